This design comes from an exercise in tuning for small area, a short achievable clock period and few clock cycles on the open sky130 flow, not from production work.
RTL that was checked went through simulation tests only; none was proved equivalent to the original.
The runs stand in the order in which they began. Some may have run side by side, so a run need not build on the results above it, and the first need not be the original design.
Some runs may be left out. An edit can pass the tests and still lose a function that they never use.
The RTL of runs 3 to 6, 9, 20 to 22 and 33 was laid out without a check of its function.

## flow/design.v

```verilog
module CONVEX(
input               CLK,
input               RST,
input       [4:0]   PT_XY,
output              READ_PT,
output reg  [9:0]   DROP_X,
output reg  [9:0]   DROP_Y,
output reg          DROP_V);
localparam IDLE     = 3'd0;
localparam INIT     = 3'd1;
localparam DELAY    = 3'd2;
localparam READ     = 3'd3;
localparam PROC     = 3'd4;
localparam WAIT     = 3'd5;
reg  [2:0]  state, state_w;
reg  [3:0]  cnt, cnt_w;
reg  [9:0]  PT_NEW_x, PT_NEW_y;
reg  [9:0]  PT_x [0:11], PT_x_w [0:11];
reg  [9:0]  PT_y [0:11], PT_y_w [0:11];
reg  [3:0]  PT_cnt;
reg  [9:0]  PT_IN_x, PT_IN_y, PT_LEFT_x, PT_LEFT_y, PT_RIGHT_x, PT_RIGHT_y;
wire [1:0]  PT_TYPE;
reg         CUT_TYPE_last;
reg  [3:0]  preserve_cnt, preserve_cnt_w;
wire [3:0]  preserve_cnt_add_one, preserve_cnt_minus_one;
reg         add_new, dropped, type_valid;
assign preserve_cnt_add_one = preserve_cnt + 1'b1;
assign preserve_cnt_minus_one = preserve_cnt - 1'b1;
assign READ_PT = (state_w == READ) || (state_w == INIT);
always @(*) begin
    state_w = state;
    case (state)
        IDLE:   state_w = INIT;
        INIT:   state_w = (cnt == 4'd11) ? DELAY : INIT;
        DELAY:  state_w = READ;
        READ:   state_w = (cnt[1:0] == 2'd3) ? PROC : READ;
        PROC:   state_w = (cnt == PT_cnt) ? WAIT : PROC;
        WAIT:   state_w = READ;
    endcase
end
always @(posedge CLK or posedge RST) begin
    if (RST)    state <= IDLE;
    else        state <= state_w;
end
always @(*) begin
    cnt_w = cnt;
    case (state)
        INIT:   cnt_w = (cnt == 4'd11) ? 4'd0 : cnt + 1'b1;
        READ:   cnt_w = (cnt[1:0] == 2'd3) ? 4'd0 : cnt + 1'b1;
        PROC:   cnt_w = cnt + 1'b1;
        WAIT:   cnt_w = 4'd0;
    endcase
end
always @(posedge CLK or posedge RST) begin
    if (RST)    cnt <= 4'd0;
    else        cnt <= cnt_w;
end
always @(posedge CLK) begin
    if (state == INIT || state == READ) begin
        PT_NEW_x <= cnt[1] ? PT_NEW_x : {PT_NEW_x[4:0], PT_XY};
        PT_NEW_y <= cnt[1] ? {PT_NEW_y[4:0], PT_XY} : PT_NEW_y;
    end
end
always @(posedge CLK) begin
    if (state == READ) PT_cnt <= preserve_cnt;
end
integer i;
always @(*) begin
    for (i = 0; i < 12; i = i + 1) begin
        PT_x_w[i] = PT_x[i];
        PT_y_w[i] = PT_y[i];
    end
    case (state)
        INIT, DELAY: begin
            for (i = 0; i < 12; i = i + 1) begin
                PT_x_w[preserve_cnt] = PT_NEW_x;
                PT_y_w[preserve_cnt] = PT_NEW_y;
            end
        end
        PROC, WAIT: begin
            for (i = 0; i < 11; i = i + 1) begin
                PT_x_w[i] = PT_x[i+1];
                PT_y_w[i] = PT_y[i+1];
            end
            if (!type_valid) begin
                PT_x_w[preserve_cnt] = PT_x[0];
                PT_y_w[preserve_cnt] = PT_y[0];
            end
            else if (PT_TYPE[1]) begin
                if (CUT_TYPE_last && !dropped) begin
                    PT_x_w[preserve_cnt] = PT_NEW_x;
                    PT_y_w[preserve_cnt] = PT_NEW_y;
                    PT_x_w[preserve_cnt_add_one] = PT_LEFT_x;
                    PT_y_w[preserve_cnt_add_one] = PT_LEFT_y;
                end
                else begin
                    PT_x_w[preserve_cnt] = PT_LEFT_x;
                    PT_y_w[preserve_cnt] = PT_LEFT_y;
                    if (!add_new && state[0]) begin
                        PT_x_w[preserve_cnt_add_one] = PT_NEW_x;
                        PT_y_w[preserve_cnt_add_one] = PT_NEW_y;
                    end
                end
            end
            else if (!PT_TYPE[0]) begin
                PT_x_w[preserve_cnt] = PT_LEFT_x;
                PT_y_w[preserve_cnt] = PT_LEFT_y;
            end
            else if (!add_new) begin
                PT_x_w[preserve_cnt] = PT_NEW_x;
                PT_y_w[preserve_cnt] = PT_NEW_y;
            end
        end
    endcase
end
always @(posedge CLK) begin
    for (i = 0; i < 12; i = i + 1) begin
        PT_x[i] <= PT_x_w[i];
        PT_y[i] <= PT_y_w[i];
    end
end
always @(posedge CLK) begin
    if (state == READ) begin
        PT_LEFT_x <= PT_x[preserve_cnt];
        PT_LEFT_y <= PT_y[preserve_cnt];
        PT_IN_x <= PT_x[0];
        PT_IN_y <= PT_y[0];
        PT_RIGHT_x <= PT_x[1];
        PT_RIGHT_y <= PT_y[1];
    end
    else begin
        PT_LEFT_x <= PT_IN_x;
        PT_LEFT_y <= PT_IN_y;
        PT_IN_x <= PT_RIGHT_x;
        PT_IN_y <= PT_RIGHT_y;
        PT_RIGHT_x <= PT_x[2];
        PT_RIGHT_y <= PT_y[2];
    end
end
TYPE t0(.clk(CLK), .IN_x(PT_IN_x), .IN_y(PT_IN_y), .LEFT_x(PT_LEFT_x), .LEFT_y(PT_LEFT_y), 
        .RIGHT_x(PT_RIGHT_x), .RIGHT_y(PT_RIGHT_y), .NEW_x(PT_NEW_x), .NEW_y(PT_NEW_y), .TYPE(PT_TYPE));
always @(posedge CLK or posedge RST) begin
    if (RST)                type_valid <= 1'b0;
    else if (state == PROC) type_valid <= 1'b1;
    else                    type_valid <= 1'b0;
end
always @(*) begin
    preserve_cnt_w = preserve_cnt;
    case(state)
        INIT: preserve_cnt_w = cnt[3:2];
        PROC, WAIT: begin
            case(PT_TYPE)
                2'd1:   preserve_cnt_w = add_new ? preserve_cnt_minus_one : preserve_cnt;
                2'd2:   preserve_cnt_w = ((CUT_TYPE_last && !dropped) || (!add_new && state[0])) ? preserve_cnt_add_one : preserve_cnt;
            endcase
        end
    endcase
end
always @(posedge CLK) begin
    if (RST)    preserve_cnt <= 3'd0;
    else        preserve_cnt <= preserve_cnt_w;
end
always @(posedge CLK or posedge RST) begin
    if (RST)                CUT_TYPE_last <= 1'b0;
    else if (type_valid)    CUT_TYPE_last <= PT_TYPE[1];
    else                    CUT_TYPE_last <= 1'b0;
end
always @(posedge CLK or posedge RST) begin
    if (RST)                add_new <= 1'b0;
    else if (type_valid)    add_new <= PT_TYPE[0] || (CUT_TYPE_last && PT_TYPE[1]) || add_new;
    else                    add_new <= 1'b0;
end
always @(posedge CLK or posedge RST) begin
    if (RST)                dropped <= 1'b0;
    else if (type_valid)    dropped <= PT_TYPE[0] || dropped;
    else                    dropped <= 1'b0;
end
always @(posedge CLK or posedge RST) begin
    if (RST) begin
        DROP_V <= 1'b0;
        DROP_X <= 10'd0;
        DROP_Y <= 10'd0;
    end
    else if (type_valid) begin
        if (PT_TYPE[0]) begin
            DROP_V <= 1'b1;
            DROP_X <= PT_LEFT_x;
            DROP_Y <= PT_LEFT_y;
        end
        else if (state[0] && !add_new && !PT_TYPE[1]) begin
            DROP_V <= 1'b1;
            DROP_X <= PT_NEW_x;
            DROP_Y <= PT_NEW_y;
        end
        else begin
            DROP_V <= 1'b0;
            DROP_X <= 10'd0;
            DROP_Y <= 10'd0;
        end
    end
    else begin
        DROP_V <= 1'b0;
        DROP_X <= 10'd0;
        DROP_Y <= 10'd0;
    end
end
endmodule
module TYPE(
    input               clk,
    input       [9:0]   IN_x,
    input       [9:0]   IN_y,
    input       [9:0]   LEFT_x,
    input       [9:0]   LEFT_y,
    input       [9:0]   RIGHT_x,
    input       [9:0]   RIGHT_y,
    input       [9:0]   NEW_x,
    input       [9:0]   NEW_y,
    output reg  [1:0]   TYPE
);
wire signed [10:0]  tmp1, tmp2, tmp3, tmp4, tmp5, tmp6;
reg  signed [20:0]  xl_yn_w, xl_yr_w, xn_yl_w, xn_yr_w, xr_yl_w, xr_yn_w;
reg  signed [20:0]  xl_yn, xl_yr, xn_yl, xn_yr, xr_yl, xr_yn;
wire                l_r;
wire        [1:0]   l_n, n_r;
assign tmp1 = (LEFT_x - IN_x);
assign tmp2 = (NEW_x - IN_x);
assign tmp3 = (RIGHT_x - IN_x);
assign tmp4 = (LEFT_y - IN_y);
assign tmp5 = (NEW_y - IN_y);
assign tmp6 = (RIGHT_y - IN_y);
always @(*) begin
    xl_yn_w = (tmp1 * tmp5);
    xl_yr_w = (tmp1 * tmp6);
    xn_yl_w = (tmp2 * tmp4);
    xn_yr_w = (tmp2 * tmp6);
    xr_yl_w = (tmp3 * tmp4);
    xr_yn_w = (tmp3 * tmp5);
end
always @(posedge clk) begin
    xl_yn <= xl_yn_w;
    xl_yr <= xl_yr_w;
    xn_yl <= xn_yl_w;
    xn_yr <= xn_yr_w;
    xr_yl <= xr_yl_w;
    xr_yn <= xr_yn_w;
end
assign l_r = (xl_yr < xr_yl) ? 1'b0 : 1'b1;
assign l_n = (xl_yn < xn_yl) ? 2'd0 : (xl_yn > xn_yl) ? 2'd1 : 2'd2;
assign n_r = (xn_yr < xr_yn) ? 2'd0 : (xn_yr > xr_yn) ? 2'd1 : 2'd2;
always @(*) begin
    TYPE = 2'd0;
    case({l_n[1], n_r[1]})
        2'b00: begin
            if (l_r == l_n[0] && l_r == n_r[0])         TYPE = 2'd0;  
            else if (l_r != l_n[0] && l_r != n_r[0])    TYPE = 2'd1;  
            else                                        TYPE = 2'd2;  
        end
        2'b01: begin
            if (l_r == l_n[0])  TYPE = 2'd0;
            else                TYPE = 2'd1;
        end
        2'b10: begin
            if (l_r == n_r[0])  TYPE = 2'd0;
            else                TYPE = 2'd1;
        end
    endcase
end
endmodule
```

## flow/run.sh

```bash
#!/bin/bash
# synth_recipe.tcl (not shown) runs the flow's synth.tcl, then flattens the netlist and writes it again
# the make line also repeats each setting of config.mk as NAME=value (left out here)
make -C /OpenROAD-flow-scripts/flow DESIGN_CONFIG=/design/flow/config.mk WORK_HOME=/design/flow/orfs CLKGATE_MAP_FILE= SYNTH_SCRIPT=/design/flow/synth_recipe.tcl finish
```

## flow/config.mk

```make
export PLATFORM = sky130hd
export DESIGN_NAME = CONVEX
export DESIGN_NICKNAME = CONVEX
export VERILOG_FILES = /design/flow/design.v
export SDC_FILE = /design/flow/constraint.sdc
export NUM_CORES = 4
export LEC_CHECK = 0
export CAP_MARGIN = 20
export CORE_MARGIN = 2
export CORE_UTILIZATION = 55
export SLEW_MARGIN = 20
```

## flow/constraint.sdc

```tcl
create_clock -name core_clock -period 8.5 [get_ports {CLK}]
set_input_delay 1.7000 -clock core_clock [delete_from_list [all_inputs] [get_ports {CLK}]]
set_output_delay 1.7000 -clock core_clock [all_outputs]
set_load 0.01 [all_outputs]
```

==> reports/qor.yml, run 1 <==
critical_path:
  crit_path_max_incr_delay_ns: 0.78
  timing_worst_setup_path_type: "flip-flop to flip-flop"
  end_kind: "flip-flop"
  crit_required_ns: 9.04
  startpoint_type: "flip-flop"
  arrival_ns: 8.51
  slowest_stage: "or4b_2"
  crit_path_frequent_cell: "fa_1"
  crit_fanout: 14
cells_and_area:
  fin_nets: 9151
  fillers: 11300
  final_layout_size_suffix_gt1_share_pct: 6.84
  syn_to_final_growth_pct: 6.50
  seqCellArea_um2: 12500
  multi_input_area_um2: 48600
drt:
  via_count: 66100
  ant_nets: 0
  drc: 0
  wl_mm: 282
  drt_iter0_drc: 10700
  viasPerCell: 6.79
  wl_per_cell_um: 29.0
  first_pass_iters: 10
die:
  die_w_um: 353
  start_util_pct: 55.2
  die_area_um2: 125000
  core_area_um2: 121000
  die_y_um: 353
  rows: 128
  io-pin-count: 29
timing:
  slew_violations: 0
  final.min_clock_period_ns: 7.96
  report.final.setup_viol: 0
  max_freq_ghz: 0.126
  fin_crit_sh_pct: 93.7
  hold_violations: 0
  rsz0062_at_grt: "false"
  relSlewSlack_pct: 19.7
  fin_setup_tns_ns: 0
  tightest_slew_ns: 1.20
  final.setup_skew_ns: 0.0656
yosys:
  ys.flop_type: "edfxtp_1"
  synth_edf_count: 264
  netlist_area_um2: 67000
  yosys_warnings: 6
  syn_nets: 9527
  synthMostInstantiatedCell: "a21oi_1"
  ys_seq_area_share_pct: 18.7
  ys_top_cells_by_area: "fa_1 (20%), edfxtp_1 (12%), a21oi_1 (8.6%), ha_1 (7.5%), dfxtp_1 (5.7%)"
  synth.distinct_cells: 78
  synth_seq_cells: 486
  synth_top_area_share_pct: 20.4
  synth_commonest_cells: "a21oi_1 (1147), inv_1 (948), nand2_1 (836), fa_1 (684), clkbuf_1 (668)"
  synth_cells: 8433
  async_reset_ff_share_pct: 6.58
  synth.avg_cell_area_um2: 7.95
  yosys.area.top_type: "fa_1"
global_route:
  antenna_found_initial: 16
  grt_pass1_vias: 63500
  grt_pass1_wl_mm: 417
  grt_start_max_net_pins: 203
  overflow: 0
  grt.total_usage_pct: 44.6
cts:
  cts_buffer_depth: 3
  cts_buffers: 68
  cts_root_buf: "clkbuf_16"
  cts_sinks: 486
  post_cts_buffers: 0
  cts_tree: "built"
  cts_max_level: 3
  clk_pin_slew_ns: 0.07
  clk_latency_ns: 0.71
worst_hold_path:
  hold_class: "flip-flop to flip-flop"
placed_design:
  port_buffers: 28
  hpwlAfterDp_mm: 188
  gp_congestion: 0.971
run:
  cap_viol_max_count: 0
status:
  status: "timing/DRC/antenna clean"
-- cell type report --
class                           count  area share [%]
Sequential cell                   486            17.6
Timing Repair Buffer              293            3.23
Tap cell                         1625            2.85
Clock buffer                       92            2.71
Antenna cell                        4          0.0140
Clock inverter                     31           0.536
Multi-Input combinational cell   6257            68.1
Inverter                          951            5.01
-- path summary, 6_finish.rpt --
path                                             from                   end  slack [ns]  cells after the start
worst max-delay path            PT_NEW_x[1]$_DFFE_PP_  t0.xn_yl[20]$_DFF_P_        0.54                     28
worst min register to register     PT_IN_y[1]$_DFF_P_  PT_LEFT_y[1]$_DFF_P_        0.42                      2
worst min-delay path               PT_IN_y[1]$_DFF_P_  PT_LEFT_y[1]$_DFF_P_        0.42                      2
max in group asynchronous                         RST   DROP_Y[7]$_DFF_PP0_        6.25                      2
min in group asynchronous                         RST   DROP_X[3]$_DFF_PP0_        1.65                      2
worst max register to register  PT_NEW_x[1]$_DFFE_PP_  t0.xn_yl[20]$_DFF_P_        0.54                     28
-- placed cells by master, fill, tap and decap left out, types with 42 or more instances in the layout --
master / netlist / layout
o211ai_1: 183 / 183
mux2_2: 43 / 43
a211oi_1: 172 / 170
fa_1: 684 / 684
nand3_1: 57 / 48
xor2_1: 52 / 50
a21oi_1: 1147 / 1138
a31oi_1: 55 / 53
nor3_1: 47 / 46
nor2b_1: 93 / 91
ha_1: 403 / 403
buf_4: 3 / 262
a221oi_1: 43 / 42
edfxtp_1: 264 / 264
dfxtp_1: 190 / 190
a21o_1: 195 / 195
and2_1: 301 / 288
nand2_1: 836 / 816
inv_1: 948 / 946
xnor2_1: 154 / 151
clkbuf_16: 0 / 70
o221ai_1: 170 / 170
nor2_1: 604 / 599
o21ai_0: 523 / 509
-- layer usage --
| metal | GRT usage (%) | routed length [um] |
|---|---|---|
| met1 | 61.8 | 108000 |
| met2 | 60.9 | 110000 |
| met3 | 15.8 | 46100 |
| met4 | 23.0 | 17500 |
| met5 | 0.302 | 103 |
-- sequential cells by signal, summed over array words and instances (netlist names), 21 cells and up --
| name | count |
|---|---|
| t0.xr_yl | 21 |
| t0.xl_yn | 21 |
| t0.xr_yn | 21 |
| t0.xl_yr | 21 |
| t0.xn_yl | 21 |
| PT_x | 120 |
| t0.xn_yr | 21 |
| PT_y | 120 |
-- worst max-delay path, delay by kind of cell (launching register included) --
kind | cells | cell delay [ns]
adders and majority gates | 7 | 3.15
AOI/OAI and AO/OA | 11 | 2.45
and+or+nand+nor | 5 | 1.35
buffers and inverters | 4 | 0.41
DFF | 1 | 0.39
xor gates and xnor gates | 1 | 0.09
-- what timing repair did --
| action | 4_1_cts | 5_1_grt |
|---|---|---|
| hold buffers | 0 | 0 |
| endpoints found under the setup margin | 0 | 3 |
| gates resized for setup | 0 | 3 |
-- per-stage QoR --
stage / setup WS (ns) / util, % / hold slack (ns) / cell area [um2] / std cells
after floorplan: 1.10 / - / 0.406 / 67000 / 8433
after global placement: 0.510 / 56.8 / 0.437 / 69000 / 9610
after detailed placement: 0.432 / 56.8 / 0.440 / 69000 / 9611
after CTS: 0.353 / 58.8 / 0.408 / 71300 / 9734
after global routing: 0.116 / 58.8 / 0.479 / 71400 / 9736
final: 0.538 / 58.8 / 0.419 / 71400 / 9739
-- kinds of logic after synthesis --
kind of cell	count (synthesis)	share of synthesized area, %
AO/OA/AOI/OAI	2799	25.9
XOR/XNOR	206	2.69
adder cells (fa/ha/maj)	1087	28.0
buffers and inverters	1690	9.56
flip-flops	486	18.7
multiplexers	76	1.22
AND/OR/NAND/NOR	2089	14.0
Testbench counts, summed over its fixed seeds: cycles 38,076.
Power of run 1 is not shown: default switching activity piles up to over one toggle a cycle in this logic, so the estimate is an artifact.
==> run 2, diff against run 1 <==
==> flow/design.v (replaced) <==
module CONVEX(
input               CLK,
input               RST,
input       [4:0]   PT_XY,
output reg          READ_PT,
output reg  [9:0]   DROP_X,
output reg  [9:0]   DROP_Y,
output reg          DROP_V);
reg  [2:0]  rx_cnt;
reg  [19:0] rx;
reg         rx_full;
reg  [19:0] pn;
reg         pn_v;
reg  [1:0]  npts;
wire        accept   = READ_PT && (rx_cnt == 3'd0 || rx_cnt == 3'd1);
wire [2:0]  rx_cnt_n = accept ? 3'd4 : (rx_cnt != 3'd0 ? rx_cnt - 3'd1 : 3'd0);
wire        rx_done  = (rx_cnt == 3'd1);
wire        pn_take;                        
wire        rx_move  = rx_full && (!pn_v || pn_take);
wire        rx_full_n = rx_done || (rx_full && !rx_move);
wire        pn_v_n    = rx_move || (pn_v && !pn_take);
always @(posedge CLK) begin
    if (rx_cnt != 3'd0) rx <= {rx[14:0], PT_XY};
    if (rx_move) pn <= rx;
end
always @(posedge CLK or posedge RST) begin
    if (RST) begin
        rx_cnt  <= 3'd0;
        rx_full <= 1'b0;
        pn_v    <= 1'b0;
        READ_PT <= 1'b0;
    end
    else begin
        rx_cnt  <= rx_cnt_n;
        rx_full <= rx_full_n;
        pn_v    <= pn_v_n;
        READ_PT <= !rx_full_n && (rx_cnt_n == 3'd0 || (rx_cnt_n == 3'd1 && !pn_v_n));
    end
end
reg  [19:0] Q [0:11];
reg  [3:0]  cnt;
wire        pop;
reg  [1:0]  npush;
reg  [19:0] D0, D1;
wire [3:0]  base = cnt - {3'd0, pop};
integer j;
always @(posedge CLK) begin
    for (j = 0; j < 12; j = j + 1) begin
        if (npush != 2'd0 && base == j)
            Q[j] <= D0;
        else if (npush == 2'd2 && base + 4'd1 == j)
            Q[j] <= D1;
        else if (pop && j < 11)
            Q[j] <= Q[(j < 11) ? j + 1 : 11];
    end
end
always @(posedge CLK or posedge RST) begin
    if (RST) cnt <= 4'd0;
    else     cnt <= base + {2'd0, npush};
end
reg         in_pass, need_last;
reg  [3:0]  popcnt;
reg  [19:0] FIRST, PREV, PT;
reg         fin;                            
reg  [3:0]  Hp;                             
wire        fin_set;
wire [3:0]  Hp_new;
wire        can_pop = (cnt >= 4'd2) || (cnt != 4'd0 && fin);
wire        last_is = in_pass && need_last;                 
wire        start   = (!in_pass || last_is) && pn_v && npts == 2'd2 && cnt != 4'd0;
wire        direct  = pn_v && npts != 2'd2;             
wire        mid_pop = in_pass && !need_last && can_pop;
assign      pop     = start || mid_pop;
assign      pn_take = start || direct;
wire        issue   = mid_pop || last_is;
wire [19:0] B       = need_last ? FIRST : Q[0];
always @(posedge CLK) begin
    if (start) begin
        FIRST <= Q[0];
        PT    <= pn;
    end
    if (pop) PREV <= Q[0];
end
always @(posedge CLK or posedge RST) begin
    if (RST) begin
        in_pass   <= 1'b0;
        need_last <= 1'b0;
        popcnt    <= 4'd0;
        npts      <= 2'd0;
        fin       <= 1'b0;
        Hp        <= 4'd0;
    end
    else begin
        if (direct) begin
            npts <= npts + 2'd1;
            if (npts == 2'd1) begin
                fin <= 1'b1;
                Hp  <= 4'd2;
            end
        end
        if (last_is) begin
            in_pass   <= 1'b0;
            need_last <= 1'b0;
            fin       <= 1'b0;
        end
        if (start) begin
            in_pass <= 1'b1;
            popcnt  <= 4'd1;
        end
        else if (mid_pop) begin
            popcnt <= popcnt + 4'd1;
            if (fin && popcnt + 4'd1 == Hp) need_last <= 1'b1;
        end
        if (fin_set) begin
            fin <= 1'b1;
            Hp  <= Hp_new;
        end
    end
end
reg         s1_v, s1_first, s1_last;
reg  [19:0] s1_A;
reg  [10:0] s1_aX, s1_nY, s1_bX, s1_bY;
reg         s2_v, s2_first, s2_last;
reg  [19:0] s2_A;
reg  [22:0] s2_s, s2_c;
reg         s3_v, s3_first, s3_last, s3_vis;
reg  [19:0] s3_A;
always @(posedge CLK) begin
    s1_A  <= PREV;
    s1_aX <= {1'b0, PREV[19:10]} - {1'b0, PT[19:10]};
    s1_nY <= {1'b0, PT[9:0]}     - {1'b0, PREV[9:0]};
    s1_bX <= {1'b0, B[19:10]}    - {1'b0, PT[19:10]};
    s1_bY <= {1'b0, B[9:0]}      - {1'b0, PT[9:0]};
    s1_first <= (popcnt == 4'd1);
    s1_last  <= need_last;
end
wire [22:0] cs_s, cs_c;
CXS cxs(.aX(s1_aX), .bY(s1_bY), .nY(s1_nY), .bX(s1_bX), .s(cs_s), .c(cs_c));
always @(posedge CLK) begin
    s2_A <= s1_A;
    s2_s <= cs_s;
    s2_c <= cs_c;
    s2_first <= s1_first;
    s2_last  <= s1_last;
end
wire [22:0] cs_t = s2_s + s2_c;
always @(posedge CLK) begin
    s3_A   <= s2_A;
    s3_vis <= cs_t[22];
    s3_first <= s2_first;
    s3_last  <= s2_last;
end
always @(posedge CLK or posedge RST) begin
    if (RST) begin
        s1_v <= 1'b0;
        s2_v <= 1'b0;
        s3_v <= 1'b0;
    end
    else begin
        s1_v <= issue;
        s2_v <= s1_v;
        s3_v <= s2_v;
    end
end
reg         prev_vis, vis0, anyvis;
reg  [19:0] R0, PD;
reg  [3:0]  Hrun;
reg         pend, pend_drop0, pend_ins0, pend_inside;
wire        vin   = prev_vis;
wire        vout  = s3_vis;
wire        dec   = s3_v && !s3_first;
wire        drop  = dec && vin && vout;
wire        ins   = dec && vout && !vin;
wire        drop0 = vout && vis0;
wire        ins0  = vis0 && !vout;
wire [3:0]  Hrun_n = Hrun - {3'd0, drop} + {3'd0, ins};
assign      fin_set = dec && s3_last;
assign      Hp_new  = Hrun_n - {3'd0, drop0} + {3'd0, ins0};
always @(*) begin
    npush = 2'd0;
    D0 = pn;
    D1 = PD;
    if (direct) begin
        npush = 2'd1;
    end
    else if (pend) begin
        D0 = R0;
        npush = pend_drop0 ? 2'd0 : pend_ins0 ? 2'd2 : 2'd1;
    end
    else if (dec) begin
        D0 = s3_A;
        npush = drop ? 2'd0 : ins ? 2'd2 : 2'd1;
    end
end
always @(posedge CLK) begin
    if (s3_v && s3_first) begin
        R0 <= s3_A;
        PD <= PT;
        vis0 <= s3_vis;
        prev_vis <= s3_vis;
        anyvis <= s3_vis;
        Hrun <= Hp;
    end
    else if (dec) begin
        prev_vis <= s3_vis;
        anyvis <= anyvis | s3_vis;
        Hrun <= Hrun_n;
    end
    if (fin_set) begin
        pend_drop0  <= drop0;
        pend_ins0   <= ins0;
        pend_inside <= !(anyvis || vout);
    end
end
always @(posedge CLK or posedge RST) begin
    if (RST) pend <= 1'b0;
    else     pend <= fin_set;
end
always @(posedge CLK) begin
    if (pend)
        {DROP_X, DROP_Y} <= pend_drop0 ? R0 : PD;
    else
        {DROP_X, DROP_Y} <= s3_A;
end
always @(posedge CLK or posedge RST) begin
    if (RST) DROP_V <= 1'b0;
    else     DROP_V <= pend ? (pend_drop0 || pend_inside) : drop;
end
endmodule
module CXS(input [10:0] aX, input [10:0] bY, input [10:0] nY, input [10:0] bX,
           output [22:0] s, output [22:0] c);
wire w1 = (aX[9] & bY[0]) ^ (aX[8] & bY[1]);
wire w2 = (aX[9] & bY[0]) & (aX[8] & bY[1]);
wire w3 = ~(aX[10] & bY[0]) ^ (aX[9] & bY[1]) ^ (aX[8] & bY[2]);
wire w4 = (~(aX[10] & bY[0]) & (aX[9] & bY[1])) | (~(aX[10] & bY[0]) & (aX[8] & bY[2])) | ((aX[9] & bY[1]) & (aX[8] & bY[2]));
wire w5 = (aX[7] & bY[3]) ^ (aX[6] & bY[4]) ^ (aX[5] & bY[5]);
wire w6 = ((aX[7] & bY[3]) & (aX[6] & bY[4])) | ((aX[7] & bY[3]) & (aX[5] & bY[5])) | ((aX[6] & bY[4]) & (aX[5] & bY[5]));
wire w7 = (aX[4] & bY[6]) ^ (aX[3] & bY[7]) ^ (aX[2] & bY[8]);
wire w8 = ((aX[4] & bY[6]) & (aX[3] & bY[7])) | ((aX[4] & bY[6]) & (aX[2] & bY[8])) | ((aX[3] & bY[7]) & (aX[2] & bY[8]));
wire w9 = ~(aX[10] & bY[1]) ^ (aX[9] & bY[2]) ^ (aX[8] & bY[3]);
wire w10 = (~(aX[10] & bY[1]) & (aX[9] & bY[2])) | (~(aX[10] & bY[1]) & (aX[8] & bY[3])) | ((aX[9] & bY[2]) & (aX[8] & bY[3]));
wire w11 = (aX[7] & bY[4]) ^ (aX[6] & bY[5]) ^ (aX[5] & bY[6]);
wire w12 = ((aX[7] & bY[4]) & (aX[6] & bY[5])) | ((aX[7] & bY[4]) & (aX[5] & bY[6])) | ((aX[6] & bY[5]) & (aX[5] & bY[6]));
wire w13 = (aX[4] & bY[7]) ^ (aX[3] & bY[8]);
wire w14 = (aX[4] & bY[7]) & (aX[3] & bY[8]);
wire w15 = ~(aX[10] & bY[2]) ^ (aX[9] & bY[3]) ^ (aX[8] & bY[4]);
wire w16 = (~(aX[10] & bY[2]) & (aX[9] & bY[3])) | (~(aX[10] & bY[2]) & (aX[8] & bY[4])) | ((aX[9] & bY[3]) & (aX[8] & bY[4]));
wire w17 = (aX[6] & bY[0]) ^ (aX[5] & bY[1]);
wire w18 = (aX[6] & bY[0]) & (aX[5] & bY[1]);
wire w19 = (aX[7] & bY[0]) ^ (aX[6] & bY[1]) ^ (aX[5] & bY[2]);
wire w20 = ((aX[7] & bY[0]) & (aX[6] & bY[1])) | ((aX[7] & bY[0]) & (aX[5] & bY[2])) | ((aX[6] & bY[1]) & (aX[5] & bY[2]));
wire w21 = (aX[4] & bY[3]) ^ (aX[3] & bY[4]) ^ (aX[2] & bY[5]);
wire w22 = ((aX[4] & bY[3]) & (aX[3] & bY[4])) | ((aX[4] & bY[3]) & (aX[2] & bY[5])) | ((aX[3] & bY[4]) & (aX[2] & bY[5]));
wire w23 = (aX[8] & bY[0]) ^ (aX[7] & bY[1]) ^ (aX[6] & bY[2]);
wire w24 = ((aX[8] & bY[0]) & (aX[7] & bY[1])) | ((aX[8] & bY[0]) & (aX[6] & bY[2])) | ((aX[7] & bY[1]) & (aX[6] & bY[2]));
wire w25 = (aX[5] & bY[3]) ^ (aX[4] & bY[4]) ^ (aX[3] & bY[5]);
wire w26 = ((aX[5] & bY[3]) & (aX[4] & bY[4])) | ((aX[5] & bY[3]) & (aX[3] & bY[5])) | ((aX[4] & bY[4]) & (aX[3] & bY[5]));
wire w27 = (aX[2] & bY[6]) ^ (aX[1] & bY[7]) ^ (aX[0] & bY[8]);
wire w28 = ((aX[2] & bY[6]) & (aX[1] & bY[7])) | ((aX[2] & bY[6]) & (aX[0] & bY[8])) | ((aX[1] & bY[7]) & (aX[0] & bY[8]));
wire w29 = (nY[8] & bX[0]) ^ (nY[7] & bX[1]);
wire w30 = (nY[8] & bX[0]) & (nY[7] & bX[1]);
wire w31 = w1 ^ (aX[7] & bY[2]) ^ (aX[6] & bY[3]);
wire w32 = (w1 & (aX[7] & bY[2])) | (w1 & (aX[6] & bY[3])) | ((aX[7] & bY[2]) & (aX[6] & bY[3]));
wire w33 = (aX[5] & bY[4]) ^ (aX[4] & bY[5]) ^ (aX[3] & bY[6]);
wire w34 = ((aX[5] & bY[4]) & (aX[4] & bY[5])) | ((aX[5] & bY[4]) & (aX[3] & bY[6])) | ((aX[4] & bY[5]) & (aX[3] & bY[6]));
wire w35 = (aX[2] & bY[7]) ^ (aX[1] & bY[8]) ^ (aX[0] & bY[9]);
wire w36 = ((aX[2] & bY[7]) & (aX[1] & bY[8])) | ((aX[2] & bY[7]) & (aX[0] & bY[9])) | ((aX[1] & bY[8]) & (aX[0] & bY[9]));
wire w37 = (nY[9] & bX[0]) ^ (nY[8] & bX[1]) ^ (nY[7] & bX[2]);
wire w38 = ((nY[9] & bX[0]) & (nY[8] & bX[1])) | ((nY[9] & bX[0]) & (nY[7] & bX[2])) | ((nY[8] & bX[1]) & (nY[7] & bX[2]));
wire w39 = (nY[6] & bX[3]) ^ (nY[5] & bX[4]) ^ (nY[4] & bX[5]);
wire w40 = ((nY[6] & bX[3]) & (nY[5] & bX[4])) | ((nY[6] & bX[3]) & (nY[4] & bX[5])) | ((nY[5] & bX[4]) & (nY[4] & bX[5]));
wire w41 = w3 ^ w5 ^ w7;
wire w42 = (w3 & w5) | (w3 & w7) | (w5 & w7);
wire w43 = (aX[1] & bY[9]) ^ (~aX[0] & bY[10]) ^ bY[10];
wire w44 = ((aX[1] & bY[9]) & (~aX[0] & bY[10])) | ((aX[1] & bY[9]) & bY[10]) | ((~aX[0] & bY[10]) & bY[10]);
wire w45 = ~(nY[10] & bX[0]) ^ (nY[9] & bX[1]) ^ (nY[8] & bX[2]);
wire w46 = (~(nY[10] & bX[0]) & (nY[9] & bX[1])) | (~(nY[10] & bX[0]) & (nY[8] & bX[2])) | ((nY[9] & bX[1]) & (nY[8] & bX[2]));
wire w47 = (nY[7] & bX[3]) ^ (nY[6] & bX[4]) ^ (nY[5] & bX[5]);
wire w48 = ((nY[7] & bX[3]) & (nY[6] & bX[4])) | ((nY[7] & bX[3]) & (nY[5] & bX[5])) | ((nY[6] & bX[4]) & (nY[5] & bX[5]));
wire w49 = (nY[4] & bX[6]) ^ (nY[3] & bX[7]) ^ (nY[2] & bX[8]);
wire w50 = ((nY[4] & bX[6]) & (nY[3] & bX[7])) | ((nY[4] & bX[6]) & (nY[2] & bX[8])) | ((nY[3] & bX[7]) & (nY[2] & bX[8]));
wire w51 = (nY[1] & bX[9]) ^ (~nY[0] & bX[10]);
wire w52 = (nY[1] & bX[9]) & (~nY[0] & bX[10]);
wire w53 = w9 ^ w11 ^ w13;
wire w54 = (w9 & w11) | (w9 & w13) | (w11 & w13);
wire w55 = (aX[2] & bY[9]) ^ (~aX[1] & bY[10]) ^ ~(nY[10] & bX[1]);
wire w56 = ((aX[2] & bY[9]) & (~aX[1] & bY[10])) | ((aX[2] & bY[9]) & ~(nY[10] & bX[1])) | ((~aX[1] & bY[10]) & ~(nY[10] & bX[1]));
wire w57 = (nY[9] & bX[2]) ^ (nY[8] & bX[3]) ^ (nY[7] & bX[4]);
wire w58 = ((nY[9] & bX[2]) & (nY[8] & bX[3])) | ((nY[9] & bX[2]) & (nY[7] & bX[4])) | ((nY[8] & bX[3]) & (nY[7] & bX[4]));
wire w59 = (nY[6] & bX[5]) ^ (nY[5] & bX[6]) ^ (nY[4] & bX[7]);
wire w60 = ((nY[6] & bX[5]) & (nY[5] & bX[6])) | ((nY[6] & bX[5]) & (nY[4] & bX[7])) | ((nY[5] & bX[6]) & (nY[4] & bX[7]));
wire w61 = (nY[3] & bX[8]) ^ (nY[2] & bX[9]) ^ (~nY[1] & bX[10]);
wire w62 = ((nY[3] & bX[8]) & (nY[2] & bX[9])) | ((nY[3] & bX[8]) & (~nY[1] & bX[10])) | ((nY[2] & bX[9]) & (~nY[1] & bX[10]));
wire w63 = 1'b1 ^ w4 ^ w6;
wire w64 = (1'b1 & w4) | (1'b1 & w6) | (w4 & w6);
wire w65 = w15 ^ (aX[7] & bY[5]) ^ (aX[6] & bY[6]);
wire w66 = (w15 & (aX[7] & bY[5])) | (w15 & (aX[6] & bY[6])) | ((aX[7] & bY[5]) & (aX[6] & bY[6]));
wire w67 = (aX[5] & bY[7]) ^ (aX[4] & bY[8]) ^ (aX[3] & bY[9]);
wire w68 = ((aX[5] & bY[7]) & (aX[4] & bY[8])) | ((aX[5] & bY[7]) & (aX[3] & bY[9])) | ((aX[4] & bY[8]) & (aX[3] & bY[9]));
wire w69 = (~aX[2] & bY[10]) ^ ~(nY[10] & bX[2]) ^ (nY[9] & bX[3]);
wire w70 = ((~aX[2] & bY[10]) & ~(nY[10] & bX[2])) | ((~aX[2] & bY[10]) & (nY[9] & bX[3])) | (~(nY[10] & bX[2]) & (nY[9] & bX[3]));
wire w71 = (nY[8] & bX[4]) ^ (nY[7] & bX[5]) ^ (nY[6] & bX[6]);
wire w72 = ((nY[8] & bX[4]) & (nY[7] & bX[5])) | ((nY[8] & bX[4]) & (nY[6] & bX[6])) | ((nY[7] & bX[5]) & (nY[6] & bX[6]));
wire w73 = (nY[5] & bX[7]) ^ (nY[4] & bX[8]) ^ (nY[3] & bX[9]);
wire w74 = ((nY[5] & bX[7]) & (nY[4] & bX[8])) | ((nY[5] & bX[7]) & (nY[3] & bX[9])) | ((nY[4] & bX[8]) & (nY[3] & bX[9]));
wire w75 = (~nY[2] & bX[10]) ^ w10 ^ w12;
wire w76 = ((~nY[2] & bX[10]) & w10) | ((~nY[2] & bX[10]) & w12) | (w10 & w12);
wire w77 = ~(aX[10] & bY[3]) ^ (aX[9] & bY[4]) ^ (aX[8] & bY[5]);
wire w78 = (~(aX[10] & bY[3]) & (aX[9] & bY[4])) | (~(aX[10] & bY[3]) & (aX[8] & bY[5])) | ((aX[9] & bY[4]) & (aX[8] & bY[5]));
wire w79 = (aX[7] & bY[6]) ^ (aX[6] & bY[7]) ^ (aX[5] & bY[8]);
wire w80 = ((aX[7] & bY[6]) & (aX[6] & bY[7])) | ((aX[7] & bY[6]) & (aX[5] & bY[8])) | ((aX[6] & bY[7]) & (aX[5] & bY[8]));
wire w81 = (aX[4] & bY[9]) ^ (~aX[3] & bY[10]) ^ ~(nY[10] & bX[3]);
wire w82 = ((aX[4] & bY[9]) & (~aX[3] & bY[10])) | ((aX[4] & bY[9]) & ~(nY[10] & bX[3])) | ((~aX[3] & bY[10]) & ~(nY[10] & bX[3]));
wire w83 = (nY[9] & bX[4]) ^ (nY[8] & bX[5]) ^ (nY[7] & bX[6]);
wire w84 = ((nY[9] & bX[4]) & (nY[8] & bX[5])) | ((nY[9] & bX[4]) & (nY[7] & bX[6])) | ((nY[8] & bX[5]) & (nY[7] & bX[6]));
wire w85 = (nY[6] & bX[7]) ^ (nY[5] & bX[8]) ^ (nY[4] & bX[9]);
wire w86 = ((nY[6] & bX[7]) & (nY[5] & bX[8])) | ((nY[6] & bX[7]) & (nY[4] & bX[9])) | ((nY[5] & bX[8]) & (nY[4] & bX[9]));
wire w87 = ~(aX[10] & bY[4]) ^ (aX[9] & bY[5]) ^ (aX[8] & bY[6]);
wire w88 = (~(aX[10] & bY[4]) & (aX[9] & bY[5])) | (~(aX[10] & bY[4]) & (aX[8] & bY[6])) | ((aX[9] & bY[5]) & (aX[8] & bY[6]));
wire w89 = (aX[7] & bY[7]) ^ (aX[6] & bY[8]) ^ (aX[5] & bY[9]);
wire w90 = ((aX[7] & bY[7]) & (aX[6] & bY[8])) | ((aX[7] & bY[7]) & (aX[5] & bY[9])) | ((aX[6] & bY[8]) & (aX[5] & bY[9]));
wire w91 = (~aX[4] & bY[10]) ^ ~(nY[10] & bX[4]) ^ (nY[9] & bX[5]);
wire w92 = ((~aX[4] & bY[10]) & ~(nY[10] & bX[4])) | ((~aX[4] & bY[10]) & (nY[9] & bX[5])) | (~(nY[10] & bX[4]) & (nY[9] & bX[5]));
wire w93 = ~(aX[10] & bY[5]) ^ (aX[9] & bY[6]) ^ (aX[8] & bY[7]);
wire w94 = (~(aX[10] & bY[5]) & (aX[9] & bY[6])) | (~(aX[10] & bY[5]) & (aX[8] & bY[7])) | ((aX[9] & bY[6]) & (aX[8] & bY[7]));
wire w95 = (aX[4] & bY[0]) ^ (aX[3] & bY[1]);
wire w96 = (aX[4] & bY[0]) & (aX[3] & bY[1]);
wire w97 = (aX[5] & bY[0]) ^ (aX[4] & bY[1]) ^ (aX[3] & bY[2]);
wire w98 = ((aX[5] & bY[0]) & (aX[4] & bY[1])) | ((aX[5] & bY[0]) & (aX[3] & bY[2])) | ((aX[4] & bY[1]) & (aX[3] & bY[2]));
wire w99 = (aX[2] & bY[3]) ^ (aX[1] & bY[4]) ^ (aX[0] & bY[5]);
wire w100 = ((aX[2] & bY[3]) & (aX[1] & bY[4])) | ((aX[2] & bY[3]) & (aX[0] & bY[5])) | ((aX[1] & bY[4]) & (aX[0] & bY[5]));
wire w101 = w17 ^ (aX[4] & bY[2]) ^ (aX[3] & bY[3]);
wire w102 = (w17 & (aX[4] & bY[2])) | (w17 & (aX[3] & bY[3])) | ((aX[4] & bY[2]) & (aX[3] & bY[3]));
wire w103 = (aX[2] & bY[4]) ^ (aX[1] & bY[5]) ^ (aX[0] & bY[6]);
wire w104 = ((aX[2] & bY[4]) & (aX[1] & bY[5])) | ((aX[2] & bY[4]) & (aX[0] & bY[6])) | ((aX[1] & bY[5]) & (aX[0] & bY[6]));
wire w105 = (nY[6] & bX[0]) ^ (nY[5] & bX[1]) ^ (nY[4] & bX[2]);
wire w106 = ((nY[6] & bX[0]) & (nY[5] & bX[1])) | ((nY[6] & bX[0]) & (nY[4] & bX[2])) | ((nY[5] & bX[1]) & (nY[4] & bX[2]));
wire w107 = w19 ^ w21 ^ (aX[1] & bY[6]);
wire w108 = (w19 & w21) | (w19 & (aX[1] & bY[6])) | (w21 & (aX[1] & bY[6]));
wire w109 = (aX[0] & bY[7]) ^ (nY[7] & bX[0]) ^ (nY[6] & bX[1]);
wire w110 = ((aX[0] & bY[7]) & (nY[7] & bX[0])) | ((aX[0] & bY[7]) & (nY[6] & bX[1])) | ((nY[7] & bX[0]) & (nY[6] & bX[1]));
wire w111 = (nY[5] & bX[2]) ^ (nY[4] & bX[3]) ^ (nY[3] & bX[4]);
wire w112 = ((nY[5] & bX[2]) & (nY[4] & bX[3])) | ((nY[5] & bX[2]) & (nY[3] & bX[4])) | ((nY[4] & bX[3]) & (nY[3] & bX[4]));
wire w113 = (nY[2] & bX[5]) ^ (nY[1] & bX[6]);
wire w114 = (nY[2] & bX[5]) & (nY[1] & bX[6]);
wire w115 = w23 ^ w25 ^ w27;
wire w116 = (w23 & w25) | (w23 & w27) | (w25 & w27);
wire w117 = w29 ^ (nY[6] & bX[2]) ^ (nY[5] & bX[3]);
wire w118 = (w29 & (nY[6] & bX[2])) | (w29 & (nY[5] & bX[3])) | ((nY[6] & bX[2]) & (nY[5] & bX[3]));
wire w119 = (nY[4] & bX[4]) ^ (nY[3] & bX[5]) ^ (nY[2] & bX[6]);
wire w120 = ((nY[4] & bX[4]) & (nY[3] & bX[5])) | ((nY[4] & bX[4]) & (nY[2] & bX[6])) | ((nY[3] & bX[5]) & (nY[2] & bX[6]));
wire w121 = (nY[1] & bX[7]) ^ (nY[0] & bX[8]) ^ w20;
wire w122 = ((nY[1] & bX[7]) & (nY[0] & bX[8])) | ((nY[1] & bX[7]) & w20) | ((nY[0] & bX[8]) & w20);
wire w123 = w31 ^ w33 ^ w35;
wire w124 = (w31 & w33) | (w31 & w35) | (w33 & w35);
wire w125 = w37 ^ w39 ^ (nY[3] & bX[6]);
wire w126 = (w37 & w39) | (w37 & (nY[3] & bX[6])) | (w39 & (nY[3] & bX[6]));
wire w127 = (nY[2] & bX[7]) ^ (nY[1] & bX[8]) ^ (nY[0] & bX[9]);
wire w128 = ((nY[2] & bX[7]) & (nY[1] & bX[8])) | ((nY[2] & bX[7]) & (nY[0] & bX[9])) | ((nY[1] & bX[8]) & (nY[0] & bX[9]));
wire w129 = w24 ^ w26 ^ w28;
wire w130 = (w24 & w26) | (w24 & w28) | (w26 & w28);
wire w131 = w41 ^ w43 ^ w45;
wire w132 = (w41 & w43) | (w41 & w45) | (w43 & w45);
wire w133 = w47 ^ w49 ^ w51;
wire w134 = (w47 & w49) | (w47 & w51) | (w49 & w51);
wire w135 = bX[10] ^ w2 ^ w32;
wire w136 = (bX[10] & w2) | (bX[10] & w32) | (w2 & w32);
wire w137 = w34 ^ w36 ^ w38;
wire w138 = (w34 & w36) | (w34 & w38) | (w36 & w38);
wire w139 = w53 ^ w55 ^ w57;
wire w140 = (w53 & w55) | (w53 & w57) | (w55 & w57);
wire w141 = w59 ^ w61 ^ w63;
wire w142 = (w59 & w61) | (w59 & w63) | (w61 & w63);
wire w143 = w8 ^ w42 ^ w44;
wire w144 = (w8 & w42) | (w8 & w44) | (w42 & w44);
wire w145 = w46 ^ w48 ^ w50;
wire w146 = (w46 & w48) | (w46 & w50) | (w48 & w50);
wire w147 = w65 ^ w67 ^ w69;
wire w148 = (w65 & w67) | (w65 & w69) | (w67 & w69);
wire w149 = w71 ^ w73 ^ w75;
wire w150 = (w71 & w73) | (w71 & w75) | (w73 & w75);
wire w151 = w14 ^ w54 ^ w56;
wire w152 = (w14 & w54) | (w14 & w56) | (w54 & w56);
wire w153 = w58 ^ w60 ^ w62;
wire w154 = (w58 & w60) | (w58 & w62) | (w60 & w62);
wire w155 = w77 ^ w79 ^ w81;
wire w156 = (w77 & w79) | (w77 & w81) | (w79 & w81);
wire w157 = w83 ^ w85 ^ (~nY[3] & bX[10]);
wire w158 = (w83 & w85) | (w83 & (~nY[3] & bX[10])) | (w85 & (~nY[3] & bX[10]));
wire w159 = w16 ^ w66 ^ w68;
wire w160 = (w16 & w66) | (w16 & w68) | (w66 & w68);
wire w161 = w70 ^ w72 ^ w74;
wire w162 = (w70 & w72) | (w70 & w74) | (w72 & w74);
wire w163 = w87 ^ w89 ^ w91;
wire w164 = (w87 & w89) | (w87 & w91) | (w89 & w91);
wire w165 = (nY[8] & bX[6]) ^ (nY[7] & bX[7]) ^ (nY[6] & bX[8]);
wire w166 = ((nY[8] & bX[6]) & (nY[7] & bX[7])) | ((nY[8] & bX[6]) & (nY[6] & bX[8])) | ((nY[7] & bX[7]) & (nY[6] & bX[8]));
wire w167 = (nY[5] & bX[9]) ^ (~nY[4] & bX[10]) ^ w78;
wire w168 = ((nY[5] & bX[9]) & (~nY[4] & bX[10])) | ((nY[5] & bX[9]) & w78) | ((~nY[4] & bX[10]) & w78);
wire w169 = w80 ^ w82 ^ w84;
wire w170 = (w80 & w82) | (w80 & w84) | (w82 & w84);
wire w171 = w93 ^ (aX[7] & bY[8]) ^ (aX[6] & bY[9]);
wire w172 = (w93 & (aX[7] & bY[8])) | (w93 & (aX[6] & bY[9])) | ((aX[7] & bY[8]) & (aX[6] & bY[9]));
wire w173 = (~aX[5] & bY[10]) ^ ~(nY[10] & bX[5]) ^ (nY[9] & bX[6]);
wire w174 = ((~aX[5] & bY[10]) & ~(nY[10] & bX[5])) | ((~aX[5] & bY[10]) & (nY[9] & bX[6])) | (~(nY[10] & bX[5]) & (nY[9] & bX[6]));
wire w175 = (nY[8] & bX[7]) ^ (nY[7] & bX[8]) ^ (nY[6] & bX[9]);
wire w176 = ((nY[8] & bX[7]) & (nY[7] & bX[8])) | ((nY[8] & bX[7]) & (nY[6] & bX[9])) | ((nY[7] & bX[8]) & (nY[6] & bX[9]));
wire w177 = (~nY[5] & bX[10]) ^ w88 ^ w90;
wire w178 = ((~nY[5] & bX[10]) & w88) | ((~nY[5] & bX[10]) & w90) | (w88 & w90);
wire w179 = ~(aX[10] & bY[6]) ^ (aX[9] & bY[7]) ^ (aX[8] & bY[8]);
wire w180 = (~(aX[10] & bY[6]) & (aX[9] & bY[7])) | (~(aX[10] & bY[6]) & (aX[8] & bY[8])) | ((aX[9] & bY[7]) & (aX[8] & bY[8]));
wire w181 = (aX[7] & bY[9]) ^ (~aX[6] & bY[10]) ^ ~(nY[10] & bX[6]);
wire w182 = ((aX[7] & bY[9]) & (~aX[6] & bY[10])) | ((aX[7] & bY[9]) & ~(nY[10] & bX[6])) | ((~aX[6] & bY[10]) & ~(nY[10] & bX[6]));
wire w183 = (nY[9] & bX[7]) ^ (nY[8] & bX[8]) ^ (nY[7] & bX[9]);
wire w184 = ((nY[9] & bX[7]) & (nY[8] & bX[8])) | ((nY[9] & bX[7]) & (nY[7] & bX[9])) | ((nY[8] & bX[8]) & (nY[7] & bX[9]));
wire w185 = ~(aX[10] & bY[7]) ^ (aX[9] & bY[8]) ^ (aX[8] & bY[9]);
wire w186 = (~(aX[10] & bY[7]) & (aX[9] & bY[8])) | (~(aX[10] & bY[7]) & (aX[8] & bY[9])) | ((aX[9] & bY[8]) & (aX[8] & bY[9]));
wire w187 = (aX[3] & bY[0]) ^ (aX[2] & bY[1]) ^ (aX[1] & bY[2]);
wire w188 = ((aX[3] & bY[0]) & (aX[2] & bY[1])) | ((aX[3] & bY[0]) & (aX[1] & bY[2])) | ((aX[2] & bY[1]) & (aX[1] & bY[2]));
wire w189 = w95 ^ (aX[2] & bY[2]) ^ (aX[1] & bY[3]);
wire w190 = (w95 & (aX[2] & bY[2])) | (w95 & (aX[1] & bY[3])) | ((aX[2] & bY[2]) & (aX[1] & bY[3]));
wire w191 = (aX[0] & bY[4]) ^ (nY[4] & bX[0]) ^ (nY[3] & bX[1]);
wire w192 = ((aX[0] & bY[4]) & (nY[4] & bX[0])) | ((aX[0] & bY[4]) & (nY[3] & bX[1])) | ((nY[4] & bX[0]) & (nY[3] & bX[1]));
wire w193 = w97 ^ w99 ^ (nY[5] & bX[0]);
wire w194 = (w97 & w99) | (w97 & (nY[5] & bX[0])) | (w99 & (nY[5] & bX[0]));
wire w195 = (nY[4] & bX[1]) ^ (nY[3] & bX[2]) ^ (nY[2] & bX[3]);
wire w196 = ((nY[4] & bX[1]) & (nY[3] & bX[2])) | ((nY[4] & bX[1]) & (nY[2] & bX[3])) | ((nY[3] & bX[2]) & (nY[2] & bX[3]));
wire w197 = (nY[1] & bX[4]) ^ (nY[0] & bX[5]);
wire w198 = (nY[1] & bX[4]) & (nY[0] & bX[5]);
wire w199 = w101 ^ w103 ^ w105;
wire w200 = (w101 & w103) | (w101 & w105) | (w103 & w105);
wire w201 = (nY[3] & bX[3]) ^ (nY[2] & bX[4]) ^ (nY[1] & bX[5]);
wire w202 = ((nY[3] & bX[3]) & (nY[2] & bX[4])) | ((nY[3] & bX[3]) & (nY[1] & bX[5])) | ((nY[2] & bX[4]) & (nY[1] & bX[5]));
wire w203 = (nY[0] & bX[6]) ^ w98 ^ w100;
wire w204 = ((nY[0] & bX[6]) & w98) | ((nY[0] & bX[6]) & w100) | (w98 & w100);
wire w205 = w107 ^ w109 ^ w111;
wire w206 = (w107 & w109) | (w107 & w111) | (w109 & w111);
wire w207 = w113 ^ (nY[0] & bX[7]) ^ w18;
wire w208 = (w113 & (nY[0] & bX[7])) | (w113 & w18) | ((nY[0] & bX[7]) & w18);
wire w209 = w102 ^ w104 ^ w106;
wire w210 = (w102 & w104) | (w102 & w106) | (w104 & w106);
wire w211 = w115 ^ w117 ^ w119;
wire w212 = (w115 & w117) | (w115 & w119) | (w117 & w119);
wire w213 = w121 ^ w22 ^ w108;
wire w214 = (w121 & w22) | (w121 & w108) | (w22 & w108);
wire w215 = w110 ^ w112 ^ w114;
wire w216 = (w110 & w112) | (w110 & w114) | (w112 & w114);
wire w217 = w123 ^ w125 ^ w127;
wire w218 = (w123 & w125) | (w123 & w127) | (w125 & w127);
wire w219 = w129 ^ w30 ^ w116;
wire w220 = (w129 & w30) | (w129 & w116) | (w30 & w116);
wire w221 = w118 ^ w120 ^ w122;
wire w222 = (w118 & w120) | (w118 & w122) | (w120 & w122);
wire w223 = w131 ^ w133 ^ w135;
wire w224 = (w131 & w133) | (w131 & w135) | (w133 & w135);
wire w225 = w137 ^ w40 ^ w124;
wire w226 = (w137 & w40) | (w137 & w124) | (w40 & w124);
wire w227 = w126 ^ w128 ^ w130;
wire w228 = (w126 & w128) | (w126 & w130) | (w128 & w130);
wire w229 = w139 ^ w141 ^ w143;
wire w230 = (w139 & w141) | (w139 & w143) | (w141 & w143);
wire w231 = w145 ^ w52 ^ w132;
wire w232 = (w145 & w52) | (w145 & w132) | (w52 & w132);
wire w233 = w134 ^ w136 ^ w138;
wire w234 = (w134 & w136) | (w134 & w138) | (w136 & w138);
wire w235 = w147 ^ w149 ^ w151;
wire w236 = (w147 & w149) | (w147 & w151) | (w149 & w151);
wire w237 = w153 ^ w64 ^ w140;
wire w238 = (w153 & w64) | (w153 & w140) | (w64 & w140);
wire w239 = w142 ^ w144 ^ w146;
wire w240 = (w142 & w144) | (w142 & w146) | (w144 & w146);
wire w241 = w155 ^ w157 ^ w159;
wire w242 = (w155 & w157) | (w155 & w159) | (w157 & w159);
wire w243 = w161 ^ w76 ^ w148;
wire w244 = (w161 & w76) | (w161 & w148) | (w76 & w148);
wire w245 = w150 ^ w152 ^ w154;
wire w246 = (w150 & w152) | (w150 & w154) | (w152 & w154);
wire w247 = w163 ^ w165 ^ w167;
wire w248 = (w163 & w165) | (w163 & w167) | (w165 & w167);
wire w249 = w169 ^ w86 ^ w156;
wire w250 = (w169 & w86) | (w169 & w156) | (w86 & w156);
wire w251 = w158 ^ w160 ^ w162;
wire w252 = (w158 & w160) | (w158 & w162) | (w160 & w162);
wire w253 = w171 ^ w173 ^ w175;
wire w254 = (w171 & w173) | (w171 & w175) | (w173 & w175);
wire w255 = w177 ^ w92 ^ w164;
wire w256 = (w177 & w92) | (w177 & w164) | (w92 & w164);
wire w257 = w166 ^ w168 ^ w170;
wire w258 = (w166 & w168) | (w166 & w170) | (w168 & w170);
wire w259 = w179 ^ w181 ^ w183;
wire w260 = (w179 & w181) | (w179 & w183) | (w181 & w183);
wire w261 = (~nY[6] & bX[10]) ^ w94 ^ w172;
wire w262 = ((~nY[6] & bX[10]) & w94) | ((~nY[6] & bX[10]) & w172) | (w94 & w172);
wire w263 = w174 ^ w176 ^ w178;
wire w264 = (w174 & w176) | (w174 & w178) | (w176 & w178);
wire w265 = w185 ^ (~aX[7] & bY[10]) ^ ~(nY[10] & bX[7]);
wire w266 = (w185 & (~aX[7] & bY[10])) | (w185 & ~(nY[10] & bX[7])) | ((~aX[7] & bY[10]) & ~(nY[10] & bX[7]));
wire w267 = (nY[9] & bX[8]) ^ (nY[8] & bX[9]) ^ (~nY[7] & bX[10]);
wire w268 = ((nY[9] & bX[8]) & (nY[8] & bX[9])) | ((nY[9] & bX[8]) & (~nY[7] & bX[10])) | ((nY[8] & bX[9]) & (~nY[7] & bX[10]));
wire w269 = w180 ^ w182 ^ w184;
wire w270 = (w180 & w182) | (w180 & w184) | (w182 & w184);
wire w271 = ~(aX[10] & bY[8]) ^ (aX[9] & bY[9]) ^ (~aX[8] & bY[10]);
wire w272 = (~(aX[10] & bY[8]) & (aX[9] & bY[9])) | (~(aX[10] & bY[8]) & (~aX[8] & bY[10])) | ((aX[9] & bY[9]) & (~aX[8] & bY[10]));
wire w273 = ~(nY[10] & bX[8]) ^ (nY[9] & bX[9]) ^ (~nY[8] & bX[10]);
wire w274 = (~(nY[10] & bX[8]) & (nY[9] & bX[9])) | (~(nY[10] & bX[8]) & (~nY[8] & bX[10])) | ((nY[9] & bX[9]) & (~nY[8] & bX[10]));
wire w275 = (aX[2] & bY[0]) ^ (aX[1] & bY[1]) ^ (aX[0] & bY[2]);
wire w276 = ((aX[2] & bY[0]) & (aX[1] & bY[1])) | ((aX[2] & bY[0]) & (aX[0] & bY[2])) | ((aX[1] & bY[1]) & (aX[0] & bY[2]));
wire w277 = w187 ^ (aX[0] & bY[3]) ^ (nY[3] & bX[0]);
wire w278 = (w187 & (aX[0] & bY[3])) | (w187 & (nY[3] & bX[0])) | ((aX[0] & bY[3]) & (nY[3] & bX[0]));
wire w279 = (nY[2] & bX[1]) ^ (nY[1] & bX[2]);
wire w280 = (nY[2] & bX[1]) & (nY[1] & bX[2]);
wire w281 = w189 ^ w191 ^ (nY[2] & bX[2]);
wire w282 = (w189 & w191) | (w189 & (nY[2] & bX[2])) | (w191 & (nY[2] & bX[2]));
wire w283 = (nY[1] & bX[3]) ^ (nY[0] & bX[4]) ^ w188;
wire w284 = ((nY[1] & bX[3]) & (nY[0] & bX[4])) | ((nY[1] & bX[3]) & w188) | ((nY[0] & bX[4]) & w188);
wire w285 = w193 ^ w195 ^ w197;
wire w286 = (w193 & w195) | (w193 & w197) | (w195 & w197);
wire w287 = w96 ^ w190 ^ w192;
wire w288 = (w96 & w190) | (w96 & w192) | (w190 & w192);
wire w289 = w199 ^ w201 ^ w203;
wire w290 = (w199 & w201) | (w199 & w203) | (w201 & w203);
wire w291 = w194 ^ w196 ^ w198;
wire w292 = (w194 & w196) | (w194 & w198) | (w196 & w198);
wire w293 = w205 ^ w207 ^ w209;
wire w294 = (w205 & w207) | (w205 & w209) | (w207 & w209);
wire w295 = w200 ^ w202 ^ w204;
wire w296 = (w200 & w202) | (w200 & w204) | (w202 & w204);
wire w297 = w211 ^ w213 ^ w215;
wire w298 = (w211 & w213) | (w211 & w215) | (w213 & w215);
wire w299 = w206 ^ w208 ^ w210;
wire w300 = (w206 & w208) | (w206 & w210) | (w208 & w210);
wire w301 = w217 ^ w219 ^ w221;
wire w302 = (w217 & w219) | (w217 & w221) | (w219 & w221);
wire w303 = w212 ^ w214 ^ w216;
wire w304 = (w212 & w214) | (w212 & w216) | (w214 & w216);
wire w305 = w223 ^ w225 ^ w227;
wire w306 = (w223 & w225) | (w223 & w227) | (w225 & w227);
wire w307 = w218 ^ w220 ^ w222;
wire w308 = (w218 & w220) | (w218 & w222) | (w220 & w222);
wire w309 = w229 ^ w231 ^ w233;
wire w310 = (w229 & w231) | (w229 & w233) | (w231 & w233);
wire w311 = w224 ^ w226 ^ w228;
wire w312 = (w224 & w226) | (w224 & w228) | (w226 & w228);
wire w313 = w235 ^ w237 ^ w239;
wire w314 = (w235 & w237) | (w235 & w239) | (w237 & w239);
wire w315 = w230 ^ w232 ^ w234;
wire w316 = (w230 & w232) | (w230 & w234) | (w232 & w234);
wire w317 = w241 ^ w243 ^ w245;
wire w318 = (w241 & w243) | (w241 & w245) | (w243 & w245);
wire w319 = w236 ^ w238 ^ w240;
wire w320 = (w236 & w238) | (w236 & w240) | (w238 & w240);
wire w321 = w247 ^ w249 ^ w251;
wire w322 = (w247 & w249) | (w247 & w251) | (w249 & w251);
wire w323 = w242 ^ w244 ^ w246;
wire w324 = (w242 & w244) | (w242 & w246) | (w244 & w246);
wire w325 = w253 ^ w255 ^ w257;
wire w326 = (w253 & w255) | (w253 & w257) | (w255 & w257);
wire w327 = w248 ^ w250 ^ w252;
wire w328 = (w248 & w250) | (w248 & w252) | (w250 & w252);
wire w329 = w259 ^ w261 ^ w263;
wire w330 = (w259 & w261) | (w259 & w263) | (w261 & w263);
wire w331 = w254 ^ w256 ^ w258;
wire w332 = (w254 & w256) | (w254 & w258) | (w256 & w258);
wire w333 = w265 ^ w267 ^ w269;
wire w334 = (w265 & w267) | (w265 & w269) | (w267 & w269);
wire w335 = w260 ^ w262 ^ w264;
wire w336 = (w260 & w262) | (w260 & w264) | (w262 & w264);
wire w337 = w271 ^ w273 ^ w186;
wire w338 = (w271 & w273) | (w271 & w186) | (w273 & w186);
wire w339 = w266 ^ w268 ^ w270;
wire w340 = (w266 & w268) | (w266 & w270) | (w268 & w270);
wire w341 = ~(aX[10] & bY[9]) ^ (~aX[9] & bY[10]) ^ ~(nY[10] & bX[9]);
wire w342 = (~(aX[10] & bY[9]) & (~aX[9] & bY[10])) | (~(aX[10] & bY[9]) & ~(nY[10] & bX[9])) | ((~aX[9] & bY[10]) & ~(nY[10] & bX[9]));
wire w343 = (~nY[9] & bX[10]) ^ w272 ^ w274;
wire w344 = ((~nY[9] & bX[10]) & w272) | ((~nY[9] & bX[10]) & w274) | (w272 & w274);
wire w345 = (aX[1] & bY[0]) ^ (aX[0] & bY[1]);
wire w346 = (aX[1] & bY[0]) & (aX[0] & bY[1]);
wire w347 = w275 ^ (nY[2] & bX[0]) ^ (nY[1] & bX[1]);
wire w348 = (w275 & (nY[2] & bX[0])) | (w275 & (nY[1] & bX[1])) | ((nY[2] & bX[0]) & (nY[1] & bX[1]));
wire w349 = w277 ^ w279 ^ (nY[0] & bX[3]);
wire w350 = (w277 & w279) | (w277 & (nY[0] & bX[3])) | (w279 & (nY[0] & bX[3]));
wire w351 = w281 ^ w283 ^ w278;
wire w352 = (w281 & w283) | (w281 & w278) | (w283 & w278);
wire w353 = w285 ^ w287 ^ w282;
wire w354 = (w285 & w287) | (w285 & w282) | (w287 & w282);
wire w355 = w289 ^ w291 ^ w286;
wire w356 = (w289 & w291) | (w289 & w286) | (w291 & w286);
wire w357 = w293 ^ w295 ^ w290;
wire w358 = (w293 & w295) | (w293 & w290) | (w295 & w290);
wire w359 = w297 ^ w299 ^ w294;
wire w360 = (w297 & w299) | (w297 & w294) | (w299 & w294);
wire w361 = w301 ^ w303 ^ w298;
wire w362 = (w301 & w303) | (w301 & w298) | (w303 & w298);
wire w363 = w305 ^ w307 ^ w302;
wire w364 = (w305 & w307) | (w305 & w302) | (w307 & w302);
wire w365 = w309 ^ w311 ^ w306;
wire w366 = (w309 & w311) | (w309 & w306) | (w311 & w306);
wire w367 = w313 ^ w315 ^ w310;
wire w368 = (w313 & w315) | (w313 & w310) | (w315 & w310);
wire w369 = w317 ^ w319 ^ w314;
wire w370 = (w317 & w319) | (w317 & w314) | (w319 & w314);
wire w371 = w321 ^ w323 ^ w318;
wire w372 = (w321 & w323) | (w321 & w318) | (w323 & w318);
wire w373 = w325 ^ w327 ^ w322;
wire w374 = (w325 & w327) | (w325 & w322) | (w327 & w322);
wire w375 = w329 ^ w331 ^ w326;
wire w376 = (w329 & w331) | (w329 & w326) | (w331 & w326);
wire w377 = w333 ^ w335 ^ w330;
wire w378 = (w333 & w335) | (w333 & w330) | (w335 & w330);
wire w379 = w337 ^ w339 ^ w334;
wire w380 = (w337 & w339) | (w337 & w334) | (w339 & w334);
wire w381 = w341 ^ w343 ^ w338;
wire w382 = (w341 & w343) | (w341 & w338) | (w343 & w338);
wire w383 = ~(~aX[10] & bY[10]) ^ ~(~nY[10] & bX[10]) ^ w342;
wire w384 = (~(~aX[10] & bY[10]) & ~(~nY[10] & bX[10])) | (~(~aX[10] & bY[10]) & w342) | (~(~nY[10] & bX[10]) & w342);
wire w385 = w345 ^ (nY[1] & bX[0]);
wire w386 = w345 & (nY[1] & bX[0]);
wire w387 = w347 ^ (nY[0] & bX[2]) ^ w346;
wire w388 = (w347 & (nY[0] & bX[2])) | (w347 & w346) | ((nY[0] & bX[2]) & w346);
wire w389 = w349 ^ w276 ^ w348;
wire w390 = (w349 & w276) | (w349 & w348) | (w276 & w348);
wire w391 = w351 ^ w280 ^ w350;
wire w392 = (w351 & w280) | (w351 & w350) | (w280 & w350);
wire w393 = w353 ^ w284 ^ w352;
wire w394 = (w353 & w284) | (w353 & w352) | (w284 & w352);
wire w395 = w355 ^ w288 ^ w354;
wire w396 = (w355 & w288) | (w355 & w354) | (w288 & w354);
wire w397 = w357 ^ w292 ^ w356;
wire w398 = (w357 & w292) | (w357 & w356) | (w292 & w356);
wire w399 = w359 ^ w296 ^ w358;
wire w400 = (w359 & w296) | (w359 & w358) | (w296 & w358);
wire w401 = w361 ^ w300 ^ w360;
wire w402 = (w361 & w300) | (w361 & w360) | (w300 & w360);
wire w403 = w363 ^ w304 ^ w362;
wire w404 = (w363 & w304) | (w363 & w362) | (w304 & w362);
wire w405 = w365 ^ w308 ^ w364;
wire w406 = (w365 & w308) | (w365 & w364) | (w308 & w364);
wire w407 = w367 ^ w312 ^ w366;
wire w408 = (w367 & w312) | (w367 & w366) | (w312 & w366);
wire w409 = w369 ^ w316 ^ w368;
wire w410 = (w369 & w316) | (w369 & w368) | (w316 & w368);
wire w411 = w371 ^ w320 ^ w370;
wire w412 = (w371 & w320) | (w371 & w370) | (w320 & w370);
wire w413 = w373 ^ w324 ^ w372;
wire w414 = (w373 & w324) | (w373 & w372) | (w324 & w372);
wire w415 = w375 ^ w328 ^ w374;
wire w416 = (w375 & w328) | (w375 & w374) | (w328 & w374);
wire w417 = w377 ^ w332 ^ w376;
wire w418 = (w377 & w332) | (w377 & w376) | (w332 & w376);
wire w419 = w379 ^ w336 ^ w378;
wire w420 = (w379 & w336) | (w379 & w378) | (w336 & w378);
wire w421 = w381 ^ w340 ^ w380;
wire w422 = (w381 & w340) | (w381 & w380) | (w340 & w380);
wire w423 = w383 ^ w344 ^ w382;
wire w424 = (w383 & w344) | (w383 & w382) | (w344 & w382);
assign s = {1'b1, w384, w423, w421, w419, w417, w415, w413, w411, w409, w407, w405, w403, w401, w399, w397, w395, w393, w391, w389, w387, w385, (aX[0] & bY[0])};
assign c = {1'b0, w424, w422, w420, w418, w416, w414, w412, w410, w408, w406, w404, w402, w400, w398, w396, w394, w392, w390, w388, w386, (nY[0] & bX[1]), (nY[0] & bX[0])};
endmodule
==> run 2 against run 1 <==
Critical path depth fell by 18; sequential share of layout area increased by 29 points; largest cell class is now registers; synthesized cell count shrank 68%.
==> reports/qor.yml, run 2 <==
status:
  status: "timing/DRC/antenna clean"
yosys:
  async_reset_ff_share_pct: 4.72  # -1.9 points
  ys.flop_type: "edfxtp_1"
  syn_nets: 3007  # -68%
  netlist_area_um2: 31600  # -53%
  synth_edf_count: 390  # +48%
  synthMostInstantiatedCell: "edfxtp_1"
  synth_seq_cells: 593  # +22%
  synth.distinct_cells: 61  # -22%
  synth.avg_cell_area_um2: 11.7  # +47%
  synth_commonest_cells: "edfxtp_1 (390), nand2_1 (285), inv_1 (272), mux2i_1 (249), fa_1 (206)"
  synth_top_area_share_pct: 37.1  # +17 points
  yosys.area.top_type: "edfxtp_1"
  synth_cells: 2700  # -68%
  ys_top_cells_by_area: "edfxtp_1 (37%), fa_1 (13%), dfxtp_1 (11%), mux2i_1 (7.9%), ha_1 (3.7%)"
  ys_seq_area_share_pct: 50.4  # +32 points
  yosys_warnings: 2  # -4
drt:
  m1WireLength_mm: 32.9  # -70%
  wl_per_cell_um: 21.2  # -27%
  ant_nets: 0  # unchanged
  viasPerCell: 5.42  # -20%
  wl_met3_mm: 2.80  # -94%
  wl_mm: 73.6  # -74%
  top_layer_used: "met4"
  first_pass_iters: 5  # -5
  wl_met2_mm: 36.4  # -67%
  drc: 0  # unchanged
  via_count: 18800  # -72%
  drt_iter0_drc: 1213  # -89%
global_route:
  grt_pass1_vias: 19700  # -69%
  grt.total_usage_pct: 25.5  # -19 points
  grt_start_max_net_pins: 62  # -69%
  overflow: 0  # unchanged
  grt_pass1_wl_mm: 116  # -72%
  antenna_found_initial: 1  # -15
timing:
  hold_violations: 0  # unchanged
  tightest_slew_ns: 1.09  # -0.108 ns
  report.final.setup_viol: 0  # unchanged
  relSlewSlack_pct: 26.5  # +6.8 points
  slew_violations: 0  # unchanged
  rsz0062_at_grt: "false"
  fin_crit_sh_pct: 59.9  # -34 points
  max_freq_ghz: 0.196  # +56%
  fin_setup_tns_ns: 0  # unchanged
  final.min_clock_period_ns: 5.09  # -2.87 ns
  final.setup_skew_ns: 0.0659  # +0.000305 ns
cts:
  clk_latency_ns: 0.64  # -0.07 ns
  clk_pin_slew_ns: 0.06  # about the same
  cts_max_level: 2  # -1
  cts_root_buf: "clkbuf_16"
  post_cts_buffers: 0  # unchanged
  cts_hold_buf: 0  # unchanged
  cts_sinks: 593  # +22%
  cts_resized: 0  # unchanged
  cts_buffer_depth: 3  # unchanged
  cts_tree: "built"
  cts_buffers: 61  # -10%
cells_and_area:
  final_layout_size_suffix_gt1_share_pct: 8.33  # +1.5 points
  largest-register: "Q"
  largest_reg_flops: 240
  fin_nets: 2975  # -67%
  diodes: 0  # -4
  syn_to_final_growth_pct: 9.18
  reg.largest.list: "Q: 240 flops, s2_c: 22 flops, s2_s: 22 flops"
  mostFrequentLayoutCell: "edfxtp_1"
  fillers: 4614  # -59%
  layout_common_cells: "edfxtp_1 (390), nand2_1 (285), inv_1 (271), mux2i_1 (249), fa_1 (206)"
die:
  rows: 87  # -32%
  die_area_um2: 59300  # -52%
  die_w_um: 244  # -31%
  io-pin-count: 29  # unchanged
  core_area_um2: 56600  # -53%
  die_y_um: 244  # -31%
  start_util_pct: 55.8  # +0.57 points
placed_design:
  hpwlAfterDp_mm: 53.1  # -72%
  gp_congestion: 0.858  # -12%
  port_buffers: 28  # unchanged
critical_path:
  crit_required_ns: 8.70  # -0.34 ns
  slowest_stage: "nand2_1"
  crit_path_max_incr_delay_ns: 1.01  # +0.23 ns
  end_kind: "flip-flop"
  arrival_ns: 5.29  # -3.22 ns
  crit_fanout: 21  # +7
  crit_chain: "nor3_1 > a22o_1 > inv_1 > ha_1 > ha_1 > or4b_1 > nand2_1 > o21a_1 > nand2_1 > nand2_1"
  crit_path_frequent_cell: "nand2_1"
  startpoint_type: "flip-flop"
  timing_worst_setup_path_type: "flip-flop to flip-flop"
worst_hold_path:
  hold_class: "flip-flop to flip-flop"
run:
  cap_viol_max_count: 0  # unchanged
## run 2: cell count changes after synthesis, moves of 172 or more
cell      previous run  this run
a21o_1             195        23
fa_1               684       206
nand2_1            836       285
ha_1               403        94
clkbuf_1           668       125
nor2_1             604       118
inv_1              948       272
mux2i_1             33       249
o211ai_1           183         2
a21oi_1           1147       108
o21ai_0            523       160
## run 2: final timing paths
path	from	end	slack (ns)	cells after the start
setup / recovery	cnt[3]$_DFF_PP0_	Q[0][1]$_DFFE_PP_	3.41	10
hold / removal	s1_A[12]$_DFF_P_	s2_A[12]$_DFF_P_	0.31	0
setup reg to reg	cnt[3]$_DFF_PP0_	Q[0][1]$_DFFE_PP_	3.41	10
hold reg to reg	s1_A[12]$_DFF_P_	s2_A[12]$_DFF_P_	0.31	0
max in group asynchronous	RST	pend$_DFF_PP0_	6.70	3
min in group asynchronous	RST	Hp[3]$_DFFE_PP0P_	1.49	3
## run 2: stage by stage
stage | hold WS (ns) | util [%] | instance area (um2) | cells | worst slack, ns
floorplan | 0.310 | - | 31600 | 2700 | 1.91
global placement | 0.310 | 57.5 | 32600 | 3361 | 3.64
detailed placement | 0.312 | 57.5 | 32600 | 3361 | 3.51
CTS | 0.316 | 60.9 | 34500 | 3469 | 3.43
global route | 0.316 | 60.9 | 34500 | 3469 | 3.04
finish | 0.310 | 60.9 | 34500 | 3469 | 3.41
## run 2: routing by layer
| layer | GRT usage (%) | vias to the layer above |
|---|---|---|
| met2 | 44.1 | 370 |
| met4 | 6.04 | 0 |
| met1 | 34.6 | 9382 |
| met5 | 0 | - |
| met3 | 3.04 | 94 |
| li1 | - | 8971 |
## run 2: cells by family after synthesis
logic type,Yosys count,share of synthesized area (%)
xor gates and xnor gates,41,1.14
adders and majority gates,300,16.8
and+or+nand+nor,652,9.91
DFF,593,50.4
AOI/OAI and AO/OA,363,6.31
buffers and inverters,444,5.50
muxes,307,9.96
## run 2: area by class of cell
type,instances,area (um2),area share (%)
clock inverter,33,288,0.835
tap,756,946,2.74
inverter,273,1020,2.97
sequential,593,15900,46.2
timing repair buffer,76,641,1.86
multi-input combinational,1663,14000,40.7
clock buffer,75,1620,4.70
## run 2: worst max-delay path, delay by kind of cell (launching register included)
kind	cells	cell delay (ns)
simple gates	5	2.84
buf+inv	1	0.11
compound gates	2	0.72
flops	1	0.48
fa+ha+maj	2	0.50
Testbench counts for the RTL of run 2, summed over its fixed seeds: cycles 26,407.
Power of run 2 is left out for the same reason.
==> run 3, diff against run 2 <==
--- a/flow/design.v
+++ b/flow/design.v
@@ -43,12 +43,16 @@
 reg  [1:0]  npush;
 reg  [19:0] D0, D1;
 wire [3:0]  base = cnt - {3'd0, pop};
+reg  [12:0] at;                             
 integer j;
+always @(*) begin
+    for (j = 0; j < 13; j = j + 1) at[j] = (cnt == j);
+end
 always @(posedge CLK) begin
     for (j = 0; j < 12; j = j + 1) begin
-        if (npush != 2'd0 && base == j)
+        if (pop ? at[j+1] : at[j])
             Q[j] <= D0;
-        else if (npush == 2'd2 && base + 4'd1 == j)
+        else if (j > 0 && (pop ? at[j] : at[(j > 0) ? j - 1 : 0]))
             Q[j] <= D1;
         else if (pop && j < 11)
             Q[j] <= Q[(j < 11) ? j + 1 : 11];
@@ -123,8 +127,6 @@
 reg         s2_v, s2_first, s2_last;
 reg  [19:0] s2_A;
 reg  [22:0] s2_s, s2_c;
-reg         s3_v, s3_first, s3_last, s3_vis;
-reg  [19:0] s3_A;
 always @(posedge CLK) begin
     s1_A  <= PREV;
     s1_aX <= {1'b0, PREV[19:10]} - {1'b0, PT[19:10]};
@@ -144,22 +146,19 @@
     s2_last  <= s1_last;
 end
 wire [22:0] cs_t = s2_s + s2_c;
-always @(posedge CLK) begin
-    s3_A   <= s2_A;
-    s3_vis <= cs_t[22];
-    s3_first <= s2_first;
-    s3_last  <= s2_last;
-end
+wire        s3_v     = s2_v;
+wire        s3_first = s2_first;
+wire        s3_last  = s2_last;
+wire        s3_vis   = cs_t[22];
+wire [19:0] s3_A     = s2_A;
 always @(posedge CLK or posedge RST) begin
     if (RST) begin
         s1_v <= 1'b0;
         s2_v <= 1'b0;
-        s3_v <= 1'b0;
     end
     else begin
         s1_v <= issue;
         s2_v <= s1_v;
-        s3_v <= s2_v;
     end
 end
 reg         prev_vis, vis0, anyvis;
--- a/flow/config.mk
+++ b/flow/config.mk
@@ -5,7 +5,9 @@
 export SDC_FILE = /design/flow/constraint.sdc
 export NUM_CORES = 4
 export LEC_CHECK = 0
+export ABC_CLOCK_PERIOD_IN_PS = 3500
 export CAP_MARGIN = 20
 export CORE_MARGIN = 2
 export CORE_UTILIZATION = 55
+export SETUP_SLACK_MARGIN = 4.5
 export SLEW_MARGIN = 20
==> run 3 against run 2 <==
Still clean on timing, DRC and antenna; worst setup slack gained 0.86 ns; first-iteration DRC count shrank 7.3%; final cell count grew 0.55%; maximum frequency grew 20%; critical path depth grew 1; sequential share of layout area shrank 1.7 points; die area shrank 1.1%; synthesized cell count shrank 0.67%; critical endpoint is now s2_s[10]$_DFF_P_; largest cell class unchanged.
==> reports/qor.yml, run 3 <==
cts:
  cts_tree: "built"
  clk_latency_ns: 0.64  # about the same
  cts_sinks: 569  # -4.0%
  cts_root_buf: "clkbuf_16"
  cts_buffer_depth: 3  # unchanged
  cts_buffers: 60  # -1.6%
  clk_pin_slew_ns: 0.06  # about the same
  cts_max_level: 2  # unchanged
critical_path:
  crit_fanout: 5  # -76%
  timing.rr.start: "s1_bY[3]$_DFF_P_"
  crit_required_ns: 9.00  # +0.30 ns
  ff2ff_setup_slack_ns: 4.27  # +0.86 ns
  timing_worst_setup_path_type: "flip-flop to flip-flop"
  r2r_end: "s2_s[10]$_DFF_P_"
  end_kind: "flip-flop"
  startpoint_type: "flip-flop"
  arrival_ns: 4.73  # -0.56 ns
  reg2reg_depth: 11  # +1
timing:
  relSlewSlack_pct: 25.6  # -0.89 points
  slew_violations: 0  # unchanged
  fin_setup_tns_ns: 0  # unchanged
  final.setup_skew_ns: 0.0221  # -0.0439 ns
  tightest_slew_ns: 1.12  # +0.0234 ns
  max_freq_ghz: 0.236  # +20%
  rsz0062_at_grt: "true"
  hold_violations: 0  # unchanged
  final.min_clock_period_ns: 4.23  # -0.860 ns
  report.final.setup_viol: 0  # unchanged
  fin_crit_sh_pct: 49.8  # -10 points
global_route:
  grt_pass1_wl_mm: 110  # -5.2%
  overflow: 0  # unchanged
  grt.total_usage_pct: 23.7  # -1.8 points
  antenna_found_initial: 1  # unchanged
  grt_start_max_net_pins: 66  # +6.5%
  grt_pass1_vias: 19600  # -0.45%
placed_design:
  port_buffers: 28  # unchanged
  hpwlAfterDp_mm: 46.8  # -12%
  gp_congestion: 0.896  # +4.5%
cells_and_area:
  fillers: 4511  # -2.2%
  fin_nets: 2996  # +0.71%
  final_layout_size_suffix_gt1_share_pct: 14.7  # +6.3 points
  diodes: 0  # unchanged
  largest-register: "Q"
  reg.largest.list: "Q: 240 flops, s2_c: 22 flops, s2_s: 22 flops"
  largest_reg_flops: 240  # unchanged
  final_core_util_pct: 62.1  # +1.2 points
  syn_to_final_growth_pct: 11.9
  mostFrequentLayoutCell: "edfxtp_1"
  layout_common_cells: "edfxtp_1 (390), nand2_1 (253), inv_1 (225), mux2i_1 (203), fa_1 (191)"
drt:
  wl_mm: 68.2  # -7.3%
  viasPerCell: 5.41  # -0.29%
  drc: 0  # unchanged
  ant_nets: 0  # unchanged
  wl_per_cell_um: 19.6  # -7.8%
  drt_iter0_drc: 1124  # -7.3%
  via_count: 18900  # +0.26%
  first_pass_iters: 7  # +2
yosys:
  yosys_warnings: 2  # unchanged
  netlist_area_um2: 31200  # -1.2%
  synthMostInstantiatedCell: "edfxtp_1"
  synth_top_area_share_pct: 37.5  # +0.43 points
  synth_commonest_cells: "edfxtp_1 (390), nand2_1 (261), inv_1 (252), fa_1 (206), mux2i_1 (203)"
  ys_top_cells_by_area: "edfxtp_1 (38%), fa_1 (13%), dfxtp_1 (9.7%), mux2i_1 (6.5%), ha_1 (4.0%)"
  synth_cells: 2682  # -0.67%
  synth.avg_cell_area_um2: 11.6  # -0.49%
  yosys.area.top_type: "edfxtp_1"
  synth_edf_count: 390  # unchanged
  ys.flop_type: "edfxtp_1"
  synth.distinct_cells: 66  # +8.2%
  syn_nets: 2995  # -0.40%
  async_reset_ff_share_pct: 4.75  # +0.023 points
  ys_seq_area_share_pct: 49.4  # -0.97 points
  synth_seq_cells: 569  # -4.0%
die:
  io-pin-count: 29  # unchanged
  die_w_um: 242  # -0.57%
  start_util_pct: 55.5  # -0.33 points
  die_y_um: 242  # -0.57%
  rows: 87  # unchanged
  die_area_um2: 58700  # -1.1%
  core_area_um2: 56300  # -0.58%
worst_hold_path:
  hp-start: "s1_last$_DFF_P_"
  hold_class: "flip-flop to flip-flop"
  holdPathStages: 0  # unchanged
  min_to: "s2_last$_DFF_P_"
status:
  status: "timing/DRC/antenna clean"
run:
  cap_viol_max_count: 0  # unchanged
==> run 3: cell types whose count changed after synthesis, sizes merged, moves of 18 or more <==
cell	before	now
a22o	3	21
and2	148	171
o21ai	192	161
dfxtp	175	152
inv	272	252
a31oi	5	26
nand2	285	261
mux2i	249	203
nor2	118	144
==> run 3: how the worst max path moves through the flow <==
stage	from	end	slack, ns	cells past startpoint
finish	s1_bY[3]$_DFF_P_	s2_s[10]$_DFF_P_	4.27	11
global route	s1_bY[3]$_DFF_P_	s2_s[10]$_DFF_P_	4.18	11
CTS	s1_bY[6]$_DFF_P_	s2_s[12]$_DFF_P_	4.27	12
detailed placement	s2_s[2]$_DFF_P_	Hp[3]$_DFFE_PP0P_	3.68	19
global placement	s2_s[2]$_DFF_P_	Hp[3]$_DFFE_PP0P_	3.78	19
floorplan	s1_bY[3]$_DFF_P_	s2_s[12]$_DFF_P_	4.39	13
==> run 3: cells by family after synthesis <==
family | share of synthesized area [%]
AOI/OAI and AO/OA | 7.69
buffers and inverters | 5.57
xor gates and xnor gates | 1.21
DFF | 49.4
muxes | 8.60
adders and majority gates | 17.2
and+or+nand+nor | 10.3
==> run 3: through the flow <==
step | area, um2 | worst slack, ns | hold WS [ns] | cells
global route | 34900 | 4.18 | 0.337 | 3488
global placement | 32100 | 3.78 | 0.311 | 3337
CTS | 34500 | 4.27 | 0.327 | 3472
detailed placement | 32100 | 3.68 | 0.312 | 3337
finish | 34900 | 4.27 | 0.329 | 3488
floorplan | 31400 | 4.39 | 0.310 | 2682
==> run 3: timing repair <==
| action | 4_1_cts | 5_1_grt |
|---|---|---|
| gates cloned | 1 | 0 |
| endpoints found under the setup margin | 49 | 43 |
| hold buffers | 0 | 0 |
| gates resized for setup | 74 | 88 |
| buffers inserted | 23 | 16 |
| pin swaps | 29 | 59 |
==> run 3: metal layers <==
metal | vias to the layer above | track usage, % | wire length, um
li1 | 9044 | - | -
met1 | 9342 | 32.5 | 31100
met2 | 372 | 39.8 | 33000
met3 | 108 | 3.68 | 2720
met4 | 0 | 6.08 | 1420
met5 | - | 0 | 0
==> run 3: cell type report <==
| cell class | count | area (um2) | share of cell area, % |
|---|---|---|---|
| clock buffer | 77 | 1620 | 4.63 |
| clock inverter | 34 | 477 | 1.36 |
| inverter | 254 | 957 | 2.74 |
| multi-input combinational | 1685 | 14500 | 41.4 |
| sequential | 569 | 15500 | 44.5 |
| tap | 756 | 946 | 2.71 |
| timing repair buffer | 112 | 943 | 2.70 |
| timing repair inverter | 1 | 5.00 | 0.0143 |
==> run 3: critical path, stage by stage, from the launching register on <==
cell,delay (ns)
dfxtp_4,0.40
nand2_2,0.07
fa_1,0.53
inv_1,0.06
fa_2,0.61
fa_2,0.44
fa_1,0.50
inv_2,0.04
fa_1,0.50
inv_1,0.05
fa_1,0.49
fa_1,0.41
Power of run 3 is left out for the same reason.
==> run 4, diff against run 3 <==
--- a/flow/config.mk
+++ b/flow/config.mk
@@ -5,7 +5,6 @@
 export SDC_FILE = /design/flow/constraint.sdc
 export NUM_CORES = 4
 export LEC_CHECK = 0
-export ABC_CLOCK_PERIOD_IN_PS = 3500
 export CAP_MARGIN = 20
 export CORE_MARGIN = 2
 export CORE_UTILIZATION = 55
==> run 4 against run 3 <==
Largest cell class unchanged; wire length stayed put; worst setup slack stayed put; critical path depth stayed put; via count stayed put.
==> reports/qor.yml, run 4 <==
status:
  status: "timing/DRC/antenna clean"
drt:
  viasPerCell: 5.41  # unchanged
  wl_per_cell_um: 19.6  # unchanged
  wl_mm: 68.2  # unchanged
  via_count: 18900  # unchanged
  drc: 0  # unchanged
  first_pass_iters: 7  # unchanged
  drt_iter0_drc: 1124  # unchanged
  ant_nets: 0  # unchanged
cts:
  cts_max_level: 2  # unchanged
  clk_latency_ns: 0.64  # about the same
  cts_root_buf: "clkbuf_16"
  cts_sinks: 569  # unchanged
  cts_buffer_depth: 3  # unchanged
  cts_buffers: 60  # unchanged
  clk_pin_slew_ns: 0.06  # about the same
  cts_tree: "built"
yosys:
  synth_seq_cells: 569  # unchanged
  syn_nets: 2995  # unchanged
  synth.distinct_cells: 66  # unchanged
  yosys_warnings: 2  # unchanged
  synth_top_area_share_pct: 37.5  # unchanged
  ys_seq_area_share_pct: 49.4  # unchanged
  ys_top_cells_by_area: "edfxtp_1 (38%), fa_1 (13%), dfxtp_1 (9.7%), mux2i_1 (6.5%), ha_1 (4.0%)"
  synth.avg_cell_area_um2: 11.6  # unchanged
  async_reset_ff_share_pct: 4.75  # unchanged
  synthMostInstantiatedCell: "edfxtp_1"
  synth_edf_count: 390  # unchanged
  synth_commonest_cells: "edfxtp_1 (390), nand2_1 (261), inv_1 (252), fa_1 (206), mux2i_1 (203)"
  netlist_area_um2: 31200  # unchanged
  ys.flop_type: "edfxtp_1"
  yosys.area.top_type: "edfxtp_1"
  synth_cells: 2682  # unchanged
placed_design:
  gp_congestion: 0.896  # unchanged
  hpwlAfterDp_mm: 46.8  # unchanged
  placed_area_um2: 32100  # unchanged
  port_buffers: 28  # unchanged
critical_path:
  reg2reg_depth: 11  # unchanged
  ff2ff_setup_slack_ns: 4.27  # about the same
  end_kind: "flip-flop"
  startpoint_type: "flip-flop"
  slowest_stage: "fa_2"
  crit_fanout: 5  # unchanged
  r2r_end: "s2_s[10]$_DFF_P_"
  crit_required_ns: 9.00  # about the same
  timing.rr.start: "s1_bY[3]$_DFF_P_"
  timing_worst_setup_path_type: "flip-flop to flip-flop"
  arrival_ns: 4.73  # about the same
  crit_path_max_incr_delay_ns: 0.61  # about the same
  crit_path_frequent_cell: "fa_1"
  crit_chain: "nand2_2 > fa_1 > inv_1 > fa_2 > fa_2 > fa_1 > inv_2 > fa_1 > inv_1 > fa_1 > fa_1"
timing:
  tightest_slew_ns: 1.12  # unchanged
  final.setup_skew_ns: 0.0221  # unchanged
  hold_violations: 0  # unchanged
  rsz0062_at_grt: "true"
  max_freq_ghz: 0.236  # unchanged
  fin_setup_tns_ns: 0  # unchanged
  slew_violations: 0  # unchanged
  relSlewSlack_pct: 25.6  # unchanged
  report.final.setup_viol: 0  # unchanged
  fin_crit_sh_pct: 49.8  # unchanged
  final.min_clock_period_ns: 4.23  # unchanged
die:
  start_util_pct: 55.5  # unchanged
  io-pin-count: 29  # unchanged
  die_w_um: 242  # unchanged
  rows: 87  # unchanged
  core_area_um2: 56300  # unchanged
  die_area_um2: 58700  # unchanged
  die_y_um: 242  # unchanged
cells_and_area:
  final_area_um2: 34900  # unchanged
  final_layout_size_suffix_gt1_share_pct: 14.7  # unchanged
  layout_common_cells: "edfxtp_1 (390), nand2_1 (253), inv_1 (225), mux2i_1 (203), fa_1 (191)"
  largest-register: "Q"
  reg.largest.list: "Q: 240 flops, s2_c: 22 flops, s2_s: 22 flops"
  syn_to_final_growth_pct: 11.9  # unchanged
  diodes: 0  # unchanged
  fin_nets: 2996  # unchanged
  mostFrequentLayoutCell: "edfxtp_1"
  largest_reg_flops: 240  # unchanged
global_route:
  overflow: 0  # unchanged
  grt_pass1_vias: 19600  # unchanged
  grtUsageMet1_pct: 32.5  # unchanged
  grt_pass1_wl_mm: 110  # unchanged
  grt.total_usage_pct: 23.7  # unchanged
  antenna_found_initial: 1  # unchanged
  grt_start_max_net_pins: 66  # unchanged
  busiest_layer: "met2"
  use_met2_pct: 39.8  # unchanged
  use_met3_pct: 3.68  # unchanged
worst_hold_path:
  hp-start: "s1_last$_DFF_P_"
  min_to: "s2_last$_DFF_P_"
  hold_class: "flip-flop to flip-flop"
  holdPathStages: 0  # unchanged
run:
  cap_viol_max_count: 0  # unchanged
[run 4: cell counts in the layout (fill, tap and decap cells not counted)]
No cell type changed its count.
[run 4: timing repair]
item,CTS,global route
pin swaps,29,59
setup buffers,23,16
cloned,1,0
hold buffers,0,0
resized for setup,74,88
endpoints found under the setup margin,49,43
[run 4: per-layer routing]
metal	up-vias	part of all wire (%)
met1	9342	46
met2	372	48
met4	0	2.1
met3	108	4.0
li1	9044	-
met5	-	0
[run 4: area by class of cell]
class                           instances  area, um2
Sequential cell                       569      15500
Inverter                              254        957
Clock buffer                           77       1620
Timing Repair Buffer                  112        943
Fill cell                            4511      21300
Timing Repair inverter                  1       5.00
Clock inverter                         34        477
Multi-Input combinational cell       1685      14500
Tap cell                              756        946
[run 4: how the worst max path moves through the flow]
stage,slack (ns),endpoint,cells past startpoint,startpoint
floorplan,4.39,s2_s[12]$_DFF_P_,13,s1_bY[3]$_DFF_P_
global placement,3.78,Hp[3]$_DFFE_PP0P_,19,s2_s[2]$_DFF_P_
detailed placement,3.68,Hp[3]$_DFFE_PP0P_,19,s2_s[2]$_DFF_P_
CTS,4.27,s2_s[12]$_DFF_P_,12,s1_bY[6]$_DFF_P_
global route,4.18,s2_s[10]$_DFF_P_,11,s1_bY[3]$_DFF_P_
finish,4.27,s2_s[10]$_DFF_P_,11,s1_bY[3]$_DFF_P_
[run 4: cell families after synthesis]
logic type,Yosys count,synth area share (%)
compound gates,398,7.69
xor+xnor,43,1.21
fa+ha+maj,306,17.2
buf+inv,428,5.57
flops,569,49.4
mux,261,8.60
simple gates,677,10.3
[run 4: worst max-delay path, delay by kind of cell (launching register included)]
family        cells  cell delay, ns
fa+ha+maj         7            3.48
buf+inv           3            0.15
flops             1            0.40
simple gates      1            0.07
[run 4: per-stage QoR]
step	setup slack [ns]	hold slack [ns]	utilization, %	cells
global route	4.18	0.337	62.1	3488
detailed placement	3.68	0.312	57.0	3337
floorplan	4.39	0.310	-	2682
finish	4.27	0.329	62.1	3488
CTS	4.27	0.327	61.4	3472
global placement	3.78	0.311	57.0	3337
Power of run 4 is left out for the same reason.
==> run 5, diff against run 4 <==
==> flow/design.v (replaced) <==
module CONVEX(
input               CLK,
input               RST,
input       [4:0]   PT_XY,
output reg          READ_PT,
output reg  [9:0]   DROP_X,
output reg  [9:0]   DROP_Y,
output reg          DROP_V);
reg  [2:0]  rx_cnt;
reg  [19:0] rx;
reg         rx_full;
reg  [19:0] pn;
reg         pn_v;
reg  [1:0]  npts;
wire        accept   = READ_PT && (rx_cnt == 3'd0 || rx_cnt == 3'd1);
wire [2:0]  rx_cnt_n = accept ? 3'd4 : (rx_cnt != 3'd0 ? rx_cnt - 3'd1 : 3'd0);
wire        rx_done  = (rx_cnt == 3'd1);
wire        pn_take;                        
wire        rx_move  = rx_full && (!pn_v || pn_take);
wire        rx_full_n = rx_done || (rx_full && !rx_move);
wire        pn_v_n    = rx_move || (pn_v && !pn_take);
always @(posedge CLK) begin
    if (rx_cnt != 3'd0) rx <= {rx[14:0], PT_XY};
    if (rx_move) pn <= rx;
end
always @(posedge CLK or posedge RST) begin
    if (RST) begin
        rx_cnt  <= 3'd0;
        rx_full <= 1'b0;
        pn_v    <= 1'b0;
        READ_PT <= 1'b1;
    end
    else begin
        rx_cnt  <= rx_cnt_n;
        rx_full <= rx_full_n;
        pn_v    <= pn_v_n;
        READ_PT <= !rx_full_n && (rx_cnt_n == 3'd0 || (rx_cnt_n == 3'd1 && !pn_v_n));
    end
end
reg  [19:0] Q [0:11];
reg  [3:0]  cnt;
wire        pop;
reg  [1:0]  npush;
reg  [19:0] D0, D1;
wire [3:0]  base = cnt - {3'd0, pop};
reg  [12:0] at;                             
integer j;
always @(*) begin
    for (j = 0; j < 13; j = j + 1) at[j] = (cnt == j);
end
always @(posedge CLK) begin
    for (j = 0; j < 12; j = j + 1) begin
        if (pop ? at[j+1] : at[j])
            Q[j] <= D0;
        else if (j > 0 && (pop ? at[j] : at[(j > 0) ? j - 1 : 0]))
            Q[j] <= D1;
        else if (pop && j < 11)
            Q[j] <= Q[(j < 11) ? j + 1 : 11];
    end
end
always @(posedge CLK or posedge RST) begin
    if (RST) cnt <= 4'd0;
    else     cnt <= base + {2'd0, npush};
end
reg         in_pass, need_last;
reg  [3:0]  popcnt;
reg  [19:0] FIRST, PREV, PT;
reg         fin;                            
reg  [3:0]  Hp;                             
wire        fin_set;
wire [3:0]  Hp_new;
wire        can_pop = (cnt >= 4'd2) || (cnt != 4'd0 && fin);
wire        last_is = in_pass && need_last;                 
wire        start   = (!in_pass || last_is) && pn_v && npts == 2'd2 && cnt != 4'd0;
wire        direct  = pn_v && npts != 2'd2;             
wire        mid_pop = in_pass && !need_last && can_pop;
assign      pop     = start || mid_pop;
assign      pn_take = start || direct;
wire        issue   = mid_pop || last_is;
wire [19:0] B       = need_last ? FIRST : Q[0];
always @(posedge CLK) begin
    if (start) begin
        FIRST <= Q[0];
        PT    <= pn;
    end
    if (pop) PREV <= Q[0];
end
always @(posedge CLK or posedge RST) begin
    if (RST) begin
        in_pass   <= 1'b0;
        need_last <= 1'b0;
        popcnt    <= 4'd0;
        npts      <= 2'd0;
        fin       <= 1'b0;
        Hp        <= 4'd0;
    end
    else begin
        if (direct) begin
            npts <= npts + 2'd1;
            if (npts == 2'd1) begin
                fin <= 1'b1;
                Hp  <= 4'd2;
            end
        end
        if (last_is) begin
            in_pass   <= 1'b0;
            need_last <= 1'b0;
            fin       <= 1'b0;
        end
        if (start) begin
            in_pass <= 1'b1;
            popcnt  <= 4'd1;
        end
        else if (mid_pop) begin
            popcnt <= popcnt + 4'd1;
            if (fin && popcnt + 4'd1 == Hp) need_last <= 1'b1;
        end
        if (fin_set) begin
            fin <= 1'b1;
            Hp  <= Hp_new;
        end
    end
end
reg         s1_v, s1_first, s1_last;
reg  [19:0] s1_A;
reg  [10:0] s1_aX, s1_nY;
reg  [5:0]  s1_oneY, s1_twoY, s1_negY, s1_oneX, s1_twoX, s1_negX;
reg         s2_v, s2_first, s2_last;
reg  [19:0] s2_A;
reg  [22:0] s2_r0, s2_r1, s2_r2;
function [17:0] booth;
    input [10:0] m;
    reg   [12:0] e;
    integer k;
    begin
        e = {m[10], m, 1'b0};
        for (k = 0; k < 6; k = k + 1) begin
            booth[k]      = e[2*k+1] ^ e[2*k];
            booth[6 + k]  = (e[2*k+2] & ~e[2*k+1] & ~e[2*k]) | (~e[2*k+2] & e[2*k+1] & e[2*k]);
            booth[12 + k] = e[2*k+2];
        end
    end
endfunction
wire [10:0] i_bX = {1'b0, B[19:10]} - {1'b0, PT[19:10]};
wire [10:0] i_bY = {1'b0, B[9:0]}   - {1'b0, PT[9:0]};
always @(posedge CLK) begin
    s1_A  <= PREV;
    s1_aX <= {1'b0, PREV[19:10]} - {1'b0, PT[19:10]};
    s1_nY <= {1'b0, PT[9:0]}     - {1'b0, PREV[9:0]};
    {s1_negY, s1_twoY, s1_oneY} <= booth(i_bY);
    {s1_negX, s1_twoX, s1_oneX} <= booth(i_bX);
    s1_first <= (popcnt == 4'd1);
    s1_last  <= need_last;
end
wire [22:0] cs_r0, cs_r1, cs_r2;
CXS cxs(.aX(s1_aX), .nY(s1_nY),
        .oneY(s1_oneY), .twoY(s1_twoY), .negY(s1_negY),
        .oneX(s1_oneX), .twoX(s1_twoX), .negX(s1_negX),
        .r0(cs_r0), .r1(cs_r1), .r2(cs_r2));
always @(posedge CLK) begin
    s2_A  <= s1_A;
    s2_r0 <= cs_r0;
    s2_r1 <= cs_r1;
    s2_r2 <= cs_r2;
    s2_first <= s1_first;
    s2_last  <= s1_last;
end
wire [22:0] cs_s = s2_r0 ^ s2_r1 ^ s2_r2;
wire [22:0] cs_c = {(s2_r0[21:0] & s2_r1[21:0]) | (s2_r0[21:0] & s2_r2[21:0]) | (s2_r1[21:0] & s2_r2[21:0]), 1'b0};
wire [22:0] cs_t = cs_s + cs_c;
wire        s3_v     = s2_v;
wire        s3_first = s2_first;
wire        s3_last  = s2_last;
wire        s3_vis   = cs_t[22];
wire [19:0] s3_A     = s2_A;
always @(posedge CLK or posedge RST) begin
    if (RST) begin
        s1_v <= 1'b0;
        s2_v <= 1'b0;
    end
    else begin
        s1_v <= issue;
        s2_v <= s1_v;
    end
end
reg         prev_vis, vis0, anyvis;
reg  [19:0] R0, PD;
reg  [3:0]  Hrun;
reg         pend, pend_drop0, pend_ins0, pend_inside;
wire        vin   = prev_vis;
wire        vout  = s3_vis;
wire        dec   = s3_v && !s3_first;
wire        drop  = dec && vin && vout;
wire        ins   = dec && vout && !vin;
wire        drop0 = vout && vis0;
wire        ins0  = vis0 && !vout;
wire [3:0]  Hrun_n = Hrun - {3'd0, drop} + {3'd0, ins};
assign      fin_set = dec && s3_last;
assign      Hp_new  = Hrun_n - {3'd0, drop0} + {3'd0, ins0};
always @(*) begin
    npush = 2'd0;
    D0 = pn;
    D1 = PD;
    if (direct) begin
        npush = 2'd1;
    end
    else if (pend) begin
        D0 = R0;
        npush = pend_drop0 ? 2'd0 : pend_ins0 ? 2'd2 : 2'd1;
    end
    else if (dec) begin
        D0 = s3_A;
        npush = drop ? 2'd0 : ins ? 2'd2 : 2'd1;
    end
end
always @(posedge CLK) begin
    if (s3_v && s3_first) begin
        R0 <= s3_A;
        PD <= PT;
        vis0 <= s3_vis;
        prev_vis <= s3_vis;
        anyvis <= s3_vis;
        Hrun <= Hp;
    end
    else if (dec) begin
        prev_vis <= s3_vis;
        anyvis <= anyvis | s3_vis;
        Hrun <= Hrun_n;
    end
    if (fin_set) begin
        pend_drop0  <= drop0;
        pend_ins0   <= ins0;
        pend_inside <= !(anyvis || vout);
    end
end
always @(posedge CLK or posedge RST) begin
    if (RST) pend <= 1'b0;
    else     pend <= fin_set;
end
always @(posedge CLK) begin
    if (pend)
        {DROP_X, DROP_Y} <= pend_drop0 ? R0 : PD;
    else
        {DROP_X, DROP_Y} <= s3_A;
end
always @(posedge CLK or posedge RST) begin
    if (RST) DROP_V <= 1'b0;
    else     DROP_V <= pend ? (pend_drop0 || pend_inside) : drop;
end
endmodule
module CXS(input [10:0] aX, input [10:0] nY,
           input [5:0] oneY, input [5:0] twoY, input [5:0] negY,
           input [5:0] oneX, input [5:0] twoX, input [5:0] negX,
           output [22:0] r0, output [22:0] r1, output [22:0] r2);
wire pY0_0 = ((oneY[0] & aX[0]) | (twoY[0] & 1'b0)) ^ negY[0];
wire pY0_1 = ((oneY[0] & aX[1]) | (twoY[0] & aX[0])) ^ negY[0];
wire pY0_2 = ((oneY[0] & aX[2]) | (twoY[0] & aX[1])) ^ negY[0];
wire pY0_3 = ((oneY[0] & aX[3]) | (twoY[0] & aX[2])) ^ negY[0];
wire pY0_4 = ((oneY[0] & aX[4]) | (twoY[0] & aX[3])) ^ negY[0];
wire pY0_5 = ((oneY[0] & aX[5]) | (twoY[0] & aX[4])) ^ negY[0];
wire pY0_6 = ((oneY[0] & aX[6]) | (twoY[0] & aX[5])) ^ negY[0];
wire pY0_7 = ((oneY[0] & aX[7]) | (twoY[0] & aX[6])) ^ negY[0];
wire pY0_8 = ((oneY[0] & aX[8]) | (twoY[0] & aX[7])) ^ negY[0];
wire pY0_9 = ((oneY[0] & aX[9]) | (twoY[0] & aX[8])) ^ negY[0];
wire pY0_10 = ((oneY[0] & aX[10]) | (twoY[0] & aX[9])) ^ negY[0];
wire pY0_11 = ((oneY[0] & aX[10]) | (twoY[0] & aX[10])) ^ negY[0];
wire pY1_0 = ((oneY[1] & aX[0]) | (twoY[1] & 1'b0)) ^ negY[1];
wire pY1_1 = ((oneY[1] & aX[1]) | (twoY[1] & aX[0])) ^ negY[1];
wire pY1_2 = ((oneY[1] & aX[2]) | (twoY[1] & aX[1])) ^ negY[1];
wire pY1_3 = ((oneY[1] & aX[3]) | (twoY[1] & aX[2])) ^ negY[1];
wire pY1_4 = ((oneY[1] & aX[4]) | (twoY[1] & aX[3])) ^ negY[1];
wire pY1_5 = ((oneY[1] & aX[5]) | (twoY[1] & aX[4])) ^ negY[1];
wire pY1_6 = ((oneY[1] & aX[6]) | (twoY[1] & aX[5])) ^ negY[1];
wire pY1_7 = ((oneY[1] & aX[7]) | (twoY[1] & aX[6])) ^ negY[1];
wire pY1_8 = ((oneY[1] & aX[8]) | (twoY[1] & aX[7])) ^ negY[1];
wire pY1_9 = ((oneY[1] & aX[9]) | (twoY[1] & aX[8])) ^ negY[1];
wire pY1_10 = ((oneY[1] & aX[10]) | (twoY[1] & aX[9])) ^ negY[1];
wire pY1_11 = ((oneY[1] & aX[10]) | (twoY[1] & aX[10])) ^ negY[1];
wire pY2_0 = ((oneY[2] & aX[0]) | (twoY[2] & 1'b0)) ^ negY[2];
wire pY2_1 = ((oneY[2] & aX[1]) | (twoY[2] & aX[0])) ^ negY[2];
wire pY2_2 = ((oneY[2] & aX[2]) | (twoY[2] & aX[1])) ^ negY[2];
wire pY2_3 = ((oneY[2] & aX[3]) | (twoY[2] & aX[2])) ^ negY[2];
wire pY2_4 = ((oneY[2] & aX[4]) | (twoY[2] & aX[3])) ^ negY[2];
wire pY2_5 = ((oneY[2] & aX[5]) | (twoY[2] & aX[4])) ^ negY[2];
wire pY2_6 = ((oneY[2] & aX[6]) | (twoY[2] & aX[5])) ^ negY[2];
wire pY2_7 = ((oneY[2] & aX[7]) | (twoY[2] & aX[6])) ^ negY[2];
wire pY2_8 = ((oneY[2] & aX[8]) | (twoY[2] & aX[7])) ^ negY[2];
wire pY2_9 = ((oneY[2] & aX[9]) | (twoY[2] & aX[8])) ^ negY[2];
wire pY2_10 = ((oneY[2] & aX[10]) | (twoY[2] & aX[9])) ^ negY[2];
wire pY2_11 = ((oneY[2] & aX[10]) | (twoY[2] & aX[10])) ^ negY[2];
wire pY3_0 = ((oneY[3] & aX[0]) | (twoY[3] & 1'b0)) ^ negY[3];
wire pY3_1 = ((oneY[3] & aX[1]) | (twoY[3] & aX[0])) ^ negY[3];
wire pY3_2 = ((oneY[3] & aX[2]) | (twoY[3] & aX[1])) ^ negY[3];
wire pY3_3 = ((oneY[3] & aX[3]) | (twoY[3] & aX[2])) ^ negY[3];
wire pY3_4 = ((oneY[3] & aX[4]) | (twoY[3] & aX[3])) ^ negY[3];
wire pY3_5 = ((oneY[3] & aX[5]) | (twoY[3] & aX[4])) ^ negY[3];
wire pY3_6 = ((oneY[3] & aX[6]) | (twoY[3] & aX[5])) ^ negY[3];
wire pY3_7 = ((oneY[3] & aX[7]) | (twoY[3] & aX[6])) ^ negY[3];
wire pY3_8 = ((oneY[3] & aX[8]) | (twoY[3] & aX[7])) ^ negY[3];
wire pY3_9 = ((oneY[3] & aX[9]) | (twoY[3] & aX[8])) ^ negY[3];
wire pY3_10 = ((oneY[3] & aX[10]) | (twoY[3] & aX[9])) ^ negY[3];
wire pY3_11 = ((oneY[3] & aX[10]) | (twoY[3] & aX[10])) ^ negY[3];
wire pY4_0 = ((oneY[4] & aX[0]) | (twoY[4] & 1'b0)) ^ negY[4];
wire pY4_1 = ((oneY[4] & aX[1]) | (twoY[4] & aX[0])) ^ negY[4];
wire pY4_2 = ((oneY[4] & aX[2]) | (twoY[4] & aX[1])) ^ negY[4];
wire pY4_3 = ((oneY[4] & aX[3]) | (twoY[4] & aX[2])) ^ negY[4];
wire pY4_4 = ((oneY[4] & aX[4]) | (twoY[4] & aX[3])) ^ negY[4];
wire pY4_5 = ((oneY[4] & aX[5]) | (twoY[4] & aX[4])) ^ negY[4];
wire pY4_6 = ((oneY[4] & aX[6]) | (twoY[4] & aX[5])) ^ negY[4];
wire pY4_7 = ((oneY[4] & aX[7]) | (twoY[4] & aX[6])) ^ negY[4];
wire pY4_8 = ((oneY[4] & aX[8]) | (twoY[4] & aX[7])) ^ negY[4];
wire pY4_9 = ((oneY[4] & aX[9]) | (twoY[4] & aX[8])) ^ negY[4];
wire pY4_10 = ((oneY[4] & aX[10]) | (twoY[4] & aX[9])) ^ negY[4];
wire pY4_11 = ((oneY[4] & aX[10]) | (twoY[4] & aX[10])) ^ negY[4];
wire pY5_0 = ((oneY[5] & aX[0]) | (twoY[5] & 1'b0)) ^ negY[5];
wire pY5_1 = ((oneY[5] & aX[1]) | (twoY[5] & aX[0])) ^ negY[5];
wire pY5_2 = ((oneY[5] & aX[2]) | (twoY[5] & aX[1])) ^ negY[5];
wire pY5_3 = ((oneY[5] & aX[3]) | (twoY[5] & aX[2])) ^ negY[5];
wire pY5_4 = ((oneY[5] & aX[4]) | (twoY[5] & aX[3])) ^ negY[5];
wire pY5_5 = ((oneY[5] & aX[5]) | (twoY[5] & aX[4])) ^ negY[5];
wire pY5_6 = ((oneY[5] & aX[6]) | (twoY[5] & aX[5])) ^ negY[5];
wire pY5_7 = ((oneY[5] & aX[7]) | (twoY[5] & aX[6])) ^ negY[5];
wire pY5_8 = ((oneY[5] & aX[8]) | (twoY[5] & aX[7])) ^ negY[5];
wire pY5_9 = ((oneY[5] & aX[9]) | (twoY[5] & aX[8])) ^ negY[5];
wire pY5_10 = ((oneY[5] & aX[10]) | (twoY[5] & aX[9])) ^ negY[5];
wire pY5_11 = ((oneY[5] & aX[10]) | (twoY[5] & aX[10])) ^ negY[5];
wire pX0_0 = ((oneX[0] & nY[0]) | (twoX[0] & 1'b0)) ^ negX[0];
wire pX0_1 = ((oneX[0] & nY[1]) | (twoX[0] & nY[0])) ^ negX[0];
wire pX0_2 = ((oneX[0] & nY[2]) | (twoX[0] & nY[1])) ^ negX[0];
wire pX0_3 = ((oneX[0] & nY[3]) | (twoX[0] & nY[2])) ^ negX[0];
wire pX0_4 = ((oneX[0] & nY[4]) | (twoX[0] & nY[3])) ^ negX[0];
wire pX0_5 = ((oneX[0] & nY[5]) | (twoX[0] & nY[4])) ^ negX[0];
wire pX0_6 = ((oneX[0] & nY[6]) | (twoX[0] & nY[5])) ^ negX[0];
wire pX0_7 = ((oneX[0] & nY[7]) | (twoX[0] & nY[6])) ^ negX[0];
wire pX0_8 = ((oneX[0] & nY[8]) | (twoX[0] & nY[7])) ^ negX[0];
wire pX0_9 = ((oneX[0] & nY[9]) | (twoX[0] & nY[8])) ^ negX[0];
wire pX0_10 = ((oneX[0] & nY[10]) | (twoX[0] & nY[9])) ^ negX[0];
wire pX0_11 = ((oneX[0] & nY[10]) | (twoX[0] & nY[10])) ^ negX[0];
wire pX1_0 = ((oneX[1] & nY[0]) | (twoX[1] & 1'b0)) ^ negX[1];
wire pX1_1 = ((oneX[1] & nY[1]) | (twoX[1] & nY[0])) ^ negX[1];
wire pX1_2 = ((oneX[1] & nY[2]) | (twoX[1] & nY[1])) ^ negX[1];
wire pX1_3 = ((oneX[1] & nY[3]) | (twoX[1] & nY[2])) ^ negX[1];
wire pX1_4 = ((oneX[1] & nY[4]) | (twoX[1] & nY[3])) ^ negX[1];
wire pX1_5 = ((oneX[1] & nY[5]) | (twoX[1] & nY[4])) ^ negX[1];
wire pX1_6 = ((oneX[1] & nY[6]) | (twoX[1] & nY[5])) ^ negX[1];
wire pX1_7 = ((oneX[1] & nY[7]) | (twoX[1] & nY[6])) ^ negX[1];
wire pX1_8 = ((oneX[1] & nY[8]) | (twoX[1] & nY[7])) ^ negX[1];
wire pX1_9 = ((oneX[1] & nY[9]) | (twoX[1] & nY[8])) ^ negX[1];
wire pX1_10 = ((oneX[1] & nY[10]) | (twoX[1] & nY[9])) ^ negX[1];
wire pX1_11 = ((oneX[1] & nY[10]) | (twoX[1] & nY[10])) ^ negX[1];
wire pX2_0 = ((oneX[2] & nY[0]) | (twoX[2] & 1'b0)) ^ negX[2];
wire pX2_1 = ((oneX[2] & nY[1]) | (twoX[2] & nY[0])) ^ negX[2];
wire pX2_2 = ((oneX[2] & nY[2]) | (twoX[2] & nY[1])) ^ negX[2];
wire pX2_3 = ((oneX[2] & nY[3]) | (twoX[2] & nY[2])) ^ negX[2];
wire pX2_4 = ((oneX[2] & nY[4]) | (twoX[2] & nY[3])) ^ negX[2];
wire pX2_5 = ((oneX[2] & nY[5]) | (twoX[2] & nY[4])) ^ negX[2];
wire pX2_6 = ((oneX[2] & nY[6]) | (twoX[2] & nY[5])) ^ negX[2];
wire pX2_7 = ((oneX[2] & nY[7]) | (twoX[2] & nY[6])) ^ negX[2];
wire pX2_8 = ((oneX[2] & nY[8]) | (twoX[2] & nY[7])) ^ negX[2];
wire pX2_9 = ((oneX[2] & nY[9]) | (twoX[2] & nY[8])) ^ negX[2];
wire pX2_10 = ((oneX[2] & nY[10]) | (twoX[2] & nY[9])) ^ negX[2];
wire pX2_11 = ((oneX[2] & nY[10]) | (twoX[2] & nY[10])) ^ negX[2];
wire pX3_0 = ((oneX[3] & nY[0]) | (twoX[3] & 1'b0)) ^ negX[3];
wire pX3_1 = ((oneX[3] & nY[1]) | (twoX[3] & nY[0])) ^ negX[3];
wire pX3_2 = ((oneX[3] & nY[2]) | (twoX[3] & nY[1])) ^ negX[3];
wire pX3_3 = ((oneX[3] & nY[3]) | (twoX[3] & nY[2])) ^ negX[3];
wire pX3_4 = ((oneX[3] & nY[4]) | (twoX[3] & nY[3])) ^ negX[3];
wire pX3_5 = ((oneX[3] & nY[5]) | (twoX[3] & nY[4])) ^ negX[3];
wire pX3_6 = ((oneX[3] & nY[6]) | (twoX[3] & nY[5])) ^ negX[3];
wire pX3_7 = ((oneX[3] & nY[7]) | (twoX[3] & nY[6])) ^ negX[3];
wire pX3_8 = ((oneX[3] & nY[8]) | (twoX[3] & nY[7])) ^ negX[3];
wire pX3_9 = ((oneX[3] & nY[9]) | (twoX[3] & nY[8])) ^ negX[3];
wire pX3_10 = ((oneX[3] & nY[10]) | (twoX[3] & nY[9])) ^ negX[3];
wire pX3_11 = ((oneX[3] & nY[10]) | (twoX[3] & nY[10])) ^ negX[3];
wire pX4_0 = ((oneX[4] & nY[0]) | (twoX[4] & 1'b0)) ^ negX[4];
wire pX4_1 = ((oneX[4] & nY[1]) | (twoX[4] & nY[0])) ^ negX[4];
wire pX4_2 = ((oneX[4] & nY[2]) | (twoX[4] & nY[1])) ^ negX[4];
wire pX4_3 = ((oneX[4] & nY[3]) | (twoX[4] & nY[2])) ^ negX[4];
wire pX4_4 = ((oneX[4] & nY[4]) | (twoX[4] & nY[3])) ^ negX[4];
wire pX4_5 = ((oneX[4] & nY[5]) | (twoX[4] & nY[4])) ^ negX[4];
wire pX4_6 = ((oneX[4] & nY[6]) | (twoX[4] & nY[5])) ^ negX[4];
wire pX4_7 = ((oneX[4] & nY[7]) | (twoX[4] & nY[6])) ^ negX[4];
wire pX4_8 = ((oneX[4] & nY[8]) | (twoX[4] & nY[7])) ^ negX[4];
wire pX4_9 = ((oneX[4] & nY[9]) | (twoX[4] & nY[8])) ^ negX[4];
wire pX4_10 = ((oneX[4] & nY[10]) | (twoX[4] & nY[9])) ^ negX[4];
wire pX4_11 = ((oneX[4] & nY[10]) | (twoX[4] & nY[10])) ^ negX[4];
wire pX5_0 = ((oneX[5] & nY[0]) | (twoX[5] & 1'b0)) ^ negX[5];
wire pX5_1 = ((oneX[5] & nY[1]) | (twoX[5] & nY[0])) ^ negX[5];
wire pX5_2 = ((oneX[5] & nY[2]) | (twoX[5] & nY[1])) ^ negX[5];
wire pX5_3 = ((oneX[5] & nY[3]) | (twoX[5] & nY[2])) ^ negX[5];
wire pX5_4 = ((oneX[5] & nY[4]) | (twoX[5] & nY[3])) ^ negX[5];
wire pX5_5 = ((oneX[5] & nY[5]) | (twoX[5] & nY[4])) ^ negX[5];
wire pX5_6 = ((oneX[5] & nY[6]) | (twoX[5] & nY[5])) ^ negX[5];
wire pX5_7 = ((oneX[5] & nY[7]) | (twoX[5] & nY[6])) ^ negX[5];
wire pX5_8 = ((oneX[5] & nY[8]) | (twoX[5] & nY[7])) ^ negX[5];
wire pX5_9 = ((oneX[5] & nY[9]) | (twoX[5] & nY[8])) ^ negX[5];
wire pX5_10 = ((oneX[5] & nY[10]) | (twoX[5] & nY[9])) ^ negX[5];
wire pX5_11 = ((oneX[5] & nY[10]) | (twoX[5] & nY[10])) ^ negX[5];
wire w1 = pY0_10 ^ pY1_8;
wire w2 = pY0_10 & pY1_8;
wire w3 = pY0_6 ^ pY1_4;
wire w4 = pY0_6 & pY1_4;
wire w5 = pY0_8 ^ pY1_6 ^ pY2_4;
wire w6 = (pY0_8 & pY1_6) | (pY0_8 & pY2_4) | (pY1_6 & pY2_4);
wire w7 = pY3_2 ^ pY4_0;
wire w8 = pY3_2 & pY4_0;
wire w9 = pY0_9 ^ pY1_7 ^ pY2_5;
wire w10 = (pY0_9 & pY1_7) | (pY0_9 & pY2_5) | (pY1_7 & pY2_5);
wire w11 = pY3_3 ^ pY4_1;
wire w12 = pY3_3 & pY4_1;
wire w13 = w1 ^ pY2_6 ^ pY3_4;
wire w14 = (w1 & pY2_6) | (w1 & pY3_4) | (pY2_6 & pY3_4);
wire w15 = pY4_2 ^ pY5_0 ^ negY[5];
wire w16 = (pY4_2 & pY5_0) | (pY4_2 & negY[5]) | (pY5_0 & negY[5]);
wire w17 = pX0_10 ^ pX1_8 ^ pX2_6;
wire w18 = (pX0_10 & pX1_8) | (pX0_10 & pX2_6) | (pX1_8 & pX2_6);
wire w19 = ~pY0_11 ^ pY1_9 ^ pY2_7;
wire w20 = (~pY0_11 & pY1_9) | (~pY0_11 & pY2_7) | (pY1_9 & pY2_7);
wire w21 = pY3_5 ^ pY4_3 ^ pY5_1;
wire w22 = (pY3_5 & pY4_3) | (pY3_5 & pY5_1) | (pY4_3 & pY5_1);
wire w23 = ~pX0_11 ^ pX1_9 ^ pX2_7;
wire w24 = (~pX0_11 & pX1_9) | (~pX0_11 & pX2_7) | (pX1_9 & pX2_7);
wire w25 = pX3_5 ^ pX4_3;
wire w26 = pX3_5 & pX4_3;
wire w27 = pY1_10 ^ pY2_8 ^ pY3_6;
wire w28 = (pY1_10 & pY2_8) | (pY1_10 & pY3_6) | (pY2_8 & pY3_6);
wire w29 = pY4_4 ^ pY5_2 ^ pX1_10;
wire w30 = (pY4_4 & pY5_2) | (pY4_4 & pX1_10) | (pY5_2 & pX1_10);
wire w31 = pX2_8 ^ pX3_6 ^ pX4_4;
wire w32 = (pX2_8 & pX3_6) | (pX2_8 & pX4_4) | (pX3_6 & pX4_4);
wire w33 = ~pY1_11 ^ pY2_9 ^ pY3_7;
wire w34 = (~pY1_11 & pY2_9) | (~pY1_11 & pY3_7) | (pY2_9 & pY3_7);
wire w35 = pY4_5 ^ pY5_3 ^ ~pX1_11;
wire w36 = (pY4_5 & pY5_3) | (pY4_5 & ~pX1_11) | (pY5_3 & ~pX1_11);
wire w37 = pX2_9 ^ pX3_7;
wire w38 = pX2_9 & pX3_7;
wire w39 = pY2_10 ^ pY3_8 ^ pY4_6;
wire w40 = (pY2_10 & pY3_8) | (pY2_10 & pY4_6) | (pY3_8 & pY4_6);
wire w41 = ~pY2_11 ^ pY3_9;
wire w42 = ~pY2_11 & pY3_9;
wire w43 = pY0_4 ^ pY1_2 ^ pY2_0;
wire w44 = (pY0_4 & pY1_2) | (pY0_4 & pY2_0) | (pY1_2 & pY2_0);
wire w45 = pY0_5 ^ pY1_3;
wire w46 = pY0_5 & pY1_3;
wire w47 = w3 ^ pY2_2 ^ pY3_0;
wire w48 = (w3 & pY2_2) | (w3 & pY3_0) | (pY2_2 & pY3_0);
wire w49 = negY[3] ^ pX0_6 ^ pX1_4;
wire w50 = (negY[3] & pX0_6) | (negY[3] & pX1_4) | (pX0_6 & pX1_4);
wire w51 = pY0_7 ^ pY1_5 ^ pY2_3;
wire w52 = (pY0_7 & pY1_5) | (pY0_7 & pY2_3) | (pY1_5 & pY2_3);
wire w53 = pY3_1 ^ pX0_7 ^ pX1_5;
wire w54 = (pY3_1 & pX0_7) | (pY3_1 & pX1_5) | (pX0_7 & pX1_5);
wire w55 = pX2_3 ^ pX3_1;
wire w56 = pX2_3 & pX3_1;
wire w57 = w5 ^ w7 ^ negY[4];
wire w58 = (w5 & w7) | (w5 & negY[4]) | (w7 & negY[4]);
wire w59 = pX0_8 ^ pX1_6 ^ pX2_4;
wire w60 = (pX0_8 & pX1_6) | (pX0_8 & pX2_4) | (pX1_6 & pX2_4);
wire w61 = pX3_2 ^ pX4_0 ^ negX[4];
wire w62 = (pX3_2 & pX4_0) | (pX3_2 & negX[4]) | (pX4_0 & negX[4]);
wire w63 = w9 ^ w11 ^ pX0_9;
wire w64 = (w9 & w11) | (w9 & pX0_9) | (w11 & pX0_9);
wire w65 = pX1_7 ^ pX2_5 ^ pX3_3;
wire w66 = (pX1_7 & pX2_5) | (pX1_7 & pX3_3) | (pX2_5 & pX3_3);
wire w67 = pX4_1 ^ w6 ^ w8;
wire w68 = (pX4_1 & w6) | (pX4_1 & w8) | (w6 & w8);
wire w69 = w13 ^ w15 ^ w17;
wire w70 = (w13 & w15) | (w13 & w17) | (w15 & w17);
wire w71 = pX3_4 ^ pX4_2 ^ pX5_0;
wire w72 = (pX3_4 & pX4_2) | (pX3_4 & pX5_0) | (pX4_2 & pX5_0);
wire w73 = negX[5] ^ w10 ^ w12;
wire w74 = (negX[5] & w10) | (negX[5] & w12) | (w10 & w12);
wire w75 = w19 ^ w21 ^ w23;
wire w76 = (w19 & w21) | (w19 & w23) | (w21 & w23);
wire w77 = w25 ^ pX5_1 ^ w2;
wire w78 = (w25 & pX5_1) | (w25 & w2) | (pX5_1 & w2);
wire w79 = w14 ^ w16 ^ w18;
wire w80 = (w14 & w16) | (w14 & w18) | (w16 & w18);
wire w81 = w27 ^ w29 ^ w31;
wire w82 = (w27 & w29) | (w27 & w31) | (w29 & w31);
wire w83 = pX5_2 ^ 1'b1 ^ w20;
wire w84 = (pX5_2 & 1'b1) | (pX5_2 & w20) | (1'b1 & w20);
wire w85 = w22 ^ w24 ^ w26;
wire w86 = (w22 & w24) | (w22 & w26) | (w24 & w26);
wire w87 = w33 ^ w35 ^ w37;
wire w88 = (w33 & w35) | (w33 & w37) | (w35 & w37);
wire w89 = pX4_5 ^ pX5_3 ^ 1'b1;
wire w90 = (pX4_5 & pX5_3) | (pX4_5 & 1'b1) | (pX5_3 & 1'b1);
wire w91 = w28 ^ w30 ^ w32;
wire w92 = (w28 & w30) | (w28 & w32) | (w30 & w32);
wire w93 = w39 ^ pY5_4 ^ pX2_10;
wire w94 = (w39 & pY5_4) | (w39 & pX2_10) | (pY5_4 & pX2_10);
wire w95 = pX3_8 ^ pX4_6 ^ pX5_4;
wire w96 = (pX3_8 & pX4_6) | (pX3_8 & pX5_4) | (pX4_6 & pX5_4);
wire w97 = w34 ^ w36 ^ w38;
wire w98 = (w34 & w36) | (w34 & w38) | (w36 & w38);
wire w99 = w41 ^ pY4_7 ^ pY5_5;
wire w100 = (w41 & pY4_7) | (w41 & pY5_5) | (pY4_7 & pY5_5);
wire w101 = ~pX2_11 ^ pX3_9 ^ pX4_7;
wire w102 = (~pX2_11 & pX3_9) | (~pX2_11 & pX4_7) | (pX3_9 & pX4_7);
wire w103 = pX5_5 ^ 1'b1 ^ w40;
wire w104 = (pX5_5 & 1'b1) | (pX5_5 & w40) | (1'b1 & w40);
wire w105 = pY3_10 ^ pY4_8 ^ pY5_6;
wire w106 = (pY3_10 & pY4_8) | (pY3_10 & pY5_6) | (pY4_8 & pY5_6);
wire w107 = pX3_10 ^ pX4_8 ^ pX5_6;
wire w108 = (pX3_10 & pX4_8) | (pX3_10 & pX5_6) | (pX4_8 & pX5_6);
wire w109 = ~pY3_11 ^ pY4_9 ^ pY5_7;
wire w110 = (~pY3_11 & pY4_9) | (~pY3_11 & pY5_7) | (pY4_9 & pY5_7);
wire w111 = ~pX3_11 ^ pX4_9;
wire w112 = ~pX3_11 & pX4_9;
wire w113 = pY0_2 ^ pY1_0 ^ negY[1];
wire w114 = (pY0_2 & pY1_0) | (pY0_2 & negY[1]) | (pY1_0 & negY[1]);
wire w115 = pY0_3 ^ pY1_1;
wire w116 = pY0_3 & pY1_1;
wire w117 = w43 ^ negY[2] ^ pX0_4;
wire w118 = (w43 & negY[2]) | (w43 & pX0_4) | (negY[2] & pX0_4);
wire w119 = pX1_2 ^ pX2_0;
wire w120 = pX1_2 & pX2_0;
wire w121 = w45 ^ pY2_1 ^ pX0_5;
wire w122 = (w45 & pY2_1) | (w45 & pX0_5) | (pY2_1 & pX0_5);
wire w123 = pX1_3 ^ pX2_1 ^ w44;
wire w124 = (pX1_3 & pX2_1) | (pX1_3 & w44) | (pX2_1 & w44);
wire w125 = w47 ^ w49 ^ pX2_2;
wire w126 = (w47 & w49) | (w47 & pX2_2) | (w49 & pX2_2);
wire w127 = pX3_0 ^ negX[3] ^ w46;
wire w128 = (pX3_0 & negX[3]) | (pX3_0 & w46) | (negX[3] & w46);
wire w129 = w51 ^ w53 ^ w55;
wire w130 = (w51 & w53) | (w51 & w55) | (w53 & w55);
wire w131 = w4 ^ w48 ^ w50;
wire w132 = (w4 & w48) | (w4 & w50) | (w48 & w50);
wire w133 = w57 ^ w59 ^ w61;
wire w134 = (w57 & w59) | (w57 & w61) | (w59 & w61);
wire w135 = w52 ^ w54 ^ w56;
wire w136 = (w52 & w54) | (w52 & w56) | (w54 & w56);
wire w137 = w63 ^ w65 ^ w67;
wire w138 = (w63 & w65) | (w63 & w67) | (w65 & w67);
wire w139 = w58 ^ w60 ^ w62;
wire w140 = (w58 & w60) | (w58 & w62) | (w60 & w62);
wire w141 = w69 ^ w71 ^ w73;
wire w142 = (w69 & w71) | (w69 & w73) | (w71 & w73);
wire w143 = w64 ^ w66 ^ w68;
wire w144 = (w64 & w66) | (w64 & w68) | (w66 & w68);
wire w145 = w75 ^ w77 ^ w79;
wire w146 = (w75 & w77) | (w75 & w79) | (w77 & w79);
wire w147 = w70 ^ w72 ^ w74;
wire w148 = (w70 & w72) | (w70 & w74) | (w72 & w74);
wire w149 = w81 ^ w83 ^ w85;
wire w150 = (w81 & w83) | (w81 & w85) | (w83 & w85);
wire w151 = w76 ^ w78 ^ w80;
wire w152 = (w76 & w78) | (w76 & w80) | (w78 & w80);
wire w153 = w87 ^ w89 ^ w91;
wire w154 = (w87 & w89) | (w87 & w91) | (w89 & w91);
wire w155 = w82 ^ w84 ^ w86;
wire w156 = (w82 & w84) | (w82 & w86) | (w84 & w86);
wire w157 = w93 ^ w95 ^ w97;
wire w158 = (w93 & w95) | (w93 & w97) | (w95 & w97);
wire w159 = w88 ^ w90 ^ w92;
wire w160 = (w88 & w90) | (w88 & w92) | (w90 & w92);
wire w161 = w99 ^ w101 ^ w103;
wire w162 = (w99 & w101) | (w99 & w103) | (w101 & w103);
wire w163 = w94 ^ w96 ^ w98;
wire w164 = (w94 & w96) | (w94 & w98) | (w96 & w98);
wire w165 = w105 ^ w107 ^ w42;
wire w166 = (w105 & w107) | (w105 & w42) | (w107 & w42);
wire w167 = w100 ^ w102 ^ w104;
wire w168 = (w100 & w102) | (w100 & w104) | (w102 & w104);
wire w169 = w109 ^ w111 ^ pX5_7;
wire w170 = (w109 & w111) | (w109 & pX5_7) | (w111 & pX5_7);
wire w171 = 1'b1 ^ w106 ^ w108;
wire w172 = (1'b1 & w106) | (1'b1 & w108) | (w106 & w108);
wire w173 = pY4_10 ^ pY5_8 ^ pX4_10;
wire w174 = (pY4_10 & pY5_8) | (pY4_10 & pX4_10) | (pY5_8 & pX4_10);
wire w175 = pX5_8 ^ w110 ^ w112;
wire w176 = (pX5_8 & w110) | (pX5_8 & w112) | (w110 & w112);
wire w177 = ~pY4_11 ^ pY5_9 ^ ~pX4_11;
wire w178 = (~pY4_11 & pY5_9) | (~pY4_11 & ~pX4_11) | (pY5_9 & ~pX4_11);
wire w179 = pX5_9 ^ 1'b1;
wire w180 = pX5_9 & 1'b1;
wire w181 = pY0_0 ^ negY[0];
wire w182 = pY0_0 & negY[0];
wire w183 = w113 ^ pX0_2;
wire w184 = w113 & pX0_2;
wire w185 = w115 ^ pX0_3 ^ pX1_1;
wire w186 = (w115 & pX0_3) | (w115 & pX1_1) | (pX0_3 & pX1_1);
wire w187 = w117 ^ w119 ^ negX[2];
wire w188 = (w117 & w119) | (w117 & negX[2]) | (w119 & negX[2]);
wire w189 = w121 ^ w123 ^ w118;
wire w190 = (w121 & w123) | (w121 & w118) | (w123 & w118);
wire w191 = w125 ^ w127 ^ w122;
wire w192 = (w125 & w127) | (w125 & w122) | (w127 & w122);
wire w193 = w129 ^ w131 ^ w126;
wire w194 = (w129 & w131) | (w129 & w126) | (w131 & w126);
wire w195 = w133 ^ w135 ^ w130;
wire w196 = (w133 & w135) | (w133 & w130) | (w135 & w130);
wire w197 = w137 ^ w139 ^ w134;
wire w198 = (w137 & w139) | (w137 & w134) | (w139 & w134);
wire w199 = w141 ^ w143 ^ w138;
wire w200 = (w141 & w143) | (w141 & w138) | (w143 & w138);
wire w201 = w145 ^ w147 ^ w142;
wire w202 = (w145 & w147) | (w145 & w142) | (w147 & w142);
wire w203 = w149 ^ w151 ^ w146;
wire w204 = (w149 & w151) | (w149 & w146) | (w151 & w146);
wire w205 = w153 ^ w155 ^ w150;
wire w206 = (w153 & w155) | (w153 & w150) | (w155 & w150);
wire w207 = w157 ^ w159 ^ w154;
wire w208 = (w157 & w159) | (w157 & w154) | (w159 & w154);
wire w209 = w161 ^ w163 ^ w158;
wire w210 = (w161 & w163) | (w161 & w158) | (w163 & w158);
wire w211 = w165 ^ w167 ^ w162;
wire w212 = (w165 & w167) | (w165 & w162) | (w167 & w162);
wire w213 = w169 ^ w171 ^ w166;
wire w214 = (w169 & w171) | (w169 & w166) | (w171 & w166);
wire w215 = w173 ^ w175 ^ w170;
wire w216 = (w173 & w175) | (w173 & w170) | (w175 & w170);
wire w217 = w177 ^ w179 ^ w174;
wire w218 = (w177 & w179) | (w177 & w174) | (w179 & w174);
wire w219 = pY5_10 ^ pX5_10 ^ w178;
wire w220 = (pY5_10 & pX5_10) | (pY5_10 & w178) | (pX5_10 & w178);
wire w221 = ~pY5_11 ^ ~pX5_11;
wire w222 = ~pY5_11 & ~pX5_11;
assign r0 = {w222, w221, w219, w217, w215, w213, w211, w209, w207, w205, w203, w201, w199, w197, w195, w193, w191, w189, w187, w185, w183, pY0_1, w181};
assign r1 = {1'b0, 1'b1, w180, w176, w172, w168, w164, w160, w156, w152, w148, w144, w140, w136, w132, w128, w124, w120, w116, w114, pX1_0, pX0_1, pX0_0};
assign r2 = {1'b0, w220, w218, w216, w214, w212, w210, w208, w206, w204, w202, w200, w198, w196, w194, w192, w190, w188, w186, w184, negX[1], w182, negX[0]};
endmodule
--- a/flow/config.mk
+++ b/flow/config.mk
@@ -8,5 +8,5 @@
 export CAP_MARGIN = 20
 export CORE_MARGIN = 2
 export CORE_UTILIZATION = 55
-export SETUP_SLACK_MARGIN = 4.5
+export SETUP_SLACK_MARGIN = 3.5
 export SLEW_MARGIN = 20
==> run 5 against run 4 <==
Still clean on timing, DRC and antenna; non-clock buffer count fell by 47; flip-flop and latch count rose by 34; final cell count fell by 5.6%; cell area barely moved; count of clock-buffer cells in the layout rose by 19; wire length rose by 0.26%; critical path type unchanged; critical endpoint is now Hp[3]$_DFFE_PP0P_.
==> reports/qor.yml, run 5 <==
status:
  status: "timing/DRC/antenna clean"
placed_design:
  port_buffers: 28  # unchanged
  gp_congestion: 0.897  # about the same
  hpwlAfterDp_mm: 48.1  # +2.9%
  placed_area_um2: 32300  # +0.80%
die:
  die_y_um: 243  # +0.52%
  rows: 87  # unchanged
  die_w_um: 243  # +0.52%
  core_area_um2: 56500  # +0.39%
  io-pin-count: 29  # unchanged
  die_area_um2: 59300  # +1.1%
  start_util_pct: 55.8  # +0.38 points
yosys:
  syn_nets: 2738  # -8.6%
  yosys.area.top_type: "edfxtp_1"
  synth_commonest_cells: "mux2i_1 (490), edfxtp_1 (390), inv_1 (263), dfxtp_1 (186), xnor2_1 (127)"
  netlist_area_um2: 31500  # +1.1%
  ys_seq_area_share_pct: 51.1  # +1.6 points
  synth_cells: 2511  # -6.4%
  async_reset_ff_share_pct: 4.48  # -0.27 points
  yosys_warnings: 2  # unchanged
  ys.flop_type: "edfxtp_1"
  synth_seq_cells: 603  # +6.0%
  ys_top_cells_by_area: "edfxtp_1 (37%), mux2i_1 (16%), dfxtp_1 (12%), fa_1 (7.2%), ha_1 (4.2%)"
  synth.avg_cell_area_um2: 12.6  # +7.9%
  synth_edf_count: 390  # unchanged
  synthMostInstantiatedCell: "mux2i_1"
  synth_top_area_share_pct: 37.1  # -0.40 points
  synth.distinct_cells: 67  # +1.5%
cts:
  clk_pin_slew_ns: 0.06  # about the same
  cts_hold_buf: 0  # unchanged
  cts_buffers: 69  # +15%
  cts_root_buf: "clkbuf_16"
  cts_sinks: 603  # +6.0%
  cts_buffer_depth: 3  # unchanged
  clk_latency_ns: 0.60  # -0.04 ns
  cts_tree: "built"
  cts_max_level: 3  # +1
cells_and_area:
  fillers: 4423  # -2.0%
  largest_reg_flops: 240  # unchanged
  multi_input_area_um2: 13900  # -3.5%
  fin_nets: 2709  # -9.6%
  mostFrequentLayoutCell: "mux2i_1"
  final_layout_size_suffix_gt1_share_pct: 8.51  # -6.2 points
  largest-register: "Q"
  syn_to_final_growth_pct: 10.7
  reg.largest.list: "Q: 240 flops, s2_r0: 23 flops, s2_r2: 22 flops"
  seqCellArea_um2: 16100  # +3.8%
  diodes: 0  # unchanged
  layout_common_cells: "mux2i_1 (484), edfxtp_1 (390), inv_1 (261), dfxtp_1 (186), xnor2_1 (126)"
  final_area_um2: 34900  # about the same
global_route:
  overflow: 0  # unchanged
  grt.total_usage_pct: 23.6  # -0.17 points
  grt_pass1_vias: 19100  # -2.5%
  antenna_found_initial: 0  # -1
  grt_start_max_net_pins: 65  # -1.5%
  grt_pass1_wl_mm: 110  # about the same
drt:
  viasPerCell: 5.59  # +3.3%
  first_pass_iters: 7  # unchanged
  via_count: 18400  # -2.4%
  wl_mm: 68.4  # +0.26%
  wl_per_cell_um: 20.8  # +6.2%
  ant_nets: 0  # unchanged
  drt_iter0_drc: 1194  # +6.2%
  drc: 0  # unchanged
timing:
  fin_setup_tns_ns: 0  # unchanged
  max_freq_ghz: 0.210  # -11%
  relSlewSlack_pct: 29.1  # +3.5 points
  final.setup_skew_ns: 0.0211  # -0.00100 ns
  report.final.setup_viol: 0  # unchanged
  tightest_slew_ns: 1.06  # -0.0522 ns
  slew_violations: 0  # unchanged
  rsz0062_at_grt: "false"
  fin_crit_sh_pct: 56.1  # +6.3 points
  hold_violations: 0  # unchanged
  final.min_clock_period_ns: 4.77  # +0.535 ns
critical_path:
  timing_worst_setup_path_type: "flip-flop to flip-flop"
  startpoint_type: "flip-flop"
  arrival_ns: 5.24  # +0.51 ns
  end_kind: "flip-flop"
  crit_fanout: 3  # -2
  crit_required_ns: 8.97  # -0.03 ns
run:
  cap_viol_max_count: 0  # unchanged
worst_hold_path:
  hold_class: "flip-flop to flip-flop"
run 5: stage by stage:
step           hold slack (ns)  util (%)  instances  setup WS, ns
2_1_floorplan            0.310         -       2511          3.79
3_3_place_gp             0.310      57.2       3156          2.93
3_5_place_dp             0.312      57.2       3157          2.67
4_1_cts                  0.325      61.6       3288          3.51
5_1_grt                  0.331      61.8       3294          3.48
6_report                 0.324      61.8       3294          3.73
run 5: final timing paths:
path,start,to,slack [ns],depth (start not counted)
max,s2_r0[19]$_DFF_P_,Hp[3]$_DFFE_PP0P_,3.73,21
min,s1_A[5]$_DFF_P_,s2_A[5]$_DFF_P_,0.32,0
max reg2reg,s2_r0[19]$_DFF_P_,Hp[3]$_DFFE_PP0P_,3.73,21
min reg2reg,s1_A[5]$_DFF_P_,s2_A[5]$_DFF_P_,0.32,0
max in group asynchronous,RST,pend$_DFF_PP0_,6.62,2
min in group asynchronous,RST,rx_cnt[0]$_DFF_PP0_,1.48,2
run 5: cell type report:
type	count	share of cell area, %
tap	756	2.71
clock inverter	31	0.982
timing repair buffer	65	1.60
multi-input combinational	1479	39.9
sequential	603	46.1
inverter	264	2.85
clock buffer	96	5.78
run 5: routing by layer:
layer,vias up,track usage [%],wire length (um)
li1,8729,-,-
met1,9199,32.0,31200
met2,370,39.5,33000
met3,113,3.28,2730
met4,0,6.98,1490
met5,-,0,0
run 5: cell families after synthesis:
kind of cell             Yosys count  share of synthesized area, %
flip-flops                       603                          51.1
buffers and inverters            429                          5.55
adder cells (fa/ha/maj)          220                          11.4
AO/OA/AOI/OAI                    291                          6.12
AND/OR/NAND/NOR                  259                          3.89
XOR/XNOR                         193                          5.36
multiplexers                     516                          16.6
run 5: critical path: stages (launching register included):
cell	delay [ns]
dfxtp_1	0.31
inv_1	0.05
fa_1	0.53
inv_1	0.05
ha_1	0.31
a21o_1	0.18
a21o_1	0.20
a221oi_4	0.34
nand3_4	0.20
xnor2_4	0.24
nand3_2	0.13
ha_4	0.33
inv_1	0.04
ha_2	0.18
fa_2	0.54
inv_1	0.06
ha_1	0.28
a21o_1	0.19
a21oi_2	0.14
xnor2_1	0.14
xnor2_1	0.13
o21ai_0	0.09
run 5: timing repair:
item	in CTS	in global routing
resized for setup	9	12
endpoints found under the hold margin	0	0
setup buffers	4	4
setup endpoints to repair	10	1
pin swaps	5	7
Power of run 5 is left out for the same reason.
==> run 6, diff against run 5 <==
--- a/flow/config.mk
+++ b/flow/config.mk
@@ -8,5 +8,5 @@
 export CAP_MARGIN = 20
 export CORE_MARGIN = 2
 export CORE_UTILIZATION = 55
-export SETUP_SLACK_MARGIN = 3.5
+export SETUP_SLACK_MARGIN = 5
 export SLEW_MARGIN = 20
==> run 6 against run 5 <==
Still clean; area after synthesis unchanged; cell area increased by 0.82%; register-to-register slack improved by 0.27 ns; sequential share of layout area decreased by 0.25 points.
==> reports/qor.yml, run 6 <==
status:
  status: "timing/DRC/antenna clean"
yosys:
  ys.flop_type: "edfxtp_1"
  ys_seq_area_share_pct: 51.1  # unchanged
  async_reset_ff_share_pct: 4.48  # unchanged
  netlist_area_um2: 31500  # unchanged
  synth.avg_cell_area_um2: 12.6  # unchanged
  synth_top_area_share_pct: 37.1  # unchanged
  synthMostInstantiatedCell: "mux2i_1"
  synth_edf_count: 390  # unchanged
  synth_commonest_cells: "mux2i_1 (490), edfxtp_1 (390), inv_1 (263), dfxtp_1 (186), xnor2_1 (127)"
  yosys.area.top_type: "edfxtp_1"
  syn_nets: 2738  # unchanged
  synth.distinct_cells: 67  # unchanged
  yosys_warnings: 2  # unchanged
  synth_seq_cells: 603  # unchanged
  synth_cells: 2511  # unchanged
  ys_top_cells_by_area: "edfxtp_1 (37%), mux2i_1 (16%), dfxtp_1 (12%), fa_1 (7.2%), ha_1 (4.2%)"
cells_and_area:
  fin_nets: 2711  # +0.074%
  mostFrequentLayoutCell: "mux2i_1"
  largest-register: "Q"
  fillers: 4408  # -0.34%
  final_core_util_pct: 62.3  # +0.50 points
  final_area_um2: 35200  # +0.82%
  multi_input_area_um2: 14200  # +2.1%
  reg.largest.list: "Q: 240 flops, s2_r0: 23 flops, s2_r2: 22 flops"
  largest_reg_flops: 240  # unchanged
  final_layout_size_suffix_gt1_share_pct: 10.5  # +2.0 points
  syn_to_final_growth_pct: 11.6
  layout.cells.non_filler: 3289  # -0.15%
  seqCellArea_um2: 16200  # +0.26%
  layout_common_cells: "mux2i_1 (484), edfxtp_1 (390), inv_1 (250), dfxtp_1 (168), xnor2_1 (125)"
  diodes: 0  # unchanged
cts:
  cts_sinks: 603  # unchanged
  cts_tree: "built"
  cts_buffers: 67  # -2.9%
  clk_pin_slew_ns: 0.06  # about the same
  clk_latency_ns: 0.61  # about the same
  cts_max_level: 3  # unchanged
  cts_root_buf: "clkbuf_16"
  cts_buffer_depth: 3  # unchanged
drt:
  wl_per_cell_um: 20.9  # +0.46%
  first_pass_iters: 6  # -1
  ant_nets: 0  # unchanged
  drc: 0  # unchanged
  wl_mm: 68.6  # +0.30%
  viasPerCell: 5.56  # -0.53%
  drt_iter0_drc: 905  # -24%
  via_count: 18300  # -0.68%
timing:
  relSlewSlack_pct: 27.8  # -1.3 points
  final.setup_skew_ns: 0.0191  # -0.00195 ns
  report.final.setup_viol: 0  # unchanged
  final.min_clock_period_ns: 4.50  # -0.269 ns
  fin_crit_sh_pct: 52.9  # -3.2 points
  rsz0062_at_grt: "true"
  slew_violations: 0  # unchanged
  hold_violations: 0  # unchanged
  fin_setup_tns_ns: 0  # unchanged
  tightest_slew_ns: 1.08  # +0.0196 ns
  max_freq_ghz: 0.222  # +6.0%
die:
  die_area_um2: 59300  # unchanged
  start_util_pct: 55.8  # unchanged
  rows: 87  # unchanged
  die_w_um: 243  # unchanged
  io-pin-count: 29  # unchanged
  die_y_um: 243  # unchanged
  core_area_um2: 56500  # unchanged
global_route:
  antenna_found_initial: 0  # unchanged
  grt_start_max_net_pins: 65  # unchanged
  grt.total_usage_pct: 23.5  # -0.056 points
  grt_pass1_vias: 18800  # -1.4%
  grt_pass1_wl_mm: 109  # -0.28%
  overflow: 0  # unchanged
placed_design:
  port_buffers: 28  # unchanged
  dp.cells: 3157  # unchanged
  hpwlAfterDp_mm: 47.5  # -1.2%
  gp_congestion: 0.938  # +4.6%
  placed_area_um2: 32400  # +0.23%
critical_path:
  arrival_ns: 4.98  # -0.26 ns
  crit_required_ns: 8.98  # about the same
  crit_fanout: 4  # +1
  ff2ff_setup_slack_ns: 4.00  # +0.27 ns
  end_kind: "flip-flop"
  startpoint_type: "flip-flop"
  timing_worst_setup_path_type: "flip-flop to flip-flop"
worst_hold_path:
  hold_class: "flip-flop to flip-flop"
run:
  cap_viol_max_count: 0  # unchanged
-- run 6: final timing paths --
kind,to,cells past startpoint,start
worst min-delay path,s2_A[11]$_DFF_P_,0,s1_A[11]$_DFF_P_
worst min register to register,s2_A[11]$_DFF_P_,0,s1_A[11]$_DFF_P_
min in group asynchronous,popcnt[1]$_DFFE_PP0N_,2,RST
max in group asynchronous,pend$_DFF_PP0_,2,RST
worst max-delay path,Hp[3]$_DFFE_PP0P_,22,s2_r2[19]$_DFF_P_
worst max register to register,Hp[3]$_DFFE_PP0P_,22,s2_r2[19]$_DFF_P_
-- run 6: final cells by class --
cell class                      count  area share [%]
Clock buffer                       86            5.29
Tap cell                          756            2.69
Clock inverter                     32           0.928
Multi-Input combinational cell   1482            40.4
Inverter                          264            2.86
Sequential cell                   603            45.9
Timing Repair Buffer               66            1.90
-- run 6: stage by stage --
step / hold WS, ns / setup slack, ns
finish: 0.318 / 4.00
global route: 0.320 / 3.76
CTS: 0.325 / 3.93
detailed placement: 0.314 / 3.36
global placement: 0.313 / 3.46
floorplan: 0.310 / 4.16
-- run 6: per-layer routing --
metal / up-vias / global-route usage (%) / part of all wire, %
met4: 0 / 6.86 / 2.5
li1: 8715 / - / -
met2: 315 / 39.0 / 49
met5: - / 0 / 0
met1: 9136 / 32.3 / 46
met3: 119 / 3.32 / 3.0
-- run 6: timing repair --
| action | 4_1_cts | 5_1_grt |
|---|---|---|
| hold buffers | 0 | 0 |
| endpoints found under the setup margin | 275 | 211 |
| gates cloned | 1 | 2 |
| resized for setup | 58 | 58 |
| buffers inserted | 6 | 5 |
| pin swaps | 26 | 17 |
-- run 6: worst max-delay path, stage by stage, from the launching register on --
cell and delay (ns):
dfxtp_2 0.32, inv_2 0.03, fa_1 0.54, inv_2 0.05, ha_4 0.25, nand4_1 0.15
buf_4 0.20, nor4_4 0.30, o311ai_2 0.19, nand3_4 0.13, xnor2_4 0.09, and3b_1 0.22
ha_4 0.26, inv_2 0.03, ha_4 0.15, fa_2 0.54, inv_2 0.06, ha_4 0.20
a21o_1 0.16, a21oi_2 0.13, xnor2_1 0.15, xnor2_1 0.14, o21ai_1 0.07
-- run 6: kinds of logic (layout without fill, tap and decap cells) --
logic type,Yosys count,after routing,share of synthesized area (%)
buf+inv,429,448,5.55
flops,603,603,51.1
simple gates,259,261,3.89
fa+ha+maj,220,220,11.4
xor+xnor,193,193,5.36
mux,516,517,16.6
compound gates,291,291,6.12
Power of run 6 is left out for the same reason.
==> run 7, diff against run 6 <==
--- a/flow/design.v
+++ b/flow/design.v
@@ -60,7 +60,7 @@
 end
 always @(posedge CLK or posedge RST) begin
     if (RST) cnt <= 4'd0;
-    else     cnt <= base + {2'd0, npush};
+    else     cnt <= (npush == 2'd0) ? base : (npush == 2'd1) ? base + 4'd1 : base + 4'd2;
 end
 reg         in_pass, need_last;
 reg  [3:0]  popcnt;
@@ -194,9 +194,14 @@
 wire        ins   = dec && vout && !vin;
 wire        drop0 = vout && vis0;
 wire        ins0  = vis0 && !vout;
-wire [3:0]  Hrun_n = Hrun - {3'd0, drop} + {3'd0, ins};
+wire [3:0]  Hrun_m2 = Hrun - 4'd2;
+wire [3:0]  Hrun_m1 = Hrun - 4'd1;
+wire [3:0]  Hrun_p1 = Hrun + 4'd1;
+wire [3:0]  Hrun_n = drop ? Hrun_m1 : ins ? Hrun_p1 : Hrun;
 assign      fin_set = dec && s3_last;
-assign      Hp_new  = Hrun_n - {3'd0, drop0} + {3'd0, ins0};
+assign      Hp_new  = (drop && drop0) ? Hrun_m2 :
+                      ((drop && !drop0) || (!ins && drop0)) ? Hrun_m1 :
+                      (!drop && !ins && ins0) || (ins && !drop0) ? Hrun_p1 : Hrun;
 always @(*) begin
     npush = 2'd0;
     D0 = pn;
==> run 7 against run 6 <==
Clock skew is 0.0032 ns lower; worst setup slack improved by 1.1 ns; flip-flop and latch count stayed put; final cell count grew 6.6%; first-iteration DRC count increased by 34%.
==> reports/qor.yml, run 7 <==
status:
  status: "timing/DRC/antenna clean"
cts:
  cts_sinks: 603  # unchanged
  cts_tree: "built"
  cts_buffer_depth: 3  # unchanged
  clk_pin_slew_ns: 0.05  # about the same
  cts_buffers: 68  # +1.5%
  clk_latency_ns: 0.59  # -0.02 ns
  cts_hold_buf: 0  # unchanged
  cts_root_buf: "clkbuf_16"
  cts_max_level: 3  # unchanged
cells_and_area:
  syn_to_final_growth_pct: 10.2
  reg.largest.list: "Q: 240 flops, s2_r0: 23 flops, s2_r2: 22 flops"
  largest-register: "Q"
  multi_input_area_um2: 13700  # -3.6%
  final_layout_size_suffix_gt1_share_pct: 9.67  # -0.87 points
  seqCellArea_um2: 16100  # about the same
  mostFrequentLayoutCell: "edfxtp_1"
  largest_reg_flops: 240  # unchanged
  diodes: 0  # unchanged
  fin_nets: 2913  # +7.5%
  layout_common_cells: "edfxtp_1 (390), mux2i_1 (248), inv_1 (224), nand2_1 (211), dfxtp_1 (173)"
  fillers: 4543  # +3.1%
yosys:
  synth_top_area_share_pct: 37.4  # +0.32 points
  netlist_area_um2: 31300  # -0.86%
  synth_seq_cells: 603  # unchanged
  synthMostInstantiatedCell: "edfxtp_1"
  synth_cells: 2751  # +9.6%
  ys_top_cells_by_area: "edfxtp_1 (37%), dfxtp_1 (12%), mux2i_1 (8.0%), fa_1 (7.1%), ha_1 (3.8%)"
  syn_nets: 2964  # +8.3%
  synth_edf_count: 390  # unchanged
  yosys.area.top_type: "edfxtp_1"
  ys_seq_area_share_pct: 51.5  # +0.44 points
  yosys_warnings: 2  # unchanged
  async_reset_ff_share_pct: 4.48  # unchanged
  synth_commonest_cells: "edfxtp_1 (390), mux2i_1 (249), inv_1 (227), nand2_1 (212), dfxtp_1 (186)"
  ys.flop_type: "edfxtp_1"
  synth.avg_cell_area_um2: 11.4  # -9.5%
  synth.distinct_cells: 63  # -6.0%
critical_path:
  r2r_end: "s2_r0[10]$_DFF_P_"
  end_kind: "flip-flop"
  ff2ff_setup_slack_ns: 5.12  # +1.12 ns
  crit_path_frequent_cell: "fa_1"
  timing_worst_setup_path_type: "flip-flop to flip-flop"
  crit_chain: "a22oi_1 > xnor2_1 > ha_1 > fa_1 > inv_1 > fa_1 > inv_1 > fa_1 > fa_1"
  timing.rr.start: "s1_twoY[1]$_DFF_P_"
  slowest_stage: "fa_1"
  crit_path_max_incr_delay_ns: 0.54  # about the same
  arrival_ns: 3.84  # -1.14 ns
  reg2reg_depth: 9  # -59%
  crit_family: "adder cells"
  crit_required_ns: 8.97  # about the same
  startpoint_type: "flip-flop"
  crit_fanout: 11  # +7
  critical_path_buf_inv_count: 2  # -3
placed_design:
  gp_congestion: 0.903  # -3.7%
  port_buffers: 28  # unchanged
  hpwlAfterDp_mm: 47.8  # +0.63%
timing:
  max_freq_ghz: 0.296  # +33%
  tightest_slew_ns: 1.15  # +0.0678 ns
  relSlewSlack_pct: 22.8  # -5.0 points
  report.final.setup_viol: 0  # unchanged
  slew_violations: 0  # unchanged
  final.setup_skew_ns: 0.0159  # -0.00318 ns
  fin_setup_tns_ns: 0  # unchanged
  final.min_clock_period_ns: 3.38  # -1.12 ns
  timing.hold.ws_ns: 0.326  # +0.00735 ns
  rsz0062_at_grt: "true"
  hold_violations: 0  # unchanged
  fin_crit_sh_pct: 39.7  # -13 points
die:
  die_area_um2: 58800  # -0.85%
  core_area_um2: 56300  # -0.39%
  rows: 87  # unchanged
  die_w_um: 242  # -0.43%
  die_y_um: 242  # -0.43%
  io-pin-count: 29  # unchanged
  start_util_pct: 55.6  # -0.27 points
global_route:
  overflow: 0  # unchanged
  antenna_found_initial: 0  # unchanged
  grt_pass1_wl_mm: 112  # +2.4%
  grt.total_usage_pct: 24.2  # +0.69 points
  grt_pass1_vias: 19600  # +4.1%
  grt_start_max_net_pins: 71  # +9.2%
drt:
  drc: 0  # unchanged
  wl_mm: 70.2  # +2.3%
  via_count: 19500  # +6.9%
  drt_iter0_drc: 1217  # +34%
  ant_nets: 0  # unchanged
  wl_per_cell_um: 20.0  # -4.0%
  viasPerCell: 5.58  # +0.29%
  first_pass_iters: 7  # +1
run:
  cap_viol_max_count: 0  # unchanged
worst_hold_path:
  min_to: "s2_last$_DFF_P_"
  hold_class: "flip-flop to flip-flop"
  holdPathStages: 0  # unchanged
  hp-start: "s1_last$_DFF_P_"
run 7: logic make-up after synthesis:
logic type	count (synthesis)	synth area share (%)
adders and majority gates	206	10.9
DFF	603	51.5
muxes	311	10.2
buffers and inverters	425	5.42
xor gates and xnor gates	188	5.27
and+or+nand+nor	504	6.92
AOI/OAI and AO/OA	514	9.77
run 7: per-layer routing:
metal	global-route usage (%)	routed length [um]	vias up
li1	-	-	9418
met1	32.7	31700	9553
met2	40.2	33600	451
met3	3.28	2910	125
met4	8.66	1970	0
met5	0	0	-
run 7: per-stage QoR:
| step | cells | worst slack, ns | instance area, um2 | util [%] |
|---|---|---|---|---|
| finish | 3506 | 5.12 | 34500 | 61.2 |
| CTS | 3501 | 4.98 | 34300 | 61.0 |
| floorplan | 2751 | 5.00 | 31300 | - |
| detailed placement | 3377 | 3.42 | 32100 | 57.0 |
| global route | 3506 | 4.95 | 34500 | 61.2 |
| global placement | 3376 | 3.54 | 32100 | 57.0 |
run 7: final cells by class:
| class | instances | share of cell area [%] |
|---|---|---|
| flip-flops and latches | 603 | 46.9 |
| multi-input cells | 1725 | 39.8 |
| clock buffers | 94 | 5.47 |
| well taps | 756 | 2.75 |
| inverters | 227 | 2.48 |
| repair buffers | 74 | 1.94 |
| clock inverters | 26 | 0.650 |
| repair inverters | 1 | 0.0145 |
run 7: worst max-delay path by stage:
stage                        endpoint  slack, ns  cells after the start               start
floorplan            cnt[3]$_DFF_PP0_       5.00                     15    cnt[1]$_DFF_PP0_
global route         cnt[3]$_DFF_PP0_       4.95                     12    cnt[0]$_DFF_PP0_
CTS                  cnt[1]$_DFF_PP0_       4.98                     12    s2_r0[7]$_DFF_P_
detailed placement   cnt[3]$_DFF_PP0_       3.42                     12    cnt[3]$_DFF_PP0_
global placement     cnt[3]$_DFF_PP0_       3.54                     12    cnt[3]$_DFF_PP0_
finish              s2_r0[10]$_DFF_P_       5.12                      9  s1_twoY[1]$_DFF_P_
run 7: repair_timing:
action | CTS | global route
endpoints found under the hold margin | 0 | 0
resized for setup | 29 | 23
buffers inserted | 1 | 4
pin swaps | 1 | 4
gates cloned | 3 | 0
setup endpoints to repair | 318 | 141
Testbench counts for the RTL of run 7, summed over its fixed seeds: cycles 24,484.
Power of run 7 is left out for the same reason.
==> run 8, diff against run 7 <==
==> flow/flow/run.sh (new file) <==
#!/bin/bash
set -euo pipefail
MARGIN=${MARGIN:-6}
sed -E "s/SETUP_SLACK_MARGIN=[0-9.]+/SETUP_SLACK_MARGIN=${MARGIN}/" standard.sh > standard_margin.sh
grep -q "SETUP_SLACK_MARGIN=${MARGIN}" standard_margin.sh
bash standard_margin.sh > flow.log 2>&1
==> flow/standard.sh (new file) <==
#!/bin/bash
# synth_recipe.tcl (not shown) runs the flow's synth.tcl, then flattens the netlist and writes it again
# the make line also repeats each setting of config.mk as NAME=value (left out here)
make -C /OpenROAD-flow-scripts/flow DESIGN_CONFIG=/design/flow/config.mk WORK_HOME=/design/flow/orfs CLKGATE_MAP_FILE= SYNTH_SCRIPT=/design/flow/synth_recipe.tcl "${@:-finish}"
removed: flow/run.sh
==> run 8 against run 7 <==
Still clean; cell area rose by 19%; area after synthesis did not move; worst setup slack improved by 0.16 ns; count of clock-buffer cells in the layout rose by 4; via count rose by 14%; first-iteration DRC count rose by 57%; die area did not move; flip-flop and latch count did not move; core utilization rose by 11 points.
==> reports/qor.yml, run 8 <==
timing:
  report.final.setup_viol: 0  # unchanged
  fin_crit_sh_pct: 37.8  # -1.9 points
  tightest_slew_ns: 1.00  # -0.150 ns
  final.min_clock_period_ns: 3.21  # -0.164 ns
  rsz0062_at_grt: "true"
  fin_setup_tns_ns: 0  # unchanged
  max_freq_ghz: 0.311  # +5.1%
  relSlewSlack_pct: 33.2  # +10 points
  hold_violations: 0  # unchanged
  slew_violations: 0  # unchanged
  final.setup_skew_ns: 0.0392  # +0.0233 ns
cts:
  cts_buffer_depth: 3  # unchanged
  cts_buffers: 66  # -2.9%
  cts_sinks: 603  # unchanged
  cts_hold_buf: 0  # unchanged
  clk_pin_slew_ns: 0.06  # about the same
  cts_max_level: 3  # unchanged
  cts_tree: "built"
  clk_latency_ns: 0.63  # +0.04 ns
  cts_root_buf: "clkbuf_16"
die:
  die_area_um2: 58800  # unchanged
  core_area_um2: 56300  # unchanged
  die_w_um: 242  # unchanged
  io-pin-count: 29  # unchanged
  rows: 87  # unchanged
  die_y_um: 242  # unchanged
  start_util_pct: 55.6  # unchanged
drt:
  wl_mm: 96.2  # +37%
  viasPerCell: 5.98  # +7.3%
  drc: 0  # unchanged
  via_count: 22400  # +14%
  drt_iter0_drc: 1910  # +57%
  wl_per_cell_um: 25.7  # +28%
  first_pass_iters: 7  # unchanged
  ant_nets: 0  # unchanged
cells_and_area:
  layout.cells.non_filler: 3742  # +6.7%
  layout_common_cells: "edfxtp_1 (390), mux2i_1 (202), inv_1 (197), nand2_1 (183), dfxtp_1 (122)"
  multi_input_area_um2: 16100  # +17%
  seqCellArea_um2: 16300  # +0.98%
  largest-register: "Q"
  syn_to_final_growth_pct: 30.6
  largest_reg_flops: 240  # unchanged
  fin_nets: 3147  # +8.0%
  mostFrequentLayoutCell: "edfxtp_1"
  diodes: 0  # unchanged
  reg.largest.list: "Q: 240 flops, s2_r0: 23 flops, s2_r2: 22 flops"
  fillers: 3761  # -17%
  final_layout_size_suffix_gt1_share_pct: 32.6  # +23 points
critical_path:
  slowest_stage: "fa_2"
  end_kind: "flip-flop"
  timing_worst_setup_path_type: "flip-flop to flip-flop"
  r2r_end: "s2_r0[10]$_DFF_P_"
  crit_path_max_incr_delay_ns: 0.54  # about the same
  crit_chain: "a22oi_2 > xnor2_1 > ha_1 > fa_2 > inv_2 > fa_2 > inv_2 > fa_2 > fa_2"
  arrival_ns: 3.67  # -0.17 ns
  crit_required_ns: 8.96  # about the same
  ff2ff_setup_slack_ns: 5.29  # +0.16 ns
  startpoint_type: "flip-flop"
  reg2reg_depth: 9  # unchanged
  timing.rr.start: "s1_oneY[0]$_DFF_P_"
  crit_path_frequent_cell: "fa_2"
  crit_fanout: 3  # -8
yosys:
  synth_commonest_cells: "edfxtp_1 (390), mux2i_1 (249), inv_1 (227), nand2_1 (212), dfxtp_1 (186)"
  ys_top_cells_by_area: "edfxtp_1 (37%), dfxtp_1 (12%), mux2i_1 (8.0%), fa_1 (7.1%), ha_1 (3.8%)"
  syn_nets: 2964  # unchanged
  ys_seq_area_share_pct: 51.5  # unchanged
  synth_edf_count: 390  # unchanged
  yosys.area.top_type: "edfxtp_1"
  synth.distinct_cells: 63  # unchanged
  ys.flop_type: "edfxtp_1"
  netlist_area_um2: 31300  # unchanged
  async_reset_ff_share_pct: 4.48  # unchanged
  yosys_warnings: 2  # unchanged
  synth_top_area_share_pct: 37.4  # unchanged
  synth.avg_cell_area_um2: 11.4  # unchanged
  synth_seq_cells: 603  # unchanged
  synthMostInstantiatedCell: "edfxtp_1"
  synth_cells: 2751  # unchanged
placed_design:
  gp_congestion: 0.916  # +1.4%
  port_buffers: 28  # unchanged
  dp.cells: 3376  # -0.030%
  hpwlAfterDp_mm: 48.6  # +1.5%
worst_hold_path:
  hold_class: "flip-flop to flip-flop"
  min_to: "s2_last$_DFF_P_"
  hp-start: "s1_last$_DFF_P_"
  holdPathStages: 0  # unchanged
run:
  cap_viol_max_count: 0  # unchanged
global_route:
  grt.total_usage_pct: 30.9  # +6.7 points
  grt_start_max_net_pins: 61  # -14%
  grt_pass1_vias: 22400  # +14%
  grt_pass1_wl_mm: 138  # +23%
  antenna_found_initial: 1  # +1
  overflow: 0  # unchanged
status:
  status: "timing/DRC/antenna clean"
## run 8: cell types whose count changed in the layout (fill, tap and decap cells not counted), sizes merged, moves of 3 or more
cell           delta
clkdlybuf4s50    -22
clkbuf           +12
clkinv            -9
buf             +243
inv               +3
bufinv            +3
## run 8: metrics by stage
| stage | instance area (um2) | worst slack, ns | hold slack [ns] | util (%) |
|---|---|---|---|---|
| detailed placement | 32500 | 4.39 | 0.312 | 57.7 |
| finish | 40900 | 5.29 | 0.326 | 72.6 |
| CTS | 38800 | 5.30 | 0.326 | 69.0 |
| global placement | 32400 | 4.48 | 0.310 | 57.7 |
| floorplan | 32000 | 5.11 | 0.310 | - |
| global route | 40900 | 5.21 | 0.327 | 72.6 |
## run 8: per-layer routing
layer  vias to the layer above  GRT usage (%)  wire length [um]
met4                         0           16.4              7380
li1                       9935              -                 -
met1                     11000           38.0             36400
met2                      1023           53.2             46700
met3                       397           4.22              5810
met5                         -              0                 0
## run 8: final cells by class
cell class | count | area share [%]
clock inverter | 22 | 0.750
timing repair buffer | 305 | 10.7
multi-input combinational | 1730 | 39.4
sequential | 603 | 39.9
tap | 756 | 2.32
timing repair inverter | 1 | 0.0184
inverter | 227 | 2.11
clock buffer | 98 | 4.82
## run 8: worst max-delay path: cells and delay by family, from the launching register on
kind / cells / cell delay, ns
AOI/OAI and AO/OA: 1 / 0.19
xor gates and xnor gates: 1 / 0.10
adders and majority gates: 5 / 2.35
buffers and inverters: 2 / 0.08
DFF: 1 / 0.37
## run 8: cell families (layout without fill, tap and decap cells)
| kind of cell | Yosys count | count (layout) | share of synthesized area [%] |
|---|---|---|---|
| buffers and inverters | 425 | 653 | 5.42 |
| multiplexers | 311 | 311 | 10.2 |
| AO/OA/AOI/OAI | 514 | 517 | 9.77 |
| XOR/XNOR | 188 | 188 | 5.27 |
| adder cells (fa/ha/maj) | 206 | 206 | 10.9 |
| flip-flops | 603 | 603 | 51.5 |
| AND/OR/NAND/NOR | 504 | 508 | 6.92 |
## run 8: worst max-delay path by stage
stage	startpoint	to	slack (ns)	depth (start not counted)
finish	s1_oneY[0]$_DFF_P_	s2_r0[10]$_DFF_P_	5.29	9
global route	s1_aX[7]$_DFF_P_	s2_r0[10]$_DFF_P_	5.21	9
CTS	s1_oneY[0]$_DFF_P_	s2_r0[10]$_DFF_P_	5.30	9
detailed placement	cnt[3]$_DFF_PP0_	cnt[3]$_DFF_PP0_	4.39	12
global placement	cnt[3]$_DFF_PP0_	cnt[3]$_DFF_PP0_	4.48	12
floorplan	cnt[1]$_DFF_PP0_	cnt[3]$_DFF_PP0_	5.11	15
## run 8: repair_timing
action / CTS / global route
gates cloned: 60 / 11
resized for setup: 649 / 324
setup buffers: 121 / 54
endpoints found under the setup margin: 511 / 423
pin swaps: 157 / 155
Power of run 8 is left out for the same reason.
==> run 9, diff against run 8 <==
--- a/flow/design.v
+++ b/flow/design.v
@@ -60,7 +60,7 @@
 end
 always @(posedge CLK or posedge RST) begin
     if (RST) cnt <= 4'd0;
-    else     cnt <= (npush == 2'd0) ? base : (npush == 2'd1) ? base + 4'd1 : base + 4'd2;
+    else     cnt <= vout ? cnt_n1 : cnt_n0;
 end
 reg         in_pass, need_last;
 reg  [3:0]  popcnt;
@@ -197,26 +197,20 @@
 wire [3:0]  Hrun_m2 = Hrun - 4'd2;
 wire [3:0]  Hrun_m1 = Hrun - 4'd1;
 wire [3:0]  Hrun_p1 = Hrun + 4'd1;
-wire [3:0]  Hrun_n = drop ? Hrun_m1 : ins ? Hrun_p1 : Hrun;
+wire [3:0]  Hrun_n  = !vout ? Hrun : vin ? Hrun_m1 : Hrun_p1;
 assign      fin_set = dec && s3_last;
-assign      Hp_new  = (drop && drop0) ? Hrun_m2 :
-                      ((drop && !drop0) || (!ins && drop0)) ? Hrun_m1 :
-                      (!drop && !ins && ins0) || (ins && !drop0) ? Hrun_p1 : Hrun;
+wire [3:0]  Hp_v0   = vis0 ? Hrun_p1 : Hrun;
+wire [3:0]  Hp_v1   = vin ? (vis0 ? Hrun_m2 : Hrun_m1) : (vis0 ? Hrun : Hrun_p1);
+assign      Hp_new  = vout ? Hp_v1 : Hp_v0;
+wire [1:0]  pend_n  = pend_drop0 ? 2'd0 : pend_ins0 ? 2'd2 : 2'd1;
+wire [1:0]  npush0  = direct ? 2'd1 : pend ? pend_n : dec ? 2'd1 : 2'd0;
+wire [1:0]  npush1  = direct ? 2'd1 : pend ? pend_n : dec ? (vin ? 2'd0 : 2'd2) : 2'd0;
+wire [3:0]  cnt_n0  = (npush0 == 2'd0) ? base : (npush0 == 2'd1) ? base + 4'd1 : base + 4'd2;
+wire [3:0]  cnt_n1  = (npush1 == 2'd0) ? base : (npush1 == 2'd1) ? base + 4'd1 : base + 4'd2;
 always @(*) begin
-    npush = 2'd0;
-    D0 = pn;
+    npush = vout ? npush1 : npush0;
+    D0 = direct ? pn : pend ? R0 : s3_A;
     D1 = PD;
-    if (direct) begin
-        npush = 2'd1;
-    end
-    else if (pend) begin
-        D0 = R0;
-        npush = pend_drop0 ? 2'd0 : pend_ins0 ? 2'd2 : 2'd1;
-    end
-    else if (dec) begin
-        D0 = s3_A;
-        npush = drop ? 2'd0 : ins ? 2'd2 : 2'd1;
-    end
 end
 always @(posedge CLK) begin
     if (s3_v && s3_first) begin
@@ -401,229 +395,229 @@
 wire pX5_9 = ((oneX[5] & nY[9]) | (twoX[5] & nY[8])) ^ negX[5];
 wire pX5_10 = ((oneX[5] & nY[10]) | (twoX[5] & nY[9])) ^ negX[5];
 wire pX5_11 = ((oneX[5] & nY[10]) | (twoX[5] & nY[10])) ^ negX[5];
-wire w1 = pY0_10 ^ pY1_8;
-wire w2 = pY0_10 & pY1_8;
-wire w3 = pY0_6 ^ pY1_4;
-wire w4 = pY0_6 & pY1_4;
-wire w5 = pY0_8 ^ pY1_6 ^ pY2_4;
-wire w6 = (pY0_8 & pY1_6) | (pY0_8 & pY2_4) | (pY1_6 & pY2_4);
-wire w7 = pY3_2 ^ pY4_0;
-wire w8 = pY3_2 & pY4_0;
-wire w9 = pY0_9 ^ pY1_7 ^ pY2_5;
-wire w10 = (pY0_9 & pY1_7) | (pY0_9 & pY2_5) | (pY1_7 & pY2_5);
-wire w11 = pY3_3 ^ pY4_1;
-wire w12 = pY3_3 & pY4_1;
-wire w13 = w1 ^ pY2_6 ^ pY3_4;
-wire w14 = (w1 & pY2_6) | (w1 & pY3_4) | (pY2_6 & pY3_4);
-wire w15 = pY4_2 ^ pY5_0 ^ negY[5];
-wire w16 = (pY4_2 & pY5_0) | (pY4_2 & negY[5]) | (pY5_0 & negY[5]);
-wire w17 = pX0_10 ^ pX1_8 ^ pX2_6;
-wire w18 = (pX0_10 & pX1_8) | (pX0_10 & pX2_6) | (pX1_8 & pX2_6);
-wire w19 = ~pY0_11 ^ pY1_9 ^ pY2_7;
-wire w20 = (~pY0_11 & pY1_9) | (~pY0_11 & pY2_7) | (pY1_9 & pY2_7);
-wire w21 = pY3_5 ^ pY4_3 ^ pY5_1;
-wire w22 = (pY3_5 & pY4_3) | (pY3_5 & pY5_1) | (pY4_3 & pY5_1);
-wire w23 = ~pX0_11 ^ pX1_9 ^ pX2_7;
-wire w24 = (~pX0_11 & pX1_9) | (~pX0_11 & pX2_7) | (pX1_9 & pX2_7);
-wire w25 = pX3_5 ^ pX4_3;
-wire w26 = pX3_5 & pX4_3;
-wire w27 = pY1_10 ^ pY2_8 ^ pY3_6;
-wire w28 = (pY1_10 & pY2_8) | (pY1_10 & pY3_6) | (pY2_8 & pY3_6);
-wire w29 = pY4_4 ^ pY5_2 ^ pX1_10;
-wire w30 = (pY4_4 & pY5_2) | (pY4_4 & pX1_10) | (pY5_2 & pX1_10);
-wire w31 = pX2_8 ^ pX3_6 ^ pX4_4;
-wire w32 = (pX2_8 & pX3_6) | (pX2_8 & pX4_4) | (pX3_6 & pX4_4);
-wire w33 = ~pY1_11 ^ pY2_9 ^ pY3_7;
-wire w34 = (~pY1_11 & pY2_9) | (~pY1_11 & pY3_7) | (pY2_9 & pY3_7);
-wire w35 = pY4_5 ^ pY5_3 ^ ~pX1_11;
-wire w36 = (pY4_5 & pY5_3) | (pY4_5 & ~pX1_11) | (pY5_3 & ~pX1_11);
-wire w37 = pX2_9 ^ pX3_7;
-wire w38 = pX2_9 & pX3_7;
-wire w39 = pY2_10 ^ pY3_8 ^ pY4_6;
-wire w40 = (pY2_10 & pY3_8) | (pY2_10 & pY4_6) | (pY3_8 & pY4_6);
-wire w41 = ~pY2_11 ^ pY3_9;
-wire w42 = ~pY2_11 & pY3_9;
-wire w43 = pY0_4 ^ pY1_2 ^ pY2_0;
-wire w44 = (pY0_4 & pY1_2) | (pY0_4 & pY2_0) | (pY1_2 & pY2_0);
-wire w45 = pY0_5 ^ pY1_3;
-wire w46 = pY0_5 & pY1_3;
-wire w47 = w3 ^ pY2_2 ^ pY3_0;
-wire w48 = (w3 & pY2_2) | (w3 & pY3_0) | (pY2_2 & pY3_0);
-wire w49 = negY[3] ^ pX0_6 ^ pX1_4;
-wire w50 = (negY[3] & pX0_6) | (negY[3] & pX1_4) | (pX0_6 & pX1_4);
-wire w51 = pY0_7 ^ pY1_5 ^ pY2_3;
-wire w52 = (pY0_7 & pY1_5) | (pY0_7 & pY2_3) | (pY1_5 & pY2_3);
-wire w53 = pY3_1 ^ pX0_7 ^ pX1_5;
-wire w54 = (pY3_1 & pX0_7) | (pY3_1 & pX1_5) | (pX0_7 & pX1_5);
-wire w55 = pX2_3 ^ pX3_1;
-wire w56 = pX2_3 & pX3_1;
-wire w57 = w5 ^ w7 ^ negY[4];
-wire w58 = (w5 & w7) | (w5 & negY[4]) | (w7 & negY[4]);
-wire w59 = pX0_8 ^ pX1_6 ^ pX2_4;
-wire w60 = (pX0_8 & pX1_6) | (pX0_8 & pX2_4) | (pX1_6 & pX2_4);
-wire w61 = pX3_2 ^ pX4_0 ^ negX[4];
-wire w62 = (pX3_2 & pX4_0) | (pX3_2 & negX[4]) | (pX4_0 & negX[4]);
-wire w63 = w9 ^ w11 ^ pX0_9;
-wire w64 = (w9 & w11) | (w9 & pX0_9) | (w11 & pX0_9);
-wire w65 = pX1_7 ^ pX2_5 ^ pX3_3;
-wire w66 = (pX1_7 & pX2_5) | (pX1_7 & pX3_3) | (pX2_5 & pX3_3);
-wire w67 = pX4_1 ^ w6 ^ w8;
-wire w68 = (pX4_1 & w6) | (pX4_1 & w8) | (w6 & w8);
-wire w69 = w13 ^ w15 ^ w17;
-wire w70 = (w13 & w15) | (w13 & w17) | (w15 & w17);
-wire w71 = pX3_4 ^ pX4_2 ^ pX5_0;
-wire w72 = (pX3_4 & pX4_2) | (pX3_4 & pX5_0) | (pX4_2 & pX5_0);
-wire w73 = negX[5] ^ w10 ^ w12;
-wire w74 = (negX[5] & w10) | (negX[5] & w12) | (w10 & w12);
-wire w75 = w19 ^ w21 ^ w23;
-wire w76 = (w19 & w21) | (w19 & w23) | (w21 & w23);
-wire w77 = w25 ^ pX5_1 ^ w2;
-wire w78 = (w25 & pX5_1) | (w25 & w2) | (pX5_1 & w2);
-wire w79 = w14 ^ w16 ^ w18;
-wire w80 = (w14 & w16) | (w14 & w18) | (w16 & w18);
-wire w81 = w27 ^ w29 ^ w31;
-wire w82 = (w27 & w29) | (w27 & w31) | (w29 & w31);
-wire w83 = pX5_2 ^ 1'b1 ^ w20;
-wire w84 = (pX5_2 & 1'b1) | (pX5_2 & w20) | (1'b1 & w20);
-wire w85 = w22 ^ w24 ^ w26;
-wire w86 = (w22 & w24) | (w22 & w26) | (w24 & w26);
-wire w87 = w33 ^ w35 ^ w37;
-wire w88 = (w33 & w35) | (w33 & w37) | (w35 & w37);
-wire w89 = pX4_5 ^ pX5_3 ^ 1'b1;
-wire w90 = (pX4_5 & pX5_3) | (pX4_5 & 1'b1) | (pX5_3 & 1'b1);
-wire w91 = w28 ^ w30 ^ w32;
-wire w92 = (w28 & w30) | (w28 & w32) | (w30 & w32);
-wire w93 = w39 ^ pY5_4 ^ pX2_10;
-wire w94 = (w39 & pY5_4) | (w39 & pX2_10) | (pY5_4 & pX2_10);
-wire w95 = pX3_8 ^ pX4_6 ^ pX5_4;
-wire w96 = (pX3_8 & pX4_6) | (pX3_8 & pX5_4) | (pX4_6 & pX5_4);
-wire w97 = w34 ^ w36 ^ w38;
-wire w98 = (w34 & w36) | (w34 & w38) | (w36 & w38);
-wire w99 = w41 ^ pY4_7 ^ pY5_5;
-wire w100 = (w41 & pY4_7) | (w41 & pY5_5) | (pY4_7 & pY5_5);
-wire w101 = ~pX2_11 ^ pX3_9 ^ pX4_7;
-wire w102 = (~pX2_11 & pX3_9) | (~pX2_11 & pX4_7) | (pX3_9 & pX4_7);
-wire w103 = pX5_5 ^ 1'b1 ^ w40;
-wire w104 = (pX5_5 & 1'b1) | (pX5_5 & w40) | (1'b1 & w40);
-wire w105 = pY3_10 ^ pY4_8 ^ pY5_6;
-wire w106 = (pY3_10 & pY4_8) | (pY3_10 & pY5_6) | (pY4_8 & pY5_6);
-wire w107 = pX3_10 ^ pX4_8 ^ pX5_6;
-wire w108 = (pX3_10 & pX4_8) | (pX3_10 & pX5_6) | (pX4_8 & pX5_6);
-wire w109 = ~pY3_11 ^ pY4_9 ^ pY5_7;
-wire w110 = (~pY3_11 & pY4_9) | (~pY3_11 & pY5_7) | (pY4_9 & pY5_7);
-wire w111 = ~pX3_11 ^ pX4_9;
-wire w112 = ~pX3_11 & pX4_9;
-wire w113 = pY0_2 ^ pY1_0 ^ negY[1];
-wire w114 = (pY0_2 & pY1_0) | (pY0_2 & negY[1]) | (pY1_0 & negY[1]);
-wire w115 = pY0_3 ^ pY1_1;
-wire w116 = pY0_3 & pY1_1;
-wire w117 = w43 ^ negY[2] ^ pX0_4;
-wire w118 = (w43 & negY[2]) | (w43 & pX0_4) | (negY[2] & pX0_4);
-wire w119 = pX1_2 ^ pX2_0;
-wire w120 = pX1_2 & pX2_0;
-wire w121 = w45 ^ pY2_1 ^ pX0_5;
-wire w122 = (w45 & pY2_1) | (w45 & pX0_5) | (pY2_1 & pX0_5);
-wire w123 = pX1_3 ^ pX2_1 ^ w44;
-wire w124 = (pX1_3 & pX2_1) | (pX1_3 & w44) | (pX2_1 & w44);
-wire w125 = w47 ^ w49 ^ pX2_2;
-wire w126 = (w47 & w49) | (w47 & pX2_2) | (w49 & pX2_2);
-wire w127 = pX3_0 ^ negX[3] ^ w46;
-wire w128 = (pX3_0 & negX[3]) | (pX3_0 & w46) | (negX[3] & w46);
-wire w129 = w51 ^ w53 ^ w55;
-wire w130 = (w51 & w53) | (w51 & w55) | (w53 & w55);
-wire w131 = w4 ^ w48 ^ w50;
-wire w132 = (w4 & w48) | (w4 & w50) | (w48 & w50);
-wire w133 = w57 ^ w59 ^ w61;
-wire w134 = (w57 & w59) | (w57 & w61) | (w59 & w61);
-wire w135 = w52 ^ w54 ^ w56;
-wire w136 = (w52 & w54) | (w52 & w56) | (w54 & w56);
-wire w137 = w63 ^ w65 ^ w67;
-wire w138 = (w63 & w65) | (w63 & w67) | (w65 & w67);
-wire w139 = w58 ^ w60 ^ w62;
-wire w140 = (w58 & w60) | (w58 & w62) | (w60 & w62);
-wire w141 = w69 ^ w71 ^ w73;
-wire w142 = (w69 & w71) | (w69 & w73) | (w71 & w73);
-wire w143 = w64 ^ w66 ^ w68;
-wire w144 = (w64 & w66) | (w64 & w68) | (w66 & w68);
-wire w145 = w75 ^ w77 ^ w79;
-wire w146 = (w75 & w77) | (w75 & w79) | (w77 & w79);
-wire w147 = w70 ^ w72 ^ w74;
-wire w148 = (w70 & w72) | (w70 & w74) | (w72 & w74);
-wire w149 = w81 ^ w83 ^ w85;
-wire w150 = (w81 & w83) | (w81 & w85) | (w83 & w85);
-wire w151 = w76 ^ w78 ^ w80;
-wire w152 = (w76 & w78) | (w76 & w80) | (w78 & w80);
-wire w153 = w87 ^ w89 ^ w91;
-wire w154 = (w87 & w89) | (w87 & w91) | (w89 & w91);
-wire w155 = w82 ^ w84 ^ w86;
-wire w156 = (w82 & w84) | (w82 & w86) | (w84 & w86);
-wire w157 = w93 ^ w95 ^ w97;
-wire w158 = (w93 & w95) | (w93 & w97) | (w95 & w97);
-wire w159 = w88 ^ w90 ^ w92;
-wire w160 = (w88 & w90) | (w88 & w92) | (w90 & w92);
-wire w161 = w99 ^ w101 ^ w103;
-wire w162 = (w99 & w101) | (w99 & w103) | (w101 & w103);
-wire w163 = w94 ^ w96 ^ w98;
-wire w164 = (w94 & w96) | (w94 & w98) | (w96 & w98);
-wire w165 = w105 ^ w107 ^ w42;
-wire w166 = (w105 & w107) | (w105 & w42) | (w107 & w42);
-wire w167 = w100 ^ w102 ^ w104;
-wire w168 = (w100 & w102) | (w100 & w104) | (w102 & w104);
-wire w169 = w109 ^ w111 ^ pX5_7;
-wire w170 = (w109 & w111) | (w109 & pX5_7) | (w111 & pX5_7);
-wire w171 = 1'b1 ^ w106 ^ w108;
-wire w172 = (1'b1 & w106) | (1'b1 & w108) | (w106 & w108);
-wire w173 = pY4_10 ^ pY5_8 ^ pX4_10;
-wire w174 = (pY4_10 & pY5_8) | (pY4_10 & pX4_10) | (pY5_8 & pX4_10);
-wire w175 = pX5_8 ^ w110 ^ w112;
-wire w176 = (pX5_8 & w110) | (pX5_8 & w112) | (w110 & w112);
-wire w177 = ~pY4_11 ^ pY5_9 ^ ~pX4_11;
-wire w178 = (~pY4_11 & pY5_9) | (~pY4_11 & ~pX4_11) | (pY5_9 & ~pX4_11);
-wire w179 = pX5_9 ^ 1'b1;
-wire w180 = pX5_9 & 1'b1;
-wire w181 = pY0_0 ^ negY[0];
-wire w182 = pY0_0 & negY[0];
-wire w183 = w113 ^ pX0_2;
-wire w184 = w113 & pX0_2;
-wire w185 = w115 ^ pX0_3 ^ pX1_1;
-wire w186 = (w115 & pX0_3) | (w115 & pX1_1) | (pX0_3 & pX1_1);
-wire w187 = w117 ^ w119 ^ negX[2];
-wire w188 = (w117 & w119) | (w117 & negX[2]) | (w119 & negX[2]);
-wire w189 = w121 ^ w123 ^ w118;
-wire w190 = (w121 & w123) | (w121 & w118) | (w123 & w118);
-wire w191 = w125 ^ w127 ^ w122;
-wire w192 = (w125 & w127) | (w125 & w122) | (w127 & w122);
-wire w193 = w129 ^ w131 ^ w126;
-wire w194 = (w129 & w131) | (w129 & w126) | (w131 & w126);
-wire w195 = w133 ^ w135 ^ w130;
-wire w196 = (w133 & w135) | (w133 & w130) | (w135 & w130);
-wire w197 = w137 ^ w139 ^ w134;
-wire w198 = (w137 & w139) | (w137 & w134) | (w139 & w134);
-wire w199 = w141 ^ w143 ^ w138;
-wire w200 = (w141 & w143) | (w141 & w138) | (w143 & w138);
-wire w201 = w145 ^ w147 ^ w142;
-wire w202 = (w145 & w147) | (w145 & w142) | (w147 & w142);
-wire w203 = w149 ^ w151 ^ w146;
-wire w204 = (w149 & w151) | (w149 & w146) | (w151 & w146);
-wire w205 = w153 ^ w155 ^ w150;
-wire w206 = (w153 & w155) | (w153 & w150) | (w155 & w150);
-wire w207 = w157 ^ w159 ^ w154;
-wire w208 = (w157 & w159) | (w157 & w154) | (w159 & w154);
-wire w209 = w161 ^ w163 ^ w158;
-wire w210 = (w161 & w163) | (w161 & w158) | (w163 & w158);
-wire w211 = w165 ^ w167 ^ w162;
-wire w212 = (w165 & w167) | (w165 & w162) | (w167 & w162);
-wire w213 = w169 ^ w171 ^ w166;
-wire w214 = (w169 & w171) | (w169 & w166) | (w171 & w166);
-wire w215 = w173 ^ w175 ^ w170;
-wire w216 = (w173 & w175) | (w173 & w170) | (w175 & w170);
-wire w217 = w177 ^ w179 ^ w174;
-wire w218 = (w177 & w179) | (w177 & w174) | (w179 & w174);
-wire w219 = pY5_10 ^ pX5_10 ^ w178;
-wire w220 = (pY5_10 & pX5_10) | (pY5_10 & w178) | (pX5_10 & w178);
-wire w221 = ~pY5_11 ^ ~pX5_11;
-wire w222 = ~pY5_11 & ~pX5_11;
-assign r0 = {w222, w221, w219, w217, w215, w213, w211, w209, w207, w205, w203, w201, w199, w197, w195, w193, w191, w189, w187, w185, w183, pY0_1, w181};
-assign r1 = {1'b0, 1'b1, w180, w176, w172, w168, w164, w160, w156, w152, w148, w144, w140, w136, w132, w128, w124, w120, w116, w114, pX1_0, pX0_1, pX0_0};
-assign r2 = {1'b0, w220, w218, w216, w214, w212, w210, w208, w206, w204, w202, w200, w198, w196, w194, w192, w190, w188, w186, w184, negX[1], w182, negX[0]};
+wire neg5s = negY[5] ^ negX[5];
+wire neg5c = negY[5] & negX[5];
+wire w1 = pY0_6 ^ pY1_4;
+wire w2 = pY0_6 & pY1_4;
+wire w3 = pY0_8 ^ pY1_6 ^ pY2_4;
+wire w4 = (pY0_8 & pY1_6) | (pY0_8 & pY2_4) | (pY1_6 & pY2_4);
+wire w5 = pY3_2 ^ pY4_0;
+wire w6 = pY3_2 & pY4_0;
+wire w7 = pY0_9 ^ pY1_7 ^ pY2_5;
+wire w8 = (pY0_9 & pY1_7) | (pY0_9 & pY2_5) | (pY1_7 & pY2_5);
+wire w9 = pY3_3 ^ pY4_1;
+wire w10 = pY3_3 & pY4_1;
+wire w11 = pY0_10 ^ pY1_8 ^ pY2_6;
+wire w12 = (pY0_10 & pY1_8) | (pY0_10 & pY2_6) | (pY1_8 & pY2_6);
+wire w13 = pY3_4 ^ pY4_2 ^ pY5_0;
+wire w14 = (pY3_4 & pY4_2) | (pY3_4 & pY5_0) | (pY4_2 & pY5_0);
+wire w15 = pX0_10 ^ pX1_8 ^ pX2_6;
+wire w16 = (pX0_10 & pX1_8) | (pX0_10 & pX2_6) | (pX1_8 & pX2_6);
+wire w17 = ~pY0_11 ^ pY1_9 ^ pY2_7;
+wire w18 = (~pY0_11 & pY1_9) | (~pY0_11 & pY2_7) | (pY1_9 & pY2_7);
+wire w19 = pY3_5 ^ pY4_3 ^ pY5_1;
+wire w20 = (pY3_5 & pY4_3) | (pY3_5 & pY5_1) | (pY4_3 & pY5_1);
+wire w21 = ~pX0_11 ^ pX1_9 ^ pX2_7;
+wire w22 = (~pX0_11 & pX1_9) | (~pX0_11 & pX2_7) | (pX1_9 & pX2_7);
+wire w23 = pX3_5 ^ pX4_3;
+wire w24 = pX3_5 & pX4_3;
+wire w25 = pY1_10 ^ pY2_8 ^ pY3_6;
+wire w26 = (pY1_10 & pY2_8) | (pY1_10 & pY3_6) | (pY2_8 & pY3_6);
+wire w27 = pY4_4 ^ pY5_2 ^ pX1_10;
+wire w28 = (pY4_4 & pY5_2) | (pY4_4 & pX1_10) | (pY5_2 & pX1_10);
+wire w29 = pX2_8 ^ pX3_6 ^ pX4_4;
+wire w30 = (pX2_8 & pX3_6) | (pX2_8 & pX4_4) | (pX3_6 & pX4_4);
+wire w31 = ~pY1_11 ^ pY2_9 ^ pY3_7;
+wire w32 = (~pY1_11 & pY2_9) | (~pY1_11 & pY3_7) | (pY2_9 & pY3_7);
+wire w33 = pY4_5 ^ pY5_3 ^ ~pX1_11;
+wire w34 = (pY4_5 & pY5_3) | (pY4_5 & ~pX1_11) | (pY5_3 & ~pX1_11);
+wire w35 = pX2_9 ^ pX3_7;
+wire w36 = pX2_9 & pX3_7;
+wire w37 = pY2_10 ^ pY3_8 ^ pY4_6;
+wire w38 = (pY2_10 & pY3_8) | (pY2_10 & pY4_6) | (pY3_8 & pY4_6);
+wire w39 = ~pY2_11 ^ pY3_9;
+wire w40 = ~pY2_11 & pY3_9;
+wire w41 = pY0_4 ^ pY1_2 ^ pY2_0;
+wire w42 = (pY0_4 & pY1_2) | (pY0_4 & pY2_0) | (pY1_2 & pY2_0);
+wire w43 = pY0_5 ^ pY1_3;
+wire w44 = pY0_5 & pY1_3;
+wire w45 = w1 ^ pY2_2 ^ pY3_0;
+wire w46 = (w1 & pY2_2) | (w1 & pY3_0) | (pY2_2 & pY3_0);
+wire w47 = negY[3] ^ pX0_6 ^ pX1_4;
+wire w48 = (negY[3] & pX0_6) | (negY[3] & pX1_4) | (pX0_6 & pX1_4);
+wire w49 = pY0_7 ^ pY1_5 ^ pY2_3;
+wire w50 = (pY0_7 & pY1_5) | (pY0_7 & pY2_3) | (pY1_5 & pY2_3);
+wire w51 = pY3_1 ^ pX0_7 ^ pX1_5;
+wire w52 = (pY3_1 & pX0_7) | (pY3_1 & pX1_5) | (pX0_7 & pX1_5);
+wire w53 = pX2_3 ^ pX3_1;
+wire w54 = pX2_3 & pX3_1;
+wire w55 = w3 ^ w5 ^ negY[4];
+wire w56 = (w3 & w5) | (w3 & negY[4]) | (w5 & negY[4]);
+wire w57 = pX0_8 ^ pX1_6 ^ pX2_4;
+wire w58 = (pX0_8 & pX1_6) | (pX0_8 & pX2_4) | (pX1_6 & pX2_4);
+wire w59 = pX3_2 ^ pX4_0 ^ negX[4];
+wire w60 = (pX3_2 & pX4_0) | (pX3_2 & negX[4]) | (pX4_0 & negX[4]);
+wire w61 = w7 ^ w9 ^ pX0_9;
+wire w62 = (w7 & w9) | (w7 & pX0_9) | (w9 & pX0_9);
+wire w63 = pX1_7 ^ pX2_5 ^ pX3_3;
+wire w64 = (pX1_7 & pX2_5) | (pX1_7 & pX3_3) | (pX2_5 & pX3_3);
+wire w65 = pX4_1 ^ w4 ^ w6;
+wire w66 = (pX4_1 & w4) | (pX4_1 & w6) | (w4 & w6);
+wire w67 = w11 ^ w13 ^ w15;
+wire w68 = (w11 & w13) | (w11 & w15) | (w13 & w15);
+wire w69 = pX3_4 ^ pX4_2 ^ pX5_0;
+wire w70 = (pX3_4 & pX4_2) | (pX3_4 & pX5_0) | (pX4_2 & pX5_0);
+wire w71 = neg5s ^ w8 ^ w10;
+wire w72 = (neg5s & w8) | (neg5s & w10) | (w8 & w10);
+wire w73 = w17 ^ w19 ^ w21;
+wire w74 = (w17 & w19) | (w17 & w21) | (w19 & w21);
+wire w75 = w23 ^ pX5_1 ^ neg5c;
+wire w76 = (w23 & pX5_1) | (w23 & neg5c) | (pX5_1 & neg5c);
+wire w77 = w12 ^ w14 ^ w16;
+wire w78 = (w12 & w14) | (w12 & w16) | (w14 & w16);
+wire w79 = w25 ^ w27 ^ w29;
+wire w80 = (w25 & w27) | (w25 & w29) | (w27 & w29);
+wire w81 = pX5_2 ^ 1'b1 ^ w18;
+wire w82 = (pX5_2 & 1'b1) | (pX5_2 & w18) | (1'b1 & w18);
+wire w83 = w20 ^ w22 ^ w24;
+wire w84 = (w20 & w22) | (w20 & w24) | (w22 & w24);
+wire w85 = w31 ^ w33 ^ w35;
+wire w86 = (w31 & w33) | (w31 & w35) | (w33 & w35);
+wire w87 = pX4_5 ^ pX5_3 ^ 1'b1;
+wire w88 = (pX4_5 & pX5_3) | (pX4_5 & 1'b1) | (pX5_3 & 1'b1);
+wire w89 = w26 ^ w28 ^ w30;
+wire w90 = (w26 & w28) | (w26 & w30) | (w28 & w30);
+wire w91 = w37 ^ pY5_4 ^ pX2_10;
+wire w92 = (w37 & pY5_4) | (w37 & pX2_10) | (pY5_4 & pX2_10);
+wire w93 = pX3_8 ^ pX4_6 ^ pX5_4;
+wire w94 = (pX3_8 & pX4_6) | (pX3_8 & pX5_4) | (pX4_6 & pX5_4);
+wire w95 = w32 ^ w34 ^ w36;
+wire w96 = (w32 & w34) | (w32 & w36) | (w34 & w36);
+wire w97 = w39 ^ pY4_7 ^ pY5_5;
+wire w98 = (w39 & pY4_7) | (w39 & pY5_5) | (pY4_7 & pY5_5);
+wire w99 = ~pX2_11 ^ pX3_9 ^ pX4_7;
+wire w100 = (~pX2_11 & pX3_9) | (~pX2_11 & pX4_7) | (pX3_9 & pX4_7);
+wire w101 = pX5_5 ^ 1'b1 ^ w38;
+wire w102 = (pX5_5 & 1'b1) | (pX5_5 & w38) | (1'b1 & w38);
+wire w103 = pY3_10 ^ pY4_8 ^ pY5_6;
+wire w104 = (pY3_10 & pY4_8) | (pY3_10 & pY5_6) | (pY4_8 & pY5_6);
+wire w105 = pX3_10 ^ pX4_8 ^ pX5_6;
+wire w106 = (pX3_10 & pX4_8) | (pX3_10 & pX5_6) | (pX4_8 & pX5_6);
+wire w107 = ~pY3_11 ^ pY4_9 ^ pY5_7;
+wire w108 = (~pY3_11 & pY4_9) | (~pY3_11 & pY5_7) | (pY4_9 & pY5_7);
+wire w109 = ~pX3_11 ^ pX4_9;
+wire w110 = ~pX3_11 & pX4_9;
+wire w111 = pY0_2 ^ pY1_0 ^ negY[1];
+wire w112 = (pY0_2 & pY1_0) | (pY0_2 & negY[1]) | (pY1_0 & negY[1]);
+wire w113 = pY0_3 ^ pY1_1;
+wire w114 = pY0_3 & pY1_1;
+wire w115 = w41 ^ negY[2] ^ pX0_4;
+wire w116 = (w41 & negY[2]) | (w41 & pX0_4) | (negY[2] & pX0_4);
+wire w117 = pX1_2 ^ pX2_0;
+wire w118 = pX1_2 & pX2_0;
+wire w119 = w43 ^ pY2_1 ^ pX0_5;
+wire w120 = (w43 & pY2_1) | (w43 & pX0_5) | (pY2_1 & pX0_5);
+wire w121 = pX1_3 ^ pX2_1 ^ w42;
+wire w122 = (pX1_3 & pX2_1) | (pX1_3 & w42) | (pX2_1 & w42);
+wire w123 = w45 ^ w47 ^ pX2_2;
+wire w124 = (w45 & w47) | (w45 & pX2_2) | (w47 & pX2_2);
+wire w125 = pX3_0 ^ negX[3] ^ w44;
+wire w126 = (pX3_0 & negX[3]) | (pX3_0 & w44) | (negX[3] & w44);
+wire w127 = w49 ^ w51 ^ w53;
+wire w128 = (w49 & w51) | (w49 & w53) | (w51 & w53);
+wire w129 = w2 ^ w46 ^ w48;
+wire w130 = (w2 & w46) | (w2 & w48) | (w46 & w48);
+wire w131 = w55 ^ w57 ^ w59;
+wire w132 = (w55 & w57) | (w55 & w59) | (w57 & w59);
+wire w133 = w50 ^ w52 ^ w54;
+wire w134 = (w50 & w52) | (w50 & w54) | (w52 & w54);
+wire w135 = w61 ^ w63 ^ w65;
+wire w136 = (w61 & w63) | (w61 & w65) | (w63 & w65);
+wire w137 = w56 ^ w58 ^ w60;
+wire w138 = (w56 & w58) | (w56 & w60) | (w58 & w60);
+wire w139 = w67 ^ w69 ^ w71;
+wire w140 = (w67 & w69) | (w67 & w71) | (w69 & w71);
+wire w141 = w62 ^ w64 ^ w66;
+wire w142 = (w62 & w64) | (w62 & w66) | (w64 & w66);
+wire w143 = w73 ^ w75 ^ w77;
+wire w144 = (w73 & w75) | (w73 & w77) | (w75 & w77);
+wire w145 = w68 ^ w70 ^ w72;
+wire w146 = (w68 & w70) | (w68 & w72) | (w70 & w72);
+wire w147 = w79 ^ w81 ^ w83;
+wire w148 = (w79 & w81) | (w79 & w83) | (w81 & w83);
+wire w149 = w74 ^ w76 ^ w78;
+wire w150 = (w74 & w76) | (w74 & w78) | (w76 & w78);
+wire w151 = w85 ^ w87 ^ w89;
+wire w152 = (w85 & w87) | (w85 & w89) | (w87 & w89);
+wire w153 = w80 ^ w82 ^ w84;
+wire w154 = (w80 & w82) | (w80 & w84) | (w82 & w84);
+wire w155 = w91 ^ w93 ^ w95;
+wire w156 = (w91 & w93) | (w91 & w95) | (w93 & w95);
+wire w157 = w86 ^ w88 ^ w90;
+wire w158 = (w86 & w88) | (w86 & w90) | (w88 & w90);
+wire w159 = w97 ^ w99 ^ w101;
+wire w160 = (w97 & w99) | (w97 & w101) | (w99 & w101);
+wire w161 = w92 ^ w94 ^ w96;
+wire w162 = (w92 & w94) | (w92 & w96) | (w94 & w96);
+wire w163 = w103 ^ w105 ^ w40;
+wire w164 = (w103 & w105) | (w103 & w40) | (w105 & w40);
+wire w165 = w98 ^ w100 ^ w102;
+wire w166 = (w98 & w100) | (w98 & w102) | (w100 & w102);
+wire w167 = w107 ^ w109 ^ pX5_7;
+wire w168 = (w107 & w109) | (w107 & pX5_7) | (w109 & pX5_7);
+wire w169 = 1'b1 ^ w104 ^ w106;
+wire w170 = (1'b1 & w104) | (1'b1 & w106) | (w104 & w106);
+wire w171 = pY4_10 ^ pY5_8 ^ pX4_10;
+wire w172 = (pY4_10 & pY5_8) | (pY4_10 & pX4_10) | (pY5_8 & pX4_10);
+wire w173 = pX5_8 ^ w108 ^ w110;
+wire w174 = (pX5_8 & w108) | (pX5_8 & w110) | (w108 & w110);
+wire w175 = ~pY4_11 ^ pY5_9 ^ ~pX4_11;
+wire w176 = (~pY4_11 & pY5_9) | (~pY4_11 & ~pX4_11) | (pY5_9 & ~pX4_11);
+wire w177 = pX5_9 ^ 1'b1;
+wire w178 = pX5_9 & 1'b1;
+wire w179 = pY0_0 ^ negY[0];
+wire w180 = pY0_0 & negY[0];
+wire w181 = w111 ^ pX0_2;
+wire w182 = w111 & pX0_2;
+wire w183 = w113 ^ pX0_3 ^ pX1_1;
+wire w184 = (w113 & pX0_3) | (w113 & pX1_1) | (pX0_3 & pX1_1);
+wire w185 = w115 ^ w117 ^ negX[2];
+wire w186 = (w115 & w117) | (w115 & negX[2]) | (w117 & negX[2]);
+wire w187 = w119 ^ w121 ^ w116;
+wire w188 = (w119 & w121) | (w119 & w116) | (w121 & w116);
+wire w189 = w123 ^ w125 ^ w120;
+wire w190 = (w123 & w125) | (w123 & w120) | (w125 & w120);
+wire w191 = w127 ^ w129 ^ w124;
+wire w192 = (w127 & w129) | (w127 & w124) | (w129 & w124);
+wire w193 = w131 ^ w133 ^ w128;
+wire w194 = (w131 & w133) | (w131 & w128) | (w133 & w128);
+wire w195 = w135 ^ w137 ^ w132;
+wire w196 = (w135 & w137) | (w135 & w132) | (w137 & w132);
+wire w197 = w139 ^ w141 ^ w136;
+wire w198 = (w139 & w141) | (w139 & w136) | (w141 & w136);
+wire w199 = w143 ^ w145 ^ w140;
+wire w200 = (w143 & w145) | (w143 & w140) | (w145 & w140);
+wire w201 = w147 ^ w149 ^ w144;
+wire w202 = (w147 & w149) | (w147 & w144) | (w149 & w144);
+wire w203 = w151 ^ w153 ^ w148;
+wire w204 = (w151 & w153) | (w151 & w148) | (w153 & w148);
+wire w205 = w155 ^ w157 ^ w152;
+wire w206 = (w155 & w157) | (w155 & w152) | (w157 & w152);
+wire w207 = w159 ^ w161 ^ w156;
+wire w208 = (w159 & w161) | (w159 & w156) | (w161 & w156);
+wire w209 = w163 ^ w165 ^ w160;
+wire w210 = (w163 & w165) | (w163 & w160) | (w165 & w160);
+wire w211 = w167 ^ w169 ^ w164;
+wire w212 = (w167 & w169) | (w167 & w164) | (w169 & w164);
+wire w213 = w171 ^ w173 ^ w168;
+wire w214 = (w171 & w173) | (w171 & w168) | (w173 & w168);
+wire w215 = w175 ^ w177 ^ w172;
+wire w216 = (w175 & w177) | (w175 & w172) | (w177 & w172);
+wire w217 = pY5_10 ^ pX5_10 ^ w176;
+wire w218 = (pY5_10 & pX5_10) | (pY5_10 & w176) | (pX5_10 & w176);
+wire w219 = ~pY5_11 ^ ~pX5_11;
+wire w220 = ~pY5_11 & ~pX5_11;
+assign r0 = {w220, w219, w217, w215, w213, w211, w209, w207, w205, w203, w201, w199, w197, w195, w193, w191, w189, w187, w185, w183, w181, pY0_1, w179};
+assign r1 = {1'b0, 1'b1, w178, w174, w170, w166, w162, w158, w154, w150, w146, w142, w138, w134, w130, w126, w122, w118, w114, w112, pX1_0, pX0_1, pX0_0};
+assign r2 = {1'b0, w218, w216, w214, w212, w210, w208, w206, w204, w202, w200, w198, w196, w194, w192, w190, w188, w186, w184, w182, negX[1], w180, negX[0]};
 endmodule
==> flow/run.sh (new file) <==
#!/bin/bash
# synth_recipe.tcl (not shown) runs the flow's synth.tcl, then flattens the netlist and writes it again
# the make line also repeats each setting of config.mk as NAME=value (left out here)
make -C /OpenROAD-flow-scripts/flow DESIGN_CONFIG=/design/flow/config.mk WORK_HOME=/design/flow/orfs CLKGATE_MAP_FILE= SYNTH_SCRIPT=/design/flow/synth_recipe.tcl finish
removed: flow/flow/run.sh
removed: flow/standard.sh
==> run 9 against run 8 <==
Worst setup slack worse by 0.23 ns; sequential share of layout area up 6.7 points; final cell count fell by 6.7%; global-route usage decreased by 7.1 points; clock skew decreased by 0.018 ns; hold slack lost 0.00084 ns; count of clock-buffer cells in the layout down 11; core utilization fell by 11 points; still clean; cell area down 15%; non-clock buffer count fell by 227; area after synthesis grew 0.18%; register-to-register slack got worse by 0.19 ns.
==> reports/qor.yml, run 9 <==
timing:
  relSlewSlack_pct: 25.8  # -7.4 points
  hold_violations: 0  # unchanged
  fin_setup_tns_ns: 0  # unchanged
  rsz0062_at_grt: "true"
  slew_violations: 0  # unchanged
  max_freq_ghz: 0.290  # -6.7%
  report.final.setup_viol: 0  # unchanged
  final.min_clock_period_ns: 3.44  # +0.231 ns
  fin_crit_sh_pct: 40.5  # +2.7 points
  tightest_slew_ns: 1.10  # +0.104 ns
  final.setup_skew_ns: 0.0216  # -0.0177 ns
global_route:
  grt_start_max_net_pins: 66  # +8.2%
  antenna_found_initial: 2  # +1
  grt_pass1_vias: 19600  # -12%
  grt_pass1_wl_mm: 111  # -20%
  overflow: 0  # unchanged
  grt.total_usage_pct: 23.8  # -7.1 points
cells_and_area:
  fin_nets: 2901  # -7.8%
  final_layout_size_suffix_gt1_share_pct: 10.3  # -22 points
  largest_reg_flops: 240  # unchanged
  fillers: 4590  # +22%
  syn_to_final_growth_pct: 10.5
  layout_common_cells: "edfxtp_1 (390), nand2_1 (284), mux2i_1 (248), inv_1 (227), o21ai_0 (174)"
  layout.cells.non_filler: 3491  # -6.7%
  seqCellArea_um2: 16100  # -1.0%
  reg.largest.list: "Q: 240 flops, s2_r0: 23 flops, s2_r2: 22 flops"
  multi_input_area_um2: 13700  # -15%
  largest-register: "Q"
  diodes: 0  # unchanged
  mostFrequentLayoutCell: "edfxtp_1"
yosys:
  netlist_area_um2: 31300  # +0.18%
  synth_commonest_cells: "edfxtp_1 (390), nand2_1 (285), mux2i_1 (250), inv_1 (229)"
  yosys_warnings: 2  # unchanged
  synth.avg_cell_area_um2: 11.5  # +0.95%
  syn_nets: 2944  # -0.67%
  synth.distinct_cells: 75  # +19%
  synth_edf_count: 390  # unchanged
  synth_top_area_share_pct: 37.4  # -0.069 points
  synthMostInstantiatedCell: "edfxtp_1"
  yosys.area.top_type: "edfxtp_1"
  ys_seq_area_share_pct: 51.4  # -0.095 points
  ys_top_cells_by_area: "edfxtp_1 (37%), dfxtp_1 (12%), mux2i_1 (8.0%), fa_1 (7.2%), ha_1 (3.8%)"
  synth_seq_cells: 603  # unchanged
  async_reset_ff_share_pct: 4.48  # unchanged
  ys.flop_type: "edfxtp_1"
  synth_cells: 2730  # -0.76%
cts:
  cts_buffer_depth: 3  # unchanged
  clk_latency_ns: 0.61  # -0.02 ns
  cts_buffers: 67  # +1.5%
  clk_pin_slew_ns: 0.06  # about the same
  cts_max_level: 3  # unchanged
  cts_tree: "built"
  cts_root_buf: "clkbuf_16"
  cts_sinks: 603  # unchanged
drt:
  drc: 0  # unchanged
  top_layer_used: "met4"
  first_pass_iters: 6  # -1
  ant_nets: 0  # unchanged
  wl_mm: 69.3  # -28%
  via_count: 19500  # -13%
  m1WireLength_mm: 31.4  # -14%
  wl_met2_mm: 33.2  # -29%
  viasPerCell: 5.58  # -6.8%
  wl_met3_mm: 2.63  # -55%
  wl_per_cell_um: 19.9  # -23%
  drt_iter0_drc: 1245  # -35%
critical_path:
  crit_fanout: 3  # unchanged
  slowest_stage: "dfstp_2"
  crit_chain: "clkdlybuf4s50_1"
  crit_path_max_incr_delay_ns: 0.59  # +0.05 ns
  end_kind: "primary output"
  crit_required_ns: 6.80  # -2.16 ns
  crit_family: "flip-flops"
  timing_worst_setup_path_type: "flip-flop to primary output"
  arrival_ns: 1.74  # -1.93 ns
  critical_path_buf_inv_count: 1  # -1
  startpoint_type: "flip-flop"
run:
  cap_viol_max_count: 0  # unchanged
placed_design:
  dp.cells: 3367  # -0.27%
  hpwlAfterDp_mm: 47.4  # -2.3%
  gp_congestion: 0.927  # +1.2%
  port_buffers: 28  # unchanged
die:
  die_w_um: 243  # about the same
  die_area_um2: 58900  # +0.18%
  start_util_pct: 55.6  # about the same
  die_y_um: 243  # about the same
  io-pin-count: 29  # unchanged
  rows: 87  # unchanged
  core_area_um2: 56400  # +0.19%
worst_hold_path:
  hold_class: "flip-flop to flip-flop"
status:
  status: "timing/DRC/antenna clean"
[run 9: changes by cell type after synthesis, sizes merged, moves of 14 or more]
cell / delta
o21ai: +94
a21oi: -89
nand3: -14
nor2: -84
nand2: +73
[run 9: kinds of logic after synthesis]
logic type / after synthesis / synth area share, %
buffers and inverters: 422 / 5.39
adders and majority gates: 208 / 11.0
AOI/OAI and AO/OA: 516 / 9.84
xor gates and xnor gates: 198 / 5.64
DFF: 603 / 51.4
and+or+nand+nor: 473 / 6.58
muxes: 310 / 10.1
[run 9: area by class of cell]
type / count / share of cell area (%)
Tap cell: 756 / 2.73
Multi-Input combinational cell: 1706 / 39.7
Inverter: 231 / 2.53
Timing Repair Buffer: 78 / 2.10
Sequential cell: 603 / 46.6
Clock inverter: 30 / 1.05
Clock buffer: 87 / 5.33
[run 9: final timing paths]
check                      slack [ns]  depth (start not counted)               start           endpoint
setup / recovery                 5.06                          1   READ_PT$_DFF_PP1_            READ_PT
hold / removal                   0.33                          0     s1_A[1]$_DFF_P_    s2_A[1]$_DFF_P_
setup reg to reg                 5.10                          8  s1_twoY[1]$_DFF_P_  s2_r0[10]$_DFF_P_
hold reg to reg                  0.33                          0     s1_A[1]$_DFF_P_    s2_A[1]$_DFF_P_
max in group asynchronous        6.53                          2                 RST   cnt[1]$_DFF_PP0_
min in group asynchronous        1.51                          2                 RST   DROP_V$_DFF_PP0_
[run 9: routing by layer]
layer / track usage [%] / up-vias
met2: 39.7 / 448
li1: - / 9327
met4: 8.17 / 0
met3: 3.64 / 145
met5: 0 / -
met1: 32.0 / 9547
[run 9: stage by stage]
| stage | hold slack (ns) | area, um2 | util (%) | setup WS, ns |
|---|---|---|---|---|
| floorplan | 0.310 | 31300 | - | 5.04 |
| global placement | 0.312 | 32200 | 57.1 | 4.65 |
| detailed placement | 0.312 | 32200 | 57.1 | 4.60 |
| CTS | 0.326 | 34500 | 61.2 | 4.96 |
| global route | 0.336 | 34600 | 61.4 | 4.96 |
| finish | 0.325 | 34600 | 61.4 | 5.06 |
[run 9: repair_timing]
item	CTS	global route
setup buffers	2	3
hold endpoints to repair	0	0
cloned	1	0
gates resized for setup	8	34
setup endpoints to repair	196	168
pin swaps	1	1
hold buffers	0	0
Power of run 9 is left out for the same reason.
==> run 10, diff against run 9 <==
--- a/flow/design.v
+++ b/flow/design.v
@@ -2,7 +2,7 @@
 input               CLK,
 input               RST,
 input       [4:0]   PT_XY,
-output reg          READ_PT,
+output              READ_PT,
 output reg  [9:0]   DROP_X,
 output reg  [9:0]   DROP_Y,
 output reg          DROP_V);
@@ -12,29 +12,34 @@
 reg  [19:0] pn;
 reg         pn_v;
 reg  [1:0]  npts;
+reg         rp_n;                           
+assign      READ_PT = !rp_n;
 wire        accept   = READ_PT && (rx_cnt == 3'd0 || rx_cnt == 3'd1);
 wire [2:0]  rx_cnt_n = accept ? 3'd4 : (rx_cnt != 3'd0 ? rx_cnt - 3'd1 : 3'd0);
 wire        rx_done  = (rx_cnt == 3'd1);
 wire        pn_take;                        
-wire        rx_move  = rx_full && (!pn_v || pn_take);
-wire        rx_full_n = rx_done || (rx_full && !rx_move);
-wire        pn_v_n    = rx_move || (pn_v && !pn_take);
+wire        pn_free  = !pn_v || pn_take;
+wire        rx_move  = rx_full && pn_free;
+wire        rx_byp   = rx_done && pn_free;
+wire        rx_full_n = (rx_done && !pn_free) || (rx_full && !rx_move);
+wire        pn_v_n    = rx_move || rx_byp || (pn_v && !pn_take);
 always @(posedge CLK) begin
     if (rx_cnt != 3'd0) rx <= {rx[14:0], PT_XY};
-    if (rx_move) pn <= rx;
+    if (rx_move)     pn <= rx;
+    else if (rx_byp) pn <= {rx[14:0], PT_XY};
 end
 always @(posedge CLK or posedge RST) begin
     if (RST) begin
         rx_cnt  <= 3'd0;
         rx_full <= 1'b0;
         pn_v    <= 1'b0;
-        READ_PT <= 1'b1;
+        rp_n    <= 1'b0;
     end
     else begin
         rx_cnt  <= rx_cnt_n;
         rx_full <= rx_full_n;
         pn_v    <= pn_v_n;
-        READ_PT <= !rx_full_n && (rx_cnt_n == 3'd0 || (rx_cnt_n == 3'd1 && !pn_v_n));
+        rp_n    <= !(!rx_full_n && (rx_cnt_n == 3'd0 || (rx_cnt_n == 3'd1 && !pn_v_n)));
     end
 end
 reg  [19:0] Q [0:11];
@@ -69,11 +74,11 @@
 reg  [3:0]  Hp;                             
 wire        fin_set;
 wire [3:0]  Hp_new;
-wire        can_pop = (cnt >= 4'd2) || (cnt != 4'd0 && fin);
+wire        all_popped = fin && (popcnt == Hp);
 wire        last_is = in_pass && need_last;                 
 wire        start   = (!in_pass || last_is) && pn_v && npts == 2'd2 && cnt != 4'd0;
 wire        direct  = pn_v && npts != 2'd2;             
-wire        mid_pop = in_pass && !need_last && can_pop;
+wire        mid_pop = in_pass && !need_last && !all_popped && cnt != 4'd0;
 assign      pop     = start || mid_pop;
 assign      pn_take = start || direct;
 wire        issue   = mid_pop || last_is;
@@ -115,6 +120,8 @@
             popcnt <= popcnt + 4'd1;
             if (fin && popcnt + 4'd1 == Hp) need_last <= 1'b1;
         end
+        else if (in_pass && !need_last && all_popped)
+            need_last <= 1'b1;
         if (fin_set) begin
             fin <= 1'b1;
             Hp  <= Hp_new;
==> run 10 against run 9 <==
Non-clock buffer count down 2; final cell count up 4.3%; cell area up 0.90%; critical path depth up 8; first-iteration DRC count up 24%; clock skew up 0.0052 ns; maximum frequency up 1.2%; hold slack about the same; global-route usage up 2.5 points; register-to-register slack about the same.
==> reports/qor.yml, run 10 <==
status:
  status: "timing/DRC/antenna clean"
yosys:
  synth_seq_cells: 603  # unchanged
  synth-xor-area-share_pct: 5.55  # -0.088 points
  netlist_area_um2: 31700  # +1.1%
  synth_cells: 2883  # +5.6%
  async_reset_ff_share_pct: 4.48  # unchanged
  synth_compound_area_share_pct: 13.1  # +3.2 points
  synthSimpleGateAreaFrac_pct: 7.42  # +0.85 points
  ys_seq_area_share_pct: 50.9  # -0.56 points
  synthMostInstantiatedCell: "edfxtp_1"
  synth_edf_count: 390  # unchanged
  ys_top_cells_by_area: "edfxtp_1 (37%), dfxtp_1 (12%), fa_1 (7.1%), mux2i_1 (5.3%), a21oi_1 (4.0%)"
  yosys_warnings: 2  # unchanged
  synth.avg_cell_area_um2: 11.0  # -4.3%
  yosys.area.top_type: "edfxtp_1"
  ys.flop_type: "edfxtp_1"
  synth_top_family_by_area: "compound AO/OA/AOI/OAI gates"
  syn_nets: 3097  # +5.2%
  synth_mux_area_share_pct: 6.76  # -3.4 points
  synth_fa_ha_area_share_pct: 10.8  # -0.15 points
  synth_top_area_share_pct: 37.0  # -0.40 points
  synth.distinct_cells: 77  # +2.7%
  synth_commonest_cells: "edfxtp_1 (390), a21oi_1 (254), inv_1 (231), nand2_1 (194), o21ai_0 (187)"
cts:
  cts_buffer_depth: 3  # unchanged
  cts_buffers: 67  # unchanged
  cts_sinks: 603  # unchanged
  cts_max_level: 3  # unchanged
  cts_tree: "built"
  cts_root_buf: "clkbuf_16"
  clk_latency_ns: 0.61  # about the same
  clk_pin_slew_ns: 0.06  # about the same
drt:
  via_count: 21100  # +8.2%
  first_pass_iters: 7  # +1
  ant_nets: 0  # unchanged
  wl_per_cell_um: 21.6  # +8.6%
  drc: 0  # unchanged
  viasPerCell: 5.79  # +3.8%
  drt_iter0_drc: 1538  # +24%
  wl_mm: 78.5  # +13%
cells_and_area:
  final_layout_size_suffix_gt1_share_pct: 9.37  # -0.95 points
  layout_common_cells: "edfxtp_1 (390), a21oi_1 (251), inv_1 (230), nand2_1 (192), o21ai_0 (185)"
  mostFrequentLayoutCell: "edfxtp_1"
  reg.largest.list: "Q: 240 flops, s2_r0: 23 flops, s2_r2: 22 flops"
  layout.cells.non_filler: 3640  # +4.3%
  fin_nets: 3044  # +4.9%
  largest_reg_flops: 240  # unchanged
  fillers: 4633  # +0.94%
  syn_to_final_growth_pct: 10.3
  largest-register: "Q"
critical_path:
  timing_worst_setup_path_type: "flip-flop to flip-flop"
  worstSetupStartpoint: "s1_aX[4]$_DFF_P_"
  slowest_stage: "dfxtp_1"
  end_kind: "flip-flop"
  crit_required_ns: 8.97  # +2.17 ns
  crit_path_max_incr_delay_ns: 0.66  # +0.07 ns
  startpoint_type: "flip-flop"
  crit_fanout: 11  # +8
  crit_path_frequent_cell: "fa_1"
  crit_chain: "a22oi_1 > xor2_1 > fa_1 > inv_1 > fa_1 > inv_1 > fa_1 > inv_1 > fa_1"
  arrival_ns: 3.87  # +2.13 ns
  reg2reg_depth: 9  # +1
  timing.rr.start: "s1_aX[4]$_DFF_P_"
timing:
  tightest_slew_ns: 1.17  # +0.0611 ns
  relSlewSlack_pct: 22.2  # -3.7 points
  fin_setup_tns_ns: 0  # unchanged
  timing.hold.ws_ns: 0.325  # -0.000115 ns
  final.min_clock_period_ns: 3.40  # -0.0405 ns
  report.final.setup_viol: 0  # unchanged
  final.setup_skew_ns: 0.0268  # +0.00522 ns
  fin_crit_sh_pct: 40.0  # -0.48 points
  slew_violations: 0  # unchanged
  max_freq_ghz: 0.294  # +1.2%
  hold_violations: 0  # unchanged
  rsz0062_at_grt: "true"
die:
  die_area_um2: 59500  # +1.1%
  die_y_um: 244  # +0.53%
  rows: 87  # unchanged
  die_w_um: 244  # +0.53%
  core_area_um2: 56700  # +0.58%
  io-pin-count: 29  # unchanged
  start_util_pct: 55.8  # +0.28 points
global_route:
  grt_pass1_wl_mm: 121  # +9.6%
  grt_start_max_net_pins: 61  # -7.6%
  grt.total_usage_pct: 26.3  # +2.5 points
  antenna_found_initial: 0  # -2
  grt_pass1_vias: 20700  # +5.7%
  overflow: 0  # unchanged
run:
  cap_viol_max_count: 0  # unchanged
placed_design:
  dp.cells: 3507  # +4.2%
  gp_congestion: 0.907  # -2.1%
  port_buffers: 28  # unchanged
  hpwlAfterDp_mm: 54.3  # +14%
worst_hold_path:
  hold_class: "flip-flop to flip-flop"
  holdPathStages: 0  # unchanged
  hp-start: "s1_A[17]$_DFF_P_"
run 10: critical path, delay by kind of cell, from the launching register on:
kind | cells | cell delay (ns)
fa+ha+maj | 4 | 2.04
flops | 1 | 0.66
xor+xnor | 1 | 0.20
compound gates | 1 | 0.19
buf+inv | 3 | 0.17
run 10: final cells by class:
class | count | area [um2] | share of cell area (%)
Timing Repair Buffer | 76 | 721 | 2.06
Multi-Input combinational cell | 1848 | 14100 | 40.3
Clock buffer | 97 | 1950 | 5.59
Clock inverter | 25 | 200 | 0.573
Sequential cell | 603 | 16100 | 46.2
Inverter | 234 | 895 | 2.56
Antenna cell | 1 | 2.50 | 0.00716
Tap cell | 756 | 946 | 2.71
run 10: worst paths after layout:
path,to,slack (ns)
worst min-delay path,s2_A[17]$_DFF_P_,0.33
max in group asynchronous,pend$_DFF_PP0_,6.65
min in group asynchronous,rx_cnt[2]$_DFF_PP0_,1.47
worst min register to register,s2_A[17]$_DFF_P_,0.33
worst max-delay path,s2_r0[10]$_DFF_P_,5.10
worst max register to register,s2_r0[10]$_DFF_P_,5.10
run 10: repair_timing:
action / 4_1_cts / 5_1_grt
setup buffers: 1 / 5
gates resized for setup: 17 / 39
setup endpoints to repair: 167 / 88
pin swaps: 2 / 4
cloned: 1 / 3
hold buffers: 0 / 0
run 10: logic make-up (layout without fill, tap and decap cells):
logic type | after synthesis | in the layout
buf+inv | 434 | 432
flops | 603 | 603
fa+ha+maj | 207 | 207
compound gates | 706 | 706
xor+xnor | 200 | 202
simple gates | 524 | 524
other cells | 0 | 1
mux | 209 | 209
run 10: per-stage QoR:
step	setup WS, ns	area [um2]	util [%]
after floorplan	5.04	31700	-
after global placement	4.10	32500	57.2
after detailed placement	3.96	32500	57.2
after CTS	5.00	34700	61.2
after global routing	4.98	34900	61.6
final	5.10	34900	61.6
run 10: metal layers:
metal / part of all wire (%) / GRT usage [%] / wire, um / vias up
li1: - / - / - / 9952
met1: 43 / 35.4 / 34100 / 10300
met2: 48 / 44.2 / 38000 / 638
met3: 5.4 / 3.91 / 4280 / 151
met4: 2.7 / 8.23 / 2110 / 0
met5: 0 / 0 / 0 / -
Testbench counts for the RTL of run 10, summed over its fixed seeds: cycles 23,697.
Power of run 10 is left out for the same reason.
==> run 11, diff against run 10 <==
==> flow/flow/run.sh (new file) <==
#!/bin/bash
set -euo pipefail
MARGIN=${MARGIN:-5.3}
sed -E "s/SETUP_SLACK_MARGIN=[0-9.]+/SETUP_SLACK_MARGIN=${MARGIN}/" standard.sh > standard_margin.sh
grep -q "SETUP_SLACK_MARGIN=${MARGIN}" standard_margin.sh
bash standard_margin.sh > flow.log 2>&1
==> flow/standard.sh (new file) <==
#!/bin/bash
# synth_recipe.tcl (not shown) runs the flow's synth.tcl, then flattens the netlist and writes it again
# the make line also repeats each setting of config.mk as NAME=value (left out here)
make -C /OpenROAD-flow-scripts/flow DESIGN_CONFIG=/design/flow/config.mk WORK_HOME=/design/flow/orfs CLKGATE_MAP_FILE= SYNTH_SCRIPT=/design/flow/synth_recipe.tcl "${@:-finish}"
removed: flow/run.sh
==> run 11 against run 10 <==
Still clean on timing, DRC and antenna; final cell count is 0.44% higher; sequential share of layout area shrank 0.24 points; wire length grew 1.4%; register-to-register slack better by 0.17 ns; worst setup slack better by 0.17 ns; clock skew fell by 0.0027 ns; hold slack worse by 0.00058 ns; first-iteration DRC count is 12% higher; area after synthesis stayed put; core utilization is 0.78 points higher; critical path depth up 5; maximum frequency rose by 5.3%.
==> reports/qor.yml, run 11 <==
status:
  status: "timing/DRC/antenna clean"
die:
  die_w_um: 244  # unchanged
  io-pin-count: 29  # unchanged
  die_area_um2: 59500  # unchanged
  start_util_pct: 55.8  # unchanged
  die_y_um: 244  # unchanged
  core_area_um2: 56700  # unchanged
  rows: 87  # unchanged
timing:
  hold_violations: 0  # unchanged
  tightest_slew_ns: 1.14  # -0.0240 ns
  final.setup_skew_ns: 0.0241  # -0.00272 ns
  final.min_clock_period_ns: 3.23  # -0.172 ns
  fin_crit_sh_pct: 38.0  # -2.0 points
  max_freq_ghz: 0.310  # +5.3%
  relSlewSlack_pct: 23.9  # +1.7 points
  rsz0062_at_grt: "true"
  fin_setup_tns_ns: 0  # unchanged
  timing.hold.ws_ns: 0.325  # -0.000576 ns
  report.final.setup_viol: 0  # unchanged
  slew_violations: 0  # unchanged
yosys:
  synthMostInstantiatedCell: "edfxtp_1"
  synth_top_area_share_pct: 37.0  # unchanged
  yosys_warnings: 2  # unchanged
  synth_cells: 2883  # unchanged
  async_reset_ff_share_pct: 4.48  # unchanged
  ys.flop_type: "edfxtp_1"
  synth.avg_cell_area_um2: 11.0  # unchanged
  synth_seq_cells: 603  # unchanged
  ys_top_cells_by_area: "edfxtp_1 (37%), dfxtp_1 (12%), fa_1 (7.1%), mux2i_1 (5.3%), a21oi_1 (4.0%)"
  netlist_area_um2: 31700  # unchanged
  synth.distinct_cells: 77  # unchanged
  synth_commonest_cells: "edfxtp_1 (390), a21oi_1 (254), inv_1 (231), nand2_1 (194), o21ai_0 (187)"
  synth_edf_count: 390  # unchanged
  ys_seq_area_share_pct: 50.9  # unchanged
  syn_nets: 3097  # unchanged
  yosys.area.top_type: "edfxtp_1"
cts:
  cts_buffer_depth: 3  # unchanged
  clk_latency_ns: 0.60  # about the same
  clk_pin_slew_ns: 0.06  # about the same
  cts_buffers: 67  # unchanged
  cts_root_buf: "clkbuf_16"
  cts_tree: "built"
  cts_max_level: 3  # unchanged
  cts_sinks: 603  # unchanged
drt:
  viasPerCell: 5.81  # +0.33%
  wl_mm: 79.6  # +1.4%
  via_count: 21200  # +0.77%
  first_pass_iters: 6  # -1
  drt_iter0_drc: 1726  # +12%
  ant_nets: 0  # unchanged
  drc: 0  # unchanged
  wl_per_cell_um: 21.8  # +1.0%
global_route:
  grt.total_usage_pct: 26.6  # +0.28 points
  overflow: 0  # unchanged
  grt_pass1_vias: 20900  # +0.72%
  grt_start_max_net_pins: 62  # +1.6%
  grt_pass1_wl_mm: 123  # +1.2%
  antenna_found_initial: 2  # +2
critical_path:
  crit_path_max_incr_delay_ns: 0.54  # -0.12 ns
  crit_chain: "inv_2 > fa_1 > inv_2 > ha_4 > a21o_1 > a211o_1 > o211ai_1 > nand3_2 > a31oi_4 > xnor2_2 > buf_6 > o21bai_2 > a211oi_2 > xnor2_1"
  reg2reg_depth: 14  # +5
  critical_path_depth: 14  # +5
  timing_worst_setup_path_type: "flip-flop to flip-flop"
  slowest_stage: "fa_1"
  end_kind: "flip-flop"
  startpoint_type: "flip-flop"
  crit_required_ns: 9.02  # +0.05 ns
  crit_fanout: 5  # -6
  crit_path_frequent_cell: "inv_2"
  arrival_ns: 3.75  # -0.12 ns
  critical_path_buf_inv_count: 3  # unchanged
  crit_family: "compound AO/OA/AOI/OAI gates"
cells_and_area:
  reg.largest.list: "Q: 240 flops, s2_r0: 23 flops, s2_r2: 22 flops"
  seqCellArea_um2: 16300  # +0.73%
  fillers: 4584  # -1.1%
  mostFrequentLayoutCell: "edfxtp_1"
  diodes: 0  # -1
  layout.cells.non_filler: 3656  # +0.44%
  syn_to_final_growth_pct: 11.7
  largest_reg_flops: 240  # unchanged
  multi_input_area_um2: 14200  # +1.1%
  largest-register: "Q"
  fin_nets: 3061  # +0.56%
  layout_common_cells: "edfxtp_1 (390), a21oi_1 (249), inv_1 (228), nand2_1 (191), o21ai_0 (179)"
  final_layout_size_suffix_gt1_share_pct: 11.8  # +2.5 points
placed_design:
  hpwlAfterDp_mm: 54.2  # -0.24%
  gp_congestion: 0.869  # -4.2%
  dp.cells: 3506  # -0.029%
  port_buffers: 28  # unchanged
run:
  cap_viol_max_count: 0  # unchanged
worst_hold_path:
  hold_class: "flip-flop to flip-flop"
  holdPathStages: 0  # unchanged
-- run 11: cell counts after synthesis --
No cell type changed its count.
-- run 11: through the flow --
| step | cell area [um2] | util (%) | setup slack, ns |
|---|---|---|---|
| after global routing | 35400 | 62.4 | 5.15 |
| after CTS | 35000 | 61.7 | 5.26 |
| after detailed placement | 32400 | 57.2 | 3.99 |
| after floorplan | 31700 | - | 5.30 |
| final | 35400 | 62.4 | 5.27 |
| after global placement | 32400 | 57.2 | 4.12 |
-- run 11: routing by layer --
metal | vias to the layer above | part of all wire, % | GRT usage (%)
met5 | - | 0 | 0
met4 | 0 | 2.6 | 8.00
met3 | 122 | 4.7 | 3.49
met2 | 610 | 49 | 44.6
met1 | 10500 | 44 | 36.3
li1 | 9977 | - | -
-- run 11: cell type report --
type | count | share of cell area (%)
multi-input combinational | 1848 | 40.2
clock buffer | 97 | 5.44
tap | 756 | 2.67
sequential | 603 | 46.0
inverter | 234 | 2.53
timing repair buffer | 92 | 2.55
clock inverter | 25 | 0.608
timing repair inverter | 1 | 0.0248
-- run 11: logic make-up (layout without fill, tap and decap cells) --
family,Yosys count,count (layout),synth area share (%)
AOI/OAI and AO/OA,706,706,13.1
xor gates and xnor gates,200,200,5.55
adders and majority gates,207,207,10.8
buffers and inverters,434,449,5.48
DFF,603,603,50.9
muxes,209,209,6.76
and+or+nand+nor,524,526,7.42
-- run 11: final timing paths --
| path | start | to | slack (ns) |
|---|---|---|---|
| worst min-delay path | s1_A[3]$_DFF_P_ | s2_A[3]$_DFF_P_ | 0.32 |
| min in group asynchronous | RST | rp_n$_DFF_PP0_ | 1.47 |
| max in group asynchronous | RST | pend$_DFF_PP0_ | 6.68 |
| worst max register to register | s2_r2[3]$_DFF_P_ | cnt[3]$_DFF_PP0_ | 5.27 |
| worst min register to register | s1_A[3]$_DFF_P_ | s2_A[3]$_DFF_P_ | 0.32 |
| worst max-delay path | s2_r2[3]$_DFF_P_ | cnt[3]$_DFF_PP0_ | 5.27 |
-- run 11: timing repair --
| action | 4_1_cts | 5_1_grt |
|---|---|---|
| cloned | 4 | 3 |
| pin swaps | 13 | 12 |
| hold buffers | 0 | 0 |
| setup buffers | 5 | 16 |
| gates resized for setup | 115 | 75 |
| endpoints found under the setup margin | 266 | 209 |
Power of run 11 is left out for the same reason.
==> run 12, diff against run 11 <==
--- a/flow/design.v
+++ b/flow/design.v
@@ -48,17 +48,20 @@
 reg  [1:0]  npush;
 reg  [19:0] D0, D1;
 wire [3:0]  base = cnt - {3'd0, pop};
+wire        s3_v, s3_first, s3_last, s3_vis;
+wire [19:0] s3_A;
 reg  [12:0] at;                             
-integer j;
+integer k, j;
 always @(*) begin
-    for (j = 0; j < 13; j = j + 1) at[j] = (cnt == j);
+    for (k = 0; k < 13; k = k + 1) at[k] = (cnt == k);
 end
+wire        base_odd = cnt[0] ^ pop;
+wire [19:0] DE = base_odd ? D1 : D0;        
+wire [19:0] DO = base_odd ? D0 : D1;        
 always @(posedge CLK) begin
     for (j = 0; j < 12; j = j + 1) begin
-        if (pop ? at[j+1] : at[j])
-            Q[j] <= D0;
-        else if (j > 0 && (pop ? at[j] : at[(j > 0) ? j - 1 : 0]))
-            Q[j] <= D1;
+        if (pop ? (at[j+1] || at[j]) : (at[j] || (j > 0 && at[(j > 0) ? j - 1 : 0])))
+            Q[j] <= (j % 2 == 0) ? DE : DO;
         else if (pop && j < 11)
             Q[j] <= Q[(j < 11) ? j + 1 : 11];
     end
@@ -69,25 +72,23 @@
 end
 reg         in_pass, need_last;
 reg  [3:0]  popcnt;
-reg  [19:0] FIRST, PREV, PT;
+reg  [19:0] PREV, PT, R0;
+reg         r0_ok;                          
 reg         fin;                            
 reg  [3:0]  Hp;                             
 wire        fin_set;
 wire [3:0]  Hp_new;
 wire        all_popped = fin && (popcnt == Hp);
-wire        last_is = in_pass && need_last;                 
+wire        last_is = in_pass && need_last && r0_ok;
 wire        start   = (!in_pass || last_is) && pn_v && npts == 2'd2 && cnt != 4'd0;
 wire        direct  = pn_v && npts != 2'd2;             
 wire        mid_pop = in_pass && !need_last && !all_popped && cnt != 4'd0;
 assign      pop     = start || mid_pop;
 assign      pn_take = start || direct;
 wire        issue   = mid_pop || last_is;
-wire [19:0] B       = need_last ? FIRST : Q[0];
+wire [19:0] B       = need_last ? R0 : Q[0];
 always @(posedge CLK) begin
-    if (start) begin
-        FIRST <= Q[0];
-        PT    <= pn;
-    end
+    if (start) PT <= pn;
     if (pop) PREV <= Q[0];
 end
 always @(posedge CLK or posedge RST) begin
@@ -175,11 +176,11 @@
 wire [22:0] cs_s = s2_r0 ^ s2_r1 ^ s2_r2;
 wire [22:0] cs_c = {(s2_r0[21:0] & s2_r1[21:0]) | (s2_r0[21:0] & s2_r2[21:0]) | (s2_r1[21:0] & s2_r2[21:0]), 1'b0};
 wire [22:0] cs_t = cs_s + cs_c;
-wire        s3_v     = s2_v;
-wire        s3_first = s2_first;
-wire        s3_last  = s2_last;
-wire        s3_vis   = cs_t[22];
-wire [19:0] s3_A     = s2_A;
+assign      s3_v     = s2_v;
+assign      s3_first = s2_first;
+assign      s3_last  = s2_last;
+assign      s3_vis   = cs_t[22];
+assign      s3_A     = s2_A;
 always @(posedge CLK or posedge RST) begin
     if (RST) begin
         s1_v <= 1'b0;
@@ -191,7 +192,7 @@
     end
 end
 reg         prev_vis, vis0, anyvis;
-reg  [19:0] R0, PD;
+reg  [19:0] PD;
 reg  [3:0]  Hrun;
 reg         pend, pend_drop0, pend_ins0, pend_inside;
 wire        vin   = prev_vis;
@@ -240,8 +241,14 @@
     end
 end
 always @(posedge CLK or posedge RST) begin
-    if (RST) pend <= 1'b0;
-    else     pend <= fin_set;
+    if (RST) begin
+        pend  <= 1'b0;
+        r0_ok <= 1'b0;
+    end
+    else begin
+        pend  <= fin_set;
+        r0_ok <= start ? 1'b0 : (s3_v && s3_first) ? 1'b1 : r0_ok;
+    end
 end
 always @(posedge CLK) begin
     if (pend)
==> run 12 against run 11 <==
Count of clock-buffer cells in the layout down 7; area after synthesis down 9.3%; sequential share of layout area grew 1.2 points; wire length decreased by 7.8%; hold slack improved by 0.0011 ns; flip-flop and latch count is 19 lower; synthesized cell count decreased by 11%; core utilization increased by 2.3 points; cell area is 5.9% lower; global-route usage increased by 0.16 points; register-to-register slack worse by 0.16 ns; critical path type unchanged; critical endpoint is now Hp[3]$_DFFE_PP0P_.
==> reports/qor.yml, run 12 <==
yosys:
  yosys.area.top_type: "edfxtp_1"
  ys.flop_type: "edfxtp_1"
  synth_top_area_share_pct: 38.7  # +1.7 points
  netlist_area_um2: 28700  # -9.3%
  synth_commonest_cells: "edfxtp_1 (370), inv_1 (249), nor2_1 (222), nand2_1 (212), a21oi_1 (199)"
  synth_seq_cells: 584  # -3.2%
  synth.avg_cell_area_um2: 11.3  # +2.5%
  yosys_warnings: 2  # unchanged
  ys_top_cells_by_area: "edfxtp_1 (39%), dfxtp_1 (13%), fa_1 (7.8%), ha_1 (4.1%), xnor2_1 (3.6%)"
  syn_nets: 2766  # -11%
  synth.distinct_cells: 65  # -16%
  ys_seq_area_share_pct: 54.1  # +3.2 points
  synth_edf_count: 370  # -5.1%
  synthMostInstantiatedCell: "edfxtp_1"
  synth_cells: 2552  # -11%
  async_reset_ff_share_pct: 4.79  # +0.32 points
cts:
  cts_buffer_depth: 3  # unchanged
  cts_buffers: 61  # -9.0%
  cts_root_buf: "clkbuf_16"
  clk_latency_ns: 0.65  # +0.05 ns
  cts_sinks: 584  # -3.2%
  clk_pin_slew_ns: 0.06  # about the same
  cts_hold_buf: 0  # unchanged
  cts_tree: "built"
  cts_max_level: 2  # -1
placed_design:
  gp_congestion: 0.953  # +9.6%
  place_ws_ns: 3.12  # -0.863 ns
  port_buffers: 28  # unchanged
  hpwlAfterDp_mm: 47.2  # -13%
timing:
  worst_slack_ns: 5.11  # -0.157 ns
  slew_violations: 0  # unchanged
  hold_violations: 0  # unchanged
  report.final.setup_viol: 0  # unchanged
  tightest_slew_ns: 1.11  # -0.0343 ns
  fin_setup_tns_ns: 0  # unchanged
  fin_crit_sh_pct: 39.8  # +1.8 points
  relSlewSlack_pct: 25.9  # +2.0 points
  final.min_clock_period_ns: 3.39  # +0.157 ns
  max_freq_ghz: 0.295  # -4.6%
  final.setup_skew_ns: 0.0334  # +0.00937 ns
  rsz0062_at_grt: "true"
cells_and_area:
  reg.largest.list: "Q: 240 flops, s2_r0: 23 flops, s2_r2: 22 flops"
  syn_to_final_growth_pct: 15.9
  largest_reg_flops: 240  # unchanged
  fillers: 4100  # -11%
  mostFrequentLayoutCell: "edfxtp_1"
  diodes: 0  # unchanged
  layout_common_cells: "edfxtp_1 (370), inv_1 (241), nor2_1 (208), nand2_1 (206), a21oi_1 (136)"
  fin_nets: 2811  # -8.2%
  final_layout_size_suffix_gt1_share_pct: 16.6  # +4.8 points
  largest-register: "Q"
critical_path:
  crit_path_frequent_cell: "inv_2"
  crit_path_max_incr_delay_ns: 0.55  # about the same
  crit_chain: "inv_2 > fa_1 > inv_2 > ha_4 > a21o_1 > a211o_1 > o211ai_1 > nand4_1 > a31oi_4 > xnor2_4 > buf_8 > mux2i_2 > xor2_1 > a22o_1"
  startpoint_type: "flip-flop"
  slowest_stage: "fa_1"
  r2r_end: "Hp[3]$_DFFE_PP0P_"
  crit_fanout: 6  # +1
  timing_worst_setup_path_type: "flip-flop to flip-flop"
  reg2reg_depth: 14  # unchanged
  ff2ff_setup_slack_ns: 5.11  # -0.16 ns
  end_kind: "flip-flop"
  crit_required_ns: 9.03  # about the same
  timing.rr.start: "s2_r2[3]$_DFF_P_"
  arrival_ns: 3.92  # +0.17 ns
global_route:
  grt_pass1_vias: 18600  # -11%
  grt_start_max_net_pins: 62  # unchanged
  grt.total_usage_pct: 26.8  # +0.16 points
  antenna_found_initial: 0  # -2
  grt_pass1_wl_mm: 109  # -11%
  overflow: 0  # unchanged
drt:
  first_pass_iters: 5  # -1
  drt_iter0_drc: 1571  # -9.0%
  via_count: 19000  # -10%
  viasPerCell: 5.72  # -1.5%
  wl_per_cell_um: 22.1  # +1.4%
  drc: 0  # unchanged
  ant_nets: 0  # unchanged
  wl_mm: 73.4  # -7.8%
die:
  rows: 83  # -4.6%
  start_util_pct: 55.8  # -0.069 points
  die_w_um: 233  # -4.7%
  die_area_um2: 54100  # -9.1%
  io-pin-count: 29  # unchanged
  die_y_um: 233  # -4.7%
  core_area_um2: 51500  # -9.2%
run:
  cap_viol_max_count: 0  # unchanged
worst_hold_path:
  min_to: "s2_A[4]$_DFF_P_"
  holdPathStages: 0  # unchanged
  hp-start: "s1_A[4]$_DFF_P_"
  hold_class: "flip-flop to flip-flop"
status:
  status: "timing/DRC/antenna clean"
-- run 12: layout make-up --
class                      count  area [um2]  share of cell area [%]
clock inverter                22         203                   0.609
clock buffer                  90        1720                    5.16
timing repair buffer         117        1180                    3.54
timing repair inverter         1        5.00                  0.0150
tap                          680         851                    2.56
sequential                   584       15700                    47.1
multi-input combinational   1581       12700                    38.1
inverter                     251         963                    2.89
-- run 12: layer usage --
metal / share of wire (%) / vias up / global-route usage [%]
li1: - / 8792 / -
met1: 40 / 9326 / 33.8
met2: 50 / 712 / 46.1
met3: 6.3 / 196 / 3.75
met4: 4.3 / 0 / 11.7
met5: 0 / - / 0
-- run 12: metrics by stage --
| step | hold slack [ns] | std cells | area [um2] | util (%) |
|---|---|---|---|---|
| after floorplan | 0.310 | 2552 | 29000 | - |
| after global placement | 0.311 | 3142 | 29800 | 57.9 |
| after detailed placement | 0.312 | 3142 | 29800 | 57.9 |
| after CTS | 0.326 | 3273 | 32100 | 62.3 |
| after global routing | 0.331 | 3326 | 33300 | 64.6 |
| final | 0.326 | 3326 | 33300 | 64.6 |
-- run 12: critical path: cells and delay by family (launching register included) --
kind	cells	cell delay, ns
AOI/OAI and AO/OA	5	1.12
xor gates and xnor gates	2	0.24
adders and majority gates	2	0.76
buffers and inverters	3	0.26
DFF	1	0.32
muxes	1	0.23
and+or+nand+nor	1	0.33
-- run 12: how the worst max path moves through the flow --
| stage | to | cells past startpoint | startpoint | slack (ns) |
|---|---|---|---|---|
| finish | Hp[3]$_DFFE_PP0P_ | 14 | s2_r2[3]$_DFF_P_ | 5.11 |
| global route | cnt[3]$_DFF_PP0_ | 14 | s2_r2[3]$_DFF_P_ | 4.92 |
| CTS | cnt[3]$_DFF_PP0_ | 14 | s2_r2[3]$_DFF_P_ | 4.95 |
| detailed placement | cnt[2]$_DFF_PP0_ | 14 | cnt[3]$_DFF_PP0_ | 3.12 |
| global placement | cnt[2]$_DFF_PP0_ | 14 | cnt[3]$_DFF_PP0_ | 3.23 |
| floorplan | cnt[2]$_DFF_PP0_ | 16 | cnt[1]$_DFF_PP0_ | 5.00 |
-- run 12: kinds of logic (layout without fill, tap and decap cells) --
family | count (synthesis) | count (layout) | synth area share (%)
muxes | 97 | 97 | 3.56
AOI/OAI and AO/OA | 550 | 550 | 11.3
xor gates and xnor gates | 202 | 202 | 6.24
adders and majority gates | 207 | 207 | 11.9
DFF | 584 | 584 | 54.1
buffers and inverters | 390 | 481 | 5.27
and+or+nand+nor | 522 | 525 | 7.65
-- run 12: repair_timing --
action | 4_1_cts | 5_1_grt
resized for setup | 112 | 203
buffers inserted | 15 | 49
pin swaps | 13 | 51
endpoints found under the setup margin | 322 | 272
gates cloned | 4 | 4
Testbench counts for the RTL of run 12, summed over its fixed seeds: cycles 24,019.
Power of run 12 is left out for the same reason.
==> run 13, diff against run 12 <==
==> flow/run.sh (new file) <==
#!/bin/bash
# synth_recipe.tcl (not shown) runs the flow's synth.tcl, then flattens the netlist and writes it again
# the make line also repeats each setting of config.mk as NAME=value (left out here)
make -C /OpenROAD-flow-scripts/flow DESIGN_CONFIG=/design/flow/config.mk WORK_HOME=/design/flow/orfs CLKGATE_MAP_FILE= SYNTH_SCRIPT=/design/flow/synth_recipe.tcl finish
removed: flow/flow/run.sh
removed: flow/standard.sh
==> run 13 against run 12 <==
Still clean on timing, DRC and antenna; hold slack lost 0.011 ns; flip-flop and latch count is the same; worst setup slack lost 0.035 ns; critical path depth is the same; maximum frequency shrank 1.0%; sequential share of layout area grew 1.7 points; non-clock buffer count shrank 54; global-route usage shrank 0.29 points; die area is the same; register-to-register slack lost 0.04 ns; synthesized cell count is the same; via count shrank 2.4%; largest cell class unchanged.
==> reports/qor.yml, run 13 <==
yosys:
  synth-xor-area-share_pct: 6.24  # unchanged
  synth_compound_area_share_pct: 11.3  # unchanged
  synth_fa_ha_area_share_pct: 11.9  # unchanged
  synth_cells: 2552  # unchanged
  synth_commonest_cells: "edfxtp_1 (370), inv_1 (249), nor2_1 (222), nand2_1 (212), a21oi_1 (199)"
  synth_top_family_by_area: "adder cells"
  synth.avg_cell_area_um2: 11.3  # unchanged
  synth_edf_count: 370  # unchanged
  ys_top_cells_by_area: "edfxtp_1 (39%), dfxtp_1 (13%), fa_1 (7.8%), ha_1 (4.1%), xnor2_1 (3.6%)"
  async_reset_ff_share_pct: 4.79  # unchanged
  ys.flop_type: "edfxtp_1"
  ys_seq_area_share_pct: 54.1  # unchanged
  synthSimpleGateAreaFrac_pct: 7.65  # unchanged
  syn_nets: 2766  # unchanged
  synth_top_area_share_pct: 38.7  # unchanged
  synth.distinct_cells: 65  # unchanged
  synth_seq_cells: 584  # unchanged
  synth_mux_area_share_pct: 3.56  # unchanged
  netlist_area_um2: 28700  # unchanged
  yosys.area.top_type: "edfxtp_1"
  yosys_warnings: 2  # unchanged
  synthMostInstantiatedCell: "edfxtp_1"
cts:
  clk_latency_ns: 0.63  # -0.02 ns
  cts_sinks: 584  # unchanged
  cts_buffers: 60  # -1.6%
  cts_root_buf: "clkbuf_16"
  cts_max_level: 2  # unchanged
  cts_buffer_depth: 3  # unchanged
  cts_tree: "built"
  clk_pin_slew_ns: 0.06  # about the same
timing:
  tightest_slew_ns: 1.07  # -0.0349 ns
  rsz0062_at_grt: "true"
  final.min_clock_period_ns: 3.42  # +0.0351 ns
  hold_violations: 0  # unchanged
  slew_violations: 0  # unchanged
  final.setup_skew_ns: 0.0278  # -0.00563 ns
  fin_setup_tns_ns: 0  # unchanged
  max_freq_ghz: 0.292  # -1.0%
  fin_crit_sh_pct: 40.3  # +0.41 points
  report.final.setup_viol: 0  # unchanged
  relSlewSlack_pct: 28.2  # +2.3 points
global_route:
  grt.total_usage_pct: 26.5  # -0.29 points
  antenna_found_initial: 1  # +1
  grt_start_max_net_pins: 65  # +4.8%
  overflow: 0  # unchanged
  grt_pass1_vias: 18600  # +0.36%
  grt_pass1_wl_mm: 108  # -0.67%
placed_design:
  gp_congestion: 0.992  # +4.1%
  port_buffers: 28  # unchanged
  hpwlAfterDp_mm: 47.0  # -0.41%
die:
  die_area_um2: 54100  # unchanged
  start_util_pct: 55.8  # unchanged
  die_w_um: 233  # unchanged
  die_y_um: 233  # unchanged
  rows: 83  # unchanged
  io-pin-count: 29  # unchanged
  core_area_um2: 51500  # unchanged
critical_path:
  timing.rr.start: "s2_r2[3]$_DFF_P_"
  ff2ff_setup_slack_ns: 5.08  # -0.04 ns
  crit_chain: "inv_2 > fa_1 > inv_2 > ha_4 > a21o_1 > a211o_1 > o211ai_1 > nand4_1 > a31oi_4 > xnor2_4 > buf_8 > mux2i_2 > xor2_1 > a22o_1"
  reg2reg_depth: 14  # unchanged
  crit_required_ns: 9.00  # -0.03 ns
  startpoint_type: "flip-flop"
  r2r_end: "Hp[3]$_DFFE_PP0P_"
  arrival_ns: 3.93  # about the same
  timing_worst_setup_path_type: "flip-flop to flip-flop"
  endpoint: "Hp[3]$_DFFE_PP0P_"
  worstSetupStartpoint: "s2_r2[3]$_DFF_P_"
  slowest_stage: "fa_1"
  end_kind: "flip-flop"
  crit_fanout: 5  # -1
  crit_path_frequent_cell: "inv_2"
  crit_path_max_incr_delay_ns: 0.54  # about the same
cells_and_area:
  fillers: 4244  # +3.5%
  mostFrequentLayoutCell: "edfxtp_1"
  largest_reg_flops: 240  # unchanged
  diodes: 0  # unchanged
  final_layout_size_suffix_gt1_share_pct: 9.27  # -7.4 points
  layout_common_cells: "edfxtp_1 (370), inv_1 (245), nor2_1 (221), nand2_1 (206), a21oi_1 (197)"
  multi_input_area_um2: 12000  # -5.7%
  fin_nets: 2754  # -2.0%
  seqCellArea_um2: 15600  # -0.91%
  syn_to_final_growth_pct: 10.8
  largest-register: "Q"
  reg.largest.list: "Q: 240 flops, s2_r0: 23 flops, s2_r2: 22 flops"
status:
  status: "timing/DRC/antenna clean"
drt:
  wl_mm: 69.8  # -5.0%
  drc: 0  # unchanged
  viasPerCell: 5.68  # -0.73%
  ant_nets: 0  # unchanged
  via_count: 18600  # -2.4%
  first_pass_iters: 5  # unchanged
  wl_per_cell_um: 21.3  # -3.3%
  drt_iter0_drc: 1510  # -3.9%
run:
  cap_viol_max_count: 0  # unchanged
worst_hold_path:
  hold_class: "flip-flop to flip-flop"
## run 13: logic make-up (layout without fill, tap and decap cells)
family / after synthesis / in the layout
fa+ha+maj: 207 / 207
simple gates: 522 / 523
buf+inv: 390 / 427
flops: 584 / 584
xor+xnor: 202 / 202
compound gates: 550 / 550
mux: 97 / 97
## run 13: what timing repair did
action	in CTS	in global routing
hold buffers	0	0
pin swaps	15	2
endpoints found under the setup margin	286	45
gates cloned	3	0
setup buffers	12	2
gates resized for setup	20	26
endpoints found under the hold margin	0	0
## run 13: how the worst min path moves through the flow
stage                                start               end  slack [ns]  cells after the start
final                      s1_A[8]$_DFF_P_   s2_A[8]$_DFF_P_        0.32                      0
after global routing       s1_A[7]$_DFF_P_   s2_A[7]$_DFF_P_        0.33                      0
after floorplan            s1_A[0]$_DFF_P_   s2_A[0]$_DFF_P_        0.31                      0
after detailed placement  s1_A[16]$_DFF_P_  s2_A[16]$_DFF_P_        0.31                      0
after global placement    s1_A[18]$_DFF_P_  s2_A[18]$_DFF_P_        0.31                      0
after CTS                  s1_A[9]$_DFF_P_   s2_A[9]$_DFF_P_        0.33                      0
## run 13: per-stage QoR
stage                     hold WS [ns]  cell area [um2]  std cells  util [%]  setup WS, ns
after global routing             0.333            31800       3270      61.8          4.90
after floorplan                  0.310            28800       2552         -          5.00
after detailed placement         0.312            29600       3141      57.5          3.37
final                            0.315            31800       3270      61.8          5.08
after global placement           0.310            29600       3141      57.5          3.45
after CTS                        0.327            31700       3268      61.6          4.91
## run 13: area by class of cell
class	instances	area share [%]
Clock buffer	80	5.05
Clock inverter	32	0.826
Inverter	251	2.99
Multi-Input combinational cell	1579	37.6
Sequential cell	584	48.9
Tap cell	680	2.67
Timing Repair Buffer	63	1.96
Timing Repair inverter	1	0.0157
## run 13: routing by layer
layer,vias to the layer above,part of all wire [%],GRT usage (%)
li1,8665,-,-
met1,9083,40,33.7
met2,663,50,46.0
met3,159,6.2,3.92
met4,0,3.4,9.49
met5,-,0,0
## run 13: worst max-delay path, delay by kind of cell, from the launching register on
family,cells,cell delay (ns)
AOI/OAI and AO/OA,5,1.13
adders and majority gates,2,0.75
DFF,1,0.32
and+or+nand+nor,1,0.32
buffers and inverters,3,0.27
xor gates and xnor gates,2,0.27
muxes,1,0.23
Power of run 13 is left out for the same reason.
==> run 14, diff against run 13 <==
--- a/flow/config.mk
+++ b/flow/config.mk
@@ -8,5 +8,6 @@
 export CAP_MARGIN = 20
 export CORE_MARGIN = 2
 export CORE_UTILIZATION = 55
+export CTS_BUF_LIST = sky130_fd_sc_hd__clkbuf_4
 export SETUP_SLACK_MARGIN = 5
 export SLEW_MARGIN = 20
==> run 14 against run 13 <==
Worst setup slack improved by 0.0079 ns; first-iteration DRC count fell by 4.5%; cell area rose by 0.39%; hold slack improved by 0.0038 ns; critical path depth fell by 5; final cell count rose by 5.3%; clock skew rose by 0.013 ns; register-to-register slack barely moved; still clean; die area did not move.
==> reports/qor.yml, run 14 <==
status:
  status: "timing/DRC/antenna clean"
critical_path:
  arrival_ns: 4.25  # +0.32 ns
  reg2reg_depth: 9  # -5
  end_kind: "flip-flop"
  crit_fanout: 11  # +6
  startpoint_type: "flip-flop"
  crit_required_ns: 9.33  # +0.33 ns
  r2r_end: "s2_r0[9]$_DFF_P_"
  timing.rr.start: "s1_twoY[1]$_DFF_P_"
  ff2ff_setup_slack_ns: 5.09  # about the same
  timing_worst_setup_path_type: "flip-flop to flip-flop"
worst_hold_path:
  hp-start: "s1_A[4]$_DFF_P_"
  min_to: "s2_A[4]$_DFF_P_"
  hold_class: "flip-flop to flip-flop"
  holdPathStages: 0  # unchanged
cts:
  cts_max_level: 4  # +2
  cts_sinks: 584  # unchanged
  cts_hold_buf: 0  # unchanged
  clk_latency_ns: 0.99  # +0.36 ns
  cts_buffer_depth: 3  # unchanged
  cts_buffers: 157  # +160%
  cts_tree: "built"
  clk_pin_slew_ns: 0.06  # about the same
  cts_root_buf: "clkbuf_4"
yosys:
  async_reset_ff_share_pct: 4.79  # unchanged
  netlist_area_um2: 28700  # unchanged
  synth.avg_cell_area_um2: 11.3  # unchanged
  ys_top_cells_by_area: "edfxtp_1 (39%), dfxtp_1 (13%), fa_1 (7.8%), ha_1 (4.1%), xnor2_1 (3.6%)"
  synth_cells: 2552  # unchanged
  yosys.area.top_type: "edfxtp_1"
  synth.distinct_cells: 65  # unchanged
  ys.flop_type: "edfxtp_1"
  synthMostInstantiatedCell: "edfxtp_1"
  synth_top_area_share_pct: 38.7  # unchanged
  synth_commonest_cells: "edfxtp_1 (370), inv_1 (249), nor2_1 (222), nand2_1 (212), a21oi_1 (199)"
  ys_seq_area_share_pct: 54.1  # unchanged
  synth_edf_count: 370  # unchanged
  syn_nets: 2766  # unchanged
  synth_seq_cells: 584  # unchanged
  yosys_warnings: 2  # unchanged
die:
  core_area_um2: 51500  # unchanged
  rows: 83  # unchanged
  die_y_um: 233  # unchanged
  start_util_pct: 55.8  # unchanged
  die_area_um2: 54100  # unchanged
  die_w_um: 233  # unchanged
  io-pin-count: 29  # unchanged
global_route:
  grt.total_usage_pct: 27.3  # +0.80 points
  antenna_found_initial: 3  # +2
  overflow: 0  # unchanged
  grt_pass1_wl_mm: 110  # +2.0%
  grt_start_max_net_pins: 65  # unchanged
  grt_pass1_vias: 19600  # +5.3%
cells_and_area:
  mostFrequentLayoutCell: "edfxtp_1"
  final_layout_size_suffix_gt1_share_pct: 14.9  # +5.6 points
  fin_nets: 2850  # +3.5%
  layout_common_cells: "edfxtp_1 (370), inv_1 (245), clkbuf_4 (229), nor2_1 (221), nand2_1 (206)"
  final_area_um2: 31900  # +0.39%
  largest-register: "Q"
  layout.cells.non_filler: 3443  # +5.3%
  largest_reg_flops: 240  # unchanged
  syn_to_final_growth_pct: 11.2
  reg.largest.list: "Q: 240 flops, s2_r0: 23 flops, s2_r2: 22 flops"
placed_design:
  placed_area_um2: 29600  # unchanged
  port_buffers: 28  # unchanged
  hpwlAfterDp_mm: 47.0  # unchanged
  dp.cells: 3141  # unchanged
  gp_congestion: 0.992  # unchanged
timing:
  report.final.setup_viol: 0  # unchanged
  rsz0062_at_grt: "true"
  relSlewSlack_pct: 27.9  # -0.26 points
  fin_crit_sh_pct: 40.2  # -0.093 points
  slew_violations: 0  # unchanged
  final.setup_skew_ns: 0.0409  # +0.0131 ns
  final.min_clock_period_ns: 3.41  # -0.00788 ns
  tightest_slew_ns: 1.08  # +0.00393 ns
  fin_setup_tns_ns: 0  # unchanged
  hold_violations: 0  # unchanged
  max_freq_ghz: 0.293  # +0.23%
drt:
  ant_nets: 0  # unchanged
  drc: 0  # unchanged
  viasPerCell: 5.57  # -1.9%
  via_count: 19200  # +3.3%
  first_pass_iters: 5  # unchanged
  wl_per_cell_um: 20.7  # -3.1%
  wl_mm: 71.2  # +2.0%
  drt_iter0_drc: 1442  # -4.5%
run:
  cap_viol_max_count: 0  # unchanged
run 14: cell types whose count changed in the layout (fill, tap and decap cells not counted), sizes merged, moves of 2 or more:
cell           before  now
bufinv              3    5
clkbuf             80  229
clkdlybuf4s50      28    6
clkinv             23   44
clkinvlp            7    5
diode               0    3
dlygate4sd2         0   21
run 14: critical path, stage by stage (launching register included):
cell,delay (ns)
dfxtp_1,0.66
a22oi_1,0.20
xor2_1,0.20
fa_1,0.52
inv_1,0.06
fa_1,0.54
inv_1,0.06
fa_1,0.54
inv_1,0.06
fa_1,0.46
run 14: worst max path at each step:
| stage | start | endpoint | slack [ns] | depth (start not counted) |
|---|---|---|---|---|
| after global routing | cnt[1]$_DFF_PP0_ | cnt[2]$_DFF_PP0_ | 4.92 | 15 |
| after floorplan | cnt[1]$_DFF_PP0_ | cnt[2]$_DFF_PP0_ | 5.00 | 16 |
| after global placement | cnt[3]$_DFF_PP0_ | cnt[2]$_DFF_PP0_ | 3.45 | 13 |
| final | s1_twoY[1]$_DFF_P_ | s2_r0[9]$_DFF_P_ | 5.09 | 9 |
| after detailed placement | cnt[3]$_DFF_PP0_ | cnt[2]$_DFF_PP0_ | 3.37 | 13 |
| after CTS | cnt[1]$_DFF_PP0_ | cnt[2]$_DFF_PP0_ | 4.88 | 15 |
run 14: area by class of cell:
| type | instances | area [um2] |
|---|---|---|
| Timing Repair inverter | 1 | 5.00 |
| Fill cell | 4329 | 19600 |
| Multi-Input combinational cell | 1579 | 11900 |
| Timing Repair Buffer | 62 | 549 |
| Tap cell | 680 | 851 |
| Clock inverter | 54 | 363 |
| Inverter | 251 | 952 |
| Antenna cell | 3 | 7.51 |
| Sequential cell | 584 | 15600 |
| Clock buffer | 229 | 1720 |
run 14: logic make-up (layout without fill, tap and decap cells):
logic type | after synthesis | after routing | synth area share [%]
DFF | 584 | 584 | 54.1
AOI/OAI and AO/OA | 550 | 550 | 11.3
and+or+nand+nor | 522 | 523 | 7.65
buffers and inverters | 390 | 597 | 5.27
adders and majority gates | 207 | 207 | 11.9
xor gates and xnor gates | 202 | 202 | 6.24
muxes | 97 | 97 | 3.56
other | 0 | 3 | 0
run 14: per-stage QoR:
stage | setup WS, ns | util, % | hold slack [ns]
after floorplan | 5.00 | - | 0.310
after global placement | 3.45 | 57.5 | 0.310
after detailed placement | 3.37 | 57.5 | 0.312
after CTS | 4.88 | 61.9 | 0.311
after global routing | 4.92 | 62.0 | 0.323
final | 5.09 | 62.0 | 0.319
run 14: what timing repair did:
action                                  4_1_cts  5_1_grt
pin swaps                                    14        2
resized for setup                            41       23
endpoints found under the setup margin      308      217
buffers inserted                             12        2
cloned                                        2        0
run 14: per-layer routing:
layer  wire length, um  global-route usage [%]  share of wire (%)  vias up
li1                  -                       -                  -     8958
met1             29000                    33.4                 41     9441
met2             36000                    46.7                 51      639
met3              4130                    5.93                5.8      140
met4              2060                    11.6                2.9        0
met5                 0                       0                  0        -
Power of run 14 is left out for the same reason.
==> run 15, diff against run 14 <==
--- a/flow/config.mk
+++ b/flow/config.mk
@@ -8,6 +8,7 @@
 export CAP_MARGIN = 20
 export CORE_MARGIN = 2
 export CORE_UTILIZATION = 55
-export CTS_BUF_LIST = sky130_fd_sc_hd__clkbuf_4
+export CTS_CLUSTER_DIAMETER = 150
+export CTS_CLUSTER_SIZE = 30
 export SETUP_SLACK_MARGIN = 5
 export SLEW_MARGIN = 20
==> run 15 against run 14 <==
Worst setup slack got worse by 0.037 ns; still clean on timing, DRC and antenna; count of clock-buffer cells in the layout fell by 190; critical path depth rose by 5; via count fell by 4.6%; clock skew fell by 0.0036 ns; maximum frequency fell by 1.1%; highest routed layer unchanged; die area did not move; critical path type unchanged.
==> reports/qor.yml, run 15 <==
placed_design:
  hpwlAfterDp_mm: 47.0  # unchanged
  port_buffers: 28  # unchanged
  placed_area_um2: 29600  # unchanged
  gp_congestion: 0.992  # unchanged
yosys:
  ys.flop_type: "edfxtp_1"
  synth.avg_cell_area_um2: 11.3  # unchanged
  synth_edf_count: 370  # unchanged
  ys_top_cells_by_area: "edfxtp_1 (39%), dfxtp_1 (13%), fa_1 (7.8%), ha_1 (4.1%), xnor2_1 (3.6%)"
  synth_top_area_share_pct: 38.7  # unchanged
  synth_cells: 2552  # unchanged
  netlist_area_um2: 28700  # unchanged
  synth_commonest_cells: "edfxtp_1 (370), inv_1 (249), nor2_1 (222), nand2_1 (212), a21oi_1 (199)"
  synth_seq_cells: 584  # unchanged
  synth.distinct_cells: 65  # unchanged
  synthMostInstantiatedCell: "edfxtp_1"
  syn_nets: 2766  # unchanged
  ys_seq_area_share_pct: 54.1  # unchanged
  async_reset_ff_share_pct: 4.79  # unchanged
  yosys.area.top_type: "edfxtp_1"
  yosys_warnings: 2  # unchanged
cells_and_area:
  syn_to_final_growth_pct: 6.72
  largest-register: "Q"
  layout_common_cells: "edfxtp_1 (370), inv_1 (245), nor2_1 (221), nand2_1 (206), a21oi_1 (193)"
  final_core_util_pct: 59.5  # -2.5 points
  reg.largest.list: "Q: 240 flops, s2_r0: 23 flops, s2_r2: 22 flops"
  final_layout_size_suffix_gt1_share_pct: 7.61  # -7.3 points
  final_area_um2: 30700  # -4.0%
  mostFrequentLayoutCell: "edfxtp_1"
  fin_nets: 2721  # -4.5%
  fillers: 4352  # +0.53%
  largest_reg_flops: 240  # unchanged
critical_path:
  arrival_ns: 3.93  # -0.32 ns
  timing_worst_setup_path_type: "flip-flop to flip-flop"
  crit_fanout: 5  # -6
  crit_path_frequent_cell: "inv_2"
  crit_family: "compound AO/OA/AOI/OAI gates"
  crit_path_max_incr_delay_ns: 0.54  # -0.12 ns
  end_kind: "flip-flop"
  startpoint_type: "flip-flop"
  slowest_stage: "fa_1"
  crit_chain: "inv_2 > fa_1 > inv_2 > ha_4 > a21o_1 > a211o_1 > o211ai_1 > nand4_1 > a31oi_4 > xnor2_4 > buf_8 > mux2i_2 > xor2_1 > a22o_1"
  crit_required_ns: 8.98  # -0.35 ns
  critical_path_buf_inv_count: 3  # unchanged
cts:
  cts_sinks: 584  # unchanged
  clk_pin_slew_ns: 0.12  # +0.06 ns
  cts_tree: "built"
  cts_max_level: 1  # -3
  clk_latency_ns: 0.59  # -0.40 ns
  cts_buffers: 23  # -85%
  cts_hold_buf: 0  # unchanged
  cts_root_buf: "clkbuf_16"
  cts_buffer_depth: 3  # unchanged
timing:
  fin_crit_sh_pct: 40.6  # +0.44 points
  final.setup_skew_ns: 0.0374  # -0.00355 ns
  rsz0062_at_grt: "true"
  relSlewSlack_pct: 25.4  # -2.5 points
  slew_violations: 0  # unchanged
  max_freq_ghz: 0.290  # -1.1%
  final.min_clock_period_ns: 3.45  # +0.0373 ns
  hold_violations: 0  # unchanged
  tightest_slew_ns: 1.11  # +0.0373 ns
  report.final.setup_viol: 0  # unchanged
  fin_setup_tns_ns: 0  # unchanged
global_route:
  grt.total_usage_pct: 26.0  # -1.3 points
  antenna_found_initial: 1  # -2
  grt_pass1_vias: 18200  # -7.3%
  grt_pass1_wl_mm: 107  # -3.2%
  grt_start_max_net_pins: 65  # unchanged
  overflow: 0  # unchanged
drt:
  drc: 0  # unchanged
  first_pass_iters: 5  # unchanged
  wl_per_cell_um: 21.6  # +4.4%
  viasPerCell: 5.71  # +2.5%
  drt_iter0_drc: 1477  # +2.4%
  ant_nets: 0  # unchanged
  wl_mm: 69.1  # -2.9%
  via_count: 18300  # -4.6%
die:
  io-pin-count: 29  # unchanged
  start_util_pct: 55.8  # unchanged
  die_w_um: 233  # unchanged
  die_area_um2: 54100  # unchanged
  core_area_um2: 51500  # unchanged
  rows: 83  # unchanged
  die_y_um: 233  # unchanged
worst_hold_path:
  hold_class: "flip-flop to flip-flop"
status:
  status: "timing/DRC/antenna clean"
run:
  cap_viol_max_count: 0  # unchanged
run 15: worst paths after layout:
| path | start | endpoint | slack [ns] | cells after the start |
|---|---|---|---|---|
| worst max-delay path | s2_r2[3]$_DFF_P_ | Hp[3]$_DFFE_PP0P_ | 5.05 | 14 |
| worst min-delay path | s1_A[17]$_DFF_P_ | s2_A[17]$_DFF_P_ | 0.33 | 0 |
| worst max register to register | s2_r2[3]$_DFF_P_ | Hp[3]$_DFFE_PP0P_ | 5.05 | 14 |
| worst min register to register | s1_A[17]$_DFF_P_ | s2_A[17]$_DFF_P_ | 0.33 | 0 |
| max in group asynchronous | RST | r0_ok$_DFFE_PP0P_ | 6.71 | 3 |
| min in group asynchronous | RST | DROP_V$_DFF_PP0_ | 1.48 | 3 |
run 15: area by class of cell:
type	count	area [um2]	share of cell area, %
Antenna cell	1	2.50	0.00816
Sequential cell	584	15600	50.8
Clock inverter	2	25.0	0.0816
Timing Repair Buffer	67	643	2.10
Tap cell	680	851	2.78
Multi-Input combinational cell	1579	12000	39.1
Inverter	251	952	3.11
Timing Repair inverter	1	5.00	0.0163
Clock buffer	39	636	2.07
run 15: metal layers:
metal	wire length [um]	global-route usage, %	share of wire (%)	vias up
met5	0	0	0	-
met4	1580	6.23	2.3	0
met3	3610	2.65	5.2	103
met2	35300	46.5	51	539
met1	28700	33.9	41	9098
li1	-	-	-	8550
run 15: logic make-up (layout without fill, tap and decap cells):
kind of cell	count (synthesis)	in the layout	share of synthesized area [%]
buffers and inverters	390	360	5.27
xor gates and xnor gates	202	202	6.24
adders and majority gates	207	207	11.9
other	0	1	0
AOI/OAI and AO/OA	550	550	11.3
DFF	584	584	54.1
and+or+nand+nor	522	523	7.65
muxes	97	97	3.56
run 15: worst reg2reg max path: stages, from the launching register on:
cell	delay [ns]
dfxtp_2	0.33
inv_2	0.03
fa_1	0.54
inv_2	0.05
ha_4	0.21
a21o_1	0.15
a211o_1	0.25
o211ai_1	0.24
nand4_1	0.32
a31oi_4	0.36
xnor2_4	0.16
buf_8	0.18
mux2i_2	0.24
xor2_1	0.09
a22o_1	0.18
run 15: what timing repair did:
action / CTS / global route
buffers inserted: 11 / 7
pin swaps: 16 / 5
setup endpoints to repair: 286 / 231
endpoints found under the hold margin: 0 / 0
cloned: 3 / 0
resized for setup: 24 / 30
run 15: stage by stage:
step | hold slack (ns) | setup WS [ns] | instances
2_1_floorplan | 0.310 | 5.00 | 2552
3_3_place_gp | 0.310 | 3.45 | 3141
3_5_place_dp | 0.312 | 3.37 | 3141
4_1_cts | 0.336 | 4.86 | 3196
5_1_grt | 0.341 | 4.83 | 3203
6_report | 0.333 | 5.05 | 3204
Power of run 15 is left out for the same reason.
==> run 16, diff against run 15 <==
--- a/flow/config.mk
+++ b/flow/config.mk
@@ -8,7 +8,7 @@
 export CAP_MARGIN = 20
 export CORE_MARGIN = 2
 export CORE_UTILIZATION = 55
-export CTS_CLUSTER_DIAMETER = 150
-export CTS_CLUSTER_SIZE = 30
+export CTS_CLUSTER_DIAMETER = 100
+export CTS_CLUSTER_SIZE = 25
 export SETUP_SLACK_MARGIN = 5
 export SLEW_MARGIN = 20
==> run 16 against run 15 <==
Critical path depth rose by 1; die area unchanged; core utilization rose by 0.44 points; register-to-register slack better by 0.03 ns; still clean on timing, DRC and antenna; non-clock buffer count rose by 1; clock skew down 0.013 ns; count of clock-buffer cells in the layout increased by 9; maximum frequency up 1.0%; hold slack about the same; worst setup slack better by 0.034 ns.
==> reports/qor.yml, run 16 <==
cells_and_area:
  reg.largest.list: "Q: 240 flops, s2_r0: 23 flops, s2_r2: 22 flops"
  syn_to_final_growth_pct: 7.51
  final_layout_size_suffix_gt1_share_pct: 8.17  # +0.56 points
  largest_reg_flops: 240  # unchanged
  largest-register: "Q"
  fillers: 4352  # unchanged
  mostFrequentLayoutCell: "edfxtp_1"
  multi_input_area_um2: 12000  # -0.11%
  fin_nets: 2727  # +0.22%
  diodes: 0  # -1
  seqCellArea_um2: 15600  # about the same
  layout_common_cells: "edfxtp_1 (370), inv_1 (245), nor2_1 (220), nand2_1 (206), a21oi_1 (192)"
die:
  start_util_pct: 55.8  # unchanged
  die_area_um2: 54100  # unchanged
  rows: 83  # unchanged
  die_w_um: 233  # unchanged
  core_area_um2: 51500  # unchanged
  die_y_um: 233  # unchanged
  io-pin-count: 29  # unchanged
timing:
  max_freq_ghz: 0.293  # +1.0%
  hold_violations: 0  # unchanged
  final.setup_skew_ns: 0.0247  # -0.0127 ns
  report.final.setup_viol: 0  # unchanged
  final.min_clock_period_ns: 3.42  # -0.0342 ns
  rsz0062_at_grt: "true"
  relSlewSlack_pct: 26.8  # +1.3 points
  fin_setup_tns_ns: 0  # unchanged
  slew_violations: 0  # unchanged
  tightest_slew_ns: 1.09  # -0.0197 ns
  fin_crit_sh_pct: 40.2  # -0.40 points
drt:
  first_pass_iters: 5  # unchanged
  viasPerCell: 5.70  # -0.18%
  drt_iter0_drc: 1409  # -4.6%
  wl_mm: 69.5  # +0.55%
  drc: 0  # unchanged
  ant_nets: 0  # unchanged
  via_count: 18300  # +0.16%
  wl_per_cell_um: 21.6  # +0.21%
yosys:
  netlist_area_um2: 28700  # unchanged
  yosys.area.top_type: "edfxtp_1"
  synth.avg_cell_area_um2: 11.3  # unchanged
  synth_edf_count: 370  # unchanged
  synth.distinct_cells: 65  # unchanged
  ys_seq_area_share_pct: 54.1  # unchanged
  synthMostInstantiatedCell: "edfxtp_1"
  ys.flop_type: "edfxtp_1"
  yosys_warnings: 2  # unchanged
  synth_seq_cells: 584  # unchanged
  syn_nets: 2766  # unchanged
  synth_top_area_share_pct: 38.7  # unchanged
  synth_commonest_cells: "edfxtp_1 (370), inv_1 (249), nor2_1 (222), nand2_1 (212), a21oi_1 (199)"
  ys_top_cells_by_area: "edfxtp_1 (39%), dfxtp_1 (13%), fa_1 (7.8%), ha_1 (4.1%), xnor2_1 (3.6%)"
  synth_cells: 2552  # unchanged
  async_reset_ff_share_pct: 4.79  # unchanged
cts:
  cts_max_level: 1  # unchanged
  cts_buffer_depth: 3  # unchanged
  cts_tree: "built"
  clk_pin_slew_ns: 0.11  # about the same
  cts_sinks: 584  # unchanged
  cts_buffers: 28  # +22%
  cts_root_buf: "clkbuf_16"
  clk_latency_ns: 0.62  # +0.03 ns
critical_path:
  critical_path_depth: 15  # +1
  reg2reg_depth: 15  # +1
  startpoint_type: "flip-flop"
  timing.rr.start: "cnt[1]$_DFF_PP0_"
  crit_fanout: 10  # +5
  timing_worst_setup_path_type: "flip-flop to flip-flop"
  crit_path_frequent_cell: "inv_1"
  r2r_end: "cnt[2]$_DFF_PP0_"
  end_kind: "flip-flop"
  crit_chain: "or4_4 > nand2_4 > nor2_4 > nor2_8 > clkinvlp_4 > buf_4 > ha_1 > xnor2_2 > inv_1 > ha_2 > inv_1 > nor2_1 > mux2_2 > a221oi_2 > a31oi_1"
  crit_required_ns: 9.00  # +0.02 ns
  arrival_ns: 3.92  # about the same
  crit_family: "simple AND/OR/NAND/NOR gates"
  endpoint: "cnt[2]$_DFF_PP0_"
  ff2ff_setup_slack_ns: 5.08  # +0.03 ns
  critical_path_buf_inv_count: 4  # +1
  crit_path_max_incr_delay_ns: 0.59  # +0.05 ns
  worstSetupStartpoint: "cnt[1]$_DFF_PP0_"
  slowest_stage: "or4_4"
worst_hold_path:
  hold_class: "flip-flop to flip-flop"
global_route:
  grt_start_max_net_pins: 65  # unchanged
  grt_pass1_vias: 18300  # +0.80%
  antenna_found_initial: 0  # -1
  overflow: 0  # unchanged
  grt.total_usage_pct: 26.2  # +0.20 points
  grt_pass1_wl_mm: 107  # +0.67%
run:
  cap_viol_max_count: 0  # unchanged
placed_design:
  hpwlAfterDp_mm: 47.0  # unchanged
  port_buffers: 28  # unchanged
  gp_congestion: 0.992  # unchanged
status:
  status: "timing/DRC/antenna clean"
## run 16: layout make-up
class	count	area share, %
Clock inverter	4	0.126
Tap cell	680	2.75
Multi-Input combinational cell	1579	38.8
Inverter	251	3.08
Clock buffer	48	2.72
Timing Repair inverter	1	0.0162
Sequential cell	584	50.4
Timing Repair Buffer	68	2.16
## run 16: cell families (layout without fill, tap and decap cells)
group / after synthesis / after routing / share of synthesized area, %
compound gates: 550 / 550 / 11.3
xor+xnor: 202 / 202 / 6.24
fa+ha+maj: 207 / 207 / 11.9
buf+inv: 390 / 372 / 5.27
flops: 584 / 584 / 54.1
mux: 97 / 97 / 3.56
simple gates: 522 / 523 / 7.65
## run 16: how the worst min path moves through the flow
stage | from | endpoint | depth (start not counted)
floorplan | s1_A[0]$_DFF_P_ | s2_A[0]$_DFF_P_ | 0
global placement | s1_A[18]$_DFF_P_ | s2_A[18]$_DFF_P_ | 0
detailed placement | s1_A[16]$_DFF_P_ | s2_A[16]$_DFF_P_ | 0
CTS | s1_A[9]$_DFF_P_ | s2_A[9]$_DFF_P_ | 0
global route | s1_A[7]$_DFF_P_ | s2_A[7]$_DFF_P_ | 0
finish | s1_A[0]$_DFF_P_ | s2_A[0]$_DFF_P_ | 0
## run 16: timing repair
item | 4_1_cts | 5_1_grt
hold buffers | 0 | 0
pin swaps | 16 | 2
resized for setup | 22 | 34
endpoints found under the setup margin | 286 | 76
gates cloned | 3 | 0
setup buffers | 13 | 6
## run 16: per-layer routing
layer / vias to the layer above / share of wire (%) / global-route usage [%]
met2: 516 / 51 / 46.3
met4: 0 / 2.6 / 7.17
met5: - / 0 / 0
li1: 8569 / - / -
met3: 115 / 5.1 / 3.06
met1: 9120 / 42 / 34.0
## run 16: metrics by stage
stage / hold slack, ns / std cells / util, % / worst slack, ns / cell area, um2
after CTS: 0.336 / 3209 / 59.7 / 4.87 / 30700
after global placement: 0.310 / 3141 / 57.5 / 3.45 / 29600
after detailed placement: 0.312 / 3141 / 57.5 / 3.37 / 29600
after floorplan: 0.310 / 2552 / - / 5.00 / 28800
final: 0.334 / 3215 / 60.0 / 5.08 / 30900
after global routing: 0.345 / 3215 / 60.0 / 4.89 / 30900
Power of run 16 is left out for the same reason.
==> run 17, diff against run 16 <==
--- a/flow/config.mk
+++ b/flow/config.mk
@@ -8,7 +8,7 @@
 export CAP_MARGIN = 20
 export CORE_MARGIN = 2
 export CORE_UTILIZATION = 55
-export CTS_CLUSTER_DIAMETER = 100
-export CTS_CLUSTER_SIZE = 25
+export CTS_CLUSTER_DIAMETER = 120
+export CTS_CLUSTER_SIZE = 20
 export SETUP_SLACK_MARGIN = 5
 export SLEW_MARGIN = 20
==> run 17 against run 16 <==
Maximum frequency grew 0.30%; area after synthesis stayed put; via count increased by 0.89%; clock skew rose by 0.014 ns; final cell count increased by 0.31%; worst setup slack better by 0.010 ns; count of clock-buffer cells in the layout increased by 12; register-to-register slack about the same; core utilization grew 0.22 points; wire length is 0.20% higher; critical endpoint is now Hp[3]$_DFFE_PP0P_; largest cell class unchanged; highest routed layer unchanged.
==> reports/qor.yml, run 17 <==
status:
  status: "timing/DRC/antenna clean"
cts:
  cts_max_level: 2  # +1
  cts_buffer_depth: 3  # unchanged
  cts_root_buf: "clkbuf_16"
  cts_tree: "built"
  clk_pin_slew_ns: 0.08  # -0.03 ns
  cts_sinks: 584  # unchanged
  cts_buffers: 35  # +25%
  clk_latency_ns: 0.60  # -0.02 ns
  cts_hold_buf: 0  # unchanged
critical_path:
  timing_worst_setup_path_type: "flip-flop to flip-flop"
  reg2reg_depth: 14  # -1
  arrival_ns: 3.89  # -0.03 ns
  end_kind: "flip-flop"
  crit_fanout: 5  # -5
  crit_required_ns: 8.98  # -0.02 ns
  startpoint_type: "flip-flop"
drt:
  first_pass_iters: 6  # +1
  via_count: 18500  # +0.89%
  viasPerCell: 5.73  # +0.58%
  drc: 0  # unchanged
  wl_per_cell_um: 21.6  # -0.11%
  wl_mm: 69.7  # +0.20%
  ant_nets: 0  # unchanged
  drt_iter0_drc: 1477  # +4.8%
cells_and_area:
  fillers: 4345  # -0.16%
  reg.largest.list: "Q: 240 flops, s2_r0: 23 flops, s2_r2: 22 flops"
  mostFrequentLayoutCell: "edfxtp_1"
  largest_reg_flops: 240  # unchanged
  syn_to_final_growth_pct: 7.90
  fin_nets: 2733  # +0.22%
  largest-register: "Q"
  diodes: 0  # unchanged
  layout_common_cells: "edfxtp_1 (370), inv_1 (245), nor2_1 (221), nand2_1 (206), a21oi_1 (195)"
  final_area_um2: 31000  # +0.36%
  final_layout_size_suffix_gt1_share_pct: 7.94  # -0.23 points
yosys:
  synth_top_area_share_pct: 38.7  # unchanged
  yosys.area.top_type: "edfxtp_1"
  synthMostInstantiatedCell: "edfxtp_1"
  synth_cells: 2552  # unchanged
  ys_seq_area_share_pct: 54.1  # unchanged
  synth_commonest_cells: "edfxtp_1 (370), inv_1 (249), nor2_1 (222), nand2_1 (212), a21oi_1 (199)"
  synth_edf_count: 370  # unchanged
  ys.flop_type: "edfxtp_1"
  syn_nets: 2766  # unchanged
  async_reset_ff_share_pct: 4.79  # unchanged
  yosys_warnings: 2  # unchanged
  netlist_area_um2: 28700  # unchanged
  ys_top_cells_by_area: "edfxtp_1 (39%), dfxtp_1 (13%), fa_1 (7.8%), ha_1 (4.1%), xnor2_1 (3.6%)"
  synth_seq_cells: 584  # unchanged
  synth.avg_cell_area_um2: 11.3  # unchanged
  synth.distinct_cells: 65  # unchanged
timing:
  relSlewSlack_pct: 27.6  # +0.88 points
  slew_violations: 0  # unchanged
  final.setup_skew_ns: 0.0388  # +0.0141 ns
  max_freq_ghz: 0.294  # +0.30%
  rsz0062_at_grt: "true"
  hold_violations: 0  # unchanged
  report.final.setup_viol: 0  # unchanged
  fin_setup_tns_ns: 0  # unchanged
  tightest_slew_ns: 1.08  # -0.0131 ns
  final.min_clock_period_ns: 3.41  # -0.0103 ns
  fin_crit_sh_pct: 40.1  # -0.12 points
die:
  die_w_um: 233  # unchanged
  die_area_um2: 54100  # unchanged
  start_util_pct: 55.8  # unchanged
  die_y_um: 233  # unchanged
  core_area_um2: 51500  # unchanged
  io-pin-count: 29  # unchanged
  rows: 83  # unchanged
placed_design:
  hpwlAfterDp_mm: 47.0  # unchanged
  gp_congestion: 0.992  # unchanged
  placed_area_um2: 29600  # unchanged
  port_buffers: 28  # unchanged
global_route:
  grt_start_max_net_pins: 65  # unchanged
  grt_pass1_wl_mm: 107  # about the same
  overflow: 0  # unchanged
  grt_pass1_vias: 18500  # +0.77%
  antenna_found_initial: 1  # +1
  grt.total_usage_pct: 26.3  # +0.18 points
worst_hold_path:
  holdPathStages: 0  # unchanged
  hold_class: "flip-flop to flip-flop"
run:
  cap_viol_max_count: 0  # unchanged
run 17: changes by cell type in the layout (fill, tap and decap cells not counted), sizes merged:
| cell | before | now |
|---|---|---|
| inv | 252 | 251 |
| buf | 40 | 38 |
| clkbuf | 48 | 60 |
| clkinv | 1 | 2 |
| clkinvlp | 3 | 2 |
| bufbuf | 0 | 1 |
run 17: what timing repair did:
item,CTS,global route
gates resized for setup,20,25
setup endpoints to repair,284,66
pin swaps,15,2
gates cloned,3,0
setup buffers,12,6
run 17: critical path, cell delays in order, from the launching register on:
cell and delay, ns:
dfxtp_2 0.33, inv_2 0.03, fa_1 0.54, inv_2 0.05
ha_4 0.21, a21o_1 0.15, a211o_1 0.25, o211ai_1 0.22
nand4_1 0.32, a31oi_4 0.32, xnor2_4 0.19, buf_8 0.20
mux2i_2 0.23, xor2_1 0.09, a22o_1 0.18
run 17: logic make-up (layout without fill, tap and decap cells):
logic type | Yosys count | count (layout) | share of synthesized area (%)
compound gates | 550 | 550 | 11.3
xor+xnor | 202 | 202 | 6.24
fa+ha+maj | 207 | 207 | 11.9
buf+inv | 390 | 382 | 5.27
flops | 584 | 584 | 54.1
mux | 97 | 97 | 3.56
simple gates | 522 | 523 | 7.65
run 17: cell type report:
type,instances,area [um2],share of cell area (%)
Inverter,251,952,3.07
Timing Repair Buffer,67,633,2.04
Clock buffer,60,991,3.20
Sequential cell,584,15600,50.2
Multi-Input combinational cell,1579,12000,38.6
Tap cell,680,851,2.74
Clock inverter,3,41.3,0.133
Timing Repair inverter,1,5.00,0.0161
run 17: through the flow:
stage                     hold slack [ns]  instances  util [%]  setup slack, ns
after floorplan                     0.310       2552         -             5.00
after global placement              0.310       3141      57.5             3.45
after detailed placement            0.312       3141      57.5             3.37
after CTS                           0.324       3219      60.0             4.93
after global routing                0.334       3225      60.2             4.90
final                               0.323       3225      60.2             5.09
run 17: path summary, 6_finish.rpt:
path / slack, ns / endpoint / from
worst max-delay path: 5.09 / Hp[3]$_DFFE_PP0P_ / s2_r2[3]$_DFF_P_
worst min-delay path: 0.32 / s2_A[8]$_DFF_P_ / s1_A[8]$_DFF_P_
worst max register to register: 5.09 / Hp[3]$_DFFE_PP0P_ / s2_r2[3]$_DFF_P_
worst min register to register: 0.32 / s2_A[8]$_DFF_P_ / s1_A[8]$_DFF_P_
max in group asynchronous: 6.71 / need_last$_DFF_PP0_ / RST
min in group asynchronous: 1.48 / cnt[1]$_DFF_PP0_ / RST
run 17: routing by layer:
layer	wire [um]	share of wire, %	vias up	track usage, %
li1	-	-	8594	-
met1	28600	41	9156	34.0
met2	34900	50	595	45.8
met3	3890	5.6	138	3.35
met4	2300	3.3	0	9.18
met5	0	0	-	0
Power of run 17 is left out for the same reason.
==> run 18, diff against run 17 <==
--- a/flow/design.v
+++ b/flow/design.v
@@ -71,31 +71,34 @@
     else     cnt <= vout ? cnt_n1 : cnt_n0;
 end
 reg         in_pass, need_last;
-reg  [3:0]  popcnt;
-reg  [19:0] PREV, PT, R0;
+reg  [3:0]  tc;                             
+reg  [19:0] PT, R0;
 reg         r0_ok;                          
 reg         fin;                            
 reg  [3:0]  Hp;                             
 wire        fin_set;
 wire [3:0]  Hp_new;
-wire        all_popped = fin && (popcnt == Hp);
+reg         s1_v, s2_v;
+wire [1:0]  ip      = {1'b0, s1_v} + {1'b0, s2_v};
+wire [19:0] A       = (ip == 2'd0) ? Q[0] : (ip == 2'd1) ? Q[1] : Q[2];
+wire [19:0] B       = need_last ? R0 : (ip == 2'd0) ? Q[1] : (ip == 2'd1) ? Q[2] : Q[3];
+wire        avail2  = (cnt >= {2'd0, ip} + 4'd2);
+wire        all_normal = fin && (tc + 4'd1 == Hp);
 wire        last_is = in_pass && need_last && r0_ok;
-wire        start   = (!in_pass || last_is) && pn_v && npts == 2'd2 && cnt != 4'd0;
+wire        start   = (!in_pass || last_is) && pn_v && npts == 2'd2;
 wire        direct  = pn_v && npts != 2'd2;             
-wire        mid_pop = in_pass && !need_last && !all_popped && cnt != 4'd0;
-assign      pop     = start || mid_pop;
+wire        normal  = in_pass && !need_last && !all_normal && avail2;
 assign      pn_take = start || direct;
-wire        issue   = mid_pop || last_is;
-wire [19:0] B       = need_last ? R0 : Q[0];
+wire        issue   = normal || last_is;
+assign      pop     = s2_v;                 
 always @(posedge CLK) begin
     if (start) PT <= pn;
-    if (pop) PREV <= Q[0];
 end
 always @(posedge CLK or posedge RST) begin
     if (RST) begin
         in_pass   <= 1'b0;
         need_last <= 1'b0;
-        popcnt    <= 4'd0;
+        tc        <= 4'd0;
         npts      <= 2'd0;
         fin       <= 1'b0;
         Hp        <= 4'd0;
@@ -115,13 +118,13 @@
         end
         if (start) begin
             in_pass <= 1'b1;
-            popcnt  <= 4'd1;
+            tc      <= 4'd0;
         end
-        else if (mid_pop) begin
-            popcnt <= popcnt + 4'd1;
-            if (fin && popcnt + 4'd1 == Hp) need_last <= 1'b1;
+        else if (normal) begin
+            tc <= tc + 4'd1;
+            if (fin && tc + 4'd2 == Hp) need_last <= 1'b1;
         end
-        else if (in_pass && !need_last && all_popped)
+        else if (in_pass && !need_last && all_normal)
             need_last <= 1'b1;
         if (fin_set) begin
             fin <= 1'b1;
@@ -129,12 +132,10 @@
         end
     end
 end
-reg         s1_v, s1_first, s1_last;
-reg  [19:0] s1_A;
+reg         s1_first, s1_last;
 reg  [10:0] s1_aX, s1_nY;
 reg  [5:0]  s1_oneY, s1_twoY, s1_negY, s1_oneX, s1_twoX, s1_negX;
-reg         s2_v, s2_first, s2_last;
-reg  [19:0] s2_A;
+reg         s2_first, s2_last;
 reg  [22:0] s2_r0, s2_r1, s2_r2;
 function [17:0] booth;
     input [10:0] m;
@@ -152,12 +153,11 @@
 wire [10:0] i_bX = {1'b0, B[19:10]} - {1'b0, PT[19:10]};
 wire [10:0] i_bY = {1'b0, B[9:0]}   - {1'b0, PT[9:0]};
 always @(posedge CLK) begin
-    s1_A  <= PREV;
-    s1_aX <= {1'b0, PREV[19:10]} - {1'b0, PT[19:10]};
-    s1_nY <= {1'b0, PT[9:0]}     - {1'b0, PREV[9:0]};
+    s1_aX <= {1'b0, A[19:10]} - {1'b0, PT[19:10]};
+    s1_nY <= {1'b0, PT[9:0]}     - {1'b0, A[9:0]};
     {s1_negY, s1_twoY, s1_oneY} <= booth(i_bY);
     {s1_negX, s1_twoX, s1_oneX} <= booth(i_bX);
-    s1_first <= (popcnt == 4'd1);
+    s1_first <= (tc == 4'd0) && !need_last;
     s1_last  <= need_last;
 end
 wire [22:0] cs_r0, cs_r1, cs_r2;
@@ -166,7 +166,6 @@
         .oneX(s1_oneX), .twoX(s1_twoX), .negX(s1_negX),
         .r0(cs_r0), .r1(cs_r1), .r2(cs_r2));
 always @(posedge CLK) begin
-    s2_A  <= s1_A;
     s2_r0 <= cs_r0;
     s2_r1 <= cs_r1;
     s2_r2 <= cs_r2;
@@ -180,7 +179,7 @@
 assign      s3_first = s2_first;
 assign      s3_last  = s2_last;
 assign      s3_vis   = cs_t[22];
-assign      s3_A     = s2_A;
+assign      s3_A     = Q[0];                  
 always @(posedge CLK or posedge RST) begin
     if (RST) begin
         s1_v <= 1'b0;
==> run 18 against run 17 <==
Register-to-register slack worse by 0.08 ns; count of clock-buffer cells in the layout decreased by 8; synthesized cell count grew 6.9%; critical endpoint is now s1_twoX[4]$_DFF_P_; largest cell class unchanged.
==> reports/qor.yml, run 18 <==
status:
  status: "timing/DRC/antenna clean"
yosys:
  synth.avg_cell_area_um2: 10.4  # -7.7%
  synth_edf_count: 350  # -5.4%
  synthMostInstantiatedCell: "edfxtp_1"
  synth.distinct_cells: 60  # -7.7%
  syn_nets: 2947  # +6.5%
  synth_cells: 2727  # +6.9%
  synth_seq_cells: 524  # -10%
  ys_seq_area_share_pct: 49.9  # -4.2 points
  synth_commonest_cells: "edfxtp_1 (350), nor2_1 (312), a21oi_1 (284), inv_1 (256), nand2_1 (214)"
  async_reset_ff_share_pct: 5.34  # +0.55 points
  yosys.area.top_type: "edfxtp_1"
  netlist_area_um2: 28300  # -1.3%
  yosys_warnings: 2  # unchanged
  ys.flop_type: "edfxtp_1"
  synth_top_area_share_pct: 37.1  # -1.6 points
  ys_top_cells_by_area: "edfxtp_1 (37%), dfxtp_1 (10%), fa_1 (7.9%), a21oi_1 (5.0%), ha_1 (4.5%)"
drt:
  wl_mm: 67.5  # -3.0%
  viasPerCell: 5.70  # -0.53%
  via_count: 19300  # +4.3%
  drt_iter0_drc: 1671  # +13%
  drc: 0  # unchanged
  ant_nets: 0  # unchanged
  wl_per_cell_um: 20.0  # -7.5%
  first_pass_iters: 5  # -1
global_route:
  grt_pass1_wl_mm: 107  # -0.43%
  grt_start_max_net_pins: 65  # unchanged
  grt_pass1_vias: 18800  # +1.7%
  antenna_found_initial: 0  # -1
  grt.total_usage_pct: 25.4  # -0.92 points
  overflow: 0  # unchanged
die:
  start_util_pct: 55.5  # -0.29 points
  io-pin-count: 29  # unchanged
  core_area_um2: 51100  # -0.81%
  die_y_um: 231  # -0.65%
  rows: 83  # unchanged
  die_area_um2: 53400  # -1.3%
  die_w_um: 231  # -0.65%
worst_hold_path:
  hold_class: "flip-flop to flip-flop"
  holdPathStages: 0  # unchanged
  hp-start: "s1_first$_DFF_P_"
  min_to: "s2_first$_DFF_P_"
timing:
  final.min_clock_period_ns: 3.48  # +0.0773 ns
  rsz0062_at_grt: "true"
  fin_setup_tns_ns: 0  # unchanged
  hold_violations: 0  # unchanged
  final.setup_skew_ns: 0.0482  # +0.00932 ns
  report.final.setup_viol: 0  # unchanged
  worst_slack_ns: 5.02  # -0.0773 ns
  slew_violations: 0  # unchanged
  max_freq_ghz: 0.287  # -2.2%
  fin_crit_sh_pct: 41.0  # +0.91 points
  tightest_slew_ns: 1.08  # -0.000383 ns
  relSlewSlack_pct: 27.8  # +0.12 points
critical_path:
  ff2ff_setup_slack_ns: 5.02  # -0.08 ns
  crit_path_max_incr_delay_ns: 0.70  # +0.16 ns
  timing_worst_setup_path_type: "flip-flop to flip-flop"
  crit_fanout: 11  # +6
  crit_family: "simple AND/OR/NAND/NOR gates"
  reg2reg_depth: 15  # +1
  timing.rr.start: "s1_v$_DFF_PP0_"
  startpoint_type: "flip-flop"
  end_kind: "flip-flop"
  r2r_end: "s1_twoX[4]$_DFF_P_"
  slowest_stage: "or4b_2"
  critical_path_buf_inv_count: 5  # +2
  crit_required_ns: 9.04  # +0.06 ns
  crit_chain: "inv_1 > ha_4 > buf_6 > buf_4 > buf_12 > mux2i_1 > nor2_1 > a21oi_1 > o21ai_0 > ha_1 > or4b_2 > o2111ai_1 > nor2_1 > inv_1 > mux2i_1"
  arrival_ns: 4.02  # +0.13 ns
cts:
  cts_max_level: 1  # -1
  cts_sinks: 524  # -10%
  clk_pin_slew_ns: 0.10  # +0.02 ns
  cts_buffer_depth: 3  # unchanged
  clk_latency_ns: 0.65  # +0.05 ns
  cts_tree: "built"
  cts_hold_buf: 0  # unchanged
  cts_root_buf: "clkbuf_16"
  cts_buffers: 30  # -14%
placed_design:
  gp_congestion: 0.941  # -5.2%
  place_ws_ns: 4.00  # +0.636 ns
  hpwlAfterDp_mm: 47.6  # +1.3%
  port_buffers: 28  # unchanged
cells_and_area:
  fillers: 4334  # -0.25%
  syn_to_final_growth_pct: 7.64
  multi_input_area_um2: 12900  # +7.5%
  reg.largest.list: "Q: 240 flops, s2_r0: 23 flops, s2_r2: 22 flops"
  largest-register: "Q"
  seqCellArea_um2: 14200  # -9.1%
  final_layout_size_suffix_gt1_share_pct: 6.63  # -1.3 points
  largest_reg_flops: 240  # unchanged
  diodes: 0  # unchanged
  mostFrequentLayoutCell: "edfxtp_1"
  fin_nets: 2899  # +6.1%
  layout_common_cells: "edfxtp_1 (350), nor2_1 (307), a21oi_1 (270), inv_1 (255), nand2_1 (213)"
run:
  cap_viol_max_count: 0  # unchanged
run 18: changes by cell type after synthesis, sizes merged, moves of 12 or more:
| cell | change |
|---|---|
| a21oi | +75 |
| buf | -38 |
| clkbuf | +59 |
| dfxtp | -40 |
| edfxtp | -20 |
| mux2 | -19 |
| mux2i | +34 |
| nor2 | +87 |
| xor2 | -12 |
run 18: worst max path at each step:
stage,startpoint,to,cells past startpoint
after floorplan,s2_v$_DFF_PP0_,s1_aX[9]$_DFF_P_,18
after global placement,s2_v$_DFF_PP0_,s1_twoX[4]$_DFF_P_,17
after detailed placement,s2_v$_DFF_PP0_,s1_twoX[4]$_DFF_P_,17
after CTS,s2_v$_DFF_PP0_,s1_twoX[4]$_DFF_P_,17
after global routing,s1_v$_DFF_PP0_,s1_aX[10]$_DFF_P_,18
final,s1_v$_DFF_PP0_,s1_twoX[4]$_DFF_P_,15
run 18: cell type report:
| type | instances | area share [%] |
|---|---|---|
| clock buffers | 52 | 2.73 |
| flip-flops and latches | 524 | 46.4 |
| repair buffers | 80 | 2.53 |
| clock inverters | 2 | 0.152 |
| multi-input cells | 1781 | 42.2 |
| inverters | 262 | 3.27 |
| well taps | 680 | 2.79 |
run 18: what timing repair did:
action                                 4_1_cts  5_1_grt
setup endpoints to repair                   73       46
gates cloned                                 0        1
gates resized for setup                     19       52
pin swaps                                    7       19
setup buffers                               12        9
endpoints found under the hold margin        0        0
run 18: per-layer routing:
metal / share of wire, % / vias up / track usage (%)
met5: 0 / - / 0
met4: 3.4 / 0 / 7.54
met3: 5.2 / 91 / 2.78
met2: 47 / 549 / 41.9
met1: 45 / 9473 / 35.7
li1: - / 9162 / -
run 18: kinds of logic (layout without fill, tap and decap cells):
kind of cell / after synthesis / count (layout) / synth area share (%)
adder cells (fa/ha/maj): 213 / 213 / 12.4
multiplexers: 112 / 112 / 4.06
buffers and inverters: 422 / 396 / 5.61
XOR/XNOR: 197 / 197 / 6.09
AO/OA/AOI/OAI: 626 / 626 / 12.7
AND/OR/NAND/NOR: 633 / 633 / 9.33
flip-flops: 524 / 524 / 49.9
run 18: stage by stage:
stage	instances	utilization (%)	hold WS [ns]	area, um2
floorplan	2727	-	0.310	28400
global placement	3305	57.1	0.313	29200
detailed placement	3305	57.1	0.323	29200
CTS	3371	59.2	0.350	30300
global route	3381	59.7	0.357	30500
finish	3381	59.7	0.351	30500
Testbench counts for the RTL of run 18, summed over its fixed seeds: cycles 23,933.
Power of run 18 is left out for the same reason.
==> run 19, diff against run 18 <==
--- a/flow/config.mk
+++ b/flow/config.mk
@@ -8,7 +8,7 @@
 export CAP_MARGIN = 20
 export CORE_MARGIN = 2
 export CORE_UTILIZATION = 55
-export CTS_CLUSTER_DIAMETER = 120
-export CTS_CLUSTER_SIZE = 20
+export CTS_CLUSTER_DIAMETER = 140
+export CTS_CLUSTER_SIZE = 24
 export SETUP_SLACK_MARGIN = 5
 export SLEW_MARGIN = 20
==> run 19 against run 18 <==
Critical path depth decreased by 6; sequential share of layout area rose by 0.33 points; count of clock-buffer cells in the layout fell by 8; hold slack gained 0.0018 ns; core utilization down 0.42 points; worst setup slack better by 0.090 ns; via count decreased by 0.75%; register-to-register slack improved by 0.09 ns; die area unchanged.
==> reports/qor.yml, run 19 <==
cells_and_area:
  final_layout_size_suffix_gt1_share_pct: 6.25  # -0.37 points
  largest-register: "Q"
  diodes: 0  # unchanged
  syn_to_final_growth_pct: 6.88
  largest_reg_flops: 240  # unchanged
  layout_common_cells: "edfxtp_1 (350), nor2_1 (307), a21oi_1 (269), inv_1 (255), nand2_1 (213)"
  mostFrequentLayoutCell: "edfxtp_1"
  fin_nets: 2888  # -0.38%
  reg.largest.list: "Q: 240 flops, s2_r0: 23 flops, s2_r2: 22 flops"
yosys:
  synth.distinct_cells: 60  # unchanged
  synth-xor-area-share_pct: 6.09  # unchanged
  synth_top_family_by_area: "compound AO/OA/AOI/OAI gates"
  synth_mux_area_share_pct: 4.06  # unchanged
  synth_compound_area_share_pct: 12.7  # unchanged
  async_reset_ff_share_pct: 5.34  # unchanged
  synth.avg_cell_area_um2: 10.4  # unchanged
  synth_edf_count: 350  # unchanged
  synth_seq_cells: 524  # unchanged
  synth_cells: 2727  # unchanged
  synth_fa_ha_area_share_pct: 12.4  # unchanged
  synth_commonest_cells: "edfxtp_1 (350), nor2_1 (312), a21oi_1 (284), inv_1 (256), nand2_1 (214)"
  ys.flop_type: "edfxtp_1"
  ys_seq_area_share_pct: 49.9  # unchanged
  ys_top_cells_by_area: "edfxtp_1 (37%), dfxtp_1 (10%), fa_1 (7.9%), a21oi_1 (5.0%), ha_1 (4.5%)"
  netlist_area_um2: 28300  # unchanged
  synth_top_area_share_pct: 37.1  # unchanged
  yosys.area.top_type: "edfxtp_1"
  synthMostInstantiatedCell: "edfxtp_1"
  yosys_warnings: 2  # unchanged
  syn_nets: 2947  # unchanged
  synthSimpleGateAreaFrac_pct: 9.33  # unchanged
drt:
  via_count: 19100  # -0.75%
  wl_per_cell_um: 19.8  # -0.65%
  ant_nets: 0  # unchanged
  first_pass_iters: 6  # +1
  drt_iter0_drc: 1564  # -6.4%
  drc: 0  # unchanged
  viasPerCell: 5.68  # -0.31%
  wl_mm: 66.8  # -1.1%
placed_design:
  port_buffers: 28  # unchanged
  gp_congestion: 0.941  # unchanged
  hpwlAfterDp_mm: 47.6  # unchanged
cts:
  cts_tree: "built"
  cts_buffer_depth: 3  # unchanged
  cts_sinks: 524  # unchanged
  cts_root_buf: "clkbuf_16"
  clk_pin_slew_ns: 0.10  # about the same
  clk_latency_ns: 0.61  # -0.04 ns
  cts_max_level: 1  # unchanged
  cts_buffers: 25  # -17%
run:
  cap_viol_max_count: 0  # unchanged
timing:
  tightest_slew_ns: 1.08  # +0.00211 ns
  rsz0062_at_grt: "true"
  report.final.setup_viol: 0  # unchanged
  slew_violations: 0  # unchanged
  fin_setup_tns_ns: 0  # unchanged
  hold_violations: 0  # unchanged
  max_freq_ghz: 0.295  # +2.6%
  final.setup_skew_ns: 0.0400  # -0.00812 ns
  relSlewSlack_pct: 27.6  # -0.14 points
  final.min_clock_period_ns: 3.39  # -0.0897 ns
  fin_crit_sh_pct: 39.9  # -1.1 points
global_route:
  overflow: 0  # unchanged
  grt.total_usage_pct: 25.4  # -0.055 points
  antenna_found_initial: 0  # unchanged
  grt_pass1_vias: 18700  # -0.31%
  grt_start_max_net_pins: 65  # unchanged
  grt_pass1_wl_mm: 107  # -0.25%
critical_path:
  end_kind: "flip-flop"
  crit_path_max_incr_delay_ns: 0.64  # -0.06 ns
  slowest_stage: "dfxtp_1"
  arrival_ns: 3.96  # -0.06 ns
  crit_required_ns: 9.06  # +0.02 ns
  startpoint_type: "flip-flop"
  timing_worst_setup_path_type: "flip-flop to flip-flop"
  crit_chain: "a22oi_1 > xor2_1 > fa_1 > inv_1 > fa_1 > inv_1 > fa_1 > inv_1 > fa_1"
  crit_fanout: 11  # unchanged
  crit_path_frequent_cell: "fa_1"
worst_hold_path:
  hold_class: "flip-flop to flip-flop"
die:
  die_w_um: 231  # unchanged
  start_util_pct: 55.5  # unchanged
  io-pin-count: 29  # unchanged
  die_y_um: 231  # unchanged
  core_area_um2: 51100  # unchanged
  rows: 83  # unchanged
  die_area_um2: 53400  # unchanged
status:
  status: "timing/DRC/antenna clean"
[run 19: cell types whose count changed in the layout (fill, tap and decap cells not counted), moves of 2 or more]
cell / delta
nor2b_1: +2
buf_6: -2
nor2b_2: -2
buf_4: -4
clkbuf_1: -4
clkbuf_16: -5
[run 19: kinds of logic after synthesis]
| logic type | Yosys count |
|---|---|
| xor+xnor | 197 |
| fa+ha+maj | 213 |
| mux | 112 |
| simple gates | 633 |
| buf+inv | 422 |
| compound gates | 626 |
| flops | 524 |
[run 19: path summary, 6_finish.rpt]
check	startpoint	end	slack [ns]	cells after the start
hold / removal	s1_first$_DFF_P_	s2_first$_DFF_P_	0.35	0
hold reg to reg	s1_first$_DFF_P_	s2_first$_DFF_P_	0.35	0
max in group asynchronous	RST	pend$_DFF_PP0_	6.67	3
min in group asynchronous	RST	rx_full$_DFF_PP0_	1.49	3
setup reg to reg	s1_aX[4]$_DFF_P_	s2_r0[10]$_DFF_P_	5.11	9
setup / recovery	s1_aX[4]$_DFF_P_	s2_r0[10]$_DFF_P_	5.11	9
[run 19: layout make-up]
cell class / count / area [um2]
Sequential cell: 524 / 14200
Tap cell: 680 / 851
Multi-Input combinational cell: 1781 / 12900
Timing Repair Buffer: 74 / 711
Clock buffer: 44 / 718
Inverter: 262 / 997
Fill cell: 4362 / 20800
Clock inverter: 1 / 8.76
[run 19: repair_timing]
action                     4_1_cts  5_1_grt
buffers inserted                11        5
setup endpoints to repair       73       56
gates resized for setup         16       50
pin swaps                        6       14
hold buffers                     0        0
[run 19: critical path: cells and delay by family, from the launching register on]
| family | cells | cell delay [ns] |
|---|---|---|
| adders and majority gates | 4 | 2.15 |
| xor gates and xnor gates | 1 | 0.19 |
| buffers and inverters | 3 | 0.18 |
| DFF | 1 | 0.64 |
| AOI/OAI and AO/OA | 1 | 0.19 |
[run 19: stage by stage]
stage,hold slack [ns],utilization (%),std cells,setup slack [ns],instance area (um2)
after floorplan,0.310,-,2727,5.01,28400
after global placement,0.313,57.1,3305,4.11,29200
after detailed placement,0.323,57.1,3305,4.00,29200
after CTS,0.352,58.9,3361,4.99,30100
after global routing,0.358,59.3,3366,4.91,30300
final,0.353,59.3,3366,5.11,30300
[run 19: per-layer routing]
metal  vias to the layer above  global-route usage (%)  share of wire (%)
met4                         0                    6.90                2.7
met1                      9393                    35.9                 45
li1                       9116                       -                  -
met2                       541                    41.9                 47
met3                        80                    2.61                5.4
met5                         -                       0                  0
Power of run 19 is left out for the same reason.
==> run 20, diff against run 19 <==
--- a/flow/design.v
+++ b/flow/design.v
@@ -78,13 +78,14 @@
 reg  [3:0]  Hp;                             
 wire        fin_set;
 wire [3:0]  Hp_new;
-reg         s1_v, s2_v;
+reg         s1_v, s2_v, s1_first, s1_last, s2_first, s2_last;
 wire [1:0]  ip      = {1'b0, s1_v} + {1'b0, s2_v};
 wire [19:0] A       = (ip == 2'd0) ? Q[0] : (ip == 2'd1) ? Q[1] : Q[2];
-wire [19:0] B       = need_last ? R0 : (ip == 2'd0) ? Q[1] : (ip == 2'd1) ? Q[2] : Q[3];
+wire        r0_now  = s2_v && s2_first;
+wire [19:0] B       = need_last ? (r0_ok ? R0 : Q[0]) : (ip == 2'd0) ? Q[1] : (ip == 2'd1) ? Q[2] : Q[3];
 wire        avail2  = (cnt >= {2'd0, ip} + 4'd2);
 wire        all_normal = fin && (tc + 4'd1 == Hp);
-wire        last_is = in_pass && need_last && r0_ok;
+wire        last_is = in_pass && need_last && (r0_ok || r0_now);
 wire        start   = (!in_pass || last_is) && pn_v && npts == 2'd2;
 wire        direct  = pn_v && npts != 2'd2;             
 wire        normal  = in_pass && !need_last && !all_normal && avail2;
@@ -132,10 +133,8 @@
         end
     end
 end
-reg         s1_first, s1_last;
 reg  [10:0] s1_aX, s1_nY;
 reg  [5:0]  s1_oneY, s1_twoY, s1_negY, s1_oneX, s1_twoX, s1_negX;
-reg         s2_first, s2_last;
 reg  [22:0] s2_r0, s2_r1, s2_r2;
 function [17:0] booth;
     input [10:0] m;
==> flow/config.mk (replaced) <==
export PLATFORM = sky130hd
export DESIGN_NAME = CONVEX
export DESIGN_NICKNAME = CONVEX
export VERILOG_FILES = /design/flow/design.v
export SDC_FILE = /design/flow/constraint.sdc
export NUM_CORES = 4
export LEC_CHECK = 0
export ABC_AREA = 1
export CAP_MARGIN = 20
export CORE_MARGIN = 2
export CORE_UTILIZATION = 55
export CTS_CLUSTER_DIAMETER = 120
export CTS_CLUSTER_SIZE = 20
export SETUP_SLACK_MARGIN = 5
export SLEW_MARGIN = 20
==> run 20 against run 19 <==
Register-to-register slack better by 0.02 ns; count of clock-buffer cells in the layout increased by 8; core utilization increased by 0.63 points; critical path depth unchanged.
==> reports/qor.yml, run 20 <==
yosys:
  synth_commonest_cells: "nand2_1 (655), inv_1 (371), edfxtp_1 (350), xor2_1 (178), o21ai_0 (172)"
  synth_edf_count: 350  # unchanged
  async_reset_ff_share_pct: 5.34  # unchanged
  synth_seq_cells: 524  # unchanged
  yosys_warnings: 2  # unchanged
  synth_top_area_share_pct: 35.9  # -1.2 points
  syn_nets: 3160  # +7.2%
  ys_top_cells_by_area: "edfxtp_1 (36%), dfxtp_1 (10%), nand2_1 (8.4%), fa_1 (7.7%), xor2_1 (5.3%)"
  synth.distinct_cells: 55  # -8.3%
  netlist_area_um2: 29300  # +3.3%
  yosys.area.top_type: "edfxtp_1"
  ys_seq_area_share_pct: 48.3  # -1.6 points
  synthMostInstantiatedCell: "nand2_1"
  ys.flop_type: "edfxtp_1"
  synth.avg_cell_area_um2: 9.96  # -4.2%
  synth_cells: 2940  # +7.8%
global_route:
  grt_pass1_vias: 20100  # +7.1%
  grt_start_max_net_pins: 57  # -12%
  antenna_found_initial: 0  # unchanged
  overflow: 0  # unchanged
  grt.total_usage_pct: 26.9  # +1.6 points
  grt_pass1_wl_mm: 117  # +9.2%
timing:
  hold_violations: 0  # unchanged
  tightest_slew_ns: 1.09  # +0.0104 ns
  final.setup_skew_ns: 0.0687  # +0.0287 ns
  fin_setup_tns_ns: 0  # unchanged
  final.min_clock_period_ns: 3.38  # -0.0153 ns
  report.final.setup_viol: 0  # unchanged
  max_freq_ghz: 0.296  # +0.45%
  fin_crit_sh_pct: 39.8  # -0.18 points
  relSlewSlack_pct: 27.1  # -0.52 points
  slew_violations: 0  # unchanged
  rsz0062_at_grt: "false"
die:
  rows: 84  # +1.2%
  die_y_um: 235  # +1.6%
  die_area_um2: 55100  # +3.3%
  die_w_um: 235  # +1.6%
  start_util_pct: 55.6  # +0.14 points
  core_area_um2: 52700  # +3.1%
  io-pin-count: 29  # unchanged
cells_and_area:
  reg.largest.list: "Q: 240 flops, s2_r0: 23 flops, s2_r2: 22 flops"
  syn_to_final_growth_pct: 7.75
  seqCellArea_um2: 14200  # about the same
  largest-register: "Q"
  fin_nets: 3170  # +9.8%
  largest_reg_flops: 240  # unchanged
  final_layout_size_suffix_gt1_share_pct: 12.2  # +6.0 points
  mostFrequentLayoutCell: "nand2_1"
  diodes: 0  # unchanged
  layout_common_cells: "nand2_1 (654), inv_1 (368), edfxtp_1 (350), xor2_1 (175), o21ai_0 (168)"
  fillers: 4572  # +4.8%
  multi_input_area_um2: 13100  # +2.2%
drt:
  drc: 0  # unchanged
  wl_mm: 75.7  # +13%
  viasPerCell: 5.59  # -1.7%
  drt_iter0_drc: 1913  # +22%
  via_count: 20500  # +6.9%
  ant_nets: 0  # unchanged
  first_pass_iters: 6  # unchanged
  wl_per_cell_um: 20.7  # +4.2%
cts:
  clk_latency_ns: 0.66  # +0.05 ns
  cts_tree: "built"
  clk_pin_slew_ns: 0.09  # about the same
  cts_max_level: 1  # unchanged
  cts_buffers: 30  # +20%
  cts_sinks: 524  # unchanged
  cts_buffer_depth: 3  # unchanged
  cts_root_buf: "clkbuf_16"
critical_path:
  ff2ff_setup_slack_ns: 5.12  # +0.02 ns
  crit_chain: "inv_2 > xor2_1 > fa_1 > inv_1 > fa_1 > inv_1 > fa_1 > inv_1 > fa_1"
  crit_required_ns: 9.05  # about the same
  slowest_stage: "dfxtp_1"
  crit_path_frequent_cell: "fa_1"
  arrival_ns: 3.92  # -0.04 ns
  end_kind: "flip-flop"
  crit_fanout: 8  # -3
  timing_worst_setup_path_type: "flip-flop to flip-flop"
  startpoint_type: "flip-flop"
  crit_path_max_incr_delay_ns: 0.63  # about the same
status:
  status: "timing/DRC/antenna clean"
placed_design:
  port_buffers: 28  # unchanged
  hpwlAfterDp_mm: 56.0  # +18%
  gp_congestion: 0.952  # +1.2%
run:
  cap_viol_max_count: 0  # unchanged
worst_hold_path:
  hold_class: "flip-flop to flip-flop"
## run 20: critical path: cells and delay by family, from the launching register on
family	cells	cell delay [ns]
adders and majority gates	4	2.09
DFF	1	0.63
buffers and inverters	4	0.37
xor gates and xnor gates	1	0.22
## run 20: area by class of cell
type	instances	area share (%)
multi-input cells	1888	41.7
repair buffers	83	2.45
inverters	421	5.39
clock inverters	3	0.242
flip-flops and latches	524	44.8
repair inverters	2	0.0396
well taps	688	2.73
clock buffers	52	2.64
## run 20: timing repair
action	in CTS	in global routing
pin swaps	0	1
setup buffers	1	24
endpoints found under the setup margin	65	36
cloned	1	3
resized for setup	21	55
hold buffers	0	0
## run 20: final timing paths
path,startpoint,endpoint,cells past startpoint
worst max-delay path,s1_negY[4]$_DFF_P_,s2_r0[12]$_DFF_P_,9
worst min-delay path,s1_last$_DFF_P_,s2_last$_DFF_P_,0
worst max register to register,s1_negY[4]$_DFF_P_,s2_r0[12]$_DFF_P_,9
worst min register to register,s1_last$_DFF_P_,s2_last$_DFF_P_,0
max in group asynchronous,RST,Hp[1]$_DFFE_PP0P_,3
min in group asynchronous,RST,cnt[0]$_DFF_PP0_,3
## run 20: layer usage
metal	track usage [%]	routed length [um]
met5	0	0
met3	2.61	3740
met1	37.4	33400
met4	8.13	2510
met2	45.0	36000
## run 20: cell families (layout without fill, tap and decap cells)
family	after synthesis	in the layout	share of synthesized area, %
and+or+nand+nor	860	860	11.7
muxes	113	113	4.37
xor gates and xnor gates	198	198	5.92
adders and majority gates	213	213	12.0
buffers and inverters	528	561	7.34
AOI/OAI and AO/OA	504	504	10.5
DFF	524	524	48.3
## run 20: through the flow
step                area, um2  cells  hold WS (ns)  setup slack (ns)  utilization (%)
global route            31600   3661         0.355              4.99             59.9
floorplan               29300   2940         0.310              5.06                -
CTS                     31100   3633         0.333              5.01             59.1
global placement        30100   3576         0.312              3.88             57.2
finish                  31600   3661         0.334              5.12             59.9
detailed placement      30100   3576         0.312              3.80             57.2
Power of run 20 is left out for the same reason.
==> run 21, diff against run 20 <==
--- a/flow/design.v
+++ b/flow/design.v
@@ -80,9 +80,10 @@
 wire [3:0]  Hp_new;
 reg         s1_v, s2_v, s1_first, s1_last, s2_first, s2_last;
 wire [1:0]  ip      = {1'b0, s1_v} + {1'b0, s2_v};
-wire [19:0] A       = (ip == 2'd0) ? Q[0] : (ip == 2'd1) ? Q[1] : Q[2];
+reg         ip_0, ip_1, ip_2;
+wire [19:0] A       = ip_0 ? Q[0] : ip_1 ? Q[1] : Q[2];
 wire        r0_now  = s2_v && s2_first;
-wire [19:0] B       = need_last ? (r0_ok ? R0 : Q[0]) : (ip == 2'd0) ? Q[1] : (ip == 2'd1) ? Q[2] : Q[3];
+wire [19:0] B       = need_last ? (r0_ok ? R0 : Q[0]) : ip_0 ? Q[1] : ip_1 ? Q[2] : Q[3];
 wire        avail2  = (cnt >= {2'd0, ip} + 4'd2);
 wire        all_normal = fin && (tc + 4'd1 == Hp);
 wire        last_is = in_pass && need_last && (r0_ok || r0_now);
@@ -183,10 +184,16 @@
     if (RST) begin
         s1_v <= 1'b0;
         s2_v <= 1'b0;
+        ip_0 <= 1'b1;
+        ip_1 <= 1'b0;
+        ip_2 <= 1'b0;
     end
     else begin
         s1_v <= issue;
         s2_v <= s1_v;
+        ip_0 <= !issue && !s1_v;
+        ip_1 <= issue ^ s1_v;
+        ip_2 <= issue && s1_v;
     end
 end
 reg         prev_vis, vis0, anyvis;
--- a/flow/config.mk
+++ b/flow/config.mk
@@ -5,7 +5,6 @@
 export SDC_FILE = /design/flow/constraint.sdc
 export NUM_CORES = 4
 export LEC_CHECK = 0
-export ABC_AREA = 1
 export CAP_MARGIN = 20
 export CORE_MARGIN = 2
 export CORE_UTILIZATION = 55
==> run 21 against run 20 <==
Count of clock-buffer cells in the layout is 3 higher; core utilization is 0.58 points lower; cell area is 3.5% lower; die area shrank 2.6%; critical path depth unchanged; clock skew down 0.045 ns; worst setup slack worse by 0.0090 ns; maximum frequency decreased by 0.26%; via count decreased by 7.3%; wire length is 12% lower; critical path type unchanged; highest routed layer unchanged.
==> reports/qor.yml, run 21 <==
yosys:
  yosys_warnings: 2  # unchanged
  synth_compound_area_share_pct: 12.5  # +2.0 points
  synth_edf_count: 350  # unchanged
  synth_mux_area_share_pct: 4.85  # +0.48 points
  synth.distinct_cells: 67  # +22%
  synth_cells: 2714  # -7.7%
  yosys.area.top_type: "edfxtp_1"
  synth_top_family_by_area: "compound AO/OA/AOI/OAI gates"
  synthMostInstantiatedCell: "edfxtp_1"
  synth_seq_cells: 526  # +0.38%
  synthSimpleGateAreaFrac_pct: 8.98  # -2.7 points
  netlist_area_um2: 28500  # -2.7%
  ys_seq_area_share_pct: 49.8  # +1.5 points
  synth_top_area_share_pct: 36.9  # +0.98 points
  ys_top_cells_by_area: "edfxtp_1 (37%), dfxtp_1 (10%), fa_1 (7.9%), a21oi_1 (4.8%), ha_1 (4.4%)"
  ys.flop_type: "edfxtp_1"
  synth.avg_cell_area_um2: 10.5  # +5.4%
  async_reset_ff_share_pct: 5.70  # +0.36 points
  synth-xor-area-share_pct: 6.05  # +0.13 points
  synth_commonest_cells: "edfxtp_1 (350), nor2_1 (317), a21oi_1 (276), inv_1 (253), nand2_1 (204)"
  syn_nets: 2934  # -7.2%
  synth_fa_ha_area_share_pct: 12.3  # +0.33 points
placed_design:
  gp_congestion: 0.887  # -6.8%
  port_buffers: 28  # unchanged
  hpwlAfterDp_mm: 48.8  # -13%
  dp.cells: 3294  # -7.9%
global_route:
  grt_start_max_net_pins: 81  # +42%
  grt_pass1_wl_mm: 106  # -9.3%
  grt_pass1_vias: 18800  # -6.3%
  antenna_found_initial: 0  # unchanged
  overflow: 0  # unchanged
  grt.total_usage_pct: 25.0  # -1.9 points
cells_and_area:
  largest_reg_flops: 240  # unchanged
  fin_nets: 2878  # -9.2%
  seqCellArea_um2: 14200  # +0.37%
  reg.largest.list: "Q: 240 flops, s2_r0: 23 flops, s2_r2: 22 flops"
  layout_common_cells: "edfxtp_1 (350), nor2_1 (312), a21oi_1 (273), inv_1 (252), nand2_1 (201)"
  multi_input_area_um2: 12800  # -2.4%
  mostFrequentLayoutCell: "edfxtp_1"
  final_layout_size_suffix_gt1_share_pct: 5.82  # -6.4 points
  fillers: 4354  # -4.8%
  syn_to_final_growth_pct: 6.82
  final_core_util_pct: 59.4  # -0.58 points
  layout.cells.non_filler: 3363  # -8.1%
  largest-register: "Q"
drt:
  ant_nets: 0  # unchanged
  drt_iter0_drc: 1419  # -26%
  viasPerCell: 5.64  # +0.93%
  wl_mm: 66.9  # -12%
  wl_per_cell_um: 19.9  # -3.8%
  first_pass_iters: 5  # -1
  drc: 0  # unchanged
  via_count: 19000  # -7.3%
die:
  die_area_um2: 53700  # -2.6%
  io-pin-count: 29  # unchanged
  start_util_pct: 55.6  # -0.057 points
  rows: 83  # -1.2%
  core_area_um2: 51300  # -2.6%
  die_w_um: 232  # -1.3%
  die_y_um: 232  # -1.3%
cts:
  cts_tree: "built"
  clk_pin_slew_ns: 0.09  # about the same
  cts_sinks: 526  # +0.38%
  cts_hold_buf: 0  # unchanged
  cts_buffer_depth: 3  # unchanged
  cts_root_buf: "clkbuf_16"
  cts_max_level: 1  # unchanged
  cts_buffers: 30  # unchanged
  clk_latency_ns: 0.63  # -0.03 ns
critical_path:
  crit_fanout: 12  # +4
  arrival_ns: 3.95  # +0.03 ns
  crit_required_ns: 9.06  # about the same
  startpoint_type: "flip-flop"
  crit_path_max_incr_delay_ns: 0.65  # +0.02 ns
  crit_path_frequent_cell: "fa_1"
  timing_worst_setup_path_type: "flip-flop to flip-flop"
  crit_chain: "a22oi_1 > xor2_1 > fa_1 > inv_1 > fa_1 > inv_1 > fa_1 > inv_1 > fa_1"
  slowest_stage: "dfxtp_1"
  end_kind: "flip-flop"
timing:
  fin_crit_sh_pct: 39.9  # +0.11 points
  tightest_slew_ns: 0.963  # -0.130 ns
  report.final.setup_viol: 0  # unchanged
  hold_violations: 0  # unchanged
  relSlewSlack_pct: 35.6  # +8.5 points
  fin_setup_tns_ns: 0  # unchanged
  timing.hold.ws_ns: 0.328  # -0.00537 ns
  slew_violations: 0  # unchanged
  rsz0062_at_grt: "true"
  max_freq_ghz: 0.295  # -0.26%
  final.min_clock_period_ns: 3.39  # +0.00897 ns
  final.setup_skew_ns: 0.0242  # -0.0445 ns
worst_hold_path:
  hold_class: "flip-flop to flip-flop"
status:
  status: "timing/DRC/antenna clean"
run:
  cap_viol_max_count: 0  # unchanged
==> run 21: cell types whose count changed after synthesis, sizes merged, moves of 88 or more <==
| cell | change |
|---|---|
| xor2 | -109 |
| inv | -127 |
| a22oi | +94 |
| nand2 | -453 |
| mux2 | -88 |
| xnor2 | +108 |
| o22ai | -104 |
| mux2i | +110 |
| a21oi | +176 |
| nor2 | +212 |
==> run 21: worst paths after layout <==
kind                                     from  cells past startpoint  slack [ns]                end
min                          s1_first$_DFF_P_                      0        0.33   s2_first$_DFF_P_
min in group asynchronous                 RST                      3        1.46   cnt[0]$_DFF_PP0_
max                        s1_oneY[2]$_DFF_P_                      9        5.11  s2_r0[14]$_DFF_P_
min reg2reg                  s1_first$_DFF_P_                      0        0.33   s2_first$_DFF_P_
max reg2reg                s1_oneY[2]$_DFF_P_                      9        5.11  s2_r0[14]$_DFF_P_
max in group asynchronous                 RST                      3        6.68     pend$_DFF_PP0_
==> run 21: repair_timing <==
item	4_1_cts	5_1_grt
gates cloned	0	4
endpoints found under the hold margin	0	0
pin swaps	1	3
buffers inserted	3	5
endpoints found under the setup margin	22	67
gates resized for setup	7	26
==> run 21: layer usage <==
metal  vias to the layer above  track usage [%]  part of all wire [%]
li1                       9129                -                     -
met1                      9315             34.8                    45
met2                       432             41.7                    48
met3                        91             3.38                   5.0
met4                         0             6.11                   2.2
met5                         -                0                     0
==> run 21: logic make-up (layout without fill, tap and decap cells) <==
family                     count (synthesis)  count (layout)
muxes                                    135             135
adders and majority gates                213             213
AOI/OAI and AO/OA                        612             612
and+or+nand+nor                          615             615
DFF                                      526             526
buffers and inverters                    416             384
xor gates and xnor gates                 197             197
other                                      0               1
==> run 21: through the flow <==
step	setup WS [ns]	area, um2
floorplan	5.04	28500
global placement	4.74	29300
detailed placement	4.71	29300
CTS	5.00	30200
global route	4.96	30400
finish	5.11	30400
==> run 21: cell type report <==
| cell class | instances | area share [%] |
|---|---|---|
| Inverter | 259 | 3.21 |
| Clock buffer | 55 | 2.84 |
| Sequential cell | 526 | 46.7 |
| Multi-Input combinational cell | 1772 | 42.1 |
| Tap cell | 680 | 2.79 |
| Timing Repair Buffer | 69 | 2.31 |
| Clock inverter | 1 | 0.0534 |
| Antenna cell | 1 | 0.00822 |
==> run 21: worst max-delay path: cells and delay by family (launching register included) <==
kind,cells,cell delay [ns]
AOI/OAI and AO/OA,1,0.20
xor gates and xnor gates,1,0.20
adders and majority gates,4,2.11
buffers and inverters,3,0.16
DFF,1,0.65
Power of run 21 is left out for the same reason.
==> run 22, diff against run 21 <==
--- a/flow/config.mk
+++ b/flow/config.mk
@@ -7,7 +7,7 @@
 export LEC_CHECK = 0
 export CAP_MARGIN = 20
 export CORE_MARGIN = 2
-export CORE_UTILIZATION = 55
+export CORE_UTILIZATION = 70
 export CTS_CLUSTER_DIAMETER = 120
 export CTS_CLUSTER_SIZE = 20
 export SETUP_SLACK_MARGIN = 5
==> run 22 against run 21 <==
Still clean; non-clock buffer count is 1 lower; synthesized cell count did not move; clock skew is 0.0027 ns higher; wire length fell by 0.48%; critical endpoint is now s2_r0[10]$_DFF_P_; highest routed layer unchanged.
==> reports/qor.yml, run 22 <==
cts:
  cts_buffers: 30  # unchanged
  cts_sinks: 526  # unchanged
  clk_latency_ns: 0.64  # about the same
  cts_tree: "built"
  clk_pin_slew_ns: 0.08  # about the same
  cts_max_level: 1  # unchanged
  cts_buffer_depth: 3  # unchanged
  cts_root_buf: "clkbuf_16"
cells_and_area:
  multi_input_area_um2: 12800  # +0.16%
  final_area_um2: 30300  # -0.48%
  fillers: 2778  # -36%
  layout.cells.non_filler: 3205  # -4.7%
  largest_reg_flops: 240  # unchanged
  syn_to_final_growth_pct: 6.30
  fin_nets: 2878  # unchanged
  final_layout_size_suffix_gt1_share_pct: 5.56  # -0.26 points
  reg.largest.list: "Q: 240 flops, s2_r0: 23 flops, s2_r2: 22 flops"
  diodes: 0  # -1
  largest-register: "Q"
  mostFrequentLayoutCell: "edfxtp_1"
  layout_common_cells: "edfxtp_1 (350), nor2_1 (314), a21oi_1 (273), inv_1 (252), nand2_1 (200)"
  seqCellArea_um2: 14200  # about the same
yosys:
  synth_commonest_cells: "edfxtp_1 (350), nor2_1 (317), a21oi_1 (276), inv_1 (253), nand2_1 (204)"
  synth_cells: 2714  # unchanged
  netlist_area_um2: 28500  # unchanged
  ys.flop_type: "edfxtp_1"
  synth_seq_cells: 526  # unchanged
  synth.distinct_cells: 67  # unchanged
  synth_edf_count: 350  # unchanged
  yosys_warnings: 2  # unchanged
  yosys.area.top_type: "edfxtp_1"
  syn_nets: 2934  # unchanged
  synthMostInstantiatedCell: "edfxtp_1"
  ys_seq_area_share_pct: 49.8  # unchanged
  ys_top_cells_by_area: "edfxtp_1 (37%), dfxtp_1 (10%), fa_1 (7.9%), a21oi_1 (4.8%), ha_1 (4.4%)"
  synth.avg_cell_area_um2: 10.5  # unchanged
  async_reset_ff_share_pct: 5.70  # unchanged
  synth_top_area_share_pct: 36.9  # unchanged
timing:
  slew_violations: 0  # unchanged
  timing.hold.ws_ns: 0.333  # +0.00469 ns
  relSlewSlack_pct: 33.5  # -2.1 points
  fin_setup_tns_ns: 0  # unchanged
  report.final.setup_viol: 0  # unchanged
  final.setup_skew_ns: 0.0269  # +0.00268 ns
  tightest_slew_ns: 0.994  # +0.0310 ns
  hold_violations: 0  # unchanged
  final.min_clock_period_ns: 3.39  # -0.00135 ns
  rsz0062_at_grt: "true"
  fin_crit_sh_pct: 39.8  # about the same
  max_freq_ghz: 0.295  # about the same
drt:
  wl_mm: 66.6  # -0.48%
  viasPerCell: 6.14  # +8.8%
  ant_nets: 0  # unchanged
  wl_per_cell_um: 20.8  # +4.4%
  via_count: 19700  # +3.7%
  drc: 0  # unchanged
  drt_iter0_drc: 1920  # +35%
  first_pass_iters: 7  # +2
global_route:
  overflow: 0  # unchanged
  antenna_found_initial: 0  # unchanged
  grt_pass1_vias: 19000  # +1.2%
  grt.total_usage_pct: 31.4  # +6.3 points
  grt_pass1_wl_mm: 103  # -2.4%
  grt_start_max_net_pins: 81  # unchanged
placed_design:
  port_buffers: 28  # unchanged
  dp.cells: 3134  # -4.9%
  gp_congestion: 0.943  # +6.4%
  hpwlAfterDp_mm: 47.6  # -2.4%
  placed_area_um2: 29100  # -0.76%
die:
  rows: 73  # -12%
  die_area_um2: 42400  # -21%
  io-pin-count: 29  # unchanged
  die_y_um: 206  # -11%
  die_w_um: 206  # -11%
  start_util_pct: 71.3  # +16 points
  core_area_um2: 40000  # -22%
critical_path:
  timing_worst_setup_path_type: "flip-flop to flip-flop"
  crit_fanout: 13  # +1
  arrival_ns: 3.88  # -0.07 ns
  crit_required_ns: 8.99  # -0.07 ns
  startpoint_type: "flip-flop"
  end_kind: "flip-flop"
run:
  cap_viol_max_count: 0  # unchanged
status:
  status: "timing/DRC/antenna clean"
worst_hold_path:
  hold_class: "flip-flop to flip-flop"
run 22: cell counts after synthesis:
Identical to the previous run, type by type.
run 22: cells by family after synthesis:
logic type | synth area share (%)
and+or+nand+nor | 8.98
AOI/OAI and AO/OA | 12.5
DFF | 49.8
buffers and inverters | 5.57
adders and majority gates | 12.3
xor gates and xnor gates | 6.05
muxes | 4.85
run 22: timing repair:
action | 4_1_cts | 5_1_grt
gates cloned | 0 | 6
buffers inserted | 4 | 5
pin swaps | 1 | 2
setup endpoints to repair | 25 | 37
resized for setup | 8 | 22
hold buffers | 0 | 0
run 22: critical path: stages (launching register included):
cell and delay, ns:
dfxtp_1 0.88, xor2_1 0.20, fa_1 0.54, inv_1 0.05
fa_1 0.47, inv_1 0.05, fa_1 0.54, inv_1 0.06
fa_1 0.46
run 22: final cells by class:
| class | instances | share of cell area [%] |
|---|---|---|
| Sequential cell | 526 | 46.9 |
| Multi-Input combinational cell | 1773 | 42.4 |
| Inverter | 259 | 3.23 |
| Clock buffer | 52 | 2.75 |
| Timing Repair Buffer | 68 | 2.44 |
| Tap cell | 525 | 2.17 |
| Clock inverter | 2 | 0.153 |
run 22: routing by layer:
layer / share of wire [%] / up-vias / routed length, um / global-route usage [%]
met4: 3.8 / 0 / 2520 / 10.7
met5: 0 / - / 0 / 0
met1: 41 / 9523 / 27200 / 43.6
li1: - / 9110 / - / -
met3: 7.9 / 140 / 5270 / 4.45
met2: 47 / 897 / 31600 / 51.2
run 22: through the flow:
stage	setup slack [ns]	util, %
CTS	5.01	75.0
global placement	4.75	72.6
global route	4.98	75.7
finish	5.11	75.7
detailed placement	4.72	72.7
floorplan	5.04	-
run 22: path summary, 6_finish.rpt:
path / depth (start not counted) / slack (ns) / end / startpoint
setup / recovery: 8 / 5.11 / s2_r0[10]$_DFF_P_ / s1_negX[1]$_DFF_P_
hold / removal: 0 / 0.33 / s2_first$_DFF_P_ / s1_first$_DFF_P_
setup reg to reg: 8 / 5.11 / s2_r0[10]$_DFF_P_ / s1_negX[1]$_DFF_P_
hold reg to reg: 0 / 0.33 / s2_first$_DFF_P_ / s1_first$_DFF_P_
max in group asynchronous: 3 / 6.69 / pend$_DFF_PP0_ / RST
min in group asynchronous: 3 / 1.45 / s1_v$_DFF_PP0_ / RST
Power of run 22 is left out for the same reason.
==> run 23, diff against run 22 <==
--- a/flow/design.v
+++ b/flow/design.v
@@ -55,7 +55,8 @@
 always @(*) begin
     for (k = 0; k < 13; k = k + 1) at[k] = (cnt == k);
 end
-wire        base_odd = cnt[0] ^ pop;
+reg         pend, pend_drop0, pend_ins0, pend_inside, pend_swap;
+wire        base_odd = cnt[0] ^ pop ^ (pend && pend_swap);
 wire [19:0] DE = base_odd ? D1 : D0;        
 wire [19:0] DO = base_odd ? D0 : D1;        
 always @(posedge CLK) begin
@@ -78,7 +79,9 @@
 reg  [3:0]  Hp;                             
 wire        fin_set;
 wire [3:0]  Hp_new;
-reg         s1_v, s2_v, s1_first, s1_last, s2_first, s2_last;
+reg         s1_v, s2_v, s1_first, s1_last, s2_first, s2_last, s1_tri, s2_tri;
+reg         tri_act;
+wire        tri_d;
 wire [1:0]  ip      = {1'b0, s1_v} + {1'b0, s2_v};
 reg         ip_0, ip_1, ip_2;
 wire [19:0] A       = ip_0 ? Q[0] : ip_1 ? Q[1] : Q[2];
@@ -86,7 +89,7 @@
 wire [19:0] B       = need_last ? (r0_ok ? R0 : Q[0]) : ip_0 ? Q[1] : ip_1 ? Q[2] : Q[3];
 wire        avail2  = (cnt >= {2'd0, ip} + 4'd2);
 wire        all_normal = fin && (tc + 4'd1 == Hp);
-wire        last_is = in_pass && need_last && (r0_ok || r0_now);
+wire        last_is = in_pass && need_last && (r0_ok || r0_now) && !tri_act;
 wire        start   = (!in_pass || last_is) && pn_v && npts == 2'd2;
 wire        direct  = pn_v && npts != 2'd2;             
 wire        normal  = in_pass && !need_last && !all_normal && avail2;
@@ -102,6 +105,7 @@
         need_last <= 1'b0;
         tc        <= 4'd0;
         npts      <= 2'd0;
+        tri_act   <= 1'b0;
         fin       <= 1'b0;
         Hp        <= 4'd0;
     end
@@ -109,8 +113,9 @@
         if (direct) begin
             npts <= npts + 2'd1;
             if (npts == 2'd1) begin
-                fin <= 1'b1;
-                Hp  <= 4'd2;
+                fin     <= 1'b1;
+                Hp      <= 4'd2;
+                tri_act <= 1'b1;
             end
         end
         if (last_is) begin
@@ -132,6 +137,11 @@
             fin <= 1'b1;
             Hp  <= Hp_new;
         end
+        if (tri_d) begin
+            in_pass   <= 1'b0;
+            need_last <= 1'b0;
+            tri_act   <= 1'b0;
+        end
     end
 end
 reg  [10:0] s1_aX, s1_nY;
@@ -159,6 +169,7 @@
     {s1_negX, s1_twoX, s1_oneX} <= booth(i_bX);
     s1_first <= (tc == 4'd0) && !need_last;
     s1_last  <= need_last;
+    s1_tri   <= tri_act;
 end
 wire [22:0] cs_r0, cs_r1, cs_r2;
 CXS cxs(.aX(s1_aX), .nY(s1_nY),
@@ -171,6 +182,7 @@
     s2_r2 <= cs_r2;
     s2_first <= s1_first;
     s2_last  <= s1_last;
+    s2_tri   <= s1_tri;
 end
 wire [22:0] cs_s = s2_r0 ^ s2_r1 ^ s2_r2;
 wire [22:0] cs_c = {(s2_r0[21:0] & s2_r1[21:0]) | (s2_r0[21:0] & s2_r2[21:0]) | (s2_r1[21:0] & s2_r2[21:0]), 1'b0};
@@ -199,7 +211,6 @@
 reg         prev_vis, vis0, anyvis;
 reg  [19:0] PD;
 reg  [3:0]  Hrun;
-reg         pend, pend_drop0, pend_ins0, pend_inside;
 wire        vin   = prev_vis;
 wire        vout  = s3_vis;
 wire        dec   = s3_v && !s3_first;
@@ -211,10 +222,11 @@
 wire [3:0]  Hrun_m1 = Hrun - 4'd1;
 wire [3:0]  Hrun_p1 = Hrun + 4'd1;
 wire [3:0]  Hrun_n  = !vout ? Hrun : vin ? Hrun_m1 : Hrun_p1;
-assign      fin_set = dec && s3_last;
+assign      tri_d   = s3_v && s2_tri;
+assign      fin_set = (dec && s3_last) || tri_d;
 wire [3:0]  Hp_v0   = vis0 ? Hrun_p1 : Hrun;
 wire [3:0]  Hp_v1   = vin ? (vis0 ? Hrun_m2 : Hrun_m1) : (vis0 ? Hrun : Hrun_p1);
-assign      Hp_new  = vout ? Hp_v1 : Hp_v0;
+assign      Hp_new  = tri_d ? 4'd3 : vout ? Hp_v1 : Hp_v0;
 wire [1:0]  pend_n  = pend_drop0 ? 2'd0 : pend_ins0 ? 2'd2 : 2'd1;
 wire [1:0]  npush0  = direct ? 2'd1 : pend ? pend_n : dec ? 2'd1 : 2'd0;
 wire [1:0]  npush1  = direct ? 2'd1 : pend ? pend_n : dec ? (vin ? 2'd0 : 2'd2) : 2'd0;
@@ -240,9 +252,10 @@
         Hrun <= Hrun_n;
     end
     if (fin_set) begin
-        pend_drop0  <= drop0;
-        pend_ins0   <= ins0;
-        pend_inside <= !(anyvis || vout);
+        pend_drop0  <= drop0 && !tri_d;
+        pend_ins0   <= ins0 || tri_d;
+        pend_inside <= !(anyvis || vout) && !tri_d;
+        pend_swap   <= tri_d && !vout;
     end
 end
 always @(posedge CLK or posedge RST) begin
--- a/flow/config.mk
+++ b/flow/config.mk
@@ -7,7 +7,7 @@
 export LEC_CHECK = 0
 export CAP_MARGIN = 20
 export CORE_MARGIN = 2
-export CORE_UTILIZATION = 70
+export CORE_UTILIZATION = 55
 export CTS_CLUSTER_DIAMETER = 120
 export CTS_CLUSTER_SIZE = 20
 export SETUP_SLACK_MARGIN = 5
==> run 23 against run 22 <==
Non-clock buffer count fell by 3; maximum frequency decreased by 1.4%; sequential share of layout area down 0.16 points; cell area rose by 1.1%; core utilization decreased by 16 points; first-iteration DRC count fell by 38%; largest cell class unchanged.
==> reports/qor.yml, run 23 <==
status:
  status: "timing/DRC/antenna clean"
timing:
  fin_crit_sh_pct: 40.4  # +0.57 points
  rsz0062_at_grt: "true"
  final.setup_skew_ns: 0.0611  # +0.0342 ns
  fin_setup_tns_ns: 0  # unchanged
  report.final.setup_viol: 0  # unchanged
  tightest_slew_ns: 1.02  # +0.0207 ns
  final.min_clock_period_ns: 3.43  # +0.0484 ns
  relSlewSlack_pct: 30.4  # -3.2 points
  max_freq_ghz: 0.291  # -1.4%
  slew_violations: 0  # unchanged
  hold_violations: 0  # unchanged
die:
  start_util_pct: 55.7  # -16 points
  die_y_um: 232  # +13%
  rows: 83  # +14%
  die_w_um: 232  # +13%
  io-pin-count: 29  # unchanged
  core_area_um2: 51300  # +28%
  die_area_um2: 53800  # +27%
cells_and_area:
  layout_common_cells: "edfxtp_1 (351), inv_1 (248), nor2_1 (246), a21oi_1 (227), nand2_1 (220)"
  diodes: 0  # unchanged
  reg.largest.list: "Q: 240 flops, s2_r0: 23 flops, s2_r2: 22 flops"
  fillers: 4297  # +55%
  largest_reg_flops: 240  # unchanged
  largest-register: "Q"
  fin_nets: 2833  # -1.6%
  mostFrequentLayoutCell: "edfxtp_1"
  final_layout_size_suffix_gt1_share_pct: 5.88  # +0.32 points
  syn_to_final_growth_pct: 7.27
critical_path:
  critical_path_buf_inv_count: 3  # unchanged
  crit_fanout: 40  # +27
  startpoint_type: "flip-flop"
  arrival_ns: 3.80  # -0.08 ns
  end_kind: "flip-flop"
  timing_worst_setup_path_type: "flip-flop to flip-flop"
  slowest_stage: "mux2i_1"
  crit_chain: "clkinv_1 > ha_1 > inv_1 > xnor2_2 > buf_4 > mux2i_1 > o21ai_0"
  ff2ff_setup_slack_ns: 5.07  # -0.05 ns
  crit_family: "buffers and inverters"
  critical_path_depth: 7  # -1
  crit_required_ns: 8.86  # -0.13 ns
  reg2reg_depth: 7  # -1
  crit_path_max_incr_delay_ns: 0.91  # +0.03 ns
yosys:
  synth.distinct_cells: 59  # -12%
  synthMostInstantiatedCell: "edfxtp_1"
  yosys_warnings: 2  # unchanged
  synth_seq_cells: 530  # +0.76%
  ys_top_cells_by_area: "edfxtp_1 (37%), dfxtp_1 (10%), fa_1 (7.9%), mux2i_1 (5.3%), ha_1 (4.4%)"
  synth_top_area_share_pct: 36.9  # +0.039 points
  synth_commonest_cells: "edfxtp_1 (351), nor2_1 (252), inv_1 (248), a21oi_1 (230), nand2_1 (222)"
  syn_nets: 2887  # -1.6%
  ys_seq_area_share_pct: 50.0  # +0.24 points
  synth.avg_cell_area_um2: 10.7  # +1.9%
  netlist_area_um2: 28600  # +0.18%
  yosys.area.top_type: "edfxtp_1"
  synth_cells: 2667  # -1.7%
  synth_edf_count: 351  # +0.29%
  async_reset_ff_share_pct: 5.85  # +0.15 points
  ys.flop_type: "edfxtp_1"
cts:
  cts_buffers: 30  # unchanged
  cts_tree: "built"
  cts_max_level: 1  # unchanged
  cts_buffer_depth: 3  # unchanged
  cts_sinks: 530  # +0.76%
  cts_root_buf: "clkbuf_16"
  clk_pin_slew_ns: 0.09  # about the same
  clk_latency_ns: 0.65  # about the same
global_route:
  grt_pass1_vias: 18800  # -1.1%
  antenna_found_initial: 0  # unchanged
  grt_start_max_net_pins: 64  # -21%
  grt_pass1_wl_mm: 107  # +4.1%
  overflow: 0  # unchanged
  grt.total_usage_pct: 25.8  # -5.5 points
placed_design:
  port_buffers: 28  # unchanged
  gp_congestion: 0.919  # -2.6%
  hpwlAfterDp_mm: 49.7  # +4.3%
drt:
  wl_per_cell_um: 20.7  # -0.23%
  viasPerCell: 5.65  # -7.9%
  first_pass_iters: 5  # -2
  drt_iter0_drc: 1199  # -38%
  drc: 0  # unchanged
  wl_mm: 68.7  # +3.2%
  via_count: 18700  # -4.7%
  ant_nets: 0  # unchanged
worst_hold_path:
  holdPathStages: 0  # unchanged
  hold_class: "flip-flop to flip-flop"
run:
  cap_viol_max_count: 0  # unchanged
[run 23: cell count changes after synthesis, sizes merged, moves of 6 or more]
cell    delta
nor2      -65
buf       -11
mux2i     +41
o21ai     +11
nand2     +18
a21o       +6
clkbuf     +6
and2       +6
a21oi     -47
[run 23: path summary, 6_finish.rpt]
check                                 start                 end
min                        s1_first$_DFF_P_    s2_first$_DFF_P_
min in group asynchronous               RST   Hp[1]$_DFFE_PP0P_
max in group asynchronous               RST      pend$_DFF_PP0_
min reg2reg                s1_first$_DFF_P_    s2_first$_DFF_P_
max reg2reg                cnt[0]$_DFF_PP0_  Q[9][16]$_DFFE_PP_
max                        cnt[0]$_DFF_PP0_  Q[9][16]$_DFFE_PP_
[run 23: metal layers]
layer | share of wire (%) | track usage [%] | vias up
li1 | - | - | 8988
met5 | 0 | 0 | -
met1 | 43 | 32.7 | 9255
met3 | 2.9 | 2.73 | 115
met4 | 3.7 | 8.59 | 0
met2 | 50 | 46.3 | 383
[run 23: logic make-up (layout without fill, tap and decap cells)]
group | after synthesis | count (layout) | synth area share [%]
DFF | 530 | 530 | 50.0
xor gates and xnor gates | 198 | 199 | 6.14
buffers and inverters | 404 | 371 | 5.32
AOI/OAI and AO/OA | 574 | 574 | 11.7
and+or+nand+nor | 572 | 572 | 8.31
adders and majority gates | 214 | 214 | 12.3
muxes | 175 | 175 | 6.24
[run 23: final cells by class]
class | instances | area (um2) | area share (%)
repair buffers | 65 | 714 | 2.33
clock inverters | 2 | 41.3 | 0.135
inverters | 252 | 946 | 3.09
multi-input cells | 1734 | 12900 | 42.3
clock buffers | 52 | 833 | 2.72
well taps | 680 | 851 | 2.78
flip-flops and latches | 530 | 14300 | 46.7
[run 23: what timing repair did]
| item | in CTS | in global routing |
|---|---|---|
| gates cloned | 4 | 1 |
| hold buffers | 0 | 0 |
| endpoints found under the setup margin | 36 | 49 |
| pin swaps | 2 | 3 |
| resized for setup | 11 | 35 |
| buffers inserted | 5 | 1 |
[run 23: worst reg2reg max path, delay by kind of cell (launching register included)]
family                   cells  cell delay, ns
adder cells (fa/ha/maj)      1            0.41
AO/OA/AOI/OAI                1            0.23
XOR/XNOR                     1            0.15
multiplexers                 1            0.93
flip-flops                   1            0.38
buffers and inverters        3            1.06
[run 23: stage by stage]
stage                     std cells  util [%]  hold WS (ns)  worst slack, ns  cell area [um2]
after floorplan                2667         -         0.310             5.03            28600
after CTS                      3310      59.3         0.336             4.97            30400
after detailed placement       3247      57.2         0.315             4.41            29400
after global placement         3247      57.2         0.314             4.49            29400
final                          3315      59.7         0.338             5.07            30600
after global routing           3315      59.7         0.343             4.87            30600
Testbench counts for the RTL of run 23, summed over its fixed seeds: cycles 23,534.
Power of run 23 is left out for the same reason.
==> run 24, diff against run 23 <==
==> flow/flow/run.sh (new file) <==
#!/bin/bash
set -euo pipefail
MARGIN=${MARGIN:-5.3}
sed -E "s/SETUP_SLACK_MARGIN=[0-9.]+/SETUP_SLACK_MARGIN=${MARGIN}/" standard.sh > standard_margin.sh
grep -q "SETUP_SLACK_MARGIN=${MARGIN}" standard_margin.sh
bash standard_margin.sh > flow.log 2>&1
==> flow/standard.sh (new file) <==
#!/bin/bash
# synth_recipe.tcl (not shown) runs the flow's synth.tcl, then flattens the netlist and writes it again
# the make line also repeats each setting of config.mk as NAME=value (left out here)
make -C /OpenROAD-flow-scripts/flow DESIGN_CONFIG=/design/flow/config.mk WORK_HOME=/design/flow/orfs CLKGATE_MAP_FILE= SYNTH_SCRIPT=/design/flow/synth_recipe.tcl "${@:-finish}"
removed: flow/run.sh
==> run 24 against run 23 <==
Maximum frequency grew 2.6%; global-route usage rose by 0.60 points; worst setup slack better by 0.087 ns; critical path depth is 3 higher; wire length up 2.7%; clock skew fell by 0.025 ns; sequential share of layout area decreased by 0.75 points; die area unchanged; final cell count rose by 0.72%; core utilization grew 1.5 points; critical endpoint is now Hp[3]$_DFFE_PP0P_.
==> reports/qor.yml, run 24 <==
critical_path:
  r2r_end: "Hp[3]$_DFFE_PP0P_"
  timing.rr.start: "s2_r0[20]$_DFF_P_"
  slowest_stage: "fa_1"
  worstSetupStartpoint: "s2_r0[20]$_DFF_P_"
  ff2ff_setup_slack_ns: 5.15  # +0.09 ns
  reg2reg_depth: 10  # +3
  crit_required_ns: 8.98  # +0.12 ns
  endpoint: "Hp[3]$_DFFE_PP0P_"
  crit_chain: "fa_1 > ha_1 > a21o_1 > a21o_1 > a221oi_4 > o211ai_4 > xnor2_4 > mux2i_1 > or3_1 > a32o_1"
  timing_worst_setup_path_type: "flip-flop to flip-flop"
  end_kind: "flip-flop"
  arrival_ns: 3.83  # +0.03 ns
  crit_path_frequent_cell: "a21o_1"
  critical_path_buf_inv_count: 0  # -3
  critical_path_depth: 10  # +3
  crit_path_max_incr_delay_ns: 0.48  # -0.43 ns
  crit_family: "compound AO/OA/AOI/OAI gates"
  crit_fanout: 5  # -88%
  startpoint_type: "flip-flop"
cts:
  cts_hold_buf: 0  # unchanged
  cts_tree: "built"
  cts_buffer_depth: 3  # unchanged
  clk_pin_slew_ns: 0.08  # about the same
  cts_buffers: 30  # unchanged
  cts_root_buf: "clkbuf_16"
  cts_sinks: 530  # unchanged
  cts_max_level: 1  # unchanged
  clk_latency_ns: 0.62  # -0.03 ns
timing:
  fin_setup_tns_ns: 0  # unchanged
  tightest_slew_ns: 1.09  # +0.0781 ns
  fin_crit_sh_pct: 39.4  # -1.0 points
  rsz0062_at_grt: "true"
  final.setup_skew_ns: 0.0362  # -0.0249 ns
  report.final.setup_viol: 0  # unchanged
  slew_violations: 0  # unchanged
  relSlewSlack_pct: 27.1  # -3.3 points
  final.min_clock_period_ns: 3.35  # -0.0865 ns
  hold_violations: 0  # unchanged
  max_freq_ghz: 0.299  # +2.6%
die:
  die_area_um2: 53800  # unchanged
  start_util_pct: 55.7  # unchanged
  rows: 83  # unchanged
  die_w_um: 232  # unchanged
  die_y_um: 232  # unchanged
  core_area_um2: 51300  # unchanged
  io-pin-count: 29  # unchanged
global_route:
  grt_pass1_wl_mm: 109  # +1.5%
  grt.total_usage_pct: 26.4  # +0.60 points
  overflow: 0  # unchanged
  grt_pass1_vias: 18800  # +0.10%
  grt_start_max_net_pins: 65  # +1.6%
  antenna_found_initial: 2  # +2
yosys:
  async_reset_ff_share_pct: 5.85  # unchanged
  synth_cells: 2667  # unchanged
  synth_edf_count: 351  # unchanged
  synthSimpleGateAreaFrac_pct: 8.31  # unchanged
  ys_top_cells_by_area: "edfxtp_1 (37%), dfxtp_1 (10%), fa_1 (7.9%), mux2i_1 (5.3%), ha_1 (4.4%)"
  ys_seq_area_share_pct: 50.0  # unchanged
  synthMostInstantiatedCell: "edfxtp_1"
  synth-xor-area-share_pct: 6.14  # unchanged
  syn_nets: 2887  # unchanged
  yosys.area.top_type: "edfxtp_1"
  yosys_warnings: 2  # unchanged
  synth.avg_cell_area_um2: 10.7  # unchanged
  synth_mux_area_share_pct: 6.24  # unchanged
  synth_compound_area_share_pct: 11.7  # unchanged
  ys.flop_type: "edfxtp_1"
  synth_fa_ha_area_share_pct: 12.3  # unchanged
  synth.distinct_cells: 59  # unchanged
  synth_commonest_cells: "edfxtp_1 (351), nor2_1 (252), inv_1 (248), a21oi_1 (230), nand2_1 (222)"
  synth_seq_cells: 530  # unchanged
  netlist_area_um2: 28600  # unchanged
  synth_top_family_by_area: "adder cells"
  synth_top_area_share_pct: 36.9  # unchanged
cells_and_area:
  syn_to_final_growth_pct: 9.90
  mostFrequentLayoutCell: "edfxtp_1"
  largest_reg_flops: 240  # unchanged
  fillers: 4266  # -0.72%
  final_area_um2: 31400  # +2.5%
  reg.largest.list: "Q: 240 flops, s2_r0: 23 flops, s2_r2: 22 flops"
  final_layout_size_suffix_gt1_share_pct: 11.2  # +5.3 points
  largest-register: "Q"
  fin_nets: 2857  # +0.85%
  diodes: 0  # unchanged
  layout_common_cells: "edfxtp_1 (351), nor2_1 (243), inv_1 (241), a21oi_1 (222), nand2_1 (217)"
drt:
  wl_mm: 70.5  # +2.7%
  drt_iter0_drc: 1502  # +25%
  via_count: 18800  # +0.54%
  first_pass_iters: 5  # unchanged
  drc: 0  # unchanged
  viasPerCell: 5.64  # -0.18%
  ant_nets: 0  # unchanged
  wl_per_cell_um: 21.1  # +1.9%
placed_design:
  gp_congestion: 0.891  # -3.1%
  port_buffers: 28  # unchanged
  hpwlAfterDp_mm: 49.5  # -0.31%
  placed_area_um2: 29400  # about the same
run:
  cap_viol_max_count: 0  # unchanged
worst_hold_path:
  hold_class: "flip-flop to flip-flop"
  holdPathStages: 0  # unchanged
  hp-start: "s1_last$_DFF_P_"
status:
  status: "timing/DRC/antenna clean"
-- run 24: changes by cell type in the layout (fill, tap and decap cells not counted), sizes merged --
cell | before | now
buf | 33 | 55
bufbuf | 3 | 5
clkdlybuf4s50 | 28 | 11
clkinv | 4 | 3
dlygate4sd2 | 0 | 17
nor2b | 23 | 24
-- run 24: metal layers --
metal  share of wire (%)  global-route usage (%)
met2                  48                    44.4
met5               0.030                       0
met1                  42                    34.2
met4                 5.4                    12.4
met3                 4.7                    3.29
-- run 24: worst min path at each step --
stage                             to  slack, ns
floorplan           s2_first$_DFF_P_       0.31
global placement      s2_tri$_DFF_P_       0.31
detailed placement    s2_tri$_DFF_P_       0.31
CTS                  s2_last$_DFF_P_       0.32
global route         s2_last$_DFF_P_       0.33
finish               s2_last$_DFF_P_       0.32
-- run 24: area by class of cell --
class / instances / area [um2] / area share, %
flip-flops and latches: 530 / 14400 / 45.9
multi-input cells: 1735 / 13400 / 42.6
inverters: 252 / 947 / 3.02
repair buffers: 88 / 941 / 3.00
clock buffers: 53 / 858 / 2.73
well taps: 680 / 851 / 2.71
clock inverters: 1 / 11.3 / 0.0359
-- run 24: cell families after synthesis --
group / count (synthesis)
mux: 175
buf+inv: 404
fa+ha+maj: 214
simple gates: 572
xor+xnor: 198
flops: 530
compound gates: 574
-- run 24: what timing repair did --
item / 4_1_cts / 5_1_grt
gates cloned: 7 / 1
pin swaps: 24 / 42
setup buffers: 12 / 14
resized for setup: 134 / 111
hold endpoints to repair: 0 / 0
endpoints found under the setup margin: 179 / 197
-- run 24: per-stage QoR --
step	instances	util [%]	setup WS [ns]	hold slack (ns)
final	3339	61.2	5.15	0.320
after global routing	3339	61.2	5.06	0.327
after CTS	3322	60.1	5.11	0.318
after detailed placement	3249	57.3	4.59	0.312
after global placement	3249	57.3	4.61	0.313
after floorplan	2667	-	5.30	0.310
Power of run 24 is left out for the same reason.
==> run 25, diff against run 24 <==
--- a/flow/design.v
+++ b/flow/design.v
@@ -56,7 +56,8 @@
     for (k = 0; k < 13; k = k + 1) at[k] = (cnt == k);
 end
 reg         pend, pend_drop0, pend_ins0, pend_inside, pend_swap;
-wire        base_odd = cnt[0] ^ pop ^ (pend && pend_swap);
+reg         bodd;
+wire        base_odd = bodd;
 wire [19:0] DE = base_odd ? D1 : D0;        
 wire [19:0] DO = base_odd ? D0 : D1;        
 always @(posedge CLK) begin
@@ -68,8 +69,14 @@
     end
 end
 always @(posedge CLK or posedge RST) begin
-    if (RST) cnt <= 4'd0;
-    else     cnt <= vout ? cnt_n1 : cnt_n0;
+    if (RST) begin
+        cnt  <= 4'd0;
+        bodd <= 1'b0;
+    end
+    else begin
+        cnt  <= vout ? cnt_n1 : cnt_n0;
+        bodd <= (vout ? cnt_n1[0] : cnt_n0[0]) ^ s1_v ^ (tri_d && !vout);
+    end
 end
 reg         in_pass, need_last;
 reg  [3:0]  tc;                             
==> flow/run.sh (new file) <==
#!/bin/bash
# synth_recipe.tcl (not shown) runs the flow's synth.tcl, then flattens the netlist and writes it again
# the make line also repeats each setting of config.mk as NAME=value (left out here)
make -C /OpenROAD-flow-scripts/flow DESIGN_CONFIG=/design/flow/config.mk WORK_HOME=/design/flow/orfs CLKGATE_MAP_FILE= SYNTH_SCRIPT=/design/flow/synth_recipe.tcl finish
removed: flow/flow/run.sh
removed: flow/standard.sh
==> run 25 against run 24 <==
Non-clock buffer count is 19 lower; area after synthesis is 0.15% higher; core utilization is 1.6 points lower; maximum frequency is 1.1% lower; count of clock-buffer cells in the layout stayed put; sequential share of layout area is 0.82 points higher; critical path type unchanged.
==> reports/qor.yml, run 25 <==
critical_path:
  critical_path_buf_inv_count: 3  # +3
  startpoint_type: "flip-flop"
  critical_path_depth: 9  # -1
  timing_worst_setup_path_type: "flip-flop to flip-flop"
  reg2reg_depth: 9  # -1
  crit_required_ns: 8.98  # about the same
  crit_path_frequent_cell: "fa_1"
  end_kind: "flip-flop"
  crit_family: "adder cells"
  crit_chain: "a22oi_1 > xor2_1 > fa_1 > inv_1 > fa_1 > inv_1 > fa_1 > inv_1 > fa_1"
  crit_path_max_incr_delay_ns: 0.72  # +0.24 ns
  arrival_ns: 3.87  # +0.04 ns
  slowest_stage: "dfxtp_1"
  crit_fanout: 12  # +7
cells_and_area:
  reg.largest.list: "Q: 240 flops, s2_r0: 23 flops, s2_r2: 22 flops"
  syn_to_final_growth_pct: 7.08
  fillers: 4337  # +1.7%
  layout_common_cells: "edfxtp_1 (350), nor2_1 (244), inv_1 (235), a21oi_1 (220), nand2_1 (204)"
  largest_reg_flops: 240  # unchanged
  largest-register: "Q"
  mostFrequentLayoutCell: "edfxtp_1"
  layout.cells.non_filler: 3302  # -1.1%
  fin_nets: 2820  # -1.3%
  final_layout_size_suffix_gt1_share_pct: 6.83  # -4.4 points
  diodes: 0  # unchanged
  final_area_um2: 30600  # -2.4%
die:
  start_util_pct: 55.6  # about the same
  rows: 83  # unchanged
  die_area_um2: 53800  # +0.15%
  die_y_um: 232  # about the same
  core_area_um2: 51400  # +0.20%
  io-pin-count: 29  # unchanged
  die_w_um: 232  # about the same
timing:
  final.min_clock_period_ns: 3.39  # +0.0387 ns
  worst_slack_ns: 5.11  # -0.0387 ns
  hold_violations: 0  # unchanged
  fin_crit_sh_pct: 39.8  # +0.46 points
  slew_violations: 0  # unchanged
  report.final.setup_viol: 0  # unchanged
  fin_setup_tns_ns: 0  # unchanged
  final.setup_skew_ns: 0.0264  # -0.00984 ns
  rsz0062_at_grt: "true"
  max_freq_ghz: 0.295  # -1.1%
  relSlewSlack_pct: 35.2  # +8.0 points
  tightest_slew_ns: 0.973  # -0.120 ns
yosys:
  synth_edf_count: 350  # -0.28%
  synth_cells: 2654  # -0.49%
  synth_top_area_share_pct: 36.7  # -0.16 points
  yosys_warnings: 2  # unchanged
  synth.distinct_cells: 62  # +5.1%
  async_reset_ff_share_pct: 6.04  # +0.19 points
  synth.avg_cell_area_um2: 10.8  # +0.64%
  ys_seq_area_share_pct: 49.9  # -0.092 points
  yosys.area.top_type: "edfxtp_1"
  ys_top_cells_by_area: "edfxtp_1 (37%), dfxtp_1 (10%), fa_1 (7.8%), mux2i_1 (5.2%), ha_1 (4.4%)"
  syn_nets: 2874  # -0.45%
  synthMostInstantiatedCell: "edfxtp_1"
  ys.flop_type: "edfxtp_1"
  synth_seq_cells: 530  # unchanged
  synth_commonest_cells: "edfxtp_1 (350), nor2_1 (247), inv_1 (235), a21oi_1 (221), nand2_1 (206)"
  netlist_area_um2: 28600  # +0.15%
drt:
  drt_iter0_drc: 1517  # +1.0%
  via_count: 18800  # -0.40%
  wl_per_cell_um: 21.0  # -0.40%
  first_pass_iters: 6  # +1
  ant_nets: 0  # unchanged
  viasPerCell: 5.68  # +0.71%
  drc: 0  # unchanged
  wl_mm: 69.5  # -1.5%
placed_design:
  place_ws_ns: 4.53  # -0.0578 ns
  dp.cells: 3238  # -0.34%
  port_buffers: 28  # unchanged
  hpwlAfterDp_mm: 49.6  # about the same
  placed_area_um2: 29400  # +0.15%
  gp_congestion: 0.963  # +8.1%
cts:
  cts_hold_buf: 0  # unchanged
  cts_root_buf: "clkbuf_16"
  cts_tree: "built"
  clk_latency_ns: 0.62  # about the same
  clk_pin_slew_ns: 0.09  # about the same
  cts_buffer_depth: 3  # unchanged
  cts_sinks: 530  # unchanged
  cts_buffers: 30  # unchanged
  cts_max_level: 1  # unchanged
worst_hold_path:
  holdPathStages: 0  # unchanged
  hold_class: "flip-flop to flip-flop"
global_route:
  grt.total_usage_pct: 26.0  # -0.39 points
  grt_start_max_net_pins: 65  # unchanged
  overflow: 0  # unchanged
  grt_pass1_wl_mm: 108  # -0.87%
  antenna_found_initial: 0  # -2
  grt_pass1_vias: 18700  # -0.95%
status:
  status: "timing/DRC/antenna clean"
run:
  cap_viol_max_count: 0  # unchanged
run 25: worst paths after layout:
kind                                          end          startpoint  slack, ns
worst max-delay path            s2_r0[12]$_DFF_P_  s1_oneX[4]$_DFF_P_       5.11
worst min-delay path             s2_first$_DFF_P_    s1_first$_DFF_P_       0.33
worst max register to register  s2_r0[12]$_DFF_P_  s1_oneX[4]$_DFF_P_       5.11
worst min register to register   s2_first$_DFF_P_    s1_first$_DFF_P_       0.33
max in group asynchronous          ip_0$_DFF_PP1_                 RST       6.64
min in group asynchronous        cnt[2]$_DFF_PP0_                 RST       1.49
run 25: logic make-up (layout without fill, tap and decap cells):
kind of cell               count (synthesis)  after routing  synth area share, %
adders and majority gates                213            213                 12.3
muxes                                    171            171                 6.09
AOI/OAI and AO/OA                        602            602                 12.4
xor gates and xnor gates                 197            197                 6.06
buffers and inverters                    393            361                 5.20
and+or+nand+nor                          548            548                 8.04
DFF                                      530            530                 49.9
run 25: worst reg2reg max path: stages (launching register included):
cell and delay [ns]:
dfxtp_1 0.72, a22oi_1 0.21, xor2_1 0.19, fa_1 0.52, inv_1 0.05, fa_1 0.48
inv_1 0.06, fa_1 0.53, inv_1 0.06, fa_1 0.46
run 25: area by class of cell:
type                            count  area (um2)  share of cell area [%]
Tap cell                          680         851                    2.78
Clock inverter                      1        11.3                  0.0368
Timing Repair Buffer               69         733                    2.39
Clock buffer                       53         858                    2.80
Inverter                          238         893                    2.92
Multi-Input combinational cell   1731       13000                    42.3
Sequential cell                   530       14300                    46.8
run 25: through the flow:
| step | hold WS (ns) | utilization [%] |
|---|---|---|
| 4_1_cts | 0.330 | 59.3 |
| 3_3_place_gp | 0.310 | 57.2 |
| 3_5_place_dp | 0.312 | 57.2 |
| 2_1_floorplan | 0.310 | - |
| 5_1_grt | 0.336 | 59.6 |
| 6_report | 0.331 | 59.6 |
run 25: routing by layer:
layer	GRT usage (%)	part of all wire, %
met2	44.3	48
met1	36.2	45
met5	0	0
met3	2.16	4.3
met4	6.63	2.2
run 25: timing repair:
action	in CTS	in global routing
resized for setup	19	41
pin swaps	3	1
hold endpoints to repair	0	0
cloned	4	1
setup buffers	1	4
setup endpoints to repair	71	50
Testbench counts for the RTL of run 25, summed over its fixed seeds: cycles 23,534.
Power of run 25 is left out for the same reason.
==> run 26, diff against run 25 <==
==> flow/flow/run.sh (new file) <==
#!/bin/bash
set -euo pipefail
MARGIN=${MARGIN:-5.3}
sed -E "s/SETUP_SLACK_MARGIN=[0-9.]+/SETUP_SLACK_MARGIN=${MARGIN}/" standard.sh > standard_margin.sh
grep -q "SETUP_SLACK_MARGIN=${MARGIN}" standard_margin.sh
bash standard_margin.sh > flow.log 2>&1
==> flow/standard.sh (new file) <==
#!/bin/bash
# synth_recipe.tcl (not shown) runs the flow's synth.tcl, then flattens the netlist and writes it again
# the make line also repeats each setting of config.mk as NAME=value (left out here)
make -C /OpenROAD-flow-scripts/flow DESIGN_CONFIG=/design/flow/config.mk WORK_HOME=/design/flow/orfs CLKGATE_MAP_FILE= SYNTH_SCRIPT=/design/flow/synth_recipe.tcl "${@:-finish}"
removed: flow/run.sh
==> run 26 against run 25 <==
Critical path depth grew 6; flip-flop and latch count is the same; first-iteration DRC count shrank 5.7%; count of clock-buffer cells in the layout shrank 2; die area is the same; clock skew grew 0.020 ns; global-route usage grew 0.49 points; cell area grew 3.5%; sequential share of layout area shrank 1.1 points; area after synthesis is the same; core utilization grew 2.1 points.
==> reports/qor.yml, run 26 <==
global_route:
  grt_pass1_vias: 19000  # +1.6%
  grt_start_max_net_pins: 65  # unchanged
  grt_pass1_wl_mm: 109  # +1.2%
  overflow: 0  # unchanged
  antenna_found_initial: 0  # unchanged
  grt.total_usage_pct: 26.5  # +0.49 points
die:
  die_area_um2: 53800  # unchanged
  rows: 83  # unchanged
  start_util_pct: 55.6  # unchanged
  die_w_um: 232  # unchanged
  core_area_um2: 51400  # unchanged
  die_y_um: 232  # unchanged
  io-pin-count: 29  # unchanged
timing:
  hold_violations: 0  # unchanged
  fin_setup_tns_ns: 0  # unchanged
  tightest_slew_ns: 1.05  # +0.0758 ns
  rsz0062_at_grt: "true"
  final.min_clock_period_ns: 3.35  # -0.0402 ns
  max_freq_ghz: 0.299  # +1.2%
  slew_violations: 0  # unchanged
  relSlewSlack_pct: 30.1  # -5.1 points
  fin_crit_sh_pct: 39.4  # -0.47 points
  final.setup_skew_ns: 0.0463  # +0.0199 ns
  report.final.setup_viol: 0  # unchanged
drt:
  viasPerCell: 5.72  # +0.61%
  via_count: 19100  # +1.9%
  wl_mm: 71.5  # +2.9%
  drt_iter0_drc: 1431  # -5.7%
  drc: 0  # unchanged
  wl_per_cell_um: 21.4  # +1.6%
  ant_nets: 0  # unchanged
  first_pass_iters: 5  # -1
critical_path:
  timing_worst_setup_path_type: "flip-flop to flip-flop"
  crit_required_ns: 9.07  # +0.09 ns
  r2r_end: "cnt[3]$_DFF_PP0_"
  crit_chain: "inv_2 > fa_1 > inv_1 > ha_1 > nand4_1 > nor3_4 > and3_4 > a221oi_4 > o211ai_4 > xnor2_4 > buf_12 > buf_16 > a21o_1 > a221oi_2 > xnor2_1"
  arrival_ns: 3.92  # +0.05 ns
  timing.rr.start: "s2_r0[15]$_DFF_P_"
  ff2ff_setup_slack_ns: 5.15  # +0.04 ns
  startpoint_type: "flip-flop"
  reg2reg_depth: 15  # +6
  worstSetupStartpoint: "s2_r0[15]$_DFF_P_"
  slowest_stage: "fa_1"
  endpoint: "cnt[3]$_DFF_PP0_"
  crit_path_max_incr_delay_ns: 0.52  # -0.20 ns
  end_kind: "flip-flop"
  crit_fanout: 5  # -7
cts:
  cts_max_level: 1  # unchanged
  clk_latency_ns: 0.64  # +0.02 ns
  cts_hold_buf: 0  # unchanged
  cts_tree: "built"
  cts_buffer_depth: 3  # unchanged
  cts_buffers: 30  # unchanged
  cts_sinks: 530  # unchanged
  cts_root_buf: "clkbuf_16"
  clk_pin_slew_ns: 0.09  # about the same
placed_design:
  gp_congestion: 0.989  # +2.8%
  port_buffers: 28  # unchanged
  hpwlAfterDp_mm: 49.2  # -0.75%
yosys:
  synth-xor-area-share_pct: 6.06  # unchanged
  synth_cells: 2654  # unchanged
  async_reset_ff_share_pct: 6.04  # unchanged
  synth_seq_cells: 530  # unchanged
  synth.avg_cell_area_um2: 10.8  # unchanged
  yosys_warnings: 2  # unchanged
  synth.distinct_cells: 62  # unchanged
  ys_seq_area_share_pct: 49.9  # unchanged
  synthSimpleGateAreaFrac_pct: 8.04  # unchanged
  ys.flop_type: "edfxtp_1"
  syn_nets: 2874  # unchanged
  synth_compound_area_share_pct: 12.4  # unchanged
  synth_fa_ha_area_share_pct: 12.3  # unchanged
  synth_top_area_share_pct: 36.7  # unchanged
  netlist_area_um2: 28600  # unchanged
  synth_mux_area_share_pct: 6.09  # unchanged
  synth_top_family_by_area: "compound AO/OA/AOI/OAI gates"
  yosys.area.top_type: "edfxtp_1"
  synth_edf_count: 350  # unchanged
  ys_top_cells_by_area: "edfxtp_1 (37%), dfxtp_1 (10%), fa_1 (7.8%), mux2i_1 (5.2%), ha_1 (4.4%)"
  synthMostInstantiatedCell: "edfxtp_1"
  synth_commonest_cells: "edfxtp_1 (350), nor2_1 (247), inv_1 (235), a21oi_1 (221), nand2_1 (206)"
cells_and_area:
  syn_to_final_growth_pct: 10.8
  fin_nets: 2863  # +1.5%
  reg.largest.list: "Q: 240 flops, s2_r0: 23 flops, s2_r2: 22 flops"
  final_layout_size_suffix_gt1_share_pct: 12.1  # +5.3 points
  diodes: 0  # unchanged
  largest-register: "Q"
  largest_reg_flops: 240  # unchanged
  layout_common_cells: "edfxtp_1 (350), nor2_1 (239), inv_1 (232), a21oi_1 (209), nand2_1 (201)"
  mostFrequentLayoutCell: "edfxtp_1"
  final_core_util_pct: 61.6  # +2.1 points
status:
  status: "timing/DRC/antenna clean"
run:
  cap_viol_max_count: 0  # unchanged
worst_hold_path:
  hold_class: "flip-flop to flip-flop"
-- run 26: worst min path at each step --
stage	endpoint	depth (start not counted)	from
floorplan	s2_first$_DFF_P_	0	s1_first$_DFF_P_
global placement	s2_tri$_DFF_P_	0	s1_tri$_DFF_P_
detailed placement	s2_last$_DFF_P_	0	s1_last$_DFF_P_
CTS	s2_last$_DFF_P_	0	s1_last$_DFF_P_
global route	s2_last$_DFF_P_	0	s1_last$_DFF_P_
finish	s2_last$_DFF_P_	0	s1_last$_DFF_P_
-- run 26: repair_timing --
action / 4_1_cts / 5_1_grt
endpoints found under the setup margin: 139 / 100
gates resized for setup: 137 / 131
cloned: 8 / 1
pin swaps: 37 / 54
buffers inserted: 28 / 18
-- run 26: logic make-up (layout without fill, tap and decap cells) --
family | Yosys count | count (layout)
AOI/OAI and AO/OA | 602 | 602
xor gates and xnor gates | 197 | 197
adders and majority gates | 213 | 213
buffers and inverters | 393 | 403
DFF | 530 | 530
muxes | 171 | 171
and+or+nand+nor | 548 | 548
-- run 26: layout make-up --
| cell class | count | area [um2] |
|---|---|---|
| Clock buffer | 51 | 830 |
| Clock inverter | 2 | 41.3 |
| Fill cell | 4226 | 19700 |
| Inverter | 238 | 893 |
| Multi-Input combinational cell | 1731 | 13400 |
| Sequential cell | 530 | 14500 |
| Tap cell | 680 | 851 |
| Timing Repair Buffer | 112 | 1230 |
-- run 26: worst max-delay path, delay by kind of cell, from the launching register on --
kind / cells / cell delay (ns)
xor gates and xnor gates: 2 / 0.35
adders and majority gates: 2 / 0.79
DFF: 1 / 0.33
AOI/OAI and AO/OA: 4 / 1.01
buffers and inverters: 4 / 0.37
and+or+nand+nor: 3 / 0.47
-- run 26: routing by layer --
metal | global-route usage [%] | vias to the layer above | share of wire [%]
met5 | 0 | - | 0
met4 | 8.27 | 0 | 3.3
met3 | 2.35 | 142 | 3.9
met2 | 45.8 | 505 | 49
met1 | 35.6 | 9424 | 44
li1 | - | 9050 | -
-- run 26: metrics by stage --
stage                     hold WS (ns)  instance area [um2]  instances  worst slack, ns
final                            0.333                31700       3344             5.15
after global routing             0.339                31700       3344             5.04
after CTS                        0.335                31100       3325             5.10
after detailed placement         0.316                29400       3236             4.49
after global placement           0.311                29400       3236             4.52
after floorplan                  0.310                28600       2654             5.30
Power of run 26 is left out for the same reason.
==> run 27, diff against run 26 <==
==> flow/flow/run.sh (replaced) <==
#!/bin/bash
set -euo pipefail
MARGIN=${MARGIN:-5.6}
sed -E "s/SETUP_SLACK_MARGIN=[0-9.]+/SETUP_SLACK_MARGIN=${MARGIN}/" standard.sh > standard_margin.sh
grep -q "SETUP_SLACK_MARGIN=${MARGIN}" standard_margin.sh
bash standard_margin.sh > flow.log 2>&1
==> run 27 against run 26 <==
Cell area grew 4.0%; final cell count grew 2.8%; core utilization up 2.5 points; worst setup slack better by 0.095 ns; count of clock-buffer cells in the layout increased by 3; maximum frequency up 2.9%; first-iteration DRC count shrank 3.3%; critical path depth down 1; area after synthesis is the same; via count up 3.8%.
==> reports/qor.yml, run 27 <==
yosys:
  synth_seq_cells: 530  # unchanged
  synth_top_area_share_pct: 36.7  # unchanged
  ys_seq_area_share_pct: 49.9  # unchanged
  synthMostInstantiatedCell: "edfxtp_1"
  synth_cells: 2654  # unchanged
  ys_top_cells_by_area: "edfxtp_1 (37%), dfxtp_1 (10%), fa_1 (7.8%), mux2i_1 (5.2%), ha_1 (4.4%)"
  synth_commonest_cells: "edfxtp_1 (350), nor2_1 (247), inv_1 (235), a21oi_1 (221), nand2_1 (206)"
  ys.flop_type: "edfxtp_1"
  yosys_warnings: 2  # unchanged
  netlist_area_um2: 28600  # unchanged
  syn_nets: 2874  # unchanged
  synth_edf_count: 350  # unchanged
  synth.avg_cell_area_um2: 10.8  # unchanged
  async_reset_ff_share_pct: 6.04  # unchanged
  yosys.area.top_type: "edfxtp_1"
  synth.distinct_cells: 62  # unchanged
cts:
  clk_pin_slew_ns: 0.09  # about the same
  cts_buffers: 30  # unchanged
  cts_buffer_depth: 3  # unchanged
  clk_latency_ns: 0.62  # -0.02 ns
  cts_sinks: 530  # unchanged
  cts_root_buf: "clkbuf_16"
  cts_tree: "built"
  cts_max_level: 1  # unchanged
worst_hold_path:
  hold_class: "flip-flop to flip-flop"
drt:
  drc: 0  # unchanged
  via_count: 19800  # +3.8%
  drt_iter0_drc: 1384  # -3.3%
  ant_nets: 0  # unchanged
  wl_mm: 75.1  # +5.1%
  wl_per_cell_um: 21.9  # +2.2%
  viasPerCell: 5.77  # +0.92%
  first_pass_iters: 5  # unchanged
cells_and_area:
  mostFrequentLayoutCell: "edfxtp_1"
  final_layout_size_suffix_gt1_share_pct: 19.3  # +7.2 points
  layout_common_cells: "edfxtp_1 (350), nor2_1 (235), inv_1 (215), a21oi_1 (210), nand2_1 (201)"
  largest_reg_flops: 240  # unchanged
  reg.largest.list: "Q: 240 flops, s2_r0: 23 flops, s2_r2: 22 flops"
  fillers: 4085  # -3.3%
  diodes: 0  # unchanged
  fin_nets: 2955  # +3.2%
  syn_to_final_growth_pct: 15.2
  largest-register: "Q"
placed_design:
  port_buffers: 28  # unchanged
  gp_congestion: 0.933  # -5.8%
  hpwlAfterDp_mm: 49.2  # about the same
die:
  io-pin-count: 29  # unchanged
  start_util_pct: 55.6  # unchanged
  rows: 83  # unchanged
  core_area_um2: 51400  # unchanged
  die_area_um2: 53800  # unchanged
  die_y_um: 232  # unchanged
  die_w_um: 232  # unchanged
global_route:
  grt.total_usage_pct: 27.6  # +1.1 points
  antenna_found_initial: 0  # unchanged
  grt_pass1_vias: 19400  # +2.2%
  grt_pass1_wl_mm: 114  # +4.0%
  grt_start_max_net_pins: 65  # unchanged
  overflow: 0  # unchanged
timing:
  fin_crit_sh_pct: 38.3  # -1.1 points
  fin_setup_tns_ns: 0  # unchanged
  report.final.setup_viol: 0  # unchanged
  hold_violations: 0  # unchanged
  tightest_slew_ns: 1.01  # -0.0369 ns
  slew_violations: 0  # unchanged
  final.setup_skew_ns: 0.0218  # -0.0245 ns
  rsz0062_at_grt: "true"
  final.min_clock_period_ns: 3.25  # -0.0952 ns
  max_freq_ghz: 0.308  # +2.9%
  relSlewSlack_pct: 32.6  # +2.5 points
critical_path:
  startpoint_type: "flip-flop"
  crit_fanout: 5  # unchanged
  timing_worst_setup_path_type: "flip-flop to flip-flop"
  crit_required_ns: 9.01  # -0.06 ns
  end_kind: "flip-flop"
  arrival_ns: 3.76  # -0.16 ns
status:
  status: "timing/DRC/antenna clean"
run:
  cap_viol_max_count: 0  # unchanged
## run 27: cell counts after synthesis
No cell type changed its count.
## run 27: final timing paths
path | endpoint | slack, ns | cells after the start | start
hold / removal | s2_tri$_DFF_P_ | 0.34 | 0 | s1_tri$_DFF_P_
max in group asynchronous | s2_v$_DFF_PP0_ | 6.65 | 3 | RST
setup / recovery | Hp[3]$_DFFE_PP0P_ | 5.25 | 14 | s2_r2[3]$_DFF_P_
min in group asynchronous | npts[0]$_DFFE_PP0P_ | 1.47 | 3 | RST
hold reg to reg | s2_tri$_DFF_P_ | 0.34 | 0 | s1_tri$_DFF_P_
setup reg to reg | Hp[3]$_DFFE_PP0P_ | 5.25 | 14 | s2_r2[3]$_DFF_P_
## run 27: metal layers
| metal | up-vias | GRT usage [%] | wire [um] |
|---|---|---|---|
| met4 | 0 | 7.85 | 2230 |
| li1 | 9239 | - | - |
| met5 | - | 0 | 0 |
| met2 | 590 | 48.0 | 37200 |
| met1 | 9869 | 36.8 | 32100 |
| met3 | 141 | 2.73 | 3690 |
## run 27: metrics by stage
stage / util (%) / hold slack [ns] / cells / area, um2 / setup WS [ns]
floorplan: - / 0.310 / 2654 / 29200 / 5.53
global placement: 57.6 / 0.313 / 3234 / 29600 / 4.55
detailed placement: 57.6 / 0.318 / 3234 / 29600 / 4.52
CTS: 62.4 / 0.339 / 3393 / 32100 / 5.23
global route: 64.1 / 0.346 / 3438 / 33000 / 5.10
finish: 64.1 / 0.338 / 3438 / 33000 / 5.25
## run 27: area by class of cell
cell class	instances	area, um2	area share, %
clock buffers	54	862	2.62
clock inverters	1	11.3	0.0342
inverters	238	893	2.71
multi-input cells	1732	13900	42.0
flip-flops and latches	530	14500	44.0
well taps	680	851	2.58
repair buffers	203	2000	6.07
## run 27: worst max-delay path, cell delays in order (launching register included)
cell and delay, ns:
dfxtp_2 0.33, inv_2 0.03, fa_1 0.54, inv_2 0.05
ha_4 0.20, a21o_1 0.18, a21oi_2 0.16, o21ai_4 0.10
a221oi_4 0.39, o211ai_4 0.17, xnor2_4 0.24, buf_8 0.19
mux2i_4 0.25, a221oi_1 0.10, nand3b_1 0.18
## run 27: cells by family after synthesis
logic type	Yosys count	synth area share (%)
compound gates	602	12.4
simple gates	548	8.04
flops	530	49.9
buf+inv	393	5.20
fa+ha+maj	213	12.3
xor+xnor	197	6.06
mux	171	6.09
## run 27: what timing repair did
item / 4_1_cts / 5_1_grt
resized for setup: 304 / 138
hold buffers: 0 / 0
cloned: 9 / 5
pin swaps: 95 / 86
setup endpoints to repair: 187 / 132
buffers inserted: 95 / 40
Power of run 27 is left out for the same reason.
==> run 28, diff against run 27 <==
==> flow/run.sh (new file) <==
#!/bin/bash
# synth_recipe.tcl (not shown) runs the flow's synth.tcl, then flattens the netlist and writes it again
# the make line also repeats each setting of config.mk as NAME=value (left out here)
make -C /OpenROAD-flow-scripts/flow DESIGN_CONFIG=/design/flow/config.mk WORK_HOME=/design/flow/orfs CLKGATE_MAP_FILE= SYNTH_SCRIPT=/design/flow/synth_recipe.tcl finish
--- a/flow/config.mk
+++ b/flow/config.mk
@@ -5,10 +5,10 @@
 export SDC_FILE = /design/flow/constraint.sdc
 export NUM_CORES = 4
 export LEC_CHECK = 0
-export CAP_MARGIN = 20
+export CAP_MARGIN = 0
 export CORE_MARGIN = 2
 export CORE_UTILIZATION = 55
 export CTS_CLUSTER_DIAMETER = 120
 export CTS_CLUSTER_SIZE = 20
 export SETUP_SLACK_MARGIN = 5
-export SLEW_MARGIN = 20
+export SLEW_MARGIN = 0
removed: flow/flow/run.sh
removed: flow/standard.sh
==> run 28 against run 27 <==
Final cell count fell by 3.9%; maximum frequency is 4.9% lower; sequential share of layout area up 2.8 points.
==> reports/qor.yml, run 28 <==
yosys:
  synthSimpleGateAreaFrac_pct: 8.04  # unchanged
  ys.flop_type: "edfxtp_1"
  yosys.area.top_type: "edfxtp_1"
  ys_seq_area_share_pct: 49.9  # unchanged
  synth-xor-area-share_pct: 6.06  # unchanged
  synth_commonest_cells: "edfxtp_1 (350), nor2_1 (247), inv_1 (235), a21oi_1 (221), nand2_1 (206)"
  synth_top_family_by_area: "compound AO/OA/AOI/OAI gates"
  synth_compound_area_share_pct: 12.4  # unchanged
  synth_mux_area_share_pct: 6.09  # unchanged
  synth.distinct_cells: 62  # unchanged
  synthMostInstantiatedCell: "edfxtp_1"
  synth_edf_count: 350  # unchanged
  syn_nets: 2874  # unchanged
  yosys_warnings: 2  # unchanged
  ys_top_cells_by_area: "edfxtp_1 (37%), dfxtp_1 (10%), fa_1 (7.8%), mux2i_1 (5.2%), ha_1 (4.4%)"
  async_reset_ff_share_pct: 6.04  # unchanged
  synth_seq_cells: 530  # unchanged
  synth_fa_ha_area_share_pct: 12.3  # unchanged
  synth.avg_cell_area_um2: 10.8  # unchanged
  synth_top_area_share_pct: 36.7  # unchanged
  netlist_area_um2: 28600  # unchanged
  synth_cells: 2654  # unchanged
drt:
  first_pass_iters: 5  # unchanged
  via_count: 18700  # -5.5%
  wl_mm: 69.7  # -7.2%
  wl_per_cell_um: 21.1  # -3.5%
  viasPerCell: 5.67  # -1.7%
  ant_nets: 0  # unchanged
  drt_iter0_drc: 1401  # +1.2%
  drc: 0  # unchanged
critical_path:
  critical_path_buf_inv_count: 3  # unchanged
  crit_fanout: 11  # +6
  end_kind: "flip-flop"
  ff2ff_setup_slack_ns: 5.08  # -0.17 ns
  crit_path_max_incr_delay_ns: 0.66  # +0.12 ns
  timing_worst_setup_path_type: "flip-flop to flip-flop"
  startpoint_type: "flip-flop"
  slowest_stage: "dfxtp_1"
  crit_path_frequent_cell: "fa_1"
  crit_chain: "a22oi_1 > xor2_1 > fa_1 > inv_1 > fa_1 > inv_1 > fa_1 > inv_1 > fa_1"
  crit_family: "adder cells"
  crit_required_ns: 9.01  # about the same
  arrival_ns: 3.93  # +0.17 ns
global_route:
  grt_pass1_vias: 18600  # -4.0%
  antenna_found_initial: 0  # unchanged
  grt_pass1_wl_mm: 108  # -5.2%
  grt_start_max_net_pins: 65  # unchanged
  overflow: 0  # unchanged
  grt.total_usage_pct: 26.0  # -1.6 points
cells_and_area:
  largest_reg_flops: 240  # unchanged
  fin_nets: 2822  # -4.5%
  layout_common_cells: "edfxtp_1 (350), nor2_1 (244), inv_1 (235), a21oi_1 (219), nand2_1 (205)"
  final_core_util_pct: 59.6  # -4.5 points
  largest-register: "Q"
  diodes: 0  # unchanged
  syn_to_final_growth_pct: 7.11
  final_layout_size_suffix_gt1_share_pct: 6.67  # -13 points
  mostFrequentLayoutCell: "edfxtp_1"
  reg.largest.list: "Q: 240 flops, s2_r0: 23 flops, s2_r2: 22 flops"
timing:
  relSlewSlack_pct: 22.0  # -11 points
  timing.hold.ws_ns: 0.333  # -0.00525 ns
  tightest_slew_ns: 1.17  # +0.155 ns
  rsz0062_at_grt: "true"
  worst_slack_ns: 5.08  # -0.169 ns
  max_freq_ghz: 0.292  # -4.9%
  report.final.setup_viol: 0  # unchanged
  final.min_clock_period_ns: 3.42  # +0.169 ns
  fin_crit_sh_pct: 40.2  # +2.0 points
  hold_violations: 0  # unchanged
  slew_violations: 0  # unchanged
  final.setup_skew_ns: 0.0246  # +0.00278 ns
  fin_setup_tns_ns: 0  # unchanged
placed_design:
  place_ws_ns: 4.48  # -0.0415 ns
  hpwlAfterDp_mm: 49.6  # +0.83%
  port_buffers: 28  # unchanged
  gp_congestion: 0.963  # +3.2%
die:
  io-pin-count: 29  # unchanged
  die_w_um: 232  # unchanged
  die_area_um2: 53800  # unchanged
  rows: 83  # unchanged
  core_area_um2: 51400  # unchanged
  die_y_um: 232  # unchanged
  start_util_pct: 55.6  # unchanged
status:
  status: "timing/DRC/antenna clean"
cts:
  cts_tree: "built"
  cts_buffer_depth: 3  # unchanged
  cts_max_level: 1  # unchanged
  cts_buffers: 30  # unchanged
  cts_hold_buf: 0  # unchanged
  clk_latency_ns: 0.63  # about the same
  cts_sinks: 530  # unchanged
  clk_pin_slew_ns: 0.09  # about the same
  cts_root_buf: "clkbuf_16"
worst_hold_path:
  hold_class: "flip-flop to flip-flop"
run:
  cap_viol_max_count: 0  # unchanged
## run 28: cell counts after synthesis
No cell type changed its count.
## run 28: cells by family after synthesis
group	after synthesis
AO/OA/AOI/OAI	602
AND/OR/NAND/NOR	548
flip-flops	530
buffers and inverters	393
adder cells (fa/ha/maj)	213
XOR/XNOR	197
multiplexers	171
## run 28: worst register-to-register path, cell delays in order, from the launching register on
cell and delay, ns:
dfxtp_1 0.66, a22oi_1 0.19, xor2_1 0.19, fa_1 0.55, inv_1 0.06, fa_1 0.54, inv_1 0.06, fa_1 0.53
inv_1 0.05, fa_1 0.47
## run 28: metrics by stage
| stage | cell area, um2 | instances |
|---|---|---|
| after floorplan | 28600 | 2654 |
| after global placement | 29400 | 3237 |
| after detailed placement | 29400 | 3237 |
| after CTS | 30500 | 3296 |
| after global routing | 30600 | 3304 |
| final | 30600 | 3304 |
## run 28: worst paths after layout
| kind | startpoint | endpoint | depth (start not counted) |
|---|---|---|---|
| hold reg to reg | s1_tri$_DFF_P_ | s2_tri$_DFF_P_ | 0 |
| min in group asynchronous | RST | cnt[3]$_DFF_PP0_ | 3 |
| max in group asynchronous | RST | r0_ok$_DFFE_PP0P_ | 3 |
| hold / removal | s1_tri$_DFF_P_ | s2_tri$_DFF_P_ | 0 |
| setup reg to reg | s1_aX[8]$_DFF_P_ | s2_r0[9]$_DFF_P_ | 9 |
| setup / recovery | s1_aX[8]$_DFF_P_ | s2_r0[9]$_DFF_P_ | 9 |
## run 28: final cells by class
type / count / area [um2]
Clock buffer: 52 / 833
Timing Repair Buffer: 71 / 733
Tap cell: 680 / 851
Fill cell: 4350 / 20800
Sequential cell: 530 / 14300
Clock inverter: 2 / 41.3
Inverter: 238 / 893
Multi-Input combinational cell: 1731 / 13000
## run 28: metal layers
layer / global-route usage [%] / routed length [um] / part of all wire [%] / up-vias
met2: 44.0 / 33400 / 48 / 530
met1: 36.1 / 31400 / 45 / 9128
met4: 6.81 / 1850 / 2.6 / 0
met5: 0 / 0 / 0 / -
li1: - / - / - / 8961
met3: 2.39 / 3060 / 4.4 / 121
## run 28: repair_timing
action                                  in CTS  in global routing
gates cloned                                 4                  2
gates resized for setup                     16                 40
buffers inserted                             1                  6
endpoints found under the setup margin      71                 47
pin swaps                                    2                  6
endpoints found under the hold margin        0                  0
Power of run 28 is left out for the same reason.
==> run 29, diff against run 28 <==
--- a/flow/design.v
+++ b/flow/design.v
@@ -18,11 +18,14 @@
 wire [2:0]  rx_cnt_n = accept ? 3'd4 : (rx_cnt != 3'd0 ? rx_cnt - 3'd1 : 3'd0);
 wire        rx_done  = (rx_cnt == 3'd1);
 wire        pn_take;                        
-wire        pn_free  = !pn_v || pn_take;
+reg         use_pn;
+wire        use_pn_n;
+wire        pn_free  = !(pn_v || use_pn) || pn_take;
 wire        rx_move  = rx_full && pn_free;
 wire        rx_byp   = rx_done && pn_free;
 wire        rx_full_n = (rx_done && !pn_free) || (rx_full && !rx_move);
-wire        pn_v_n    = rx_move || rx_byp || (pn_v && !pn_take);
+wire        pn_start;                       
+wire        pn_v_n    = rx_move || rx_byp || (pn_v && !pn_take && !pn_start);
 always @(posedge CLK) begin
     if (rx_cnt != 3'd0) rx <= {rx[14:0], PT_XY};
     if (rx_move)     pn <= rx;
@@ -33,13 +36,15 @@
         rx_cnt  <= 3'd0;
         rx_full <= 1'b0;
         pn_v    <= 1'b0;
+        use_pn  <= 1'b0;
         rp_n    <= 1'b0;
     end
     else begin
         rx_cnt  <= rx_cnt_n;
         rx_full <= rx_full_n;
         pn_v    <= pn_v_n;
-        rp_n    <= !(!rx_full_n && (rx_cnt_n == 3'd0 || (rx_cnt_n == 3'd1 && !pn_v_n)));
+        use_pn  <= use_pn_n;
+        rp_n    <= !(!rx_full_n && (rx_cnt_n == 3'd0 || (rx_cnt_n == 3'd1 && !pn_v_n && !use_pn_n)));
     end
 end
 reg  [19:0] Q [0:11];
@@ -100,11 +105,16 @@
 wire        start   = (!in_pass || last_is) && pn_v && npts == 2'd2;
 wire        direct  = pn_v && npts != 2'd2;             
 wire        normal  = in_pass && !need_last && !all_normal && avail2;
-assign      pn_take = start || direct;
+wire        keep_pn  = start && (s1_v || s2_v);
+wire        to_pt    = (start && !keep_pn) || (use_pn && pend);
+assign      use_pn_n = keep_pn || (use_pn && !pend);
+assign      pn_take  = direct || to_pt;
+assign      pn_start = start;
+wire [19:0] P        = use_pn ? pn : PT;    
 wire        issue   = normal || last_is;
 assign      pop     = s2_v;                 
 always @(posedge CLK) begin
-    if (start) PT <= pn;
+    if (to_pt) PT <= pn;
 end
 always @(posedge CLK or posedge RST) begin
     if (RST) begin
@@ -167,11 +177,11 @@
         end
     end
 endfunction
-wire [10:0] i_bX = {1'b0, B[19:10]} - {1'b0, PT[19:10]};
-wire [10:0] i_bY = {1'b0, B[9:0]}   - {1'b0, PT[9:0]};
+wire [10:0] i_bX = {1'b0, B[19:10]} - {1'b0, P[19:10]};
+wire [10:0] i_bY = {1'b0, B[9:0]}   - {1'b0, P[9:0]};
 always @(posedge CLK) begin
-    s1_aX <= {1'b0, A[19:10]} - {1'b0, PT[19:10]};
-    s1_nY <= {1'b0, PT[9:0]}     - {1'b0, A[9:0]};
+    s1_aX <= {1'b0, A[19:10]} - {1'b0, P[19:10]};
+    s1_nY <= {1'b0, P[9:0]}      - {1'b0, A[9:0]};
     {s1_negY, s1_twoY, s1_oneY} <= booth(i_bY);
     {s1_negX, s1_twoX, s1_oneX} <= booth(i_bX);
     s1_first <= (tc == 4'd0) && !need_last;
@@ -216,7 +226,6 @@
     end
 end
 reg         prev_vis, vis0, anyvis;
-reg  [19:0] PD;
 reg  [3:0]  Hrun;
 wire        vin   = prev_vis;
 wire        vout  = s3_vis;
@@ -242,12 +251,11 @@
 always @(*) begin
     npush = vout ? npush1 : npush0;
     D0 = direct ? pn : pend ? R0 : s3_A;
-    D1 = PD;
+    D1 = PT;
 end
 always @(posedge CLK) begin
     if (s3_v && s3_first) begin
         R0 <= s3_A;
-        PD <= PT;
         vis0 <= s3_vis;
         prev_vis <= s3_vis;
         anyvis <= s3_vis;
@@ -277,7 +285,7 @@
 end
 always @(posedge CLK) begin
     if (pend)
-        {DROP_X, DROP_Y} <= pend_drop0 ? R0 : PD;
+        {DROP_X, DROP_Y} <= pend_drop0 ? R0 : PT;
     else
         {DROP_X, DROP_Y} <= s3_A;
 end
--- a/flow/config.mk
+++ b/flow/config.mk
@@ -5,10 +5,10 @@
 export SDC_FILE = /design/flow/constraint.sdc
 export NUM_CORES = 4
 export LEC_CHECK = 0
-export CAP_MARGIN = 0
+export CAP_MARGIN = 20
 export CORE_MARGIN = 2
 export CORE_UTILIZATION = 55
 export CTS_CLUSTER_DIAMETER = 120
 export CTS_CLUSTER_SIZE = 20
 export SETUP_SLACK_MARGIN = 5
-export SLEW_MARGIN = 0
+export SLEW_MARGIN = 20
==> run 29 against run 28 <==
Global-route usage decreased by 0.26 points; flip-flop and latch count decreased by 19; count of clock-buffer cells in the layout decreased by 2; core utilization increased by 0.096 points; synthesized cell count increased by 0.94%; still clean on timing, DRC and antenna; sequential share of layout area decreased by 1.7 points; non-clock buffer count increased by 6; critical path depth increased by 3; area after synthesis decreased by 0.93%; hold slack got worse by 0.0064 ns; die area decreased by 0.92%.
==> reports/qor.yml, run 29 <==
yosys:
  synth_seq_cells: 511  # -3.6%
  synth_commonest_cells: "edfxtp_1 (330), nor2_1 (242), a21oi_1 (228), inv_1 (225), nand2_1 (219)"
  async_reset_ff_share_pct: 6.46  # +0.42 points
  synth_top_family_by_area: "compound AO/OA/AOI/OAI gates"
  synth-xor-area-share_pct: 6.09  # +0.026 points
  ys_seq_area_share_pct: 48.4  # -1.6 points
  ys_top_cells_by_area: "edfxtp_1 (35%), dfxtp_1 (10%), fa_1 (7.9%), mux2i_1 (5.9%), ha_1 (4.5%)"
  synth_compound_area_share_pct: 12.5  # +0.099 points
  synth_top_area_share_pct: 35.0  # -1.8 points
  syn_nets: 2900  # +0.90%
  synth_cells: 2679  # +0.94%
  synthSimpleGateAreaFrac_pct: 8.57  # +0.53 points
  synthMostInstantiatedCell: "edfxtp_1"
  synth.distinct_cells: 61  # -1.6%
  synth_fa_ha_area_share_pct: 12.5  # +0.20 points
  yosys_warnings: 2  # unchanged
  synth_edf_count: 330  # -5.7%
  ys.flop_type: "edfxtp_1"
  synth_mux_area_share_pct: 6.85  # +0.76 points
  netlist_area_um2: 28300  # -0.93%
  yosys.area.top_type: "edfxtp_1"
  synth.avg_cell_area_um2: 10.6  # -1.9%
cts:
  clk_pin_slew_ns: 0.10  # about the same
  clk_latency_ns: 0.60  # -0.03 ns
  cts_root_buf: "clkbuf_16"
  cts_tree: "built"
  cts_hold_buf: 0  # unchanged
  cts_sinks: 511  # -3.6%
  cts_buffers: 29  # -3.3%
  cts_buffer_depth: 3  # unchanged
  cts_max_level: 1  # unchanged
critical_path:
  arrival_ns: 4.01  # +0.08 ns
  reg2reg_depth: 12  # +3
  timing_worst_setup_path_type: "flip-flop to flip-flop"
  r2r_end: "Hp[3]$_DFFE_PP0P_"
  end_kind: "flip-flop"
  crit_fanout: 6  # -5
  worstSetupStartpoint: "s2_r0[3]$_DFF_P_"
  startpoint_type: "flip-flop"
  crit_required_ns: 9.00  # about the same
  timing.rr.start: "s2_r0[3]$_DFF_P_"
  endpoint: "Hp[3]$_DFFE_PP0P_"
  ff2ff_setup_slack_ns: 4.99  # -0.09 ns
status:
  status: "timing/DRC/antenna clean"
global_route:
  grt_pass1_wl_mm: 107  # -0.88%
  grt.total_usage_pct: 25.7  # -0.26 points
  antenna_found_initial: 1  # +1
  grt_start_max_net_pins: 67  # +3.1%
  grt_pass1_vias: 18600  # -0.19%
  overflow: 0  # unchanged
placed_design:
  gp_congestion: 0.912  # -5.3%
  port_buffers: 28  # unchanged
  place_ws_ns: 3.85  # -0.631 ns
  placed_area_um2: 29100  # -1.1%
  hpwlAfterDp_mm: 49.9  # +0.61%
cells_and_area:
  largest_reg_flops: 240  # unchanged
  reg.largest.list: "Q: 240 flops, s2_r0: 23 flops, s2_r2: 22 flops"
  largest-register: "Q"
  fin_nets: 2849  # +0.96%
  final_area_um2: 30500  # -0.45%
  syn_to_final_growth_pct: 7.64
  mostFrequentLayoutCell: "edfxtp_1"
  layout_common_cells: "edfxtp_1 (330), nor2_1 (238), a21oi_1 (223), inv_1 (220), nand2_1 (215)"
  final_layout_size_suffix_gt1_share_pct: 6.68  # +0.015 points
  seqCellArea_um2: 13700  # -4.1%
  diodes: 0  # unchanged
  multi_input_area_um2: 13400  # +3.5%
  fillers: 4363  # +0.30%
timing:
  report.final.setup_viol: 0  # unchanged
  slew_violations: 0  # unchanged
  fin_crit_sh_pct: 41.3  # +1.1 points
  final.setup_skew_ns: 0.0227  # -0.00184 ns
  worst_slack_ns: 4.99  # -0.0896 ns
  fin_setup_tns_ns: 0  # unchanged
  hold_violations: 0  # unchanged
  final.min_clock_period_ns: 3.51  # +0.0896 ns
  max_freq_ghz: 0.285  # -2.6%
  rsz0062_at_grt: "true"
  tightest_slew_ns: 1.05  # -0.113 ns
  relSlewSlack_pct: 29.8  # +7.7 points
worst_hold_path:
  holdPathStages: 0  # unchanged
  hold_class: "flip-flop to flip-flop"
die:
  core_area_um2: 51100  # -0.61%
  rows: 83  # unchanged
  die_w_um: 231  # -0.46%
  io-pin-count: 29  # unchanged
  die_y_um: 231  # -0.46%
  start_util_pct: 55.5  # -0.18 points
  die_area_um2: 53300  # -0.92%
drt:
  ant_nets: 0  # unchanged
  wl_mm: 67.9  # -2.6%
  drt_iter0_drc: 1285  # -8.3%
  via_count: 18800  # +0.25%
  drc: 0  # unchanged
  wl_per_cell_um: 20.4  # -3.3%
  viasPerCell: 5.65  # -0.47%
  first_pass_iters: 5  # unchanged
run:
  cap_viol_max_count: 0  # unchanged
run 29: cell types whose count changed after synthesis, moves of 6 or more:
cell      before  now
nor3b_1        2    8
xor2_1        75   67
nand2b_1      27   19
o21a_1        14    5
a21oi_1      221  228
inv_1        235  225
nand2_1      206  219
a21o_1        23   14
edfxtp_1     350  330
o21ai_0      172  179
mux2i_1      148  168
xnor2_1      121  128
run 29: worst max-delay path, stage by stage (launching register included):
cell	delay, ns
dfxtp_1	0.31
inv_1	0.05
fa_1	0.52
inv_1	0.06
ha_4	0.21
a2111o_1	0.36
o211ai_1	0.45
o211ai_1	0.30
xnor2_4	0.21
buf_12	0.17
and2_4	0.14
or3_4	0.37
a32o_1	0.26
run 29: what timing repair did:
action | CTS | global route
resized for setup | 29 | 40
setup endpoints to repair | 40 | 55
gates cloned | 5 | 0
buffers inserted | 11 | 8
pin swaps | 10 | 17
run 29: layout make-up:
| cell class | count | area share [%] |
|---|---|---|
| Clock buffer | 50 | 2.64 |
| Inverter | 227 | 2.79 |
| Multi-Input combinational cell | 1782 | 44.0 |
| Tap cell | 680 | 2.79 |
| Sequential cell | 511 | 45.0 |
| Timing Repair Buffer | 77 | 2.74 |
| Clock inverter | 1 | 0.0369 |
run 29: per-layer routing:
metal	wire length [um]	track usage, %	share of wire, %
met1	30300	34.8	45
met2	33200	44.3	49
met3	2360	2.11	3.5
met4	2000	7.64	2.9
met5	14	0	0.021
run 29: worst min-delay path by stage:
| stage | startpoint | endpoint |
|---|---|---|
| after floorplan | s1_first$_DFF_P_ | s2_first$_DFF_P_ |
| after global placement | s1_last$_DFF_P_ | s2_last$_DFF_P_ |
| after detailed placement | s1_last$_DFF_P_ | s2_last$_DFF_P_ |
| after CTS | s1_tri$_DFF_P_ | s2_tri$_DFF_P_ |
| after global routing | s1_last$_DFF_P_ | s2_last$_DFF_P_ |
| final | s1_tri$_DFF_P_ | s2_tri$_DFF_P_ |
run 29: logic make-up (layout without fill, tap and decap cells):
logic type,Yosys count,in the layout
AOI/OAI and AO/OA,607,607
and+or+nand+nor,573,573
DFF,511,511
buffers and inverters,386,355
adders and majority gates,215,215
xor gates and xnor gates,196,196
muxes,191,191
run 29: metrics by stage:
stage	hold slack [ns]	utilization, %	cells
after CTS	0.332	59.3	3319
final	0.326	59.7	3328
after floorplan	0.310	-	2679
after global routing	0.342	59.7	3328
after global placement	0.312	56.9	3252
after detailed placement	0.312	56.9	3252
Testbench counts for the RTL of run 29, summed over its fixed seeds: cycles 23,534.
Power of run 29 is left out for the same reason.
==> run 30, diff against run 29 <==
--- a/flow/design.v
+++ b/flow/design.v
@@ -50,7 +50,6 @@
 reg  [19:0] Q [0:11];
 reg  [3:0]  cnt;
 wire        pop;
-reg  [1:0]  npush;
 reg  [19:0] D0, D1;
 wire [3:0]  base = cnt - {3'd0, pop};
 wire        s3_v, s3_first, s3_last, s3_vis;
@@ -60,7 +59,7 @@
 always @(*) begin
     for (k = 0; k < 13; k = k + 1) at[k] = (cnt == k);
 end
-reg         pend, pend_drop0, pend_ins0, pend_inside, pend_swap;
+reg         pend, pend_drop0, pend_ins0, pend_inside;
 reg         bodd;
 wire        base_odd = bodd;
 wire [19:0] DE = base_odd ? D1 : D0;        
@@ -90,12 +89,11 @@
 reg         fin;                            
 reg  [3:0]  Hp;                             
 wire        fin_set;
-wire [3:0]  Hp_new;
 reg         s1_v, s2_v, s1_first, s1_last, s2_first, s2_last, s1_tri, s2_tri;
 reg         tri_act;
 wire        tri_d;
 wire [1:0]  ip      = {1'b0, s1_v} + {1'b0, s2_v};
-reg         ip_0, ip_1, ip_2;
+reg         ip_0, ip_1;
 wire [19:0] A       = ip_0 ? Q[0] : ip_1 ? Q[1] : Q[2];
 wire        r0_now  = s2_v && s2_first;
 wire [19:0] B       = need_last ? (r0_ok ? R0 : Q[0]) : ip_0 ? Q[1] : ip_1 ? Q[2] : Q[3];
@@ -124,14 +122,12 @@
         npts      <= 2'd0;
         tri_act   <= 1'b0;
         fin       <= 1'b0;
-        Hp        <= 4'd0;
     end
     else begin
         if (direct) begin
             npts <= npts + 2'd1;
             if (npts == 2'd1) begin
                 fin     <= 1'b1;
-                Hp      <= 4'd2;
                 tri_act <= 1'b1;
             end
         end
@@ -152,7 +148,6 @@
             need_last <= 1'b1;
         if (fin_set) begin
             fin <= 1'b1;
-            Hp  <= Hp_new;
         end
         if (tri_d) begin
             in_pass   <= 1'b0;
@@ -215,14 +210,12 @@
         s2_v <= 1'b0;
         ip_0 <= 1'b1;
         ip_1 <= 1'b0;
-        ip_2 <= 1'b0;
     end
     else begin
         s1_v <= issue;
         s2_v <= s1_v;
         ip_0 <= !issue && !s1_v;
         ip_1 <= issue ^ s1_v;
-        ip_2 <= issue && s1_v;
     end
 end
 reg         prev_vis, vis0, anyvis;
@@ -231,25 +224,33 @@
 wire        vout  = s3_vis;
 wire        dec   = s3_v && !s3_first;
 wire        drop  = dec && vin && vout;
-wire        ins   = dec && vout && !vin;
 wire        drop0 = vout && vis0;
 wire        ins0  = vis0 && !vout;
 wire [3:0]  Hrun_m2 = Hrun - 4'd2;
 wire [3:0]  Hrun_m1 = Hrun - 4'd1;
 wire [3:0]  Hrun_p1 = Hrun + 4'd1;
-wire [3:0]  Hrun_n  = !vout ? Hrun : vin ? Hrun_m1 : Hrun_p1;
 assign      tri_d   = s3_v && s2_tri;
 assign      fin_set = (dec && s3_last) || tri_d;
 wire [3:0]  Hp_v0   = vis0 ? Hrun_p1 : Hrun;
 wire [3:0]  Hp_v1   = vin ? (vis0 ? Hrun_m2 : Hrun_m1) : (vis0 ? Hrun : Hrun_p1);
-assign      Hp_new  = tri_d ? 4'd3 : vout ? Hp_v1 : Hp_v0;
+wire [3:0]  Hp_h    = (direct && npts == 2'd1) ? 4'd2 : Hp;
+wire [3:0]  Hp_c0   = fin_set ? (tri_d ? 4'd3 : Hp_v0) : Hp_h;
+wire [3:0]  Hp_c1   = fin_set ? (tri_d ? 4'd3 : Hp_v1) : Hp_h;
+wire [3:0]  Hrun_c0 = (s3_v && s3_first) ? Hp : Hrun;
+wire [3:0]  Hrun_c1 = (s3_v && s3_first) ? Hp : dec ? (vin ? Hrun_m1 : Hrun_p1) : Hrun;
+always @(posedge CLK or posedge RST) begin
+    if (RST) Hp <= 4'd0;
+    else     Hp <= vout ? Hp_c1 : Hp_c0;
+end
+always @(posedge CLK) begin
+    Hrun <= vout ? Hrun_c1 : Hrun_c0;
+end
 wire [1:0]  pend_n  = pend_drop0 ? 2'd0 : pend_ins0 ? 2'd2 : 2'd1;
 wire [1:0]  npush0  = direct ? 2'd1 : pend ? pend_n : dec ? 2'd1 : 2'd0;
 wire [1:0]  npush1  = direct ? 2'd1 : pend ? pend_n : dec ? (vin ? 2'd0 : 2'd2) : 2'd0;
 wire [3:0]  cnt_n0  = (npush0 == 2'd0) ? base : (npush0 == 2'd1) ? base + 4'd1 : base + 4'd2;
 wire [3:0]  cnt_n1  = (npush1 == 2'd0) ? base : (npush1 == 2'd1) ? base + 4'd1 : base + 4'd2;
 always @(*) begin
-    npush = vout ? npush1 : npush0;
     D0 = direct ? pn : pend ? R0 : s3_A;
     D1 = PT;
 end
@@ -259,18 +260,15 @@
         vis0 <= s3_vis;
         prev_vis <= s3_vis;
         anyvis <= s3_vis;
-        Hrun <= Hp;
     end
     else if (dec) begin
         prev_vis <= s3_vis;
         anyvis <= anyvis | s3_vis;
-        Hrun <= Hrun_n;
     end
     if (fin_set) begin
         pend_drop0  <= drop0 && !tri_d;
         pend_ins0   <= ins0 || tri_d;
         pend_inside <= !(anyvis || vout) && !tri_d;
-        pend_swap   <= tri_d && !vout;
     end
 end
 always @(posedge CLK or posedge RST) begin
==> run 30 against run 29 <==
Wire length down 0.18%; maximum frequency up 3.6%; via count down 0.16%; register-to-register slack better by 0.12 ns; clock skew up 0.011 ns; final cell count down 1.1%; area after synthesis down 0.45%; critical endpoint is now Hrun[2]$_DFFE_PP_.
==> reports/qor.yml, run 30 <==
yosys:
  yosys.area.top_type: "edfxtp_1"
  ys_seq_area_share_pct: 48.6  # +0.22 points
  synthMostInstantiatedCell: "edfxtp_1"
  synth.distinct_cells: 61  # unchanged
  synth.avg_cell_area_um2: 10.6  # +0.44%
  netlist_area_um2: 28200  # -0.45%
  synth_seq_cells: 511  # unchanged
  synth_top_area_share_pct: 35.1  # +0.16 points
  syn_nets: 2876  # -0.83%
  ys_top_cells_by_area: "edfxtp_1 (35%), dfxtp_1 (11%), fa_1 (7.9%), mux2i_1 (6.0%), ha_1 (4.5%)"
  synth_cells: 2655  # -0.90%
  async_reset_ff_share_pct: 6.46  # unchanged
  ys.flop_type: "edfxtp_1"
  yosys_warnings: 2  # unchanged
  synth_edf_count: 330  # unchanged
  synth_commonest_cells: "edfxtp_1 (330), nor2_1 (241), inv_1 (232), a21oi_1 (229), nand2_1 (217)"
critical_path:
  arrival_ns: 3.76  # -0.25 ns
  startpoint_type: "flip-flop"
  end_kind: "flip-flop"
  crit_path_max_incr_delay_ns: 0.53  # about the same
  crit_required_ns: 8.87  # -0.13 ns
  crit_family: "adder cells"
  crit_chain: "inv_1 > fa_1 > inv_1 > ha_1 > a2111o_1 > o211ai_1 > nand3_2 > xor2_4 > buf_6 > buf_4 > nor2_4 > mux2_4"
  slowest_stage: "fa_1"
  critical_path_buf_inv_count: 4  # +1
  crit_fanout: 5  # -1
  timing_worst_setup_path_type: "flip-flop to flip-flop"
  crit_path_frequent_cell: "inv_1"
cells_and_area:
  final_layout_size_suffix_gt1_share_pct: 5.73  # -0.96 points
  largest_reg_flops: 240  # unchanged
  largest-register: "Q"
  diodes: 0  # unchanged
  fin_nets: 2820  # -1.0%
  mostFrequentLayoutCell: "edfxtp_1"
  reg.largest.list: "Q: 240 flops, s2_r0: 23 flops, s2_r2: 22 flops"
  layout_common_cells: "edfxtp_1 (330), nor2_1 (237), inv_1 (232), a21oi_1 (226), nand2_1 (215)"
  syn_to_final_growth_pct: 7.08
placed_design:
  gp_congestion: 0.881  # -3.4%
  hpwlAfterDp_mm: 49.0  # -1.8%
  port_buffers: 28  # unchanged
cts:
  clk_pin_slew_ns: 0.09  # about the same
  cts_tree: "built"
  cts_root_buf: "clkbuf_16"
  cts_sinks: 511  # unchanged
  clk_latency_ns: 0.64  # +0.04 ns
  cts_buffers: 29  # unchanged
  cts_max_level: 1  # unchanged
  cts_hold_buf: 0  # unchanged
  cts_buffer_depth: 3  # unchanged
die:
  io-pin-count: 29  # unchanged
  die_w_um: 230  # -0.22%
  die_y_um: 230  # -0.22%
  rows: 82  # -1.2%
  core_area_um2: 50400  # -1.4%
  die_area_um2: 53100  # -0.45%
  start_util_pct: 56.0  # +0.53 points
timing:
  relSlewSlack_pct: 26.8  # -3.0 points
  slew_violations: 0  # unchanged
  fin_setup_tns_ns: 0  # unchanged
  max_freq_ghz: 0.295  # +3.6%
  fin_crit_sh_pct: 39.9  # -1.4 points
  final.setup_skew_ns: 0.0337  # +0.0110 ns
  report.final.setup_viol: 0  # unchanged
  rsz0062_at_grt: "false"
  final.min_clock_period_ns: 3.39  # -0.122 ns
  hold_violations: 0  # unchanged
  tightest_slew_ns: 1.10  # +0.0449 ns
worst_hold_path:
  hold_class: "flip-flop to flip-flop"
drt:
  first_pass_iters: 6  # +1
  via_count: 18800  # -0.16%
  drt_iter0_drc: 1640  # +28%
  drc: 0  # unchanged
  wl_per_cell_um: 20.6  # +0.94%
  wl_mm: 67.8  # -0.18%
  viasPerCell: 5.70  # +0.96%
  ant_nets: 0  # unchanged
global_route:
  grt.total_usage_pct: 25.7  # -0.066 points
  grt_start_max_net_pins: 60  # -10%
  grt_pass1_vias: 18400  # -0.98%
  antenna_found_initial: 0  # -1
  grt_pass1_wl_mm: 106  # -0.45%
  overflow: 0  # unchanged
status:
  status: "timing/DRC/antenna clean"
run:
  cap_viol_max_count: 0  # unchanged
run 30: cell count changes in the layout (fill, tap and decap cells not counted), sizes merged, moves of 3 or more:
cell    delta
a211oi     -3
buf        -8
inv        +9
mux2       +4
nand2b     -6
nand3      +3
nor3       +4
nor3b      -3
o21ai      -9
o21bai     -3
run 30: cells by family (layout without fill, tap and decap cells):
| group | after synthesis | count (layout) | share of synthesized area, % |
|---|---|---|---|
| buffers and inverters | 392 | 356 | 5.25 |
| XOR/XNOR | 199 | 199 | 6.25 |
| multiplexers | 196 | 196 | 7.08 |
| AND/OR/NAND/NOR | 559 | 559 | 8.32 |
| adder cells (fa/ha/maj) | 215 | 215 | 12.5 |
| AO/OA/AOI/OAI | 583 | 583 | 12.0 |
| flip-flops | 511 | 511 | 48.6 |
run 30: area by class of cell:
class | instances | area, um2
Multi-Input combinational cell | 1752 | 13200
Clock inverter | 2 | 31.3
Clock buffer | 49 | 801
Sequential cell | 511 | 13700
Timing Repair Buffer | 70 | 761
Inverter | 235 | 882
Fill cell | 4203 | 20200
Tap cell | 672 | 841
run 30: path summary, 6_finish.rpt:
kind / slack, ns / endpoint / from / cells after the start
max in group asynchronous: 6.61 / r0_ok$_DFFE_PP0P_ / RST / 3
worst min register to register: 0.33 / s2_last$_DFF_P_ / s1_last$_DFF_P_ / 0
min in group asynchronous: 1.48 / rx_cnt[2]$_DFF_PP0_ / RST / 3
worst max register to register: 5.11 / Hrun[2]$_DFFE_PP_ / s2_r0[3]$_DFF_P_ / 12
worst min-delay path: 0.33 / s2_last$_DFF_P_ / s1_last$_DFF_P_ / 0
worst max-delay path: 5.11 / Hrun[2]$_DFFE_PP_ / s2_r0[3]$_DFF_P_ / 12
run 30: stage by stage:
step	utilization (%)	worst slack (ns)	instance area (um2)	hold WS [ns]	instances
6_report	60.0	5.11	30200	0.330	3291
5_1_grt	60.0	5.00	30200	0.334	3291
4_1_cts	59.7	5.00	30100	0.329	3286
3_5_place_dp	57.5	4.63	29000	0.313	3223
3_3_place_gp	57.5	4.65	28900	0.313	3221
2_1_floorplan	-	5.10	28200	0.310	2655
run 30: worst register-to-register path, stage by stage (launching register included):
cell      delay (ns)
dfxtp_1         0.31
inv_1           0.05
fa_1            0.53
inv_1           0.04
ha_1            0.28
a2111o_1        0.37
o211ai_1        0.39
nand3_2         0.22
xor2_4          0.21
buf_6           0.14
buf_4           0.14
nor2_4          0.16
mux2_4          0.32
run 30: routing by layer:
metal | part of all wire [%] | track usage (%) | vias to the layer above
li1 | - | - | 8971
met1 | 46 | 36.6 | 9146
met2 | 45 | 41.2 | 547
met3 | 5.7 | 3.24 | 93
met4 | 3.2 | 7.72 | 0
met5 | 0 | 0 | -
run 30: repair_timing:
action / CTS / global route
pin swaps: 8 / 5
setup endpoints to repair: 48 / 53
gates cloned: 4 / 1
resized for setup: 15 / 23
setup buffers: 8 / 4
Testbench counts for the RTL of run 30, summed over its fixed seeds: cycles 23,534.
Power of run 30 is left out for the same reason.
==> run 31, diff against run 30 <==
--- a/flow/config.mk
+++ b/flow/config.mk
@@ -8,7 +8,7 @@
 export CAP_MARGIN = 20
 export CORE_MARGIN = 2
 export CORE_UTILIZATION = 55
-export CTS_CLUSTER_DIAMETER = 120
-export CTS_CLUSTER_SIZE = 20
+export CTS_CLUSTER_DIAMETER = 140
+export CTS_CLUSTER_SIZE = 24
 export SETUP_SLACK_MARGIN = 5
 export SLEW_MARGIN = 20
==> run 31 against run 30 <==
Critical path depth up 2; register-to-register slack is essentially flat; final cell count down 0.40%; die area unchanged; largest cell class unchanged; clock skew is 0.0070 ns lower; flip-flop and latch count stayed put; area after synthesis unchanged.
==> reports/qor.yml, run 31 <==
cells_and_area:
  reg.largest.list: "Q: 240 flops, s2_r0: 23 flops, s2_r2: 22 flops"
  largest-register: "Q"
  syn_to_final_growth_pct: 6.27
  fin_nets: 2809  # -0.39%
  mostFrequentLayoutCell: "edfxtp_1"
  layout_common_cells: "edfxtp_1 (330), nor2_1 (237), inv_1 (232), a21oi_1 (226), nand2_1 (214)"
  largest_reg_flops: 240  # unchanged
  diodes: 0  # unchanged
  final_layout_size_suffix_gt1_share_pct: 5.33  # -0.39 points
global_route:
  grt_start_max_net_pins: 60  # unchanged
  antenna_found_initial: 0  # unchanged
  overflow: 0  # unchanged
  grt.total_usage_pct: 25.4  # -0.30 points
  grt_pass1_vias: 18300  # -0.66%
  grt_pass1_wl_mm: 105  # -0.93%
critical_path:
  crit_path_max_incr_delay_ns: 0.46  # -0.07 ns
  crit_fanout: 23  # +18
  end_kind: "flip-flop"
  timing.rr.start: "use_pn$_DFF_PP0_"
  crit_required_ns: 9.01  # +0.14 ns
  timing_worst_setup_path_type: "flip-flop to flip-flop"
  crit_chain: "buf_4 > mux2i_1 > inv_1 > ha_1 > inv_1 > fa_1 > a21o_1 > a21oi_2 > o21bai_1 > a2111o_1 > nand2_1 > xnor2_1 > or2_2 > mux2i_1"
  worstSetupStartpoint: "use_pn$_DFF_PP0_"
  slowest_stage: "fa_1"
  critical_path_buf_inv_count: 3  # -1
  crit_family: "compound AO/OA/AOI/OAI gates"
  startpoint_type: "flip-flop"
  arrival_ns: 3.90  # +0.14 ns
worst_hold_path:
  hold_class: "flip-flop to flip-flop"
  hp-start: "s1_last$_DFF_P_"
yosys:
  synth.avg_cell_area_um2: 10.6  # unchanged
  ys_top_cells_by_area: "edfxtp_1 (35%), dfxtp_1 (11%), fa_1 (7.9%), mux2i_1 (6.0%), ha_1 (4.5%)"
  yosys.area.top_type: "edfxtp_1"
  syn_nets: 2876  # unchanged
  synth_commonest_cells: "edfxtp_1 (330), nor2_1 (241), inv_1 (232), a21oi_1 (229), nand2_1 (217)"
  synth.distinct_cells: 61  # unchanged
  synth_cells: 2655  # unchanged
  synth_edf_count: 330  # unchanged
  yosys_warnings: 2  # unchanged
  ys_seq_area_share_pct: 48.6  # unchanged
  synth_top_area_share_pct: 35.1  # unchanged
  ys.flop_type: "edfxtp_1"
  async_reset_ff_share_pct: 6.46  # unchanged
  synthMostInstantiatedCell: "edfxtp_1"
  synth_seq_cells: 511  # unchanged
  netlist_area_um2: 28200  # unchanged
status:
  status: "timing/DRC/antenna clean"
die:
  io-pin-count: 29  # unchanged
  die_area_um2: 53100  # unchanged
  die_w_um: 230  # unchanged
  rows: 82  # unchanged
  start_util_pct: 56.0  # unchanged
  core_area_um2: 50400  # unchanged
  die_y_um: 230  # unchanged
placed_design:
  port_buffers: 28  # unchanged
  hpwlAfterDp_mm: 49.0  # unchanged
  gp_congestion: 0.881  # unchanged
cts:
  cts_max_level: 1  # unchanged
  cts_sinks: 511  # unchanged
  cts_buffers: 25  # -14%
  cts_hold_buf: 0  # unchanged
  clk_latency_ns: 0.60  # -0.04 ns
  clk_pin_slew_ns: 0.10  # about the same
  cts_root_buf: "clkbuf_16"
  cts_tree: "built"
  cts_buffer_depth: 3  # unchanged
timing:
  max_freq_ghz: 0.295  # about the same
  relSlewSlack_pct: 25.6  # -1.2 points
  rsz0062_at_grt: "true"
  fin_setup_tns_ns: 0  # unchanged
  report.final.setup_viol: 0  # unchanged
  timing.hold.ws_ns: 0.338  # +0.00776 ns
  final.setup_skew_ns: 0.0268  # -0.00698 ns
  slew_violations: 0  # unchanged
  hold_violations: 0  # unchanged
  tightest_slew_ns: 1.12  # +0.0176 ns
  fin_crit_sh_pct: 39.9  # about the same
  final.min_clock_period_ns: 3.39  # +0.0000300 ns
drt:
  wl_per_cell_um: 20.5  # -0.39%
  drt_iter0_drc: 1649  # +0.55%
  wl_mm: 67.3  # -0.79%
  via_count: 18700  # -0.16%
  drc: 0  # unchanged
  viasPerCell: 5.71  # +0.24%
  ant_nets: 0  # unchanged
  first_pass_iters: 6  # unchanged
run:
  cap_viol_max_count: 0  # unchanged
## run 31: cell count changes in the layout (fill, tap and decap cells not counted), sizes merged
cell,before,now
buf,37,31
bufbuf,4,2
clkbuf,50,45
## run 31: final cells by class
type                       instances  area, um2
fill                            4228      20400
sequential                       511      13700
multi-input combinational       1752      13100
inverter                         235        882
tap                              672        841
clock buffer                      43        693
timing repair buffer              63        668
clock inverter                     2       28.8
## run 31: metal layers
layer	wire length (um)	vias to the layer above	share of wire, %	track usage [%]
li1	-	8949	-	-
met3	4090	78	6.1	3.13
met2	30600	553	46	40.6
met1	30700	9147	46	36.5
met5	0	-	0	0
met4	1860	0	2.8	7.18
## run 31: worst paths after layout
check,end,slack [ns],depth (start not counted)
worst min register to register,s2_last$_DFF_P_,0.34,0
worst max-delay path,s1_twoY[4]$_DFF_P_,5.11,14
worst max register to register,s1_twoY[4]$_DFF_P_,5.11,14
min in group asynchronous,rx_cnt[2]$_DFF_PP0_,1.52,3
worst min-delay path,s2_last$_DFF_P_,0.34,0
max in group asynchronous,pend$_DFF_PP0_,6.59,3
## run 31: timing repair
action	4_1_cts	5_1_grt
hold endpoints to repair	0	0
pin swaps	1	3
cloned	2	2
setup endpoints to repair	48	46
resized for setup	11	18
buffers inserted	4	2
## run 31: through the flow
step / util (%) / std cells / setup slack, ns / cell area, um2
floorplan: - / 2655 / 5.10 / 28200
global placement: 57.5 / 3221 / 4.65 / 28900
detailed placement: 57.5 / 3223 / 4.63 / 29000
CTS: 59.2 / 3274 / 4.96 / 29800
global route: 59.5 / 3278 / 4.90 / 30000
finish: 59.5 / 3278 / 5.11 / 30000
## run 31: kinds of logic (layout without fill, tap and decap cells)
logic type | after synthesis | in the layout | share of synthesized area [%]
AO/OA/AOI/OAI | 583 | 583 | 12.0
XOR/XNOR | 199 | 199 | 6.25
adder cells (fa/ha/maj) | 215 | 215 | 12.5
buffers and inverters | 392 | 343 | 5.25
flip-flops | 511 | 511 | 48.6
multiplexers | 196 | 196 | 7.08
AND/OR/NAND/NOR | 559 | 559 | 8.32
Power of run 31 is left out for the same reason.
==> run 32, diff against run 31 <==
--- a/flow/design.v
+++ b/flow/design.v
@@ -198,11 +198,25 @@
 end
 wire [22:0] cs_s = s2_r0 ^ s2_r1 ^ s2_r2;
 wire [22:0] cs_c = {(s2_r0[21:0] & s2_r1[21:0]) | (s2_r0[21:0] & s2_r2[21:0]) | (s2_r1[21:0] & s2_r2[21:0]), 1'b0};
-wire [22:0] cs_t = cs_s + cs_c;
+wire [21:0] cs_g = cs_s[21:0] & cs_c[21:0];
+wire [21:0] cs_p = cs_s[21:0] | cs_c[21:0];
+reg  [31:0] t_g, t_p;
+integer     lv, q;
+always @(*) begin
+    t_g = {10'd0, cs_g};
+    t_p = {{10{1'b1}}, cs_p};
+    for (lv = 1; lv < 32; lv = lv * 2)
+        for (q = 0; q < 32; q = q + 2 * lv) begin
+            t_g[q] = t_g[q + lv] | (t_p[q + lv] & t_g[q]);
+            t_p[q] = t_p[q + lv] & t_p[q];
+        end
+end
+wire [1:0]  cs_gp = {t_g[0], t_p[0]};
+wire        cs_sign = cs_s[22] ^ cs_c[22] ^ cs_gp[1];
 assign      s3_v     = s2_v;
 assign      s3_first = s2_first;
 assign      s3_last  = s2_last;
-assign      s3_vis   = cs_t[22];
+assign      s3_vis   = cs_sign;
 assign      s3_A     = Q[0];                  
 always @(posedge CLK or posedge RST) begin
     if (RST) begin
--- a/flow/config.mk
+++ b/flow/config.mk
@@ -8,7 +8,7 @@
 export CAP_MARGIN = 20
 export CORE_MARGIN = 2
 export CORE_UTILIZATION = 55
-export CTS_CLUSTER_DIAMETER = 140
-export CTS_CLUSTER_SIZE = 24
+export CTS_CLUSTER_DIAMETER = 120
+export CTS_CLUSTER_SIZE = 20
 export SETUP_SLACK_MARGIN = 5
 export SLEW_MARGIN = 20
==> run 32 against run 31 <==
Still clean; sequential share of layout area grew 0.087 points; first-iteration DRC count shrank 9.0%; cell area shrank 0.16%; synthesized cell count shrank 0.94%; final cell count shrank 0.61%; worst setup slack lost 0.040 ns; clock skew shrank 0.0050 ns; core utilization is essentially flat; flip-flop and latch count is the same; register-to-register slack lost 0.04 ns; die area shrank 0.49%.
==> reports/qor.yml, run 32 <==
status:
  status: "timing/DRC/antenna clean"
cts:
  cts_tree: "built"
  cts_sinks: 511  # unchanged
  clk_latency_ns: 0.62  # +0.02 ns
  clk_pin_slew_ns: 0.09  # about the same
  cts_buffer_depth: 3  # unchanged
  cts_root_buf: "clkbuf_16"
  cts_buffers: 29  # +16%
  cts_hold_buf: 0  # unchanged
  cts_max_level: 1  # unchanged
yosys:
  synth_commonest_cells: "edfxtp_1 (330), nor2_1 (241), inv_1 (227), a21oi_1 (224), nand2_1 (205)"
  yosys.area.top_type: "edfxtp_1"
  ys_seq_area_share_pct: 48.8  # +0.24 points
  synthMostInstantiatedCell: "edfxtp_1"
  ys_top_cells_by_area: "edfxtp_1 (35%), dfxtp_1 (11%), fa_1 (8.0%), mux2i_1 (6.0%), a21oi_1 (4.0%)"
  synth_cells: 2630  # -0.94%
  synth_seq_cells: 511  # unchanged
  ys.flop_type: "edfxtp_1"
  async_reset_ff_share_pct: 6.46  # unchanged
  yosys_warnings: 2  # unchanged
  synth_top_area_share_pct: 35.3  # +0.18 points
  netlist_area_um2: 28100  # -0.50%
  syn_nets: 2831  # -1.6%
  synth_edf_count: 330  # unchanged
  synth.distinct_cells: 74  # +21%
  synth.avg_cell_area_um2: 10.7  # +0.45%
die:
  die_w_um: 230  # -0.25%
  die_area_um2: 52800  # -0.49%
  start_util_pct: 55.8  # -0.16 points
  die_y_um: 230  # -0.25%
  rows: 82  # unchanged
  io-pin-count: 29  # unchanged
  core_area_um2: 50300  # -0.20%
drt:
  wl_mm: 66.8  # -0.75%
  viasPerCell: 5.67  # -0.72%
  first_pass_iters: 8  # +2
  drc: 0  # unchanged
  via_count: 18500  # -1.3%
  ant_nets: 0  # unchanged
  wl_per_cell_um: 20.5  # -0.14%
  drt_iter0_drc: 1500  # -9.0%
cells_and_area:
  fillers: 4247  # +0.45%
  layout_common_cells: "edfxtp_1 (330), nor2_1 (238), inv_1 (227), a21oi_1 (221), nand2_1 (202)"
  fin_nets: 2766  # -1.5%
  seqCellArea_um2: 13700  # about the same
  largest-register: "Q"
  diodes: 0  # unchanged
  largest_reg_flops: 240  # unchanged
  multi_input_area_um2: 13000  # -0.80%
  syn_to_final_growth_pct: 6.63
  final_layout_size_suffix_gt1_share_pct: 5.65  # +0.31 points
  mostFrequentLayoutCell: "edfxtp_1"
  reg.largest.list: "Q: 240 flops, s2_r0: 23 flops, s2_r2: 22 flops"
timing:
  tightest_slew_ns: 1.10  # -0.0134 ns
  max_freq_ghz: 0.292  # -1.2%
  fin_crit_sh_pct: 40.3  # +0.46 points
  hold_violations: 0  # unchanged
  rsz0062_at_grt: "true"
  relSlewSlack_pct: 26.5  # +0.89 points
  slew_violations: 0  # unchanged
  report.final.setup_viol: 0  # unchanged
  fin_setup_tns_ns: 0  # unchanged
  final.setup_skew_ns: 0.0217  # -0.00502 ns
  final.min_clock_period_ns: 3.43  # +0.0395 ns
  worst_slack_ns: 5.07  # -0.0395 ns
critical_path:
  r2r_end: "s2_r0[14]$_DFF_P_"
  worstSetupStartpoint: "s1_oneY[2]$_DFF_P_"
  end_kind: "flip-flop"
  ff2ff_setup_slack_ns: 5.07  # -0.04 ns
  crit_path_max_incr_delay_ns: 0.66  # +0.20 ns
  crit_required_ns: 8.98  # -0.03 ns
  arrival_ns: 3.90  # about the same
  startpoint_type: "flip-flop"
  crit_path_frequent_cell: "fa_1"
  crit_chain: "a22oi_1 > xnor2_1 > fa_1 > inv_1 > fa_1 > inv_1 > fa_1 > fa_1"
  timing_worst_setup_path_type: "flip-flop to flip-flop"
  crit_fanout: 12  # -48%
  timing.rr.start: "s1_oneY[2]$_DFF_P_"
  endpoint: "s2_r0[14]$_DFF_P_"
  reg2reg_depth: 8  # -6
  slowest_stage: "dfxtp_1"
global_route:
  overflow: 0  # unchanged
  grt.total_usage_pct: 25.4  # +0.040 points
  antenna_found_initial: 0  # unchanged
  grt_pass1_wl_mm: 106  # +0.33%
  grt_pass1_vias: 18500  # +1.6%
  grt_start_max_net_pins: 81  # +35%
placed_design:
  gp_congestion: 0.871  # -1.2%
  hpwlAfterDp_mm: 48.4  # -1.1%
  port_buffers: 28  # unchanged
  place_ws_ns: 4.62  # -0.0169 ns
worst_hold_path:
  hold_class: "flip-flop to flip-flop"
  holdPathStages: 0  # unchanged
run:
  cap_viol_max_count: 0  # unchanged
run 32: cell families (layout without fill, tap and decap cells):
| kind of cell | Yosys count | count (layout) | share of synthesized area [%] |
|---|---|---|---|
| buffers and inverters | 386 | 341 | 5.24 |
| adders and majority gates | 197 | 197 | 11.8 |
| DFF | 511 | 511 | 48.8 |
| AOI/OAI and AO/OA | 603 | 603 | 12.8 |
| and+or+nand+nor | 537 | 538 | 8.03 |
| xor gates and xnor gates | 202 | 202 | 6.33 |
| muxes | 194 | 194 | 7.06 |
run 32: layer usage:
metal	vias up	track usage, %	share of wire (%)	wire (um)
li1	8907	-	-	-
met1	9048	36.7	46	31000
met2	451	41.9	47	31300
met3	73	2.50	4.9	3240
met4	0	5.34	1.7	1170
met5	-	0	0	0
run 32: worst min path at each step:
| stage | from | end |
|---|---|---|
| CTS | s1_first$_DFF_P_ | s2_first$_DFF_P_ |
| floorplan | s1_first$_DFF_P_ | s2_first$_DFF_P_ |
| global route | s1_last$_DFF_P_ | s2_last$_DFF_P_ |
| finish | s1_last$_DFF_P_ | s2_last$_DFF_P_ |
| detailed placement | s1_last$_DFF_P_ | s2_last$_DFF_P_ |
| global placement | s1_last$_DFF_P_ | s2_last$_DFF_P_ |
run 32: timing repair:
action,CTS,global route
buffers inserted,2,3
gates cloned,1,3
endpoints found under the setup margin,34,38
gates resized for setup,7,20
pin swaps,1,3
run 32: critical path: cells and delay by family, from the launching register on:
kind	cells	cell delay [ns]
compound gates	1	0.19
xor+xnor	1	0.19
fa+ha+maj	4	2.13
buf+inv	2	0.12
flops	1	0.66
run 32: final cells by class:
cell class	instances	share of cell area, %
Clock buffer	50	2.69
Tap cell	672	2.81
Inverter	227	2.85
Clock inverter	2	0.0669
Sequential cell	511	45.8
Timing Repair Buffer	62	2.17
Multi-Input combinational cell	1734	43.6
run 32: stage by stage:
step,std cells,hold slack [ns],util (%),area (um2)
6_report,3258,0.335,59.5,29900
5_1_grt,3258,0.341,59.5,29900
4_1_cts,3251,0.339,59.2,29700
3_5_place_dp,3196,0.322,57.4,28900
3_3_place_gp,3195,0.313,57.4,28800
2_1_floorplan,2630,0.310,-,28100
Testbench counts for the RTL of run 32, summed over its fixed seeds: cycles 23,534.
Power of run 32 is left out for the same reason.
==> run 33, diff against run 32 <==
--- a/flow/design.v
+++ b/flow/design.v
@@ -158,6 +158,7 @@
 end
 reg  [10:0] s1_aX, s1_nY;
 reg  [5:0]  s1_oneY, s1_twoY, s1_negY, s1_oneX, s1_twoX, s1_negX;
+reg  [5:0]  s1_oneY_n, s1_twoY_n, s1_oneX_n, s1_twoX_n;    
 reg  [22:0] s2_r0, s2_r1, s2_r2;
 function [17:0] booth;
     input [10:0] m;
@@ -174,11 +175,15 @@
 endfunction
 wire [10:0] i_bX = {1'b0, B[19:10]} - {1'b0, P[19:10]};
 wire [10:0] i_bY = {1'b0, B[9:0]}   - {1'b0, P[9:0]};
+wire [17:0] i_encY = booth(i_bY);
+wire [17:0] i_encX = booth(i_bX);
 always @(posedge CLK) begin
     s1_aX <= {1'b0, A[19:10]} - {1'b0, P[19:10]};
     s1_nY <= {1'b0, P[9:0]}      - {1'b0, A[9:0]};
-    {s1_negY, s1_twoY, s1_oneY} <= booth(i_bY);
-    {s1_negX, s1_twoX, s1_oneX} <= booth(i_bX);
+    {s1_negY, s1_twoY, s1_oneY} <= i_encY;
+    {s1_negX, s1_twoX, s1_oneX} <= i_encX;
+    {s1_twoY_n, s1_oneY_n} <= ~i_encY[11:0];
+    {s1_twoX_n, s1_oneX_n} <= ~i_encX[11:0];
     s1_first <= (tc == 4'd0) && !need_last;
     s1_last  <= need_last;
     s1_tri   <= tri_act;
@@ -187,6 +192,7 @@
 CXS cxs(.aX(s1_aX), .nY(s1_nY),
         .oneY(s1_oneY), .twoY(s1_twoY), .negY(s1_negY),
         .oneX(s1_oneX), .twoX(s1_twoX), .negX(s1_negX),
+        .oneY_n(s1_oneY_n), .twoY_n(s1_twoY_n), .oneX_n(s1_oneX_n), .twoX_n(s1_twoX_n),
         .r0(cs_r0), .r1(cs_r1), .r2(cs_r2));
 always @(posedge CLK) begin
     s2_r0 <= cs_r0;
@@ -309,6 +315,7 @@
 module CXS(input [10:0] aX, input [10:0] nY,
            input [5:0] oneY, input [5:0] twoY, input [5:0] negY,
            input [5:0] oneX, input [5:0] twoX, input [5:0] negX,
+           input [5:0] oneY_n, input [5:0] twoY_n, input [5:0] oneX_n, input [5:0] twoX_n,
            output [22:0] r0, output [22:0] r1, output [22:0] r2);
 wire pY0_0 = ((oneY[0] & aX[0]) | (twoY[0] & 1'b0)) ^ negY[0];
 wire pY0_1 = ((oneY[0] & aX[1]) | (twoY[0] & aX[0])) ^ negY[0];
@@ -316,144 +323,144 @@
 wire pY0_3 = ((oneY[0] & aX[3]) | (twoY[0] & aX[2])) ^ negY[0];
 wire pY0_4 = ((oneY[0] & aX[4]) | (twoY[0] & aX[3])) ^ negY[0];
 wire pY0_5 = ((oneY[0] & aX[5]) | (twoY[0] & aX[4])) ^ negY[0];
-wire pY0_6 = ((oneY[0] & aX[6]) | (twoY[0] & aX[5])) ^ negY[0];
-wire pY0_7 = ((oneY[0] & aX[7]) | (twoY[0] & aX[6])) ^ negY[0];
-wire pY0_8 = ((oneY[0] & aX[8]) | (twoY[0] & aX[7])) ^ negY[0];
-wire pY0_9 = ((oneY[0] & aX[9]) | (twoY[0] & aX[8])) ^ negY[0];
-wire pY0_10 = ((oneY[0] & aX[10]) | (twoY[0] & aX[9])) ^ negY[0];
-wire pY0_11 = ((oneY[0] & aX[10]) | (twoY[0] & aX[10])) ^ negY[0];
+wire pY0_6 = ((~oneY_n[0] & aX[6]) | (~twoY_n[0] & aX[5])) ^ negY[0];
+wire pY0_7 = ((~oneY_n[0] & aX[7]) | (~twoY_n[0] & aX[6])) ^ negY[0];
+wire pY0_8 = ((~oneY_n[0] & aX[8]) | (~twoY_n[0] & aX[7])) ^ negY[0];
+wire pY0_9 = ((~oneY_n[0] & aX[9]) | (~twoY_n[0] & aX[8])) ^ negY[0];
+wire pY0_10 = ((~oneY_n[0] & aX[10]) | (~twoY_n[0] & aX[9])) ^ negY[0];
+wire pY0_11 = ((~oneY_n[0] & aX[10]) | (~twoY_n[0] & aX[10])) ^ negY[0];
 wire pY1_0 = ((oneY[1] & aX[0]) | (twoY[1] & 1'b0)) ^ negY[1];
 wire pY1_1 = ((oneY[1] & aX[1]) | (twoY[1] & aX[0])) ^ negY[1];
 wire pY1_2 = ((oneY[1] & aX[2]) | (twoY[1] & aX[1])) ^ negY[1];
 wire pY1_3 = ((oneY[1] & aX[3]) | (twoY[1] & aX[2])) ^ negY[1];
 wire pY1_4 = ((oneY[1] & aX[4]) | (twoY[1] & aX[3])) ^ negY[1];
 wire pY1_5 = ((oneY[1] & aX[5]) | (twoY[1] & aX[4])) ^ negY[1];
-wire pY1_6 = ((oneY[1] & aX[6]) | (twoY[1] & aX[5])) ^ negY[1];
-wire pY1_7 = ((oneY[1] & aX[7]) | (twoY[1] & aX[6])) ^ negY[1];
-wire pY1_8 = ((oneY[1] & aX[8]) | (twoY[1] & aX[7])) ^ negY[1];
-wire pY1_9 = ((oneY[1] & aX[9]) | (twoY[1] & aX[8])) ^ negY[1];
-wire pY1_10 = ((oneY[1] & aX[10]) | (twoY[1] & aX[9])) ^ negY[1];
-wire pY1_11 = ((oneY[1] & aX[10]) | (twoY[1] & aX[10])) ^ negY[1];
+wire pY1_6 = ((~oneY_n[1] & aX[6]) | (~twoY_n[1] & aX[5])) ^ negY[1];
+wire pY1_7 = ((~oneY_n[1] & aX[7]) | (~twoY_n[1] & aX[6])) ^ negY[1];
+wire pY1_8 = ((~oneY_n[1] & aX[8]) | (~twoY_n[1] & aX[7])) ^ negY[1];
+wire pY1_9 = ((~oneY_n[1] & aX[9]) | (~twoY_n[1] & aX[8])) ^ negY[1];
+wire pY1_10 = ((~oneY_n[1] & aX[10]) | (~twoY_n[1] & aX[9])) ^ negY[1];
+wire pY1_11 = ((~oneY_n[1] & aX[10]) | (~twoY_n[1] & aX[10])) ^ negY[1];
 wire pY2_0 = ((oneY[2] & aX[0]) | (twoY[2] & 1'b0)) ^ negY[2];
 wire pY2_1 = ((oneY[2] & aX[1]) | (twoY[2] & aX[0])) ^ negY[2];
 wire pY2_2 = ((oneY[2] & aX[2]) | (twoY[2] & aX[1])) ^ negY[2];
 wire pY2_3 = ((oneY[2] & aX[3]) | (twoY[2] & aX[2])) ^ negY[2];
 wire pY2_4 = ((oneY[2] & aX[4]) | (twoY[2] & aX[3])) ^ negY[2];
 wire pY2_5 = ((oneY[2] & aX[5]) | (twoY[2] & aX[4])) ^ negY[2];
-wire pY2_6 = ((oneY[2] & aX[6]) | (twoY[2] & aX[5])) ^ negY[2];
-wire pY2_7 = ((oneY[2] & aX[7]) | (twoY[2] & aX[6])) ^ negY[2];
-wire pY2_8 = ((oneY[2] & aX[8]) | (twoY[2] & aX[7])) ^ negY[2];
-wire pY2_9 = ((oneY[2] & aX[9]) | (twoY[2] & aX[8])) ^ negY[2];
-wire pY2_10 = ((oneY[2] & aX[10]) | (twoY[2] & aX[9])) ^ negY[2];
-wire pY2_11 = ((oneY[2] & aX[10]) | (twoY[2] & aX[10])) ^ negY[2];
+wire pY2_6 = ((~oneY_n[2] & aX[6]) | (~twoY_n[2] & aX[5])) ^ negY[2];
+wire pY2_7 = ((~oneY_n[2] & aX[7]) | (~twoY_n[2] & aX[6])) ^ negY[2];
+wire pY2_8 = ((~oneY_n[2] & aX[8]) | (~twoY_n[2] & aX[7])) ^ negY[2];
+wire pY2_9 = ((~oneY_n[2] & aX[9]) | (~twoY_n[2] & aX[8])) ^ negY[2];
+wire pY2_10 = ((~oneY_n[2] & aX[10]) | (~twoY_n[2] & aX[9])) ^ negY[2];
+wire pY2_11 = ((~oneY_n[2] & aX[10]) | (~twoY_n[2] & aX[10])) ^ negY[2];
 wire pY3_0 = ((oneY[3] & aX[0]) | (twoY[3] & 1'b0)) ^ negY[3];
 wire pY3_1 = ((oneY[3] & aX[1]) | (twoY[3] & aX[0])) ^ negY[3];
 wire pY3_2 = ((oneY[3] & aX[2]) | (twoY[3] & aX[1])) ^ negY[3];
 wire pY3_3 = ((oneY[3] & aX[3]) | (twoY[3] & aX[2])) ^ negY[3];
 wire pY3_4 = ((oneY[3] & aX[4]) | (twoY[3] & aX[3])) ^ negY[3];
 wire pY3_5 = ((oneY[3] & aX[5]) | (twoY[3] & aX[4])) ^ negY[3];
-wire pY3_6 = ((oneY[3] & aX[6]) | (twoY[3] & aX[5])) ^ negY[3];
-wire pY3_7 = ((oneY[3] & aX[7]) | (twoY[3] & aX[6])) ^ negY[3];
-wire pY3_8 = ((oneY[3] & aX[8]) | (twoY[3] & aX[7])) ^ negY[3];
-wire pY3_9 = ((oneY[3] & aX[9]) | (twoY[3] & aX[8])) ^ negY[3];
-wire pY3_10 = ((oneY[3] & aX[10]) | (twoY[3] & aX[9])) ^ negY[3];
-wire pY3_11 = ((oneY[3] & aX[10]) | (twoY[3] & aX[10])) ^ negY[3];
+wire pY3_6 = ((~oneY_n[3] & aX[6]) | (~twoY_n[3] & aX[5])) ^ negY[3];
+wire pY3_7 = ((~oneY_n[3] & aX[7]) | (~twoY_n[3] & aX[6])) ^ negY[3];
+wire pY3_8 = ((~oneY_n[3] & aX[8]) | (~twoY_n[3] & aX[7])) ^ negY[3];
+wire pY3_9 = ((~oneY_n[3] & aX[9]) | (~twoY_n[3] & aX[8])) ^ negY[3];
+wire pY3_10 = ((~oneY_n[3] & aX[10]) | (~twoY_n[3] & aX[9])) ^ negY[3];
+wire pY3_11 = ((~oneY_n[3] & aX[10]) | (~twoY_n[3] & aX[10])) ^ negY[3];
 wire pY4_0 = ((oneY[4] & aX[0]) | (twoY[4] & 1'b0)) ^ negY[4];
 wire pY4_1 = ((oneY[4] & aX[1]) | (twoY[4] & aX[0])) ^ negY[4];
 wire pY4_2 = ((oneY[4] & aX[2]) | (twoY[4] & aX[1])) ^ negY[4];
 wire pY4_3 = ((oneY[4] & aX[3]) | (twoY[4] & aX[2])) ^ negY[4];
 wire pY4_4 = ((oneY[4] & aX[4]) | (twoY[4] & aX[3])) ^ negY[4];
 wire pY4_5 = ((oneY[4] & aX[5]) | (twoY[4] & aX[4])) ^ negY[4];
-wire pY4_6 = ((oneY[4] & aX[6]) | (twoY[4] & aX[5])) ^ negY[4];
-wire pY4_7 = ((oneY[4] & aX[7]) | (twoY[4] & aX[6])) ^ negY[4];
-wire pY4_8 = ((oneY[4] & aX[8]) | (twoY[4] & aX[7])) ^ negY[4];
-wire pY4_9 = ((oneY[4] & aX[9]) | (twoY[4] & aX[8])) ^ negY[4];
-wire pY4_10 = ((oneY[4] & aX[10]) | (twoY[4] & aX[9])) ^ negY[4];
-wire pY4_11 = ((oneY[4] & aX[10]) | (twoY[4] & aX[10])) ^ negY[4];
+wire pY4_6 = ((~oneY_n[4] & aX[6]) | (~twoY_n[4] & aX[5])) ^ negY[4];
+wire pY4_7 = ((~oneY_n[4] & aX[7]) | (~twoY_n[4] & aX[6])) ^ negY[4];
+wire pY4_8 = ((~oneY_n[4] & aX[8]) | (~twoY_n[4] & aX[7])) ^ negY[4];
+wire pY4_9 = ((~oneY_n[4] & aX[9]) | (~twoY_n[4] & aX[8])) ^ negY[4];
+wire pY4_10 = ((~oneY_n[4] & aX[10]) | (~twoY_n[4] & aX[9])) ^ negY[4];
+wire pY4_11 = ((~oneY_n[4] & aX[10]) | (~twoY_n[4] & aX[10])) ^ negY[4];
 wire pY5_0 = ((oneY[5] & aX[0]) | (twoY[5] & 1'b0)) ^ negY[5];
 wire pY5_1 = ((oneY[5] & aX[1]) | (twoY[5] & aX[0])) ^ negY[5];
 wire pY5_2 = ((oneY[5] & aX[2]) | (twoY[5] & aX[1])) ^ negY[5];
 wire pY5_3 = ((oneY[5] & aX[3]) | (twoY[5] & aX[2])) ^ negY[5];
 wire pY5_4 = ((oneY[5] & aX[4]) | (twoY[5] & aX[3])) ^ negY[5];
 wire pY5_5 = ((oneY[5] & aX[5]) | (twoY[5] & aX[4])) ^ negY[5];
-wire pY5_6 = ((oneY[5] & aX[6]) | (twoY[5] & aX[5])) ^ negY[5];
-wire pY5_7 = ((oneY[5] & aX[7]) | (twoY[5] & aX[6])) ^ negY[5];
-wire pY5_8 = ((oneY[5] & aX[8]) | (twoY[5] & aX[7])) ^ negY[5];
-wire pY5_9 = ((oneY[5] & aX[9]) | (twoY[5] & aX[8])) ^ negY[5];
-wire pY5_10 = ((oneY[5] & aX[10]) | (twoY[5] & aX[9])) ^ negY[5];
-wire pY5_11 = ((oneY[5] & aX[10]) | (twoY[5] & aX[10])) ^ negY[5];
+wire pY5_6 = ((~oneY_n[5] & aX[6]) | (~twoY_n[5] & aX[5])) ^ negY[5];
+wire pY5_7 = ((~oneY_n[5] & aX[7]) | (~twoY_n[5] & aX[6])) ^ negY[5];
+wire pY5_8 = ((~oneY_n[5] & aX[8]) | (~twoY_n[5] & aX[7])) ^ negY[5];
+wire pY5_9 = ((~oneY_n[5] & aX[9]) | (~twoY_n[5] & aX[8])) ^ negY[5];
+wire pY5_10 = ((~oneY_n[5] & aX[10]) | (~twoY_n[5] & aX[9])) ^ negY[5];
+wire pY5_11 = ((~oneY_n[5] & aX[10]) | (~twoY_n[5] & aX[10])) ^ negY[5];
 wire pX0_0 = ((oneX[0] & nY[0]) | (twoX[0] & 1'b0)) ^ negX[0];
 wire pX0_1 = ((oneX[0] & nY[1]) | (twoX[0] & nY[0])) ^ negX[0];
 wire pX0_2 = ((oneX[0] & nY[2]) | (twoX[0] & nY[1])) ^ negX[0];
 wire pX0_3 = ((oneX[0] & nY[3]) | (twoX[0] & nY[2])) ^ negX[0];
 wire pX0_4 = ((oneX[0] & nY[4]) | (twoX[0] & nY[3])) ^ negX[0];
 wire pX0_5 = ((oneX[0] & nY[5]) | (twoX[0] & nY[4])) ^ negX[0];
-wire pX0_6 = ((oneX[0] & nY[6]) | (twoX[0] & nY[5])) ^ negX[0];
-wire pX0_7 = ((oneX[0] & nY[7]) | (twoX[0] & nY[6])) ^ negX[0];
-wire pX0_8 = ((oneX[0] & nY[8]) | (twoX[0] & nY[7])) ^ negX[0];
-wire pX0_9 = ((oneX[0] & nY[9]) | (twoX[0] & nY[8])) ^ negX[0];
-wire pX0_10 = ((oneX[0] & nY[10]) | (twoX[0] & nY[9])) ^ negX[0];
-wire pX0_11 = ((oneX[0] & nY[10]) | (twoX[0] & nY[10])) ^ negX[0];
+wire pX0_6 = ((~oneX_n[0] & nY[6]) | (~twoX_n[0] & nY[5])) ^ negX[0];
+wire pX0_7 = ((~oneX_n[0] & nY[7]) | (~twoX_n[0] & nY[6])) ^ negX[0];
+wire pX0_8 = ((~oneX_n[0] & nY[8]) | (~twoX_n[0] & nY[7])) ^ negX[0];
+wire pX0_9 = ((~oneX_n[0] & nY[9]) | (~twoX_n[0] & nY[8])) ^ negX[0];
+wire pX0_10 = ((~oneX_n[0] & nY[10]) | (~twoX_n[0] & nY[9])) ^ negX[0];
+wire pX0_11 = ((~oneX_n[0] & nY[10]) | (~twoX_n[0] & nY[10])) ^ negX[0];
 wire pX1_0 = ((oneX[1] & nY[0]) | (twoX[1] & 1'b0)) ^ negX[1];
 wire pX1_1 = ((oneX[1] & nY[1]) | (twoX[1] & nY[0])) ^ negX[1];
 wire pX1_2 = ((oneX[1] & nY[2]) | (twoX[1] & nY[1])) ^ negX[1];
 wire pX1_3 = ((oneX[1] & nY[3]) | (twoX[1] & nY[2])) ^ negX[1];
 wire pX1_4 = ((oneX[1] & nY[4]) | (twoX[1] & nY[3])) ^ negX[1];
 wire pX1_5 = ((oneX[1] & nY[5]) | (twoX[1] & nY[4])) ^ negX[1];
-wire pX1_6 = ((oneX[1] & nY[6]) | (twoX[1] & nY[5])) ^ negX[1];
-wire pX1_7 = ((oneX[1] & nY[7]) | (twoX[1] & nY[6])) ^ negX[1];
-wire pX1_8 = ((oneX[1] & nY[8]) | (twoX[1] & nY[7])) ^ negX[1];
-wire pX1_9 = ((oneX[1] & nY[9]) | (twoX[1] & nY[8])) ^ negX[1];
-wire pX1_10 = ((oneX[1] & nY[10]) | (twoX[1] & nY[9])) ^ negX[1];
-wire pX1_11 = ((oneX[1] & nY[10]) | (twoX[1] & nY[10])) ^ negX[1];
+wire pX1_6 = ((~oneX_n[1] & nY[6]) | (~twoX_n[1] & nY[5])) ^ negX[1];
+wire pX1_7 = ((~oneX_n[1] & nY[7]) | (~twoX_n[1] & nY[6])) ^ negX[1];
+wire pX1_8 = ((~oneX_n[1] & nY[8]) | (~twoX_n[1] & nY[7])) ^ negX[1];
+wire pX1_9 = ((~oneX_n[1] & nY[9]) | (~twoX_n[1] & nY[8])) ^ negX[1];
+wire pX1_10 = ((~oneX_n[1] & nY[10]) | (~twoX_n[1] & nY[9])) ^ negX[1];
+wire pX1_11 = ((~oneX_n[1] & nY[10]) | (~twoX_n[1] & nY[10])) ^ negX[1];
 wire pX2_0 = ((oneX[2] & nY[0]) | (twoX[2] & 1'b0)) ^ negX[2];
 wire pX2_1 = ((oneX[2] & nY[1]) | (twoX[2] & nY[0])) ^ negX[2];
 wire pX2_2 = ((oneX[2] & nY[2]) | (twoX[2] & nY[1])) ^ negX[2];
 wire pX2_3 = ((oneX[2] & nY[3]) | (twoX[2] & nY[2])) ^ negX[2];
 wire pX2_4 = ((oneX[2] & nY[4]) | (twoX[2] & nY[3])) ^ negX[2];
 wire pX2_5 = ((oneX[2] & nY[5]) | (twoX[2] & nY[4])) ^ negX[2];
-wire pX2_6 = ((oneX[2] & nY[6]) | (twoX[2] & nY[5])) ^ negX[2];
-wire pX2_7 = ((oneX[2] & nY[7]) | (twoX[2] & nY[6])) ^ negX[2];
-wire pX2_8 = ((oneX[2] & nY[8]) | (twoX[2] & nY[7])) ^ negX[2];
-wire pX2_9 = ((oneX[2] & nY[9]) | (twoX[2] & nY[8])) ^ negX[2];
-wire pX2_10 = ((oneX[2] & nY[10]) | (twoX[2] & nY[9])) ^ negX[2];
-wire pX2_11 = ((oneX[2] & nY[10]) | (twoX[2] & nY[10])) ^ negX[2];
+wire pX2_6 = ((~oneX_n[2] & nY[6]) | (~twoX_n[2] & nY[5])) ^ negX[2];
+wire pX2_7 = ((~oneX_n[2] & nY[7]) | (~twoX_n[2] & nY[6])) ^ negX[2];
+wire pX2_8 = ((~oneX_n[2] & nY[8]) | (~twoX_n[2] & nY[7])) ^ negX[2];
+wire pX2_9 = ((~oneX_n[2] & nY[9]) | (~twoX_n[2] & nY[8])) ^ negX[2];
+wire pX2_10 = ((~oneX_n[2] & nY[10]) | (~twoX_n[2] & nY[9])) ^ negX[2];
+wire pX2_11 = ((~oneX_n[2] & nY[10]) | (~twoX_n[2] & nY[10])) ^ negX[2];
 wire pX3_0 = ((oneX[3] & nY[0]) | (twoX[3] & 1'b0)) ^ negX[3];
 wire pX3_1 = ((oneX[3] & nY[1]) | (twoX[3] & nY[0])) ^ negX[3];
 wire pX3_2 = ((oneX[3] & nY[2]) | (twoX[3] & nY[1])) ^ negX[3];
 wire pX3_3 = ((oneX[3] & nY[3]) | (twoX[3] & nY[2])) ^ negX[3];
 wire pX3_4 = ((oneX[3] & nY[4]) | (twoX[3] & nY[3])) ^ negX[3];
 wire pX3_5 = ((oneX[3] & nY[5]) | (twoX[3] & nY[4])) ^ negX[3];
-wire pX3_6 = ((oneX[3] & nY[6]) | (twoX[3] & nY[5])) ^ negX[3];
-wire pX3_7 = ((oneX[3] & nY[7]) | (twoX[3] & nY[6])) ^ negX[3];
-wire pX3_8 = ((oneX[3] & nY[8]) | (twoX[3] & nY[7])) ^ negX[3];
-wire pX3_9 = ((oneX[3] & nY[9]) | (twoX[3] & nY[8])) ^ negX[3];
-wire pX3_10 = ((oneX[3] & nY[10]) | (twoX[3] & nY[9])) ^ negX[3];
-wire pX3_11 = ((oneX[3] & nY[10]) | (twoX[3] & nY[10])) ^ negX[3];
+wire pX3_6 = ((~oneX_n[3] & nY[6]) | (~twoX_n[3] & nY[5])) ^ negX[3];
+wire pX3_7 = ((~oneX_n[3] & nY[7]) | (~twoX_n[3] & nY[6])) ^ negX[3];
+wire pX3_8 = ((~oneX_n[3] & nY[8]) | (~twoX_n[3] & nY[7])) ^ negX[3];
+wire pX3_9 = ((~oneX_n[3] & nY[9]) | (~twoX_n[3] & nY[8])) ^ negX[3];
+wire pX3_10 = ((~oneX_n[3] & nY[10]) | (~twoX_n[3] & nY[9])) ^ negX[3];
+wire pX3_11 = ((~oneX_n[3] & nY[10]) | (~twoX_n[3] & nY[10])) ^ negX[3];
 wire pX4_0 = ((oneX[4] & nY[0]) | (twoX[4] & 1'b0)) ^ negX[4];
 wire pX4_1 = ((oneX[4] & nY[1]) | (twoX[4] & nY[0])) ^ negX[4];
 wire pX4_2 = ((oneX[4] & nY[2]) | (twoX[4] & nY[1])) ^ negX[4];
 wire pX4_3 = ((oneX[4] & nY[3]) | (twoX[4] & nY[2])) ^ negX[4];
 wire pX4_4 = ((oneX[4] & nY[4]) | (twoX[4] & nY[3])) ^ negX[4];
 wire pX4_5 = ((oneX[4] & nY[5]) | (twoX[4] & nY[4])) ^ negX[4];
-wire pX4_6 = ((oneX[4] & nY[6]) | (twoX[4] & nY[5])) ^ negX[4];
-wire pX4_7 = ((oneX[4] & nY[7]) | (twoX[4] & nY[6])) ^ negX[4];
-wire pX4_8 = ((oneX[4] & nY[8]) | (twoX[4] & nY[7])) ^ negX[4];
-wire pX4_9 = ((oneX[4] & nY[9]) | (twoX[4] & nY[8])) ^ negX[4];
-wire pX4_10 = ((oneX[4] & nY[10]) | (twoX[4] & nY[9])) ^ negX[4];
-wire pX4_11 = ((oneX[4] & nY[10]) | (twoX[4] & nY[10])) ^ negX[4];
+wire pX4_6 = ((~oneX_n[4] & nY[6]) | (~twoX_n[4] & nY[5])) ^ negX[4];
+wire pX4_7 = ((~oneX_n[4] & nY[7]) | (~twoX_n[4] & nY[6])) ^ negX[4];
+wire pX4_8 = ((~oneX_n[4] & nY[8]) | (~twoX_n[4] & nY[7])) ^ negX[4];
+wire pX4_9 = ((~oneX_n[4] & nY[9]) | (~twoX_n[4] & nY[8])) ^ negX[4];
+wire pX4_10 = ((~oneX_n[4] & nY[10]) | (~twoX_n[4] & nY[9])) ^ negX[4];
+wire pX4_11 = ((~oneX_n[4] & nY[10]) | (~twoX_n[4] & nY[10])) ^ negX[4];
 wire pX5_0 = ((oneX[5] & nY[0]) | (twoX[5] & 1'b0)) ^ negX[5];
 wire pX5_1 = ((oneX[5] & nY[1]) | (twoX[5] & nY[0])) ^ negX[5];
 wire pX5_2 = ((oneX[5] & nY[2]) | (twoX[5] & nY[1])) ^ negX[5];
 wire pX5_3 = ((oneX[5] & nY[3]) | (twoX[5] & nY[2])) ^ negX[5];
 wire pX5_4 = ((oneX[5] & nY[4]) | (twoX[5] & nY[3])) ^ negX[5];
 wire pX5_5 = ((oneX[5] & nY[5]) | (twoX[5] & nY[4])) ^ negX[5];
-wire pX5_6 = ((oneX[5] & nY[6]) | (twoX[5] & nY[5])) ^ negX[5];
-wire pX5_7 = ((oneX[5] & nY[7]) | (twoX[5] & nY[6])) ^ negX[5];
-wire pX5_8 = ((oneX[5] & nY[8]) | (twoX[5] & nY[7])) ^ negX[5];
-wire pX5_9 = ((oneX[5] & nY[9]) | (twoX[5] & nY[8])) ^ negX[5];
-wire pX5_10 = ((oneX[5] & nY[10]) | (twoX[5] & nY[9])) ^ negX[5];
-wire pX5_11 = ((oneX[5] & nY[10]) | (twoX[5] & nY[10])) ^ negX[5];
+wire pX5_6 = ((~oneX_n[5] & nY[6]) | (~twoX_n[5] & nY[5])) ^ negX[5];
+wire pX5_7 = ((~oneX_n[5] & nY[7]) | (~twoX_n[5] & nY[6])) ^ negX[5];
+wire pX5_8 = ((~oneX_n[5] & nY[8]) | (~twoX_n[5] & nY[7])) ^ negX[5];
+wire pX5_9 = ((~oneX_n[5] & nY[9]) | (~twoX_n[5] & nY[8])) ^ negX[5];
+wire pX5_10 = ((~oneX_n[5] & nY[10]) | (~twoX_n[5] & nY[9])) ^ negX[5];
+wire pX5_11 = ((~oneX_n[5] & nY[10]) | (~twoX_n[5] & nY[10])) ^ negX[5];
 wire neg5s = negY[5] ^ negX[5];
 wire neg5c = negY[5] & negX[5];
 wire w1 = pY0_6 ^ pY1_4;
==> run 33 against run 32 <==
Wire length is 2.0% higher; critical path depth is 1 higher; cell area is 2.5% higher; die area is 1.6% higher; count of clock-buffer cells in the layout is 3 higher; global-route usage hardly changed.
==> reports/qor.yml, run 33 <==
drt:
  viasPerCell: 5.64  # -0.56%
  first_pass_iters: 7  # -1
  drt_iter0_drc: 1498  # -0.13%
  ant_nets: 0  # unchanged
  via_count: 18900  # +2.3%
  drc: 0  # unchanged
  wl_per_cell_um: 20.3  # -0.83%
  wl_mm: 68.1  # +2.0%
global_route:
  antenna_found_initial: 0  # unchanged
  grt_pass1_wl_mm: 106  # +0.27%
  grt_pass1_vias: 18400  # -0.54%
  overflow: 0  # unchanged
  grt.total_usage_pct: 25.4  # about the same
  grt_start_max_net_pins: 68  # -16%
die:
  die_area_um2: 53700  # +1.6%
  core_area_um2: 51300  # +2.0%
  start_util_pct: 55.6  # -0.22 points
  io-pin-count: 29  # unchanged
  die_w_um: 232  # +0.80%
  die_y_um: 232  # +0.80%
  rows: 83  # +1.2%
cells_and_area:
  final_layout_size_suffix_gt1_share_pct: 5.80  # +0.16 points
  reg.largest.list: "Q: 240 flops, s2_r0: 23 flops, s2_r2: 22 flops"
  mostFrequentLayoutCell: "edfxtp_1"
  fillers: 4375  # +3.0%
  syn_to_final_growth_pct: 7.49
  fin_nets: 2851  # +3.1%
  diodes: 0  # unchanged
  layout_common_cells: "edfxtp_1 (330), inv_1 (241), nor2_1 (237), nand2_1 (230), a21oi_1 (218)"
  largest-register: "Q"
  largest_reg_flops: 240  # unchanged
cts:
  cts_buffer_depth: 3  # unchanged
  clk_latency_ns: 0.62  # about the same
  clk_pin_slew_ns: 0.09  # about the same
  cts_tree: "built"
  cts_root_buf: "clkbuf_16"
  cts_sinks: 533  # +4.3%
  cts_max_level: 1  # unchanged
  cts_buffers: 30  # +3.4%
  cts_hold_buf: 0  # unchanged
yosys:
  synth_seq_cells: 533  # +4.3%
  ys_top_cells_by_area: "edfxtp_1 (35%), dfxtp_1 (12%), fa_1 (7.9%), mux2i_1 (5.9%), a21oi_1 (3.9%)"
  async_reset_ff_share_pct: 6.19  # -0.27 points
  synth.avg_cell_area_um2: 10.7  # -0.14%
  synth_cells: 2677  # +1.8%
  synthMostInstantiatedCell: "edfxtp_1"
  netlist_area_um2: 28500  # +1.6%
  yosys_warnings: 2  # unchanged
  syn_nets: 2878  # +1.7%
  synth_top_area_share_pct: 34.7  # -0.57 points
  ys_seq_area_share_pct: 49.6  # +0.75 points
  ys.flop_type: "edfxtp_1"
  yosys.area.top_type: "edfxtp_1"
  synth.distinct_cells: 63  # -15%
  synth_edf_count: 330  # unchanged
  synth_commonest_cells: "edfxtp_1 (330), inv_1 (244), nor2_1 (240), nand2_1 (231), a21oi_1 (221)"
placed_design:
  hpwlAfterDp_mm: 50.4  # +4.1%
  port_buffers: 28  # unchanged
  gp_congestion: 0.913  # +4.8%
critical_path:
  startpoint_type: "flip-flop"
  end_kind: "flip-flop"
  ff2ff_setup_slack_ns: 5.13  # +0.05 ns
  reg2reg_depth: 9  # +1
  r2r_end: "s2_r0[12]$_DFF_P_"
  endpoint: "s2_r0[12]$_DFF_P_"
  arrival_ns: 3.92  # +0.02 ns
  worstSetupStartpoint: "s1_nY[10]$_DFF_P_"
  timing_worst_setup_path_type: "flip-flop to flip-flop"
  crit_fanout: 7  # -5
  crit_required_ns: 9.05  # +0.07 ns
  timing.rr.start: "s1_nY[10]$_DFF_P_"
status:
  status: "timing/DRC/antenna clean"
timing:
  final.min_clock_period_ns: 3.37  # -0.0546 ns
  rsz0062_at_grt: "true"
  hold_violations: 0  # unchanged
  slew_violations: 0  # unchanged
  report.final.setup_viol: 0  # unchanged
  fin_crit_sh_pct: 39.7  # -0.64 points
  fin_setup_tns_ns: 0  # unchanged
  tightest_slew_ns: 1.05  # -0.0485 ns
  final.setup_skew_ns: 0.0254  # +0.00363 ns
  max_freq_ghz: 0.296  # +1.6%
  relSlewSlack_pct: 29.5  # +3.0 points
run:
  cap_viol_max_count: 0  # unchanged
worst_hold_path:
  hold_class: "flip-flop to flip-flop"
-- run 33: cell count changes in the layout (fill, tap and decap cells not counted), sizes merged, moves of 4 or more --
| cell | change |
|---|---|
| xnor2 | +7 |
| nand3 | +7 |
| a22oi | -50 |
| buf | +6 |
| clkinv | +4 |
| dfxtp | +22 |
| nor3 | -4 |
| inv | +14 |
| nand2b | +6 |
| o22ai | +49 |
| o21a | +6 |
| nand2 | +24 |
| a211oi | -4 |
| clkinvlp | +5 |
-- run 33: area by class of cell --
cell class                      instances  area (um2)  share of cell area, %
Timing Repair inverter                  1        5.00                 0.0163
Multi-Input combinational cell       1765       13100                   42.7
Inverter                              250         955                   3.11
Tap cell                              680         851                   2.77
Sequential cell                       533       14200                   46.2
Clock inverter                          1        8.76                 0.0286
Timing Repair Buffer                   69         737                   2.40
Clock buffer                           53         858                   2.80
-- run 33: cell families (layout without fill, tap and decap cells) --
kind of cell	count (synthesis)	count (layout)	synth area share, %
buffers and inverters	379	374	5.03
XOR/XNOR	209	209	6.42
AND/OR/NAND/NOR	576	576	8.47
adder cells (fa/ha/maj)	195	195	11.5
AO/OA/AOI/OAI	590	590	12.1
flip-flops	533	533	49.6
multiplexers	195	195	6.97
-- run 33: how the worst min path moves through the flow --
stage,from,cells past startpoint,end,slack (ns)
floorplan,s1_first$_DFF_P_,0,s2_first$_DFF_P_,0.31
global placement,s1_tri$_DFF_P_,0,s2_tri$_DFF_P_,0.31
detailed placement,s1_tri$_DFF_P_,0,s2_tri$_DFF_P_,0.31
CTS,s1_first$_DFF_P_,0,s2_first$_DFF_P_,0.34
global route,s1_last$_DFF_P_,0,s2_last$_DFF_P_,0.34
finish,s1_last$_DFF_P_,0,s2_last$_DFF_P_,0.33
-- run 33: metal layers --
metal | GRT usage (%) | vias up | wire (um)
met3 | 2.38 | 96 | 2980
li1 | - | 9121 | -
met1 | 35.7 | 9246 | 30900
met5 | 0 | - | 0
met2 | 43.1 | 442 | 32800
met4 | 5.43 | 0 | 1410
-- run 33: per-stage QoR --
stage          setup slack, ns  utilization, %  hold slack, ns  std cells  instance area [um2]
6_report                  5.13            59.8           0.325       3352                30700
4_1_cts                   4.93            59.3           0.335       3338                30400
2_1_floorplan             5.04               -           0.310       2677                28500
5_1_grt                   4.94            59.8           0.344       3352                30700
3_3_place_gp              4.66            57.3           0.313       3280                29400
3_5_place_dp              4.58            57.4           0.314       3281                29400
-- run 33: worst max-delay path, stage by stage (launching register included) --
cell and delay, ns:
dfxtp_1 0.55, inv_1 0.23, o22ai_1 0.24, xor2_1 0.12, fa_1 0.51, inv_1 0.05
fa_1 0.50, inv_1 0.06, fa_1 0.50, fa_1 0.54
-- run 33: timing repair --
item                                    CTS  global route
cloned                                    2             3
resized for setup                        12            25
endpoints found under the setup margin   25            31
buffers inserted                          1            10
pin swaps                                 0             3
Power of run 33 is left out for the same reason.

static timing again, ports no longer ideal:
The results above use ideal ports. As a check the final layouts listed here were re-extracted and re-timed, cells and wires unchanged.
Step 1: set_driving_cell puts a clkbuf_16 on CLK and a buf_2 on each other input, an assumption about the parent block.
Step 2 also shifts input and output timing later by t, the mid clock arrival at the registers, as if the neighbouring blocks saw the same clock.
Three values: no drivers, after step 1, after step 2; two values: the first two.
run | t (ns) | slack for setup (ns) | worst setup path after step 2 | worst register clock-pin slew, ns | worst data-port slew with drivers (ns)
run 1 | 0.763 | 0.538 / 0.538 / 0.538 | register to register | 0.07 / 0.07 | 0.07
run 2 | 0.667 | 3.409 / 3.409 / 3.409 | register to register | 0.07 / 0.07 | 0.06
run 3 | 0.686 | 4.269 / 4.269 / 4.269 | register to register | 0.06 / 0.06 | 0.05
run 4 | 0.686 | 4.269 / 4.269 / 4.269 | register to register | 0.06 / 0.06 | 0.05
run 5 | 0.647 | 3.734 / 3.734 / 3.734 | register to register | 0.06 / 0.06 | 0.03
run 6 | 0.667 | 4.003 / 4.003 / 4.003 | register to register | 0.06 / 0.06 | 0.03
run 7 | 0.648 | 5.124 / 5.095 / 5.124 | register to register | 0.07 / 0.07 | 0.04
run 8 | 0.666 | 5.289 / 5.289 / 5.289 | register to register | 0.07 / 0.07 | 0.04
run 9 | 0.655 | 5.058 / 4.999 / 5.098 | register to register | 0.06 / 0.06 | 0.04
run 10 | 0.655 | 5.098 / 5.098 / 5.098 | register to register | 0.06 / 0.06 | 0.05
run 11 | 0.653 | 5.270 / 5.270 / 5.270 | register to register | 0.06 / 0.06 | 0.04
run 12 | 0.695 | 5.113 / 5.113 / 5.113 | register to register | 0.07 / 0.07 | 0.04
run 13 | 0.687 | 5.078 / 5.078 / 5.078 | register to register | 0.07 / 0.07 | 0.04
run 14 | 1.028 | 5.086 / 5.083 / 5.086 | register to register | 0.08 / 0.08 | 0.04
run 15 | 0.633 | 5.049 / 5.049 / 5.049 | register to register | 0.12 / 0.12 | 0.04
run 16 | 0.665 | 5.083 / 5.083 / 5.083 | register to register | 0.11 / 0.11 | 0.04
run 17 | 0.641 | 5.093 / 5.093 / 5.093 | register to register | 0.09 / 0.09 | 0.04
run 18 | 0.674 | 5.016 / 5.016 / 5.016 | register to register | 0.10 / 0.10 | 0.04
run 19 | 0.654 | 5.106 / 5.106 / 5.106 | register to register | 0.11 / 0.11 | 0.04
run 20 | 0.688 | 5.121 / 5.121 / 5.121 | register to register | 0.10 / 0.10 | 0.03
run 21 | 0.678 | 5.112 / 5.053 / 5.112 | register to register | 0.09 / 0.09 | 0.05
run 22 | 0.680 | 5.113 / 5.076 / 5.113 | register to register | 0.09 / 0.09 | 0.05
run 23 | 0.680 | 5.065 / 5.065 / 5.065 | register to register | 0.09 / 0.09 | 0.05
run 24 | 0.666 | 5.152 / 5.152 / 5.152 | register to register | 0.10 / 0.10 | 0.06
run 25 | 0.661 | 5.113 / 5.113 / 5.113 | register to register | 0.09 / 0.09 | 0.04
run 26 | 0.683 | 5.153 / 5.153 / 5.153 | register to register | 0.09 / 0.09 | 0.04
run 27 | 0.674 | 5.248 / 5.248 / 5.248 | register to register | 0.09 / 0.09 | 0.03
run 28 | 0.675 | 5.079 / 5.079 / 5.079 | register to register | 0.10 / 0.10 | 0.03
run 29 | 0.649 | 4.990 / 4.990 / 4.990 | register to register | 0.10 / 0.10 | 0.05
run 30 | 0.679 | 5.111 / 5.099 / 5.111 | register to register | 0.10 / 0.10 | 0.03
run 31 | 0.647 | 5.111 / 5.111 / 5.111 | register to register | 0.11 / 0.11 | 0.03
run 32 | 0.668 | 5.072 / 5.072 / 5.072 | register to register | 0.09 / 0.09 | 0.03
run 33 | 0.663 | 5.126 / 5.117 / 5.126 | register to register | 0.10 / 0.10 | 0.03
After both steps setup and hold are still met in every run listed.
